Context: an optimization exercise on an open-source flow, tuned for a short achievable clock period and few clock cycles. The choices shown serve that exercise and are no tape-out recipe. Only simulation tests tie the RTL to the original design; equivalence was not proved. Order is by start time. A run may have started before the one above it ended, and the first run may already hold edits. The series may have gaps, and a smaller design here may also do less where the tests do not look. Power figures rest on the tool's default switching activity, not on a simulated workload.

`run.sh`:
```
#!/bin/bash
# synth_recipe.tcl (not shown) runs the flow's synth.tcl, then flattens the netlist and writes it again
# the make line also repeats each setting of config.mk as NAME=value (left out here)
make -C /OpenROAD-flow-scripts/flow DESIGN_CONFIG=/design/flow/config.mk WORK_HOME=/design/flow/orfs CLKGATE_MAP_FILE= SYNTH_SCRIPT=/design/flow/synth_recipe.tcl finish
```
`config.mk`:
```
export PLATFORM = sky130hd
export DESIGN_NAME = myCPU
export DESIGN_NICKNAME = myCPU
export VERILOG_FILES = /design/flow/design.v
export SDC_FILE = /design/flow/constraint.sdc
export NUM_CORES = 4
export LEC_CHECK = 0
export CAP_MARGIN = 20
export CORE_MARGIN = 2
export CORE_UTILIZATION = 40
export SLEW_MARGIN = 20
```
`constraint.sdc`:
```
create_clock -name core_clock -period 8.5 [get_ports {cpu_clk}]
set_input_delay 1.7000 -clock core_clock [delete_from_list [all_inputs] [get_ports {cpu_clk}]]
set_output_delay 1.7000 -clock core_clock [all_outputs]
set_load 0.01 [all_outputs]
```
`design.v`:
```
module pc(
  input wire rst,
  input wire clk,
  input wire[31:0] din,
  input wire data_hazard,
  input wire control_hazard,
  output reg[31:0] pc
);
always @(posedge clk or posedge rst) begin
  if(rst) begin
      pc<=0;
  end
  else if(control_hazard) pc<=din;
  else if(data_hazard) pc<=pc;
  else pc <= din;
end
endmodule
module npc(
  input wire[1:0] op,
  input wire br,
  input wire[31:0] offset,
  input wire[31:0] rs_imm,
  input wire[31:0] pc,
  output wire[31:0] pc4,
  output reg[31:0] npc
);
assign pc4 = pc+4;
always @(*) begin
  if(op == 2'b01) npc = rs_imm;
  else if(op == 2'b10 && br == 1) npc = pc+offset-8;
  else if(op == 2'b10 && br == 0) npc = pc+4;
  else if(op == 2'b11) npc = pc+offset-8;
  else npc = pc+4;
end
endmodule
module IF_ID(
  input wire clk,
  input wire rst,
  input wire[31:0] IF_inst,
  input wire[31:0] IF_pc4,
  input wire data_hazard,
  input wire control_hazard,   
  output reg[31:0] ID_inst,
  output reg[31:0] ID_pc4
);
always @(posedge clk or posedge rst) begin
  if(rst) ID_inst<=0;
  else if(control_hazard) ID_inst<=0;
  else if(data_hazard) ID_inst<=ID_inst;
  else ID_inst<=IF_inst;
end
always @(posedge clk or posedge rst) begin
  if(rst) ID_pc4<=0;
  else if(control_hazard) ID_pc4<=0;
  else if(data_hazard) ID_pc4<=ID_pc4;
  else ID_pc4<=IF_pc4;
end
endmodule
module control #(
    localparam OP_R    = 7'b0110011,
    localparam OP_I    = 7'b0010011,
    localparam OP_LOAD = 7'b0000011,
    localparam OP_S    = 7'b0100011,
    localparam OP_B    = 7'b1100011,
    localparam OP_LUI  = 7'b0110111,
    localparam OP_JAL  = 7'b1101111,
    localparam OP_JALR = 7'b1100111
)
(
  input wire[31:0] inst,
  output reg[1:0] npc_op,
  output reg rf_we,
  output reg[1:0] rf_wsel,
  output reg[2:0] sext_op,
  output reg alub_sel,
  output reg dram_we,
  output reg[3:0] alu_op,
  output reg[1:0] rf_re
);
wire[6:0] opcode = inst[6:0];
wire[2:0] funct3 = inst[14:12];
wire[6:0] funct7 = inst[31:25];
always @(*) begin
  case(opcode)
    OP_R, OP_I, OP_LOAD, OP_LUI, OP_S: npc_op = 2'b00;
    OP_JALR:                           npc_op = 2'b01;
    OP_B:                              npc_op = 2'b10;
    OP_JAL:                            npc_op = 2'b11;
    default:                           npc_op = 2'b00;
  endcase
end
always @(*) begin
  if(opcode == OP_B || opcode == OP_S) rf_we = 0;
  else rf_we  = 1;
end
always @(*) begin
  case(opcode)
    OP_R, OP_I: rf_wsel = 2'b00;
    OP_LOAD: rf_wsel = 2'b01;
    OP_JALR, OP_JAL: rf_wsel = 2'b10;
    OP_LUI: rf_wsel = 2'b11;
    default: rf_wsel = 2'b00;
  endcase
end
always @(*) begin
  case(opcode)
    OP_I:
      case(funct3)
        3'b001, 3'b101: sext_op = 3'b010; 
        default: sext_op = 3'b001;
      endcase
    OP_LOAD, OP_JALR: sext_op = 3'b001;
    OP_LUI: sext_op = 3'b101;
    OP_JAL: sext_op = 3'b110;
    OP_B: sext_op = 3'b100;
    OP_S: sext_op = 3'b011;
    OP_R: sext_op = 3'b000;
    default: sext_op = 3'b000;
  endcase
end
always @ (*) begin
    case (opcode)
        OP_I, OP_LOAD, OP_S, OP_JALR:
            alub_sel = 1;  
        default:
            alub_sel = 0;  
    endcase
end
always @(*) begin
  if(opcode == OP_S) dram_we = 1;
  else dram_we = 0;
end
always @ (*) begin
    case (opcode)
        OP_R: begin
            case (funct3)
                3'b000 : alu_op = funct7[5] ? 4'b0001 : 4'b0000;
                3'b111 : alu_op = 4'b0010;
                3'b110 : alu_op = 4'b0011 ;
                3'b100 : alu_op = 4'b0100;
                3'b001 : alu_op = 4'b0101;
                3'b101 : alu_op = funct7[5] ? 4'b0111 : 4'b0110;
                default: alu_op = 4'b0010;
            endcase
        end
        OP_I: begin
            case (funct3)
                3'b000 : alu_op = 4'b0000;
                3'b111 : alu_op = 4'b0010;
                3'b110 : alu_op = 4'b0011 ;
                3'b100 : alu_op = 4'b0100;
                3'b001 : alu_op = 4'b0101;
                3'b101 : alu_op = funct7[5] ? 4'b0111 : 4'b0110;
                default: alu_op = 4'b0010;
            endcase
        end
        OP_LOAD, OP_S, OP_JALR:
            alu_op = 4'b0000;
        OP_B:begin
            case(funct3)
              3'b000 : alu_op = 4'b1000;
              3'b001 : alu_op = 4'b1001;
              3'b100 : alu_op = 4'b1010;
              3'b101 : alu_op = 4'b1011;
              default: alu_op = 4'b1000;
            endcase
        end
        default:
            alu_op = 4'b0010;
    endcase
end
always @(*) begin
  case(opcode)
    OP_I, OP_LOAD, OP_JALR:
      rf_re = 2'b01;
    OP_LUI, OP_JAL:
      rf_re = 2'b00;
    default: 
      rf_re = 2'b11;
  endcase
end
endmodule
module sext(
  input wire[31:0] din,
  input wire[2:0] op,
  output reg[31:0] ext
);
wire sign=din[31];
always @(*) begin
  if(op == 3'b000) ext=0;
  else if(op == 3'b001) ext={{20{sign}},{din[31:20]}};
  else if(op == 3'b010) ext={{27{1'b0}},{din[24:20]}};
  else if(op == 3'b011) ext={{20{sign}},{din[31:25]},{din[11:7]}};
  else if(op == 3'b100) ext={{19{sign}},{din[31]},{din[7]},{din[30:25]},{din[11:8]},{1'b0}};
  else if(op == 3'b101) ext={{din[31:12]},{12{1'b0}}};
  else if(op == 3'b110) ext={{11{sign}},{din[31]},{din[19:12]},{din[20]},{din[30:21]},{1'b0}};
  else ext = 0;
end
endmodule
module RF(
  input wire clk,
  input wire[4:0] rR1,
  input wire[4:0] rR2,
  input wire[4:0] wR,
  input wire we,
  input wire[1:0] rf_wsel,
  input wire[31:0] pc4,  
  input wire[31:0] ext,  
  input wire[31:0] alu_c,  
  input wire[31:0] rd,   
  output wire[31:0] rD1,
  output wire[31:0] rD2,
  output reg[31:0] wD   
);
reg[31:0] rf[31:0];
assign rD1 = (rR1 == 5'b0)? 32'b0 : rf[rR1];
assign rD2 = (rR2 == 5'b0)? 32'b0 : rf[rR2];
always @(*) begin
  case(rf_wsel)
    2'b00 : wD = alu_c;
    2'b01 : wD = rd;
    2'b10 : wD = pc4;
    2'b11 : wD = ext;
    default: wD = pc4;
  endcase
end
always @(posedge clk) begin
    if(we && (wR != 5'b0)) rf[wR] <= wD;
end
endmodule
module ID_EX(
  input wire clk,
  input wire rst,
  input wire[1:0] ID_npc_op,
  input wire ID_ram_we,
  input wire[3:0] ID_alu_op,
  input wire ID_alub_sel,
  input wire ID_rf_we,
  input wire[1:0] ID_rf_wsel,
  input wire[4:0] ID_wR,
  input wire[31:0] ID_pc4,
  input wire[31:0] ID_rD1,
  input wire[31:0] ID_rD2,
  input wire[31:0] ID_ext,
  output reg[1:0] EX_npc_op,
  output reg EX_ram_we,
  output reg[3:0] EX_alu_op,
  output reg EX_alub_sel,
  output reg EX_rf_we,
  output reg[1:0] EX_rf_wsel,
  output reg[4:0] EX_wR,
  output reg[31:0] EX_pc4,
  output reg[31:0] EX_rD1,
  output reg[31:0] EX_rD2,
  output reg[31:0] EX_ext,
  input wire control_hazard, 
  input wire data_hazard
);
always @(posedge clk or posedge rst) begin
  if(rst) EX_npc_op<=0;
  else if(control_hazard | data_hazard) EX_npc_op<=0;
  else EX_npc_op <= ID_npc_op;
end
always @(posedge clk or posedge rst) begin
  if(rst) EX_ram_we<=0;
  else if(control_hazard | data_hazard) EX_ram_we<=0;
  else EX_ram_we <= ID_ram_we;
end
always @(posedge clk or posedge rst) begin
  if(rst) EX_alu_op<=0;
  else if(control_hazard | data_hazard) EX_alu_op<=0;
  else EX_alu_op <= ID_alu_op;
end
always @(posedge clk or posedge rst) begin
  if(rst) EX_alub_sel<=0;
  else if(control_hazard | data_hazard) EX_alub_sel<=0;
  else EX_alub_sel <= ID_alub_sel;
end
always @(posedge clk or posedge rst) begin
  if(rst) EX_rf_we<=0;
  else if(control_hazard | data_hazard) EX_rf_we<=0;
  else EX_rf_we <= ID_rf_we;
end
always @(posedge clk or posedge rst) begin
  if(rst) EX_rf_wsel<=0;
  else if(control_hazard | data_hazard) EX_rf_wsel<=0;
  else EX_rf_wsel <= ID_rf_wsel;
end
always @(posedge clk or posedge rst) begin
  if(rst) EX_wR<=0;
  else if(control_hazard | data_hazard) EX_wR<=0;
  else EX_wR <= ID_wR;
end
always @(posedge clk or posedge rst) begin
  if(rst) EX_pc4<=0;
  else if(control_hazard | data_hazard) EX_pc4<=0;
  else EX_pc4 <= ID_pc4;
end
always @(posedge clk or posedge rst) begin
  if(rst) EX_rD1<=0;
  else if(control_hazard | data_hazard) EX_rD1<=0;
  else EX_rD1 <= ID_rD1;
end
always @(posedge clk or posedge rst) begin
  if(rst) EX_rD2<=0;
  else if(control_hazard | data_hazard) EX_rD2<=0;
  else EX_rD2 <= ID_rD2;
end
always @(posedge clk or posedge rst) begin
  if(rst) EX_ext<=0;
  else if(control_hazard | data_hazard) EX_ext<=0;
  else EX_ext <= ID_ext;
end
endmodule
module alu(
  input wire[31:0] rs1,
  input wire[31:0] rs2,
  input wire[31:0] imm,
  input wire alub_sel,
  input wire[3:0] alu_op,
  output wire[31:0] alu_c,
  output wire alu_f
);
  wire[31:0] dataA = rs1;
  wire[31:0] dataB = alub_sel ? imm : rs2;
  reg[31:0] result;
    always @(*) begin
        case(alu_op)
            4'b0000 : result = dataA + dataB;
            4'b0001 : result = dataA - dataB;
            4'b0010 : result = dataA & dataB;
            4'b0011  : result = dataA | dataB;
            4'b0100 : result = dataA ^ dataB;
            4'b0101 : result = dataA << dataB[4:0];
            4'b0110 : result = dataA >> dataB[4:0];
            4'b0111 : result = ($signed(dataA)) >>> dataB[4:0];
            default : result = 0;
        endcase
    end
    assign alu_c = result;
    wire[31:0] sub = dataA - dataB;
    wire lt = (dataA[31] ^ dataB[31]) ? dataA[31] : sub[31];
    reg f;
    always @(*) begin
      if(alu_op == 4'b1000 && sub == 0) f = 1;
      else if(alu_op == 4'b1001 && sub != 0) f = 1;
      else if(alu_op == 4'b1010 && lt) f = 1;
      else if(alu_op == 4'b1011 && lt == 0) f = 1;
      else f = 0; 
    end
    assign alu_f = f;
endmodule
module EX_MEM(
  input wire clk,
  input wire rst,
  input wire EX_ram_we,
  input wire EX_rf_we,
  input wire[1:0] EX_rf_wsel,
  input wire[4:0] EX_wR,
  input wire[31:0] EX_pc4,
  input wire[31:0] EX_alu_c,
  input wire[31:0] EX_rD2,
  input wire[31:0] EX_ext,
  output reg MEM_ram_we,
  output reg MEM_rf_we,
  output reg[1:0] MEM_rf_wsel,
  output reg[4:0] MEM_wR,
  output reg[31:0] MEM_pc4,
  output reg[31:0] MEM_alu_c,
  output reg[31:0] MEM_rD2,
  output reg[31:0] MEM_ext
);
always @(posedge clk or posedge rst) begin
  if(rst) MEM_ram_we <= 0;
  else MEM_ram_we <= EX_ram_we;
end
always @(posedge clk or posedge rst) begin
  if(rst) MEM_rf_we <= 0;
  else MEM_rf_we <= EX_rf_we;
end
always @(posedge clk or posedge rst) begin
  if(rst) MEM_rf_wsel <= 0;
  else MEM_rf_wsel <= EX_rf_wsel;
end
always @(posedge clk or posedge rst) begin
  if(rst) MEM_wR <= 0;
  else MEM_wR <= EX_wR;
end
always @(posedge clk or posedge rst) begin
  if(rst) MEM_pc4 <= 0;
  else MEM_pc4 <= EX_pc4;
end
always @(posedge clk or posedge rst) begin
  if(rst) MEM_alu_c <= 0;
  else MEM_alu_c <= EX_alu_c;
end
always @(posedge clk or posedge rst) begin
  if(rst) MEM_rD2 <= 0;
  else MEM_rD2 <= EX_rD2;
end
always @(posedge clk or posedge rst) begin
  if(rst) MEM_ext <= 0;
  else MEM_ext <= EX_ext;
end
endmodule
module MEM_WB(
  input wire clk,
  input wire rst,
  input wire MEM_rf_we,
  input wire[1:0] MEM_rf_wsel,
  input wire[4:0] MEM_wR,
  input wire[31:0] MEM_pc4,
  input wire[31:0] MEM_alu_c,
  input wire[31:0] MEM_rd,
  input wire[31:0] MEM_ext,
  output reg WB_rf_we,
  output reg[1:0] WB_rf_wsel,
  output reg[4:0] WB_wR,
  output reg[31:0] WB_pc4,
  output reg[31:0] WB_alu_c,
  output reg[31:0] WB_rd,
  output reg[31:0] WB_ext
);
always @(posedge clk or posedge rst) begin
  if(rst) WB_rf_we <= 0;
  else WB_rf_we <= MEM_rf_we;
end
always @(posedge clk or posedge rst) begin
  if(rst) WB_rf_wsel <= 0;
  else WB_rf_wsel <= MEM_rf_wsel;
end
always @(posedge clk or posedge rst) begin
  if(rst) WB_wR <= 0;
  else WB_wR <= MEM_wR;
end
always @(posedge clk or posedge rst) begin
  if(rst) WB_pc4 <= 0;
  else WB_pc4 <= MEM_pc4;
end
always @(posedge clk or posedge rst) begin
  if(rst) WB_alu_c <= 0;
  else WB_alu_c <= MEM_alu_c;
end
always @(posedge clk or posedge rst) begin
  if(rst) WB_rd <= 0;
  else WB_rd <= MEM_rd;
end
always @(posedge clk or posedge rst) begin
  if(rst) WB_ext <= 0;
  else WB_ext <= MEM_ext;
end
endmodule
module data_hazard_detection(
  input wire[4:0] ID_rR1,
  input wire[4:0] ID_rR2,
  input wire[1:0] ID_rf_re,  
  input wire[31:0] ID_rD1,
  input wire[31:0] ID_rD2,
  input wire[4:0] EX_wR,
  input wire EX_rf_we,
  input wire[1:0] EX_rf_wsel,
  input wire[31:0] EX_pc4,
  input wire[31:0] EX_ext,
  input wire[31:0] EX_alu_c,
  input wire[4:0] MEM_wR,
  input wire MEM_rf_we,
  input wire[1:0] MEM_rf_wsel,
  input wire[31:0] MEM_pc4,
  input wire[31:0] MEM_ext,
  input wire[31:0] MEM_alu_c,
  input wire[31:0] MEM_rd,
  input wire[4:0] WB_wR,
  input wire WB_rf_we,
  input wire[1:0] WB_rf_wsel,
  input wire[31:0] WB_pc4,
  input wire[31:0] WB_ext,
  input wire[31:0] WB_alu_c,
  input wire[31:0] WB_rd,
  output reg[31:0] new_rD1,
  output reg[31:0] new_rD2,
  output wire data_hazard    
);
wire rR1_a = (ID_rR1 == EX_wR) & EX_rf_we &  ID_rf_re[0] & (ID_rR1 != 5'b0);
wire rR2_a = (ID_rR2 == EX_wR) & EX_rf_we &  ID_rf_re[1] & (ID_rR2 != 5'b0);
wire rR1_b = (ID_rR1 == MEM_wR) & MEM_rf_we &  ID_rf_re[0] & (ID_rR1 != 5'b0);
wire rR2_b = (ID_rR2 == MEM_wR) & MEM_rf_we &  ID_rf_re[1] & (ID_rR2 != 5'b0);
wire rR1_c = (ID_rR1 == WB_wR) & WB_rf_we &  ID_rf_re[0] & (ID_rR1 != 5'b0);
wire rR2_c = (ID_rR2 == WB_wR) & WB_rf_we &  ID_rf_re[1] & (ID_rR2 != 5'b0);
assign data_hazard = (rR1_a && EX_rf_wsel == 2'b01) || (rR2_a && EX_rf_wsel == 2'b01);
always @(*) begin
  if(rR1_a) begin
    case(EX_rf_wsel)
      2'b10: new_rD1=EX_pc4;
      2'b11: new_rD1=EX_ext;
      2'b00: new_rD1=EX_alu_c;
      default: new_rD1=EX_alu_c;
    endcase
  end
  else if(rR1_b) begin
    case(MEM_rf_wsel)
    2'b10: new_rD1=MEM_pc4;
    2'b11: new_rD1=MEM_ext;
    2'b00: new_rD1=MEM_alu_c;
    2'b01: new_rD1=MEM_rd;
    default: new_rD1=MEM_alu_c;
    endcase
  end
  else if(rR1_c) begin
    case(WB_rf_wsel)
    2'b10: new_rD1=WB_pc4;
    2'b11: new_rD1=WB_ext;
    2'b00: new_rD1=WB_alu_c;
    2'b01: new_rD1=WB_rd;
    default: new_rD1=WB_alu_c;
    endcase
  end
  else new_rD1=ID_rD1;
end
always @(*) begin
  if(rR2_a) begin
    case(EX_rf_wsel)
      2'b10: new_rD2=EX_pc4;
      2'b11: new_rD2=EX_ext;
      2'b00: new_rD2=EX_alu_c;
      default: new_rD2=EX_alu_c;
    endcase
  end
  else if(rR2_b) begin
    case(MEM_rf_wsel)
    2'b10: new_rD2=MEM_pc4;
    2'b11: new_rD2=MEM_ext;
    2'b00: new_rD2=MEM_alu_c;
    2'b01: new_rD2=MEM_rd;
    default: new_rD2=MEM_alu_c;
    endcase
  end
  else if(rR2_c) begin
    case(WB_rf_wsel)
    2'b10: new_rD2=WB_pc4;
    2'b11: new_rD2=WB_ext;
    2'b00: new_rD2=WB_alu_c;
    2'b01: new_rD2=WB_rd;
    default: new_rD2=WB_alu_c;
    endcase
  end
  else new_rD2=ID_rD2;
end
endmodule
module control_hazard_detection(
  input wire[1:0] EX_npc_op,
  input wire alu_f,
  output reg control_hazard
);
always @(*) begin
  if(EX_npc_op == 2'b01 || EX_npc_op == 2'b11) control_hazard = 1'b1;
  else if(EX_npc_op == 2'b10 && alu_f == 1) control_hazard = 1'b1;
  else control_hazard = 1'b0;
end
endmodule
`timescale 1ns / 1ps
module myCPU (
    input  wire         cpu_rst,
    input  wire         cpu_clk,
    output wire [13:0]  inst_addr,
    input  wire [31:0]  inst,
    output wire [31:0]  Bus_addr,
    input  wire [31:0]  Bus_rdata,
    output wire         Bus_wen,
    output wire [31:0]  Bus_wdata
);
wire[31:0] pc;
wire[31:0] npc;
wire[31:0] pc4;
wire[31:0] ID_inst;
wire[31:0] ID_pc4;
wire[1:0] npc_op;
wire rf_we;
wire[1:0] rf_wsel;
wire[2:0] sext_op;
wire alub_sel;
wire dram_we;
wire[3:0] alu_op;
wire[1:0] rf_re;
wire[31:0] ext;
wire[31:0] rD1;
wire[31:0] rD2;
wire[31:0] wD;
wire[1:0] EX_npc_op;
wire EX_ram_we;
wire[3:0] EX_alu_op;
wire EX_alub_sel;
wire EX_rf_we;
wire[1:0] EX_rf_wsel;
wire[4:0] EX_wR;
wire[31:0] EX_pc4;
wire[31:0] EX_rD1;
wire[31:0] EX_rD2;
wire[31:0] EX_ext;
wire[31:0] alu_c;
wire alu_f;
wire MEM_ram_we;
wire MEM_rf_we;
wire[1:0] MEM_rf_wsel;
wire[4:0] MEM_wR;
wire[31:0] MEM_pc4;
wire[31:0] MEM_alu_c;
wire[31:0] MEM_rD2;
wire[31:0] MEM_ext;
wire[31:0] rd;
wire WB_rf_we;
wire[1:0] WB_rf_wsel;
wire[4:0] WB_wR;
wire[31:0] WB_pc4;
wire[31:0] WB_alu_c;
wire[31:0] WB_rd;
wire[31:0] WB_ext;
wire[31:0] new_rD1;
wire[31:0] new_rD2;
wire data_hazard;
wire control_hazard;
pc PC(
  .rst(cpu_rst),
  .clk(cpu_clk),
  .din(npc),
  .data_hazard(data_hazard),
  .control_hazard(control_hazard),
  .pc(pc)
);
npc NPC(
  .op(EX_npc_op),
  .br(alu_f),
  .offset(EX_ext),
  .rs_imm(alu_c),
  .pc(pc),
  .pc4(pc4),
  .npc(npc)
);
assign inst_addr = pc[15:2];
IF_ID U_IF_ID(
  .clk(cpu_clk),
  .rst(cpu_rst),
  .IF_inst(inst),
  .IF_pc4(pc4),
  .data_hazard(data_hazard),
  .control_hazard(control_hazard),   
  .ID_inst(ID_inst),
  .ID_pc4(ID_pc4)
);
control CU(
  .inst(ID_inst),
  .npc_op(npc_op),
  .rf_we(rf_we),
  .rf_wsel(rf_wsel),
  .sext_op(sext_op),
  .alub_sel(alub_sel),
  .dram_we(dram_we),
  .alu_op(alu_op),
  .rf_re(rf_re)
);
sext SEXT(
  .din(ID_inst),
  .op(sext_op),
  .ext(ext)
);
RF U_RF(
  .clk(cpu_clk),
  .rR1(ID_inst[19:15]),
  .rR2(ID_inst[24:20]),
  .wR(WB_wR),
  .we(WB_rf_we),
  .rf_wsel(WB_rf_wsel),
  .pc4(WB_pc4),  
  .ext(WB_ext),  
  .alu_c(WB_alu_c),  
  .rd(WB_rd),   
  .rD1(rD1),
  .rD2(rD2),
  .wD(wD)  
);
ID_EX U_ID_EX(
  .clk(cpu_clk),
  .rst(cpu_rst),
  .ID_npc_op(npc_op),
  .ID_ram_we(dram_we),
  .ID_alu_op(alu_op),
  .ID_alub_sel(alub_sel),
  .ID_rf_we(rf_we),
  .ID_rf_wsel(rf_wsel),
  .ID_wR(ID_inst[11:7]),
  .ID_pc4(ID_pc4),
  .ID_rD1(new_rD1),
  .ID_rD2(new_rD2),
  .ID_ext(ext),
  .EX_npc_op(EX_npc_op),
  .EX_ram_we(EX_ram_we),
  .EX_alu_op(EX_alu_op),
  .EX_alub_sel(EX_alub_sel),
  .EX_rf_we(EX_rf_we),
  .EX_rf_wsel(EX_rf_wsel),
  .EX_wR(EX_wR),
  .EX_pc4(EX_pc4),
  .EX_rD1(EX_rD1),
  .EX_rD2(EX_rD2),
  .EX_ext(EX_ext),
  .control_hazard(control_hazard), 
  .data_hazard(data_hazard)
);
alu ALU(
  .rs1(EX_rD1),
  .rs2(EX_rD2),
  .imm(EX_ext),
  .alub_sel(EX_alub_sel),
  .alu_op(EX_alu_op),
  .alu_c(alu_c),
  .alu_f(alu_f)
);
EX_MEM U_EX_MEM(
  .clk(cpu_clk),
  .rst(cpu_rst),
  .EX_ram_we(EX_ram_we),
  .EX_rf_we(EX_rf_we),
  .EX_rf_wsel(EX_rf_wsel),
  .EX_wR(EX_wR),
  .EX_pc4(EX_pc4),
  .EX_alu_c(alu_c),
  .EX_rD2(EX_rD2),
  .EX_ext(EX_ext),
  .MEM_ram_we(MEM_ram_we),
  .MEM_rf_we(MEM_rf_we),
  .MEM_rf_wsel(MEM_rf_wsel),
  .MEM_wR(MEM_wR),
  .MEM_pc4(MEM_pc4),
  .MEM_alu_c(MEM_alu_c),
  .MEM_rD2(MEM_rD2),
  .MEM_ext(MEM_ext)
);
assign Bus_addr = MEM_alu_c;   
assign rd = Bus_rdata;     
assign Bus_wen = MEM_ram_we;  
assign Bus_wdata = MEM_rD2;    
MEM_WB U_MEM_WB(
  .clk(cpu_clk),
  .rst(cpu_rst),
  .MEM_rf_we(MEM_rf_we),
  .MEM_rf_wsel(MEM_rf_wsel),
  .MEM_wR(MEM_wR),
  .MEM_pc4(MEM_pc4),
  .MEM_alu_c(MEM_alu_c),
  .MEM_rd(rd),
  .MEM_ext(MEM_ext),
  .WB_rf_we(WB_rf_we),
  .WB_rf_wsel(WB_rf_wsel),
  .WB_wR(WB_wR),
  .WB_pc4(WB_pc4),
  .WB_alu_c(WB_alu_c),
  .WB_rd(WB_rd),
  .WB_ext(WB_ext)
);
data_hazard_detection U_datahazard_detection(
  .ID_rR1(ID_inst[19:15]),
  .ID_rR2(ID_inst[24:20]),
  .ID_rf_re(rf_re),  
  .ID_rD1(rD1),
  .ID_rD2(rD2),
  .EX_wR(EX_wR),
  .EX_rf_we(EX_rf_we),
  .EX_rf_wsel(EX_rf_wsel),
  .EX_pc4(EX_pc4),
  .EX_ext(EX_ext),
  .EX_alu_c(alu_c),
  .MEM_wR(MEM_wR),
  .MEM_rf_we(MEM_rf_we),
  .MEM_rf_wsel(MEM_rf_wsel),
  .MEM_pc4(MEM_pc4),
  .MEM_ext(MEM_ext),
  .MEM_alu_c(MEM_alu_c),
  .MEM_rd(rd),
  .WB_wR(WB_wR),
  .WB_rf_we(WB_rf_we),
  .WB_rf_wsel(WB_rf_wsel),
  .WB_pc4(WB_pc4),
  .WB_ext(WB_ext),
  .WB_alu_c(WB_alu_c),
  .WB_rd(WB_rd),
  .new_rD1(new_rD1),
  .new_rD2(new_rD2),
  .data_hazard(data_hazard)
);
control_hazard_detection U_control_hazard_detection(
  .EX_npc_op(EX_npc_op),
  .alu_f(alu_f),
  .control_hazard(control_hazard)
);
endmodule
```
==> results.json, run 1 <==
{
  "outcome": "timing/DRC/antenna clean",
  "die_w_um": 450,
  "layout_common_cells": "edfxtp_1, mux4_2, dfrtp_1",
  "antenna_found_initial": 9,
  "synth_flop_cell": "edfxtp_1",
  "grt_pass1_wl_um": 412000,
  "final_util_pct": 45.7,
  "drv_slew": 0,
  "timing.rr.end": "PC.pc[2]$_DFFE_PP0P_",
  "grt_max_degree": 175,
  "clock.fmax_mhz": 131,
  "crit_type": "reg -> reg",
  "setup-violations-final": 0,
  "grt_pass1_vias": 53300,
  "yosysWarnings": 12,
  "syn_area_sq_um": 79600,
  "cts_resized": 0,
  "crit_path_top_delay_cell": "mux2i_1",
  "holdCritPathClass": "reg -> reg",
  "clockBufferDepth": 3,
  "cp_max_fo": 21,
  "crit_path_end_kind": "flip-flop",
  "tns_ns": 0,
  "cts_setup_buffers": 0,
  "critPathMaxStageDelay_ns": 0.77,
  "num_vias": 53000,
  "area_growth_pct": 13.4,
  "vias_per_cell": 6.33,
  "gp_congestion": 1.00,
  "hold_violations": 0,
  "cts_buffers": 166,
  "dieArea_sq_um": 203000,
  "cpMostUsedCell": "nor2_1",
  "powerDensity_nw_per_um2": 272,
  "period_needed_ns": 7.61,
  "yosysUniqueCellTypes": 94,
  "cts.clk_slew.worst_paths_ns": 0.06,
  "final_common_cell": "edfxtp_1",
  "cp_top_family": "simple AND/OR/NAND/NOR gates",
  "p_leak_nw": 32.4,
  "setup_slack_ns": 0.890,
  "synthSimpleGateAreaFrac_pct": 5.99,
  "avgSynthCellArea_sq_um": 14.6,
  "fp-row-count": 163,
  "slew_headroom_pct": 14.2,
  "rr_startpoint": "U_ID_EX.EX_alub_sel$_DFF_PP0_",
  "grt.overflow.total": 0,
  "hold_depth": 0,
  "async_flop_share_pct": 33.4,
  "die_y_um": 450,
  "synthXorXnorAreaFrac_pct": 1.28,
  "hold-path-endpoint": "U_MEM_WB.WB_ext[29]$_DFF_PP0_",
  "synth_top_family_by_area": "multiplexers",
  "worstHoldStart": "U_EX_MEM.MEM_ext[29]$_DFF_PP0_",
  "skew_ns": 0.0471,
  "ios": 145,
  "ys_seq_area_share_pct": 54.8,
  "worst_pin_slew_ns": 1.25,
  "drc_errors": 0,
  "nNetsFinal": 5812,
  "rsz0062_at_grt": "no",
  "htreeDepth": 4,
  "wirelength_um": 292000,
  "ys_seq_elements": 1537,
  "max-vdd-ir-drop_uv": 170,
  "synth-compound-area-share_pct": 8.13,
  "port_buffers": 144,
  "clk_latency_ns": 0.84,
  "drtAntennaViolNets": 0,
  "crit_arrival_ns": 8.29,
  "dp_hpwl_um": 199000,
  "postSynthCellCount": 5454,
  "cts.sinks": 1537,
  "drive_gt1_share_pct": 23.7,
  "coreArea_sq_um": 197000,
  "hold_buffers": 0,
  "maxCapViolCount": 0,
  "synthAdderAreaFrac_pct": 2.60,
  "start_util_pct": 40.3,
  "cts_tree": "yes",
  "cp.buffers_inverters": 4,
  "cts-root-buf": "clkbuf_16",
  "avgRoutedWirePerCell_um": 35.0,
  "post-route-period-util_pct": 89.5,
  "start_kind": "flip-flop",
  "pre_cts_slack_ns": 1.05,
  "synth_enable_flop_cells": 1024,
  "synth.area.mux_share_pct": 24.1,
  "dr.pass1.iters": 5,
  "timing.reg2reg.setup_slack_ns": 0.89,
  "grtUsageTotal_pct": 28.7,
  "power_mw": 24.6,
  "worstRegToRegCells": 27,
  "drt_iter0_markers": 6625,
  "required_ns": 9.18
}
[area by class of cell]
type | count | area (sq um)
Clock inverter | 87 | 785
Tap cell | 2640 | 3300
Multi-Input combinational cell | 3312 | 34000
Fill cell | 17400 | 107000
Antenna cell | 3 | 7.51
Timing Repair Buffer | 334 | 3040
Sequential cell | 1537 | 43600
Clock buffer | 217 | 4600
Inverter | 232 | 875
[synth_stat cells (46+ instances only)]
cell / count / share of area, %
mux2_2: 77 / 1.1
nand3_1: 61 / 0.38
xnor2_1: 77 / 0.85
o211ai_1: 46 / 0.43
o21ai_0: 139 / 0.87
a211oi_1: 105 / 0.99
clkbuf_1: 281 / 1.3
nand2_1: 272 / 1.3
ha_1: 159 / 2.5
nor2_1: 429 / 2.0
mux4_2: 739 / 21
mux2i_1: 162 / 2.0
buf_1: 76 / 0.36
edfxtp_1: 1024 / 39
dfrtp_1: 513 / 16
a21oi_1: 274 / 1.7
a22oi_1: 67 / 0.63
inv_1: 228 / 1.1
and2_1: 55 / 0.43
[metrics by stage]
stage | hold WS, ns | cell area (sq um) | cells
after global placement | 0.353 | 84900 | 8055
after detailed placement | 0.356 | 84900 | 8055
after floorplan | 0.331 | 79700 | 5485
after CTS | 0.354 | 90200 | 8359
after global routing | 0.372 | 90200 | 8359
final | 0.352 | 90300 | 8362
[state kept, by name, summed over array words and instances, names as in the netlist, 32 cells and up]
| name | count |
|---|---|
| U_RF.rf | 1024 |
| PC.pc | 32 |
| U_EX_MEM.MEM_alu_c | 32 |
| U_EX_MEM.MEM_ext | 32 |
| U_EX_MEM.MEM_pc4 | 32 |
| U_EX_MEM.MEM_rD2 | 32 |
| U_ID_EX.EX_ext | 32 |
| U_ID_EX.EX_pc4 | 32 |
| U_ID_EX.EX_rD1 | 32 |
| U_ID_EX.EX_rD2 | 32 |
| U_IF_ID.ID_inst | 32 |
| U_IF_ID.ID_pc4 | 32 |
| U_MEM_WB.WB_alu_c | 32 |
| U_MEM_WB.WB_ext | 32 |
| U_MEM_WB.WB_pc4 | 32 |
| U_MEM_WB.WB_rd | 32 |
[logic make-up (layout without fill, tap and decap cells)]
family,after synthesis,in the layout
XOR/XNOR,116,116
adder cells (fa/ha/maj),163,163
AND/OR/NAND/NOR,1046,1046
buffers and inverters,636,870
flip-flops,1537,1537
AO/OA/AOI/OAI,974,974
other,1,35
multiplexers,981,981
[worst max path at each step]
stage,startpoint,end,slack [ns],cells past startpoint
after floorplan,cpu_rst,PC.pc[0]$_DFFE_PP0P_,-0.17,1
after global placement,U_ID_EX.EX_alub_sel$_DFF_PP0_,U_ID_EX.EX_ext[31]$_DFF_PP0_,0.84,25
after detailed placement,U_ID_EX.EX_alub_sel$_DFF_PP0_,PC.pc[2]$_DFFE_PP0P_,1.05,27
after CTS,U_ID_EX.EX_alub_sel$_DFF_PP0_,PC.pc[2]$_DFFE_PP0P_,1.02,27
after global routing,U_ID_EX.EX_alub_sel$_DFF_PP0_,PC.pc[2]$_DFFE_PP0P_,0.58,28
final,U_ID_EX.EX_alub_sel$_DFF_PP0_,PC.pc[2]$_DFFE_PP0P_,0.89,27
[power breakdown]
group          leakage [nW]  internal (mW)  switching (mW)  total [mW]
registers              15.8           9.12           0.818        9.93
logic                  13.9           2.68            4.76        7.45
clock network          2.66           4.08            3.11        7.20
[routing by layer]
metal | vias to the layer above | global-route usage [%] | share of wire, %
met5 | - | 0 | 0.0092
met1 | 28100 | 37.3 | 38
met2 | 2548 | 44.7 | 46
met3 | 611 | 5.16 | 7.7
li1 | 21700 | - | -
met4 | 4 | 18.6 | 7.6
Testbench counts, summed over its fixed seeds: cycles 278,814.
==> run 2, diff against run 1 <==
==> design.v (replaced) <==
`timescale 1ns / 1ps
module myCPU (
    input  wire         cpu_rst,
    input  wire         cpu_clk,
    output wire [13:0]  inst_addr,
    input  wire [31:0]  inst,
    output wire [31:0]  Bus_addr,
    input  wire [31:0]  Bus_rdata,
    output wire         Bus_wen,
    output wire [31:0]  Bus_wdata
);
localparam OP_R    = 7'b0110011;
localparam OP_I    = 7'b0010011;
localparam OP_LOAD = 7'b0000011;
localparam OP_S    = 7'b0100011;
localparam OP_B    = 7'b1100011;
localparam OP_LUI  = 7'b0110111;
localparam OP_JAL  = 7'b1101111;
localparam OP_JALR = 7'b1100111;
wire clk = cpu_clk;
wire rst = cpu_rst;
reg  [31:0] pc_f;
reg  [31:0] bv;
reg  [24:0] btag [0:31];
reg  [29:0] btgt [0:31];
reg         ID_valid;
reg  [31:0] ID_inst;
reg  [31:0] ID_pc;
reg  [31:0] ID_pc4;
reg         ID_pred;
reg  [31:0] ID_pnext;
reg         EX_valid;
reg  [31:0] EX_A, EX_B, EX_S;
reg         EX_sub, EX_arith;
reg         EX_sel_add, EX_sel_and, EX_sel_or, EX_sel_xor, EX_sel_sll, EX_sel_sr, EX_sel_link;
reg  [4:0]  EX_rd;
reg         EX_wen, EX_ld, EX_st, EX_br, EX_jalr, EX_ctrl;
reg  [2:0]  EX_f3;
reg         EX_pred;
reg  [31:0] EX_alt, EX_chk, EX_tgt, EX_link, EX_pc;
reg  [31:0] MEM_res, MEM_sd;
reg         MEM_we, MEM_wen, MEM_ld, MEM_ctrl, MEM_taken;
reg  [4:0]  MEM_rd;
reg  [31:0] MEM_pc, MEM_tgt;
reg  [31:0] WB_val;
reg         WB_wen;
reg  [4:0]  WB_rd;
reg  [31:0] rf [1:31];
wire [4:0]  bidx     = pc_f[6:2];
wire        btb_hit  = bv[bidx] & (btag[bidx] == pc_f[31:7]);
wire [31:0] pc_f4    = pc_f + 32'd4;
wire [31:0] pred_nxt = btb_hit ? {btgt[bidx], 2'b00} : pc_f4;
assign inst_addr = pc_f[15:2];
wire [6:0] op  = ID_inst[6:0];
wire [2:0] f3  = ID_inst[14:12];
wire [4:0] rd  = ID_inst[11:7];
wire [4:0] rs1 = ID_inst[19:15];
wire [4:0] rs2 = ID_inst[24:20];
wire is_r    = (op == OP_R);
wire is_i    = (op == OP_I);
wire is_ld   = (op == OP_LOAD);
wire is_st   = (op == OP_S);
wire is_br   = (op == OP_B);
wire is_lui  = (op == OP_LUI);
wire is_jal  = (op == OP_JAL);
wire is_jalr = (op == OP_JALR);
wire use1    = is_r | is_i | is_ld | is_st | is_br | is_jalr;
wire use2    = is_r | is_st | is_br;
wire wen     = (is_r | is_i | is_ld | is_lui | is_jal | is_jalr) & (rd != 5'd0);
wire use_imm = is_i | is_ld | is_st | is_lui | is_jalr;
wire s = ID_inst[31];
wire [31:0] imm_i = {{20{s}}, ID_inst[31:20]};
wire [31:0] imm_s = {{20{s}}, ID_inst[31:25], ID_inst[11:7]};
wire [31:0] imm_b = {{19{s}}, s, ID_inst[7], ID_inst[30:25], ID_inst[11:8], 1'b0};
wire [31:0] imm_u = {ID_inst[31:12], 12'b0};
wire [31:0] imm_j = {{11{s}}, s, ID_inst[19:12], ID_inst[20], ID_inst[30:21], 1'b0};
wire [31:0] imm   = is_lui ? imm_u : is_st ? imm_s : imm_i;
wire [31:0] id_tgt = ID_pc + (is_jal ? imm_j : imm_b);
wire [31:0] id_chk = ID_pnext - imm_i;
wire        mis_ex;
wire [31:0] ex_res;
wire [31:0] mem_fwd = MEM_ld ? Bus_rdata : MEM_res;
wire h1_ex  = EX_wen  & (EX_rd  == rs1);
wire h2_ex  = EX_wen  & (EX_rd  == rs2);
wire h1_mem = MEM_wen & (MEM_rd == rs1);
wire h2_mem = MEM_wen & (MEM_rd == rs2);
wire h1_wb  = WB_wen  & (WB_rd  == rs1);
wire h2_wb  = WB_wen  & (WB_rd  == rs2);
wire stall = ID_valid & EX_ld & ((h1_ex & use1) | (h2_ex & use2));
wire [31:0] rf1 = (rs1 == 5'd0) ? 32'd0 : rf[rs1];
wire [31:0] rf2 = (rs2 == 5'd0) ? 32'd0 : rf[rs2];
wire [31:0] fwd1 = h1_ex ? ex_res : h1_mem ? mem_fwd : h1_wb ? WB_val : rf1;
wire [31:0] fwd2 = h2_ex ? ex_res : h2_mem ? mem_fwd : h2_wb ? WB_val : rf2;
wire st_taken = is_jal | (is_br & s);
wire is_ctrl  = is_jal | is_jalr | is_br;
wire redir_take = ID_valid & ~ID_pred & st_taken;
wire redir_back = ID_valid & ID_pred & ~is_ctrl;
wire redir_id   = (redir_take | redir_back) & ~stall;
wire id_pred    = redir_take ? 1'b1 : redir_back ? 1'b0 : ID_pred;
wire [31:0] redir_pc = redir_back ? ID_pc4 : id_tgt;
wire [31:0] bx  = EX_B ^ {32{EX_sub}};
wire [31:0] sum = EX_A + bx + {31'd0, EX_sub};
wire        eq  = (EX_A == EX_B);
wire        lt  = (EX_A[31] ^ EX_B[31]) ? EX_A[31] : sum[31];
wire        cond = EX_f3[2] ? (lt ^ EX_f3[0]) : (eq ^ EX_f3[0]);
wire [31:0] sll = EX_A << EX_B[4:0];
wire [31:0] sr  = $signed({EX_arith & EX_A[31], EX_A}) >>> EX_B[4:0];
assign ex_res = ({32{EX_sel_add}}  & sum)
              | ({32{EX_sel_and}}  & (EX_A & EX_B))
              | ({32{EX_sel_or}}   & (EX_A | EX_B))
              | ({32{EX_sel_xor}}  & (EX_A ^ EX_B))
              | ({32{EX_sel_sll}}  & sll)
              | ({32{EX_sel_sr}}   & sr)
              | ({32{EX_sel_link}} & EX_link);
wire mis_br   = EX_br & (cond != EX_pred);
wire mis_jalr = EX_jalr & (EX_A != EX_chk);
assign mis_ex = mis_br | mis_jalr;
wire [31:0] ex_redir = EX_jalr ? sum : EX_alt;
always @(posedge clk or posedge rst) begin
  if (rst) begin
    pc_f     <= 32'd0;
    ID_valid <= 1'b0;
    EX_valid <= 1'b0;
    EX_wen <= 1'b0; EX_ld <= 1'b0; EX_st <= 1'b0; EX_br <= 1'b0; EX_jalr <= 1'b0; EX_ctrl <= 1'b0;
    MEM_we <= 1'b0; MEM_wen <= 1'b0; MEM_ld <= 1'b0; MEM_ctrl <= 1'b0;
    WB_wen <= 1'b0;
  end else begin
    if (mis_ex)        pc_f <= ex_redir;
    else if (stall)    pc_f <= pc_f;
    else if (redir_id) pc_f <= redir_pc;
    else               pc_f <= pred_nxt;
    if (mis_ex | redir_id) ID_valid <= 1'b0;
    else if (!stall)       ID_valid <= 1'b1;
    if (mis_ex | stall | ~ID_valid) begin
      EX_valid <= 1'b0;
      EX_wen <= 1'b0; EX_ld <= 1'b0; EX_st <= 1'b0; EX_br <= 1'b0; EX_jalr <= 1'b0; EX_ctrl <= 1'b0;
    end else begin
      EX_valid <= 1'b1;
      EX_wen  <= wen;
      EX_ld   <= is_ld;
      EX_st   <= is_st;
      EX_br   <= is_br;
      EX_jalr <= is_jalr;
      EX_ctrl <= is_ctrl;
    end
    MEM_we   <= EX_st;
    MEM_wen  <= EX_wen;
    MEM_ld   <= EX_ld;
    MEM_ctrl <= EX_ctrl;
    WB_wen <= MEM_wen;
  end
end
always @(posedge clk or posedge rst) begin
  if (rst) bv <= 32'd0;
  else if (MEM_ctrl) begin
    if (MEM_taken) bv[MEM_pc[6:2]] <= 1'b1;
    else if (btag[MEM_pc[6:2]] == MEM_pc[31:7]) bv[MEM_pc[6:2]] <= 1'b0;
  end
end
always @(posedge clk) begin
  if (MEM_ctrl & MEM_taken) begin
    btag[MEM_pc[6:2]] <= MEM_pc[31:7];
    btgt[MEM_pc[6:2]] <= MEM_tgt[31:2];
  end
  if (!stall) begin
    ID_inst  <= inst;
    ID_pc    <= pc_f;
    ID_pc4   <= pc_f4;
    ID_pred  <= btb_hit;
    ID_pnext <= pred_nxt;
  end
  EX_A       <= use1 ? fwd1 : 32'd0;
  EX_B       <= use_imm ? imm : fwd2;
  EX_S       <= fwd2;
  EX_sub     <= is_br | (is_r & (f3 == 3'b000) & ID_inst[30]);
  EX_arith   <= ID_inst[30];
  EX_sel_add <= ((is_r | is_i) & (f3 == 3'b000)) | is_ld | is_st | is_lui;
  EX_sel_and <= (is_r | is_i) & (f3 == 3'b111);
  EX_sel_or  <= (is_r | is_i) & (f3 == 3'b110);
  EX_sel_xor <= (is_r | is_i) & (f3 == 3'b100);
  EX_sel_sll <= (is_r | is_i) & (f3 == 3'b001);
  EX_sel_sr  <= (is_r | is_i) & (f3 == 3'b101);
  EX_sel_link <= is_jal | is_jalr;
  EX_rd      <= rd;
  EX_f3      <= f3;
  EX_pred    <= id_pred;
  EX_alt     <= id_pred ? ID_pc4 : id_tgt;
  EX_chk     <= id_chk;
  EX_tgt     <= id_tgt;
  EX_link    <= ID_pc4;
  EX_pc      <= ID_pc;
  MEM_res   <= ex_res;
  MEM_sd    <= EX_S;
  MEM_rd    <= EX_rd;
  MEM_taken <= EX_br ? cond : 1'b1;
  MEM_pc    <= EX_pc;
  MEM_tgt   <= EX_jalr ? sum : EX_tgt;
  WB_val <= mem_fwd;
  WB_rd  <= MEM_rd;
  if (WB_wen) rf[WB_rd] <= WB_val;
end
assign Bus_addr  = MEM_res;
assign Bus_wdata = MEM_sd;
assign Bus_wen   = MEM_we;
endmodule
--- a/config.mk
+++ b/config.mk
@@ -5,7 +5,9 @@
 export SDC_FILE = /design/flow/constraint.sdc
 export NUM_CORES = 4
 export LEC_CHECK = 0
+export ABC_CLOCK_PERIOD_IN_PS = 3000
 export CAP_MARGIN = 20
 export CORE_MARGIN = 2
 export CORE_UTILIZATION = 40
+export SETUP_SLACK_MARGIN = 5.0
 export SLEW_MARGIN = 20
==> run 2 against run 1 <==
Clock-buffer cell count grew 251. Critical path depth is 11 lower. Die area rose by 91%. Sequential power increased by 130%. Via count is 84% higher. Register-to-register slack improved by 3.1 ns. Setup slack improved by 3.1 ns. Synthesized cell count up 66%. Cell area up 100%. Clock power rose by 120%. Total power increased by 130%.
==> results.json, run 2 <==
{
  "outcome": "timing/DRC/antenna clean",
  "period_needed_ns": 4.54,
  "die_w_um": 622,
  "clock.fmax_mhz": 220,
  "vias_per_cell": 6.49,
  "fp-row-count": 227,
  "rsz0062_at_grt": "yes",
  "cts.clk_slew.worst_paths_ns": 0.07,
  "cp_max_fo": 16,
  "start_util_pct": 40.1,
  "final_common_cell": "edfxtp_1",
  "yosysWarnings": 1,
  "area_growth_pct": 19.9,
  "drv_slew": 0,
  "tns_ns": 0,
  "cts_tree": "yes",
  "antenna_found_initial": 49,
  "cts_buffers": 355,
  "synth_top_area_share_pct": 56.5,
  "yosys.area.top_type": "edfxtp_1",
  "async_flop_share_pct": 2.23,
  "drive_gt1_share_pct": 33.0,
  "start_kind": "flip-flop",
  "drc_errors": 0,
  "synth_flop_cell": "edfxtp_1",
  "nNetsFinal": 9893,
  "syn_area_sq_um": 153000,
  "nFillCells": 31500,
  "coreArea_sq_um": 381000,
  "max-vdd-ir-drop_uv": 308,
  "placed_cells": 13900,
  "clockBufferDepth": 4,
  "yosysUniqueCellTypes": 101,
  "ios": 145,
  "grt.overflow.total": 0,
  "ys_top_cells_by_area": "edfxtp_1, mux4_2, dfxtp_1, mux2i_1, ha_1",
  "required_ns": 9.37,
  "crit_type": "reg -> reg",
  "clk_latency_ns": 0.96,
  "htreeDepth": 5,
  "grt_pass1_wl_um": 762000,
  "synth_enable_flop_cells": 2879,
  "worst_pin_slew_ns": 1.33,
  "holdCritPathClass": "reg -> reg",
  "wirelength_um": 561000,
  "hold_buffers": 0,
  "ys_seq_elements": 3401,
  "port_buffers": 144,
  "multi_input_area_sq_um": 56800,
  "hold_violations": 0,
  "grt_pass1_vias": 94400,
  "fin_cells": 15000,
  "gp_congestion": 0.954,
  "drtAntennaViolNets": 0,
  "largest_reg_flops": 992,
  "grtUsageTotal_pct": 28.0,
  "dieArea_sq_um": 387000,
  "synth_common_cells": "edfxtp_1, mux4_2, dfxtp_1",
  "postSynthCellCount": 9062,
  "cts-root-buf": "clkbuf_16",
  "yosysMostFrequentCell": "edfxtp_1",
  "seq_area_sq_um": 97500,
  "grt_max_degree": 121,
  "cts.sinks": 3401,
  "setup-violations-final": 0,
  "maxCapViolCount": 0,
  "dr.pass1.iters": 7,
  "crit_path_end_kind": "flip-flop",
  "powerDensity_nw_per_um2": 311,
  "top_register": "rf",
  "avgRoutedWirePerCell_um": 37.4,
  "p_leak_nw": 62.7,
  "die_y_um": 622,
  "crit_arrival_ns": 5.41,
  "slew_headroom_pct": 10.6,
  "layout_common_cells": "edfxtp_1, mux4_2, mux2i_1",
  "final_util_pct": 48.1,
  "post-route-period-util_pct": 53.4,
  "skew_ns": 0.0769,
  "dp_hpwl_um": 320000,
  "drt_iter0_markers": 14100,
  "avgSynthCellArea_sq_um": 16.9,
  "num_vias": 97500,
  "ys_seq_area_share_pct": 63.6
}
[run 2: cell type report]
class / count / area share [%]
multi-input combinational: 4828 / 31.0
antenna: 15 / 0.0205
clock inverter: 188 / 1.09
sequential: 3401 / 53.2
inverter: 201 / 0.424
clock buffer: 468 / 5.31
timing repair buffer: 871 / 5.58
tap: 5038 / 3.44
[run 2: through the flow]
step                hold slack [ns]  worst slack [ns]  area [sq um]  power, mW
detailed placement            0.312              2.53        161000       37.6
global route                  0.314              3.91        183000       58.5
CTS                           0.311              4.04        180000       55.7
floorplan                     0.310              4.49        154000       31.8
global placement              0.312              2.58        161000       37.4
finish                        0.313              3.96        183000       57.1
[run 2: logic make-up after synthesis]
| logic type | after synthesis | synth area share, % |
|---|---|---|
| XOR/XNOR | 243 | 1.40 |
| AO/OA/AOI/OAI | 1425 | 6.28 |
| flip-flops | 3401 | 63.6 |
| buffers and inverters | 838 | 2.40 |
| multiplexers | 1739 | 21.1 |
| adder cells (fa/ha/maj) | 169 | 1.40 |
| AND/OR/NAND/NOR | 1247 | 3.82 |
[run 2: routing by layer]
layer	part of all wire (%)	global-route usage, %	vias to the layer above
met1	36	36.8	51300
met5	0.035	0	-
met3	11	6.09	1396
met4	6.6	15.2	32
li1	-	-	38100
met2	46	43.6	6607
[run 2: report_power, final]
group / internal, mW / switching (mW) / total [mW]
clock: 9.10 / 6.78 / 15.9
sequential: 20.5 / 2.15 / 22.6
combinational: 8.10 / 10.5 / 18.6
[run 2: critical path, cell delays in order (launching register included)]
cell	delay (ns)
dfrtp_4	0.53
buf_12	0.16
buf_12	0.13
bufbuf_16	0.30
nor2b_2	0.43
a221oi_1	0.14
o21ai_1	0.25
a31oi_1	0.20
nor2_1	0.30
or4bb_1	0.45
and4b_1	0.32
nand4_1	0.15
buf_12	0.21
mux2_4	0.33
a221oi_2	0.23
a211oi_1	0.08
a21oi_1	0.18
[run 2: worst paths after layout]
kind	from	to	slack (ns)	cells after the start
worst max-delay path	pc_f[4]$_DFFE_PP0P_	pc_f[19]$_DFFE_PP0P_	3.96	16
worst min-delay path	EX_pc[22]$_DFF_P_	MEM_pc[22]$_DFF_P_	0.31	0
worst max register to register	pc_f[4]$_DFFE_PP0P_	pc_f[19]$_DFFE_PP0P_	3.96	16
worst min register to register	EX_pc[22]$_DFF_P_	MEM_pc[22]$_DFF_P_	0.31	0
max in group asynchronous	cpu_rst	pc_f[2]$_DFFE_PP0P_	6.30	3
min in group asynchronous	cpu_rst	MEM_we$_DFF_PP0_	1.06	2
[run 2: repair_timing]
action                                   CTS  global route
gates resized for setup                  820           384
setup buffers                            252           156
endpoints found under the setup margin  2196           514
gates cloned                              46            15
pin swaps                                159           178
Testbench counts for the RTL of run 2, summed over its fixed seeds: cycles 214,292.
==> run 3, diff against run 2 <==
==> design.v (replaced) <==
`timescale 1ns / 1ps
module myCPU (
    input  wire         cpu_rst,
    input  wire         cpu_clk,
    output wire [13:0]  inst_addr,
    input  wire [31:0]  inst,
    output wire [31:0]  Bus_addr,
    input  wire [31:0]  Bus_rdata,
    output wire         Bus_wen,
    output wire [31:0]  Bus_wdata
);
localparam OP_R    = 7'b0110011;
localparam OP_I    = 7'b0010011;
localparam OP_LOAD = 7'b0000011;
localparam OP_S    = 7'b0100011;
localparam OP_B    = 7'b1100011;
localparam OP_LUI  = 7'b0110111;
localparam OP_JAL  = 7'b1101111;
localparam OP_JALR = 7'b1100111;
wire clk = cpu_clk;
wire rst = cpu_rst;
reg  [31:0] pc_f;
reg  [31:0] bv;
reg  [8:0]  btag [0:31];
reg  [13:0] btgt [0:31];
reg         ID_valid;
reg  [31:0] ID_inst;
reg  [31:0] ID_pc;
reg  [31:0] ID_pc4;
reg         ID_pred;
reg  [31:0] ID_pnext;
reg         EX_valid;
reg  [31:0] EX_A, EX_B, EX_S;
reg         EX_sub, EX_arith;
reg         EX_sel_add, EX_sel_and, EX_sel_or, EX_sel_xor, EX_sel_sll, EX_sel_sr, EX_sel_link;
reg  [4:0]  EX_rd;
reg         EX_wen, EX_ld, EX_st, EX_br, EX_jal, EX_jalr;
reg  [2:0]  EX_f3;
reg         EX_pnpc4;
reg  [31:0] EX_pnext, EX_chk, EX_tgt, EX_pc4, EX_pc;
reg         mis_r;
reg  [31:0] tgt_r;
reg  [31:0] MEM_res, MEM_sd;
reg         MEM_we, MEM_wen, MEM_ld, MEM_ctrl, MEM_taken, MEM_tagm;
reg  [4:0]  MEM_rd;
reg  [31:0] MEM_pc;
reg  [13:0] MEM_tgt;
reg  [31:0] WB_val;
reg         WB_wen;
reg  [4:0]  WB_rd;
reg  [31:0] rf [1:31];
wire [4:0]  bidx     = pc_f[6:2];
wire        btb_hit  = bv[bidx] & (btag[bidx] == pc_f[15:7]);
wire [31:0] pc_f4    = pc_f + 32'd4;
wire [31:0] pred_nxt = btb_hit ? {pc_f[31:16], btgt[bidx], 2'b00} : pc_f4;
assign inst_addr = pc_f[15:2];
wire [6:0] op  = ID_inst[6:0];
wire [2:0] f3  = ID_inst[14:12];
wire [4:0] rd  = ID_inst[11:7];
wire [4:0] rs1 = ID_inst[19:15];
wire [4:0] rs2 = ID_inst[24:20];
wire is_r    = (op == OP_R);
wire is_i    = (op == OP_I);
wire is_ld   = (op == OP_LOAD);
wire is_st   = (op == OP_S);
wire is_br   = (op == OP_B);
wire is_lui  = (op == OP_LUI);
wire is_jal  = (op == OP_JAL);
wire is_jalr = (op == OP_JALR);
wire use1    = is_r | is_i | is_ld | is_st | is_br | is_jalr;
wire use2    = is_r | is_st | is_br;
wire wen     = (is_r | is_i | is_ld | is_lui | is_jal | is_jalr) & (rd != 5'd0);
wire use_imm = is_i | is_ld | is_st | is_lui | is_jalr;
wire s = ID_inst[31];
wire [31:0] imm_i = {{20{s}}, ID_inst[31:20]};
wire [31:0] imm_s = {{20{s}}, ID_inst[31:25], ID_inst[11:7]};
wire [31:0] imm_b = {{19{s}}, s, ID_inst[7], ID_inst[30:25], ID_inst[11:8], 1'b0};
wire [31:0] imm_u = {ID_inst[31:12], 12'b0};
wire [31:0] imm_j = {{11{s}}, s, ID_inst[19:12], ID_inst[20], ID_inst[30:21], 1'b0};
wire [31:0] imm   = is_lui ? imm_u : is_st ? imm_s : imm_i;
wire [31:0] tgt_b  = ID_pc + imm_b;
wire [31:0] tgt_j  = ID_pc + imm_j;
wire [31:0] id_tgt = is_jal ? tgt_j : tgt_b;
wire [31:0] id_chk = ID_pnext - imm_i;
wire [31:0] mem_fwd = MEM_ld ? Bus_rdata : MEM_res;
wire h1_ex  = EX_wen  & (EX_rd  == rs1);
wire h2_ex  = EX_wen  & (EX_rd  == rs2);
wire h1_mem = MEM_wen & (MEM_rd == rs1);
wire h2_mem = MEM_wen & (MEM_rd == rs2);
wire h1_wb  = WB_wen  & (WB_rd  == rs1);
wire h2_wb  = WB_wen  & (WB_rd  == rs2);
wire stall = ID_valid & EX_ld & ((h1_ex & use1) | (h2_ex & use2));
wire [31:0] rf1 = (rs1 == 5'd0) ? 32'd0 : rf[rs1];
wire [31:0] rf2 = (rs2 == 5'd0) ? 32'd0 : rf[rs2];
wire st_taken = is_jal | (is_br & s);
wire redir_id = ID_valid & ~ID_pred & st_taken & ~stall & ~mis_r;
wire [31:0] bx  = EX_B ^ {32{EX_sub}};
wire [31:0] sum = EX_A + bx + {31'd0, EX_sub};
wire        eq  = (EX_A == EX_B);
wire        lt  = (EX_A[31] ^ EX_B[31]) ? EX_A[31] : sum[31];
wire        cond = EX_f3[2] ? (lt ^ EX_f3[0]) : (eq ^ EX_f3[0]);
wire [31:0] sll = EX_A << EX_B[4:0];
wire [31:0] sr  = $signed({EX_arith & EX_A[31], EX_A}) >>> EX_B[4:0];
wire [31:0] ex_oth = ({32{EX_sel_and}}  & (EX_A & EX_B))
                   | ({32{EX_sel_or}}   & (EX_A | EX_B))
                   | ({32{EX_sel_xor}}  & (EX_A ^ EX_B))
                   | ({32{EX_sel_sll}}  & sll)
                   | ({32{EX_sel_sr}}   & sr)
                   | ({32{EX_sel_link}} & EX_pc4);
wire [31:0] ex_res = ({32{EX_sel_add}} & sum) | ex_oth;
wire eq_tgt = (EX_tgt == EX_pnext);
wire taken  = EX_jal | (EX_br & cond);
wire mis    = EX_valid & ~mis_r & (
                EX_jalr ? (EX_A != EX_chk) :
                taken   ? ~eq_tgt : ~EX_pnpc4);
wire [31:0] red_tgt = EX_jalr ? sum : taken ? EX_tgt : EX_pc4;
wire s1_ex  = use1 & h1_ex;
wire s1_mem = use1 & ~h1_ex & h1_mem;
wire s1_wb  = use1 & ~h1_ex & ~h1_mem & h1_wb;
wire s1_rf  = use1 & ~h1_ex & ~h1_mem & ~h1_wb;
wire s2_ex  = h2_ex;
wire s2_mem = ~h2_ex & h2_mem;
wire s2_wb  = ~h2_ex & ~h2_mem & h2_wb;
wire s2_rf  = ~h2_ex & ~h2_mem & ~h2_wb;
wire [31:0] fwd1 = ({32{s1_ex & EX_sel_add}} & sum) | ({32{s1_ex}} & ex_oth)
                 | ({32{s1_mem}} & mem_fwd) | ({32{s1_wb}} & WB_val) | ({32{s1_rf}} & rf1);
wire [31:0] fwd2 = ({32{s2_ex & EX_sel_add}} & sum) | ({32{s2_ex}} & ex_oth)
                 | ({32{s2_mem}} & mem_fwd) | ({32{s2_wb}} & WB_val) | ({32{s2_rf}} & rf2);
wire [31:0] opb  = ({32{~use_imm & s2_ex & EX_sel_add}} & sum) | ({32{~use_imm & s2_ex}} & ex_oth)
                 | ({32{~use_imm & s2_mem}} & mem_fwd) | ({32{~use_imm & s2_wb}} & WB_val)
                 | ({32{~use_imm & s2_rf}} & rf2) | ({32{use_imm}} & imm);
always @(posedge clk or posedge rst) begin
  if (rst) begin
    pc_f     <= 32'd0;
    ID_valid <= 1'b0;
    EX_valid <= 1'b0;
    EX_wen <= 1'b0; EX_ld <= 1'b0; EX_st <= 1'b0; EX_br <= 1'b0; EX_jal <= 1'b0; EX_jalr <= 1'b0;
    mis_r <= 1'b0;
    MEM_we <= 1'b0; MEM_wen <= 1'b0; MEM_ld <= 1'b0; MEM_ctrl <= 1'b0;
    WB_wen <= 1'b0;
  end else begin
    if (mis_r)         pc_f <= tgt_r;
    else if (stall)    pc_f <= pc_f;
    else if (redir_id) pc_f <= id_tgt;
    else               pc_f <= pred_nxt;
    if (mis_r | redir_id) ID_valid <= 1'b0;
    else if (!stall)      ID_valid <= 1'b1;
    if (mis_r | stall | ~ID_valid) begin
      EX_valid <= 1'b0;
      EX_wen <= 1'b0; EX_ld <= 1'b0; EX_st <= 1'b0; EX_br <= 1'b0; EX_jal <= 1'b0; EX_jalr <= 1'b0;
    end else begin
      EX_valid <= 1'b1;
      EX_wen  <= wen;
      EX_ld   <= is_ld;
      EX_st   <= is_st;
      EX_br   <= is_br;
      EX_jal  <= is_jal;
      EX_jalr <= is_jalr;
    end
    mis_r <= mis;
    MEM_we   <= EX_st & ~mis_r;
    MEM_wen  <= EX_wen & ~mis_r;
    MEM_ld   <= EX_ld & ~mis_r;
    MEM_ctrl <= (EX_br | EX_jal | EX_jalr) & ~mis_r;
    WB_wen <= MEM_wen;
  end
end
always @(posedge clk or posedge rst) begin
  if (rst) bv <= 32'd0;
  else if (MEM_ctrl) begin
    if (MEM_taken)     bv[MEM_pc[6:2]] <= 1'b1;
    else if (MEM_tagm) bv[MEM_pc[6:2]] <= 1'b0;
  end
end
always @(posedge clk) begin
  if (MEM_ctrl & MEM_taken) begin
    btag[MEM_pc[6:2]] <= MEM_pc[15:7];
    btgt[MEM_pc[6:2]] <= MEM_tgt;
  end
  if (!stall) begin
    ID_inst  <= inst;
    ID_pc    <= pc_f;
    ID_pc4   <= pc_f4;
    ID_pred  <= btb_hit;
    ID_pnext <= pred_nxt;
  end
  EX_A       <= fwd1;
  EX_B       <= opb;
  EX_S       <= fwd2;
  EX_sub     <= is_br | (is_r & (f3 == 3'b000) & ID_inst[30]);
  EX_arith   <= ID_inst[30];
  EX_sel_add <= ((is_r | is_i) & (f3 == 3'b000)) | is_ld | is_st | is_lui;
  EX_sel_and <= (is_r | is_i) & (f3 == 3'b111);
  EX_sel_or  <= (is_r | is_i) & (f3 == 3'b110);
  EX_sel_xor <= (is_r | is_i) & (f3 == 3'b100);
  EX_sel_sll <= (is_r | is_i) & (f3 == 3'b001);
  EX_sel_sr  <= (is_r | is_i) & (f3 == 3'b101);
  EX_sel_link <= is_jal | is_jalr;
  EX_rd      <= rd;
  EX_f3      <= f3;
  EX_pnext   <= redir_id ? id_tgt : ID_pnext;
  EX_pnpc4   <= ~redir_id & (ID_pnext == ID_pc4);
  EX_chk     <= id_chk;
  EX_tgt     <= id_tgt;
  EX_pc4     <= ID_pc4;
  EX_pc      <= ID_pc;
  tgt_r <= red_tgt;
  MEM_res   <= ex_res;
  MEM_sd    <= EX_S;
  MEM_rd    <= EX_rd;
  MEM_taken <= taken | EX_jalr;
  MEM_tagm  <= (btag[EX_pc[6:2]] == EX_pc[15:7]);
  MEM_pc    <= EX_pc;
  MEM_tgt   <= EX_jalr ? sum[15:2] : EX_tgt[15:2];
  WB_val <= mem_fwd;
  WB_rd  <= MEM_rd;
  if (WB_wen) rf[WB_rd] <= WB_val;
end
assign Bus_addr  = MEM_res;
assign Bus_wdata = MEM_sd;
assign Bus_wen   = MEM_we;
endmodule
==> run 3 against run 2 <==
Still clean on timing, DRC and antenna. Critical path depth rose by 6. Global-route usage up 0.38 points. Sequential power is 31% lower. Total power decreased by 34%. Non-clock buffer count fell by 112. Core utilization grew 0.88 points. Sequential share of layout area is 3.6 points lower. First-iteration DRC count shrank 25%. Cell count fell by 24%. Clock-buffer cell count shrank 99. Critical path type unchanged. Largest power group unchanged.
==> results.json, run 3 <==
{
  "drive_gt1_share_pct": 34.4,
  "cp_max_fo": 4,
  "final_common_cell": "edfxtp_1",
  "yosys.area.top_type": "edfxtp_1",
  "crit_arrival_ns": 4.88,
  "syn_area_sq_um": 110000,
  "dieArea_sq_um": 280000,
  "drv_slew": 0,
  "crit_type": "reg -> reg",
  "yosysMostFrequentCell": "edfxtp_1",
  "outcome": "timing/DRC/antenna clean",
  "grt_pass1_vias": 71300,
  "start_util_pct": 40.3,
  "place_area_sq_um": 117000,
  "vias_per_cell": 6.46,
  "cts_buffers": 264,
  "clock.fmax_mhz": 242,
  "fp-row-count": 192,
  "worst_pin_slew_ns": 1.13,
  "gp_congestion": 0.975,
  "layout_common_cells": "edfxtp_1, mux4_2, buf_4",
  "async_flop_share_pct": 3.30,
  "antenna_found_initial": 25,
  "rr_startpoint": "ID_inst[2]$_DFFE_PN_",
  "clk_latency_ns": 0.91,
  "cts_tree": "yes",
  "tns_ns": 0,
  "powerDensity_nw_per_um2": 279,
  "grt_max_degree": 103,
  "hold_violations": 0,
  "ios": 145,
  "rsz0062_at_grt": "yes",
  "num_vias": 73700,
  "clockBufferDepth": 4,
  "cts.sinks": 2365,
  "grt_util_met3_pct": 6.41,
  "avgRoutedWirePerCell_um": 35.6,
  "timing.rr.end": "pc_f[25]$_DFFE_PP0P_",
  "setup-violations-final": 0,
  "largest_reg_flops": 992,
  "cts.clk_slew.worst_paths_ns": 0.06,
  "placed_cells": 10500,
  "dp_hpwl_um": 239000,
  "die_w_um": 530,
  "port_buffers": 144,
  "skew_ns": 0.0799,
  "start_kind": "flip-flop",
  "drtAntennaViolNets": 0,
  "avgSynthCellArea_sq_um": 15.8,
  "p_leak_nw": 46.1,
  "yosysWarnings": 1,
  "top_register": "rf",
  "ys_top_cells_by_area": "edfxtp_1, mux4_2, dfxtp_1, mux2i_1, ha_1",
  "period_needed_ns": 4.13,
  "synth_enable_flop_cells": 1855,
  "use_met1_pct": 38.6,
  "ys_seq_area_share_pct": 60.0,
  "grt_use_met2_pct": 42.2,
  "pre_cts_slack_ns": 2.73,
  "yosysUniqueCellTypes": 91,
  "coreArea_sq_um": 274000,
  "fin_area_sq_um": 134000,
  "hold_buffers": 0,
  "fin_cells": 11400,
  "crit_path_end_kind": "flip-flop",
  "hold_depth": 0,
  "worstHoldStart": "EX_S[29]$_DFF_P_",
  "post-route-period-util_pct": 48.6,
  "dr.pass1.iters": 6,
  "power_mw": 37.4,
  "synth_common_cells": "edfxtp_1, mux4_2, dfxtp_1",
  "cts-root-buf": "clkbuf_16",
  "hold-path-endpoint": "MEM_sd[29]$_DFF_P_",
  "ys_seq_elements": 2365,
  "required_ns": 9.25,
  "worstRegToRegCells": 22,
  "grt.overflow.total": 0,
  "grtUsageTotal_pct": 28.4,
  "max-vdd-ir-drop_uv": 184,
  "top_usage_layer": "met2",
  "synth_top_area_share_pct": 50.4,
  "timing.reg2reg.setup_slack_ns": 4.37,
  "area_growth_pct": 21.5,
  "drc_errors": 0,
  "wirelength_um": 407000,
  "maxCapViolCount": 0,
  "setup_slack_ns": 4.37,
  "htreeDepth": 5,
  "postSynthCellCount": 6972,
  "holdCritPathClass": "reg -> reg",
  "drt_iter0_markers": 10600,
  "synth_flop_cell": "edfxtp_1",
  "grt_pass1_wl_um": 561000,
  "slew_headroom_pct": 24.1,
  "die_y_um": 530,
  "nNetsFinal": 7722
}
-- run 3: changes by cell type in the layout (fill, tap and decap cells not counted), moves of 87 or more --
cell,before,now
edfxtp_1,2879,1855
mux4_2,1156,906
mux2i_1,412,215
clkbuf_16,375,272
a22oi_1,174,76
a21oi_1,243,156
-- run 3: area by class of cell --
class	instances	area, sq um
inverter	180	709
fill	22700	140000
timing repair inverter	1	7.51
timing repair buffer	759	8260
antenna	14	35.0
tap	3686	4610
clock inverter	115	1260
clock buffer	369	7390
multi-input combinational	3920	45400
sequential	2365	66500
-- run 3: how the worst max path moves through the flow --
stage,slack (ns),cells after the start,start,to
after global placement,2.81,12,EX_sub$_DFF_P_,EX_B[20]$_DFF_P_
after CTS,4.48,21,ID_inst[5]$_DFFE_PN_,pc_f[25]$_DFFE_PP0P_
after detailed placement,2.73,12,EX_sub$_DFF_P_,EX_B[20]$_DFF_P_
final,4.37,22,ID_inst[2]$_DFFE_PN_,pc_f[25]$_DFFE_PP0P_
after global routing,4.22,22,ID_inst[2]$_DFFE_PN_,pc_f[25]$_DFFE_PP0P_
after floorplan,0.63,8,ID_inst[21]$_DFFE_PN_,ID_inst[0]$_DFFE_PN_
-- run 3: timing repair --
item                       in CTS  in global routing
cloned                         37                  2
gates resized for setup       641                401
setup endpoints to repair     431                256
pin swaps                     157                198
setup buffers                 260                123
hold endpoints to repair        0                  0
-- run 3: report_power, final --
part / switching (mW) / leakage (nW) / internal, mW / total, mW
clock: 4.90 / 4.23 / 6.64 / 11.5
sequential: 1.61 / 21.6 / 13.9 / 15.5
combinational: 5.59 / 20.3 / 4.75 / 10.3
total: 12.1 / 46.1 / 25.3 / 37.4
-- run 3: cell families after synthesis --
logic type,after synthesis,share of synthesized area [%]
AO/OA/AOI/OAI,1085,6.81
XOR/XNOR,290,2.30
AND/OR/NAND/NOR,1143,4.87
buffers and inverters,690,2.56
adder cells (fa/ha/maj),165,1.89
flip-flops,2365,60.0
multiplexers,1234,21.6
-- run 3: critical path: stages (launching register included) --
cell and delay, ns:
edfxtp_1 0.57, nand2_2 0.18, nor3_4 0.05, buf_6 0.14, nand2_8 0.07, buf_6 0.12
nand2_4 0.05, o21ai_4 0.09, ha_4 0.17, inv_2 0.04, fa_2 0.36, nor2b_4 0.16
o2111ai_4 0.13, a311oi_2 0.26, buf_4 0.17, o21ai_4 0.09, a211oi_4 0.31, buf_4 0.16
nor2_2 0.03, a221o_1 0.41, xnor2_2 0.19, o21ai_1 0.14, o21ai_1 0.08
-- run 3: metal layers --
layer | vias to the layer above | share of wire (%)
met5 | - | 0.016
met4 | 10 | 6.5
met3 | 1028 | 11
met2 | 4765 | 44
met1 | 38700 | 38
li1 | 29200 | -
-- run 3: per-stage QoR --
step                      util [%]  hold WS, ns
final                         49.0        0.325
after global routing          48.9        0.331
after CTS                     47.8        0.325
after detailed placement      42.6        0.312
after global placement        42.6        0.313
after floorplan                  -        0.310
Testbench counts for the RTL of run 3, summed over its fixed seeds: cycles 218,737.
==> run 4, diff against run 3 <==
--- a/config.mk
+++ b/config.mk
@@ -9,5 +9,8 @@
 export CAP_MARGIN = 20
 export CORE_MARGIN = 2
 export CORE_UTILIZATION = 40
+export CTS_BUF_LIST = sky130_fd_sc_hd__clkbuf_16 sky130_fd_sc_hd__clkbuf_8
+export CTS_CLUSTER_DIAMETER = 60
+export CTS_CLUSTER_SIZE = 30
 export SETUP_SLACK_MARGIN = 5.0
 export SLEW_MARGIN = 20
==> run 4 against run 3 <==
Clock power shrank 18%. Maximum frequency rose by 0.64%. Area after synthesis stayed put. Core utilization shrank 1.1 points.
==> results.json, run 4 <==
{
  "yosysUniqueCellTypes": 91,
  "outcome": "timing/DRC/antenna clean",
  "top_register": "rf",
  "dr.pass1.iters": 9,
  "timing.rr.end": "pc_f[25]$_DFFE_PP0P_",
  "yosysWarnings": 1,
  "wirelength_um": 403000,
  "start_util_pct": 40.3,
  "synth_flop_cell": "edfxtp_1",
  "area_growth_pct": 18.8,
  "hold_violations": 0,
  "post-route-period-util_pct": 48.3,
  "max-vdd-ir-drop_uv": 232,
  "htreeDepth": 4,
  "power.switching_mw": 12.0,
  "ys_seq_area_share_pct": 60.0,
  "coreArea_sq_um": 274000,
  "tns_ns": 0,
  "async_flop_share_pct": 3.30,
  "die_w_um": 530,
  "drv_slew": 0,
  "endpoint": "pc_f[25]$_DFFE_PP0P_",
  "required_ns": 9.29,
  "grt_pass1_vias": 70200,
  "timing.reg2reg.setup_slack_ns": 4.40,
  "drive_gt1_share_pct": 33.6,
  "pwr-share-clk_pct": 27.0,
  "start_kind": "flip-flop",
  "switching_share_pct": 34.1,
  "ys_seq_elements": 2365,
  "antenna_found_initial": 27,
  "worstRegToRegCells": 19,
  "port_buffers": 144,
  "drtAntennaViolNets": 0,
  "period_needed_ns": 4.10,
  "skew_ns": 0.0949,
  "clockBufferDepth": 4,
  "grt_max_degree": 103,
  "fin_area_sq_um": 131000,
  "place_area_sq_um": 117000,
  "yosys.area.top_type": "edfxtp_1",
  "vias_per_cell": 6.47,
  "drc_errors": 0,
  "ios": 145,
  "die_y_um": 530,
  "clk_latency_ns": 0.91,
  "dieArea_sq_um": 280000,
  "cts_tree": "yes",
  "power_frac_seq_pct": 44.2,
  "grt_pass1_wl_um": 555000,
  "setup-violations-final": 0,
  "synth_enable_flop_cells": 1855,
  "avgSynthCellArea_sq_um": 15.8,
  "power_mw": 35.1,
  "crit_arrival_ns": 4.89,
  "ys_top_cells_by_area": "edfxtp_1, mux4_2, dfxtp_1, mux2i_1, ha_1",
  "grtUsageTotal_pct": 28.1,
  "num_vias": 72700,
  "largest_reg_flops": 992,
  "cp-startpoint": "ID_inst[5]$_DFFE_PN_",
  "cp_max_fo": 5,
  "layout_common_cells": "edfxtp_1, mux4_2, buf_4",
  "postSynthCellCount": 6972,
  "drt_iter0_markers": 10100,
  "synth_common_cells": "edfxtp_1, mux4_2, dfxtp_1",
  "slew_headroom_pct": 21.4,
  "rsz0062_at_grt": "yes",
  "rr_startpoint": "ID_inst[5]$_DFFE_PN_",
  "avgRoutedWirePerCell_um": 35.9,
  "crit_path_end_kind": "flip-flop",
  "cts.clk_slew.worst_paths_ns": 0.09,
  "combPwrFrac_pct": 28.8,
  "pre_cts_slack_ns": 2.73,
  "crit_type": "reg -> reg",
  "cts_buffers": 185,
  "dp_hpwl_um": 239000,
  "p_leak_nw": 44.8,
  "cts-root-buf": "clkbuf_16",
  "gp_congestion": 0.975,
  "holdCritPathClass": "reg -> reg",
  "nNetsFinal": 7606,
  "syn_area_sq_um": 110000,
  "clock.fmax_mhz": 244,
  "final_common_cell": "edfxtp_1",
  "maxCapViolCount": 0,
  "setup_slack_ns": 4.40,
  "hold_buffers": 0,
  "grt.overflow.total": 0,
  "worst_pin_slew_ns": 1.17,
  "powerDensity_nw_per_um2": 268,
  "yosysMostFrequentCell": "edfxtp_1",
  "cts.sinks": 2365,
  "synth_top_area_share_pct": 50.4,
  "internal-power_mw": 23.2,
  "fp-row-count": 192
}
==> run 4: cell types whose count changed in the layout (fill, tap and decap cells not counted), moves of 14 or more <==
cell	before	now
inv_6	10	24
clkinv_2	30	13
clkinv_1	34	5
clkdlybuf4s50_1	102	88
dlygate4sd2_1	33	51
clkinv_8	5	19
clkbuf_1	72	0
clkbuf_16	272	192
clkbuf_8	28	2
inv_8	0	21
buf_6	127	85
==> run 4: through the flow <==
step,util (%),hold slack (ns),std cells
4_1_cts,46.9,0.331,11100
2_1_floorplan,-,0.310,6972
6_report,47.9,0.331,11200
5_1_grt,47.9,0.333,11200
3_5_place_dp,42.6,0.312,10500
3_3_place_gp,42.6,0.313,10500
==> run 4: area by class of cell <==
| cell class | instances | area (sq um) |
|---|---|---|
| fill | 23000 | 143000 |
| sequential | 2365 | 66500 |
| multi-input combinational | 3921 | 45200 |
| timing repair buffer | 721 | 7720 |
| clock buffer | 188 | 4690 |
| tap | 3686 | 4610 |
| clock inverter | 147 | 1820 |
| inverter | 180 | 709 |
| antenna | 22 | 55.1 |
| timing repair inverter | 1 | 7.51 |
==> run 4: what timing repair did <==
| item | CTS | global route |
|---|---|---|
| pin swaps | 190 | 194 |
| cloned | 31 | 5 |
| endpoints found under the setup margin | 444 | 312 |
| buffers inserted | 243 | 107 |
| gates resized for setup | 623 | 326 |
==> run 4: kinds of logic after synthesis <==
logic type               count (synthesis)  share of synthesized area [%]
adder cells (fa/ha/maj)                165                           1.89
AND/OR/NAND/NOR                       1143                           4.87
AO/OA/AOI/OAI                         1085                           6.81
buffers and inverters                  690                           2.56
XOR/XNOR                               290                           2.30
multiplexers                          1234                           21.6
flip-flops                            2365                           60.0
==> run 4: worst min-delay path by stage <==
stage	start	endpoint	cells past startpoint
floorplan	EX_S[0]$_DFF_P_	MEM_sd[0]$_DFF_P_	0
global placement	EX_S[8]$_DFF_P_	MEM_sd[8]$_DFF_P_	0
detailed placement	EX_S[6]$_DFF_P_	MEM_sd[6]$_DFF_P_	0
CTS	EX_S[20]$_DFF_P_	MEM_sd[20]$_DFF_P_	0
global route	EX_S[9]$_DFF_P_	MEM_sd[9]$_DFF_P_	0
finish	EX_S[4]$_DFF_P_	MEM_sd[4]$_DFF_P_	0
==> run 4: power groups by stage <==
stage / sequential, mW / combinational, mW / clock, mW
5_1_grt: 15.6 / 10.6 / 9.95
3_5_place_dp: 15.9 / 7.80 / 0
3_3_place_gp: 15.8 / 7.76 / 0
2_1_floorplan: 14.8 / 5.71 / 0
6_report: 15.5 / 10.1 / 9.48
4_1_cts: 15.5 / 9.38 / 9.55
==> run 4: metal layers <==
| layer | vias to the layer above | GRT usage (%) | share of wire (%) |
|---|---|---|---|
| met3 | 980 | 6.35 | 11 |
| met2 | 4669 | 42.1 | 44 |
| met5 | - | 0.154 | 0.034 |
| met1 | 38100 | 38.2 | 38 |
| met4 | 16 | 14.9 | 6.3 |
| li1 | 28900 | - | - |
==> run 4: worst max-delay path: stages (launching register included) <==
cell and delay, ns:
edfxtp_1 0.63, nand2_2 0.13, nor3_4 0.22, buf_12 0.15, nand2_8 0.06, o21ai_4 0.14, ha_4 0.17, inv_2 0.04
fa_2 0.36, nor2b_4 0.16, o2111ai_4 0.13, a311oi_2 0.25, buf_4 0.17, o21ai_4 0.09, a211oi_4 0.35, nor2_1 0.07
a221o_1 0.42, xnor2_2 0.20, o21ai_1 0.15, o21ai_1 0.08
==> run 5, diff against run 4 <==
--- a/design.v
+++ b/design.v
@@ -1,4 +1,34 @@
 `timescale 1ns / 1ps
+module ksadd #(parameter W = 32) (
+  input  wire [W-1:0] a,
+  input  wire [W-1:0] b,
+  input  wire         ci,
+  output wire [W-1:0] s,
+  output wire [W-1:0] sn
+);
+  wire [W-1:0] p0 = a ^ b;
+  wire [W-1:0] g0 = (a & b) | {{(W-1){1'b0}}, p0[0] & ci};
+  wire [6*W-1:0] g, p;
+  assign g[W-1:0] = g0;
+  assign p[W-1:0] = p0;
+  genvar l, i;
+  generate
+    for (l = 0; l < 5; l = l + 1) begin : lv
+      for (i = 0; i < W; i = i + 1) begin : bt
+        if (i >= (1 << l)) begin : m
+          assign g[(l+1)*W+i] = g[l*W+i] | (p[l*W+i] & g[l*W+i-(1 << l)]);
+          assign p[(l+1)*W+i] = p[l*W+i] & p[l*W+i-(1 << l)];
+        end else begin : c
+          assign g[(l+1)*W+i] = g[l*W+i];
+          assign p[(l+1)*W+i] = p[l*W+i];
+        end
+      end
+    end
+  endgenerate
+  wire [W-1:0] c = {g[5*W+W-2:5*W], ci};
+  assign s  = p0 ^ c;
+  assign sn = ~(p0 ^ c);
+endmodule
 module myCPU (
     input  wire         cpu_rst,
     input  wire         cpu_clk,
@@ -29,8 +59,9 @@
 reg  [31:0] ID_pc4;
 reg         ID_pred;
 reg  [31:0] ID_pnext;
+reg  [31:0] ID_tgtb, ID_tgtj;
 reg         EX_valid;
-reg  [31:0] EX_A, EX_B, EX_S;
+reg  [31:0] EX_A, EX_Bx, EX_S;
 reg         EX_sub, EX_arith;
 reg         EX_sel_add, EX_sel_and, EX_sel_or, EX_sel_xor, EX_sel_sll, EX_sel_sr, EX_sel_link;
 reg  [4:0]  EX_rd;
@@ -54,6 +85,12 @@
 wire [31:0] pc_f4    = pc_f + 32'd4;
 wire [31:0] pred_nxt = btb_hit ? {pc_f[31:16], btgt[bidx], 2'b00} : pc_f4;
 assign inst_addr = pc_f[15:2];
+wire        fs = inst[31];
+wire [31:0] f_imm_b = {{19{fs}}, fs, inst[7], inst[30:25], inst[11:8], 1'b0};
+wire [31:0] f_imm_j = {{11{fs}}, fs, inst[19:12], inst[20], inst[30:21], 1'b0};
+wire [31:0] f_tgtb, f_tgtj, f_unb, f_unj;
+ksadd #(32) u_tgtb (.a(pc_f), .b(f_imm_b), .ci(1'b0), .s(f_tgtb), .sn(f_unb));
+ksadd #(32) u_tgtj (.a(pc_f), .b(f_imm_j), .ci(1'b0), .s(f_tgtj), .sn(f_unj));
 wire [6:0] op  = ID_inst[6:0];
 wire [2:0] f3  = ID_inst[14:12];
 wire [4:0] rd  = ID_inst[11:7];
@@ -74,14 +111,12 @@
 wire s = ID_inst[31];
 wire [31:0] imm_i = {{20{s}}, ID_inst[31:20]};
 wire [31:0] imm_s = {{20{s}}, ID_inst[31:25], ID_inst[11:7]};
-wire [31:0] imm_b = {{19{s}}, s, ID_inst[7], ID_inst[30:25], ID_inst[11:8], 1'b0};
 wire [31:0] imm_u = {ID_inst[31:12], 12'b0};
-wire [31:0] imm_j = {{11{s}}, s, ID_inst[19:12], ID_inst[20], ID_inst[30:21], 1'b0};
 wire [31:0] imm   = is_lui ? imm_u : is_st ? imm_s : imm_i;
-wire [31:0] tgt_b  = ID_pc + imm_b;
-wire [31:0] tgt_j  = ID_pc + imm_j;
-wire [31:0] id_tgt = is_jal ? tgt_j : tgt_b;
-wire [31:0] id_chk = ID_pnext - imm_i;
+wire [31:0] id_tgt = is_jal ? ID_tgtj : ID_tgtb;
+wire [31:0] id_chk, id_chkn;
+ksadd #(32) u_chk (.a(ID_pnext), .b(~imm_i), .ci(1'b1), .s(id_chk), .sn(id_chkn));
+wire sub_id = is_br | (is_r & (f3 == 3'b000) & ID_inst[30]);
 wire [31:0] mem_fwd = MEM_ld ? Bus_rdata : MEM_res;
 wire h1_ex  = EX_wen  & (EX_rd  == rs1);
 wire h2_ex  = EX_wen  & (EX_rd  == rs2);
@@ -94,16 +129,16 @@
 wire [31:0] rf2 = (rs2 == 5'd0) ? 32'd0 : rf[rs2];
 wire st_taken = is_jal | (is_br & s);
 wire redir_id = ID_valid & ~ID_pred & st_taken & ~stall & ~mis_r;
-wire [31:0] bx  = EX_B ^ {32{EX_sub}};
-wire [31:0] sum = EX_A + bx + {31'd0, EX_sub};
-wire        eq  = (EX_A == EX_B);
-wire        lt  = (EX_A[31] ^ EX_B[31]) ? EX_A[31] : sum[31];
+wire [31:0] sum, sumn;
+ksadd #(32) u_alu (.a(EX_A), .b(EX_Bx), .ci(EX_sub), .s(sum), .sn(sumn));
+wire        eq  = &(EX_A ^ EX_Bx);
+wire        lt  = (EX_A[31] ~^ EX_Bx[31]) ? EX_A[31] : sum[31];
 wire        cond = EX_f3[2] ? (lt ^ EX_f3[0]) : (eq ^ EX_f3[0]);
-wire [31:0] sll = EX_A << EX_B[4:0];
-wire [31:0] sr  = $signed({EX_arith & EX_A[31], EX_A}) >>> EX_B[4:0];
-wire [31:0] ex_oth = ({32{EX_sel_and}}  & (EX_A & EX_B))
-                   | ({32{EX_sel_or}}   & (EX_A | EX_B))
-                   | ({32{EX_sel_xor}}  & (EX_A ^ EX_B))
+wire [31:0] sll = EX_A << EX_Bx[4:0];
+wire [31:0] sr  = $signed({EX_arith & EX_A[31], EX_A}) >>> EX_Bx[4:0];
+wire [31:0] ex_oth = ({32{EX_sel_and}}  & (EX_A & EX_Bx))
+                   | ({32{EX_sel_or}}   & (EX_A | EX_Bx))
+                   | ({32{EX_sel_xor}}  & (EX_A ^ EX_Bx))
                    | ({32{EX_sel_sll}}  & sll)
                    | ({32{EX_sel_sr}}   & sr)
                    | ({32{EX_sel_link}} & EX_pc4);
@@ -126,9 +161,12 @@
                  | ({32{s1_mem}} & mem_fwd) | ({32{s1_wb}} & WB_val) | ({32{s1_rf}} & rf1);
 wire [31:0] fwd2 = ({32{s2_ex & EX_sel_add}} & sum) | ({32{s2_ex}} & ex_oth)
                  | ({32{s2_mem}} & mem_fwd) | ({32{s2_wb}} & WB_val) | ({32{s2_rf}} & rf2);
-wire [31:0] opb  = ({32{~use_imm & s2_ex & EX_sel_add}} & sum) | ({32{~use_imm & s2_ex}} & ex_oth)
-                 | ({32{~use_imm & s2_mem}} & mem_fwd) | ({32{~use_imm & s2_wb}} & WB_val)
-                 | ({32{~use_imm & s2_rf}} & rf2) | ({32{use_imm}} & imm);
+wire [31:0] subv = {32{sub_id}};
+wire [31:0] opb  = ({32{~use_imm & ~sub_id & s2_ex & EX_sel_add}} & sum)
+                 | ({32{~use_imm &  sub_id & s2_ex & EX_sel_add}} & sumn)
+                 | ({32{~use_imm & s2_ex & ~EX_sel_add}} & (ex_oth ^ subv))
+                 | ({32{~use_imm & s2_mem}} & (mem_fwd ^ subv)) | ({32{~use_imm & s2_wb}} & (WB_val ^ subv))
+                 | ({32{~use_imm & s2_rf}} & (rf2 ^ subv)) | ({32{use_imm}} & imm);
 always @(posedge clk or posedge rst) begin
   if (rst) begin
     pc_f     <= 32'd0;
@@ -183,11 +221,13 @@
     ID_pc4   <= pc_f4;
     ID_pred  <= btb_hit;
     ID_pnext <= pred_nxt;
+    ID_tgtb  <= f_tgtb;
+    ID_tgtj  <= f_tgtj;
   end
   EX_A       <= fwd1;
-  EX_B       <= opb;
+  EX_Bx      <= opb;
   EX_S       <= fwd2;
-  EX_sub     <= is_br | (is_r & (f3 == 3'b000) & ID_inst[30]);
+  EX_sub     <= sub_id;
   EX_arith   <= ID_inst[30];
   EX_sel_add <= ((is_r | is_i) & (f3 == 3'b000)) | is_ld | is_st | is_lui;
   EX_sel_and <= (is_r | is_i) & (f3 == 3'b111);
--- a/config.mk
+++ b/config.mk
@@ -9,8 +9,5 @@
 export CAP_MARGIN = 20
 export CORE_MARGIN = 2
 export CORE_UTILIZATION = 40
-export CTS_BUF_LIST = sky130_fd_sc_hd__clkbuf_16 sky130_fd_sc_hd__clkbuf_8
-export CTS_CLUSTER_DIAMETER = 60
-export CTS_CLUSTER_SIZE = 30
 export SETUP_SLACK_MARGIN = 5.0
 export SLEW_MARGIN = 20
==> run 5 against run 4 <==
Routed wire length rose by 0.86%. Via count rose by 2.3%. Critical path type unchanged. Register-to-register slack got worse by 0.02 ns. Non-clock buffer count fell by 72. Clock power rose by 19%. Critical endpoint is now tgt_r[15]$_DFF_P_. Total power rose by 6.3%. Global-route usage fell by 0.56 points. Sequential share of layout area fell by 0.39 points. Hold slack got worse by 0.0061 ns. Cell count rose by 3.8%. Highest routed layer unchanged. Die area rose by 2.9%.
==> results.json, run 5 <==
{
  "outcome": "timing/DRC/antenna clean",
  "rr_startpoint": "EX_Bx[4]$_DFF_P_",
  "crit_type": "reg -> reg",
  "synth_top_family_by_area": "multiplexers",
  "timing.rr.end": "tgt_r[15]$_DFF_P_",
  "clk_latency_ns": 0.93,
  "timing.reg2reg.setup_slack_ns": 4.37,
  "endpoint": "tgt_r[15]$_DFF_P_",
  "start_util_pct": 40.3,
  "port_buffers": 144,
  "synthAdderAreaFrac_pct": 1.70,
  "combPwrFrac_pct": 27.4,
  "vias_per_cell": 6.38,
  "grtUsageTotal_pct": 27.5,
  "grt_max_degree": 103,
  "drc_errors": 0,
  "grt.overflow.total": 0,
  "top_register": "rf",
  "critPathMaxStageDelay_ns": 0.41,
  "cp.depth": 21,
  "hold_ws_ns": 0.325,
  "crit_arrival_ns": 4.96,
  "worstRegToRegCells": 21,
  "cp.buffers_inverters": 5,
  "internal-power_mw": 25.3,
  "fp-row-count": 195,
  "yosysUniqueCellTypes": 103,
  "synth_flop_cell": "edfxtp_1",
  "ys_top_cells_by_area": "edfxtp_1, mux4_2, dfxtp_1, mux2i_1, dfrtp_1",
  "crit_path_top_delay_cell": "or3b_4",
  "dieArea_sq_um": 289000,
  "final_common_cell": "edfxtp_1",
  "worst_pin_slew_ns": 1.34,
  "dp_hpwl_um": 250000,
  "cts.clk_slew.worst_paths_ns": 0.06,
  "largest_reg_flops": 992,
  "power_frac_seq_pct": 42.3,
  "holdCritPathClass": "reg -> reg",
  "cts_buffers": 268,
  "synth_common_cells": "edfxtp_1, mux4_2, dfxtp_1",
  "async_flop_share_pct": 3.23,
  "rsz0062_at_grt": "yes",
  "dr.pass1.iters": 7,
  "ios": 145,
  "avgRoutedWirePerCell_um": 34.9,
  "drtAntennaViolNets": 0,
  "die_w_um": 537,
  "powerDensity_nw_per_um2": 276,
  "syn_area_sq_um": 114000,
  "ys_seq_elements": 2412,
  "layout_common_cells": "edfxtp_1, mux4_2, dfxtp_1",
  "tns_ns": 0,
  "drt_iter0_markers": 10200,
  "drv_slew": 0,
  "num_vias": 74400,
  "post-route-period-util_pct": 48.5,
  "grt_pass1_wl_um": 562000,
  "drive_gt1_share_pct": 31.7,
  "setup-violations-final": 0,
  "power.switching_mw": 12.0,
  "cp_top_family": "compound AO/OA/AOI/OAI gates",
  "pwr-share-clk_pct": 30.3,
  "synth.area.mux_share_pct": 22.0,
  "required_ns": 9.33,
  "yosysMostFrequentCell": "edfxtp_1",
  "synth_enable_flop_cells": 1901,
  "wirelength_um": 407000,
  "synthXorXnorAreaFrac_pct": 2.46,
  "clock.fmax_mhz": 242,
  "switching_share_pct": 32.2,
  "cp_max_fo": 8,
  "grt_pass1_vias": 73400,
  "max-vdd-ir-drop_uv": 214,
  "maxCapViolCount": 0,
  "start_kind": "flip-flop",
  "crit_path_end_kind": "flip-flop",
  "hold_violations": 0,
  "synthSimpleGateAreaFrac_pct": 4.65,
  "yosys.area.top_type": "edfxtp_1",
  "antenna_found_initial": 47,
  "postSynthCellCount": 7281,
  "avgSynthCellArea_sq_um": 15.6,
  "period_needed_ns": 4.13,
  "clockBufferDepth": 4,
  "coreArea_sq_um": 283000,
  "cts_tree": "yes",
  "die_y_um": 537,
  "hold_buffers": 0,
  "crit_chain": "buf_12 > inv_8 > buf_12 > ha_4 > a21o_1 > a21oi_2 > o21ai_1 > or3b_4 > o221ai_4 > a31oi_4 > a21oi_2 > o21ai_1 > a31o_2 > fa_2 > inv_2 > a21oi_4 > xnor2_2 > a21oi_4 > buf_8 > mux2_4 > o21a_1",
  "skew_ns": 0.0951,
  "cts.sinks": 2412,
  "area_growth_pct": 18.8,
  "cts-root-buf": "clkbuf_16",
  "synth_top_area_share_pct": 50.2,
  "yosysWarnings": 1,
  "p_leak_nw": 46.6,
  "gp_congestion": 0.962,
  "slew_headroom_pct": 10.2,
  "ys_seq_area_share_pct": 59.5,
  "htreeDepth": 5,
  "cp-startpoint": "EX_Bx[4]$_DFF_P_",
  "nNetsFinal": 7888,
  "synth-compound-area-share_pct": 6.92
}
run 5: cell types whose count changed after synthesis, sizes merged, moves of 24 or more:
cell | previous run | this run
mux4 | 906 | 930
a211oi | 122 | 30
mux2i | 227 | 298
xor2 | 182 | 146
buf | 198 | 222
a21oi | 193 | 305
edfxtp | 1855 | 1901
o31ai | 43 | 19
o21ai | 194 | 264
xnor2 | 108 | 173
nor2 | 370 | 397
nand3 | 66 | 101
run 5: worst min path at each step:
stage | start | to | slack, ns | depth (start not counted)
finish | EX_S[3]$_DFF_P_ | MEM_sd[3]$_DFF_P_ | 0.33 | 0
global route | EX_S[16]$_DFF_P_ | MEM_sd[16]$_DFF_P_ | 0.33 | 0
CTS | EX_S[9]$_DFF_P_ | MEM_sd[9]$_DFF_P_ | 0.32 | 0
detailed placement | EX_S[3]$_DFF_P_ | MEM_sd[3]$_DFF_P_ | 0.31 | 0
global placement | EX_S[21]$_DFF_P_ | MEM_sd[21]$_DFF_P_ | 0.32 | 0
floorplan | EX_S[0]$_DFF_P_ | MEM_sd[0]$_DFF_P_ | 0.31 | 0
run 5: logic make-up after synthesis:
family / after synthesis
compound gates: 1187
buf+inv: 733
fa+ha+maj: 151
xor+xnor: 319
flops: 2412
simple gates: 1151
mux: 1328
run 5: stage by stage:
stage | cells | setup slack (ns) | power [mW] | util [%] | cell area, sq um
after floorplan | 7281 | 4.52 | 21.0 | - | 114000
after global placement | 10800 | 2.96 | 24.1 | 42.5 | 120000
final | 11700 | 4.37 | 37.4 | 47.8 | 135000
after detailed placement | 10800 | 2.96 | 24.2 | 42.5 | 120000
after global routing | 11600 | 4.25 | 38.5 | 47.8 | 135000
after CTS | 11500 | 4.43 | 36.8 | 47.1 | 133000
run 5: power groups by stage:
stage / Clock, mW / Combinational [mW] / Sequential [mW]
floorplan: 0 / 5.90 / 15.1
global placement: 0 / 8.00 / 16.1
detailed placement: 0 / 8.04 / 16.2
CTS: 11.4 / 9.62 / 15.8
global route: 11.9 / 10.7 / 15.9
finish: 11.3 / 10.2 / 15.8
run 5: routing by layer:
| layer | wire (um) | GRT usage, % | up-vias |
|---|---|---|---|
| met5 | 247 | 0 | - |
| met4 | 24000 | 14.2 | 22 |
| met3 | 41700 | 5.93 | 940 |
| met2 | 183000 | 41.9 | 4463 |
| met1 | 157000 | 37.2 | 39000 |
| li1 | - | - | 29900 |
run 5: layout make-up:
cell class / instances / area (sq um)
antenna: 24 / 60.1
clock buffer: 353 / 7250
clock inverter: 134 / 1200
fill: 23800 / 147000
inverter: 195 / 802
multi-input combinational: 4140 / 46000
sequential: 2412 / 67900
tap: 3743 / 4680
timing repair buffer: 649 / 7160
timing repair inverter: 5 / 68.8
run 5: what timing repair did:
action | 4_1_cts | 5_1_grt
cloned | 36 | 4
resized for setup | 604 | 264
setup buffers | 196 | 85
endpoints found under the setup margin | 559 | 220
pin swaps | 78 | 118
Testbench counts for the RTL of run 5, summed over its fixed seeds: cycles 218,737.
==> run 6, diff against run 5 <==
--- a/design.v
+++ b/design.v
@@ -70,7 +70,9 @@
 reg         EX_pnpc4;
 reg  [31:0] EX_pnext, EX_chk, EX_tgt, EX_pc4, EX_pc;
 reg         mis_r;
-reg  [31:0] tgt_r;
+reg  [31:0] tgt_a, tgt_n;
+reg         tgt_s;
+reg  [13:0] pc_on;
 reg  [31:0] MEM_res, MEM_sd;
 reg         MEM_we, MEM_wen, MEM_ld, MEM_ctrl, MEM_taken, MEM_tagm;
 reg  [4:0]  MEM_rd;
@@ -84,7 +86,7 @@
 wire        btb_hit  = bv[bidx] & (btag[bidx] == pc_f[15:7]);
 wire [31:0] pc_f4    = pc_f + 32'd4;
 wire [31:0] pred_nxt = btb_hit ? {pc_f[31:16], btgt[bidx], 2'b00} : pc_f4;
-assign inst_addr = pc_f[15:2];
+assign inst_addr = ~pc_on;
 wire        fs = inst[31];
 wire [31:0] f_imm_b = {{19{fs}}, fs, inst[7], inst[30:25], inst[11:8], 1'b0};
 wire [31:0] f_imm_j = {{11{fs}}, fs, inst[19:12], inst[20], inst[30:21], 1'b0};
@@ -118,17 +120,24 @@
 ksadd #(32) u_chk (.a(ID_pnext), .b(~imm_i), .ci(1'b1), .s(id_chk), .sn(id_chkn));
 wire sub_id = is_br | (is_r & (f3 == 3'b000) & ID_inst[30]);
 wire [31:0] mem_fwd = MEM_ld ? Bus_rdata : MEM_res;
-wire h1_ex  = EX_wen  & (EX_rd  == rs1);
-wire h2_ex  = EX_wen  & (EX_rd  == rs2);
+wire [31:0] tgt_r = tgt_s ? tgt_a : tgt_n;
+wire m2       = ID_valid & (ID_pc == tgt_r);
+wire m3       = (pc_f == tgt_r);
+wire kill_id  = mis_r & ~m2;
+wire redirect = mis_r & ~m2 & ~m3;
+wire ID_live  = ID_valid & ~kill_id;
+wire ex_wen_l = EX_wen & ~mis_r;
+wire h1_ex  = ex_wen_l & (EX_rd  == rs1);
+wire h2_ex  = ex_wen_l & (EX_rd  == rs2);
 wire h1_mem = MEM_wen & (MEM_rd == rs1);
 wire h2_mem = MEM_wen & (MEM_rd == rs2);
 wire h1_wb  = WB_wen  & (WB_rd  == rs1);
 wire h2_wb  = WB_wen  & (WB_rd  == rs2);
-wire stall = ID_valid & EX_ld & ((h1_ex & use1) | (h2_ex & use2));
+wire stall = ID_live & EX_ld & ((h1_ex & use1) | (h2_ex & use2));
 wire [31:0] rf1 = (rs1 == 5'd0) ? 32'd0 : rf[rs1];
 wire [31:0] rf2 = (rs2 == 5'd0) ? 32'd0 : rf[rs2];
 wire st_taken = is_jal | (is_br & s);
-wire redir_id = ID_valid & ~ID_pred & st_taken & ~stall & ~mis_r;
+wire redir_id = ID_live & ~ID_pred & st_taken & ~stall;
 wire [31:0] sum, sumn;
 ksadd #(32) u_alu (.a(EX_A), .b(EX_Bx), .ci(EX_sub), .s(sum), .sn(sumn));
 wire        eq  = &(EX_A ^ EX_Bx);
@@ -148,7 +157,6 @@
 wire mis    = EX_valid & ~mis_r & (
                 EX_jalr ? (EX_A != EX_chk) :
                 taken   ? ~eq_tgt : ~EX_pnpc4);
-wire [31:0] red_tgt = EX_jalr ? sum : taken ? EX_tgt : EX_pc4;
 wire s1_ex  = use1 & h1_ex;
 wire s1_mem = use1 & ~h1_ex & h1_mem;
 wire s1_wb  = use1 & ~h1_ex & ~h1_mem & h1_wb;
@@ -167,9 +175,11 @@
                  | ({32{~use_imm & s2_ex & ~EX_sel_add}} & (ex_oth ^ subv))
                  | ({32{~use_imm & s2_mem}} & (mem_fwd ^ subv)) | ({32{~use_imm & s2_wb}} & (WB_val ^ subv))
                  | ({32{~use_imm & s2_rf}} & (rf2 ^ subv)) | ({32{use_imm}} & imm);
+wire [31:0] pc_nxt = redirect ? tgt_r : stall ? pc_f : redir_id ? id_tgt : pred_nxt;
 always @(posedge clk or posedge rst) begin
   if (rst) begin
     pc_f     <= 32'd0;
+    pc_on    <= 14'h3fff;
     ID_valid <= 1'b0;
     EX_valid <= 1'b0;
     EX_wen <= 1'b0; EX_ld <= 1'b0; EX_st <= 1'b0; EX_br <= 1'b0; EX_jal <= 1'b0; EX_jalr <= 1'b0;
@@ -177,13 +187,11 @@
     MEM_we <= 1'b0; MEM_wen <= 1'b0; MEM_ld <= 1'b0; MEM_ctrl <= 1'b0;
     WB_wen <= 1'b0;
   end else begin
-    if (mis_r)         pc_f <= tgt_r;
-    else if (stall)    pc_f <= pc_f;
-    else if (redir_id) pc_f <= id_tgt;
-    else               pc_f <= pred_nxt;
-    if (mis_r | redir_id) ID_valid <= 1'b0;
+    pc_f  <= pc_nxt;
+    pc_on <= ~pc_nxt[15:2];
+    if (redirect | redir_id) ID_valid <= 1'b0;
     else if (!stall)      ID_valid <= 1'b1;
-    if (mis_r | stall | ~ID_valid) begin
+    if (stall | ~ID_live) begin
       EX_valid <= 1'b0;
       EX_wen <= 1'b0; EX_ld <= 1'b0; EX_st <= 1'b0; EX_br <= 1'b0; EX_jal <= 1'b0; EX_jalr <= 1'b0;
     end else begin
@@ -244,7 +252,9 @@
   EX_tgt     <= id_tgt;
   EX_pc4     <= ID_pc4;
   EX_pc      <= ID_pc;
-  tgt_r <= red_tgt;
+  tgt_a <= EX_jalr ? sum : EX_tgt;
+  tgt_n <= EX_pc4;
+  tgt_s <= EX_jalr | taken;
   MEM_res   <= ex_res;
   MEM_sd    <= EX_S;
   MEM_rd    <= EX_rd;
==> run 6 against run 5 <==
Non-clock buffer count down 33. Critical path type unchanged. Clock power up 8%. Sequential share of layout area about the same. Critical endpoint is now mis_r$_DFF_PP0_. Routed wire length up 4.2%. Flip-flop and latch count up 48. Core utilization down 0.067 points. Cell count up 0.89%. Still clean.
==> results.json, run 6 <==
{
  "hold_depth": 0,
  "place_area_sq_um": 123000,
  "holdCritPathClass": "reg -> reg",
  "crit_path_end_kind": "flip-flop",
  "grt_pass1_vias": 74000,
  "ios": 145,
  "placed_cells": 11000,
  "clk_latency_ns": 0.93,
  "synth_common_cells": "edfxtp_1, mux4_2, dfxtp_1",
  "drtAntennaViolNets": 0,
  "ys_seq_area_share_pct": 59.5,
  "layout_common_cells": "edfxtp_1, mux4_2, dfxtp_1",
  "port_buffers": 144,
  "cts-root-buf": "clkbuf_16",
  "maxCapViolCount": 0,
  "required_ns": 9.34,
  "gp_congestion": 0.994,
  "crit_type": "reg -> reg",
  "cts.sinks": 2460,
  "clockBufferDepth": 4,
  "worstRegToRegCells": 18,
  "syn_area_sq_um": 116000,
  "async_flop_share_pct": 3.74,
  "worstHoldStart": "EX_S[23]$_DFF_P_",
  "drc_errors": 0,
  "powerDensity_nw_per_um2": 273,
  "timing.reg2reg.setup_slack_ns": 4.56,
  "dp_hpwl_um": 262000,
  "cts_buffers": 277,
  "cts_tree": "yes",
  "synth_enable_flop_cells": 1917,
  "max-vdd-ir-drop_uv": 187,
  "yosys.area.top_type": "edfxtp_1",
  "yosysWarnings": 1,
  "start_kind": "flip-flop",
  "coreArea_sq_um": 288000,
  "slew_headroom_pct": 11.9,
  "grt.overflow.total": 0,
  "setup-violations-final": 0,
  "die_y_um": 542,
  "skew_ns": 0.111,
  "nNetsFinal": 7956,
  "avgRoutedWirePerCell_um": 36.1,
  "synth_flop_cell": "edfxtp_1",
  "grtUsageTotal_pct": 28.1,
  "fin_area_sq_um": 138000,
  "area_growth_pct": 18.8,
  "timing.rr.end": "mis_r$_DFF_PP0_",
  "pre_cts_slack_ns": 3.08,
  "hold_violations": 0,
  "largest_reg_flops": 992,
  "yosysMostFrequentCell": "edfxtp_1",
  "ys_seq_elements": 2460,
  "fp-row-count": 197,
  "post-route-period-util_pct": 46.3,
  "wirelength_um": 424000,
  "p_leak_nw": 47.4,
  "drv_slew": 0,
  "dieArea_sq_um": 294000,
  "drive_gt1_share_pct": 32.1,
  "cp_max_fo": 6,
  "dr.pass1.iters": 8,
  "rsz0062_at_grt": "yes",
  "num_vias": 75900,
  "crit_arrival_ns": 4.78,
  "antenna_found_initial": 33,
  "ys_top_cells_by_area": "edfxtp_1, mux4_2, dfxtp_1, mux2i_1, xnor2_1",
  "cts.clk_slew.worst_paths_ns": 0.06,
  "die_w_um": 542,
  "synth_top_area_share_pct": 49.7,
  "worst_pin_slew_ns": 1.31,
  "outcome": "timing/DRC/antenna clean",
  "tns_ns": 0,
  "yosysUniqueCellTypes": 94,
  "avgSynthCellArea_sq_um": 15.7,
  "power_mw": 37.6,
  "grt_pass1_wl_um": 582000,
  "postSynthCellCount": 7364,
  "drt_iter0_markers": 10300,
  "htreeDepth": 5,
  "top_register": "rf",
  "vias_per_cell": 6.45,
  "rr_startpoint": "EX_Bx[3]$_DFF_P_",
  "grt_max_degree": 113,
  "fin_cells": 11800,
  "setup_slack_ns": 4.56,
  "start_util_pct": 40.2,
  "clock.fmax_mhz": 254,
  "final_common_cell": "edfxtp_1",
  "hold-path-endpoint": "MEM_sd[23]$_DFF_P_",
  "period_needed_ns": 3.94
}
## run 6: changes by cell type in the layout (fill, tap and decap cells not counted), moves of 36 or more
cell / previous run / this run
xnor2_1: 153 / 211
nor2_1: 307 / 362
o21ai_1: 61 / 12
nand2_1: 315 / 364
mux2_2: 97 / 141
mux2i_1: 258 / 170
a22oi_1: 89 / 53
## run 6: where the power goes
part	internal, mW	switching, mW
combinational	4.19	5.14
clock	7.04	5.11
sequential	14.5	1.55
total	25.7	11.8
## run 6: worst max-delay path, stage by stage (launching register included)
cell       delay, ns
dfxtp_4         0.37
buf_12          0.16
clkinv_16       0.08
ha_4            0.24
o21a_1          0.11
o31a_1          0.14
o221a_4         0.24
o211ai_1        0.31
a21oi_2         0.15
o21ai_4         0.21
a31oi_4         0.13
o211ai_1        0.20
nand2_1         0.10
fa_2            0.36
o21ai_4         0.16
xor2_2          0.11
a21oi_2         0.19
mux2_4          0.33
a2111oi_4       0.27
## run 6: final cells by class
cell class                 count  area [sq um]
clock buffer                 362          7610
sequential                  2460         69200
antenna                       14          35.0
tap                         3781          4730
multi-input combinational   4202         47000
inverter                     179           774
fill                       24200        151000
timing repair buffer         616          6710
timing repair inverter         3          27.5
clock inverter               142          1590
## run 6: routing by layer
layer / wire length [um] / global-route usage, % / vias to the layer above
li1: - / - / 30300
met1: 163000 / 38.0 / 39600
met2: 188000 / 42.3 / 4895
met3: 45200 / 5.97 / 1065
met4: 28200 / 15.6 / 10
met5: 57 / 0 / -
## run 6: worst max-delay path by stage
stage                 startpoint                     end  cells past startpoint
6_report        EX_Bx[3]$_DFF_P_         mis_r$_DFF_PP0_                     18
5_1_grt         EX_Bx[3]$_DFF_P_       EX_Bx[31]$_DFF_P_                     18
4_1_cts        EX_Bx[16]$_DFF_P_         mis_r$_DFF_PP0_                     17
3_5_place_dp   pc_f[2]$_DFF_PP0_   ID_pnext[2]$_DFFE_PN_                      8
3_3_place_gp   pc_f[2]$_DFF_PP0_  ID_pnext[11]$_DFFE_PN_                      9
2_1_floorplan   EX_Bx[1]$_DFF_P_         mis_r$_DFF_PP0_                     20
## run 6: logic make-up after synthesis
logic type | after synthesis | synth area share (%)
adder cells (fa/ha/maj) | 151 | 1.67
flip-flops | 2460 | 59.5
XOR/XNOR | 369 | 2.79
multiplexers | 1336 | 22.1
AND/OR/NAND/NOR | 1245 | 4.90
AO/OA/AOI/OAI | 1101 | 6.64
buffers and inverters | 702 | 2.43
## run 6: through the flow
stage / util, % / hold slack (ns)
after floorplan: - / 0.310
after global placement: 42.6 / 0.312
after detailed placement: 42.6 / 0.312
after CTS: 47.1 / 0.326
after global routing: 47.8 / 0.334
final: 47.8 / 0.326
## run 6: what timing repair did
item | 4_1_cts | 5_1_grt
setup buffers | 129 | 80
endpoints found under the setup margin | 676 | 257
hold buffers | 0 | 0
pin swaps | 100 | 91
cloned | 20 | 11
gates resized for setup | 627 | 185
Testbench counts for the RTL of run 6, summed over its fixed seeds: cycles 216,787.
==> run 7, diff against run 6 <==
--- a/design.v
+++ b/design.v
@@ -53,19 +53,22 @@
 reg  [31:0] bv;
 reg  [8:0]  btag [0:31];
 reg  [13:0] btgt [0:31];
+reg  [5:0]  bcnt  [0:31];
+reg  [5:0]  btrip [0:31];
+reg  [31:0] bconf, bexit;
 reg         ID_valid;
 reg  [31:0] ID_inst;
 reg  [31:0] ID_pc;
 reg  [31:0] ID_pc4;
-reg         ID_pred;
+reg         ID_pred, ID_pnt;
 reg  [31:0] ID_pnext;
-reg  [31:0] ID_tgtb, ID_tgtj;
+reg  [31:0] ID_tgtb, ID_tgtj, ID_jr1, ID_jr2;
 reg         EX_valid;
 reg  [31:0] EX_A, EX_Bx, EX_S;
 reg         EX_sub, EX_arith;
 reg         EX_sel_add, EX_sel_and, EX_sel_or, EX_sel_xor, EX_sel_sll, EX_sel_sr, EX_sel_link;
 reg  [4:0]  EX_rd;
-reg         EX_wen, EX_ld, EX_st, EX_br, EX_jal, EX_jalr;
+reg         EX_wen, EX_ld, EX_st, EX_br, EX_jal, EX_jalr, EX_back;
 reg  [2:0]  EX_f3;
 reg         EX_pnpc4;
 reg  [31:0] EX_pnext, EX_chk, EX_tgt, EX_pc4, EX_pc;
@@ -74,7 +77,7 @@
 reg         tgt_s;
 reg  [13:0] pc_on;
 reg  [31:0] MEM_res, MEM_sd;
-reg         MEM_we, MEM_wen, MEM_ld, MEM_ctrl, MEM_taken, MEM_tagm;
+reg         MEM_we, MEM_wen, MEM_ld, MEM_ctrl, MEM_taken, MEM_tagm, MEM_back, MEM_link;
 reg  [4:0]  MEM_rd;
 reg  [31:0] MEM_pc;
 reg  [13:0] MEM_tgt;
@@ -83,7 +86,8 @@
 reg  [4:0]  WB_rd;
 reg  [31:0] rf [1:31];
 wire [4:0]  bidx     = pc_f[6:2];
-wire        btb_hit  = bv[bidx] & (btag[bidx] == pc_f[15:7]);
+wire        btb_any  = bv[bidx] & (btag[bidx] == pc_f[15:7]);
+wire        btb_hit  = btb_any & ~bexit[bidx];
 wire [31:0] pc_f4    = pc_f + 32'd4;
 wire [31:0] pred_nxt = btb_hit ? {pc_f[31:16], btgt[bidx], 2'b00} : pc_f4;
 assign inst_addr = ~pc_on;
@@ -93,6 +97,10 @@
 wire [31:0] f_tgtb, f_tgtj, f_unb, f_unj;
 ksadd #(32) u_tgtb (.a(pc_f), .b(f_imm_b), .ci(1'b0), .s(f_tgtb), .sn(f_unb));
 ksadd #(32) u_tgtj (.a(pc_f), .b(f_imm_j), .ci(1'b0), .s(f_tgtj), .sn(f_unj));
+wire [31:0] f_imm_i = {{20{fs}}, inst[31:20]};
+wire [31:0] f_jr1, f_jr2, f_unr1, f_unr2;
+ksadd #(32) u_jr1 (.a(ID_pc4), .b(f_imm_i), .ci(1'b0), .s(f_jr1), .sn(f_unr1));
+ksadd #(32) u_jr2 (.a(EX_pc4), .b(f_imm_i), .ci(1'b0), .s(f_jr2), .sn(f_unr2));
 wire [6:0] op  = ID_inst[6:0];
 wire [2:0] f3  = ID_inst[14:12];
 wire [4:0] rd  = ID_inst[11:7];
@@ -136,8 +144,14 @@
 wire stall = ID_live & EX_ld & ((h1_ex & use1) | (h2_ex & use2));
 wire [31:0] rf1 = (rs1 == 5'd0) ? 32'd0 : rf[rs1];
 wire [31:0] rf2 = (rs2 == 5'd0) ? 32'd0 : rf[rs2];
-wire st_taken = is_jal | (is_br & s);
+wire lk_ex  = h1_ex & EX_sel_link;
+wire lk_mem = ~h1_ex & h1_mem & MEM_link;
+wire [31:0] lk_val = lk_ex ? EX_pc4 : MEM_res;
+wire [31:0] jr_tgt = lk_ex ? ID_jr1 : ID_jr2;
+wire jr_ok    = is_jalr & (lk_ex | lk_mem);
+wire st_taken = is_jal | (is_br & s & ~ID_pnt) | jr_ok;
 wire redir_id = ID_live & ~ID_pred & st_taken & ~stall;
+wire [31:0] rd_tgt = is_jalr ? jr_tgt : id_tgt;
 wire [31:0] sum, sumn;
 ksadd #(32) u_alu (.a(EX_A), .b(EX_Bx), .ci(EX_sub), .s(sum), .sn(sumn));
 wire        eq  = &(EX_A ^ EX_Bx);
@@ -175,14 +189,14 @@
                  | ({32{~use_imm & s2_ex & ~EX_sel_add}} & (ex_oth ^ subv))
                  | ({32{~use_imm & s2_mem}} & (mem_fwd ^ subv)) | ({32{~use_imm & s2_wb}} & (WB_val ^ subv))
                  | ({32{~use_imm & s2_rf}} & (rf2 ^ subv)) | ({32{use_imm}} & imm);
-wire [31:0] pc_nxt = redirect ? tgt_r : stall ? pc_f : redir_id ? id_tgt : pred_nxt;
+wire [31:0] pc_nxt = redirect ? tgt_r : stall ? pc_f : redir_id ? rd_tgt : pred_nxt;
 always @(posedge clk or posedge rst) begin
   if (rst) begin
     pc_f     <= 32'd0;
     pc_on    <= 14'h3fff;
     ID_valid <= 1'b0;
     EX_valid <= 1'b0;
-    EX_wen <= 1'b0; EX_ld <= 1'b0; EX_st <= 1'b0; EX_br <= 1'b0; EX_jal <= 1'b0; EX_jalr <= 1'b0;
+    EX_wen <= 1'b0; EX_ld <= 1'b0; EX_st <= 1'b0; EX_br <= 1'b0; EX_jal <= 1'b0; EX_jalr <= 1'b0; EX_back <= 1'b0;
     mis_r <= 1'b0;
     MEM_we <= 1'b0; MEM_wen <= 1'b0; MEM_ld <= 1'b0; MEM_ctrl <= 1'b0;
     WB_wen <= 1'b0;
@@ -193,7 +207,7 @@
     else if (!stall)      ID_valid <= 1'b1;
     if (stall | ~ID_live) begin
       EX_valid <= 1'b0;
-      EX_wen <= 1'b0; EX_ld <= 1'b0; EX_st <= 1'b0; EX_br <= 1'b0; EX_jal <= 1'b0; EX_jalr <= 1'b0;
+      EX_wen <= 1'b0; EX_ld <= 1'b0; EX_st <= 1'b0; EX_br <= 1'b0; EX_jal <= 1'b0; EX_jalr <= 1'b0; EX_back <= 1'b0;
     end else begin
       EX_valid <= 1'b1;
       EX_wen  <= wen;
@@ -202,6 +216,7 @@
       EX_br   <= is_br;
       EX_jal  <= is_jal;
       EX_jalr <= is_jalr;
+      EX_back <= is_br & s;
     end
     mis_r <= mis;
     MEM_we   <= EX_st & ~mis_r;
@@ -214,8 +229,8 @@
 always @(posedge clk or posedge rst) begin
   if (rst) bv <= 32'd0;
   else if (MEM_ctrl) begin
-    if (MEM_taken)     bv[MEM_pc[6:2]] <= 1'b1;
-    else if (MEM_tagm) bv[MEM_pc[6:2]] <= 1'b0;
+    if (MEM_taken)                bv[MEM_pc[6:2]] <= 1'b1;
+    else if (MEM_tagm & ~MEM_back) bv[MEM_pc[6:2]] <= 1'b0;
   end
 end
 always @(posedge clk) begin
@@ -223,14 +238,34 @@
     btag[MEM_pc[6:2]] <= MEM_pc[15:7];
     btgt[MEM_pc[6:2]] <= MEM_tgt;
   end
+  if (MEM_ctrl) begin
+    if (MEM_taken) begin
+      if (MEM_tagm) begin
+        if (bcnt[MEM_pc[6:2]] != 6'd63) bcnt[MEM_pc[6:2]] <= bcnt[MEM_pc[6:2]] + 6'd1;
+        bexit[MEM_pc[6:2]] <= bconf[MEM_pc[6:2]] & (bcnt[MEM_pc[6:2]] + 6'd1 == btrip[MEM_pc[6:2]]);
+      end else begin
+        bcnt[MEM_pc[6:2]]  <= 6'd1;
+        bconf[MEM_pc[6:2]] <= 1'b0;
+        bexit[MEM_pc[6:2]] <= 1'b0;
+      end
+    end else if (MEM_tagm & MEM_back) begin
+      btrip[MEM_pc[6:2]] <= bcnt[MEM_pc[6:2]];
+      bconf[MEM_pc[6:2]] <= (bcnt[MEM_pc[6:2]] != 6'd63);
+      bcnt[MEM_pc[6:2]]  <= 6'd0;
+      bexit[MEM_pc[6:2]] <= 1'b0;
+    end
+  end
   if (!stall) begin
     ID_inst  <= inst;
     ID_pc    <= pc_f;
     ID_pc4   <= pc_f4;
     ID_pred  <= btb_hit;
+    ID_pnt   <= btb_any & ~btb_hit;
     ID_pnext <= pred_nxt;
     ID_tgtb  <= f_tgtb;
     ID_tgtj  <= f_tgtj;
+    ID_jr1   <= f_jr1;
+    ID_jr2   <= f_jr2;
   end
   EX_A       <= fwd1;
   EX_Bx      <= opb;
@@ -246,9 +281,9 @@
   EX_sel_link <= is_jal | is_jalr;
   EX_rd      <= rd;
   EX_f3      <= f3;
-  EX_pnext   <= redir_id ? id_tgt : ID_pnext;
+  EX_pnext   <= redir_id ? rd_tgt : ID_pnext;
   EX_pnpc4   <= ~redir_id & (ID_pnext == ID_pc4);
-  EX_chk     <= id_chk;
+  EX_chk     <= (redir_id & is_jalr) ? lk_val : id_chk;
   EX_tgt     <= id_tgt;
   EX_pc4     <= ID_pc4;
   EX_pc      <= ID_pc;
@@ -259,7 +294,9 @@
   MEM_sd    <= EX_S;
   MEM_rd    <= EX_rd;
   MEM_taken <= taken | EX_jalr;
-  MEM_tagm  <= (btag[EX_pc[6:2]] == EX_pc[15:7]);
+  MEM_tagm  <= bv[EX_pc[6:2]] & (btag[EX_pc[6:2]] == EX_pc[15:7]);
+  MEM_back  <= EX_back;
+  MEM_link  <= EX_sel_link;
   MEM_pc    <= EX_pc;
   MEM_tgt   <= EX_jalr ? sum[15:2] : EX_tgt[15:2];
   WB_val <= mem_fwd;
==> run 7 against run 6 <==
Largest cell class unchanged. Sequential power grew 26%. Global-route usage shrank 0.14 points. Combinational power grew 65%. Clock power grew 17%. Sequential share of layout area shrank 0.13 points. First-iteration DRC count grew 38%.
==> results.json, run 7 <==
{
  "slew_headroom_pct": 23.5,
  "crit_path_top_delay_cell": "mux4_2",
  "grt_pass1_vias": 90400,
  "antenna_found_initial": 44,
  "max-vdd-ir-drop_uv": 328,
  "start_util_pct": 40.2,
  "cp_max_fo": 18,
  "skew_ns": 0.0471,
  "worst_pin_slew_ns": 1.13,
  "clockBufferDepth": 4,
  "setup-violations-final": 0,
  "cts-root-buf": "clkbuf_16",
  "seq_area_sq_um": 84700,
  "synth_common_cells": "edfxtp_1, mux4_2, nand2_1",
  "hold_violations": 0,
  "synth_enable_flop_cells": 2430,
  "power_mw": 50.0,
  "timing.rr.end": "bexit[3]$_DFFE_PP_",
  "crit_path_end_kind": "flip-flop",
  "outcome": "timing/DRC/antenna clean",
  "rsz0062_at_grt": "yes",
  "yosysWarnings": 1,
  "p_leak_nw": 58.3,
  "ys_top_cells_by_area": "edfxtp_1, mux4_2, dfxtp_1, mux2i_1, ha_1",
  "grt.overflow.total": 0,
  "drt_iter0_markers": 14300,
  "hold_ws_ns": 0.325,
  "coreArea_sq_um": 349000,
  "post-route-period-util_pct": 45.2,
  "drc_errors": 0,
  "cts_tree": "yes",
  "ys_seq_elements": 2976,
  "crit_type": "reg -> reg",
  "worstHoldStart": "EX_S[8]$_DFF_P_",
  "place_area_sq_um": 148000,
  "tns_ns": 0,
  "hold_depth": 0,
  "timing.reg2reg.setup_slack_ns": 4.66,
  "nNetsFinal": 9970,
  "top_register": "rf",
  "yosysUniqueCellTypes": 95,
  "die_w_um": 596,
  "nFillCells": 29100,
  "period_needed_ns": 3.84,
  "rr_startpoint": "MEM_pc[2]$_DFF_P_",
  "htreeDepth": 5,
  "die_y_um": 596,
  "area_growth_pct": 20.4,
  "dp_hpwl_um": 315000,
  "fin_area_sq_um": 169000,
  "power_frac_seq_pct": 40.6,
  "switching_share_pct": 33.4,
  "cts_buffers": 320,
  "multi_input_area_sq_um": 57500,
  "synth_flop_cell": "edfxtp_1",
  "holdCritPathClass": "reg -> reg",
  "async_flop_share_pct": 3.13,
  "cts.clk_slew.worst_paths_ns": 0.06,
  "layout_common_cells": "edfxtp_1, mux4_2, nand2_1",
  "postSynthCellCount": 9149,
  "wirelength_um": 515000,
  "critPathMaxStageDelay_ns": 0.52,
  "ys_seq_area_share_pct": 60.1,
  "num_vias": 93700,
  "grt_pass1_wl_um": 705000,
  "power.switching_mw": 16.7,
  "avgRoutedWirePerCell_um": 35.4,
  "combPwrFrac_pct": 30.8,
  "crit_chain": "buf_12 > buf_16 > mux4_2 > a22oi_1 > nand4_1 > buf_12 > buf_4 > nand3_1 > xor2_2 > xnor2_1 > or3_4 > or3_4 > o31ai_2",
  "maxCapViolCount": 0,
  "gp_congestion": 1.01,
  "fp-row-count": 217,
  "yosysMostFrequentCell": "edfxtp_1",
  "yosys.area.top_type": "edfxtp_1",
  "drtAntennaViolNets": 0,
  "required_ns": 9.22,
  "syn_area_sq_um": 140000,
  "clk_latency_ns": 0.93,
  "drive_gt1_share_pct": 32.4,
  "dr.pass1.iters": 9,
  "hold_buffers": 0,
  "hold-path-endpoint": "MEM_sd[8]$_DFF_P_",
  "grtUsageTotal_pct": 28.0,
  "crit_arrival_ns": 4.56,
  "internal-power_mw": 33.3,
  "synth_top_area_share_pct": 52.0,
  "start_kind": "flip-flop",
  "drv_slew": 0,
  "cts.sinks": 2976,
  "grt_max_degree": 89,
  "clock.fmax_mhz": 261,
  "worstRegToRegCells": 13,
  "dieArea_sq_um": 356000,
  "ios": 145,
  "port_buffers": 144,
  "largest_reg_flops": 992,
  "powerDensity_nw_per_um2": 296,
  "vias_per_cell": 6.43,
  "final_common_cell": "edfxtp_1",
  "pwr-share-clk_pct": 28.7,
  "avgSynthCellArea_sq_um": 15.3
}
run 7: power by group through the flow:
stage / Clock, mW / Combinational (mW) / Sequential [mW]
floorplan: 0 / 8.42 / 19.4
global placement: 0 / 12.0 / 20.6
detailed placement: 0 / 12.1 / 20.7
CTS: 14.5 / 14.3 / 20.2
global route: 15.0 / 16.1 / 20.3
finish: 14.3 / 15.4 / 20.3
run 7: worst max path at each step:
stage	to	startpoint	cells after the start
2_1_floorplan	ID_jr2[30]$_DFFE_PN_	inst[20]	13
3_3_place_gp	ID_jr1[30]$_DFFE_PN_	inst[22]	12
5_1_grt	bexit[7]$_DFFE_PP_	MEM_pc[2]$_DFF_P_	13
4_1_cts	bexit[19]$_DFFE_PP_	MEM_pc[2]$_DFF_P_	13
3_5_place_dp	ID_jr1[30]$_DFFE_PN_	inst[22]	12
6_report	bexit[3]$_DFFE_PP_	MEM_pc[2]$_DFF_P_	13
run 7: metal layers:
metal  track usage [%]  wire length [um]
met5                 0                79
met4              14.8             32400
met3              5.80             55100
met2              42.6            231000
met1              37.8            197000
run 7: final cells by class:
class / instances / share of cell area, %
diodes: 19 / 0.0281
clock buffers: 413 / 5.17
clock inverters: 171 / 1.13
inverters: 209 / 0.504
multi-input cells: 5362 / 34.0
flip-flops and latches: 2976 / 50.1
well taps: 4599 / 3.40
repair buffers: 814 / 5.61
repair inverters: 3 / 0.0148
run 7: logic make-up after synthesis:
| family | Yosys count | share of synthesized area [%] |
|---|---|---|
| flip-flops | 2976 | 60.1 |
| AND/OR/NAND/NOR | 1697 | 5.52 |
| AO/OA/AOI/OAI | 1525 | 7.14 |
| multiplexers | 1494 | 20.2 |
| buffers and inverters | 814 | 2.38 |
| XOR/XNOR | 425 | 2.66 |
| adder cells (fa/ha/maj) | 218 | 1.99 |
run 7: what timing repair did:
item,in CTS,in global routing
resized for setup,1011,374
pin swaps,137,159
setup buffers,221,132
cloned,51,22
endpoints found under the setup margin,1251,724
endpoints found under the hold margin,0,0
run 7: critical path: cells and delay by family, from the launching register on:
| kind | cells | cell delay (ns) |
|---|---|---|
| and+or+nand+nor | 4 | 1.21 |
| buffers and inverters | 4 | 0.68 |
| muxes | 1 | 0.52 |
| DFF | 1 | 0.44 |
| AOI/OAI and AO/OA | 2 | 0.44 |
| xor gates and xnor gates | 2 | 0.31 |
run 7: stage by stage:
stage	cells	setup slack (ns)	utilization, %
detailed placement	13500	2.79	42.5
global placement	13500	2.83	42.5
CTS	14400	4.58	47.4
global route	14600	4.52	48.4
finish	14600	4.66	48.4
floorplan	9149	4.39	-
Testbench counts for the RTL of run 7, summed over its fixed seeds: cycles 211,957.
==> run 8, diff against run 7 <==
--- a/config.mk
+++ b/config.mk
@@ -8,6 +8,7 @@
 export ABC_CLOCK_PERIOD_IN_PS = 3000
 export CAP_MARGIN = 20
 export CORE_MARGIN = 2
-export CORE_UTILIZATION = 40
+export CORE_UTILIZATION = 60
+export PLACE_DENSITY = 0.75
 export SETUP_SLACK_MARGIN = 5.0
 export SLEW_MARGIN = 20
==> run 8 against run 7 <==
Via count is 4.7% higher. Sequential share of layout area is 0.60 points higher. Area after synthesis stayed put. Maximum frequency is 3.7% lower. Sequential power hardly changed. Clock-buffer cell count stayed put. Combinational power is 5% higher. Die area is 33% lower. Routed wire length is 4.6% higher. Total power is 1.1% higher. Largest power group unchanged.
==> results.json, run 8 <==
{
  "outcome": "timing/DRC/antenna clean",
  "antenna_found_initial": 35,
  "cts.clk_slew.worst_paths_ns": 0.06,
  "synth_flop_cell": "edfxtp_1",
  "gp_congestion": 1.05,
  "drive_gt1_share_pct": 32.5,
  "crit_path_end_kind": "flip-flop",
  "nNetsFinal": 9998,
  "dieArea_sq_um": 238000,
  "vias_per_cell": 7.54,
  "num_vias": 98100,
  "yosysWarnings": 1,
  "yosysMostFrequentCell": "edfxtp_1",
  "p_leak_nw": 58.5,
  "final_util_pct": 71.8,
  "area_growth_pct": 19.0,
  "clockBufferDepth": 4,
  "setup_slack_ns": 4.51,
  "max-vdd-ir-drop_uv": 447,
  "skew_ns": 0.104,
  "worst_pin_slew_ns": 1.19,
  "slew_headroom_pct": 20.7,
  "cts_buffers": 324,
  "yosysUniqueCellTypes": 95,
  "crit_arrival_ns": 4.79,
  "setup-violations-final": 0,
  "start_kind": "flip-flop",
  "clock.fmax_mhz": 251,
  "synth_top_area_share_pct": 52.0,
  "async_flop_share_pct": 3.13,
  "crit_type": "reg -> reg",
  "hold_depth": 0,
  "synth_common_cells": "edfxtp_1, mux4_2, nand2_1",
  "ys_top_cells_by_area": "edfxtp_1, mux4_2, dfxtp_1, mux2i_1, ha_1",
  "largest_reg_flops": 992,
  "start_util_pct": 60.4,
  "final_common_cell": "edfxtp_1",
  "grt_max_degree": 89,
  "wirelength_um": 539000,
  "pre_cts_slack_ns": 2.84,
  "grt.overflow.total": 0,
  "grt_pass1_wl_um": 734000,
  "timing.rr.end": "bexit[14]$_DFFE_PP_",
  "holdCritPathClass": "reg -> reg",
  "dp_hpwl_um": 319000,
  "cts.sinks": 2976,
  "cts-root-buf": "clkbuf_16",
  "layout_common_cells": "edfxtp_1, mux4_2, nand2_1",
  "dr.pass1.iters": 9,
  "cp-startpoint": "MEM_pc[2]$_DFF_P_",
  "required_ns": 9.30,
  "ys_seq_elements": 2976,
  "grt_pass1_vias": 94400,
  "drc_errors": 0,
  "fp-row-count": 177,
  "port_buffers": 144,
  "die_y_um": 488,
  "avgSynthCellArea_sq_um": 15.3,
  "htreeDepth": 5,
  "syn_area_sq_um": 140000,
  "clk_latency_ns": 1.00,
  "grtUsageTotal_pct": 44.5,
  "drt_iter0_markers": 16500,
  "cp_max_fo": 7,
  "ios": 145,
  "rsz0062_at_grt": "yes",
  "postSynthCellCount": 9149,
  "drtAntennaViolNets": 0,
  "maxCapViolCount": 0,
  "timing.reg2reg.setup_slack_ns": 4.51,
  "avgRoutedWirePerCell_um": 41.4,
  "hold-path-endpoint": "MEM_sd[23]$_DFF_P_",
  "rr_startpoint": "MEM_pc[2]$_DFF_P_",
  "powerDensity_nw_per_um2": 303,
  "worstHoldStart": "EX_S[23]$_DFF_P_",
  "top_register": "rf",
  "hold_violations": 0,
  "tns_ns": 0,
  "drv_slew": 0,
  "yosys.area.top_type": "edfxtp_1",
  "worstRegToRegCells": 14,
  "synth_enable_flop_cells": 2430,
  "hold_buffers": 0,
  "post-route-period-util_pct": 46.9,
  "ys_seq_area_share_pct": 60.1,
  "cts_tree": "yes",
  "coreArea_sq_um": 233000,
  "period_needed_ns": 3.99,
  "die_w_um": 488
}
run 8: cell type report:
type | count | area, sq um
diodes | 20 | 50.0
clock buffers | 413 | 8840
inverters | 209 | 838
multi-input cells | 5366 | 57500
clock inverters | 151 | 1420
repair inverters | 2 | 17.5
flip-flops and latches | 2976 | 84700
repair buffers | 835 | 9810
fillers | 14300 | 65500
well taps | 3043 | 3810
run 8: what timing repair did:
| item | 4_1_cts | 5_1_grt |
|---|---|---|
| gates resized for setup | 932 | 377 |
| buffers inserted | 258 | 119 |
| setup endpoints to repair | 1877 | 773 |
| pin swaps | 130 | 157 |
| gates cloned | 57 | 15 |
run 8: layer usage:
metal | vias up | track usage [%] | part of all wire (%)
met3 | 2155 | 11.4 | 14
met1 | 49300 | 57.5 | 33
met5 | - | 0 | 0.048
met2 | 9154 | 66.6 | 45
li1 | 37500 | - | -
met4 | 18 | 31.0 | 9.0
run 8: worst max path at each step:
stage	endpoint	slack, ns	cells past startpoint
after floorplan	ID_jr2[30]$_DFFE_PN_	4.39	13
after global placement	pc_f[23]$_DFFE_PP0P_	3.00	12
after detailed placement	pc_f[23]$_DFFE_PP0P_	2.84	12
after CTS	bexit[5]$_DFFE_PP_	4.72	13
after global routing	bexit[10]$_DFFE_PP_	4.51	14
final	bexit[14]$_DFFE_PP_	4.51	14
run 8: critical path, stage by stage (launching register included):
cell and delay [ns]:
dfxtp_4 0.47, buf_6 0.16, buf_12 0.15, mux4_2 0.52, a22oi_2 0.15, nand4_1 0.27, buf_12 0.24, ha_4 0.25
xor2_2 0.19, nor3_2 0.16, nand4_1 0.12, or3_4 0.42, or3_4 0.44, buf_12 0.16, o21ai_2 0.10
run 8: where the power goes:
group          total (mW)  switching, mW  internal (mW)
registers            20.3           1.93           18.4
clock network        14.0           5.96           8.04
logic                16.2           9.20           7.01
total                50.5           17.1           33.5
run 8: cells by family (layout without fill, tap and decap cells):
| kind of cell | count (synthesis) | after routing | synth area share, % |
|---|---|---|---|
| AOI/OAI and AO/OA | 1525 | 1525 | 7.14 |
| DFF | 2976 | 2976 | 60.1 |
| muxes | 1494 | 1494 | 20.2 |
| buffers and inverters | 814 | 1610 | 2.38 |
| adders and majority gates | 218 | 218 | 1.99 |
| other | 0 | 20 | 0 |
| xor gates and xnor gates | 425 | 425 | 2.66 |
| and+or+nand+nor | 1697 | 1704 | 5.52 |
run 8: stage by stage:
stage	power, mW	cell area [sq um]	hold slack, ns	instances
6_report	50.5	167000	0.326	13000
5_1_grt	51.5	167000	0.332	13000
4_1_cts	48.8	164000	0.325	12900
3_5_place_dp	32.6	146000	0.312	12000
3_3_place_gp	32.4	146000	0.314	12000
2_1_floorplan	27.8	141000	0.310	9149
==> run 9, diff against run 8 <==
--- a/design.v
+++ b/design.v
@@ -65,6 +65,7 @@
 reg  [31:0] ID_tgtb, ID_tgtj, ID_jr1, ID_jr2;
 reg         EX_valid;
 reg  [31:0] EX_A, EX_Bx, EX_S;
+reg         EX_sfwd;
 reg         EX_sub, EX_arith;
 reg         EX_sel_add, EX_sel_and, EX_sel_or, EX_sel_xor, EX_sel_sll, EX_sel_sr, EX_sel_link;
 reg  [4:0]  EX_rd;
@@ -81,6 +82,8 @@
 reg  [4:0]  MEM_rd;
 reg  [31:0] MEM_pc;
 reg  [13:0] MEM_tgt;
+reg  [5:0]  MEM_cnt1, MEM_cnt0;
+reg         MEM_ext, MEM_cnf;
 reg  [31:0] WB_val;
 reg         WB_wen;
 reg  [4:0]  WB_rd;
@@ -89,7 +92,6 @@
 wire        btb_any  = bv[bidx] & (btag[bidx] == pc_f[15:7]);
 wire        btb_hit  = btb_any & ~bexit[bidx];
 wire [31:0] pc_f4    = pc_f + 32'd4;
-wire [31:0] pred_nxt = btb_hit ? {pc_f[31:16], btgt[bidx], 2'b00} : pc_f4;
 assign inst_addr = ~pc_on;
 wire        fs = inst[31];
 wire [31:0] f_imm_b = {{19{fs}}, fs, inst[7], inst[30:25], inst[11:8], 1'b0};
@@ -101,6 +103,15 @@
 wire [31:0] f_jr1, f_jr2, f_unr1, f_unr2;
 ksadd #(32) u_jr1 (.a(ID_pc4), .b(f_imm_i), .ci(1'b0), .s(f_jr1), .sn(f_unr1));
 ksadd #(32) u_jr2 (.a(EX_pc4), .b(f_imm_i), .ci(1'b0), .s(f_jr2), .sn(f_unr2));
+wire        f_jal = (inst[6:0] == 7'b1101111);
+wire        f_bwd = (inst[6:0] == 7'b1100011) & fs;
+wire        f_st  = (f_jal | f_bwd) & ~btb_any;
+wire [13:0] f_fb, f_fj, f_fbn, f_fjn;
+ksadd #(14) u_fb (.a(pc_f[15:2]), .b(f_imm_b[15:2]), .ci(1'b0), .s(f_fb), .sn(f_fbn));
+ksadd #(14) u_fj (.a(pc_f[15:2]), .b(f_imm_j[15:2]), .ci(1'b0), .s(f_fj), .sn(f_fjn));
+wire [13:0] f_fast = f_jal ? f_fj : f_fb;
+wire [31:0] pred_nxt = btb_hit ? {pc_f[31:16], btgt[bidx], 2'b00} :
+                       f_st    ? {pc_f[31:16], f_fast, 2'b00} : pc_f4;
 wire [6:0] op  = ID_inst[6:0];
 wire [2:0] f3  = ID_inst[14:12];
 wire [4:0] rd  = ID_inst[11:7];
@@ -149,7 +160,7 @@
 wire [31:0] lk_val = lk_ex ? EX_pc4 : MEM_res;
 wire [31:0] jr_tgt = lk_ex ? ID_jr1 : ID_jr2;
 wire jr_ok    = is_jalr & (lk_ex | lk_mem);
-wire st_taken = is_jal | (is_br & s & ~ID_pnt) | jr_ok;
+wire st_taken = jr_ok;
 wire redir_id = ID_live & ~ID_pred & st_taken & ~stall;
 wire [31:0] rd_tgt = is_jalr ? jr_tgt : id_tgt;
 wire [31:0] sum, sumn;
@@ -168,9 +179,13 @@
 wire [31:0] ex_res = ({32{EX_sel_add}} & sum) | ex_oth;
 wire eq_tgt = (EX_tgt == EX_pnext);
 wire taken  = EX_jal | (EX_br & cond);
-wire mis    = EX_valid & ~mis_r & (
-                EX_jalr ? (EX_A != EX_chk) :
-                taken   ? ~eq_tgt : ~EX_pnpc4);
+wire mT     = ~eq_tgt;
+wire mN     = ~EX_pnpc4;
+wire x1     = EX_f3[0] ? mN : mT;
+wire x0     = EX_f3[0] ? mT : mN;
+wire cc     = EX_f3[2] ? lt : eq;
+wire mis_o  = EX_jalr ? (EX_A != EX_chk) : EX_jal ? mT : mN;
+wire mis    = EX_valid & ~mis_r & (EX_br ? (cc ? x1 : x0) : mis_o);
 wire s1_ex  = use1 & h1_ex;
 wire s1_mem = use1 & ~h1_ex & h1_mem;
 wire s1_wb  = use1 & ~h1_ex & ~h1_mem & h1_wb;
@@ -181,8 +196,7 @@
 wire s2_rf  = ~h2_ex & ~h2_mem & ~h2_wb;
 wire [31:0] fwd1 = ({32{s1_ex & EX_sel_add}} & sum) | ({32{s1_ex}} & ex_oth)
                  | ({32{s1_mem}} & mem_fwd) | ({32{s1_wb}} & WB_val) | ({32{s1_rf}} & rf1);
-wire [31:0] fwd2 = ({32{s2_ex & EX_sel_add}} & sum) | ({32{s2_ex}} & ex_oth)
-                 | ({32{s2_mem}} & mem_fwd) | ({32{s2_wb}} & WB_val) | ({32{s2_rf}} & rf2);
+wire [31:0] fwd2 = ({32{s2_mem}} & mem_fwd) | ({32{s2_wb}} & WB_val) | ({32{s2_rf}} & rf2);
 wire [31:0] subv = {32{sub_id}};
 wire [31:0] opb  = ({32{~use_imm & ~sub_id & s2_ex & EX_sel_add}} & sum)
                  | ({32{~use_imm &  sub_id & s2_ex & EX_sel_add}} & sumn)
@@ -241,16 +255,16 @@
   if (MEM_ctrl) begin
     if (MEM_taken) begin
       if (MEM_tagm) begin
-        if (bcnt[MEM_pc[6:2]] != 6'd63) bcnt[MEM_pc[6:2]] <= bcnt[MEM_pc[6:2]] + 6'd1;
-        bexit[MEM_pc[6:2]] <= bconf[MEM_pc[6:2]] & (bcnt[MEM_pc[6:2]] + 6'd1 == btrip[MEM_pc[6:2]]);
+        bcnt[MEM_pc[6:2]]  <= MEM_cnt1;
+        bexit[MEM_pc[6:2]] <= MEM_ext;
       end else begin
         bcnt[MEM_pc[6:2]]  <= 6'd1;
         bconf[MEM_pc[6:2]] <= 1'b0;
         bexit[MEM_pc[6:2]] <= 1'b0;
       end
     end else if (MEM_tagm & MEM_back) begin
-      btrip[MEM_pc[6:2]] <= bcnt[MEM_pc[6:2]];
-      bconf[MEM_pc[6:2]] <= (bcnt[MEM_pc[6:2]] != 6'd63);
+      btrip[MEM_pc[6:2]] <= MEM_cnt0;
+      bconf[MEM_pc[6:2]] <= MEM_cnf;
       bcnt[MEM_pc[6:2]]  <= 6'd0;
       bexit[MEM_pc[6:2]] <= 1'b0;
     end
@@ -259,7 +273,7 @@
     ID_inst  <= inst;
     ID_pc    <= pc_f;
     ID_pc4   <= pc_f4;
-    ID_pred  <= btb_hit;
+    ID_pred  <= btb_hit | f_st;
     ID_pnt   <= btb_any & ~btb_hit;
     ID_pnext <= pred_nxt;
     ID_tgtb  <= f_tgtb;
@@ -270,6 +284,7 @@
   EX_A       <= fwd1;
   EX_Bx      <= opb;
   EX_S       <= fwd2;
+  EX_sfwd    <= s2_ex;
   EX_sub     <= sub_id;
   EX_arith   <= ID_inst[30];
   EX_sel_add <= ((is_r | is_i) & (f3 == 3'b000)) | is_ld | is_st | is_lui;
@@ -291,11 +306,15 @@
   tgt_n <= EX_pc4;
   tgt_s <= EX_jalr | taken;
   MEM_res   <= ex_res;
-  MEM_sd    <= EX_S;
+  MEM_sd    <= EX_sfwd ? MEM_res : EX_S;
   MEM_rd    <= EX_rd;
   MEM_taken <= taken | EX_jalr;
   MEM_tagm  <= bv[EX_pc[6:2]] & (btag[EX_pc[6:2]] == EX_pc[15:7]);
   MEM_back  <= EX_back;
+  MEM_cnt0  <= bcnt[EX_pc[6:2]];
+  MEM_cnt1  <= (bcnt[EX_pc[6:2]] == 6'd63) ? 6'd63 : bcnt[EX_pc[6:2]] + 6'd1;
+  MEM_ext   <= bconf[EX_pc[6:2]] & (bcnt[EX_pc[6:2]] + 6'd1 == btrip[EX_pc[6:2]]);
+  MEM_cnf   <= (bcnt[EX_pc[6:2]] != 6'd63);
   MEM_link  <= EX_sel_link;
   MEM_pc    <= EX_pc;
   MEM_tgt   <= EX_jalr ? sum[15:2] : EX_tgt[15:2];
--- a/config.mk
+++ b/config.mk
@@ -8,7 +8,6 @@
 export ABC_CLOCK_PERIOD_IN_PS = 3000
 export CAP_MARGIN = 20
 export CORE_MARGIN = 2
-export CORE_UTILIZATION = 60
-export PLACE_DENSITY = 0.75
+export CORE_UTILIZATION = 40
 export SETUP_SLACK_MARGIN = 5.0
 export SLEW_MARGIN = 20
==> run 9 against run 8 <==
Non-clock buffer count down 22. Area after synthesis up 0.84%. Die area up 51%. Cell area up 2.1%. Largest power group unchanged.
==> results.json, run 9 <==
{
  "outcome": "timing/DRC/antenna clean",
  "cts-root-buf": "clkbuf_16",
  "cp_max_fo": 8,
  "drc_errors": 0,
  "vias_per_cell": 6.37,
  "layout_common_cells": "edfxtp_1, mux4_2, nand2_1",
  "grt_pass1_wl_um": 703000,
  "holdCritPathClass": "reg -> reg",
  "nFillCells": 29600,
  "yosysWarnings": 1,
  "hold_violations": 0,
  "drv_slew": 0,
  "gp_congestion": 1.00,
  "top_register": "rf",
  "die_y_um": 599,
  "dp_hpwl_um": 319000,
  "hold_depth": 0,
  "tns_ns": 0,
  "cts.clk_slew.worst_paths_ns": 0.06,
  "clockBufferDepth": 4,
  "drt_iter0_markers": 13100,
  "drive_gt1_share_pct": 32.2,
  "crit_type": "reg -> reg",
  "slew_headroom_pct": 7.01,
  "async_flop_share_pct": 3.11,
  "ys_top_cells_by_area": "edfxtp_1, mux4_2, dfxtp_1, mux2i_1, ha_1",
  "grtUsageTotal_pct": 27.6,
  "drtAntennaViolNets": 0,
  "powerDensity_nw_per_um2": 298,
  "wirelength_um": 510000,
  "crit_arrival_ns": 4.83,
  "skew_ns": 0.0510,
  "hold_buffers": 0,
  "cts_tree": "yes",
  "num_vias": 94300,
  "area_growth_pct": 20.5,
  "rsz0062_at_grt": "yes",
  "dieArea_sq_um": 359000,
  "ys_seq_elements": 2990,
  "p_leak_nw": 58.8,
  "avgRoutedWirePerCell_um": 34.4,
  "start_util_pct": 40.2,
  "yosysUniqueCellTypes": 97,
  "synth_top_area_share_pct": 51.5,
  "fin_area_sq_um": 171000,
  "coreArea_sq_um": 352000,
  "grt.overflow.total": 0,
  "synth_flop_cell": "edfxtp_1",
  "die_w_um": 599,
  "pre_cts_slack_ns": 2.75,
  "cts_buffers": 327,
  "required_ns": 9.30,
  "crit_path_end_kind": "flip-flop",
  "period_needed_ns": 4.03,
  "postSynthCellCount": 9234,
  "syn_area_sq_um": 142000,
  "max-vdd-ir-drop_uv": 223,
  "place_area_sq_um": 150000,
  "dr.pass1.iters": 9,
  "maxCapViolCount": 0,
  "final_common_cell": "edfxtp_1",
  "post-route-period-util_pct": 47.4,
  "avgSynthCellArea_sq_um": 15.3,
  "setup-violations-final": 0,
  "setup_slack_ns": 4.47,
  "nNetsFinal": 10100,
  "worstRegToRegCells": 13,
  "cts.sinks": 2990,
  "ys_seq_area_share_pct": 59.8,
  "synth_common_cells": "edfxtp_1, mux4_2, nand2_1",
  "clk_latency_ns": 0.94,
  "ios": 145,
  "yosys.area.top_type": "edfxtp_1",
  "largest_reg_flops": 992,
  "worst_pin_slew_ns": 1.38,
  "fp-row-count": 218,
  "htreeDepth": 5,
  "hold_ws_ns": 0.356,
  "clock.fmax_mhz": 248,
  "final_util_pct": 48.4,
  "grt_pass1_vias": 91400,
  "yosysMostFrequentCell": "edfxtp_1",
  "port_buffers": 144,
  "synth_enable_flop_cells": 2429,
  "start_kind": "flip-flop",
  "grt_max_degree": 100,
  "antenna_found_initial": 51
}
run 9: per-stage QoR:
step	std cells	power (mW)
detailed placement	13700	33.6
floorplan	9234	28.4
finish	14800	50.7
CTS	14600	49.6
global route	14800	52.2
global placement	13700	33.5
run 9: worst paths after layout:
path | slack (ns) | startpoint | endpoint
min | 0.36 | EX_back$_DFF_PP0_ | MEM_back$_DFF_P_
min in group asynchronous | 1.55 | cpu_rst | async pin
min reg2reg | 0.36 | EX_back$_DFF_PP0_ | MEM_back$_DFF_P_
max | 4.47 | pc_f[2]$_DFF_PP0_ | pc_f[2]$_DFF_PP0_
max reg2reg | 4.47 | pc_f[2]$_DFF_PP0_ | pc_f[2]$_DFF_PP0_
max in group asynchronous | 5.36 | cpu_rst | pc_f[11]$_DFF_PP0_
run 9: layout make-up:
type                       instances  area, sq um  area share [%]
tap                             4730         5920            3.47
multi-input combinational       5429        58300            34.2
clock buffer                     424         8970            5.26
inverter                         210          887           0.520
timing repair buffer             813         9570            5.61
clock inverter                   178         1810            1.06
sequential                      2990        85000            49.8
antenna                           35         87.6          0.0514
timing repair inverter             3         33.8          0.0198
run 9: worst max-delay path: stages (launching register included):
cell and delay [ns]:
dfrtp_4 0.50, buf_12 0.17, buf_8 0.14, buf_12 0.12, mux4_2 0.43, a22oi_2 0.32
nand4_1 0.19, xor2_1 0.19, or3_4 0.38, or4b_4 0.59, and2_4 0.27, buf_6 0.16
a211oi_4 0.28, o21ai_2 0.13
run 9: logic make-up (layout without fill, tap and decap cells):
family          count (synthesis)  count (layout)  synth area share (%)
compound gates               1504            1504                  7.04
flops                        2990            2990                  59.8
buf+inv                       822            1628                  2.33
fa+ha+maj                     219             219                  1.99
simple gates                 1725            1732                  5.56
mux                          1552            1552                  20.7
xor+xnor                      422             422                  2.61
other cells                     0              35                     0
run 9: power by group:
group          switching [mW]  internal (mW)  total [mW]
registers                1.89           18.1        20.0
logic                    9.23           7.13        16.4
clock network            6.09           8.34        14.4
total                    17.2           33.5        50.7
run 9: timing repair:
| action | CTS | global route |
|---|---|---|
| gates cloned | 48 | 20 |
| endpoints found under the setup margin | 1239 | 334 |
| setup buffers | 220 | 145 |
| pin swaps | 145 | 167 |
| resized for setup | 866 | 394 |
run 9: routing by layer:
metal	GRT usage, %	up-vias	share of wire (%)
met5	0	-	0.026
met4	13.0	22	5.5
met3	6.46	1238	11
met2	41.9	6053	45
met1	37.5	49100	38
li1	-	37900	-
Testbench counts for the RTL of run 9, summed over its fixed seeds: cycles 207,390.
==> run 10, diff against run 9 <==
--- a/design.v
+++ b/design.v
@@ -83,14 +83,23 @@
 reg  [31:0] MEM_pc;
 reg  [13:0] MEM_tgt;
 reg  [5:0]  MEM_cnt1, MEM_cnt0;
+reg  [5:0]  EX_bcnt, EX_btrip;
+reg         EX_bconf;
 reg         MEM_ext, MEM_cnf;
 reg  [31:0] WB_val;
 reg         WB_wen;
 reg  [4:0]  WB_rd;
 reg  [31:0] rf [1:31];
 wire [4:0]  bidx     = pc_f[6:2];
-wire        btb_any  = bv[bidx] & (btag[bidx] == pc_f[15:7]);
-wire        btb_hit  = btb_any & ~bexit[bidx];
+wire [31:0] bm;
+genvar bi;
+generate
+  for (bi = 0; bi < 32; bi = bi + 1) begin : btbm
+    assign bm[bi] = bv[bi] & (btag[bi] == pc_f[15:7]);
+  end
+endgenerate
+wire        btb_any  = bm[bidx];
+wire        btb_ex   = bexit[bidx];
 wire [31:0] pc_f4    = pc_f + 32'd4;
 assign inst_addr = ~pc_on;
 wire        fs = inst[31];
@@ -105,13 +114,14 @@
 ksadd #(32) u_jr2 (.a(EX_pc4), .b(f_imm_i), .ci(1'b0), .s(f_jr2), .sn(f_unr2));
 wire        f_jal = (inst[6:0] == 7'b1101111);
 wire        f_bwd = (inst[6:0] == 7'b1100011) & fs;
-wire        f_st  = (f_jal | f_bwd) & ~btb_any;
+wire        f_jf  = f_jal | f_bwd;
 wire [13:0] f_fb, f_fj, f_fbn, f_fjn;
 ksadd #(14) u_fb (.a(pc_f[15:2]), .b(f_imm_b[15:2]), .ci(1'b0), .s(f_fb), .sn(f_fbn));
 ksadd #(14) u_fj (.a(pc_f[15:2]), .b(f_imm_j[15:2]), .ci(1'b0), .s(f_fj), .sn(f_fjn));
 wire [13:0] f_fast = f_jal ? f_fj : f_fb;
-wire [31:0] pred_nxt = btb_hit ? {pc_f[31:16], btgt[bidx], 2'b00} :
-                       f_st    ? {pc_f[31:16], f_fast, 2'b00} : pc_f4;
+wire [13:0] pred_lo  = btb_any ? (btb_ex ? pc_f4[15:2] : btgt[bidx]) :
+                                 (f_jf ? f_fast : pc_f4[15:2]);
+wire [31:0] pred_nxt = {pc_f4[31:16], pred_lo, pc_f4[1:0]};
 wire [6:0] op  = ID_inst[6:0];
 wire [2:0] f3  = ID_inst[14:12];
 wire [4:0] rd  = ID_inst[11:7];
@@ -140,8 +150,8 @@
 wire sub_id = is_br | (is_r & (f3 == 3'b000) & ID_inst[30]);
 wire [31:0] mem_fwd = MEM_ld ? Bus_rdata : MEM_res;
 wire [31:0] tgt_r = tgt_s ? tgt_a : tgt_n;
-wire m2       = ID_valid & (ID_pc == tgt_r);
-wire m3       = (pc_f == tgt_r);
+wire m2       = ID_valid & (tgt_s ? (ID_pc == tgt_a) : (ID_pc == tgt_n));
+wire m3       = tgt_s ? (pc_f == tgt_a) : (pc_f == tgt_n);
 wire kill_id  = mis_r & ~m2;
 wire redirect = mis_r & ~m2 & ~m3;
 wire ID_live  = ID_valid & ~kill_id;
@@ -161,7 +171,8 @@
 wire [31:0] jr_tgt = lk_ex ? ID_jr1 : ID_jr2;
 wire jr_ok    = is_jalr & (lk_ex | lk_mem);
 wire st_taken = jr_ok;
-wire redir_id = ID_live & ~ID_pred & st_taken & ~stall;
+wire id_rd    = ~ID_pred & st_taken;
+wire redir_id = ID_live & id_rd & ~stall;
 wire [31:0] rd_tgt = is_jalr ? jr_tgt : id_tgt;
 wire [31:0] sum, sumn;
 ksadd #(32) u_alu (.a(EX_A), .b(EX_Bx), .ci(EX_sub), .s(sum), .sn(sumn));
@@ -273,8 +284,8 @@
     ID_inst  <= inst;
     ID_pc    <= pc_f;
     ID_pc4   <= pc_f4;
-    ID_pred  <= btb_hit | f_st;
-    ID_pnt   <= btb_any & ~btb_hit;
+    ID_pred  <= btb_any ? ~btb_ex : f_jf;
+    ID_pnt   <= btb_any & btb_ex;
     ID_pnext <= pred_nxt;
     ID_tgtb  <= f_tgtb;
     ID_tgtj  <= f_tgtj;
@@ -296,12 +307,15 @@
   EX_sel_link <= is_jal | is_jalr;
   EX_rd      <= rd;
   EX_f3      <= f3;
-  EX_pnext   <= redir_id ? rd_tgt : ID_pnext;
-  EX_pnpc4   <= ~redir_id & (ID_pnext == ID_pc4);
-  EX_chk     <= (redir_id & is_jalr) ? lk_val : id_chk;
+  EX_pnext   <= id_rd ? rd_tgt : ID_pnext;
+  EX_pnpc4   <= ~id_rd & (ID_pnext == ID_pc4);
+  EX_chk     <= (id_rd & is_jalr) ? lk_val : id_chk;
   EX_tgt     <= id_tgt;
   EX_pc4     <= ID_pc4;
   EX_pc      <= ID_pc;
+  EX_bcnt    <= bcnt[ID_pc[6:2]];
+  EX_btrip   <= btrip[ID_pc[6:2]];
+  EX_bconf   <= bconf[ID_pc[6:2]];
   tgt_a <= EX_jalr ? sum : EX_tgt;
   tgt_n <= EX_pc4;
   tgt_s <= EX_jalr | taken;
@@ -311,10 +325,10 @@
   MEM_taken <= taken | EX_jalr;
   MEM_tagm  <= bv[EX_pc[6:2]] & (btag[EX_pc[6:2]] == EX_pc[15:7]);
   MEM_back  <= EX_back;
-  MEM_cnt0  <= bcnt[EX_pc[6:2]];
-  MEM_cnt1  <= (bcnt[EX_pc[6:2]] == 6'd63) ? 6'd63 : bcnt[EX_pc[6:2]] + 6'd1;
-  MEM_ext   <= bconf[EX_pc[6:2]] & (bcnt[EX_pc[6:2]] + 6'd1 == btrip[EX_pc[6:2]]);
-  MEM_cnf   <= (bcnt[EX_pc[6:2]] != 6'd63);
+  MEM_cnt0  <= EX_bcnt;
+  MEM_cnt1  <= (EX_bcnt == 6'd63) ? 6'd63 : EX_bcnt + 6'd1;
+  MEM_ext   <= EX_bconf & (EX_bcnt + 6'd1 == EX_btrip);
+  MEM_cnf   <= (EX_bcnt != 6'd63);
   MEM_link  <= EX_sel_link;
   MEM_pc    <= EX_pc;
   MEM_tgt   <= EX_jalr ? sum[15:2] : EX_tgt[15:2];
==> run 10 against run 9 <==
Clock power is essentially flat. Cell count grew 0.92%. Maximum frequency grew 3.5%. Flip-flop and latch count shrank 5. Routed wire length grew 0.29%. Total power shrank 1.1%. Largest power group unchanged.
==> results.json, run 10 <==
{
  "synth_enable_flop_cells": 2411,
  "cts.sinks": 2985,
  "yosysMostFrequentCell": "edfxtp_1",
  "pwr-share-clk_pct": 28.4,
  "crit_type": "reg -> reg",
  "nNetsFinal": 10200,
  "nFillCells": 29900,
  "area_growth_pct": 18.3,
  "power.switching_mw": 17.0,
  "cts_tree": "yes",
  "switching_share_pct": 33.8,
  "drtAntennaViolNets": 0,
  "rsz0062_at_grt": "yes",
  "postSynthCellCount": 9437,
  "crit_path_end_kind": "flip-flop",
  "top_register": "rf",
  "final_common_cell": "edfxtp_1",
  "ios": 145,
  "start_util_pct": 40.2,
  "skew_ns": 0.119,
  "dp_hpwl_um": 324000,
  "post-route-period-util_pct": 45.8,
  "layout_common_cells": "edfxtp_1, mux4_2, nand2_1",
  "start_kind": "flip-flop",
  "holdCritPathClass": "reg -> reg",
  "dr.pass1.iters": 9,
  "period_needed_ns": 3.89,
  "grt_pass1_wl_um": 709000,
  "num_vias": 92900,
  "ys_seq_area_share_pct": 59.5,
  "outcome": "timing/DRC/antenna clean",
  "vias_per_cell": 6.22,
  "yosys.area.top_type": "edfxtp_1",
  "clockBufferDepth": 4,
  "ys_seq_elements": 2985,
  "powerDensity_nw_per_um2": 299,
  "async_flop_share_pct": 3.12,
  "syn_area_sq_um": 142000,
  "grt_pass1_vias": 91400,
  "synth_flop_cell": "edfxtp_1",
  "worst_pin_slew_ns": 1.25,
  "crit_arrival_ns": 4.71,
  "hold_violations": 0,
  "slew_headroom_pct": 16.7,
  "maxCapViolCount": 0,
  "avgRoutedWirePerCell_um": 34.2,
  "clk_latency_ns": 0.98,
  "drt_iter0_markers": 11900,
  "ys_top_cells_by_area": "edfxtp_1, mux4_2, dfxtp_1, xnor2_1, ha_1",
  "grt_max_degree": 105,
  "htreeDepth": 5,
  "fin_cells": 14900,
  "setup-violations-final": 0,
  "drive_gt1_share_pct": 29.1,
  "die_w_um": 599,
  "wirelength_um": 512000,
  "gp_congestion": 1.00,
  "largest_reg_flops": 992,
  "place_area_sq_um": 150000,
  "placed_cells": 14000,
  "grt.overflow.total": 0,
  "cts-root-buf": "clkbuf_16",
  "die_y_um": 599,
  "power_frac_seq_pct": 40.3,
  "coreArea_sq_um": 353000,
  "cts_buffers": 327,
  "internal-power_mw": 33.2,
  "fin_area_sq_um": 168000,
  "cp_max_fo": 3,
  "max-vdd-ir-drop_uv": 224,
  "cts.clk_slew.worst_paths_ns": 0.06,
  "drv_slew": 0,
  "grtUsageTotal_pct": 27.9,
  "required_ns": 9.32,
  "clock.fmax_mhz": 257,
  "antenna_found_initial": 37,
  "synth_common_cells": "edfxtp_1, mux4_2, nand2_1",
  "drc_errors": 0,
  "tns_ns": 0,
  "port_buffers": 144,
  "p_leak_nw": 57.3,
  "yosysWarnings": 1,
  "synth_top_area_share_pct": 51.0,
  "dieArea_sq_um": 359000,
  "avgSynthCellArea_sq_um": 15.0,
  "fp-row-count": 218,
  "yosysUniqueCellTypes": 102,
  "combPwrFrac_pct": 31.3
}
==> run 10: power groups by stage <==
stage	Combinational [mW]	Clock [mW]	Sequential [mW]
6_report	15.7	14.3	20.2
5_1_grt	16.4	15.0	20.3
4_1_cts	14.9	14.4	20.2
3_5_place_dp	13.1	0	20.7
3_3_place_gp	13.0	0	20.6
2_1_floorplan	9.31	0	19.3
==> run 10: repair_timing <==
item	CTS	global route
setup endpoints to repair	1033	327
gates resized for setup	726	248
hold buffers	0	0
pin swaps	117	130
gates cloned	20	9
buffers inserted	245	104
==> run 10: critical path, cell delays in order, from the launching register on <==
cell      delay, ns
dfxtp_2        0.33
buf_12         0.13
buf_4          0.15
ha_1           0.25
a211oi_4       0.19
o21bai_2       0.12
a21oi_4        0.20
o221ai_4       0.18
a21oi_4        0.21
o41ai_4        0.09
a22oi_2        0.28
o21ai_4        0.10
a31oi_4        0.18
o21ai_2        0.08
fa_2           0.62
nor2_1         0.07
a21oi_1        0.12
o221ai_1       0.14
a21oi_2        0.16
o221ai_1       0.11
==> run 10: per-layer routing <==
layer | share of wire, % | up-vias | global-route usage, %
met2 | 46 | 5232 | 43.4
li1 | - | 38200 | -
met1 | 39 | 48400 | 37.0
met5 | 0.0076 | - | 0
met4 | 6.0 | 6 | 14.5
met3 | 9.4 | 1112 | 5.65
==> run 10: logic make-up after synthesis <==
| kind of cell | synth area share, % |
|---|---|
| AO/OA/AOI/OAI | 6.92 |
| XOR/XNOR | 4.30 |
| adder cells (fa/ha/maj) | 1.98 |
| flip-flops | 59.5 |
| multiplexers | 19.0 |
| buffers and inverters | 2.53 |
| AND/OR/NAND/NOR | 5.75 |
==> run 10: cell type report <==
| cell class | instances | area [sq um] | share of cell area (%) |
|---|---|---|---|
| inverter | 220 | 906 | 0.540 |
| timing repair buffer | 791 | 8310 | 4.95 |
| antenna | 23 | 57.6 | 0.0343 |
| clock buffer | 433 | 8910 | 5.31 |
| timing repair inverter | 1 | 7.51 | 0.00448 |
| clock inverter | 157 | 1630 | 0.974 |
| multi-input combinational | 5608 | 57300 | 34.2 |
| sequential | 2985 | 84700 | 50.5 |
| tap | 4730 | 5920 | 3.53 |
==> run 10: path summary, 6_finish.rpt <==
kind / start / endpoint / slack [ns] / depth (start not counted)
min reg2reg: EX_pc[14]$_DFF_P_ / MEM_pc[14]$_DFF_P_ / 0.34 / 0
max: EX_A[1]$_DFF_P_ / EX_Bx[31]$_DFF_P_ / 4.61 / 19
max in group asynchronous: cpu_rst / MEM_ld$_DFF_PP0_ / 5.97 / 3
min in group asynchronous: cpu_rst / pc_f[11]$_DFF_PP0_ / 1.13 / 2
min: EX_pc[14]$_DFF_P_ / MEM_pc[14]$_DFF_P_ / 0.34 / 0
max reg2reg: EX_A[1]$_DFF_P_ / EX_Bx[31]$_DFF_P_ / 4.61 / 19
==> run 10: through the flow <==
step	total power, mW	util (%)	hold slack (ns)	worst slack, ns
2_1_floorplan	28.6	-	0.324	4.11
3_3_place_gp	33.6	42.5	0.341	2.52
3_5_place_dp	33.8	42.5	0.329	2.59
4_1_cts	49.5	46.9	0.338	4.50
5_1_grt	51.8	47.6	0.344	4.55
6_report	50.2	47.6	0.340	4.61
Testbench counts for the RTL of run 10, summed over its fixed seeds: cycles 207,390.
==> run 11, diff against run 10 <==
--- a/design.v
+++ b/design.v
@@ -112,15 +112,7 @@
 wire [31:0] f_jr1, f_jr2, f_unr1, f_unr2;
 ksadd #(32) u_jr1 (.a(ID_pc4), .b(f_imm_i), .ci(1'b0), .s(f_jr1), .sn(f_unr1));
 ksadd #(32) u_jr2 (.a(EX_pc4), .b(f_imm_i), .ci(1'b0), .s(f_jr2), .sn(f_unr2));
-wire        f_jal = (inst[6:0] == 7'b1101111);
-wire        f_bwd = (inst[6:0] == 7'b1100011) & fs;
-wire        f_jf  = f_jal | f_bwd;
-wire [13:0] f_fb, f_fj, f_fbn, f_fjn;
-ksadd #(14) u_fb (.a(pc_f[15:2]), .b(f_imm_b[15:2]), .ci(1'b0), .s(f_fb), .sn(f_fbn));
-ksadd #(14) u_fj (.a(pc_f[15:2]), .b(f_imm_j[15:2]), .ci(1'b0), .s(f_fj), .sn(f_fjn));
-wire [13:0] f_fast = f_jal ? f_fj : f_fb;
-wire [13:0] pred_lo  = btb_any ? (btb_ex ? pc_f4[15:2] : btgt[bidx]) :
-                                 (f_jf ? f_fast : pc_f4[15:2]);
+wire [13:0] pred_lo  = (btb_any & ~btb_ex) ? btgt[bidx] : pc_f4[15:2];
 wire [31:0] pred_nxt = {pc_f4[31:16], pred_lo, pc_f4[1:0]};
 wire [6:0] op  = ID_inst[6:0];
 wire [2:0] f3  = ID_inst[14:12];
@@ -170,7 +162,7 @@
 wire [31:0] lk_val = lk_ex ? EX_pc4 : MEM_res;
 wire [31:0] jr_tgt = lk_ex ? ID_jr1 : ID_jr2;
 wire jr_ok    = is_jalr & (lk_ex | lk_mem);
-wire st_taken = jr_ok;
+wire st_taken = is_jal | (is_br & s & ~ID_pnt) | jr_ok;
 wire id_rd    = ~ID_pred & st_taken;
 wire redir_id = ID_live & id_rd & ~stall;
 wire [31:0] rd_tgt = is_jalr ? jr_tgt : id_tgt;
@@ -284,7 +276,7 @@
     ID_inst  <= inst;
     ID_pc    <= pc_f;
     ID_pc4   <= pc_f4;
-    ID_pred  <= btb_any ? ~btb_ex : f_jf;
+    ID_pred  <= btb_any & ~btb_ex;
     ID_pnt   <= btb_any & btb_ex;
     ID_pnext <= pred_nxt;
     ID_tgtb  <= f_tgtb;
==> run 11 against run 10 <==
Flip-flop and latch count up 1. Largest cell class unchanged. Largest power group unchanged. Synthesized cell count down 2.3%. Register-to-register slack better by 0.15 ns.
==> results.json, run 11 <==
{
  "ios": 145,
  "top_register": "rf",
  "max-vdd-ir-drop_uv": 301,
  "final_util_pct": 47.6,
  "worstHoldStart": "EX_back$_DFF_PP0_",
  "yosysUniqueCellTypes": 83,
  "async_flop_share_pct": 3.11,
  "hold_violations": 0,
  "start_kind": "flip-flop",
  "layout_common_cells": "edfxtp_1, mux4_2, nor2_1",
  "required_ns": 9.28,
  "dr.pass1.iters": 9,
  "synth_top_area_share_pct": 51.4,
  "port_buffers": 144,
  "avgSynthCellArea_sq_um": 15.3,
  "slew_headroom_pct": 18.1,
  "nNetsFinal": 9925,
  "grtUsageTotal_pct": 27.5,
  "vias_per_cell": 6.35,
  "num_vias": 92200,
  "worst_pin_slew_ns": 1.22,
  "clockBufferDepth": 4,
  "ys_seq_area_share_pct": 59.9,
  "p_leak_nw": 56.2,
  "antenna_found_initial": 48,
  "yosys.area.top_type": "edfxtp_1",
  "die_w_um": 598,
  "nFillCells": 29500,
  "cts.sinks": 2986,
  "area_growth_pct": 18.1,
  "avgRoutedWirePerCell_um": 34.9,
  "holdCritPathClass": "reg -> reg",
  "dieArea_sq_um": 357000,
  "dp_hpwl_um": 318000,
  "grt_max_degree": 106,
  "synth_enable_flop_cells": 2412,
  "yosysMostFrequentCell": "edfxtp_1",
  "final_common_cell": "edfxtp_1",
  "htreeDepth": 5,
  "ys_seq_elements": 2986,
  "drtAntennaViolNets": 0,
  "syn_area_sq_um": 141000,
  "maxCapViolCount": 0,
  "synth_flop_cell": "edfxtp_1",
  "coreArea_sq_um": 350000,
  "drive_gt1_share_pct": 29.7,
  "clk_latency_ns": 0.95,
  "cp_max_fo": 7,
  "crit_path_end_kind": "flip-flop",
  "grt_pass1_wl_um": 696000,
  "grt.overflow.total": 0,
  "start_util_pct": 40.3,
  "largest_reg_flops": 992,
  "powerDensity_nw_per_um2": 293,
  "gp_congestion": 0.986,
  "fp-row-count": 217,
  "grt_pass1_vias": 89100,
  "cp-startpoint": "pc_f[8]$_DFF_PP0_",
  "setup_slack_ns": 4.76,
  "tns_ns": 0,
  "rr_startpoint": "pc_f[8]$_DFF_PP0_",
  "ys_top_cells_by_area": "edfxtp_1, mux4_2, dfxtp_1, xnor2_1, ha_1",
  "cts_buffers": 325,
  "cts_tree": "yes",
  "drv_slew": 0,
  "cts-root-buf": "clkbuf_16",
  "rsz0062_at_grt": "yes",
  "placed_cells": 13600,
  "post-route-period-util_pct": 44.0,
  "drc_errors": 0,
  "yosysWarnings": 1,
  "drt_iter0_markers": 13600,
  "crit_type": "reg -> reg",
  "wirelength_um": 508000,
  "die_y_um": 598,
  "clock.fmax_mhz": 267,
  "setup-violations-final": 0,
  "cts.clk_slew.worst_paths_ns": 0.06,
  "synth_common_cells": "edfxtp_1, mux4_2, nor2_1",
  "fin_cells": 14500,
  "skew_ns": 0.107,
  "outcome": "timing/DRC/antenna clean",
  "postSynthCellCount": 9218,
  "period_needed_ns": 3.74,
  "crit_arrival_ns": 4.52,
  "pre_cts_slack_ns": 2.71
}
[run 11: cell types whose count changed in the layout (fill, tap and decap cells not counted), sizes merged, moves of 34 or more]
cell / delta
nand2: -130
buf: -104
nor2: +95
o21ai: -64
mux2: +63
nor3: -58
inv: -51
a21o: -43
xnor2: -43
xor2: +34
[run 11: final timing paths]
kind                                endpoint  depth (start not counted)  slack (ns)
min in group asynchronous          async pin                          2        1.40
max in group asynchronous  pc_f[5]$_DFF_PP0_                          3        5.49
min                         MEM_back$_DFF_P_                          0        0.34
min reg2reg                 MEM_back$_DFF_P_                          0        0.34
max reg2reg                pc_f[4]$_DFF_PP0_                         12        4.76
max                        pc_f[4]$_DFF_PP0_                         12        4.76
[run 11: what timing repair did]
item	in CTS	in global routing
hold buffers	0	0
endpoints found under the setup margin	787	420
pin swaps	79	130
gates cloned	37	18
buffers inserted	171	86
resized for setup	726	287
[run 11: layout make-up]
cell class / instances / area [sq um] / area share [%]
multi-input combinational: 5468 / 56800 / 34.1
tap: 4599 / 5750 / 3.46
inverter: 162 / 697 / 0.419
antenna: 31 / 77.6 / 0.0466
timing repair buffer: 696 / 7750 / 4.66
timing repair inverter: 3 / 40.0 / 0.0240
sequential: 2986 / 84800 / 50.9
clock inverter: 166 / 1680 / 1.01
clock buffer: 420 / 8890 / 5.34
[run 11: per-layer routing]
layer  vias to the layer above  track usage (%)  wire, um
met3                      1152             5.83     52900
met2                      5585             41.2    225000
met1                     48100             37.9    200000
met4                        16             13.7     29200
li1                      37400                -         -
met5                         -                0        91
[run 11: worst max-delay path: stages (launching register included)]
cell       delay, ns
dfrtp_4         0.58
buf_16          0.20
buf_6           0.13
xnor2_2         0.15
nand4_1         0.10
nor3_1          0.17
a311oi_1        0.09
a211oi_2        0.39
a2111oi_4       0.12
or4_4           0.58
or2_4           0.34
mux2_4          0.34
a221o_1         0.34
[run 11: power by group]
part	total (mW)	internal, mW	switching (mW)	leakage, nW
Combinational	14.9	6.41	8.51	23.8
Sequential	19.7	18.0	1.70	27.3
Clock	14.2	8.08	6.12	5.18
Total	48.8	32.5	16.3	56.2
[run 11: kinds of logic (layout without fill, tap and decap cells)]
| kind of cell | count (synthesis) | count (layout) | synth area share (%) |
|---|---|---|---|
| flops | 2986 | 2986 | 59.9 |
| simple gates | 1694 | 1700 | 5.49 |
| mux | 1457 | 1457 | 19.6 |
| compound gates | 1408 | 1408 | 6.50 |
| buf+inv | 770 | 1447 | 2.28 |
| xor+xnor | 686 | 686 | 4.27 |
| fa+ha+maj | 217 | 217 | 1.97 |
| other cells | 0 | 31 | 0 |
[run 11: stage by stage]
step           power [mW]  hold WS, ns  instance area (sq um)
4_1_cts              48.1        0.347                 164000
3_3_place_gp         32.6        0.339                 149000
3_5_place_dp         32.8        0.333                 149000
5_1_grt              50.3        0.355                 166000
6_report             48.8        0.344                 166000
2_1_floorplan        27.8        0.324                 142000
Testbench counts for the RTL of run 11, summed over its fixed seeds: cycles 211,957.
==> run 12, diff against run 11 <==
--- a/design.v
+++ b/design.v
@@ -29,6 +29,40 @@
   assign s  = p0 ^ c;
   assign sn = ~(p0 ^ c);
 endmodule
+module slt32 (
+  input  wire [31:0] a,
+  input  wire [31:0] b,
+  output wire        lt
+);
+  wire [31:0] x = {~a[31], a[30:0]};
+  wire [31:0] y = {~b[31], b[30:0]};
+  wire [31:0] l0 = ~x & y;
+  wire [31:0] e0 = ~(x ^ y);
+  wire [15:0] l1, e1;
+  wire [7:0]  l2, e2;
+  wire [3:0]  l3, e3;
+  wire [1:0]  l4, e4;
+  genvar i;
+  generate
+    for (i = 0; i < 16; i = i + 1) begin : g1
+      assign l1[i] = l0[2*i+1] | (e0[2*i+1] & l0[2*i]);
+      assign e1[i] = e0[2*i+1] & e0[2*i];
+    end
+    for (i = 0; i < 8; i = i + 1) begin : g2
+      assign l2[i] = l1[2*i+1] | (e1[2*i+1] & l1[2*i]);
+      assign e2[i] = e1[2*i+1] & e1[2*i];
+    end
+    for (i = 0; i < 4; i = i + 1) begin : g3
+      assign l3[i] = l2[2*i+1] | (e2[2*i+1] & l2[2*i]);
+      assign e3[i] = e2[2*i+1] & e2[2*i];
+    end
+    for (i = 0; i < 2; i = i + 1) begin : g4
+      assign l4[i] = l3[2*i+1] | (e3[2*i+1] & l3[2*i]);
+      assign e4[i] = e3[2*i+1] & e3[2*i];
+    end
+  endgenerate
+  assign lt = l4[1] | (e4[1] & l4[0]);
+endmodule
 module myCPU (
     input  wire         cpu_rst,
     input  wire         cpu_clk,
@@ -62,7 +96,7 @@
 reg  [31:0] ID_pc4;
 reg         ID_pred, ID_pnt;
 reg  [31:0] ID_pnext;
-reg  [31:0] ID_tgtb, ID_tgtj, ID_jr1, ID_jr2;
+reg  [31:0] ID_jr1, ID_jr2;
 reg         EX_valid;
 reg  [31:0] EX_A, EX_Bx, EX_S;
 reg         EX_sfwd;
@@ -105,14 +139,19 @@
 wire        fs = inst[31];
 wire [31:0] f_imm_b = {{19{fs}}, fs, inst[7], inst[30:25], inst[11:8], 1'b0};
 wire [31:0] f_imm_j = {{11{fs}}, fs, inst[19:12], inst[20], inst[30:21], 1'b0};
-wire [31:0] f_tgtb, f_tgtj, f_unb, f_unj;
-ksadd #(32) u_tgtb (.a(pc_f), .b(f_imm_b), .ci(1'b0), .s(f_tgtb), .sn(f_unb));
-ksadd #(32) u_tgtj (.a(pc_f), .b(f_imm_j), .ci(1'b0), .s(f_tgtj), .sn(f_unj));
 wire [31:0] f_imm_i = {{20{fs}}, inst[31:20]};
 wire [31:0] f_jr1, f_jr2, f_unr1, f_unr2;
 ksadd #(32) u_jr1 (.a(ID_pc4), .b(f_imm_i), .ci(1'b0), .s(f_jr1), .sn(f_unr1));
 ksadd #(32) u_jr2 (.a(EX_pc4), .b(f_imm_i), .ci(1'b0), .s(f_jr2), .sn(f_unr2));
-wire [13:0] pred_lo  = (btb_any & ~btb_ex) ? btgt[bidx] : pc_f4[15:2];
+wire        f_jal = (inst[6:0] == 7'b1101111);
+wire        f_bwd = (inst[6:0] == 7'b1100011) & fs;
+wire        f_jf  = f_jal | f_bwd;
+wire [13:0] f_fb, f_fj, f_fbn, f_fjn;
+ksadd #(14) u_fb (.a(pc_f[15:2]), .b(f_imm_b[15:2]), .ci(1'b0), .s(f_fb), .sn(f_fbn));
+ksadd #(14) u_fj (.a(pc_f[15:2]), .b(f_imm_j[15:2]), .ci(1'b0), .s(f_fj), .sn(f_fjn));
+wire [13:0] f_fast = f_jal ? f_fj : f_fb;
+wire [13:0] pred_lo  = btb_any ? (btb_ex ? pc_f4[15:2] : btgt[bidx]) :
+                                 (f_jf ? f_fast : pc_f4[15:2]);
 wire [31:0] pred_nxt = {pc_f4[31:16], pred_lo, pc_f4[1:0]};
 wire [6:0] op  = ID_inst[6:0];
 wire [2:0] f3  = ID_inst[14:12];
@@ -136,7 +175,10 @@
 wire [31:0] imm_s = {{20{s}}, ID_inst[31:25], ID_inst[11:7]};
 wire [31:0] imm_u = {ID_inst[31:12], 12'b0};
 wire [31:0] imm   = is_lui ? imm_u : is_st ? imm_s : imm_i;
-wire [31:0] id_tgt = is_jal ? ID_tgtj : ID_tgtb;
+wire [31:0] imm_bj = is_jal ? {{11{s}}, s, ID_inst[19:12], ID_inst[20], ID_inst[30:21], 1'b0}
+                            : {{19{s}}, s, ID_inst[7], ID_inst[30:25], ID_inst[11:8], 1'b0};
+wire [31:0] id_tgt, id_tgtn;
+ksadd #(32) u_tgt (.a(ID_pc), .b(imm_bj), .ci(1'b0), .s(id_tgt), .sn(id_tgtn));
 wire [31:0] id_chk, id_chkn;
 ksadd #(32) u_chk (.a(ID_pnext), .b(~imm_i), .ci(1'b1), .s(id_chk), .sn(id_chkn));
 wire sub_id = is_br | (is_r & (f3 == 3'b000) & ID_inst[30]);
@@ -162,14 +204,15 @@
 wire [31:0] lk_val = lk_ex ? EX_pc4 : MEM_res;
 wire [31:0] jr_tgt = lk_ex ? ID_jr1 : ID_jr2;
 wire jr_ok    = is_jalr & (lk_ex | lk_mem);
-wire st_taken = is_jal | (is_br & s & ~ID_pnt) | jr_ok;
+wire st_taken = jr_ok;
 wire id_rd    = ~ID_pred & st_taken;
 wire redir_id = ID_live & id_rd & ~stall;
-wire [31:0] rd_tgt = is_jalr ? jr_tgt : id_tgt;
+wire [31:0] rd_tgt = jr_tgt;
 wire [31:0] sum, sumn;
 ksadd #(32) u_alu (.a(EX_A), .b(EX_Bx), .ci(EX_sub), .s(sum), .sn(sumn));
 wire        eq  = &(EX_A ^ EX_Bx);
-wire        lt  = (EX_A[31] ~^ EX_Bx[31]) ? EX_A[31] : sum[31];
+wire        lt;
+slt32 u_lt (.a(EX_A), .b(~EX_Bx), .lt(lt));
 wire        cond = EX_f3[2] ? (lt ^ EX_f3[0]) : (eq ^ EX_f3[0]);
 wire [31:0] sll = EX_A << EX_Bx[4:0];
 wire [31:0] sr  = $signed({EX_arith & EX_A[31], EX_A}) >>> EX_Bx[4:0];
@@ -276,11 +319,9 @@
     ID_inst  <= inst;
     ID_pc    <= pc_f;
     ID_pc4   <= pc_f4;
-    ID_pred  <= btb_any & ~btb_ex;
+    ID_pred  <= btb_any ? ~btb_ex : f_jf;
     ID_pnt   <= btb_any & btb_ex;
     ID_pnext <= pred_nxt;
-    ID_tgtb  <= f_tgtb;
-    ID_tgtj  <= f_tgtj;
     ID_jr1   <= f_jr1;
     ID_jr2   <= f_jr2;
   end
==> run 12 against run 11 <==
Still clean. Cell count decreased by 0.90%. Clock-buffer cell count is 12 lower. Clock power barely moved. Hold slack worse by 0.012 ns. Critical path type unchanged. Largest power group unchanged.
==> results.json, run 12 <==
{
  "num_vias": 92100,
  "nNetsFinal": 9835,
  "largest_reg_flops": 992,
  "cts_tree": "yes",
  "rr_startpoint": "pc_f[13]$_DFF_PP0_",
  "dp_hpwl_um": 327000,
  "start_kind": "flip-flop",
  "crit_path_end_kind": "flip-flop",
  "vias_per_cell": 6.40,
  "crit_path_top_delay_cell": "mux4_2",
  "crit_arrival_ns": 4.44,
  "cts-root-buf": "clkbuf_16",
  "period_needed_ns": 3.75,
  "clk_latency_ns": 0.97,
  "yosysUniqueCellTypes": 88,
  "yosysWarnings": 1,
  "cp.buffers_inverters": 6,
  "outcome": "timing/DRC/antenna clean",
  "clockBufferDepth": 4,
  "cp_top_family": "multiplexers",
  "ios": 145,
  "setup-violations-final": 0,
  "place_area_sq_um": 147000,
  "grt_pass1_wl_um": 705000,
  "hold_buffers": 0,
  "crit_chain": "buf_12 > xor2_1 > nor4_2 > nand4_1 > o221ai_2 > o21ai_2 > mux4_2 > mux2i_4 > buf_12 > buf_8 > mux2i_4 > inv_4 > buf_4 > o21ai_4 > inv_1",
  "wirelength_um": 517000,
  "port_buffers": 144,
  "skew_ns": 0.0852,
  "worst_pin_slew_ns": 1.17,
  "setup_slack_ns": 4.75,
  "grtUsageTotal_pct": 28.6,
  "drt_iter0_markers": 12800,
  "grt_pass1_vias": 89200,
  "final_util_pct": 47.5,
  "max-vdd-ir-drop_uv": 205,
  "top_register": "rf",
  "avgRoutedWirePerCell_um": 35.9,
  "cp.depth": 15,
  "worstRegToRegCells": 15,
  "cts.sinks": 2922,
  "drc_errors": 0,
  "drtAntennaViolNets": 0,
  "grt.overflow.total": 0,
  "cp_max_fo": 19,
  "powerDensity_nw_per_um2": 299,
  "async_flop_share_pct": 3.18,
  "endpoint": "ID_pnext[5]$_DFFE_PN_",
  "dr.pass1.iters": 8,
  "maxCapViolCount": 0,
  "layout_common_cells": "edfxtp_1, mux4_2, nor2_1",
  "synth_enable_flop_cells": 2349,
  "fp-row-count": 216,
  "postSynthCellCount": 9109,
  "ys_top_cells_by_area": "edfxtp_1, mux4_2, dfxtp_1, xnor2_1, mux2i_1",
  "drv_slew": 0,
  "final_common_cell": "edfxtp_1",
  "fin_area_sq_um": 164000,
  "cts_buffers": 324,
  "syn_area_sq_um": 139000,
  "drive_gt1_share_pct": 29.6,
  "slew_headroom_pct": 21.7,
  "area_growth_pct": 18.3,
  "synth_flop_cell": "edfxtp_1",
  "required_ns": 9.19,
  "seq_area_sq_um": 82800,
  "multi_input_area_sq_um": 56800,
  "htreeDepth": 5,
  "coreArea_sq_um": 346000,
  "dieArea_sq_um": 352000,
  "timing.rr.end": "ID_pnext[5]$_DFFE_PN_",
  "synth_common_cells": "edfxtp_1, mux4_2, nor2_1",
  "p_leak_nw": 56.2,
  "rsz0062_at_grt": "yes",
  "grt_max_degree": 101,
  "cp-startpoint": "pc_f[13]$_DFF_PP0_",
  "yosys.area.top_type": "edfxtp_1",
  "gp_congestion": 1.02,
  "yosysMostFrequentCell": "edfxtp_1",
  "antenna_found_initial": 33,
  "holdCritPathClass": "reg -> reg",
  "power_mw": 49.1,
  "post-route-period-util_pct": 44.1,
  "cts.clk_slew.worst_paths_ns": 0.06,
  "ys_seq_elements": 2922,
  "start_util_pct": 40.2,
  "ys_seq_area_share_pct": 59.4,
  "pre_cts_slack_ns": 3.03,
  "crit_type": "reg -> reg",
  "timing.reg2reg.setup_slack_ns": 4.75,
  "avgSynthCellArea_sq_um": 15.3,
  "synth_top_area_share_pct": 50.8,
  "die_w_um": 593,
  "tns_ns": 0,
  "clock.fmax_mhz": 267,
  "die_y_um": 593,
  "nFillCells": 29300,
  "critPathMaxStageDelay_ns": 0.54,
  "hold_violations": 0
}
run 12: cell types whose count changed in the layout (fill, tap and decap cells not counted), sizes merged, moves of 23 or more:
cell | before | now
a21o | 96 | 127
a2bb2oi | 7 | 32
a31oi | 84 | 19
edfxtp | 2412 | 2349
inv | 172 | 211
mux2 | 188 | 137
mux2i | 246 | 288
nand2 | 465 | 399
nor2 | 605 | 558
o21ai | 357 | 380
xnor2 | 440 | 375
xor2 | 245 | 302
run 12: cell type report:
| cell class | instances | area share (%) |
|---|---|---|
| timing repair buffer | 693 | 4.58 |
| multi-input combinational | 5406 | 34.6 |
| antenna | 13 | 0.0198 |
| clock buffer | 408 | 5.32 |
| clock inverter | 181 | 1.15 |
| inverter | 199 | 0.494 |
| tap | 4578 | 3.49 |
| sequential | 2922 | 50.4 |
run 12: report_power, final:
group / internal (mW) / switching, mW
sequential: 17.6 / 2.07
combinational: 6.60 / 8.54
clock: 8.24 / 6.05
total: 32.4 / 16.7
run 12: worst min path at each step:
stage,slack (ns),cells past startpoint,end,startpoint
3_5_place_dp,0.34,0,MEM_pc[4]$_DFF_P_,EX_pc[4]$_DFF_P_
3_3_place_gp,0.34,0,MEM_back$_DFF_P_,EX_back$_DFF_PP0_
6_report,0.33,0,MEM_pc[4]$_DFF_P_,EX_pc[4]$_DFF_P_
2_1_floorplan,0.32,0,MEM_back$_DFF_P_,EX_back$_DFF_PP0_
5_1_grt,0.36,0,MEM_pc[4]$_DFF_P_,EX_pc[4]$_DFF_P_
4_1_cts,0.33,0,MEM_pc[4]$_DFF_P_,EX_pc[4]$_DFF_P_
run 12: through the flow:
stage          hold WS, ns  instances
4_1_cts              0.334      14300
2_1_floorplan        0.324       9109
3_3_place_gp         0.339      13500
6_report             0.332      14400
3_5_place_dp         0.344      13500
5_1_grt              0.359      14400
run 12: metal layers:
metal | wire (um) | GRT usage (%) | part of all wire, % | up-vias
met3 | 50800 | 5.57 | 9.8 | 1244
met5 | 162 | 0 | 0.031 | -
met2 | 233000 | 43.6 | 45 | 5689
li1 | - | - | - | 37100
met1 | 202000 | 38.9 | 39 | 48100
met4 | 31200 | 14.8 | 6.0 | 24
run 12: cell families after synthesis:
kind of cell | count (synthesis) | share of synthesized area (%)
AO/OA/AOI/OAI | 1450 | 6.93
XOR/XNOR | 677 | 4.27
adder cells (fa/ha/maj) | 223 | 2.05
AND/OR/NAND/NOR | 1603 | 5.36
flip-flops | 2922 | 59.4
multiplexers | 1445 | 19.7
buffers and inverters | 789 | 2.28
run 12: repair_timing:
action	CTS	global route
pin swaps	91	135
gates resized for setup	686	267
setup endpoints to repair	591	158
hold endpoints to repair	0	0
gates cloned	26	14
setup buffers	169	107
Testbench counts for the RTL of run 12, summed over its fixed seeds: cycles 207,390.
==> run 13, diff against run 12 <==
--- a/design.v
+++ b/design.v
@@ -96,7 +96,7 @@
 reg  [31:0] ID_pc4;
 reg         ID_pred, ID_pnt;
 reg  [31:0] ID_pnext;
-reg  [31:0] ID_jr1, ID_jr2;
+reg  [31:0] ID_tgtb, ID_tgtj, ID_jr1, ID_jr2;
 reg         EX_valid;
 reg  [31:0] EX_A, EX_Bx, EX_S;
 reg         EX_sfwd;
@@ -139,19 +139,14 @@
 wire        fs = inst[31];
 wire [31:0] f_imm_b = {{19{fs}}, fs, inst[7], inst[30:25], inst[11:8], 1'b0};
 wire [31:0] f_imm_j = {{11{fs}}, fs, inst[19:12], inst[20], inst[30:21], 1'b0};
+wire [31:0] f_tgtb, f_tgtj, f_unb, f_unj;
+ksadd #(32) u_tgtb (.a(pc_f), .b(f_imm_b), .ci(1'b0), .s(f_tgtb), .sn(f_unb));
+ksadd #(32) u_tgtj (.a(pc_f), .b(f_imm_j), .ci(1'b0), .s(f_tgtj), .sn(f_unj));
 wire [31:0] f_imm_i = {{20{fs}}, inst[31:20]};
 wire [31:0] f_jr1, f_jr2, f_unr1, f_unr2;
 ksadd #(32) u_jr1 (.a(ID_pc4), .b(f_imm_i), .ci(1'b0), .s(f_jr1), .sn(f_unr1));
 ksadd #(32) u_jr2 (.a(EX_pc4), .b(f_imm_i), .ci(1'b0), .s(f_jr2), .sn(f_unr2));
-wire        f_jal = (inst[6:0] == 7'b1101111);
-wire        f_bwd = (inst[6:0] == 7'b1100011) & fs;
-wire        f_jf  = f_jal | f_bwd;
-wire [13:0] f_fb, f_fj, f_fbn, f_fjn;
-ksadd #(14) u_fb (.a(pc_f[15:2]), .b(f_imm_b[15:2]), .ci(1'b0), .s(f_fb), .sn(f_fbn));
-ksadd #(14) u_fj (.a(pc_f[15:2]), .b(f_imm_j[15:2]), .ci(1'b0), .s(f_fj), .sn(f_fjn));
-wire [13:0] f_fast = f_jal ? f_fj : f_fb;
-wire [13:0] pred_lo  = btb_any ? (btb_ex ? pc_f4[15:2] : btgt[bidx]) :
-                                 (f_jf ? f_fast : pc_f4[15:2]);
+wire [13:0] pred_lo  = (btb_any & ~btb_ex) ? btgt[bidx] : pc_f4[15:2];
 wire [31:0] pred_nxt = {pc_f4[31:16], pred_lo, pc_f4[1:0]};
 wire [6:0] op  = ID_inst[6:0];
 wire [2:0] f3  = ID_inst[14:12];
@@ -175,10 +170,7 @@
 wire [31:0] imm_s = {{20{s}}, ID_inst[31:25], ID_inst[11:7]};
 wire [31:0] imm_u = {ID_inst[31:12], 12'b0};
 wire [31:0] imm   = is_lui ? imm_u : is_st ? imm_s : imm_i;
-wire [31:0] imm_bj = is_jal ? {{11{s}}, s, ID_inst[19:12], ID_inst[20], ID_inst[30:21], 1'b0}
-                            : {{19{s}}, s, ID_inst[7], ID_inst[30:25], ID_inst[11:8], 1'b0};
-wire [31:0] id_tgt, id_tgtn;
-ksadd #(32) u_tgt (.a(ID_pc), .b(imm_bj), .ci(1'b0), .s(id_tgt), .sn(id_tgtn));
+wire [31:0] id_tgt = is_jal ? ID_tgtj : ID_tgtb;
 wire [31:0] id_chk, id_chkn;
 ksadd #(32) u_chk (.a(ID_pnext), .b(~imm_i), .ci(1'b1), .s(id_chk), .sn(id_chkn));
 wire sub_id = is_br | (is_r & (f3 == 3'b000) & ID_inst[30]);
@@ -204,10 +196,10 @@
 wire [31:0] lk_val = lk_ex ? EX_pc4 : MEM_res;
 wire [31:0] jr_tgt = lk_ex ? ID_jr1 : ID_jr2;
 wire jr_ok    = is_jalr & (lk_ex | lk_mem);
-wire st_taken = jr_ok;
+wire st_taken = is_jal | (is_br & s & ~ID_pnt) | jr_ok;
 wire id_rd    = ~ID_pred & st_taken;
 wire redir_id = ID_live & id_rd & ~stall;
-wire [31:0] rd_tgt = jr_tgt;
+wire [31:0] rd_tgt = is_jalr ? jr_tgt : id_tgt;
 wire [31:0] sum, sumn;
 ksadd #(32) u_alu (.a(EX_A), .b(EX_Bx), .ci(EX_sub), .s(sum), .sn(sumn));
 wire        eq  = &(EX_A ^ EX_Bx);
@@ -319,9 +311,11 @@
     ID_inst  <= inst;
     ID_pc    <= pc_f;
     ID_pc4   <= pc_f4;
-    ID_pred  <= btb_any ? ~btb_ex : f_jf;
+    ID_pred  <= btb_any & ~btb_ex;
     ID_pnt   <= btb_any & btb_ex;
     ID_pnext <= pred_nxt;
+    ID_tgtb  <= f_tgtb;
+    ID_tgtj  <= f_tgtj;
     ID_jr1   <= f_jr1;
     ID_jr2   <= f_jr2;
   end
==> run 13 against run 12 <==
Still clean on timing, DRC and antenna. Non-clock buffer count rose by 24. Die area rose by 2.2%. Register-to-register slack improved by 0.15 ns. Core utilization fell by 0.14 points. Clock skew fell by 0.013 ns. Area after synthesis rose by 2.2%. Global-route usage rose by 0.076 points. Clock-buffer cell count rose by 6. Largest cell class unchanged. Largest power group unchanged. Highest routed layer unchanged.
==> results.json, run 13 <==
{
  "worst_pin_slew_ns": 1.25,
  "grtUsageTotal_pct": 28.6,
  "cts.clk_slew.worst_paths_ns": 0.06,
  "pwr-share-clk_pct": 28.8,
  "setup-violations-final": 0,
  "start_kind": "input pin",
  "synthXorXnorAreaFrac_pct": 4.18,
  "powerDensity_nw_per_um2": 297,
  "crit_path_end_kind": "flip-flop",
  "avgSynthCellArea_sq_um": 15.2,
  "dr.pass1.iters": 6,
  "drive_gt1_share_pct": 29.8,
  "ys_top_cells_by_area": "edfxtp_1, mux4_2, dfxtp_1, xnor2_1, ha_1",
  "cts_tree": "yes",
  "drt_iter0_markers": 12000,
  "antenna_found_initial": 47,
  "num_vias": 93100,
  "setup_slack_ns": 4.77,
  "yosysUniqueCellTypes": 96,
  "start_util_pct": 40.2,
  "hold_buffers": 0,
  "holdCritPathClass": "reg -> reg",
  "yosys.area.top_type": "edfxtp_1",
  "multi_input_area_sq_um": 57500,
  "synth_enable_flop_cells": 2412,
  "seq_area_sq_um": 84700,
  "die_w_um": 600,
  "cts.sinks": 2986,
  "yosysMostFrequentCell": "edfxtp_1",
  "ys_seq_elements": 2986,
  "internal-power_mw": 32.8,
  "crit_type": "in -> reg",
  "switching_share_pct": 33.8,
  "combPwrFrac_pct": 30.3,
  "drv_slew": 0,
  "drc_errors": 0,
  "ys_seq_area_share_pct": 59.5,
  "final_common_cell": "edfxtp_1",
  "post-route-period-util_pct": 43.9,
  "synthAdderAreaFrac_pct": 1.94,
  "top_register": "rf",
  "die_y_um": 600,
  "ios": 145,
  "synth.area.mux_share_pct": 19.7,
  "rsz0062_at_grt": "yes",
  "fp-row-count": 218,
  "cp_max_fo": 5,
  "synth_common_cells": "edfxtp_1, mux4_2, nor2_1",
  "yosysWarnings": 1,
  "clockBufferDepth": 4,
  "grt.overflow.total": 0,
  "nNetsFinal": 10000,
  "avgRoutedWirePerCell_um": 35.8,
  "power_frac_seq_pct": 40.9,
  "drtAntennaViolNets": 0,
  "outcome": "timing/DRC/antenna clean",
  "pre_cts_slack_ns": 2.66,
  "maxCapViolCount": 0,
  "synth_top_area_share_pct": 51.0,
  "crit_arrival_ns": 4.38,
  "nFillCells": 30000,
  "grt_max_degree": 99,
  "synth_flop_cell": "edfxtp_1",
  "p_leak_nw": 56.6,
  "syn_area_sq_um": 142000,
  "htreeDepth": 5,
  "coreArea_sq_um": 353000,
  "max-vdd-ir-drop_uv": 194,
  "required_ns": 9.15,
  "synthSimpleGateAreaFrac_pct": 5.59,
  "gp_congestion": 1.01,
  "dieArea_sq_um": 360000,
  "layout_common_cells": "edfxtp_1, mux4_2, nor2_1",
  "dp_hpwl_um": 332000,
  "clk_latency_ns": 0.95,
  "cts_buffers": 328,
  "synth-compound-area-share_pct": 6.76,
  "tns_ns": 0,
  "postSynthCellCount": 9313,
  "synth_top_family_by_area": "multiplexers",
  "skew_ns": 0.0724,
  "clock.fmax_mhz": 268,
  "largest_reg_flops": 992,
  "cts-root-buf": "clkbuf_16",
  "port_buffers": 144,
  "area_growth_pct": 17.8,
  "async_flop_share_pct": 3.11,
  "hold_violations": 0,
  "period_needed_ns": 3.73,
  "vias_per_cell": 6.31,
  "power.switching_mw": 16.8,
  "wirelength_um": 529000,
  "slew_headroom_pct": 16.2,
  "grt_pass1_wl_um": 724000,
  "grt_pass1_vias": 91300
}
==> run 13: cell types whose count changed in the layout (fill, tap and decap cells not counted), sizes merged, moves of 22 or more <==
cell | before | now
mux2 | 137 | 219
nor2 | 558 | 626
o21ai | 380 | 316
edfxtp | 2349 | 2412
xor2 | 302 | 258
xnor2 | 375 | 416
a31oi | 19 | 54
inv | 211 | 177
mux2i | 288 | 256
buf | 542 | 570
nand2 | 399 | 427
a2bb2oi | 32 | 8
a21o | 127 | 105
==> run 13: power groups by stage <==
stage	Sequential, mW	Combinational (mW)	Clock (mW)
finish	20.3	15.1	14.3
global route	20.4	15.8	15.0
CTS	20.3	14.0	14.4
detailed placement	20.7	12.9	0
global placement	20.7	12.8	0
floorplan	19.3	9.24	0
==> run 13: path summary, 6_finish.rpt <==
path / endpoint / slack [ns] / from / depth (start not counted)
setup / recovery: ID_tgtb[29]$_DFFE_PN_ / 4.77 / inst[8] / 14
hold / removal: MEM_pc[4]$_DFF_P_ / 0.38 / EX_pc[4]$_DFF_P_ / 0
setup reg to reg: ID_tgtb[29]$_DFFE_PN_ / 4.90 / pc_f[2]$_DFF_PP0_ / 13
hold reg to reg: MEM_pc[4]$_DFF_P_ / 0.38 / EX_pc[4]$_DFF_P_ / 0
max in group asynchronous: pc_f[15]$_DFF_PP0_ / 5.31 / cpu_rst / 3
min in group asynchronous: async pin / 1.53 / cpu_rst / 2
==> run 13: cell families after synthesis <==
logic type                 after synthesis
AOI/OAI and AO/OA                     1433
xor gates and xnor gates               675
adders and majority gates              216
buffers and inverters                  786
DFF                                   2986
muxes                                 1495
and+or+nand+nor                       1722
==> run 13: metal layers <==
metal / vias up / global-route usage, % / wire length [um]
met3: 1286 / 5.07 / 48600
li1: 37800 / - / -
met5: - / 0 / 137
met4: 20 / 17.0 / 37900
met2: 5317 / 45.1 / 242000
met1: 48700 / 37.3 / 200000
==> run 13: cell type report <==
class                      count  area share (%)
tap                         4730            3.54
timing repair inverter         1         0.00524
clock buffer                 414            5.31
inverter                     164           0.396
antenna                       22          0.0329
timing repair buffer         717            4.63
clock inverter               189            1.04
sequential                  2986            50.7
multi-input combinational   5543            34.4
==> run 13: metrics by stage <==
stage / cells / power, mW / utilization (%) / hold WS (ns) / instance area [sq um]
floorplan: 9313 / 28.5 / - / 0.324 / 143000
global placement: 13800 / 33.5 / 42.5 / 0.381 / 150000
detailed placement: 13800 / 33.7 / 42.5 / 0.381 / 150000
CTS: 14600 / 48.7 / 46.6 / 0.384 / 165000
global route: 14800 / 51.2 / 47.4 / 0.380 / 167000
finish: 14800 / 49.6 / 47.4 / 0.382 / 167000
==> run 13: repair_timing <==
| item | in CTS | in global routing |
|---|---|---|
| gates resized for setup | 684 | 236 |
| pin swaps | 91 | 98 |
| setup endpoints to repair | 688 | 221 |
| cloned | 25 | 14 |
| buffers inserted | 149 | 127 |
==> run 13: worst max-delay path: stages <==
cell and delay, ns:
buf_12 0.12, ha_4 0.16, inv_2 0.05, fa_2 0.20
nor2b_2 0.05, o31a_1 0.29, buf_6 0.14, or3_4 0.34
a21oi_4 0.21, o21ai_4 0.09, a311o_1 0.42, a31o_4 0.29
a41oi_2 0.19, xnor2_1 0.08
Testbench counts for the RTL of run 13, summed over its fixed seeds: cycles 211,957.
==> run 14, diff against run 13 <==
--- a/design.v
+++ b/design.v
@@ -96,7 +96,7 @@
 reg  [31:0] ID_pc4;
 reg         ID_pred, ID_pnt;
 reg  [31:0] ID_pnext;
-reg  [31:0] ID_tgtb, ID_tgtj, ID_jr1, ID_jr2;
+reg  [31:0] ID_jr1, ID_jr2;
 reg         EX_valid;
 reg  [31:0] EX_A, EX_Bx, EX_S;
 reg         EX_sfwd;
@@ -110,7 +110,7 @@
 reg         mis_r;
 reg  [31:0] tgt_a, tgt_n;
 reg         tgt_s;
-reg  [13:0] pc_on;
+reg  [13:0] pc_o;
 reg  [31:0] MEM_res, MEM_sd;
 reg         MEM_we, MEM_wen, MEM_ld, MEM_ctrl, MEM_taken, MEM_tagm, MEM_back, MEM_link;
 reg  [4:0]  MEM_rd;
@@ -135,18 +135,23 @@
 wire        btb_any  = bm[bidx];
 wire        btb_ex   = bexit[bidx];
 wire [31:0] pc_f4    = pc_f + 32'd4;
-assign inst_addr = ~pc_on;
+assign inst_addr = pc_o;
 wire        fs = inst[31];
 wire [31:0] f_imm_b = {{19{fs}}, fs, inst[7], inst[30:25], inst[11:8], 1'b0};
 wire [31:0] f_imm_j = {{11{fs}}, fs, inst[19:12], inst[20], inst[30:21], 1'b0};
-wire [31:0] f_tgtb, f_tgtj, f_unb, f_unj;
-ksadd #(32) u_tgtb (.a(pc_f), .b(f_imm_b), .ci(1'b0), .s(f_tgtb), .sn(f_unb));
-ksadd #(32) u_tgtj (.a(pc_f), .b(f_imm_j), .ci(1'b0), .s(f_tgtj), .sn(f_unj));
 wire [31:0] f_imm_i = {{20{fs}}, inst[31:20]};
 wire [31:0] f_jr1, f_jr2, f_unr1, f_unr2;
 ksadd #(32) u_jr1 (.a(ID_pc4), .b(f_imm_i), .ci(1'b0), .s(f_jr1), .sn(f_unr1));
 ksadd #(32) u_jr2 (.a(EX_pc4), .b(f_imm_i), .ci(1'b0), .s(f_jr2), .sn(f_unr2));
-wire [13:0] pred_lo  = (btb_any & ~btb_ex) ? btgt[bidx] : pc_f4[15:2];
+wire        f_jal = (inst[6:0] == 7'b1101111);
+wire        f_bwd = (inst[6:0] == 7'b1100011) & fs;
+wire        f_jf  = f_jal | f_bwd;
+wire [13:0] f_fb, f_fj, f_fbn, f_fjn;
+ksadd #(14) u_fb (.a(pc_f[15:2]), .b(f_imm_b[15:2]), .ci(1'b0), .s(f_fb), .sn(f_fbn));
+ksadd #(14) u_fj (.a(pc_f[15:2]), .b(f_imm_j[15:2]), .ci(1'b0), .s(f_fj), .sn(f_fjn));
+wire [13:0] f_fast = f_jal ? f_fj : f_fb;
+wire [13:0] pred_lo  = btb_any ? (btb_ex ? pc_f4[15:2] : btgt[bidx]) :
+                                 (f_jf ? f_fast : pc_f4[15:2]);
 wire [31:0] pred_nxt = {pc_f4[31:16], pred_lo, pc_f4[1:0]};
 wire [6:0] op  = ID_inst[6:0];
 wire [2:0] f3  = ID_inst[14:12];
@@ -170,7 +175,10 @@
 wire [31:0] imm_s = {{20{s}}, ID_inst[31:25], ID_inst[11:7]};
 wire [31:0] imm_u = {ID_inst[31:12], 12'b0};
 wire [31:0] imm   = is_lui ? imm_u : is_st ? imm_s : imm_i;
-wire [31:0] id_tgt = is_jal ? ID_tgtj : ID_tgtb;
+wire [31:0] imm_bj = is_jal ? {{11{s}}, s, ID_inst[19:12], ID_inst[20], ID_inst[30:21], 1'b0}
+                            : {{19{s}}, s, ID_inst[7], ID_inst[30:25], ID_inst[11:8], 1'b0};
+wire [31:0] id_tgt, id_tgtn;
+ksadd #(32) u_tgt (.a(ID_pc), .b(imm_bj), .ci(1'b0), .s(id_tgt), .sn(id_tgtn));
 wire [31:0] id_chk, id_chkn;
 ksadd #(32) u_chk (.a(ID_pnext), .b(~imm_i), .ci(1'b1), .s(id_chk), .sn(id_chkn));
 wire sub_id = is_br | (is_r & (f3 == 3'b000) & ID_inst[30]);
@@ -196,10 +204,10 @@
 wire [31:0] lk_val = lk_ex ? EX_pc4 : MEM_res;
 wire [31:0] jr_tgt = lk_ex ? ID_jr1 : ID_jr2;
 wire jr_ok    = is_jalr & (lk_ex | lk_mem);
-wire st_taken = is_jal | (is_br & s & ~ID_pnt) | jr_ok;
+wire st_taken = jr_ok;
 wire id_rd    = ~ID_pred & st_taken;
 wire redir_id = ID_live & id_rd & ~stall;
-wire [31:0] rd_tgt = is_jalr ? jr_tgt : id_tgt;
+wire [31:0] rd_tgt = jr_tgt;
 wire [31:0] sum, sumn;
 ksadd #(32) u_alu (.a(EX_A), .b(EX_Bx), .ci(EX_sub), .s(sum), .sn(sumn));
 wire        eq  = &(EX_A ^ EX_Bx);
@@ -242,10 +250,16 @@
                  | ({32{~use_imm & s2_mem}} & (mem_fwd ^ subv)) | ({32{~use_imm & s2_wb}} & (WB_val ^ subv))
                  | ({32{~use_imm & s2_rf}} & (rf2 ^ subv)) | ({32{use_imm}} & imm);
 wire [31:0] pc_nxt = redirect ? tgt_r : stall ? pc_f : redir_id ? rd_tgt : pred_nxt;
+wire sel_r = redirect;
+wire sel_s = ~redirect & stall;
+wire sel_i = ~redirect & ~stall & redir_id;
+wire sel_p = ~redirect & ~stall & ~redir_id;
+wire [13:0] pc_o_d = ({14{sel_r}} & tgt_r[15:2]) | ({14{sel_s}} & pc_o)
+                   | ({14{sel_i}} & rd_tgt[15:2]) | ({14{sel_p}} & pred_lo);
 always @(posedge clk or posedge rst) begin
   if (rst) begin
     pc_f     <= 32'd0;
-    pc_on    <= 14'h3fff;
+    pc_o     <= 14'h0;
     ID_valid <= 1'b0;
     EX_valid <= 1'b0;
     EX_wen <= 1'b0; EX_ld <= 1'b0; EX_st <= 1'b0; EX_br <= 1'b0; EX_jal <= 1'b0; EX_jalr <= 1'b0; EX_back <= 1'b0;
@@ -254,7 +268,7 @@
     WB_wen <= 1'b0;
   end else begin
     pc_f  <= pc_nxt;
-    pc_on <= ~pc_nxt[15:2];
+    pc_o  <= pc_o_d;
     if (redirect | redir_id) ID_valid <= 1'b0;
     else if (!stall)      ID_valid <= 1'b1;
     if (stall | ~ID_live) begin
@@ -311,11 +325,9 @@
     ID_inst  <= inst;
     ID_pc    <= pc_f;
     ID_pc4   <= pc_f4;
-    ID_pred  <= btb_any & ~btb_ex;
+    ID_pred  <= btb_any ? ~btb_ex : f_jf;
     ID_pnt   <= btb_any & btb_ex;
     ID_pnext <= pred_nxt;
-    ID_tgtb  <= f_tgtb;
-    ID_tgtj  <= f_tgtj;
     ID_jr1   <= f_jr1;
     ID_jr2   <= f_jr2;
   end
==> run 14 against run 13 <==
Still clean. Clock skew increased by 0.018 ns. Clock power grew 3%. Non-clock buffer count increased by 4. Largest cell class unchanged. Highest routed layer unchanged.
==> results.json, run 14 <==
{
  "outcome": "timing/DRC/antenna clean",
  "post-route-period-util_pct": 48.6,
  "setup_slack_ns": 4.37,
  "yosysUniqueCellTypes": 90,
  "die_y_um": 593,
  "start_util_pct": 40.2,
  "grt.overflow.total": 0,
  "worst_pin_slew_ns": 1.33,
  "vias_per_cell": 6.33,
  "synthSimpleGateAreaFrac_pct": 5.01,
  "pre_cts_slack_ns": 2.91,
  "rsz0062_at_grt": "yes",
  "max-vdd-ir-drop_uv": 222,
  "hold_violations": 0,
  "gp_congestion": 0.997,
  "cts_tree": "yes",
  "synth_enable_flop_cells": 2349,
  "drc_errors": 0,
  "yosysWarnings": 1,
  "drt_iter0_markers": 12400,
  "synth_common_cells": "edfxtp_1, mux4_2, nor2_1",
  "cts-root-buf": "clkbuf_16",
  "cts_buffers": 321,
  "async_flop_share_pct": 3.18,
  "die_w_um": 593,
  "drtAntennaViolNets": 0,
  "drive_gt1_share_pct": 29.4,
  "fp-row-count": 216,
  "grt_pass1_wl_um": 695000,
  "synth_flop_cell": "edfxtp_1",
  "crit_path_top_delay_cell": "edfxtp_1",
  "cp.buffers_inverters": 0,
  "cts.clk_slew.worst_paths_ns": 0.06,
  "skew_ns": 0.0905,
  "tns_ns": 0,
  "ios": 145,
  "nFillCells": 29200,
  "holdCritPathClass": "reg -> reg",
  "grtUsageTotal_pct": 28.0,
  "required_ns": 9.38,
  "syn_area_sq_um": 139000,
  "clockBufferDepth": 4,
  "clk_latency_ns": 0.97,
  "coreArea_sq_um": 346000,
  "nNetsFinal": 9785,
  "drv_slew": 0,
  "crit_arrival_ns": 5.01,
  "yosysMostFrequentCell": "edfxtp_1",
  "grt_max_degree": 104,
  "avgRoutedWirePerCell_um": 35.4,
  "worstHoldStart": "EX_back$_DFF_PP0_",
  "synthAdderAreaFrac_pct": 2.06,
  "cp_top_family": "compound AO/OA/AOI/OAI gates",
  "area_growth_pct": 18.7,
  "synth_top_family_by_area": "multiplexers",
  "powerDensity_nw_per_um2": 297,
  "crit_type": "reg -> reg",
  "grt_pass1_vias": 89100,
  "slew_headroom_pct": 11.3,
  "synth_top_area_share_pct": 50.8,
  "rr_startpoint": "ID_inst[1]$_DFFE_PN_",
  "cpMostUsedCell": "a21oi_2",
  "crit_path_end_kind": "flip-flop",
  "htreeDepth": 5,
  "cp-startpoint": "ID_inst[1]$_DFFE_PN_",
  "top_register": "rf",
  "largest_reg_flops": 992,
  "maxCapViolCount": 0,
  "crit_chain": "nand2_4 > nor3_4 > nand2_4 > nand2_2 > o21ai_2 > ha_2 > fa_2 > a21oi_2 > o21ai_2 > a2111oi_4 > nor3_4 > o211ai_1 > a21oi_2 > or3_4 > a31o_4 > a21oi_2 > xnor2_1",
  "synth-compound-area-share_pct": 7.01,
  "layout_common_cells": "edfxtp_1, mux4_2, nor2_1",
  "dieArea_sq_um": 352000,
  "synthXorXnorAreaFrac_pct": 4.23,
  "port_buffers": 144,
  "avgSynthCellArea_sq_um": 15.4,
  "ys_seq_elements": 2922,
  "cp_max_fo": 4,
  "period_needed_ns": 4.13,
  "synth.area.mux_share_pct": 19.9,
  "yosys.area.top_type": "edfxtp_1",
  "critPathMaxStageDelay_ns": 0.61,
  "start_kind": "flip-flop",
  "wirelength_um": 508000,
  "antenna_found_initial": 29,
  "clock.fmax_mhz": 242,
  "ys_top_cells_by_area": "edfxtp_1, mux4_2, dfxtp_1, xnor2_1, mux2i_1",
  "final_common_cell": "edfxtp_1",
  "p_leak_nw": 57.0,
  "num_vias": 90900,
  "cts.sinks": 2922,
  "ys_seq_area_share_pct": 59.4,
  "setup-violations-final": 0,
  "postSynthCellCount": 9030,
  "dr.pass1.iters": 9,
  "dp_hpwl_um": 317000
}
[run 14: report_power, final]
group	switching, mW	leakage (nW)	internal (mW)
logic	8.26	24.9	6.38
clock network	6.09	5.46	8.71
registers	2.02	26.6	17.5
total	16.4	57.0	32.6
[run 14: cells by family after synthesis]
kind of cell | after synthesis
simple gates | 1500
fa+ha+maj | 224
mux | 1449
xor+xnor | 671
flops | 2922
compound gates | 1501
buf+inv | 763
[run 14: final cells by class]
| class | count | area, sq um | share of cell area (%) |
|---|---|---|---|
| Timing Repair inverter | 2 | 12.5 | 0.00760 |
| Inverter | 175 | 694 | 0.422 |
| Tap cell | 4578 | 5730 | 3.48 |
| Multi-Input combinational cell | 5352 | 56500 | 34.3 |
| Clock inverter | 164 | 2000 | 1.22 |
| Sequential cell | 2922 | 82800 | 50.3 |
| Clock buffer | 430 | 9140 | 5.55 |
| Antenna cell | 12 | 30.0 | 0.0182 |
| Timing Repair Buffer | 721 | 7860 | 4.77 |
[run 14: path summary, 6_finish.rpt]
| path | endpoint | slack (ns) | depth (start not counted) |
|---|---|---|---|
| setup / recovery | EX_tgt[29]$_DFF_P_ | 4.37 | 17 |
| max in group asynchronous | pc_f[14]$_DFFE_PP0P_ | 5.39 | 3 |
| hold / removal | MEM_back$_DFF_P_ | 0.35 | 0 |
| setup reg to reg | EX_tgt[29]$_DFF_P_ | 4.37 | 17 |
| min in group asynchronous | MEM_ctrl$_DFF_PP0_ | 1.50 | 2 |
| hold reg to reg | MEM_back$_DFF_P_ | 0.35 | 0 |
[run 14: layer usage]
layer / wire (um) / track usage [%] / up-vias
met5: 103 / 0.0947 / -
met4: 34000 / 15.9 / 10
met3: 48000 / 5.11 / 1189
met2: 232000 / 43.7 / 5297
met1: 194000 / 37.0 / 47600
li1: - / - / 36800
[run 14: through the flow]
step	hold WS, ns	cell area, sq um	std cells	utilization [%]	power, mW
finish	0.354	165000	14400	47.7	49.0
global route	0.370	165000	14300	47.6	50.5
CTS	0.357	162000	14200	46.8	48.0
detailed placement	0.334	147000	13400	42.4	32.4
global placement	0.339	147000	13400	42.4	32.2
floorplan	0.324	139000	9030	-	27.5
[run 14: timing repair]
action | in CTS | in global routing
gates cloned | 29 | 20
hold endpoints to repair | 0 | 0
hold buffers | 0 | 0
setup buffers | 154 | 129
resized for setup | 641 | 283
pin swaps | 79 | 112
setup endpoints to repair | 611 | 301
[run 14: worst reg2reg max path, cell delays in order, from the launching register on]
cell,delay (ns)
edfxtp_1,0.61
nand2_4,0.13
nor3_4,0.28
nand2_4,0.10
nand2_2,0.07
o21ai_2,0.06
ha_2,0.20
fa_2,0.41
a21oi_2,0.19
o21ai_2,0.12
a2111oi_4,0.45
nor3_4,0.13
o211ai_1,0.33
a21oi_2,0.13
or3_4,0.36
a31o_4,0.23
a21oi_2,0.14
xnor2_1,0.12
Testbench counts for the RTL of run 14, summed over its fixed seeds: cycles 207,390.
==> run 15, diff against run 14 <==
--- a/design.v
+++ b/design.v
@@ -84,12 +84,12 @@
 wire clk = cpu_clk;
 wire rst = cpu_rst;
 reg  [31:0] pc_f;
-reg  [31:0] bv;
-reg  [8:0]  btag [0:31];
-reg  [13:0] btgt [0:31];
-reg  [5:0]  bcnt  [0:31];
-reg  [5:0]  btrip [0:31];
-reg  [31:0] bconf, bexit;
+reg  [15:0] bv;
+reg  [7:0]  btag [0:15];
+reg  [13:0] btgt [0:15];
+reg  [5:0]  bcnt  [0:15];
+reg  [5:0]  btrip [0:15];
+reg  [15:0] bconf, bexit;
 reg         ID_valid;
 reg  [31:0] ID_inst;
 reg  [31:0] ID_pc;
@@ -124,12 +124,12 @@
 reg         WB_wen;
 reg  [4:0]  WB_rd;
 reg  [31:0] rf [1:31];
-wire [4:0]  bidx     = pc_f[6:2];
-wire [31:0] bm;
+wire [3:0]  bidx     = pc_f[5:2];
+wire [15:0] bm;
 genvar bi;
 generate
-  for (bi = 0; bi < 32; bi = bi + 1) begin : btbm
-    assign bm[bi] = bv[bi] & (btag[bi] == pc_f[15:7]);
+  for (bi = 0; bi < 16; bi = bi + 1) begin : btbm
+    assign bm[bi] = bv[bi] & (btag[bi] == pc_f[13:6]);
   end
 endgenerate
 wire        btb_any  = bm[bidx];
@@ -293,32 +293,32 @@
   end
 end
 always @(posedge clk or posedge rst) begin
-  if (rst) bv <= 32'd0;
+  if (rst) bv <= 16'd0;
   else if (MEM_ctrl) begin
-    if (MEM_taken)                bv[MEM_pc[6:2]] <= 1'b1;
-    else if (MEM_tagm & ~MEM_back) bv[MEM_pc[6:2]] <= 1'b0;
+    if (MEM_taken)                bv[MEM_pc[5:2]] <= 1'b1;
+    else if (MEM_tagm & ~MEM_back) bv[MEM_pc[5:2]] <= 1'b0;
   end
 end
 always @(posedge clk) begin
   if (MEM_ctrl & MEM_taken) begin
-    btag[MEM_pc[6:2]] <= MEM_pc[15:7];
-    btgt[MEM_pc[6:2]] <= MEM_tgt;
+    btag[MEM_pc[5:2]] <= MEM_pc[13:6];
+    btgt[MEM_pc[5:2]] <= MEM_tgt;
   end
   if (MEM_ctrl) begin
     if (MEM_taken) begin
       if (MEM_tagm) begin
-        bcnt[MEM_pc[6:2]]  <= MEM_cnt1;
-        bexit[MEM_pc[6:2]] <= MEM_ext;
+        bcnt[MEM_pc[5:2]]  <= MEM_cnt1;
+        bexit[MEM_pc[5:2]] <= MEM_ext;
       end else begin
-        bcnt[MEM_pc[6:2]]  <= 6'd1;
-        bconf[MEM_pc[6:2]] <= 1'b0;
-        bexit[MEM_pc[6:2]] <= 1'b0;
+        bcnt[MEM_pc[5:2]]  <= 6'd1;
+        bconf[MEM_pc[5:2]] <= 1'b0;
+        bexit[MEM_pc[5:2]] <= 1'b0;
       end
     end else if (MEM_tagm & MEM_back) begin
-      btrip[MEM_pc[6:2]] <= MEM_cnt0;
-      bconf[MEM_pc[6:2]] <= MEM_cnf;
-      bcnt[MEM_pc[6:2]]  <= 6'd0;
-      bexit[MEM_pc[6:2]] <= 1'b0;
+      btrip[MEM_pc[5:2]] <= MEM_cnt0;
+      bconf[MEM_pc[5:2]] <= MEM_cnf;
+      bcnt[MEM_pc[5:2]]  <= 6'd0;
+      bexit[MEM_pc[5:2]] <= 1'b0;
     end
   end
   if (!stall) begin
@@ -352,9 +352,9 @@
   EX_tgt     <= id_tgt;
   EX_pc4     <= ID_pc4;
   EX_pc      <= ID_pc;
-  EX_bcnt    <= bcnt[ID_pc[6:2]];
-  EX_btrip   <= btrip[ID_pc[6:2]];
-  EX_bconf   <= bconf[ID_pc[6:2]];
+  EX_bcnt    <= bcnt[ID_pc[5:2]];
+  EX_btrip   <= btrip[ID_pc[5:2]];
+  EX_bconf   <= bconf[ID_pc[5:2]];
   tgt_a <= EX_jalr ? sum : EX_tgt;
   tgt_n <= EX_pc4;
   tgt_s <= EX_jalr | taken;
@@ -362,7 +362,7 @@
   MEM_sd    <= EX_sfwd ? MEM_res : EX_S;
   MEM_rd    <= EX_rd;
   MEM_taken <= taken | EX_jalr;
-  MEM_tagm  <= bv[EX_pc[6:2]] & (btag[EX_pc[6:2]] == EX_pc[15:7]);
+  MEM_tagm  <= bv[EX_pc[5:2]] & (btag[EX_pc[5:2]] == EX_pc[13:6]);
   MEM_back  <= EX_back;
   MEM_cnt0  <= EX_bcnt;
   MEM_cnt1  <= (EX_bcnt == 6'd63) ? 6'd63 : EX_bcnt + 6'd1;
==> run 15 against run 14 <==
Total power fell by 25%. Combinational power fell by about 30%. Setup slack improved by 0.38 ns. Core utilization rose by 0.35 points. Routed wire length fell by 16%. Cell area fell by 19%. Clock-buffer cell count fell by 83. Sequential power fell by 21%. Largest power group unchanged. Maximum frequency rose by 10%. Die area fell by 19%. Highest routed layer unchanged. Cell count fell by 16%. Critical path type unchanged.
==> results.json, run 15 <==
{
  "synth.area.mux_share_pct": 20.6,
  "drive_gt1_share_pct": 29.8,
  "cts.clk_slew.worst_paths_ns": 0.06,
  "rsz0062_at_grt": "yes",
  "num_vias": 76500,
  "power_mw": 37.0,
  "pwr-share-clk_pct": 30.9,
  "wirelength_um": 425000,
  "gp_congestion": 1.01,
  "tns_ns": 0,
  "synthAdderAreaFrac_pct": 2.55,
  "crit_chain": "and3b_2 > nand4_1 > inv_2 > nand2_4 > nand2_2 > o21ai_2 > ha_2 > fa_2 > a211oi_4 > o21ai_2 > a31oi_2 > buf_4 > o311ai_4 > a41o_1 > a21oi_4 > a2111oi_4 > o21a_1 > nor2_1 > xnor2_1",
  "hold_violations": 0,
  "vias_per_cell": 6.34,
  "holdCritPathClass": "reg -> reg",
  "seq_area_sq_um": 64000,
  "internal-power_mw": 24.6,
  "synth_enable_flop_cells": 1741,
  "cpMostUsedCell": "o21ai_2",
  "skew_ns": 0.0959,
  "clockBufferDepth": 4,
  "fin_cells": 12100,
  "pre_cts_slack_ns": 3.18,
  "htreeDepth": 5,
  "nNetsFinal": 8406,
  "cp-startpoint": "ID_inst[4]$_DFFE_PN_",
  "period_needed_ns": 3.75,
  "multi_input_area_sq_um": 48700,
  "rr_startpoint": "ID_inst[4]$_DFFE_PN_",
  "cts_buffers": 262,
  "p_leak_nw": 47.5,
  "postSynthCellCount": 7659,
  "ys_top_cells_by_area": "edfxtp_1, mux4_2, dfxtp_1, mux2i_1, xnor2_1",
  "drt_iter0_markers": 10700,
  "synthSimpleGateAreaFrac_pct": 5.64,
  "ys_seq_area_share_pct": 56.9,
  "start_util_pct": 40.1,
  "fp-row-count": 194,
  "grt_pass1_wl_um": 580000,
  "yosysMostFrequentCell": "edfxtp_1",
  "placed_cells": 11300,
  "slew_headroom_pct": 31.5,
  "grt.overflow.total": 0,
  "avgRoutedWirePerCell_um": 35.2,
  "crit_path_end_kind": "flip-flop",
  "drtAntennaViolNets": 0,
  "yosysWarnings": 1,
  "cp_max_fo": 5,
  "synth_top_family_by_area": "multiplexers",
  "synth-compound-area-share_pct": 8.01,
  "start_kind": "flip-flop",
  "cts-root-buf": "clkbuf_16",
  "required_ns": 9.32,
  "final_common_cell": "edfxtp_1",
  "combPwrFrac_pct": 27.5,
  "switching_share_pct": 33.4,
  "top_register": "rf",
  "timing.rr.end": "EX_tgt[29]$_DFF_P_",
  "worst_pin_slew_ns": 1.03,
  "hold_ws_ns": 0.338,
  "worstHoldStart": "EX_pc[6]$_DFF_P_",
  "hold_buffers": 0,
  "worstRegToRegCells": 19,
  "powerDensity_nw_per_um2": 276,
  "critPathMaxStageDelay_ns": 0.49,
  "cts_tree": "yes",
  "timing.reg2reg.setup_slack_ns": 4.75,
  "yosys.area.top_type": "edfxtp_1",
  "yosysUniqueCellTypes": 88,
  "layout_common_cells": "edfxtp_1, mux4_2, nor2_1",
  "dp_hpwl_um": 270000,
  "fin_area_sq_um": 134000,
  "maxCapViolCount": 0,
  "hold-path-endpoint": "MEM_pc[6]$_DFF_P_",
  "antenna_found_initial": 26,
  "final_util_pct": 48.0,
  "power.switching_mw": 12.4,
  "setup_slack_ns": 4.75,
  "outcome": "timing/DRC/antenna clean",
  "grtUsageTotal_pct": 28.7,
  "drv_slew": 0,
  "cts.sinks": 2294,
  "port_buffers": 144,
  "drc_errors": 0,
  "grt_pass1_vias": 73900,
  "avgSynthCellArea_sq_um": 14.6,
  "ys_seq_elements": 2294,
  "setup-violations-final": 0,
  "syn_area_sq_um": 112000,
  "dr.pass1.iters": 7,
  "area_growth_pct": 19.6,
  "post-route-period-util_pct": 44.1,
  "ios": 145,
  "synth_flop_cell": "edfxtp_1",
  "crit_type": "reg -> reg",
  "power_frac_seq_pct": 41.6,
  "synth_top_area_share_pct": 46.7,
  "dieArea_sq_um": 284000,
  "async_flop_share_pct": 3.36,
  "synthXorXnorAreaFrac_pct": 3.97,
  "synth_common_cells": "edfxtp_1, mux4_2, dfxtp_1",
  "die_w_um": 533,
  "largest_reg_flops": 992,
  "die_y_um": 533,
  "grt_max_degree": 126,
  "clock.fmax_mhz": 267,
  "hold_depth": 0,
  "crit_arrival_ns": 4.57,
  "place_area_sq_um": 119000,
  "max-vdd-ir-drop_uv": 184,
  "clk_latency_ns": 0.95,
  "coreArea_sq_um": 279000,
  "crit_path_top_delay_cell": "edfxtp_1",
  "nFillCells": 23600
}
[run 15: cell count changes in the layout (fill, tap and decap cells not counted), sizes merged, moves of 23 or more]
cell / delta
nor2: -42
o21ai: -123
buf: -39
nand4: -26
edfxtp: -608
xor2: -125
mux4: -201
clkdlybuf4s50: +26
nor4: -35
xnor2: -38
dlygate4sd2: -23
a21oi: -25
clkbuf: -76
[run 15: worst max path at each step]
stage	to	slack, ns	depth (start not counted)
floorplan	ID_jr2[30]$_DFFE_PN_	4.44	13
CTS	EX_tgt[29]$_DFF_P_	4.74	19
finish	EX_tgt[29]$_DFF_P_	4.75	19
detailed placement	ID_jr2[30]$_DFFE_PN_	3.18	14
global route	EX_tgt[31]$_DFF_P_	4.57	18
global placement	ID_jr2[30]$_DFFE_PN_	3.17	14
[run 15: kinds of logic (layout without fill, tap and decap cells)]
logic type               Yosys count  after routing
XOR/XNOR                         508            508
AND/OR/NAND/NOR                 1374           1379
buffers and inverters            654           1319
flip-flops                      2294           2294
adder cells (fa/ha/maj)          223            223
multiplexers                    1254           1254
AO/OA/AOI/OAI                   1352           1352
other                              0              6
[run 15: routing by layer]
layer,GRT usage (%),vias to the layer above,part of all wire (%)
li1,-,31200,-
met5,0,-,0.0068
met4,14.9,4,6.3
met2,43.3,4577,44
met3,5.52,870,10
met1,39.5,39800,39
[run 15: power groups by stage]
stage                     Combinational [mW]  Clock (mW)  Sequential (mW)
final                                   10.2        11.4             15.4
after global routing                    10.7        12.0             15.4
after CTS                               9.52        11.5             15.3
after detailed placement                8.87           0             15.6
after global placement                  8.81           0             15.6
after floorplan                         6.25           0             14.5
[run 15: critical path, delay by kind of cell, from the launching register on]
family | cells | cell delay [ns]
compound gates | 9 | 1.46
simple gates | 5 | 0.72
fa+ha+maj | 2 | 0.56
flops | 1 | 0.49
buf+inv | 2 | 0.33
xor+xnor | 1 | 0.13
[run 15: cell type report]
class	instances	share of cell area, %
clock inverters	129	1.02
clock buffers	347	5.38
flip-flops and latches	2294	47.8
repair buffers	689	5.49
well taps	3724	3.48
diodes	6	0.0112
inverters	152	0.478
repair inverters	2	0.0150
multi-input cells	4716	36.3
[run 15: timing repair]
action / 4_1_cts / 5_1_grt
endpoints found under the hold margin: 0 / 0
cloned: 20 / 26
endpoints found under the setup margin: 529 / 171
pin swaps: 59 / 124
buffers inserted: 143 / 130
gates resized for setup: 519 / 303
Testbench counts for the RTL of run 15, summed over its fixed seeds: cycles 208,858.
==> run 16, diff against run 15 <==
--- a/design.v
+++ b/design.v
@@ -175,10 +175,12 @@
 wire [31:0] imm_s = {{20{s}}, ID_inst[31:25], ID_inst[11:7]};
 wire [31:0] imm_u = {ID_inst[31:12], 12'b0};
 wire [31:0] imm   = is_lui ? imm_u : is_st ? imm_s : imm_i;
-wire [31:0] imm_bj = is_jal ? {{11{s}}, s, ID_inst[19:12], ID_inst[20], ID_inst[30:21], 1'b0}
-                            : {{19{s}}, s, ID_inst[7], ID_inst[30:25], ID_inst[11:8], 1'b0};
-wire [31:0] id_tgt, id_tgtn;
-ksadd #(32) u_tgt (.a(ID_pc), .b(imm_bj), .ci(1'b0), .s(id_tgt), .sn(id_tgtn));
+wire [31:0] imm_j = {{11{s}}, s, ID_inst[19:12], ID_inst[20], ID_inst[30:21], 1'b0};
+wire [31:0] imm_b = {{19{s}}, s, ID_inst[7], ID_inst[30:25], ID_inst[11:8], 1'b0};
+wire [31:0] id_tgtj, id_tgtb, id_tgtjn, id_tgtbn;
+ksadd #(32) u_tgtj (.a(ID_pc), .b(imm_j), .ci(1'b0), .s(id_tgtj), .sn(id_tgtjn));
+ksadd #(32) u_tgtb (.a(ID_pc), .b(imm_b), .ci(1'b0), .s(id_tgtb), .sn(id_tgtbn));
+wire [31:0] id_tgt = is_jal ? id_tgtj : id_tgtb;
 wire [31:0] id_chk, id_chkn;
 ksadd #(32) u_chk (.a(ID_pnext), .b(~imm_i), .ci(1'b1), .s(id_chk), .sn(id_chkn));
 wire sub_id = is_br | (is_r & (f3 == 3'b000) & ID_inst[30]);
@@ -196,7 +198,7 @@
 wire h2_mem = MEM_wen & (MEM_rd == rs2);
 wire h1_wb  = WB_wen  & (WB_rd  == rs1);
 wire h2_wb  = WB_wen  & (WB_rd  == rs2);
-wire stall = ID_live & EX_ld & ((h1_ex & use1) | (h2_ex & use2));
+wire stall = ID_live & EX_ld & ((h1_ex & use1) | (h2_ex & use2 & ~is_st));
 wire [31:0] rf1 = (rs1 == 5'd0) ? 32'd0 : rf[rs1];
 wire [31:0] rf2 = (rs2 == 5'd0) ? 32'd0 : rf[rs2];
 wire lk_ex  = h1_ex & EX_sel_link;
@@ -359,7 +361,7 @@
   tgt_n <= EX_pc4;
   tgt_s <= EX_jalr | taken;
   MEM_res   <= ex_res;
-  MEM_sd    <= EX_sfwd ? MEM_res : EX_S;
+  MEM_sd    <= EX_sfwd ? mem_fwd : EX_S;
   MEM_rd    <= EX_rd;
   MEM_taken <= taken | EX_jalr;
   MEM_tagm  <= bv[EX_pc[5:2]] & (btag[EX_pc[5:2]] == EX_pc[13:6]);
==> run 16 against run 15 <==
Still clean. Hold slack lost 0.0082 ns. Sequential power hardly changed. Flip-flop and latch count is the same. Sequential share of layout area increased by 0.084 points. Combinational power up 13%. Cell count up 1.7%. Register-to-register slack better by 0.19 ns. Non-clock buffer count down 90. Via count is 2.9% higher. Critical path type unchanged. Largest cell class unchanged. Largest power group unchanged.
==> results.json, run 16 <==
{
  "cts-root-buf": "clkbuf_16",
  "period_needed_ns": 3.56,
  "crit_arrival_ns": 4.33,
  "max-vdd-ir-drop_uv": 191,
  "powerDensity_nw_per_um2": 285,
  "fp-row-count": 195,
  "worstHoldStart": "EX_rd[1]$_DFF_P_",
  "synth_top_area_share_pct": 45.9,
  "hold_violations": 0,
  "pre_cts_slack_ns": 3.21,
  "yosys.area.top_type": "edfxtp_1",
  "htreeDepth": 4,
  "setup_slack_ns": 4.94,
  "power_mw": 38.1,
  "num_vias": 78700,
  "placed_cells": 11600,
  "timing.reg2reg.setup_slack_ns": 4.94,
  "cp-startpoint": "ID_inst[24]$_DFFE_PN_",
  "yosysUniqueCellTypes": 104,
  "die_w_um": 538,
  "drtAntennaViolNets": 0,
  "die_y_um": 538,
  "nNetsFinal": 8597,
  "drive_gt1_share_pct": 27.2,
  "clk_latency_ns": 0.97,
  "grt_pass1_wl_um": 592000,
  "port_buffers": 144,
  "dr.pass1.iters": 8,
  "crit_type": "reg -> reg",
  "coreArea_sq_um": 283000,
  "worstRegToRegCells": 13,
  "timing.rr.end": "EX_Bx[16]$_DFF_P_",
  "holdCritPathClass": "reg -> reg",
  "setup-violations-final": 0,
  "maxCapViolCount": 0,
  "wirelength_um": 431000,
  "layout_common_cells": "edfxtp_1, mux4_2, nor2_1",
  "fin_cells": 12300,
  "tns_ns": 0,
  "endpoint": "EX_Bx[16]$_DFF_P_",
  "postSynthCellCount": 7967,
  "drt_iter0_markers": 11200,
  "ys_seq_area_share_pct": 56.0,
  "drv_slew": 0,
  "synth_flop_cell": "edfxtp_1",
  "cts.clk_slew.worst_paths_ns": 0.07,
  "skew_ns": 0.109,
  "start_util_pct": 40.3,
  "top_register": "rf",
  "yosysWarnings": 1,
  "synth_enable_flop_cells": 1741,
  "rsz0062_at_grt": "yes",
  "cts_tree": "yes",
  "ys_seq_elements": 2294,
  "yosysMostFrequentCell": "edfxtp_1",
  "post-route-period-util_pct": 41.9,
  "area_growth_pct": 17.4,
  "slew_headroom_pct": 19.7,
  "largest_reg_flops": 992,
  "avgSynthCellArea_sq_um": 14.3,
  "cts_buffers": 242,
  "grt_max_degree": 81,
  "start_kind": "flip-flop",
  "grt.overflow.total": 0,
  "syn_area_sq_um": 114000,
  "rr_startpoint": "ID_inst[24]$_DFFE_PN_",
  "async_flop_share_pct": 3.36,
  "p_leak_nw": 47.0,
  "clock.fmax_mhz": 281,
  "crit_path_end_kind": "flip-flop",
  "ios": 145,
  "final_common_cell": "edfxtp_1",
  "worst_pin_slew_ns": 1.19,
  "grt_pass1_vias": 75300,
  "avgRoutedWirePerCell_um": 35.1,
  "grtUsageTotal_pct": 29.1,
  "cp_max_fo": 21,
  "drc_errors": 0,
  "antenna_found_initial": 38,
  "dieArea_sq_um": 289000,
  "final_util_pct": 47.3,
  "clockBufferDepth": 4,
  "synth_common_cells": "edfxtp_1, mux4_2, nor2_1",
  "ys_top_cells_by_area": "edfxtp_1, mux4_2, dfxtp_1, mux2i_1, ha_1",
  "dp_hpwl_um": 280000,
  "vias_per_cell": 6.42,
  "outcome": "timing/DRC/antenna clean",
  "required_ns": 9.27,
  "cts.sinks": 2294,
  "gp_congestion": 1.03
}
[run 16: cell types whose count changed after synthesis, moves of 26 or more]
cell,delta
mux2_2,-36
nor2_1,+28
a21o_1,-29
inv_1,+46
nand2_1,+63
a21oi_1,+81
a211oi_1,+26
[run 16: logic make-up (layout without fill, tap and decap cells)]
kind of cell               count (synthesis)  in the layout  synth area share [%]
DFF                                     2294           2294                  56.0
and+or+nand+nor                         1505           1507                  6.09
AOI/OAI and AO/OA                       1484           1485                  8.77
muxes                                   1219           1219                  19.9
buffers and inverters                    720           1245                  2.65
xor gates and xnor gates                 508            508                  3.94
adders and majority gates                237            237                  2.66
other                                      0             26                     0
[run 16: metrics by stage]
step / area [sq um] / hold WS (ns)
6_report: 134000 / 0.330
3_3_place_gp: 121000 / 0.368
4_1_cts: 132000 / 0.349
3_5_place_dp: 121000 / 0.371
5_1_grt: 134000 / 0.368
2_1_floorplan: 115000 / 0.324
[run 16: worst max-delay path, stage by stage (launching register included)]
cell and delay (ns):
edfxtp_1 0.41, buf_12 0.18, buf_4 0.16, xor2_1 0.16
nor4_2 0.35, and3_4 0.31, buf_12 0.20, nor3_1 0.06
buf_4 0.21, a22o_2 0.37, a221oi_4 0.40, o21ai_0 0.22
a21oi_1 0.22, o211ai_1 0.14
[run 16: how the worst min path moves through the flow]
| stage | to | slack (ns) | depth (start not counted) |
|---|---|---|---|
| 4_1_cts | MEM_rd[1]$_DFF_P_ | 0.35 | 0 |
| 2_1_floorplan | MEM_back$_DFF_P_ | 0.32 | 0 |
| 3_3_place_gp | MEM_pc[12]$_DFF_P_ | 0.37 | 0 |
| 3_5_place_dp | MEM_pc[12]$_DFF_P_ | 0.37 | 0 |
| 6_report | MEM_rd[1]$_DFF_P_ | 0.33 | 0 |
| 5_1_grt | MEM_rd[1]$_DFF_P_ | 0.37 | 0 |
[run 16: where the power goes]
part           internal (mW)  leakage [nW]  switching (mW)  total, mW
sequential              13.7          20.9            1.80       15.5
clock                   6.41          4.01            4.61       11.0
combinational           4.86          22.1            6.64       11.5
[run 16: per-layer routing]
layer	wire length, um	up-vias	global-route usage [%]
met5	82	-	0
met4	28900	14	16.1
met3	44400	1038	5.35
met2	190000	4991	43.6
met1	168000	40500	40.0
li1	-	32200	-
[run 16: repair_timing]
action | CTS | global route
setup buffers | 105 | 95
hold buffers | 0 | 0
setup endpoints to repair | 473 | 151
cloned | 18 | 9
gates resized for setup | 492 | 229
pin swaps | 36 | 60
[run 16: area by class of cell]
class	instances	area, sq um
Antenna cell	26	65.1
Clock buffer	306	6650
Clock inverter	139	1530
Fill cell	24300	149000
Inverter	200	796
Multi-Input combinational cell	4956	49800
Sequential cell	2294	64000
Tap cell	3743	4680
Timing Repair Buffer	599	6210
Timing Repair inverter	1	7.51
Testbench counts for the RTL of run 16, summed over its fixed seeds: cycles 208,666.
==> run 17, diff against run 16 <==
--- a/design.v
+++ b/design.v
@@ -96,7 +96,8 @@
 reg  [31:0] ID_pc4;
 reg         ID_pred, ID_pnt;
 reg  [31:0] ID_pnext;
-reg  [31:0] ID_jr1, ID_jr2;
+reg  [15:0] ID_jr1, ID_jr2;
+reg         ID_jr1x, ID_jr2x;
 reg         EX_valid;
 reg  [31:0] EX_A, EX_Bx, EX_S;
 reg         EX_sfwd;
@@ -140,9 +141,9 @@
 wire [31:0] f_imm_b = {{19{fs}}, fs, inst[7], inst[30:25], inst[11:8], 1'b0};
 wire [31:0] f_imm_j = {{11{fs}}, fs, inst[19:12], inst[20], inst[30:21], 1'b0};
 wire [31:0] f_imm_i = {{20{fs}}, inst[31:20]};
-wire [31:0] f_jr1, f_jr2, f_unr1, f_unr2;
-ksadd #(32) u_jr1 (.a(ID_pc4), .b(f_imm_i), .ci(1'b0), .s(f_jr1), .sn(f_unr1));
-ksadd #(32) u_jr2 (.a(EX_pc4), .b(f_imm_i), .ci(1'b0), .s(f_jr2), .sn(f_unr2));
+wire [16:0] f_jr1, f_jr2, f_unr1, f_unr2;
+ksadd #(17) u_jr1 (.a({1'b0, ID_pc4[15:0]}), .b({1'b0, f_imm_i[15:0]}), .ci(1'b0), .s(f_jr1), .sn(f_unr1));
+ksadd #(17) u_jr2 (.a({1'b0, EX_pc4[15:0]}), .b({1'b0, f_imm_i[15:0]}), .ci(1'b0), .s(f_jr2), .sn(f_unr2));
 wire        f_jal = (inst[6:0] == 7'b1101111);
 wire        f_bwd = (inst[6:0] == 7'b1100011) & fs;
 wire        f_jf  = f_jal | f_bwd;
@@ -204,8 +205,8 @@
 wire lk_ex  = h1_ex & EX_sel_link;
 wire lk_mem = ~h1_ex & h1_mem & MEM_link;
 wire [31:0] lk_val = lk_ex ? EX_pc4 : MEM_res;
-wire [31:0] jr_tgt = lk_ex ? ID_jr1 : ID_jr2;
-wire jr_ok    = is_jalr & (lk_ex | lk_mem);
+wire [31:0] jr_tgt = lk_ex ? {EX_pc4[31:16], ID_jr1} : {MEM_res[31:16], ID_jr2};
+wire jr_ok    = is_jalr & ((lk_ex & ID_jr1x) | (lk_mem & ID_jr2x));
 wire st_taken = jr_ok;
 wire id_rd    = ~ID_pred & st_taken;
 wire redir_id = ID_live & id_rd & ~stall;
@@ -330,8 +331,10 @@
     ID_pred  <= btb_any ? ~btb_ex : f_jf;
     ID_pnt   <= btb_any & btb_ex;
     ID_pnext <= pred_nxt;
-    ID_jr1   <= f_jr1;
-    ID_jr2   <= f_jr2;
+    ID_jr1   <= f_jr1[15:0];
+    ID_jr2   <= f_jr2[15:0];
+    ID_jr1x  <= (f_jr1[16] == fs);
+    ID_jr2x  <= (f_jr2[16] == fs);
   end
   EX_A       <= fwd1;
   EX_Bx      <= opb;
==> run 17 against run 16 <==
Maximum frequency is 0.72% lower. Largest power group unchanged. Sequential share of layout area rose by 0.83 points. Hold slack improved by 0.048 ns. Via count shrank 2.6%. Area after synthesis down 2.4%. First-iteration DRC count is 5.0% lower. Still clean on timing, DRC and antenna. Clock-buffer cell count increased by 21. Synthesized cell count decreased by 3.2%. Total power fell by 6.3%. Setup slack worse by 0.026 ns.
==> results.json, run 17 <==
{
  "avgSynthCellArea_sq_um": 14.4,
  "num_vias": 76700,
  "clockBufferDepth": 4,
  "grt_pass1_wl_um": 573000,
  "ys_seq_area_share_pct": 56.5,
  "synth_enable_flop_cells": 1711,
  "drive_gt1_share_pct": 26.8,
  "synth_top_area_share_pct": 46.2,
  "cp_max_fo": 31,
  "seq_area_sq_um": 63100,
  "synthAdderAreaFrac_pct": 2.39,
  "fp-row-count": 193,
  "start_util_pct": 40.2,
  "nNetsFinal": 8235,
  "grt_max_degree": 110,
  "async_flop_share_pct": 3.40,
  "ios": 145,
  "synth_top_family_by_area": "multiplexers",
  "synthXorXnorAreaFrac_pct": 3.81,
  "rr_startpoint": "ID_inst[18]$_DFFE_PN_",
  "period_needed_ns": 3.59,
  "required_ns": 9.27,
  "drc_errors": 0,
  "p_leak_nw": 45.0,
  "post-route-period-util_pct": 42.2,
  "nFillCells": 23900,
  "ys_top_cells_by_area": "edfxtp_1, mux4_2, dfxtp_1, mux2i_1, xnor2_1",
  "port_buffers": 144,
  "antenna_found_initial": 38,
  "combPwrFrac_pct": 27.7,
  "tns_ns": 0,
  "pwr-share-clk_pct": 29.8,
  "switching_share_pct": 33.6,
  "start_kind": "flip-flop",
  "clock.fmax_mhz": 279,
  "hold_buffers": 0,
  "htreeDepth": 4,
  "synth.area.mux_share_pct": 20.4,
  "synth_common_cells": "edfxtp_1, mux4_2, nor2_1",
  "cts-root-buf": "clkbuf_16",
  "hold_ws_ns": 0.378,
  "die_y_um": 531,
  "max-vdd-ir-drop_uv": 207,
  "slew_headroom_pct": 31.4,
  "cts_buffers": 242,
  "setup-violations-final": 0,
  "clk_latency_ns": 0.91,
  "worstHoldStart": "EX_pc[3]$_DFF_P_",
  "top_register": "rf",
  "avgRoutedWirePerCell_um": 35.1,
  "grt_pass1_vias": 73100,
  "multi_input_area_sq_um": 47800,
  "wirelength_um": 417000,
  "crit_path_end_kind": "flip-flop",
  "power.switching_mw": 12.0,
  "postSynthCellCount": 7715,
  "area_growth_pct": 16.6,
  "holdCritPathClass": "reg -> reg",
  "drt_iter0_markers": 10600,
  "worst_pin_slew_ns": 1.02,
  "drtAntennaViolNets": 0,
  "final_common_cell": "edfxtp_1",
  "rsz0062_at_grt": "yes",
  "ys_seq_elements": 2264,
  "internal-power_mw": 23.7,
  "largest_reg_flops": 992,
  "skew_ns": 0.0972,
  "cts_tree": "yes",
  "drv_slew": 0,
  "yosysMostFrequentCell": "edfxtp_1",
  "powerDensity_nw_per_um2": 275,
  "die_w_um": 531,
  "grt.overflow.total": 0,
  "cts.sinks": 2264,
  "crit_type": "reg -> reg",
  "vias_per_cell": 6.45,
  "gp_congestion": 1.01,
  "synth_flop_cell": "edfxtp_1",
  "yosysWarnings": 1,
  "syn_area_sq_um": 111000,
  "crit_arrival_ns": 4.36,
  "coreArea_sq_um": 276000,
  "layout_common_cells": "edfxtp_1, mux4_2, nor2_1",
  "synth-compound-area-share_pct": 8.48,
  "cp-startpoint": "ID_inst[18]$_DFFE_PN_",
  "hold_violations": 0,
  "synthSimpleGateAreaFrac_pct": 5.92,
  "outcome": "timing/DRC/antenna clean",
  "power_frac_seq_pct": 42.5,
  "yosysUniqueCellTypes": 88,
  "dr.pass1.iters": 9,
  "yosys.area.top_type": "edfxtp_1",
  "grtUsageTotal_pct": 28.8,
  "dp_hpwl_um": 273000,
  "maxCapViolCount": 0,
  "cts.clk_slew.worst_paths_ns": 0.06,
  "dieArea_sq_um": 282000
}
## run 17: changes by cell type after synthesis, moves of 21 or more
cell	change
ha_1	-30
buf_1	+21
nor3_1	+56
a22oi_1	+24
a21oi_1	-56
a211oi_1	+36
o221ai_1	-40
inv_1	-30
clkbuf_1	+36
nand3_1	+28
nand2_1	-79
edfxtp_1	-30
buf_2	-25
## run 17: worst paths after layout
path                                   endpoint  slack, ns  cells past startpoint
max reg2reg                pc_f[18]$_DFFE_PP0P_       4.91                      9
max                        pc_f[18]$_DFFE_PP0P_       4.91                      9
max in group asynchronous      MEM_ld$_DFF_PP0_       5.99                      4
min in group asynchronous  pc_f[13]$_DFFE_PP0P_       1.37                      3
min                           MEM_pc[3]$_DFF_P_       0.38                      0
min reg2reg                   MEM_pc[3]$_DFF_P_       0.38                      0
## run 17: layout make-up
type / instances / area share, %
antenna: 19 / 0.0367
tap: 3705 / 3.58
timing repair buffer: 521 / 4.17
multi-input combinational: 4754 / 36.9
inverter: 174 / 0.547
timing repair inverter: 5 / 0.0290
clock inverter: 121 / 0.979
clock buffer: 327 / 5.09
sequential: 2264 / 48.7
## run 17: kinds of logic (layout without fill, tap and decap cells)
family / count (synthesis) / in the layout
other: 0 / 19
DFF: 2264 / 2264
AOI/OAI and AO/OA: 1405 / 1405
xor gates and xnor gates: 482 / 482
buffers and inverters: 698 / 1148
muxes: 1218 / 1218
and+or+nand+nor: 1441 / 1442
adders and majority gates: 207 / 207
## run 17: timing repair
action / in CTS / in global routing
setup buffers: 114 / 52
cloned: 14 / 9
endpoints found under the setup margin: 494 / 270
pin swaps: 36 / 47
hold endpoints to repair: 0 / 0
resized for setup: 473 / 183
## run 17: critical path, cell delays in order, from the launching register on
cell and delay [ns]:
edfxtp_1 0.54, xnor2_1 0.18, nand4_1 0.15, nor3_4 0.08, buf_4 0.15, nand2_4 0.39, buf_4 0.63, mux2i_1 0.86
o32ai_1 0.15, a221o_1 0.29
## run 17: metal layers
layer	wire length, um	vias up	part of all wire (%)	track usage (%)
met3	45400	945	11	6.13
met2	185000	4896	44	43.2
li1	-	31000	-	-
met5	152	-	0.036	0
met4	24000	20	5.8	14.2
met1	163000	39800	39	39.6
## run 17: through the flow
stage / cell area, sq um / std cells / total power [mW] / utilization, % / setup slack [ns]
final: 130000 / 11900 / 35.7 / 46.9 / 4.91
after global placement: 118000 / 11200 / 24.3 / 42.5 / 2.76
after CTS: 128000 / 11800 / 35.3 / 46.3 / 4.85
after floorplan: 112000 / 7715 / 20.5 / - / 3.79
after global routing: 130000 / 11900 / 36.7 / 46.9 / 4.88
after detailed placement: 118000 / 11200 / 24.3 / 42.5 / 2.72
## run 17: power groups by stage
stage                     sequential, mW  combinational (mW)  clock, mW
after floorplan                     14.3                6.27          0
after global placement              15.3                8.91          0
after detailed placement            15.4                8.94          0
after CTS                           15.1                9.45       10.7
after global routing                15.2                10.4       11.2
final                               15.1                9.88       10.6
Testbench counts for the RTL of run 17, summed over its fixed seeds: cycles 208,666.
==> run 18, diff against run 17 <==
==> flow/run.sh (new file) <==
#!/bin/bash
set -euo pipefail
echo "export SETUP_SLACK_MARGIN = 6.0" >> config.mk
bash standard.sh finish > standard_flow.log 2>&1
==> standard.sh (new file) <==
#!/bin/bash
# synth_recipe.tcl (not shown) runs the flow's synth.tcl, then flattens the netlist and writes it again
# the make line also repeats each setting of config.mk as NAME=value (left out here)
make -C /OpenROAD-flow-scripts/flow DESIGN_CONFIG=/design/flow/config.mk WORK_HOME=/design/flow/orfs CLKGATE_MAP_FILE= SYNTH_SCRIPT=/design/flow/synth_recipe.tcl "${@:-finish}"
--- a/config.mk
+++ b/config.mk
@@ -9,5 +9,5 @@
 export CAP_MARGIN = 20
 export CORE_MARGIN = 2
 export CORE_UTILIZATION = 40
-export SETUP_SLACK_MARGIN = 5.0
 export SLEW_MARGIN = 20
+export SETUP_SLACK_MARGIN = 6.0
removed: run.sh
==> run 18 against run 17 <==
Still clean on timing, DRC and antenna. Critical path depth grew 1. First-iteration DRC count increased by 15%. Synthesized cell count stayed put. Clock power grew 5%. Sequential power about the same. Maximum frequency grew 4.1%. Register-to-register slack improved by 0.14 ns. Sequential share of layout area decreased by 5.4 points. Largest cell class unchanged. Highest routed layer unchanged.
==> results.json, run 18 <==
{
  "crit_chain": "ha_1 > a31oi_2 > a21oi_1 > o31a_1 > a221o_1 > a221o_1 > o31a_1 > buf_6 > a2111oi_4 > a221oi_2",
  "critPathMaxStageDelay_ns": 0.59,
  "powerDensity_nw_per_um2": 267,
  "clock.fmax_mhz": 290,
  "grtUsageTotal_pct": 31.5,
  "rsz0062_at_grt": "yes",
  "holdCritPathClass": "reg -> reg",
  "worstHoldStart": "MEM_rd[2]$_DFF_P_",
  "post-route-period-util_pct": 40.5,
  "clk_latency_ns": 0.91,
  "postSynthCellCount": 7715,
  "vias_per_cell": 6.53,
  "top_register": "rf",
  "clockBufferDepth": 4,
  "yosysWarnings": 1,
  "setup_slack_ns": 5.06,
  "synth_top_area_share_pct": 46.2,
  "synth_flop_cell": "edfxtp_1",
  "tns_ns": 0,
  "period_needed_ns": 3.44,
  "wirelength_um": 457000,
  "ys_seq_area_share_pct": 56.5,
  "ys_top_cells_by_area": "edfxtp_1, mux4_2, dfxtp_1, mux2i_1, xnor2_1",
  "pre_cts_slack_ns": 3.38,
  "maxCapViolCount": 0,
  "skew_ns": 0.0914,
  "yosysMostFrequentCell": "edfxtp_1",
  "grt_util_met3_pct": 7.58,
  "yosysUniqueCellTypes": 88,
  "worst_pin_slew_ns": 1.03,
  "drt_iter0_markers": 12200,
  "grt_use_met2_pct": 46.3,
  "die_w_um": 531,
  "hold_buffers": 0,
  "synth_enable_flop_cells": 1711,
  "dr.pass1.iters": 8,
  "cp_max_fo": 6,
  "hold_depth": 0,
  "power_mw": 39.0,
  "p_leak_nw": 51.8,
  "grt_pass1_wl_um": 623000,
  "htreeDepth": 4,
  "dp_hpwl_um": 272000,
  "nFillCells": 22200,
  "rr_startpoint": "ID_pnext[6]$_DFFE_PN_",
  "dieArea_sq_um": 282000,
  "avgRoutedWirePerCell_um": 36.2,
  "grt_pass1_vias": 79000,
  "use_met1_pct": 42.5,
  "cts.clk_slew.worst_paths_ns": 0.06,
  "slew_headroom_pct": 31.3,
  "crit_type": "reg -> reg",
  "drive_gt1_share_pct": 42.2,
  "syn_area_sq_um": 111000,
  "cp-startpoint": "ID_pnext[6]$_DFFE_PN_",
  "gp_congestion": 1.01,
  "start_util_pct": 40.2,
  "required_ns": 9.25,
  "multi_input_area_sq_um": 53500,
  "ios": 145,
  "worstRegToRegCells": 10,
  "top_usage_layer": "met2",
  "num_vias": 82300,
  "hold_violations": 0,
  "antenna_found_initial": 36,
  "ys_seq_elements": 2264,
  "layout_common_cells": "edfxtp_1, mux4_2, buf_4",
  "grt_max_degree": 65,
  "setup-violations-final": 0,
  "start_kind": "flip-flop",
  "crit_arrival_ns": 4.20,
  "crit_path_top_delay_cell": "edfxtp_1",
  "timing.reg2reg.setup_slack_ns": 5.06,
  "synth_common_cells": "edfxtp_1, mux4_2, nor2_1",
  "area_growth_pct": 31.3,
  "cts.sinks": 2264,
  "die_y_um": 531,
  "hold-path-endpoint": "WB_rd[2]$_DFF_P_",
  "outcome": "timing/DRC/antenna clean",
  "grt.overflow.total": 0,
  "async_flop_share_pct": 3.40,
  "coreArea_sq_um": 276000,
  "avgSynthCellArea_sq_um": 14.4,
  "crit_path_end_kind": "flip-flop",
  "max-vdd-ir-drop_uv": 193,
  "cts-root-buf": "clkbuf_16",
  "drc_errors": 0,
  "final_common_cell": "edfxtp_1",
  "cts_buffers": 245,
  "drv_slew": 0,
  "drtAntennaViolNets": 0,
  "cts_tree": "yes",
  "timing.rr.end": "EX_chk[28]$_DFF_P_",
  "fp-row-count": 193,
  "nNetsFinal": 8967,
  "seq_area_sq_um": 63200,
  "yosys.area.top_type": "edfxtp_1",
  "largest_reg_flops": 992,
  "port_buffers": 144
}
## run 18: cell counts after synthesis
No cell type changed its count.
## run 18: critical path, delay by kind of cell (launching register included)
kind	cells	cell delay (ns)
buf+inv	1	0.16
compound gates	8	2.10
fa+ha+maj	1	0.44
flops	1	0.59
## run 18: cell families after synthesis
group,after synthesis,share of synthesized area (%)
flip-flops,2264,56.5
AND/OR/NAND/NOR,1441,5.92
AO/OA/AOI/OAI,1405,8.48
multiplexers,1218,20.4
buffers and inverters,698,2.48
XOR/XNOR,482,3.81
adder cells (fa/ha/maj),207,2.39
## run 18: stage by stage
step / cells / hold WS [ns] / util [%] / cell area [sq um]
global route: 12600 / 0.337 / 52.8 / 146000
finish: 12600 / 0.332 / 52.8 / 146000
CTS: 12400 / 0.334 / 51.3 / 142000
global placement: 11200 / 0.366 / 42.9 / 119000
detailed placement: 11200 / 0.363 / 42.9 / 119000
floorplan: 7715 / 0.324 / - / 113000
## run 18: power by group
part,leakage [nW],switching [mW],internal (mW)
Combinational,27.2,6.83,5.89
Sequential,20.5,1.82,13.4
Clock,4.04,4.61,6.46
## run 18: how the worst max path moves through the flow
stage,end,slack [ns]
6_report,EX_chk[28]$_DFF_P_,5.06
5_1_grt,EX_chk[28]$_DFF_P_,4.98
4_1_cts,EX_chk[28]$_DFF_P_,5.09
3_5_place_dp,ID_jr1x$_DFFE_PN_,3.38
3_3_place_gp,ID_jr1x$_DFFE_PN_,3.43
2_1_floorplan,ID_inst[0]$_DFFE_PN_,3.79
## run 18: layout make-up
cell class | instances | area share (%)
Antenna cell | 20 | 0.0343
Sequential cell | 2264 | 43.3
Inverter | 174 | 0.511
Tap cell | 3705 | 3.17
Multi-Input combinational cell | 4760 | 36.7
Timing Repair inverter | 2 | 0.0111
Clock buffer | 297 | 4.56
Clock inverter | 149 | 1.09
Timing Repair Buffer | 1247 | 10.7
## run 18: per-layer routing
metal	routed length [um]	share of wire [%]
met1	171000	37
met2	197000	43
met3	55200	12
met4	33300	7.3
met5	91	0.020
## run 18: what timing repair did
item                                    in CTS  in global routing
gates cloned                               104                 15
gates resized for setup                   2031                530
buffers inserted                           613                182
pin swaps                                  331                295
endpoints found under the setup margin    1144                659
==> run 19, diff against run 18 <==
--- a/design.v
+++ b/design.v
@@ -151,8 +151,12 @@
 ksadd #(14) u_fb (.a(pc_f[15:2]), .b(f_imm_b[15:2]), .ci(1'b0), .s(f_fb), .sn(f_fbn));
 ksadd #(14) u_fj (.a(pc_f[15:2]), .b(f_imm_j[15:2]), .ci(1'b0), .s(f_fj), .sn(f_fjn));
 wire [13:0] f_fast = f_jal ? f_fj : f_fb;
+wire        id_link = ID_valid & ((ID_inst[6:0] == 7'b1101111) | (ID_inst[6:0] == 7'b1100111))
+                    & (ID_inst[11:7] != 5'd0);
+wire        f_jrp = (inst[6:0] == 7'b1100111) & (inst[19:15] == ID_inst[11:7]) & id_link
+                  & (f_jr1[16] == fs);
 wire [13:0] pred_lo  = btb_any ? (btb_ex ? pc_f4[15:2] : btgt[bidx]) :
-                                 (f_jf ? f_fast : pc_f4[15:2]);
+                                 (f_jf ? f_fast : f_jrp ? f_jr1[15:2] : pc_f4[15:2]);
 wire [31:0] pred_nxt = {pc_f4[31:16], pred_lo, pc_f4[1:0]};
 wire [6:0] op  = ID_inst[6:0];
 wire [2:0] f3  = ID_inst[14:12];
@@ -328,7 +332,7 @@
     ID_inst  <= inst;
     ID_pc    <= pc_f;
     ID_pc4   <= pc_f4;
-    ID_pred  <= btb_any ? ~btb_ex : f_jf;
+    ID_pred  <= btb_any ? ~btb_ex : (f_jf | f_jrp);
     ID_pnt   <= btb_any & btb_ex;
     ID_pnext <= pred_nxt;
     ID_jr1   <= f_jr1[15:0];
==> run.sh (new file) <==
#!/bin/bash
# synth_recipe.tcl (not shown) runs the flow's synth.tcl, then flattens the netlist and writes it again
# the make line also repeats each setting of config.mk as NAME=value (left out here)
make -C /OpenROAD-flow-scripts/flow DESIGN_CONFIG=/design/flow/config.mk WORK_HOME=/design/flow/orfs CLKGATE_MAP_FILE= SYNTH_SCRIPT=/design/flow/synth_recipe.tcl finish
--- a/config.mk
+++ b/config.mk
@@ -9,5 +9,5 @@
 export CAP_MARGIN = 20
 export CORE_MARGIN = 2
 export CORE_UTILIZATION = 40
+export SETUP_SLACK_MARGIN = 5.0
 export SLEW_MARGIN = 20
-export SETUP_SLACK_MARGIN = 6.0
removed: flow/run.sh
removed: standard.sh
==> run 19 against run 18 <==
Sequential share of layout area rose by 5.1 points. First-iteration DRC count fell by 19%. Area after synthesis fell by 0.24%. Flip-flop and latch count did not move. Clock skew fell by 0.044 ns. Combinational power fell by 14%. Clock-buffer cell count rose by 19. Largest power group unchanged. Highest routed layer unchanged.
==> results.json, run 19 <==
{
  "largest_reg_flops": 992,
  "holdCritPathClass": "reg -> reg",
  "drtAntennaViolNets": 0,
  "clock.fmax_mhz": 246,
  "yosysWarnings": 1,
  "crit_path_end_kind": "flip-flop",
  "clk_latency_ns": 0.92,
  "area_growth_pct": 17.5,
  "synth_top_area_share_pct": 46.3,
  "cp_max_fo": 3,
  "power_mw": 37.0,
  "drive_gt1_share_pct": 27.8,
  "cts.clk_slew.worst_paths_ns": 0.07,
  "vias_per_cell": 6.37,
  "coreArea_sq_um": 276000,
  "worstRegToRegCells": 12,
  "synth_enable_flop_cells": 1711,
  "fin_area_sq_um": 130000,
  "max-vdd-ir-drop_uv": 212,
  "grt_pass1_vias": 73100,
  "cts_tree": "yes",
  "slew_headroom_pct": 19.6,
  "cp-startpoint": "inst[20]",
  "worst_pin_slew_ns": 1.17,
  "start_util_pct": 40.1,
  "crit_type": "in -> reg",
  "endpoint": "pc_o[3]$_DFF_PP0_",
  "async_flop_share_pct": 3.40,
  "postSynthCellCount": 7706,
  "hold_buffers": 0,
  "rsz0062_at_grt": "yes",
  "p_leak_nw": 45.1,
  "cts.sinks": 2264,
  "rr_startpoint": "pc_f[8]$_DFFE_PP0P_",
  "avgRoutedWirePerCell_um": 35.6,
  "syn_area_sq_um": 111000,
  "place_area_sq_um": 117000,
  "yosys.area.top_type": "edfxtp_1",
  "nNetsFinal": 8290,
  "layout_common_cells": "edfxtp_1, mux4_2, nor2_1",
  "htreeDepth": 4,
  "maxCapViolCount": 0,
  "yosysMostFrequentCell": "edfxtp_1",
  "top_register": "rf",
  "cts-root-buf": "clkbuf_16",
  "hold_ws_ns": 0.347,
  "crit_arrival_ns": 4.84,
  "wirelength_um": 425000,
  "gp_congestion": 0.992,
  "ios": 145,
  "synth_common_cells": "edfxtp_1, mux4_2, nor2_1",
  "ys_seq_area_share_pct": 56.7,
  "timing.reg2reg.setup_slack_ns": 4.70,
  "die_y_um": 531,
  "fin_cells": 11900,
  "drc_errors": 0,
  "grt_max_degree": 111,
  "fp-row-count": 193,
  "grtUsageTotal_pct": 29.4,
  "grt.overflow.total": 0,
  "timing.rr.end": "pc_o[3]$_DFF_PP0_",
  "synth_flop_cell": "edfxtp_1",
  "antenna_found_initial": 28,
  "port_buffers": 144,
  "setup-violations-final": 0,
  "clockBufferDepth": 4,
  "outcome": "timing/DRC/antenna clean",
  "period_needed_ns": 4.06,
  "start_kind": "input pin",
  "yosysUniqueCellTypes": 102,
  "num_vias": 76000,
  "drt_iter0_markers": 9936,
  "die_w_um": 531,
  "powerDensity_nw_per_um2": 284,
  "avgSynthCellArea_sq_um": 14.4,
  "drv_slew": 0,
  "placed_cells": 11300,
  "cts_buffers": 236,
  "final_common_cell": "edfxtp_1",
  "dp_hpwl_um": 276000,
  "required_ns": 9.28,
  "ys_seq_elements": 2264,
  "hold_violations": 0,
  "tns_ns": 0,
  "ys_top_cells_by_area": "edfxtp_1, mux4_2, dfxtp_1, xnor2_1, mux2i_1",
  "grt_pass1_wl_um": 580000,
  "post-route-period-util_pct": 47.8,
  "dieArea_sq_um": 282000,
  "dr.pass1.iters": 9,
  "skew_ns": 0.0473
}
==> run 19: changes by cell type after synthesis, moves of 34 or more <==
cell	previous run	this run
nor3_1	134	96
buf_1	99	63
nand2_1	369	425
o21ai_1	2	36
clkbuf_1	351	313
a21o_1	148	99
==> run 19: how the worst min path moves through the flow <==
stage,from,to,slack (ns),cells past startpoint
6_report,EX_back$_DFF_PP0_,MEM_back$_DFF_P_,0.35,0
4_1_cts,EX_back$_DFF_PP0_,MEM_back$_DFF_P_,0.35,0
3_5_place_dp,EX_back$_DFF_PP0_,MEM_back$_DFF_P_,0.34,0
5_1_grt,EX_back$_DFF_PP0_,MEM_back$_DFF_P_,0.35,0
3_3_place_gp,EX_back$_DFF_PP0_,MEM_back$_DFF_P_,0.34,0
2_1_floorplan,EX_back$_DFF_PP0_,MEM_back$_DFF_P_,0.32,0
==> run 19: kinds of logic (layout without fill, tap and decap cells) <==
| logic type | after synthesis | count (layout) | share of synthesized area [%] |
|---|---|---|---|
| compound gates | 1369 | 1369 | 8.23 |
| xor+xnor | 481 | 481 | 3.80 |
| fa+ha+maj | 206 | 206 | 2.38 |
| buf+inv | 703 | 1209 | 2.69 |
| flops | 2264 | 2264 | 56.7 |
| mux | 1203 | 1203 | 20.1 |
| other cells | 0 | 21 | 0 |
| simple gates | 1480 | 1480 | 6.14 |
==> run 19: layout make-up <==
class,count,area (sq um)
fill,24000,146000
sequential,2264,63100
multi-input combinational,4739,47500
clock buffer,316,6610
timing repair buffer,586,6260
tap,3705,4640
clock inverter,116,1390
inverter,188,771
antenna,21,52.6
timing repair inverter,3,23.8
==> run 19: stage by stage <==
step | util [%] | setup WS, ns
detailed placement | 42.4 | 2.63
global route | 47.2 | 4.37
floorplan | - | 3.92
global placement | 42.4 | 2.63
finish | 47.2 | 4.44
CTS | 46.5 | 4.53
==> run 19: critical path, cell delays in order <==
cell	delay (ns)
buf_6	0.07
buf_8	0.12
ha_4	0.15
fa_2	0.22
a211o_1	0.13
o211ai_1	0.14
a211o_1	0.36
a311o_1	0.36
a21oi_4	0.24
mux2_4	0.36
or3_1	0.32
a31o_1	0.23
and2_4	0.16
a211o_1	0.28
==> run 19: power by group <==
part	total, mW	leakage [nW]	internal [mW]	switching (mW)
Clock	10.8	3.91	6.28	4.55
Sequential	15.3	20.6	13.5	1.85
Combinational	10.9	20.6	4.58	6.32
Total	37.0	45.1	24.3	12.7
==> run 19: what timing repair did <==
action | 4_1_cts | 5_1_grt
gates resized for setup | 569 | 216
gates cloned | 21 | 10
pin swaps | 71 | 76
buffers inserted | 119 | 71
endpoints found under the setup margin | 570 | 230
==> run 19: routing by layer <==
metal	wire, um	part of all wire (%)	global-route usage [%]
met5	64	0.015	0
met3	39400	9.3	5.04
met2	192000	45	45.4
met1	165000	39	39.4
met4	28500	6.7	16.5
Testbench counts for the RTL of run 19, summed over its fixed seeds: cycles 207,080.
==> run 20, diff against run 19 <==
--- a/design.v
+++ b/design.v
@@ -107,6 +107,8 @@
 reg         EX_wen, EX_ld, EX_st, EX_br, EX_jal, EX_jalr, EX_back;
 reg  [2:0]  EX_f3;
 reg         EX_pnpc4;
+reg         EX_zadd;
+reg  [31:0] EX_nimm;
 reg  [31:0] EX_pnext, EX_chk, EX_tgt, EX_pc4, EX_pc;
 reg         mis_r;
 reg  [31:0] tgt_a, tgt_n;
@@ -151,12 +153,8 @@
 ksadd #(14) u_fb (.a(pc_f[15:2]), .b(f_imm_b[15:2]), .ci(1'b0), .s(f_fb), .sn(f_fbn));
 ksadd #(14) u_fj (.a(pc_f[15:2]), .b(f_imm_j[15:2]), .ci(1'b0), .s(f_fj), .sn(f_fjn));
 wire [13:0] f_fast = f_jal ? f_fj : f_fb;
-wire        id_link = ID_valid & ((ID_inst[6:0] == 7'b1101111) | (ID_inst[6:0] == 7'b1100111))
-                    & (ID_inst[11:7] != 5'd0);
-wire        f_jrp = (inst[6:0] == 7'b1100111) & (inst[19:15] == ID_inst[11:7]) & id_link
-                  & (f_jr1[16] == fs);
 wire [13:0] pred_lo  = btb_any ? (btb_ex ? pc_f4[15:2] : btgt[bidx]) :
-                                 (f_jf ? f_fast : f_jrp ? f_jr1[15:2] : pc_f4[15:2]);
+                                 (f_jf ? f_fast : pc_f4[15:2]);
 wire [31:0] pred_nxt = {pc_f4[31:16], pred_lo, pc_f4[1:0]};
 wire [6:0] op  = ID_inst[6:0];
 wire [2:0] f3  = ID_inst[14:12];
@@ -189,6 +187,8 @@
 wire [31:0] id_chk, id_chkn;
 ksadd #(32) u_chk (.a(ID_pnext), .b(~imm_i), .ci(1'b1), .s(id_chk), .sn(id_chkn));
 wire sub_id = is_br | (is_r & (f3 == 3'b000) & ID_inst[30]);
+wire [31:0] id_nimm, id_nimmn;
+ksadd #(32) u_nimm (.a(32'd0), .b(~imm), .ci(1'b1), .s(id_nimm), .sn(id_nimmn));
 wire [31:0] mem_fwd = MEM_ld ? Bus_rdata : MEM_res;
 wire [31:0] tgt_r = tgt_s ? tgt_a : tgt_n;
 wire m2       = ID_valid & (tgt_s ? (ID_pc == tgt_a) : (ID_pc == tgt_n));
@@ -213,8 +213,10 @@
 wire jr_ok    = is_jalr & ((lk_ex & ID_jr1x) | (lk_mem & ID_jr2x));
 wire st_taken = jr_ok;
 wire id_rd    = ~ID_pred & st_taken;
-wire redir_id = ID_live & id_rd & ~stall;
-wire [31:0] rd_tgt = jr_tgt;
+wire eqz      = (EX_A == EX_nimm);
+wire id_nt    = ID_pred & is_br & ~f3[2] & (rs2 == 5'd0) & h1_ex & EX_zadd & (f3[0] ? eqz : ~eqz);
+wire redir_id = ID_live & (id_rd | id_nt) & ~stall;
+wire [31:0] rd_tgt = id_nt ? ID_pc4 : jr_tgt;
 wire [31:0] sum, sumn;
 ksadd #(32) u_alu (.a(EX_A), .b(EX_Bx), .ci(EX_sub), .s(sum), .sn(sumn));
 wire        eq  = &(EX_A ^ EX_Bx);
@@ -332,7 +334,7 @@
     ID_inst  <= inst;
     ID_pc    <= pc_f;
     ID_pc4   <= pc_f4;
-    ID_pred  <= btb_any ? ~btb_ex : (f_jf | f_jrp);
+    ID_pred  <= btb_any ? ~btb_ex : f_jf;
     ID_pnt   <= btb_any & btb_ex;
     ID_pnext <= pred_nxt;
     ID_jr1   <= f_jr1[15:0];
@@ -355,8 +357,10 @@
   EX_sel_link <= is_jal | is_jalr;
   EX_rd      <= rd;
   EX_f3      <= f3;
-  EX_pnext   <= id_rd ? rd_tgt : ID_pnext;
-  EX_pnpc4   <= ~id_rd & (ID_pnext == ID_pc4);
+  EX_pnext   <= id_rd ? jr_tgt : id_nt ? ID_pc4 : ID_pnext;
+  EX_pnpc4   <= id_nt | (~id_rd & (ID_pnext == ID_pc4));
+  EX_zadd    <= (is_i & (f3 == 3'b000)) | is_lui;
+  EX_nimm    <= id_nimm;
   EX_chk     <= (id_rd & is_jalr) ? lk_val : id_chk;
   EX_tgt     <= id_tgt;
   EX_pc4     <= ID_pc4;
==> run 20 against run 19 <==
Combinational power is 5% lower. Clock power about the same. Maximum frequency rose by 13%. Global-route usage shrank 0.061 points. Routed wire length increased by 1.3%. Hold slack lost 0.0053 ns. Clock-buffer cell count increased by 8. Cell count rose by 1.7%. Flip-flop and latch count increased by 33. Die area rose by 1.2%. Register-to-register slack better by 0.20 ns. Critical path type is now reg -> reg. Critical endpoint is now pc_o[1]$_DFF_PP0_.
==> results.json, run 20 <==
{
  "setup-violations-final": 0,
  "critPathMaxStageDelay_ns": 0.66,
  "tns_ns": 0,
  "drc_errors": 0,
  "grtUsageTotal_pct": 29.3,
  "grt_pass1_wl_um": 591000,
  "maxCapViolCount": 0,
  "yosysWarnings": 1,
  "rr_startpoint": "pc_f[9]$_DFFE_PP0P_",
  "async_flop_share_pct": 3.35,
  "coreArea_sq_um": 279000,
  "nNetsFinal": 8467,
  "synth-compound-area-share_pct": 8.15,
  "post-route-period-util_pct": 42.3,
  "cpMostUsedCell": "a21o_1",
  "skew_ns": 0.122,
  "clockBufferDepth": 4,
  "placed_cells": 11400,
  "cp-startpoint": "pc_f[9]$_DFFE_PP0P_",
  "p_leak_nw": 46.3,
  "vias_per_cell": 6.36,
  "synth_top_area_share_pct": 45.8,
  "postSynthCellCount": 7850,
  "die_w_um": 534,
  "avgRoutedWirePerCell_um": 35.4,
  "cts-root-buf": "clkbuf_16",
  "yosys.area.top_type": "edfxtp_1",
  "fin_cells": 12100,
  "grt_max_degree": 95,
  "place_area_sq_um": 119000,
  "start_kind": "flip-flop",
  "synthSimpleGateAreaFrac_pct": 6.12,
  "clock.fmax_mhz": 278,
  "drv_slew": 0,
  "synth_flop_cell": "edfxtp_1",
  "port_buffers": 144,
  "avgSynthCellArea_sq_um": 14.3,
  "yosysMostFrequentCell": "edfxtp_1",
  "synth_enable_flop_cells": 1711,
  "final_common_cell": "edfxtp_1",
  "cts_buffers": 245,
  "synthAdderAreaFrac_pct": 2.38,
  "ys_top_cells_by_area": "edfxtp_1, mux4_2, dfxtp_1, mux2i_1, xnor2_1",
  "drtAntennaViolNets": 0,
  "crit_path_top_delay_cell": "mux4_2",
  "dieArea_sq_um": 285000,
  "start_util_pct": 40.2,
  "hold_violations": 0,
  "slew_headroom_pct": 19.6,
  "yosysUniqueCellTypes": 91,
  "power_mw": 36.6,
  "gp_congestion": 1.00,
  "worst_pin_slew_ns": 1.20,
  "powerDensity_nw_per_um2": 276,
  "holdCritPathClass": "reg -> reg",
  "synth_top_family_by_area": "multiplexers",
  "layout_common_cells": "edfxtp_1, mux4_2, nor2_1",
  "cts.sinks": 2297,
  "cts.clk_slew.worst_paths_ns": 0.06,
  "crit_chain": "buf_12 > buf_8 > xor2_2 > nor4_2 > nand4_1 > nor4_4 > o31ai_4 > mux4_2 > or2_4 > o221a_4 > a21o_1 > a21o_1",
  "hold_buffers": 0,
  "ys_seq_elements": 2297,
  "ys_seq_area_share_pct": 56.6,
  "grt.overflow.total": 0,
  "required_ns": 9.28,
  "area_growth_pct": 18.2,
  "period_needed_ns": 3.60,
  "grt_pass1_vias": 73900,
  "dp_hpwl_um": 281000,
  "outcome": "timing/DRC/antenna clean",
  "crit_type": "reg -> reg",
  "crit_arrival_ns": 4.38,
  "wirelength_um": 430000,
  "max-vdd-ir-drop_uv": 209,
  "htreeDepth": 4,
  "dr.pass1.iters": 8,
  "synth.area.mux_share_pct": 20.1,
  "num_vias": 77200,
  "syn_area_sq_um": 112000,
  "drive_gt1_share_pct": 27.8,
  "antenna_found_initial": 38,
  "hold_ws_ns": 0.341,
  "cts_tree": "yes",
  "clk_latency_ns": 0.96,
  "die_y_um": 534,
  "largest_reg_flops": 992,
  "cp_max_fo": 6,
  "crit_path_end_kind": "flip-flop",
  "fin_area_sq_um": 133000,
  "fp-row-count": 194,
  "top_register": "rf",
  "synthXorXnorAreaFrac_pct": 4.25,
  "synth_common_cells": "edfxtp_1, mux4_2, nor2_1",
  "rsz0062_at_grt": "yes",
  "worstHoldStart": "MEM_rd[1]$_DFF_P_",
  "drt_iter0_markers": 10900,
  "ios": 145
}
run 20: routing by layer:
layer | GRT usage (%) | wire [um] | vias to the layer above
met2 | 44.2 | 191000 | 4681
met5 | 0 | 124 | -
met4 | 13.8 | 24600 | 18
met3 | 5.24 | 42600 | 906
met1 | 41.3 | 172000 | 40000
li1 | - | - | 31600
run 20: timing repair:
action / in CTS / in global routing
pin swaps: 48 / 73
cloned: 26 / 6
gates resized for setup: 578 / 251
endpoints found under the setup margin: 570 / 215
buffers inserted: 128 / 67
run 20: report_power, final:
group	internal [mW]	switching, mW
Combinational	4.53	5.84
Clock	6.33	4.65
Sequential	13.6	1.67
run 20: area by class of cell:
| cell class | count | area, sq um |
|---|---|---|
| clock inverter | 138 | 1450 |
| sequential | 2297 | 63800 |
| clock buffer | 324 | 6740 |
| inverter | 161 | 676 |
| timing repair inverter | 1 | 7.51 |
| antenna | 14 | 35.0 |
| fill | 23900 | 147000 |
| timing repair buffer | 620 | 6640 |
| multi-input combinational | 4867 | 48700 |
| tap | 3724 | 4660 |
run 20: worst max-delay path: cells and delay by family (launching register included):
| family | cells | cell delay (ns) |
|---|---|---|
| AND/OR/NAND/NOR | 4 | 1.14 |
| AO/OA/AOI/OAI | 4 | 0.77 |
| multiplexers | 1 | 0.66 |
| flip-flops | 1 | 0.42 |
| buffers and inverters | 2 | 0.28 |
| XOR/XNOR | 1 | 0.17 |
run 20: final timing paths:
kind                       cells after the start  slack (ns)                  end
hold reg to reg                                0        0.34     WB_rd[1]$_DFF_P_
max in group asynchronous                      4        5.89  pc_f[9]$_DFFE_PP0P_
hold / removal                                 0        0.34     WB_rd[1]$_DFF_P_
min in group asynchronous                      3        1.28     EX_wen$_DFF_PP0_
setup reg to reg                              12        4.90    pc_o[1]$_DFF_PP0_
setup / recovery                              12        4.90    pc_o[1]$_DFF_PP0_
run 20: cell families (layout without fill, tap and decap cells):
kind of cell    Yosys count  after routing
fa+ha+maj               208            208
other cells               0             14
mux                    1232           1233
simple gates           1490           1490
flops                  2297           2297
buf+inv                 687           1244
compound gates         1391           1391
xor+xnor                545            545
run 20: metrics by stage:
stage | utilization (%) | setup slack [ns]
after CTS | 46.8 | 4.85
after global placement | 42.6 | 3.28
after floorplan | - | 4.66
final | 47.5 | 4.90
after global routing | 47.5 | 4.77
after detailed placement | 42.6 | 3.28
Testbench counts for the RTL of run 20, summed over its fixed seeds: cycles 205,280.
==> run 21, diff against run 20 <==
==> flow/run.sh (new file) <==
#!/bin/bash
set -euo pipefail
echo "export SETUP_SLACK_MARGIN = 6.0" >> config.mk
bash standard.sh finish > standard_flow.log 2>&1
==> standard.sh (new file) <==
#!/bin/bash
# synth_recipe.tcl (not shown) runs the flow's synth.tcl, then flattens the netlist and writes it again
# the make line also repeats each setting of config.mk as NAME=value (left out here)
make -C /OpenROAD-flow-scripts/flow DESIGN_CONFIG=/design/flow/config.mk WORK_HOME=/design/flow/orfs CLKGATE_MAP_FILE= SYNTH_SCRIPT=/design/flow/synth_recipe.tcl "${@:-finish}"
--- a/config.mk
+++ b/config.mk
@@ -9,5 +9,5 @@
 export CAP_MARGIN = 20
 export CORE_MARGIN = 2
 export CORE_UTILIZATION = 40
-export SETUP_SLACK_MARGIN = 5.0
 export SLEW_MARGIN = 20
+export SETUP_SLACK_MARGIN = 6.0
removed: run.sh
==> run 21 against run 20 <==
Sequential power about the same. First-iteration DRC count increased by 12%. Clock-buffer cell count decreased by 23. Core utilization increased by 5.3 points. Highest routed layer unchanged. Largest cell class unchanged. Die area unchanged. Routed wire length increased by 8.7%. Critical endpoint is now pc_f[8]$_DFFE_PP0P_. Flip-flop and latch count unchanged. Largest power group unchanged. Cell count increased by 5.9%.
==> results.json, run 21 <==
{
  "dieArea_sq_um": 285000,
  "crit_type": "reg -> reg",
  "ios": 145,
  "period_needed_ns": 3.53,
  "worstRegToRegCells": 14,
  "final_common_cell": "edfxtp_1",
  "vias_per_cell": 6.48,
  "area_growth_pct": 31.4,
  "avgSynthCellArea_sq_um": 14.3,
  "coreArea_sq_um": 279000,
  "gp_congestion": 0.994,
  "hold_depth": 0,
  "cts.clk_slew.worst_paths_ns": 0.07,
  "htreeDepth": 4,
  "internal-power_mw": 25.7,
  "outcome": "timing/DRC/antenna clean",
  "cts.sinks": 2297,
  "cts_buffers": 242,
  "multi_input_area_sq_um": 53900,
  "drtAntennaViolNets": 0,
  "pwr-share-clk_pct": 27.3,
  "wl_met3_um": 54400,
  "p_leak_nw": 52.1,
  "maxCapViolCount": 0,
  "clock.fmax_mhz": 283,
  "synth_flop_cell": "edfxtp_1",
  "postSynthCellCount": 7850,
  "grt.overflow.total": 0,
  "holdCritPathClass": "reg -> reg",
  "yosysWarnings": 1,
  "combPwrFrac_pct": 33.2,
  "power_frac_seq_pct": 39.5,
  "avgRoutedWirePerCell_um": 36.4,
  "port_buffers": 144,
  "post-route-period-util_pct": 41.6,
  "start_util_pct": 40.2,
  "power_mw": 39.0,
  "antenna_found_initial": 30,
  "wirelength_um": 468000,
  "start_kind": "flip-flop",
  "yosysUniqueCellTypes": 91,
  "async_flop_share_pct": 3.35,
  "powerDensity_nw_per_um2": 264,
  "seq_area_sq_um": 63900,
  "dp_hpwl_um": 272000,
  "power.switching_mw": 13.3,
  "drt_iter0_markers": 12200,
  "die_w_um": 534,
  "grt_pass1_vias": 80300,
  "crit_arrival_ns": 4.33,
  "synth_top_area_share_pct": 45.8,
  "drc_errors": 0,
  "timing.rr.end": "pc_f[8]$_DFFE_PP0P_",
  "clockBufferDepth": 4,
  "rsz0062_at_grt": "yes",
  "largest_reg_flops": 992,
  "critPathMaxStageDelay_ns": 0.53,
  "syn_area_sq_um": 112000,
  "synth_common_cells": "edfxtp_1, mux4_2, nor2_1",
  "crit_chain": "buf_4 > bufbuf_16 > xor2_1 > nor3_1 > nand3_1 > o311ai_1 > o31ai_4 > mux4_2 > buf_12 > buf_8 > a211oi_4 > a31oi_4 > a211o_1 > a21o_1",
  "cts-root-buf": "clkbuf_16",
  "dr.pass1.iters": 8,
  "num_vias": 83400,
  "yosys.area.top_type": "edfxtp_1",
  "drv_slew": 0,
  "slew_headroom_pct": 25.4,
  "clk_latency_ns": 0.97,
  "cp_max_fo": 10,
  "nNetsFinal": 9183,
  "met2_length_um": 204000,
  "place_area_sq_um": 120000,
  "yosysMostFrequentCell": "edfxtp_1",
  "skew_ns": 0.125,
  "ys_top_cells_by_area": "edfxtp_1, mux4_2, dfxtp_1, mux2i_1, xnor2_1",
  "endpoint": "pc_f[8]$_DFFE_PP0P_",
  "top_register": "rf",
  "rr_startpoint": "pc_f[10]$_DFFE_PP0P_",
  "grtUsageTotal_pct": 31.7,
  "hold_violations": 0,
  "switching_share_pct": 34.2,
  "wl_met1_um": 175000,
  "grt_max_degree": 80,
  "cts_tree": "yes",
  "setup-violations-final": 0,
  "drive_gt1_share_pct": 41.7,
  "fin_area_sq_um": 148000,
  "ys_seq_area_share_pct": 56.6,
  "nFillCells": 22300,
  "cp-startpoint": "pc_f[10]$_DFFE_PP0P_",
  "fp-row-count": 194,
  "routed.top_layer": "met5",
  "die_y_um": 534,
  "max-vdd-ir-drop_uv": 213,
  "worst_pin_slew_ns": 1.11,
  "grt_pass1_wl_um": 637000,
  "synth_enable_flop_cells": 1711,
  "layout_common_cells": "edfxtp_1, mux4_2, buf_4",
  "crit_path_end_kind": "flip-flop",
  "tns_ns": 0,
  "timing.reg2reg.setup_slack_ns": 4.97,
  "crit_path_top_delay_cell": "mux4_2",
  "required_ns": 9.30,
  "hold_buffers": 0,
  "ys_seq_elements": 2297
}
-- run 21: power groups by stage --
| stage | registers [mW] | logic (mW) | clock network, mW |
|---|---|---|---|
| 6_report | 15.4 | 12.9 | 10.7 |
| 5_1_grt | 15.4 | 13.4 | 11.2 |
| 4_1_cts | 15.3 | 11.8 | 10.7 |
| 3_5_place_dp | 15.5 | 8.96 | 0 |
| 3_3_place_gp | 15.5 | 8.93 | 0 |
| 2_1_floorplan | 14.5 | 6.47 | 0 |
-- run 21: how the worst min path moves through the flow --
stage	from	to	slack, ns
6_report	EX_pc[4]$_DFF_P_	MEM_pc[4]$_DFF_P_	0.36
5_1_grt	EX_pc[4]$_DFF_P_	MEM_pc[4]$_DFF_P_	0.37
4_1_cts	EX_pc[4]$_DFF_P_	MEM_pc[4]$_DFF_P_	0.36
3_5_place_dp	EX_back$_DFF_PP0_	MEM_back$_DFF_P_	0.34
3_3_place_gp	EX_back$_DFF_PP0_	MEM_back$_DFF_P_	0.34
2_1_floorplan	EX_back$_DFF_PP0_	MEM_back$_DFF_P_	0.32
-- run 21: per-stage QoR --
step | setup WS [ns] | hold WS (ns) | std cells | util, %
final | 4.97 | 0.364 | 12900 | 52.8
after global routing | 4.88 | 0.367 | 12800 | 52.8
after CTS | 5.01 | 0.363 | 12600 | 51.2
after detailed placement | 3.39 | 0.342 | 11400 | 42.8
after global placement | 3.36 | 0.344 | 11400 | 42.8
after floorplan | 4.66 | 0.324 | 7850 | -
-- run 21: cell type report --
class,count,share of cell area (%)
sequential,2297,43.3
multi-input combinational,4872,36.5
timing repair buffer,1307,10.9
clock buffer,301,4.32
tap,3724,3.16
clock inverter,153,0.978
inverter,161,0.478
timing repair inverter,28,0.297
antenna,17,0.0288
-- run 21: per-layer routing --
metal  vias to the layer above  global-route usage, %
met5                         -                      0
met4                        10                   18.7
met3                      1381                   7.74
met2                      6025                   46.9
met1                     42900                   42.4
li1                      33100                      -
-- run 21: repair_timing --
item	in CTS	in global routing
pin swaps	394	329
gates cloned	117	14
gates resized for setup	2124	434
buffers inserted	655	216
endpoints found under the setup margin	1474	950
-- run 21: kinds of logic (layout without fill, tap and decap cells) --
kind of cell | after synthesis | count (layout) | synth area share, %
flops | 2297 | 2297 | 56.6
other cells | 0 | 17 | 0
xor+xnor | 545 | 545 | 4.25
buf+inv | 687 | 1950 | 2.41
compound gates | 1391 | 1392 | 8.15
mux | 1232 | 1233 | 20.1
simple gates | 1490 | 1494 | 6.12
fa+ha+maj | 208 | 208 | 2.38
-- run 21: critical path: cells and delay by family (launching register included) --
kind / cells / cell delay, ns
AO/OA/AOI/OAI: 6 / 1.06
buffers and inverters: 4 / 0.78
multiplexers: 1 / 0.53
flip-flops: 1 / 0.43
AND/OR/NAND/NOR: 2 / 0.43
XOR/XNOR: 1 / 0.19
==> run 22, diff against run 21 <==
--- a/design.v
+++ b/design.v
@@ -85,7 +85,7 @@
 wire rst = cpu_rst;
 reg  [31:0] pc_f;
 reg  [15:0] bv;
-reg  [7:0]  btag [0:15];
+reg  [5:0]  btag [0:15];
 reg  [13:0] btgt [0:15];
 reg  [5:0]  bcnt  [0:15];
 reg  [5:0]  btrip [0:15];
@@ -132,7 +132,7 @@
 genvar bi;
 generate
   for (bi = 0; bi < 16; bi = bi + 1) begin : btbm
-    assign bm[bi] = bv[bi] & (btag[bi] == pc_f[13:6]);
+    assign bm[bi] = bv[bi] & (btag[bi] == pc_f[11:6]);
   end
 endgenerate
 wire        btb_any  = bm[bidx];
@@ -310,7 +310,7 @@
 end
 always @(posedge clk) begin
   if (MEM_ctrl & MEM_taken) begin
-    btag[MEM_pc[5:2]] <= MEM_pc[13:6];
+    btag[MEM_pc[5:2]] <= MEM_pc[11:6];
     btgt[MEM_pc[5:2]] <= MEM_tgt;
   end
   if (MEM_ctrl) begin
@@ -375,7 +375,7 @@
   MEM_sd    <= EX_sfwd ? mem_fwd : EX_S;
   MEM_rd    <= EX_rd;
   MEM_taken <= taken | EX_jalr;
-  MEM_tagm  <= bv[EX_pc[5:2]] & (btag[EX_pc[5:2]] == EX_pc[13:6]);
+  MEM_tagm  <= bv[EX_pc[5:2]] & (btag[EX_pc[5:2]] == EX_pc[11:6]);
   MEM_back  <= EX_back;
   MEM_cnt0  <= EX_bcnt;
   MEM_cnt1  <= (EX_bcnt == 6'd63) ? 6'd63 : EX_bcnt + 6'd1;
==> run 22 against run 21 <==
Still clean on timing, DRC and antenna. Clock skew fell by 0.0041 ns. Die area fell by 0.92%. Non-clock buffer count fell by 49. Core utilization fell by 0.28 points. Via count fell by 1.4%. Critical endpoint is now EX_tgt[31]$_DFF_P_.
==> results.json, run 22 <==
{
  "hold_violations": 0,
  "crit_path_top_delay_cell": "a2111oi_4",
  "die_w_um": 531,
  "fin_cells": 12700,
  "drt_iter0_markers": 11400,
  "top_usage_layer": "met2",
  "dieArea_sq_um": 282000,
  "place_area_sq_um": 119000,
  "cts_tree": "yes",
  "postSynthCellCount": 7799,
  "crit_arrival_ns": 4.31,
  "worstHoldStart": "EX_pc[3]$_DFF_P_",
  "synth_common_cells": "edfxtp_1, mux4_2, nor2_1",
  "timing.rr.end": "EX_tgt[31]$_DFF_P_",
  "grt_pass1_vias": 78600,
  "clk_latency_ns": 0.98,
  "drtAntennaViolNets": 0,
  "grt_use_met2_pct": 46.9,
  "layout_common_cells": "edfxtp_1, mux4_2, buf_4",
  "cts-root-buf": "clkbuf_16",
  "fp-row-count": 193,
  "yosys.area.top_type": "edfxtp_1",
  "synth_flop_cell": "edfxtp_1",
  "holdCritPathClass": "reg -> reg",
  "avgSynthCellArea_sq_um": 14.3,
  "vias_per_cell": 6.46,
  "fin_area_sq_um": 145000,
  "cpMostUsedCell": "buf_12",
  "clockBufferDepth": 4,
  "grt.overflow.total": 0,
  "required_ns": 9.29,
  "drive_gt1_share_pct": 41.4,
  "crit_chain": "buf_12 > buf_12 > ha_4 > inv_2 > fa_2 > nor2b_2 > o31a_1 > o2111ai_2 > and4_4 > nor4_4 > a2111oi_4 > or3_4 > nand3_4 > a2111o_1 > o211a_1",
  "ys_seq_elements": 2261,
  "outcome": "timing/DRC/antenna clean",
  "setup_slack_ns": 4.99,
  "cts.sinks": 2261,
  "yosysWarnings": 1,
  "rsz0062_at_grt": "yes",
  "pre_cts_slack_ns": 3.35,
  "ys_top_cells_by_area": "edfxtp_1, mux4_2, dfxtp_1, mux2i_1, xnor2_1",
  "cts.clk_slew.worst_paths_ns": 0.07,
  "hold_depth": 0,
  "cts_buffers": 240,
  "antenna_found_initial": 31,
  "coreArea_sq_um": 276000,
  "start_kind": "flip-flop",
  "tns_ns": 0,
  "htreeDepth": 4,
  "dr.pass1.iters": 7,
  "gp_congestion": 0.993,
  "area_growth_pct": 30.6,
  "die_y_um": 531,
  "hold-path-endpoint": "MEM_pc[3]$_DFF_P_",
  "largest_reg_flops": 992,
  "max-vdd-ir-drop_uv": 213,
  "synth_enable_flop_cells": 1679,
  "placed_cells": 11300,
  "yosysUniqueCellTypes": 100,
  "grt_util_met3_pct": 7.74,
  "crit_path_end_kind": "flip-flop",
  "start_util_pct": 40.2,
  "num_vias": 82200,
  "drc_errors": 0,
  "cp_max_fo": 2,
  "setup-violations-final": 0,
  "crit_type": "reg -> reg",
  "synth_top_area_share_pct": 45.3,
  "syn_area_sq_um": 111000,
  "maxCapViolCount": 0,
  "nNetsFinal": 9069,
  "grtUsageTotal_pct": 31.7,
  "critPathMaxStageDelay_ns": 0.54,
  "port_buffers": 144,
  "timing.reg2reg.setup_slack_ns": 4.99,
  "powerDensity_nw_per_um2": 265,
  "worst_pin_slew_ns": 1.12,
  "use_met1_pct": 42.4,
  "post-route-period-util_pct": 41.4,
  "ios": 145,
  "period_needed_ns": 3.51,
  "slew_headroom_pct": 24.9,
  "rr_startpoint": "ID_pc[1]$_DFFE_PN_",
  "power_mw": 38.5,
  "top_register": "rf",
  "p_leak_nw": 52.2,
  "avgRoutedWirePerCell_um": 36.4,
  "yosysMostFrequentCell": "edfxtp_1",
  "clock.fmax_mhz": 285,
  "dp_hpwl_um": 272000,
  "async_flop_share_pct": 3.41,
  "final_common_cell": "edfxtp_1",
  "worstRegToRegCells": 15,
  "hold_buffers": 0,
  "grt_pass1_wl_um": 633000,
  "wirelength_um": 464000,
  "skew_ns": 0.120,
  "drv_slew": 0,
  "ys_seq_area_share_pct": 56.1,
  "grt_max_degree": 67
}
## run 22: per-stage QoR
stage / utilization, % / hold WS [ns]
after floorplan: - / 0.324
after global placement: 42.9 / 0.353
after detailed placement: 42.9 / 0.355
after CTS: 51.1 / 0.365
after global routing: 52.5 / 0.370
final: 52.5 / 0.367
## run 22: cell type report
| type | count | area [sq um] |
|---|---|---|
| Tap cell | 3705 | 4640 |
| Antenna cell | 13 | 32.5 |
| Multi-Input combinational cell | 4826 | 53300 |
| Clock buffer | 319 | 6600 |
| Clock inverter | 133 | 1410 |
| Inverter | 199 | 850 |
| Fill cell | 22300 | 131000 |
| Sequential cell | 2261 | 62800 |
| Timing Repair inverter | 9 | 144 |
| Timing Repair Buffer | 1258 | 15500 |
## run 22: worst max path at each step
stage | from | endpoint | slack (ns) | cells past startpoint
after floorplan | inst[28] | ID_pnext[15]$_DFFE_PN_ | 4.62 | 11
after global placement | inst[20] | ID_jr1x$_DFFE_PN_ | 3.41 | 14
after detailed placement | inst[20] | ID_jr1x$_DFFE_PN_ | 3.35 | 14
after CTS | ID_pc[1]$_DFFE_PN_ | EX_tgt[31]$_DFF_P_ | 5.07 | 15
after global routing | ID_pc[1]$_DFFE_PN_ | EX_tgt[31]$_DFF_P_ | 4.96 | 15
final | ID_pc[1]$_DFFE_PN_ | EX_tgt[31]$_DFF_P_ | 4.99 | 15
## run 22: cell families (layout without fill, tap and decap cells)
group / count (synthesis) / in the layout / synth area share (%)
adders and majority gates: 208 / 208 / 2.40
AOI/OAI and AO/OA: 1382 / 1385 / 8.38
other: 0 / 13 / 0
muxes: 1228 / 1229 / 20.3
DFF: 2261 / 2261 / 56.1
and+or+nand+nor: 1513 / 1523 / 6.34
xor gates and xnor gates: 481 / 481 / 3.79
buffers and inverters: 726 / 1918 / 2.68
## run 22: metal layers
metal  wire [um]  vias up
li1            -    32800
met2      201000     5739
met3       53000     1346
met5         199        -
met4       35000       30
met1      174000    42300
## run 22: power by group
group          switching, mW  internal [mW]
registers               1.82           13.4
clock network           4.64           6.17
logic                   6.67           5.84
## run 22: timing repair
action | 4_1_cts | 5_1_grt
gates resized for setup | 1915 | 491
pin swaps | 356 | 312
setup endpoints to repair | 1147 | 815
buffers inserted | 601 | 193
cloned | 123 | 11
## run 22: worst max-delay path, delay by kind of cell, from the launching register on
kind	cells	cell delay, ns
AOI/OAI and AO/OA	5	1.55
and+or+nand+nor	5	0.70
DFF	1	0.43
adders and majority gates	2	0.37
buffers and inverters	3	0.34
Testbench counts for the RTL of run 22, summed over its fixed seeds: cycles 205,280.
==> run 23, diff against run 22 <==
--- a/design.v
+++ b/design.v
@@ -114,6 +114,7 @@
 reg  [31:0] tgt_a, tgt_n;
 reg         tgt_s;
 reg  [13:0] pc_o;
+reg  [9:0]  pc_bn;
 reg  [31:0] MEM_res, MEM_sd;
 reg         MEM_we, MEM_wen, MEM_ld, MEM_ctrl, MEM_taken, MEM_tagm, MEM_back, MEM_link;
 reg  [4:0]  MEM_rd;
@@ -127,12 +128,12 @@
 reg         WB_wen;
 reg  [4:0]  WB_rd;
 reg  [31:0] rf [1:31];
-wire [3:0]  bidx     = pc_f[5:2];
+wire [3:0]  bidx     = ~pc_bn[3:0];
 wire [15:0] bm;
 genvar bi;
 generate
   for (bi = 0; bi < 16; bi = bi + 1) begin : btbm
-    assign bm[bi] = bv[bi] & (btag[bi] == pc_f[11:6]);
+    assign bm[bi] = bv[bi] & (btag[bi] == ~pc_bn[9:4]);
   end
 endgenerate
 wire        btb_any  = bm[bidx];
@@ -269,6 +270,7 @@
   if (rst) begin
     pc_f     <= 32'd0;
     pc_o     <= 14'h0;
+    pc_bn    <= 10'h3ff;
     ID_valid <= 1'b0;
     EX_valid <= 1'b0;
     EX_wen <= 1'b0; EX_ld <= 1'b0; EX_st <= 1'b0; EX_br <= 1'b0; EX_jal <= 1'b0; EX_jalr <= 1'b0; EX_back <= 1'b0;
@@ -278,6 +280,7 @@
   end else begin
     pc_f  <= pc_nxt;
     pc_o  <= pc_o_d;
+    pc_bn <= ~pc_nxt[11:2];
     if (redirect | redir_id) ID_valid <= 1'b0;
     else if (!stall)      ID_valid <= 1'b1;
     if (stall | ~ID_live) begin
==> run 23 against run 22 <==
Cell area up 0.31%. Global-route usage up 0.28 points. Core utilization rose by 0.16 points. Largest cell class unchanged. Critical path type unchanged. Synthesized cell count up 0.85%. Cell count increased by 0.76%. Via count barely moved. First-iteration DRC count grew 2.9%. Area after synthesis barely moved.
==> results.json, run 23 <==
{
  "cp.depth": 13,
  "p_leak_nw": 51.9,
  "clockBufferDepth": 4,
  "dp_hpwl_um": 281000,
  "syn_area_sq_um": 111000,
  "power_mw": 38.4,
  "final_common_cell": "edfxtp_1",
  "start_kind": "flip-flop",
  "cp-startpoint": "MEM_taken$_DFF_P_",
  "rr_startpoint": "MEM_taken$_DFF_P_",
  "largest_reg_flops": 992,
  "num_vias": 82100,
  "grt_pass1_vias": 78100,
  "port_buffers": 144,
  "cts_buffers": 243,
  "postSynthCellCount": 7865,
  "synth_common_cells": "edfxtp_1, mux4_2, nor2_1",
  "layout_common_cells": "edfxtp_1, mux4_2, buf_4",
  "cp.buffers_inverters": 4,
  "worst_pin_slew_ns": 1.12,
  "drive_gt1_share_pct": 42.0,
  "synth_flop_cell": "edfxtp_1",
  "nNetsFinal": 9170,
  "dr.pass1.iters": 9,
  "post-route-period-util_pct": 42.7,
  "rsz0062_at_grt": "yes",
  "ios": 145,
  "die_w_um": 531,
  "synth_top_area_share_pct": 45.4,
  "avgSynthCellArea_sq_um": 14.1,
  "async_flop_share_pct": 3.83,
  "endpoint": "pc_o[13]$_DFF_PP0_",
  "yosysUniqueCellTypes": 93,
  "grt_max_degree": 66,
  "hold_ws_ns": 0.344,
  "grt.overflow.total": 0,
  "antenna_found_initial": 36,
  "grt_pass1_wl_um": 628000,
  "clk_latency_ns": 0.91,
  "nFillCells": 22500,
  "grtUsageTotal_pct": 32.0,
  "start_util_pct": 40.2,
  "top_register": "rf",
  "max-vdd-ir-drop_uv": 234,
  "hold_violations": 0,
  "synth_enable_flop_cells": 1679,
  "period_needed_ns": 3.63,
  "ys_seq_area_share_pct": 56.4,
  "crit_path_top_delay_cell": "or3b_4",
  "ys_seq_elements": 2271,
  "htreeDepth": 4,
  "cts.clk_slew.worst_paths_ns": 0.07,
  "outcome": "timing/DRC/antenna clean",
  "cpMostUsedCell": "buf_12",
  "place_area_sq_um": 118000,
  "drtAntennaViolNets": 0,
  "avgRoutedWirePerCell_um": 36.4,
  "cts_tree": "yes",
  "die_y_um": 531,
  "setup-violations-final": 0,
  "worstRegToRegCells": 13,
  "crit_path_end_kind": "flip-flop",
  "yosys.area.top_type": "edfxtp_1",
  "critPathMaxStageDelay_ns": 0.46,
  "dieArea_sq_um": 282000,
  "area_growth_pct": 31.1,
  "cts-root-buf": "clkbuf_16",
  "cp_top_family": "simple AND/OR/NAND/NOR gates",
  "timing.reg2reg.setup_slack_ns": 4.87,
  "gp_congestion": 1.00,
  "fp-row-count": 193,
  "maxCapViolCount": 0,
  "drt_iter0_markers": 11700,
  "coreArea_sq_um": 276000,
  "crit_chain": "buf_4 > buf_12 > buf_16 > mux2i_4 > xnor2_1 > nor4_1 > nand3_1 > o31ai_4 > or3b_4 > and3_4 > buf_12 > a21bo_2 > a21o_1",
  "slew_headroom_pct": 25.0,
  "crit_type": "reg -> reg",
  "ys_top_cells_by_area": "edfxtp_1, mux4_2, dfxtp_1, mux2i_1, xnor2_1",
  "tns_ns": 0,
  "drc_errors": 0,
  "vias_per_cell": 6.41,
  "required_ns": 9.22,
  "clock.fmax_mhz": 275,
  "drv_slew": 0,
  "powerDensity_nw_per_um2": 263,
  "cp_max_fo": 12,
  "wirelength_um": 467000,
  "skew_ns": 0.112,
  "timing.rr.end": "pc_o[13]$_DFF_PP0_",
  "holdCritPathClass": "reg -> reg",
  "fin_area_sq_um": 146000,
  "cts.sinks": 2271,
  "yosysMostFrequentCell": "edfxtp_1",
  "crit_arrival_ns": 4.36,
  "yosysWarnings": 1
}
-- run 23: logic make-up after synthesis --
| kind of cell | synth area share, % |
|---|---|
| adders and majority gates | 2.40 |
| xor gates and xnor gates | 4.10 |
| AOI/OAI and AO/OA | 8.22 |
| DFF | 56.4 |
| muxes | 20.0 |
| buffers and inverters | 2.58 |
| and+or+nand+nor | 6.28 |
-- run 23: layout make-up --
type	count	area [sq um]	share of cell area, %
diodes	13	32.5	0.0223
repair buffers	1294	15600	10.7
inverters	194	817	0.561
repair inverters	5	37.5	0.0258
well taps	3705	4640	3.18
clock buffers	302	6460	4.43
flip-flops and latches	2271	63100	43.3
clock inverters	149	1540	1.05
multi-input cells	4887	53500	36.7
-- run 23: power breakdown --
group          internal [mW]  switching, mW  leakage [nW]
Sequential              13.4           2.00          20.6
Combinational           5.72           6.39          27.4
Clock                   6.20           4.61          3.89
-- run 23: repair_timing --
action,4_1_cts,5_1_grt
hold buffers,0,0
gates resized for setup,1951,636
pin swaps,387,367
endpoints found under the setup margin,1130,822
setup buffers,609,244
gates cloned,77,30
hold endpoints to repair,0,0
-- run 23: worst min-delay path by stage --
stage          depth (start not counted)  slack (ns)          endpoint         startpoint
2_1_floorplan                          0        0.32  MEM_back$_DFF_P_  EX_back$_DFF_PP0_
3_3_place_gp                           0        0.33  MEM_back$_DFF_P_  EX_back$_DFF_PP0_
3_5_place_dp                           0        0.33  MEM_back$_DFF_P_  EX_back$_DFF_PP0_
4_1_cts                                0        0.35  MEM_back$_DFF_P_  EX_back$_DFF_PP0_
5_1_grt                                0        0.36  MEM_back$_DFF_P_  EX_back$_DFF_PP0_
6_report                               0        0.34  MEM_back$_DFF_P_  EX_back$_DFF_PP0_
-- run 23: worst reg2reg max path, delay by kind of cell, from the launching register on --
family                    cells  cell delay [ns]
muxes                         1             0.34
xor gates and xnor gates      1             0.14
AOI/OAI and AO/OA             3             0.77
buffers and inverters         4             0.56
DFF                           1             0.44
and+or+nand+nor               4             1.20
-- run 23: stage by stage --
step / utilization [%] / cells / setup WS [ns]
detailed placement: 42.8 / 11400 / 2.99
global placement: 42.8 / 11400 / 3.03
floorplan: - / 7865 / 3.90
CTS: 50.7 / 12500 / 5.11
global route: 52.7 / 12800 / 4.88
finish: 52.7 / 12800 / 4.87
-- run 23: routing by layer --
layer / track usage (%) / vias up / share of wire, %
met1: 43.1 / 42500 / 38
met3: 7.24 / 1281 / 11
li1: - / 32900 / -
met5: 0 / - / 0.034
met2: 47.1 / 5462 / 43
met4: 19.2 / 22 / 7.5
Testbench counts for the RTL of run 23, summed over its fixed seeds: cycles 205,280.
==> run 24, diff against run 23 <==
--- a/config.mk
+++ b/config.mk
@@ -9,5 +9,6 @@
 export CAP_MARGIN = 20
 export CORE_MARGIN = 2
 export CORE_UTILIZATION = 40
+export PLACE_DENSITY = 0.7
 export SLEW_MARGIN = 20
 export SETUP_SLACK_MARGIN = 6.0
==> run 24 against run 23 <==
Via count is 4.6% higher. Cell area is 1.3% higher. Combinational power is 5% higher. Routed wire length is 2.2% higher. Sequential share of layout area is 0.54 points lower. Global-route usage is 0.23 points higher. Clock skew is 0.024 ns higher. Hold slack worse by 0.011 ns. Clock power hardly changed. Critical path depth is 1 higher. Highest routed layer unchanged.
==> results.json, run 24 <==
{
  "grt.overflow.total": 0,
  "crit_type": "reg -> reg",
  "coreArea_sq_um": 276000,
  "holdCritPathClass": "reg -> reg",
  "antenna_found_initial": 43,
  "ys_seq_area_share_pct": 56.4,
  "syn_area_sq_um": 111000,
  "hold_buffers": 0,
  "largest_reg_flops": 992,
  "nNetsFinal": 9328,
  "start_kind": "flip-flop",
  "required_ns": 9.31,
  "ys_seq_elements": 2271,
  "synth_flop_cell": "edfxtp_1",
  "maxCapViolCount": 0,
  "rsz0062_at_grt": "yes",
  "skew_ns": 0.135,
  "grtUsageTotal_pct": 32.2,
  "drc_errors": 0,
  "power_frac_seq_pct": 39.7,
  "async_flop_share_pct": 3.83,
  "num_vias": 85900,
  "clockBufferDepth": 4,
  "area_growth_pct": 32.8,
  "drtAntennaViolNets": 0,
  "htreeDepth": 4,
  "nFillCells": 21300,
  "yosysMostFrequentCell": "edfxtp_1",
  "start_util_pct": 40.2,
  "die_y_um": 531,
  "crit_path_end_kind": "flip-flop",
  "worst_pin_slew_ns": 1.27,
  "cts.sinks": 2271,
  "yosys.area.top_type": "edfxtp_1",
  "tns_ns": 0,
  "port_buffers": 144,
  "layout_common_cells": "edfxtp_1, mux4_2, buf_4",
  "powerDensity_nw_per_um2": 262,
  "wirelength_um": 477000,
  "max-vdd-ir-drop_uv": 228,
  "met2_length_um": 209000,
  "placed_cells": 11400,
  "outcome": "timing/DRC/antenna clean",
  "synth_enable_flop_cells": 1679,
  "final_common_cell": "edfxtp_1",
  "clock.fmax_mhz": 283,
  "postSynthCellCount": 7865,
  "internal-power_mw": 25.4,
  "crit_path_top_delay_cell": "xnor2_1",
  "cp_max_fo": 9,
  "cts-root-buf": "clkbuf_16",
  "grt_pass1_vias": 81800,
  "gp_congestion": 1.04,
  "ys_top_cells_by_area": "edfxtp_1, mux4_2, dfxtp_1, mux2i_1, xnor2_1",
  "combPwrFrac_pct": 32.9,
  "post-route-period-util_pct": 41.6,
  "vias_per_cell": 6.62,
  "hold_violations": 0,
  "top_register": "rf",
  "wl_met3_um": 61800,
  "period_needed_ns": 3.54,
  "crit_arrival_ns": 4.35,
  "dp_hpwl_um": 273000,
  "grt_max_degree": 66,
  "synth_common_cells": "edfxtp_1, mux4_2, nor2_1",
  "p_leak_nw": 53.0,
  "cts_tree": "yes",
  "setup-violations-final": 0,
  "power.switching_mw": 13.3,
  "cpMostUsedCell": "buf_12",
  "drive_gt1_share_pct": 42.7,
  "ios": 145,
  "cts_buffers": 235,
  "yosysUniqueCellTypes": 93,
  "drt_iter0_markers": 13500,
  "critPathMaxStageDelay_ns": 0.75,
  "slew_headroom_pct": 15.3,
  "switching_share_pct": 34.3,
  "fin_cells": 13000,
  "routed.top_layer": "met5",
  "yosysWarnings": 1,
  "cts.clk_slew.worst_paths_ns": 0.06,
  "synth_top_area_share_pct": 45.4,
  "dieArea_sq_um": 282000,
  "wl_met1_um": 159000,
  "die_w_um": 531,
  "avgRoutedWirePerCell_um": 36.8,
  "dr.pass1.iters": 8,
  "crit_chain": "buf_12 > buf_6 > mux2i_4 > xnor2_1 > nor3_1 > nand3_1 > o31ai_4 > buf_4 > o21bai_4 > buf_12 > buf_12 > buf_6 > or2_2 > and4_1",
  "fp-row-count": 193,
  "grt_pass1_wl_um": 639000,
  "avgSynthCellArea_sq_um": 14.1,
  "clk_latency_ns": 0.96,
  "pwr-share-clk_pct": 27.4,
  "drv_slew": 0
}
-- run 24: metal layers --
layer,vias up,track usage [%]
met3,2103,9.06
li1,33200,-
met4,26,24.1
met5,-,0
met2,7510,48.6
met1,43100,39.4
-- run 24: cell type report --
class	count	area, sq um	area share (%)
multi-input cells	4888	53500	36.2
clock buffers	299	6320	4.28
repair inverters	6	60.1	0.0407
diodes	17	42.5	0.0288
well taps	3705	4640	3.14
inverters	194	868	0.588
clock inverters	135	1380	0.934
flip-flops and latches	2271	63100	42.8
repair buffers	1458	17700	12.0
-- run 24: kinds of logic after synthesis --
kind of cell    share of synthesized area, %
simple gates                            6.28
compound gates                          8.22
flops                                   56.4
mux                                     20.0
buf+inv                                 2.58
xor+xnor                                4.10
fa+ha+maj                               2.40
-- run 24: critical path, delay by kind of cell, from the launching register on --
| family | cells | cell delay, ns |
|---|---|---|
| AO/OA/AOI/OAI | 2 | 0.27 |
| XOR/XNOR | 1 | 0.75 |
| buffers and inverters | 6 | 0.86 |
| flip-flops | 1 | 0.37 |
| multiplexers | 1 | 0.20 |
| AND/OR/NAND/NOR | 4 | 0.97 |
-- run 24: path summary, 6_finish.rpt --
kind	start	to	slack [ns]	cells after the start
worst max-delay path	MEM_taken$_DFF_P_	pc_bn[5]$_DFF_PP1_	4.96	14
worst min-delay path	MEM_rd[1]$_DFF_P_	WB_rd[1]$_DFF_P_	0.33	0
worst max register to register	MEM_taken$_DFF_P_	pc_bn[5]$_DFF_PP1_	4.96	14
worst min register to register	MEM_rd[1]$_DFF_P_	WB_rd[1]$_DFF_P_	0.33	0
max in group asynchronous	cpu_rst	MEM_ld$_DFF_PP0_	6.13	4
min in group asynchronous	cpu_rst	pc_o[2]$_DFF_PP0_	1.39	3
-- run 24: timing repair --
action	4_1_cts	5_1_grt
pin swaps	338	353
resized for setup	2029	624
endpoints found under the setup margin	1506	915
buffers inserted	694	274
cloned	123	22
-- run 24: stage by stage --
| stage | cell area, sq um | hold WS (ns) | setup slack (ns) | utilization (%) | power (mW) |
|---|---|---|---|---|---|
| 2_1_floorplan | 114000 | 0.324 | 3.90 | - | 20.6 |
| 3_3_place_gp | 119000 | 0.333 | 3.39 | 42.9 | 23.9 |
| 3_5_place_dp | 119000 | 0.329 | 3.39 | 42.9 | 24.0 |
| 4_1_cts | 142000 | 0.342 | 5.21 | 51.4 | 36.8 |
| 5_1_grt | 148000 | 0.351 | 5.01 | 53.4 | 39.5 |
| 6_report | 148000 | 0.333 | 4.96 | 53.4 | 38.6 |
-- run 24: power groups by stage --
stage	Sequential, mW	Combinational [mW]	Clock, mW
6_report	15.3	12.7	10.6
5_1_grt	15.4	13.1	11.0
4_1_cts	15.2	11.1	10.5
3_5_place_dp	15.5	8.50	0
3_3_place_gp	15.5	8.44	0
2_1_floorplan	14.4	6.23	0
==> run 25, diff against run 24 <==
--- a/design.v
+++ b/design.v
@@ -114,7 +114,6 @@
 reg  [31:0] tgt_a, tgt_n;
 reg         tgt_s;
 reg  [13:0] pc_o;
-reg  [9:0]  pc_bn;
 reg  [31:0] MEM_res, MEM_sd;
 reg         MEM_we, MEM_wen, MEM_ld, MEM_ctrl, MEM_taken, MEM_tagm, MEM_back, MEM_link;
 reg  [4:0]  MEM_rd;
@@ -128,12 +127,12 @@
 reg         WB_wen;
 reg  [4:0]  WB_rd;
 reg  [31:0] rf [1:31];
-wire [3:0]  bidx     = ~pc_bn[3:0];
+wire [3:0]  bidx     = pc_f[5:2];
 wire [15:0] bm;
 genvar bi;
 generate
   for (bi = 0; bi < 16; bi = bi + 1) begin : btbm
-    assign bm[bi] = bv[bi] & (btag[bi] == ~pc_bn[9:4]);
+    assign bm[bi] = bv[bi] & (btag[bi] == pc_f[11:6]);
   end
 endgenerate
 wire        btb_any  = bm[bidx];
@@ -270,7 +269,6 @@
   if (rst) begin
     pc_f     <= 32'd0;
     pc_o     <= 14'h0;
-    pc_bn    <= 10'h3ff;
     ID_valid <= 1'b0;
     EX_valid <= 1'b0;
     EX_wen <= 1'b0; EX_ld <= 1'b0; EX_st <= 1'b0; EX_br <= 1'b0; EX_jal <= 1'b0; EX_jalr <= 1'b0; EX_back <= 1'b0;
@@ -280,7 +278,6 @@
   end else begin
     pc_f  <= pc_nxt;
     pc_o  <= pc_o_d;
-    pc_bn <= ~pc_nxt[11:2];
     if (redirect | redir_id) ID_valid <= 1'b0;
     else if (!stall)      ID_valid <= 1'b1;
     if (stall | ~ID_live) begin
==> flow/run.sh (replaced) <==
#!/bin/bash
set -euo pipefail
echo "export SETUP_SLACK_MARGIN = 6.5" >> config.mk
bash standard.sh finish > standard_flow.log 2>&1
--- a/config.mk
+++ b/config.mk
@@ -9,6 +9,5 @@
 export CAP_MARGIN = 20
 export CORE_MARGIN = 2
 export CORE_UTILIZATION = 40
-export PLACE_DENSITY = 0.7
 export SLEW_MARGIN = 20
-export SETUP_SLACK_MARGIN = 6.0
+export SETUP_SLACK_MARGIN = 6.5
==> run 25 against run 24 <==
Still clean on timing, DRC and antenna. Clock skew barely moved. Cell count up 0.38%. Total power increased by 2.8%. Hold slack better by 0.012 ns. Maximum frequency up 0.58%. Core utilization up 1.3 points. Die area barely moved. Largest power group unchanged. Highest routed layer unchanged.
==> results.json, run 25 <==
{
  "pre_cts_slack_ns": 3.09,
  "cp.depth": 14,
  "setup_slack_ns": 4.98,
  "crit_type": "reg -> reg",
  "synth_common_cells": "edfxtp_1, mux4_2, nor2_1",
  "timing.rr.end": "EX_tgt[31]$_DFF_P_",
  "max-vdd-ir-drop_uv": 198,
  "yosysUniqueCellTypes": 100,
  "largest_reg_flops": 992,
  "cp-startpoint": "ID_inst[31]$_DFFE_PN_",
  "drtAntennaViolNets": 0,
  "cts_buffers": 245,
  "die_w_um": 531,
  "p_leak_nw": 54.5,
  "powerDensity_nw_per_um2": 262,
  "setup-violations-final": 0,
  "gp_congestion": 0.995,
  "post-route-period-util_pct": 41.4,
  "placed_cells": 11300,
  "rsz0062_at_grt": "yes",
  "crit_path_end_kind": "flip-flop",
  "drt_iter0_markers": 12600,
  "vias_per_cell": 6.50,
  "tns_ns": 0,
  "clk_latency_ns": 0.96,
  "wirelength_um": 478000,
  "holdCritPathClass": "reg -> reg",
  "slew_headroom_pct": 32.7,
  "ys_top_cells_by_area": "edfxtp_1, mux4_2, dfxtp_1, mux2i_1, xnor2_1",
  "num_vias": 84600,
  "fp-row-count": 193,
  "dieArea_sq_um": 282000,
  "drv_slew": 0,
  "postSynthCellCount": 7799,
  "port_buffers": 144,
  "grt_max_degree": 62,
  "worstRegToRegCells": 14,
  "grt_pass1_wl_um": 644000,
  "start_util_pct": 40.2,
  "crit_chain": "buf_6 > clkbuf_16 > ha_4 > a21oi_2 > o21ai_2 > or4_4 > o211ai_4 > nor4_4 > buf_6 > a2111oi_4 > or3_4 > nand3_4 > a2111o_1 > o211a_1",
  "ys_seq_elements": 2261,
  "rr_startpoint": "ID_inst[31]$_DFFE_PN_",
  "area_growth_pct": 36.0,
  "ys_seq_area_share_pct": 56.1,
  "multi_input_area_sq_um": 55200,
  "period_needed_ns": 3.52,
  "antenna_found_initial": 35,
  "seq_area_sq_um": 62900,
  "drc_errors": 0,
  "worst_pin_slew_ns": 1.01,
  "htreeDepth": 4,
  "grt.overflow.total": 0,
  "ios": 145,
  "async_flop_share_pct": 3.41,
  "hold_violations": 0,
  "avgSynthCellArea_sq_um": 14.3,
  "crit_arrival_ns": 4.33,
  "skew_ns": 0.135,
  "drive_gt1_share_pct": 45.7,
  "outcome": "timing/DRC/antenna clean",
  "avgRoutedWirePerCell_um": 36.7,
  "yosysMostFrequentCell": "edfxtp_1",
  "fin_cells": 13000,
  "cts_tree": "yes",
  "dp_hpwl_um": 267000,
  "layout_common_cells": "edfxtp_1, mux4_2, buf_4",
  "start_kind": "flip-flop",
  "synth_enable_flop_cells": 1679,
  "syn_area_sq_um": 111000,
  "critPathMaxStageDelay_ns": 0.52,
  "maxCapViolCount": 0,
  "required_ns": 9.31,
  "die_y_um": 531,
  "grt_pass1_vias": 80500,
  "grtUsageTotal_pct": 32.3,
  "timing.reg2reg.setup_slack_ns": 4.98,
  "top_register": "rf",
  "synth_flop_cell": "edfxtp_1",
  "cts-root-buf": "clkbuf_16",
  "synth_top_area_share_pct": 45.3,
  "endpoint": "EX_tgt[31]$_DFF_P_",
  "yosys.area.top_type": "edfxtp_1",
  "coreArea_sq_um": 276000,
  "crit_path_top_delay_cell": "or4_4",
  "final_common_cell": "edfxtp_1",
  "clockBufferDepth": 4,
  "dr.pass1.iters": 9,
  "nFillCells": 21400,
  "cts.sinks": 2261,
  "cp_max_fo": 5,
  "hold_buffers": 0,
  "clock.fmax_mhz": 284,
  "cpMostUsedCell": "buf_6",
  "cp_top_family": "compound AO/OA/AOI/OAI gates",
  "nNetsFinal": 9365,
  "cts.clk_slew.worst_paths_ns": 0.06,
  "cp.buffers_inverters": 3,
  "yosysWarnings": 1
}
==> run 25: changes by cell type after synthesis, moves of 15 or more <==
cell	delta
a22oi_1	-15
nor3_1	+32
nand2_1	-73
a21oi_1	-88
nand4_1	+16
nand3b_1	-16
o21ai_0	-23
xor2_1	-36
==> run 25: worst min path at each step <==
stage / start / end / depth (start not counted)
floorplan: EX_back$_DFF_PP0_ / MEM_back$_DFF_P_ / 0
global placement: EX_pc[4]$_DFF_P_ / MEM_pc[4]$_DFF_P_ / 0
detailed placement: EX_back$_DFF_PP0_ / MEM_back$_DFF_P_ / 0
CTS: EX_pc[4]$_DFF_P_ / MEM_pc[4]$_DFF_P_ / 0
global route: EX_pc[4]$_DFF_P_ / MEM_pc[4]$_DFF_P_ / 0
finish: EX_pc[4]$_DFF_P_ / MEM_pc[4]$_DFF_P_ / 0
==> run 25: routing by layer <==
metal	wire (um)	part of all wire, %	global-route usage (%)
met1	172000	36	42.7
met2	205000	43	47.1
met3	61800	13	8.26
met4	39400	8.2	20.9
met5	90	0.019	0
==> run 25: repair_timing <==
item | 4_1_cts | 5_1_grt
setup buffers | 780 | 307
hold endpoints to repair | 0 | 0
resized for setup | 2172 | 635
pin swaps | 415 | 386
gates cloned | 140 | 22
setup endpoints to repair | 2407 | 1371
==> run 25: layout make-up <==
cell class,instances,area share (%)
tap,3705,3.06
inverter,199,0.585
clock buffer,313,4.40
sequential,2261,41.5
clock inverter,141,1.10
timing repair inverter,16,0.168
timing repair buffer,1527,12.6
multi-input combinational,4841,36.5
antenna,19,0.0314
==> run 25: cells by family after synthesis <==
| group | after synthesis | synth area share (%) |
|---|---|---|
| flip-flops | 2261 | 56.1 |
| AND/OR/NAND/NOR | 1513 | 6.34 |
| AO/OA/AOI/OAI | 1382 | 8.38 |
| multiplexers | 1228 | 20.3 |
| buffers and inverters | 726 | 2.68 |
| XOR/XNOR | 481 | 3.79 |
| adder cells (fa/ha/maj) | 208 | 2.40 |
==> run 25: through the flow <==
| step | hold WS [ns] | utilization [%] | cell area (sq um) | power [mW] |
|---|---|---|---|---|
| 2_1_floorplan | 0.324 | - | 115000 | 21.0 |
| 5_1_grt | 0.355 | 54.7 | 151000 | 40.7 |
| 4_1_cts | 0.343 | 52.6 | 145000 | 38.1 |
| 3_3_place_gp | 0.337 | 43.1 | 119000 | 24.2 |
| 3_5_place_dp | 0.343 | 43.1 | 119000 | 24.3 |
| 6_report | 0.344 | 54.7 | 151000 | 39.7 |
==> run 25: where the power goes <==
| part | internal, mW | switching [mW] |
|---|---|---|
| logic | 6.33 | 6.91 |
| registers | 13.4 | 1.89 |
| clock network | 6.58 | 4.64 |
Testbench counts for the RTL of run 25, summed over its fixed seeds: cycles 205,280.
==> run 26, diff against run 25 <==
==> design.v: back to that of run 17 <==
==> flow/run.sh (replaced) <==
#!/bin/bash
set -euo pipefail
echo "export SETUP_SLACK_MARGIN = 6.0" >> config.mk
bash standard.sh finish > standard_flow.log 2>&1
--- a/config.mk
+++ b/config.mk
@@ -9,5 +9,6 @@
 export CAP_MARGIN = 20
 export CORE_MARGIN = 2
 export CORE_UTILIZATION = 40
+export PLACE_DENSITY = 0.7
 export SLEW_MARGIN = 20
-export SETUP_SLACK_MARGIN = 6.5
+export SETUP_SLACK_MARGIN = 6.0
==> run 26 against run 25 <==
Still clean. Largest cell class unchanged. Cell area shrank 3.2%. Global-route usage shrank 0.35 points. Clock power is essentially flat.
==> results.json, run 26 <==
{
  "outcome": "timing/DRC/antenna clean",
  "avgSynthCellArea_sq_um": 14.4,
  "wirelength_um": 466000,
  "dp_hpwl_um": 275000,
  "ys_top_cells_by_area": "edfxtp_1, mux4_2, dfxtp_1, mux2i_1, xnor2_1",
  "clk_latency_ns": 0.98,
  "ios": 145,
  "skew_ns": 0.116,
  "critPathMaxStageDelay_ns": 0.39,
  "pwr-share-clk_pct": 28.7,
  "syn_area_sq_um": 111000,
  "drive_gt1_share_pct": 42.9,
  "worstRegToRegCells": 14,
  "die_y_um": 531,
  "internal-power_mw": 25.8,
  "crit_path_top_delay_cell": "dfxtp_4",
  "synth_common_cells": "edfxtp_1, mux4_2, nor2_1",
  "yosysUniqueCellTypes": 88,
  "worst_pin_slew_ns": 1.22,
  "avgRoutedWirePerCell_um": 36.8,
  "start_util_pct": 40.2,
  "hold_violations": 0,
  "largest_reg_flops": 992,
  "post-route-period-util_pct": 41.8,
  "maxCapViolCount": 0,
  "ys_seq_elements": 2264,
  "area_growth_pct": 31.7,
  "final_common_cell": "edfxtp_1",
  "cts.sinks": 2264,
  "setup-violations-final": 0,
  "antenna_found_initial": 29,
  "power_frac_seq_pct": 38.7,
  "drt_iter0_markers": 13300,
  "synth_enable_flop_cells": 1711,
  "cts.clk_slew.worst_paths_ns": 0.07,
  "nFillCells": 21600,
  "cts_tree": "yes",
  "crit_type": "reg -> reg",
  "grt.overflow.total": 0,
  "ys_seq_area_share_pct": 56.5,
  "timing.rr.end": "pc_o[3]$_DFF_PP0_",
  "drtAntennaViolNets": 0,
  "placed_cells": 11200,
  "cts-root-buf": "clkbuf_16",
  "worstHoldStart": "EX_pc[3]$_DFF_P_",
  "dieArea_sq_um": 282000,
  "grt_pass1_wl_um": 635000,
  "powerDensity_nw_per_um2": 268,
  "period_needed_ns": 3.55,
  "drc_errors": 0,
  "async_flop_share_pct": 3.40,
  "grtUsageTotal_pct": 31.9,
  "vias_per_cell": 6.64,
  "grt_max_degree": 62,
  "clockBufferDepth": 4,
  "fp-row-count": 193,
  "max-vdd-ir-drop_uv": 217,
  "cts_buffers": 238,
  "dr.pass1.iters": 7,
  "postSynthCellCount": 7715,
  "combPwrFrac_pct": 32.6,
  "cp_max_fo": 6,
  "num_vias": 83900,
  "crit_path_end_kind": "flip-flop",
  "cpMostUsedCell": "buf_12",
  "synth_top_area_share_pct": 46.2,
  "top_register": "rf",
  "synth_flop_cell": "edfxtp_1",
  "hold_depth": 0,
  "required_ns": 9.25,
  "holdCritPathClass": "reg -> reg",
  "die_w_um": 531,
  "fin_cells": 12600,
  "slew_headroom_pct": 18.9,
  "power.switching_mw": 13.4,
  "timing.reg2reg.setup_slack_ns": 4.95,
  "port_buffers": 144,
  "yosys.area.top_type": "edfxtp_1",
  "p_leak_nw": 52.0,
  "grt_pass1_vias": 80600,
  "rr_startpoint": "MEM_taken$_DFF_P_",
  "htreeDepth": 4,
  "start_kind": "flip-flop",
  "tns_ns": 0,
  "rsz0062_at_grt": "yes",
  "layout_common_cells": "edfxtp_1, mux4_2, buf_4",
  "switching_share_pct": 34.1,
  "clock.fmax_mhz": 282,
  "final_util_pct": 52.9,
  "crit_chain": "buf_12 > buf_12 > mux2i_4 > xnor2_2 > nor4_2 > nand3_2 > o31ai_4 > buf_6 > buf_12 > nand4_4 > buf_6 > and3b_2 > a211o_1 > a21o_1",
  "nNetsFinal": 8996,
  "gp_congestion": 1.02,
  "crit_arrival_ns": 4.30,
  "yosysMostFrequentCell": "edfxtp_1",
  "yosysWarnings": 1,
  "hold-path-endpoint": "MEM_pc[3]$_DFF_P_",
  "coreArea_sq_um": 276000,
  "drv_slew": 0
}
run 26: cell count changes after synthesis, moves of 27 or more:
| cell | delta |
|---|---|
| buf_2 | -35 |
| nor3_1 | +28 |
| edfxtp_1 | +32 |
| nor2_1 | -27 |
| dfxtp_1 | -29 |
run 26: area by class of cell:
| type | count | area [sq um] | area share [%] |
|---|---|---|---|
| clock buffer | 291 | 6390 | 4.37 |
| inverter | 174 | 747 | 0.510 |
| timing repair inverter | 6 | 52.6 | 0.0359 |
| antenna | 17 | 42.5 | 0.0291 |
| clock inverter | 150 | 1940 | 1.33 |
| timing repair buffer | 1280 | 15800 | 10.8 |
| tap | 3705 | 4640 | 3.17 |
| sequential | 2264 | 63200 | 43.2 |
| multi-input combinational | 4759 | 53500 | 36.5 |
run 26: repair_timing:
item | 4_1_cts | 5_1_grt
hold buffers | 0 | 0
setup buffers | 625 | 207
endpoints found under the setup margin | 1415 | 640
gates cloned | 103 | 20
pin swaps | 345 | 330
resized for setup | 1938 | 663
run 26: kinds of logic after synthesis:
family / after synthesis / share of synthesized area, %
xor+xnor: 482 / 3.81
mux: 1218 / 20.4
compound gates: 1405 / 8.48
fa+ha+maj: 207 / 2.39
flops: 2264 / 56.5
buf+inv: 698 / 2.48
simple gates: 1441 / 5.92
run 26: power by group through the flow:
stage | Clock (mW) | Combinational (mW) | Sequential [mW]
after global placement | 0 | 9.02 | 15.4
after detailed placement | 0 | 9.08 | 15.4
after floorplan | 0 | 6.56 | 14.3
after CTS | 11.2 | 11.5 | 15.1
final | 11.3 | 12.8 | 15.2
after global routing | 11.7 | 13.2 | 15.2
run 26: worst max-delay path, delay by kind of cell, from the launching register on:
family	cells	cell delay, ns
compound gates	3	0.85
simple gates	4	0.98
buf+inv	5	0.70
flops	1	0.39
xor+xnor	1	0.15
mux	1	0.29
run 26: through the flow:
step | power (mW) | setup slack, ns | hold slack, ns | instance area [sq um]
after floorplan | 20.9 | 3.79 | 0.324 | 113000
after global routing | 40.1 | 4.97 | 0.319 | 146000
after detailed placement | 24.5 | 2.72 | 0.359 | 119000
after global placement | 24.4 | 2.80 | 0.355 | 119000
after CTS | 37.7 | 5.08 | 0.308 | 141000
final | 39.2 | 4.95 | 0.327 | 146000
run 26: per-layer routing:
| layer | part of all wire [%] | vias up | global-route usage, % |
|---|---|---|---|
| li1 | - | 32700 | - |
| met1 | 35 | 42400 | 40.1 |
| met2 | 43 | 6975 | 47.2 |
| met3 | 13 | 1826 | 9.72 |
| met4 | 8.8 | 22 | 22.2 |
| met5 | 0.031 | - | 0 |
run 26: worst max path at each step:
stage                           from                     to  depth (start not counted)
6_report           MEM_taken$_DFF_P_      pc_o[3]$_DFF_PP0_                         14
5_1_grt        ID_inst[24]$_DFFE_PN_     EX_chk[28]$_DFF_P_                         12
4_1_cts           ID_pc[0]$_DFFE_PN_     EX_chk[26]$_DFF_P_                         12
3_5_place_dp       MEM_taken$_DFF_P_    ID_pc[15]$_DFFE_PN_                          9
3_3_place_gp       MEM_taken$_DFF_P_  ID_inst[20]$_DFFE_PN_                          9
2_1_floorplan      MEM_taken$_DFF_P_   ID_inst[0]$_DFFE_PN_                         11
Testbench counts for the RTL of run 26, summed over its fixed seeds: cycles 208,666.

static timing again, ports no longer ideal:
In the flow no input, the clock included, has a driving cell. The finished layouts below were timed again as built, in two steps. Step 1 sets driving cells, clkbuf_16 on the clock port and buf_2 on the other inputs (assumed; they add their load-dependent delay and slew). Step 2 moves the port delays by t, midway between the first and last clock arrival at a register: inputs arrive t later, outputs are due t later. That takes back most of the time a late clock gives input paths. Slacks: no drivers / after step 1 / after step 2; pairs: no drivers / after step 1.
| run | shift t [ns] | setup WS [ns] | worst data-port slew with drivers (ns) |
|---|---|---|---|
| run 1 | 0.899 | 0.890 / 0.890 / 0.890 | 0.06 |
| run 2 | 1.042 | 3.962 / 3.962 / 3.962 | 0.10 |
| run 3 | 0.960 | 4.371 / 4.371 / 4.371 | 0.20 |
| run 4 | 0.958 | 4.397 / 4.397 / 4.397 | 0.20 |
| run 5 | 0.984 | 4.374 / 4.374 / 3.904 | 0.19 |
| run 6 | 0.975 | 4.560 / 4.560 / 4.050 | 0.21 |
| run 7 | 1.014 | 4.662 / 4.662 / 3.696 | 0.24 |
| run 8 | 1.042 | 4.513 / 4.513 / 3.993 | 0.12 |
| run 9 | 1.042 | 4.472 / 4.472 / 3.744 | 0.28 |
| run 10 | 1.025 | 4.608 / 4.608 / 3.774 | 0.29 |
| run 11 | 0.992 | 4.759 / 4.663 / 3.671 | 0.30 |
| run 12 | 1.019 | 4.751 / 4.751 / 3.751 | 0.40 |
| run 13 | 1.023 | 4.770 / 4.652 / 3.629 | 0.31 |
| run 14 | 1.026 | 4.370 / 4.370 / 3.924 | 0.23 |
| run 15 | 0.995 | 4.754 / 4.754 / 3.984 | 0.10 |
| run 16 | 1.000 | 4.940 / 4.933 / 4.032 | 0.18 |
| run 17 | 0.967 | 4.915 / 4.915 / 3.980 | 0.15 |
| run 18 | 0.980 | 5.056 / 5.056 / 4.330 | 0.21 |
| run 19 | 0.991 | 4.436 / 4.485 / 3.494 | 0.09 |
| run 20 | 0.986 | 4.905 / 4.905 / 4.107 | 0.19 |
| run 21 | 0.998 | 4.968 / 4.968 / 4.180 | 0.21 |
| run 22 | 1.022 | 4.985 / 4.985 / 4.074 | 0.19 |
| run 23 | 0.950 | 4.868 / 4.868 / 4.227 | 0.15 |
| run 24 | 0.971 | 4.963 / 4.963 / 4.179 | 0.22 |
| run 25 | 0.995 | 4.984 / 4.984 / 4.033 | 0.27 |
| run 26 | 1.010 | 4.950 / 4.950 / 4.289 | 0.24 |
After both steps every run listed still meets setup and hold. The setup slack of run 13, which loses most, moves by -0.118 ns with the drivers and by -1.141 ns with both steps.
